Context: an optimization exercise on an open-source flow, tuned for small area and a short achievable clock period. The choices shown serve that exercise and are no tape-out recipe.
RTL that was checked went through simulation tests only; none was proved equivalent to the original.
Runs are listed by start time; runs that overlapped did not see each other's results, and the first one shown may already differ from the original design.
Not every run is shown, and edits may drop behaviour that the tests do not exercise.
The RTL of runs 2 to 5, 8, 10, 12 to 17, 20, 21, 23 and 24 was laid out without a check of its function.

`flow/config.mk`:
```
export PLATFORM = sky130hd
export DESIGN_NAME = arm7_execute
export DESIGN_NICKNAME = arm7_execute
export VERILOG_FILES = /design/flow/design.v
export SDC_FILE = /design/flow/constraint.sdc
export NUM_CORES = 4
export LEC_CHECK = 0
export CAP_MARGIN = 20
export CORE_MARGIN = 2
export CORE_UTILIZATION = 40
export SLEW_MARGIN = 20
```
`flow/design.v`:
```
module alu(opcode, operand_1, operand_2, result, nzcv_old, nzcv, c_from_shifter, isWriteback);
parameter N = 32; 
input[3:0] opcode;	 
input wire [N-1:0] operand_1;  
input wire [N-1:0] operand_2;
input wire[3:0] nzcv_old;  
input wire c_from_shifter; 
output reg isWriteback;  
output reg[N-1:0] result;  
output reg [3:0] nzcv; 	 
reg cin;
reg cout;
reg[N-1:0] neg;
always @(*) begin
	cin = 0;
	cout = 0;
	neg = 0;
	nzcv= nzcv_old;
	case(opcode)
		4'd0: begin
			result = operand_1 & operand_2;
			nzcv[1] = c_from_shifter;
			isWriteback = 1;
		end
		4'd1: begin
			result = operand_1 ^ operand_2;
			isWriteback = 1;
			nzcv[1] = c_from_shifter;
		end
		4'd2: begin
			neg = -operand_2;
			{cin, result[N-2:0]} = operand_1[N-2:0]+neg[N-2:0]; 
			{cout, result[N-1]} = cin+ operand_1[N-1]+neg[N-1];
			nzcv[1]  = cout;	 
			nzcv[0] = cin^cout;  
			isWriteback = 1;
		end
		4'd3: begin
			neg = -operand_1;
			{cin, result[N-2:0]} = operand_2[N-2:0]+neg[N-2:0]; 
			{cout, result[N-1]} = cin+ operand_2[N-1]+neg[N-1];
			nzcv[1]  = cout;	 
			nzcv[0] = cin^cout;  
			isWriteback = 1;
		end
		4'd4: begin
			{cin, result[N-2:0]} = operand_1[N-2:0]+operand_2[N-2:0]; 
			{cout, result[N-1]} = cin+ operand_1[N-1]+operand_2[N-1];
			nzcv[1]  = cout;	 
			nzcv[0] = cin^cout;  
			isWriteback = 1;
		end
		4'd5: begin
			{cin, result[N-2:0]} = operand_1[N-2:0]+operand_2[N-2:0]+nzcv_old[1]; 
			{cout, result[N-1]} = cin+ operand_1[N-1]+operand_2[N-1];
			nzcv[1]  = cout;	 
			nzcv[0] = cin^cout;  
			isWriteback = 1;
		end
		4'd6: begin
			neg = -operand_2;
			{cin, result[N-2:0]} = operand_1[N-2:0]+neg[N-2:0]+nzcv_old[1]-1; 
			{cout, result[N-1]} = cin+ operand_1[N-1]+neg[N-1];
			nzcv[1]  = cout;	 
			nzcv[0] = cin^cout;  
			isWriteback = 1;
		end
		4'd7: begin
			neg = -operand_1;
			{cin, result[N-2:0]} = operand_2[N-2:0]+neg[N-2:0]+nzcv_old[1]-1; 
			{cout, result[N-1]} = cin+ operand_2[N-1]+neg[N-1];
			nzcv[1]  = cout;	 
			nzcv[0] = cin^cout;  
			isWriteback = 1;
		end
		4'd8: begin
			result = operand_1 & operand_2;
			isWriteback = 0;
			nzcv[1] = c_from_shifter;
		end
		4'd9: begin
			result = operand_1 ^ operand_2;
			isWriteback = 0;
			nzcv[1] = c_from_shifter;
		end
		4'd10: begin
			neg = -operand_2;
			{cin, result[N-2:0]} = operand_1[N-2:0]+neg[N-2:0]; 
			{cout, result[N-1]} = cin+ operand_1[N-1]+neg[N-1];
			nzcv[1]  = cout;	 
			nzcv[0] = cin^cout;  
			isWriteback = 0;
		end
		4'd11: begin
			{cin, result[N-2:0]} = operand_1[N-2:0]+operand_2[N-2:0]; 
			{cout, result[N-1]} = cin+ operand_1[N-1]+operand_2[N-1];
			nzcv[1]  = cout;	 
			nzcv[0] = cin^cout;  
			isWriteback = 0;
		end
		4'd12: begin
			result = operand_1 | operand_2;
			isWriteback = 1;
			nzcv[1] = c_from_shifter;
		end
		4'd13: begin
			result = operand_2;
			isWriteback = 1;
			nzcv[1] =c_from_shifter;
		end
		4'd14: begin
			result = operand_1 & (~operand_2);
			isWriteback = 1;
			nzcv[1] =c_from_shifter;
		end
		4'd15: begin
			result = ~operand_2;
			isWriteback = 1;
			nzcv[1] = c_from_shifter;
		end
	endcase
	nzcv[3] = result[N-1]; 	 
	nzcv[2] = (result == 0);  
end
endmodule
module bshift(instr_bit_25,imm_value, Rm, Rs, operand2, cin, c_to_alu, direct_data, use_shifter);
	parameter n=32;
	input [n-1:0] direct_data;
	input use_shifter;
	input instr_bit_25;  
	input [11:0] imm_value;  
	input [n-1:0] Rm;
	input [n-1:0] Rs;
	output [n-1:0] operand2;  
	input cin;
	output reg c_to_alu;
	wire instr_bit_25;
	wire [11:0] imm_value;
	reg [n-1:0] in;
	reg [n-1:0] out;
	reg [7:0] shiftby;  
	reg [n-1:0] junk;
	assign operand2 =(use_shifter==1)?out:direct_data ;
	always @* begin 
		in = 0;
		shiftby = 0;
		junk = 0;
		out = 0;
		c_to_alu = 0;
		if (instr_bit_25) begin
			in[n-1:8] = 0;
			in[7:0] = imm_value[7:0];
			shiftby[0]=0;
			shiftby[7:4]=4'd0;
			shiftby[4:1] = imm_value[11:8];
			{junk,out} = {in,in} >> shiftby[7:0];
			if(shiftby[7:0]==0) c_to_alu = cin;
			else c_to_alu = out[31];
		end
		else begin  
			if(imm_value[6:4] == 0) begin
				in = Rm;
				{c_to_alu,out} = {cin ,in} << imm_value[11:7];
			end
			if(imm_value[6:4] == 3'd1) begin
				in = Rm;
				shiftby[7:0] = Rs[7:0];
				{c_to_alu,out} = {cin,in} << shiftby[7:0];
			end
			if(imm_value[6:4] == 3'd2) begin
				in = Rm;
				{out, c_to_alu} = {in,cin} >> imm_value[11:7];
			end
			if(imm_value[6:4] == 3'd3) begin
				in = Rm;
				shiftby[7:0] = Rs[7:0];
				{out, c_to_alu} = {in,cin} >> shiftby[7:0];
			end
			if(imm_value[6:4] == 3'd4) begin
				in = Rm;
				if(in[n-1]){junk,out, c_to_alu} = {32'hFFFFFFFF,in,cin} >> imm_value[11:7];
				else {out, c_to_alu} = {in,cin} >> imm_value[11:7];
			end
			if(imm_value[6:4] == 3'd5) begin
				in = Rm;
				shiftby[7:0] = Rs[7:0];
				if(in[n-1]) {junk,out, c_to_alu} = {32'hFFFFFFFF,in,cin} >> shiftby[7:0];
				else {out,c_to_alu} = {in,cin} >> shiftby[7:0];
			end
			if((imm_value[6:4] == 3'd6)&&(imm_value[11:7]!=5'd0)) begin
				in = Rm;
				{junk,out,c_to_alu} = {in,in,cin} >> imm_value[11:7];
			end
			if(imm_value[6:4] == 3'd7) begin
				in=Rm;
				shiftby[7:0] = Rs[7:0];
				{junk,out,c_to_alu} = {in,in,cin} >> shiftby[4:0];  
			end
			if((imm_value[6:4] == 3'd6)&&(imm_value[11:7]==5'd0)) begin
				in= Rm;
				{out, c_to_alu} = {cin, in};
			end
		end
	end
endmodule 
module cond ( nzcv,  condition_code, will_this_be_executed);
input wire[3:0] nzcv;
input wire[3:0] condition_code;
output reg will_this_be_executed;
always @* begin
case(condition_code)
	0: begin	 
	if(nzcv[2] == 1)  will_this_be_executed = 1;
	else will_this_be_executed = 0;	
	end
	1: begin  
	if(nzcv[2] == 0)  will_this_be_executed = 1;
	else will_this_be_executed = 0;	
	end
	2: begin  
	if(nzcv[1] == 1)  will_this_be_executed = 1;
	else will_this_be_executed = 0;	
	end	
	3: begin  
	if(nzcv[1] == 0)  will_this_be_executed = 1;
	else will_this_be_executed = 0;	
	end	
	4: begin  
	if(nzcv[3] == 1)  will_this_be_executed = 1;
	else will_this_be_executed = 0;	
	end	
	5: begin  
	if(nzcv[3] == 0)  will_this_be_executed = 1;
	else will_this_be_executed = 0;	
	end	
	6: begin  
	if(nzcv[0] == 1)  will_this_be_executed = 1;
	else will_this_be_executed = 0;	
	end	
	7: begin  
	if(nzcv[0] == 0)  will_this_be_executed = 1;
	else will_this_be_executed = 0;	
	end	
	8: begin  
	if(nzcv[1] == 1 && nzcv[2] == 0)  will_this_be_executed = 1;
	else will_this_be_executed = 0;	
	end	
	9: begin  
	if(nzcv[1] == 0 && nzcv[2] == 1)  will_this_be_executed = 1;
	else will_this_be_executed = 0;	
	end	
	10: begin  
	if(nzcv[3] == nzcv[0])  will_this_be_executed = 1;
	else will_this_be_executed = 0;	
	end	
	11: begin  
	if(nzcv[3] != nzcv[0])  will_this_be_executed = 1;
	else will_this_be_executed = 0;	
	end	
	12: begin  
	if(nzcv[2] == 0 && nzcv[3] == nzcv[0])  will_this_be_executed = 1;
	else will_this_be_executed = 0;	
	end	
	13: begin  
	if(nzcv[2] == 0 || nzcv[3] != nzcv[0])  will_this_be_executed = 1;
	else will_this_be_executed = 0;	
	end	
	14: begin  
	will_this_be_executed = 1;	
	end	
	15: begin  
	will_this_be_executed = 1;
	end
endcase
end
endmodule
module multiplier(    Rs, Rm, result  );
parameter N = 32; 
output wire[N-1:0] result;
input wire[N-1:0] Rs;
input wire[N-1:0] Rm;
assign result = Rm*Rs;
endmodule
module inst_decode(ir, instr_type);
input wire [31:0] ir;
output reg[3:0] instr_type;
always@* begin
	instr_type = 9;
	if(ir[27] == 1 && ir[26] ==1) instr_type = 12;
	if(ir[27] == 1 && ir[26] == 0) begin
		if(ir[25] == 0) instr_type = 10;
		else if(ir[25] == 1) instr_type = 11;
	end
	if(ir[27] == 0 && ir[26] == 1) begin
		if(ir[25] == 0) instr_type = 8;
		else begin
			if(ir[4] == 1) instr_type = 9;
			if(ir[4] == 0) instr_type = 8;
		end
	end
	if(ir[27] == 0 && ir[26] == 0) begin
		if(ir[25] == 1) instr_type = 7;
		else begin
			if(ir[11:8] == 4'b1111 && ir[7:4] == 4'b0001) instr_type = 2;
			else if( (( ir[7] ==1) && (ir[4] == 1)) == 0) instr_type = 7;
			else if( ir[6] == 1) instr_type = 6;
			else if( ir[6] == 0 && ir[5] == 1 && ir[22] == 1) instr_type = 5;
			else if( ir[6] == 0 && ir[5] == 1 && ir[22] == 1) instr_type = 4;
			else if( ir[6] == 0 && ir[5] == 0 && ir[24] == 1) instr_type = 3;
			else if( ir[6] == 0 && ir[5] == 0 && ir[24] == 0 && ir[23] ==1) instr_type = 1;
			else if( ir[6] == 0 && ir[5] == 0 && ir[24] == 0 && ir[23] ==0) instr_type = 0;
		end
	end
end
endmodule
module arm7_execute (
	input             clk,
	input      [31:0] instr_i,   
	input      [31:0] rn_i,      
	input      [31:0] rd_i,      
	input      [31:0] rs_i,      
	input      [31:0] rm_i,      
	input      [31:0] pc_i,      
	input      [3:0]  nzcv_i,    
	output reg [31:0] result_o,
	output reg [3:0]  nzcv_o,
	output reg        wb_o,
	output reg        exec_o
);
localparam T_MULTIPLY          = 4'd0;
localparam T_DATA_PROCESSING   = 4'd7;
localparam T_LOAD_STORE        = 4'd8;
localparam T_BRANCH            = 4'd11;
localparam OP_SUB              = 4'd2;
localparam OP_ADD              = 4'd4;
reg [31:0] instr_q, rn_q, rd_q, rs_q, rm_q, pc_q;
reg [3:0]  nzcv_q;
always @(posedge clk) begin
	instr_q <= instr_i;
	rn_q    <= rn_i;
	rd_q    <= rd_i;
	rs_q    <= rs_i;
	rm_q    <= rm_i;
	pc_q    <= pc_i;
	nzcv_q  <= nzcv_i;
end
wire [3:0]  instr_type;
wire [31:0] mult_result;
wire [31:0] shifter_result;
wire        c_to_alu;
wire [31:0] alu_result;
wire [3:0]  alu_nzcv;
wire        alu_is_writeback;
wire        will_this_be_executed;
reg        use_shifter;
reg [31:0] alu_operand_1;
reg [31:0] alu_operand_2;
reg [3:0]  alu_opcode;
inst_decode InstructionDecoder(
	.ir(instr_q),
	.instr_type(instr_type)
);
multiplier Multiplier(
	.Rs(rs_q),
	.Rm(rm_q),
	.result(mult_result)
);
always @(*) begin
	alu_operand_2 = 0;
	case (instr_type)
		T_DATA_PROCESSING: begin
			alu_operand_1 = rn_q;
			use_shifter = 1;
			alu_opcode = instr_q[24:21];
		end
		T_MULTIPLY: begin
			alu_operand_1 = (instr_q[21] == 1) ? rd_q : 32'd0;	 
			alu_operand_2 = mult_result;
			use_shifter = 0;
			alu_opcode = OP_ADD;
		end
		T_BRANCH: begin
			alu_operand_1 = pc_q - 4;
			alu_operand_2 = (instr_q[23] == 1) ? {6'b111111, instr_q[23:0], 2'b00} : {6'b000000, instr_q[23:0], 2'b00};
			use_shifter = 0;
			alu_opcode = OP_ADD;
		end
		T_LOAD_STORE: begin
			alu_operand_1 = rn_q;
			use_shifter = 1;
			alu_opcode = (instr_q[23] == 1) ? OP_ADD : OP_SUB;
		end
		default: begin
			alu_operand_1 = rn_q;
			use_shifter = 1;
			alu_opcode = OP_ADD;
		end
	endcase
end
bshift BarrelShifter(
	.instr_bit_25(instr_q[25]),
	.imm_value(instr_q[11:0]),
	.Rs(rs_q),
	.Rm(rm_q),
	.cin(nzcv_q[1]),
	.direct_data(alu_operand_2),
	.use_shifter(use_shifter),
	.operand2(shifter_result),
	.c_to_alu(c_to_alu)
);
alu ALU(
	.opcode(alu_opcode),
	.operand_1(alu_operand_1),
	.operand_2(shifter_result),
	.nzcv_old(nzcv_q),
	.c_from_shifter(c_to_alu),
	.result(alu_result),
	.nzcv(alu_nzcv),
	.isWriteback(alu_is_writeback)
);
cond conditionFieldChecker(
	.nzcv(nzcv_q),
	.condition_code(instr_q[31:28]),
	.will_this_be_executed(will_this_be_executed)
);
always @(posedge clk) begin
	result_o <= alu_result;
	nzcv_o   <= alu_nzcv;
	wb_o     <= alu_is_writeback;
	exec_o   <= will_this_be_executed;
end
endmodule
```
`flow/constraint.sdc`:
```
create_clock -name core_clock -period 13.0 [get_ports {clk}]
set_input_delay 2.6000 -clock core_clock [delete_from_list [all_inputs] [get_ports {clk}]]
set_output_delay 2.6000 -clock core_clock [all_outputs]
set_load 0.01 [all_outputs]
```
`flow/run.sh`:
```
#!/bin/bash
# synth_recipe.tcl (not shown) runs the flow's synth.tcl, then flattens the netlist and writes it again
# the make line also repeats each setting of config.mk as NAME=value (left out here)
make -C /OpenROAD-flow-scripts/flow DESIGN_CONFIG=/design/flow/config.mk WORK_HOME=/design/flow/orfs CLKGATE_MAP_FILE= SYNTH_SCRIPT=/design/flow/synth_recipe.tcl finish
```
==> flow_summary.ini, run 1 <==
[sta]
setup_tns_ns = 0
max_freq_mhz = 80.7
drv_slew = 0
worst-slew-pin-transition_ns = 1.32
slew_headroom_pct = 12.2
setup_viol = 0
final-hold-violation-count = 0
fin_skew_ns = 0.0587
post-route-period-util_pct = 95.3
period_minus_slack_ns = 12.39
rsz0062_at_grt = false

[floorplan]
die_x_um = 360
fp-row-count = 130
fp.dieArea_sq_mm = 0.130
io_pins = 235
die_h_um = 360
initial_core_util_pct = 40.4
coreArea_sq_mm = 0.126

[cells_and_area]
drive_gt1_share_pct = 11.5
fin_nets = 7286
layout-area-overhead-vs-synth_pct = 11.3

[route]
drc_errors = 0
first_pass_iters = 8
viasPerCell = 6.76
routedWlPerCell_um = 35.0
vias = 54579
ant_nets = 0
drtIter0Drc = 7692
routed_wl_um = 283000

[setup_path]
critPathMaxFanout = 14
startpoint_type = flip-flop
critical_path_depth = 39
cp.arrival_ns = 12.95
cp_slowest_stage_delay_ns = 0.66
critPathMostFrequentCell = fa_1
slowest_stage = dfxtp_2
cp.required_ns = 13.56
critPathBufInv = 5
r2r_cells = 39
crit_path_end_kind = flip-flop
criticalPathCategory = reg -> reg
crit_family = adder cells

[synthesis]
ys.flop_type = dfxtp_1
synth-seq-area-share_pct = 9.19
synth_area_sq_mm = 0.0508
synth_top_cell_area_share_pct = 16.4
synthArstFlopShare_pct = 0
synth_warnings = 5
synth_area_leader_cell = fa_1
synth-edff-count = 0
synth_seq_cells = 233
postSynthAreaPerCell_sq_um = 8.00
yosysMostFrequentCell = nand2_1
synthesis.nets = 7248
synthTopCellsByCount = 635 x nand2_1, 517 x inv_1, 434 x nor2_1, 417 x fa_1, 374 x clkbuf_1
synth_cells = 6347
synth.distinct_cells = 114
synthTopCellsByArea = fa_1 16%, dfxtp_1 9.2%, ha_1 7.1%

[global_routing]
antenna_found_initial = 30
overflow = 0
grtUsageTotal_pct = 42.1
grt_pass1_wl_um = 396000
grt_max_degree = 104
first_global_vias = 52008

[status]
run_status = no timing/DRC/antenna violations

[clock_network]
clockBufferDepth = 3
root_buffer = clkbuf_16
hold_buffers = 0
cts_tree = built
clock_latency_ns = 0.70
numCtsBuffers = 31
h-tree-depth = 1
clk_pin_slew_worst_paths_ns = 0.08
clkSinkCount = 233

[placement]
dp_hpwl_um = 223000
numPortBuffers = 234
place.gp.congestion = 1.07

[worst_hold_path]
hold_path_class = reg -> reg
whs_path_depth = 2

[run]
cap_violations = 0
==> cells by family (layout without fill, tap and decap cells) <==
| kind of cell | Yosys count | in the layout | share of synthesized area, % |
|---|---|---|---|
| adders and majority gates | 704 | 704 | 23.5 |
| buffers and inverters | 1034 | 1094 | 8.01 |
| xor gates and xnor gates | 274 | 274 | 4.74 |
| and+or+nand+nor | 2126 | 2126 | 21.0 |
| AOI/OAI and AO/OA | 1567 | 1567 | 21.6 |
| DFF | 233 | 233 | 9.19 |
| muxes | 409 | 409 | 11.9 |
| other | 0 | 11 | 0 |
==> placed cells by master (no fill, tap or decap), drive strengths merged, types with 50 or more instances in the layout <==
cell             n
nor4            60
mux2i          172
dfxtp          233
a21oi          329
nand4           71
mux2            91
xor2            70
o21ai          264
nor2           435
inv            524
nand3          117
mux4           146
fa             417
a31oi           53
clkdlybuf4s50  234
a211oi          98
buf            281
and2           329
o211ai          74
a21o            58
ha             287
nor3           144
xnor2          204
nand2b          50
nand2          636
a221oi          92
o22ai           59
o221ai          50
==> worst register-to-register path, delay by kind of cell, from the launching register on <==
kind	cells	cell delay, ns
buffers and inverters	5	0.37
flip-flops	1	0.66
XOR/XNOR	1	0.30
AND/OR/NAND/NOR	10	2.70
AO/OA/AOI/OAI	12	2.88
adder cells (fa/ha/maj)	11	5.35
==> final timing paths <==
kind | start | end | slack (ns)
setup / recovery | rm_q[11] | nzcv_o[2] | 0.61
hold / removal | instr_q[31] | exec_o | 0.58
setup reg to reg | rm_q[11] | nzcv_o[2] | 0.61
hold reg to reg | instr_q[31] | exec_o | 0.58
==> state kept, by name, indices dropped and copies added, names as in the netlist <==
name      cells
instr_q      32
pc_q         32
rd_q         32
result_o     32
rm_q         32
rn_q         32
rs_q         32
nzcv_q        4
nzcv_o        3
exec_o        1
wb_o          1
==> final cells by class <==
cell class	count	area (sq um)
Clock inverter	17	220
Clock buffer	38	822
Timing Repair Buffer	516	4530
Multi-Input combinational cell	5080	42200
Sequential cell	233	4730
Tap cell	1650	2060
Fill cell	12728	69200
Antenna cell	11	27.5
Inverter	523	1960
==> repair_timing <==
action,4_1_cts,5_1_grt
setup endpoints to repair,0,4
hold endpoints to repair,0,0
gates resized for setup,0,12
buffers inserted,0,1
==> per-layer routing <==
metal  up-vias  routed length, um  share of wire, %  GRT usage, %
li1      22777                  -                 -             -
met1     27149             117000                41          58.1
met2      3809             112000                39          58.6
met3       824              37100                13          14.1
met4        20              17000               6.0          20.3
met5         -                119             0.042             0
==> stage by stage <==
| step | util, % | instance area [sq um] | hold slack (ns) | setup slack, ns | std cells |
|---|---|---|---|---|---|
| after floorplan | - | 50800 | 0.529 | 0.0851 | 6347 |
| after global placement | 44.0 | 55400 | 0.577 | 0.852 | 8000 |
| after detailed placement | 44.0 | 55400 | 0.575 | 0.571 | 8000 |
| after CTS | 44.9 | 56400 | 0.587 | 0.492 | 8055 |
| after global routing | 44.9 | 56500 | 0.627 | 0.00298 | 8057 |
| final | 44.9 | 56500 | 0.581 | 0.607 | 8068 |
Power of run 1 is not shown: the default activity estimate is doubtful for this run.
==> inputs of run 2 (changes only) <==
==> flow/design.v (replaced) <==
module alu(opcode, operand_1, operand_2, c_old, v_old, c_from_shifter,
           is_mul, ms, mc, k31, k32, result, c_flag, v_flag, isWriteback);
	input  [3:0]  opcode;
	input  [31:0] operand_1, operand_2;
	input         c_old, v_old, c_from_shifter;
	input         is_mul;
	input  [31:0] ms, mc;    
	input         k31, k32;
	output reg [31:0] result;
	output reg    c_flag, v_flag;
	output        isWriteback;
	wire arith = (opcode[3:2] == 2'b01) | (opcode[3:1] == 3'b001) | (opcode[3:1] == 3'b101);
	wire sub   = (opcode == 4'd2) | (opcode == 4'd3) | (opcode == 4'd6) | (opcode == 4'd7) | (opcode == 4'd10);
	wire swap  = (opcode == 4'd3) | (opcode == 4'd7);
	wire usec  = (opcode == 4'd5) | (opcode == 4'd6) | (opcode == 4'd7);
	assign isWriteback = (opcode[3:2] != 2'b10);
	wire [31:0] x  = swap ? operand_2 : operand_1;    
	wire [31:0] y  = swap ? operand_1 : operand_2;    
	wire [31:0] yi = y ^ {32{sub}};
	wire        ci = usec ? c_old : sub;
	wire [31:0] aa = is_mul ? ms : x;
	wire [31:0] bb = is_mul ? {mc[30:0], 1'b0} : yi;
	wire        cc = is_mul ? 1'b0 : ci;
	wire [32:0] sum = {1'b0, aa} + {1'b0, bb} + {32'd0, cc};
	wire        cout = sum[32];
	wire        c31  = sum[31] ^ aa[31] ^ bb[31];
	wire        yz   = (y[30:0] == 31'd0);
	wire        zc31 = ~c31;
	wire        zc   = (zc31 & x[31]) | (zc31 & y[31]) | (x[31] & y[31]);
	reg [31:0] logic_r;
	always @* begin
		case (opcode)
			4'd0, 4'd8:  logic_r = operand_1 & operand_2;
			4'd1, 4'd9:  logic_r = operand_1 ^ operand_2;
			4'd12:       logic_r = operand_1 | operand_2;
			4'd13:       logic_r = operand_2;
			4'd14:       logic_r = operand_1 & ~operand_2;
			default:     logic_r = ~operand_2;
		endcase
	end
	always @* begin
		if (is_mul) begin
			result = sum[31:0];
			c_flag = mc[31] ^ cout ^ k32;
			v_flag = (mc[30] ^ c31 ^ k31) ^ c_flag;
		end else if (arith) begin
			result = sum[31:0];
			if (sub & yz) begin
				c_flag = zc;
				v_flag = zc31 ^ zc;
			end else begin
				c_flag = cout;
				v_flag = c31 ^ cout;
			end
		end else begin
			result = logic_r;
			c_flag = c_from_shifter;
			v_flag = v_old;
		end
	end
endmodule
module bshift(instr_bit_25, imm_value, Rm, Rs, cin, operand2, c_to_alu);
	input        instr_bit_25;
	input [11:0] imm_value;
	input [31:0] Rm;
	input [7:0]  Rs;
	input        cin;
	output reg [31:0] operand2;
	output reg        c_to_alu;
	wire [2:0] sh   = imm_value[6:4];
	wire       reg_form = sh[0];
	wire [7:0] amt  = reg_form ? Rs : {3'd0, imm_value[11:7]};
	wire [4:0] a5   = amt[4:0];
	wire       hi   = |amt[7:5];           
	wire       a5z  = (a5 == 5'd0);
	wire       lsl  = (sh[2:1] == 2'd0);
	wire       lsr  = (sh[2:1] == 2'd1);
	wire       asr  = (sh[2:1] == 2'd2);
	wire       ror  = (sh[2:1] == 2'd3);
	wire       rrx  = ror & ~reg_form & a5z;
	wire       sign = Rm[31];
	wire [31:0] src = instr_bit_25 ? {24'd0, imm_value[7:0]} : Rm;
	wire [4:0]  r   = instr_bit_25 ? {imm_value[11:8], 1'b0} :
	                  lsl ? (5'd0 - a5) :
	                  rrx ? 5'd1 : a5;
	wire [31:0] s0 = r[0] ? {src[0],    src[31:1]}  : src;
	wire [31:0] s1 = r[1] ? {s0[1:0],   s0[31:2]}   : s0;
	wire [31:0] s2 = r[2] ? {s1[3:0],   s1[31:4]}   : s1;
	wire [31:0] s3 = r[3] ? {s2[7:0],   s2[31:8]}   : s2;
	wire [31:0] rot = r[4] ? {s3[15:0], s3[31:16]}  : s3;
	wire [31:0] rmask = 32'hffffffff >> a5;
	wire [31:0] lmask = 32'hffffffff << a5;
	always @* begin
		if (instr_bit_25) begin
			operand2 = rot;
			c_to_alu = (imm_value[11:8] == 4'd0) ? cin : rot[31];
		end else if (lsl) begin
			if (amt == 8'd0) begin
				operand2 = Rm;
				c_to_alu = cin;
			end else if (hi) begin
				operand2 = 32'd0;
				c_to_alu = (amt == 8'd32) ? Rm[0] : 1'b0;
			end else begin
				operand2 = rot & lmask;
				c_to_alu = rot[0];
			end
		end else if (lsr) begin
			if (amt == 8'd0) begin
				operand2 = Rm;
				c_to_alu = cin;
			end else if (hi) begin
				operand2 = 32'd0;
				c_to_alu = (amt == 8'd32) ? Rm[31] : 1'b0;
			end else begin
				operand2 = rot & rmask;
				c_to_alu = rot[31];
			end
		end else if (asr) begin
			if (amt == 8'd0) begin
				operand2 = Rm;
				c_to_alu = cin;
			end else if (!hi) begin
				operand2 = (rot & rmask) | ({32{sign}} & ~rmask);
				c_to_alu = rot[31];
			end else if (amt == 8'd32) begin
				operand2 = {32{sign}};
				c_to_alu = sign;
			end else if (amt <= 8'd64) begin
				operand2 = (sign && amt != 8'd64) ? rmask : 32'd0;
				c_to_alu = sign;
			end else begin
				operand2 = 32'd0;
				c_to_alu = 1'b0;
			end
		end else begin  
			if (rrx) begin
				operand2 = {cin, rot[30:0]};
				c_to_alu = rot[31];
			end else if (a5z) begin
				operand2 = Rm;
				c_to_alu = cin;
			end else begin
				operand2 = rot;
				c_to_alu = rot[31];
			end
		end
	end
endmodule
module cond(nzcv, condition_code, will_this_be_executed);
	input  [3:0] nzcv;
	input  [3:0] condition_code;
	output reg   will_this_be_executed;
	wire n = nzcv[3], z = nzcv[2], c = nzcv[1], v = nzcv[0];
	always @* begin
		case (condition_code)
			4'd0:  will_this_be_executed = z;
			4'd1:  will_this_be_executed = ~z;
			4'd2:  will_this_be_executed = c;
			4'd3:  will_this_be_executed = ~c;
			4'd4:  will_this_be_executed = n;
			4'd5:  will_this_be_executed = ~n;
			4'd6:  will_this_be_executed = v;
			4'd7:  will_this_be_executed = ~v;
			4'd8:  will_this_be_executed = c & ~z;
			4'd9:  will_this_be_executed = ~c & z;
			4'd10: will_this_be_executed = (n == v);
			4'd11: will_this_be_executed = (n != v);
			4'd12: will_this_be_executed = ~z & (n == v);
			4'd13: will_this_be_executed = ~z | (n != v);
			default: will_this_be_executed = 1'b1;
		endcase
	end
endmodule
module multiplier(m, m3, rs, S, C);
input wire [31:0] m, m3, rs;
output wire [31:0] S, C;
wire q0_0 = 1'b0 ^ rs[2];
wire q0_1 = rs[0] ^ rs[2];
wire q0_2 = rs[1] ^ rs[2];
wire s1_0 = ~q0_2 & (q0_1 ^ q0_0);
wire s2_0 = (~q0_2 & q0_1 & q0_0) | (q0_2 & ~q0_1 & ~q0_0);
wire s3_0 = q0_2 & (q0_1 ^ q0_0);
wire s4_0 = q0_2 & q0_1 & q0_0;
wire n_0 = rs[2];
wire q1_0 = rs[2] ^ rs[5];
wire q1_1 = rs[3] ^ rs[5];
wire q1_2 = rs[4] ^ rs[5];
wire s1_1 = ~q1_2 & (q1_1 ^ q1_0);
wire s2_1 = (~q1_2 & q1_1 & q1_0) | (q1_2 & ~q1_1 & ~q1_0);
wire s3_1 = q1_2 & (q1_1 ^ q1_0);
wire s4_1 = q1_2 & q1_1 & q1_0;
wire n_1 = rs[5];
wire q2_0 = rs[5] ^ rs[8];
wire q2_1 = rs[6] ^ rs[8];
wire q2_2 = rs[7] ^ rs[8];
wire s1_2 = ~q2_2 & (q2_1 ^ q2_0);
wire s2_2 = (~q2_2 & q2_1 & q2_0) | (q2_2 & ~q2_1 & ~q2_0);
wire s3_2 = q2_2 & (q2_1 ^ q2_0);
wire s4_2 = q2_2 & q2_1 & q2_0;
wire n_2 = rs[8];
wire q3_0 = rs[8] ^ rs[11];
wire q3_1 = rs[9] ^ rs[11];
wire q3_2 = rs[10] ^ rs[11];
wire s1_3 = ~q3_2 & (q3_1 ^ q3_0);
wire s2_3 = (~q3_2 & q3_1 & q3_0) | (q3_2 & ~q3_1 & ~q3_0);
wire s3_3 = q3_2 & (q3_1 ^ q3_0);
wire s4_3 = q3_2 & q3_1 & q3_0;
wire n_3 = rs[11];
wire q4_0 = rs[11] ^ rs[14];
wire q4_1 = rs[12] ^ rs[14];
wire q4_2 = rs[13] ^ rs[14];
wire s1_4 = ~q4_2 & (q4_1 ^ q4_0);
wire s2_4 = (~q4_2 & q4_1 & q4_0) | (q4_2 & ~q4_1 & ~q4_0);
wire s3_4 = q4_2 & (q4_1 ^ q4_0);
wire s4_4 = q4_2 & q4_1 & q4_0;
wire n_4 = rs[14];
wire q5_0 = rs[14] ^ rs[17];
wire q5_1 = rs[15] ^ rs[17];
wire q5_2 = rs[16] ^ rs[17];
wire s1_5 = ~q5_2 & (q5_1 ^ q5_0);
wire s2_5 = (~q5_2 & q5_1 & q5_0) | (q5_2 & ~q5_1 & ~q5_0);
wire s3_5 = q5_2 & (q5_1 ^ q5_0);
wire s4_5 = q5_2 & q5_1 & q5_0;
wire n_5 = rs[17];
wire q6_0 = rs[17] ^ rs[20];
wire q6_1 = rs[18] ^ rs[20];
wire q6_2 = rs[19] ^ rs[20];
wire s1_6 = ~q6_2 & (q6_1 ^ q6_0);
wire s2_6 = (~q6_2 & q6_1 & q6_0) | (q6_2 & ~q6_1 & ~q6_0);
wire s3_6 = q6_2 & (q6_1 ^ q6_0);
wire s4_6 = q6_2 & q6_1 & q6_0;
wire n_6 = rs[20];
wire q7_0 = rs[20] ^ rs[23];
wire q7_1 = rs[21] ^ rs[23];
wire q7_2 = rs[22] ^ rs[23];
wire s1_7 = ~q7_2 & (q7_1 ^ q7_0);
wire s2_7 = (~q7_2 & q7_1 & q7_0) | (q7_2 & ~q7_1 & ~q7_0);
wire s3_7 = q7_2 & (q7_1 ^ q7_0);
wire s4_7 = q7_2 & q7_1 & q7_0;
wire n_7 = rs[23];
wire q8_0 = rs[23] ^ rs[26];
wire q8_1 = rs[24] ^ rs[26];
wire q8_2 = rs[25] ^ rs[26];
wire s1_8 = ~q8_2 & (q8_1 ^ q8_0);
wire s2_8 = (~q8_2 & q8_1 & q8_0) | (q8_2 & ~q8_1 & ~q8_0);
wire s3_8 = q8_2 & (q8_1 ^ q8_0);
wire s4_8 = q8_2 & q8_1 & q8_0;
wire n_8 = rs[26];
wire q9_0 = rs[26] ^ rs[29];
wire q9_1 = rs[27] ^ rs[29];
wire q9_2 = rs[28] ^ rs[29];
wire s1_9 = ~q9_2 & (q9_1 ^ q9_0);
wire s2_9 = (~q9_2 & q9_1 & q9_0) | (q9_2 & ~q9_1 & ~q9_0);
wire s3_9 = q9_2 & (q9_1 ^ q9_0);
wire s4_9 = q9_2 & q9_1 & q9_0;
wire n_9 = rs[29];
wire q10_0 = rs[29] ^ 1'b0;
wire q10_1 = rs[30] ^ 1'b0;
wire q10_2 = rs[31] ^ 1'b0;
wire s1_10 = ~q10_2 & (q10_1 ^ q10_0);
wire s2_10 = (~q10_2 & q10_1 & q10_0) | (q10_2 & ~q10_1 & ~q10_0);
wire s3_10 = q10_2 & (q10_1 ^ q10_0);
wire s4_10 = q10_2 & q10_1 & q10_0;
wire n_10 = 1'b0;
wire pp0_0 = ((s1_0 & m[0]) | (s3_0 & m3[0])) ^ n_0;
wire pp0_1 = ((s1_0 & m[1]) | (s3_0 & m3[1]) | (s2_0 & m[0])) ^ n_0;
wire pp0_2 = ((s1_0 & m[2]) | (s3_0 & m3[2]) | (s2_0 & m[1]) | (s4_0 & m[0])) ^ n_0;
wire pp0_3 = ((s1_0 & m[3]) | (s3_0 & m3[3]) | (s2_0 & m[2]) | (s4_0 & m[1])) ^ n_0;
wire pp0_4 = ((s1_0 & m[4]) | (s3_0 & m3[4]) | (s2_0 & m[3]) | (s4_0 & m[2])) ^ n_0;
wire pp0_5 = ((s1_0 & m[5]) | (s3_0 & m3[5]) | (s2_0 & m[4]) | (s4_0 & m[3])) ^ n_0;
wire pp0_6 = ((s1_0 & m[6]) | (s3_0 & m3[6]) | (s2_0 & m[5]) | (s4_0 & m[4])) ^ n_0;
wire pp0_7 = ((s1_0 & m[7]) | (s3_0 & m3[7]) | (s2_0 & m[6]) | (s4_0 & m[5])) ^ n_0;
wire pp0_8 = ((s1_0 & m[8]) | (s3_0 & m3[8]) | (s2_0 & m[7]) | (s4_0 & m[6])) ^ n_0;
wire pp0_9 = ((s1_0 & m[9]) | (s3_0 & m3[9]) | (s2_0 & m[8]) | (s4_0 & m[7])) ^ n_0;
wire pp0_10 = ((s1_0 & m[10]) | (s3_0 & m3[10]) | (s2_0 & m[9]) | (s4_0 & m[8])) ^ n_0;
wire pp0_11 = ((s1_0 & m[11]) | (s3_0 & m3[11]) | (s2_0 & m[10]) | (s4_0 & m[9])) ^ n_0;
wire pp0_12 = ((s1_0 & m[12]) | (s3_0 & m3[12]) | (s2_0 & m[11]) | (s4_0 & m[10])) ^ n_0;
wire pp0_13 = ((s1_0 & m[13]) | (s3_0 & m3[13]) | (s2_0 & m[12]) | (s4_0 & m[11])) ^ n_0;
wire pp0_14 = ((s1_0 & m[14]) | (s3_0 & m3[14]) | (s2_0 & m[13]) | (s4_0 & m[12])) ^ n_0;
wire pp0_15 = ((s1_0 & m[15]) | (s3_0 & m3[15]) | (s2_0 & m[14]) | (s4_0 & m[13])) ^ n_0;
wire pp0_16 = ((s1_0 & m[16]) | (s3_0 & m3[16]) | (s2_0 & m[15]) | (s4_0 & m[14])) ^ n_0;
wire pp0_17 = ((s1_0 & m[17]) | (s3_0 & m3[17]) | (s2_0 & m[16]) | (s4_0 & m[15])) ^ n_0;
wire pp0_18 = ((s1_0 & m[18]) | (s3_0 & m3[18]) | (s2_0 & m[17]) | (s4_0 & m[16])) ^ n_0;
wire pp0_19 = ((s1_0 & m[19]) | (s3_0 & m3[19]) | (s2_0 & m[18]) | (s4_0 & m[17])) ^ n_0;
wire pp0_20 = ((s1_0 & m[20]) | (s3_0 & m3[20]) | (s2_0 & m[19]) | (s4_0 & m[18])) ^ n_0;
wire pp0_21 = ((s1_0 & m[21]) | (s3_0 & m3[21]) | (s2_0 & m[20]) | (s4_0 & m[19])) ^ n_0;
wire pp0_22 = ((s1_0 & m[22]) | (s3_0 & m3[22]) | (s2_0 & m[21]) | (s4_0 & m[20])) ^ n_0;
wire pp0_23 = ((s1_0 & m[23]) | (s3_0 & m3[23]) | (s2_0 & m[22]) | (s4_0 & m[21])) ^ n_0;
wire pp0_24 = ((s1_0 & m[24]) | (s3_0 & m3[24]) | (s2_0 & m[23]) | (s4_0 & m[22])) ^ n_0;
wire pp0_25 = ((s1_0 & m[25]) | (s3_0 & m3[25]) | (s2_0 & m[24]) | (s4_0 & m[23])) ^ n_0;
wire pp0_26 = ((s1_0 & m[26]) | (s3_0 & m3[26]) | (s2_0 & m[25]) | (s4_0 & m[24])) ^ n_0;
wire pp0_27 = ((s1_0 & m[27]) | (s3_0 & m3[27]) | (s2_0 & m[26]) | (s4_0 & m[25])) ^ n_0;
wire pp0_28 = ((s1_0 & m[28]) | (s3_0 & m3[28]) | (s2_0 & m[27]) | (s4_0 & m[26])) ^ n_0;
wire pp0_29 = ((s1_0 & m[29]) | (s3_0 & m3[29]) | (s2_0 & m[28]) | (s4_0 & m[27])) ^ n_0;
wire pp0_30 = ((s1_0 & m[30]) | (s3_0 & m3[30]) | (s2_0 & m[29]) | (s4_0 & m[28])) ^ n_0;
wire pp0_31 = ((s1_0 & m[31]) | (s3_0 & m3[31]) | (s2_0 & m[30]) | (s4_0 & m[29])) ^ n_0;
wire pp1_0 = ((s1_1 & m[0]) | (s3_1 & m3[0])) ^ n_1;
wire pp1_1 = ((s1_1 & m[1]) | (s3_1 & m3[1]) | (s2_1 & m[0])) ^ n_1;
wire pp1_2 = ((s1_1 & m[2]) | (s3_1 & m3[2]) | (s2_1 & m[1]) | (s4_1 & m[0])) ^ n_1;
wire pp1_3 = ((s1_1 & m[3]) | (s3_1 & m3[3]) | (s2_1 & m[2]) | (s4_1 & m[1])) ^ n_1;
wire pp1_4 = ((s1_1 & m[4]) | (s3_1 & m3[4]) | (s2_1 & m[3]) | (s4_1 & m[2])) ^ n_1;
wire pp1_5 = ((s1_1 & m[5]) | (s3_1 & m3[5]) | (s2_1 & m[4]) | (s4_1 & m[3])) ^ n_1;
wire pp1_6 = ((s1_1 & m[6]) | (s3_1 & m3[6]) | (s2_1 & m[5]) | (s4_1 & m[4])) ^ n_1;
wire pp1_7 = ((s1_1 & m[7]) | (s3_1 & m3[7]) | (s2_1 & m[6]) | (s4_1 & m[5])) ^ n_1;
wire pp1_8 = ((s1_1 & m[8]) | (s3_1 & m3[8]) | (s2_1 & m[7]) | (s4_1 & m[6])) ^ n_1;
wire pp1_9 = ((s1_1 & m[9]) | (s3_1 & m3[9]) | (s2_1 & m[8]) | (s4_1 & m[7])) ^ n_1;
wire pp1_10 = ((s1_1 & m[10]) | (s3_1 & m3[10]) | (s2_1 & m[9]) | (s4_1 & m[8])) ^ n_1;
wire pp1_11 = ((s1_1 & m[11]) | (s3_1 & m3[11]) | (s2_1 & m[10]) | (s4_1 & m[9])) ^ n_1;
wire pp1_12 = ((s1_1 & m[12]) | (s3_1 & m3[12]) | (s2_1 & m[11]) | (s4_1 & m[10])) ^ n_1;
wire pp1_13 = ((s1_1 & m[13]) | (s3_1 & m3[13]) | (s2_1 & m[12]) | (s4_1 & m[11])) ^ n_1;
wire pp1_14 = ((s1_1 & m[14]) | (s3_1 & m3[14]) | (s2_1 & m[13]) | (s4_1 & m[12])) ^ n_1;
wire pp1_15 = ((s1_1 & m[15]) | (s3_1 & m3[15]) | (s2_1 & m[14]) | (s4_1 & m[13])) ^ n_1;
wire pp1_16 = ((s1_1 & m[16]) | (s3_1 & m3[16]) | (s2_1 & m[15]) | (s4_1 & m[14])) ^ n_1;
wire pp1_17 = ((s1_1 & m[17]) | (s3_1 & m3[17]) | (s2_1 & m[16]) | (s4_1 & m[15])) ^ n_1;
wire pp1_18 = ((s1_1 & m[18]) | (s3_1 & m3[18]) | (s2_1 & m[17]) | (s4_1 & m[16])) ^ n_1;
wire pp1_19 = ((s1_1 & m[19]) | (s3_1 & m3[19]) | (s2_1 & m[18]) | (s4_1 & m[17])) ^ n_1;
wire pp1_20 = ((s1_1 & m[20]) | (s3_1 & m3[20]) | (s2_1 & m[19]) | (s4_1 & m[18])) ^ n_1;
wire pp1_21 = ((s1_1 & m[21]) | (s3_1 & m3[21]) | (s2_1 & m[20]) | (s4_1 & m[19])) ^ n_1;
wire pp1_22 = ((s1_1 & m[22]) | (s3_1 & m3[22]) | (s2_1 & m[21]) | (s4_1 & m[20])) ^ n_1;
wire pp1_23 = ((s1_1 & m[23]) | (s3_1 & m3[23]) | (s2_1 & m[22]) | (s4_1 & m[21])) ^ n_1;
wire pp1_24 = ((s1_1 & m[24]) | (s3_1 & m3[24]) | (s2_1 & m[23]) | (s4_1 & m[22])) ^ n_1;
wire pp1_25 = ((s1_1 & m[25]) | (s3_1 & m3[25]) | (s2_1 & m[24]) | (s4_1 & m[23])) ^ n_1;
wire pp1_26 = ((s1_1 & m[26]) | (s3_1 & m3[26]) | (s2_1 & m[25]) | (s4_1 & m[24])) ^ n_1;
wire pp1_27 = ((s1_1 & m[27]) | (s3_1 & m3[27]) | (s2_1 & m[26]) | (s4_1 & m[25])) ^ n_1;
wire pp1_28 = ((s1_1 & m[28]) | (s3_1 & m3[28]) | (s2_1 & m[27]) | (s4_1 & m[26])) ^ n_1;
wire pp2_0 = ((s1_2 & m[0]) | (s3_2 & m3[0])) ^ n_2;
wire pp2_1 = ((s1_2 & m[1]) | (s3_2 & m3[1]) | (s2_2 & m[0])) ^ n_2;
wire pp2_2 = ((s1_2 & m[2]) | (s3_2 & m3[2]) | (s2_2 & m[1]) | (s4_2 & m[0])) ^ n_2;
wire pp2_3 = ((s1_2 & m[3]) | (s3_2 & m3[3]) | (s2_2 & m[2]) | (s4_2 & m[1])) ^ n_2;
wire pp2_4 = ((s1_2 & m[4]) | (s3_2 & m3[4]) | (s2_2 & m[3]) | (s4_2 & m[2])) ^ n_2;
wire pp2_5 = ((s1_2 & m[5]) | (s3_2 & m3[5]) | (s2_2 & m[4]) | (s4_2 & m[3])) ^ n_2;
wire pp2_6 = ((s1_2 & m[6]) | (s3_2 & m3[6]) | (s2_2 & m[5]) | (s4_2 & m[4])) ^ n_2;
wire pp2_7 = ((s1_2 & m[7]) | (s3_2 & m3[7]) | (s2_2 & m[6]) | (s4_2 & m[5])) ^ n_2;
wire pp2_8 = ((s1_2 & m[8]) | (s3_2 & m3[8]) | (s2_2 & m[7]) | (s4_2 & m[6])) ^ n_2;
wire pp2_9 = ((s1_2 & m[9]) | (s3_2 & m3[9]) | (s2_2 & m[8]) | (s4_2 & m[7])) ^ n_2;
wire pp2_10 = ((s1_2 & m[10]) | (s3_2 & m3[10]) | (s2_2 & m[9]) | (s4_2 & m[8])) ^ n_2;
wire pp2_11 = ((s1_2 & m[11]) | (s3_2 & m3[11]) | (s2_2 & m[10]) | (s4_2 & m[9])) ^ n_2;
wire pp2_12 = ((s1_2 & m[12]) | (s3_2 & m3[12]) | (s2_2 & m[11]) | (s4_2 & m[10])) ^ n_2;
wire pp2_13 = ((s1_2 & m[13]) | (s3_2 & m3[13]) | (s2_2 & m[12]) | (s4_2 & m[11])) ^ n_2;
wire pp2_14 = ((s1_2 & m[14]) | (s3_2 & m3[14]) | (s2_2 & m[13]) | (s4_2 & m[12])) ^ n_2;
wire pp2_15 = ((s1_2 & m[15]) | (s3_2 & m3[15]) | (s2_2 & m[14]) | (s4_2 & m[13])) ^ n_2;
wire pp2_16 = ((s1_2 & m[16]) | (s3_2 & m3[16]) | (s2_2 & m[15]) | (s4_2 & m[14])) ^ n_2;
wire pp2_17 = ((s1_2 & m[17]) | (s3_2 & m3[17]) | (s2_2 & m[16]) | (s4_2 & m[15])) ^ n_2;
wire pp2_18 = ((s1_2 & m[18]) | (s3_2 & m3[18]) | (s2_2 & m[17]) | (s4_2 & m[16])) ^ n_2;
wire pp2_19 = ((s1_2 & m[19]) | (s3_2 & m3[19]) | (s2_2 & m[18]) | (s4_2 & m[17])) ^ n_2;
wire pp2_20 = ((s1_2 & m[20]) | (s3_2 & m3[20]) | (s2_2 & m[19]) | (s4_2 & m[18])) ^ n_2;
wire pp2_21 = ((s1_2 & m[21]) | (s3_2 & m3[21]) | (s2_2 & m[20]) | (s4_2 & m[19])) ^ n_2;
wire pp2_22 = ((s1_2 & m[22]) | (s3_2 & m3[22]) | (s2_2 & m[21]) | (s4_2 & m[20])) ^ n_2;
wire pp2_23 = ((s1_2 & m[23]) | (s3_2 & m3[23]) | (s2_2 & m[22]) | (s4_2 & m[21])) ^ n_2;
wire pp2_24 = ((s1_2 & m[24]) | (s3_2 & m3[24]) | (s2_2 & m[23]) | (s4_2 & m[22])) ^ n_2;
wire pp2_25 = ((s1_2 & m[25]) | (s3_2 & m3[25]) | (s2_2 & m[24]) | (s4_2 & m[23])) ^ n_2;
wire pp3_0 = ((s1_3 & m[0]) | (s3_3 & m3[0])) ^ n_3;
wire pp3_1 = ((s1_3 & m[1]) | (s3_3 & m3[1]) | (s2_3 & m[0])) ^ n_3;
wire pp3_2 = ((s1_3 & m[2]) | (s3_3 & m3[2]) | (s2_3 & m[1]) | (s4_3 & m[0])) ^ n_3;
wire pp3_3 = ((s1_3 & m[3]) | (s3_3 & m3[3]) | (s2_3 & m[2]) | (s4_3 & m[1])) ^ n_3;
wire pp3_4 = ((s1_3 & m[4]) | (s3_3 & m3[4]) | (s2_3 & m[3]) | (s4_3 & m[2])) ^ n_3;
wire pp3_5 = ((s1_3 & m[5]) | (s3_3 & m3[5]) | (s2_3 & m[4]) | (s4_3 & m[3])) ^ n_3;
wire pp3_6 = ((s1_3 & m[6]) | (s3_3 & m3[6]) | (s2_3 & m[5]) | (s4_3 & m[4])) ^ n_3;
wire pp3_7 = ((s1_3 & m[7]) | (s3_3 & m3[7]) | (s2_3 & m[6]) | (s4_3 & m[5])) ^ n_3;
wire pp3_8 = ((s1_3 & m[8]) | (s3_3 & m3[8]) | (s2_3 & m[7]) | (s4_3 & m[6])) ^ n_3;
wire pp3_9 = ((s1_3 & m[9]) | (s3_3 & m3[9]) | (s2_3 & m[8]) | (s4_3 & m[7])) ^ n_3;
wire pp3_10 = ((s1_3 & m[10]) | (s3_3 & m3[10]) | (s2_3 & m[9]) | (s4_3 & m[8])) ^ n_3;
wire pp3_11 = ((s1_3 & m[11]) | (s3_3 & m3[11]) | (s2_3 & m[10]) | (s4_3 & m[9])) ^ n_3;
wire pp3_12 = ((s1_3 & m[12]) | (s3_3 & m3[12]) | (s2_3 & m[11]) | (s4_3 & m[10])) ^ n_3;
wire pp3_13 = ((s1_3 & m[13]) | (s3_3 & m3[13]) | (s2_3 & m[12]) | (s4_3 & m[11])) ^ n_3;
wire pp3_14 = ((s1_3 & m[14]) | (s3_3 & m3[14]) | (s2_3 & m[13]) | (s4_3 & m[12])) ^ n_3;
wire pp3_15 = ((s1_3 & m[15]) | (s3_3 & m3[15]) | (s2_3 & m[14]) | (s4_3 & m[13])) ^ n_3;
wire pp3_16 = ((s1_3 & m[16]) | (s3_3 & m3[16]) | (s2_3 & m[15]) | (s4_3 & m[14])) ^ n_3;
wire pp3_17 = ((s1_3 & m[17]) | (s3_3 & m3[17]) | (s2_3 & m[16]) | (s4_3 & m[15])) ^ n_3;
wire pp3_18 = ((s1_3 & m[18]) | (s3_3 & m3[18]) | (s2_3 & m[17]) | (s4_3 & m[16])) ^ n_3;
wire pp3_19 = ((s1_3 & m[19]) | (s3_3 & m3[19]) | (s2_3 & m[18]) | (s4_3 & m[17])) ^ n_3;
wire pp3_20 = ((s1_3 & m[20]) | (s3_3 & m3[20]) | (s2_3 & m[19]) | (s4_3 & m[18])) ^ n_3;
wire pp3_21 = ((s1_3 & m[21]) | (s3_3 & m3[21]) | (s2_3 & m[20]) | (s4_3 & m[19])) ^ n_3;
wire pp3_22 = ((s1_3 & m[22]) | (s3_3 & m3[22]) | (s2_3 & m[21]) | (s4_3 & m[20])) ^ n_3;
wire pp4_0 = ((s1_4 & m[0]) | (s3_4 & m3[0])) ^ n_4;
wire pp4_1 = ((s1_4 & m[1]) | (s3_4 & m3[1]) | (s2_4 & m[0])) ^ n_4;
wire pp4_2 = ((s1_4 & m[2]) | (s3_4 & m3[2]) | (s2_4 & m[1]) | (s4_4 & m[0])) ^ n_4;
wire pp4_3 = ((s1_4 & m[3]) | (s3_4 & m3[3]) | (s2_4 & m[2]) | (s4_4 & m[1])) ^ n_4;
wire pp4_4 = ((s1_4 & m[4]) | (s3_4 & m3[4]) | (s2_4 & m[3]) | (s4_4 & m[2])) ^ n_4;
wire pp4_5 = ((s1_4 & m[5]) | (s3_4 & m3[5]) | (s2_4 & m[4]) | (s4_4 & m[3])) ^ n_4;
wire pp4_6 = ((s1_4 & m[6]) | (s3_4 & m3[6]) | (s2_4 & m[5]) | (s4_4 & m[4])) ^ n_4;
wire pp4_7 = ((s1_4 & m[7]) | (s3_4 & m3[7]) | (s2_4 & m[6]) | (s4_4 & m[5])) ^ n_4;
wire pp4_8 = ((s1_4 & m[8]) | (s3_4 & m3[8]) | (s2_4 & m[7]) | (s4_4 & m[6])) ^ n_4;
wire pp4_9 = ((s1_4 & m[9]) | (s3_4 & m3[9]) | (s2_4 & m[8]) | (s4_4 & m[7])) ^ n_4;
wire pp4_10 = ((s1_4 & m[10]) | (s3_4 & m3[10]) | (s2_4 & m[9]) | (s4_4 & m[8])) ^ n_4;
wire pp4_11 = ((s1_4 & m[11]) | (s3_4 & m3[11]) | (s2_4 & m[10]) | (s4_4 & m[9])) ^ n_4;
wire pp4_12 = ((s1_4 & m[12]) | (s3_4 & m3[12]) | (s2_4 & m[11]) | (s4_4 & m[10])) ^ n_4;
wire pp4_13 = ((s1_4 & m[13]) | (s3_4 & m3[13]) | (s2_4 & m[12]) | (s4_4 & m[11])) ^ n_4;
wire pp4_14 = ((s1_4 & m[14]) | (s3_4 & m3[14]) | (s2_4 & m[13]) | (s4_4 & m[12])) ^ n_4;
wire pp4_15 = ((s1_4 & m[15]) | (s3_4 & m3[15]) | (s2_4 & m[14]) | (s4_4 & m[13])) ^ n_4;
wire pp4_16 = ((s1_4 & m[16]) | (s3_4 & m3[16]) | (s2_4 & m[15]) | (s4_4 & m[14])) ^ n_4;
wire pp4_17 = ((s1_4 & m[17]) | (s3_4 & m3[17]) | (s2_4 & m[16]) | (s4_4 & m[15])) ^ n_4;
wire pp4_18 = ((s1_4 & m[18]) | (s3_4 & m3[18]) | (s2_4 & m[17]) | (s4_4 & m[16])) ^ n_4;
wire pp4_19 = ((s1_4 & m[19]) | (s3_4 & m3[19]) | (s2_4 & m[18]) | (s4_4 & m[17])) ^ n_4;
wire pp5_0 = ((s1_5 & m[0]) | (s3_5 & m3[0])) ^ n_5;
wire pp5_1 = ((s1_5 & m[1]) | (s3_5 & m3[1]) | (s2_5 & m[0])) ^ n_5;
wire pp5_2 = ((s1_5 & m[2]) | (s3_5 & m3[2]) | (s2_5 & m[1]) | (s4_5 & m[0])) ^ n_5;
wire pp5_3 = ((s1_5 & m[3]) | (s3_5 & m3[3]) | (s2_5 & m[2]) | (s4_5 & m[1])) ^ n_5;
wire pp5_4 = ((s1_5 & m[4]) | (s3_5 & m3[4]) | (s2_5 & m[3]) | (s4_5 & m[2])) ^ n_5;
wire pp5_5 = ((s1_5 & m[5]) | (s3_5 & m3[5]) | (s2_5 & m[4]) | (s4_5 & m[3])) ^ n_5;
wire pp5_6 = ((s1_5 & m[6]) | (s3_5 & m3[6]) | (s2_5 & m[5]) | (s4_5 & m[4])) ^ n_5;
wire pp5_7 = ((s1_5 & m[7]) | (s3_5 & m3[7]) | (s2_5 & m[6]) | (s4_5 & m[5])) ^ n_5;
wire pp5_8 = ((s1_5 & m[8]) | (s3_5 & m3[8]) | (s2_5 & m[7]) | (s4_5 & m[6])) ^ n_5;
wire pp5_9 = ((s1_5 & m[9]) | (s3_5 & m3[9]) | (s2_5 & m[8]) | (s4_5 & m[7])) ^ n_5;
wire pp5_10 = ((s1_5 & m[10]) | (s3_5 & m3[10]) | (s2_5 & m[9]) | (s4_5 & m[8])) ^ n_5;
wire pp5_11 = ((s1_5 & m[11]) | (s3_5 & m3[11]) | (s2_5 & m[10]) | (s4_5 & m[9])) ^ n_5;
wire pp5_12 = ((s1_5 & m[12]) | (s3_5 & m3[12]) | (s2_5 & m[11]) | (s4_5 & m[10])) ^ n_5;
wire pp5_13 = ((s1_5 & m[13]) | (s3_5 & m3[13]) | (s2_5 & m[12]) | (s4_5 & m[11])) ^ n_5;
wire pp5_14 = ((s1_5 & m[14]) | (s3_5 & m3[14]) | (s2_5 & m[13]) | (s4_5 & m[12])) ^ n_5;
wire pp5_15 = ((s1_5 & m[15]) | (s3_5 & m3[15]) | (s2_5 & m[14]) | (s4_5 & m[13])) ^ n_5;
wire pp5_16 = ((s1_5 & m[16]) | (s3_5 & m3[16]) | (s2_5 & m[15]) | (s4_5 & m[14])) ^ n_5;
wire pp6_0 = ((s1_6 & m[0]) | (s3_6 & m3[0])) ^ n_6;
wire pp6_1 = ((s1_6 & m[1]) | (s3_6 & m3[1]) | (s2_6 & m[0])) ^ n_6;
wire pp6_2 = ((s1_6 & m[2]) | (s3_6 & m3[2]) | (s2_6 & m[1]) | (s4_6 & m[0])) ^ n_6;
wire pp6_3 = ((s1_6 & m[3]) | (s3_6 & m3[3]) | (s2_6 & m[2]) | (s4_6 & m[1])) ^ n_6;
wire pp6_4 = ((s1_6 & m[4]) | (s3_6 & m3[4]) | (s2_6 & m[3]) | (s4_6 & m[2])) ^ n_6;
wire pp6_5 = ((s1_6 & m[5]) | (s3_6 & m3[5]) | (s2_6 & m[4]) | (s4_6 & m[3])) ^ n_6;
wire pp6_6 = ((s1_6 & m[6]) | (s3_6 & m3[6]) | (s2_6 & m[5]) | (s4_6 & m[4])) ^ n_6;
wire pp6_7 = ((s1_6 & m[7]) | (s3_6 & m3[7]) | (s2_6 & m[6]) | (s4_6 & m[5])) ^ n_6;
wire pp6_8 = ((s1_6 & m[8]) | (s3_6 & m3[8]) | (s2_6 & m[7]) | (s4_6 & m[6])) ^ n_6;
wire pp6_9 = ((s1_6 & m[9]) | (s3_6 & m3[9]) | (s2_6 & m[8]) | (s4_6 & m[7])) ^ n_6;
wire pp6_10 = ((s1_6 & m[10]) | (s3_6 & m3[10]) | (s2_6 & m[9]) | (s4_6 & m[8])) ^ n_6;
wire pp6_11 = ((s1_6 & m[11]) | (s3_6 & m3[11]) | (s2_6 & m[10]) | (s4_6 & m[9])) ^ n_6;
wire pp6_12 = ((s1_6 & m[12]) | (s3_6 & m3[12]) | (s2_6 & m[11]) | (s4_6 & m[10])) ^ n_6;
wire pp6_13 = ((s1_6 & m[13]) | (s3_6 & m3[13]) | (s2_6 & m[12]) | (s4_6 & m[11])) ^ n_6;
wire pp7_0 = ((s1_7 & m[0]) | (s3_7 & m3[0])) ^ n_7;
wire pp7_1 = ((s1_7 & m[1]) | (s3_7 & m3[1]) | (s2_7 & m[0])) ^ n_7;
wire pp7_2 = ((s1_7 & m[2]) | (s3_7 & m3[2]) | (s2_7 & m[1]) | (s4_7 & m[0])) ^ n_7;
wire pp7_3 = ((s1_7 & m[3]) | (s3_7 & m3[3]) | (s2_7 & m[2]) | (s4_7 & m[1])) ^ n_7;
wire pp7_4 = ((s1_7 & m[4]) | (s3_7 & m3[4]) | (s2_7 & m[3]) | (s4_7 & m[2])) ^ n_7;
wire pp7_5 = ((s1_7 & m[5]) | (s3_7 & m3[5]) | (s2_7 & m[4]) | (s4_7 & m[3])) ^ n_7;
wire pp7_6 = ((s1_7 & m[6]) | (s3_7 & m3[6]) | (s2_7 & m[5]) | (s4_7 & m[4])) ^ n_7;
wire pp7_7 = ((s1_7 & m[7]) | (s3_7 & m3[7]) | (s2_7 & m[6]) | (s4_7 & m[5])) ^ n_7;
wire pp7_8 = ((s1_7 & m[8]) | (s3_7 & m3[8]) | (s2_7 & m[7]) | (s4_7 & m[6])) ^ n_7;
wire pp7_9 = ((s1_7 & m[9]) | (s3_7 & m3[9]) | (s2_7 & m[8]) | (s4_7 & m[7])) ^ n_7;
wire pp7_10 = ((s1_7 & m[10]) | (s3_7 & m3[10]) | (s2_7 & m[9]) | (s4_7 & m[8])) ^ n_7;
wire pp8_0 = ((s1_8 & m[0]) | (s3_8 & m3[0])) ^ n_8;
wire pp8_1 = ((s1_8 & m[1]) | (s3_8 & m3[1]) | (s2_8 & m[0])) ^ n_8;
wire pp8_2 = ((s1_8 & m[2]) | (s3_8 & m3[2]) | (s2_8 & m[1]) | (s4_8 & m[0])) ^ n_8;
wire pp8_3 = ((s1_8 & m[3]) | (s3_8 & m3[3]) | (s2_8 & m[2]) | (s4_8 & m[1])) ^ n_8;
wire pp8_4 = ((s1_8 & m[4]) | (s3_8 & m3[4]) | (s2_8 & m[3]) | (s4_8 & m[2])) ^ n_8;
wire pp8_5 = ((s1_8 & m[5]) | (s3_8 & m3[5]) | (s2_8 & m[4]) | (s4_8 & m[3])) ^ n_8;
wire pp8_6 = ((s1_8 & m[6]) | (s3_8 & m3[6]) | (s2_8 & m[5]) | (s4_8 & m[4])) ^ n_8;
wire pp8_7 = ((s1_8 & m[7]) | (s3_8 & m3[7]) | (s2_8 & m[6]) | (s4_8 & m[5])) ^ n_8;
wire pp9_0 = ((s1_9 & m[0]) | (s3_9 & m3[0])) ^ n_9;
wire pp9_1 = ((s1_9 & m[1]) | (s3_9 & m3[1]) | (s2_9 & m[0])) ^ n_9;
wire pp9_2 = ((s1_9 & m[2]) | (s3_9 & m3[2]) | (s2_9 & m[1]) | (s4_9 & m[0])) ^ n_9;
wire pp9_3 = ((s1_9 & m[3]) | (s3_9 & m3[3]) | (s2_9 & m[2]) | (s4_9 & m[1])) ^ n_9;
wire pp9_4 = ((s1_9 & m[4]) | (s3_9 & m3[4]) | (s2_9 & m[3]) | (s4_9 & m[2])) ^ n_9;
wire pp10_0 = (s1_10 & m[0]) | (s3_10 & m3[0]);
wire pp10_1 = (s1_10 & m[1]) | (s3_10 & m3[1]) | (s2_10 & m[0]);
wire hs275 = n_8 ^ pp0_24;
wire hc275 = n_8 & pp0_24;
wire hs277 = pp0_25 ^ pp1_22;
wire hc277 = pp0_25 & pp1_22;
wire hs279 = pp0_26 ^ pp1_23;
wire hc279 = pp0_26 & pp1_23;
wire fs281 = n_9 ^ pp0_27 ^ pp1_24;
wire fc281 = (n_9 & pp0_27) | (n_9 & pp1_24) | (pp0_27 & pp1_24);
wire hs283 = pp2_21 ^ pp3_18;
wire hc283 = pp2_21 & pp3_18;
wire fs285 = pp0_28 ^ pp1_25 ^ pp2_22;
wire fc285 = (pp0_28 & pp1_25) | (pp0_28 & pp2_22) | (pp1_25 & pp2_22);
wire hs287 = pp3_19 ^ pp4_16;
wire hc287 = pp3_19 & pp4_16;
wire fs289 = pp0_29 ^ pp1_26 ^ pp2_23;
wire fc289 = (pp0_29 & pp1_26) | (pp0_29 & pp2_23) | (pp1_26 & pp2_23);
wire hs291 = pp3_20 ^ pp4_17;
wire hc291 = pp3_20 & pp4_17;
wire fs293 = pp0_30 ^ pp10_0 ^ pp1_27;
wire fc293 = (pp0_30 & pp10_0) | (pp0_30 & pp1_27) | (pp10_0 & pp1_27);
wire fs295 = pp2_24 ^ pp3_21 ^ pp4_18;
wire fc295 = (pp2_24 & pp3_21) | (pp2_24 & pp4_18) | (pp3_21 & pp4_18);
wire fs297 = pp0_31 ^ pp10_1 ^ pp1_28;
wire fc297 = (pp0_31 & pp10_1) | (pp0_31 & pp1_28) | (pp10_1 & pp1_28);
wire fs299 = pp2_25 ^ pp3_22 ^ pp4_19;
wire fc299 = (pp2_25 & pp3_22) | (pp2_25 & pp4_19) | (pp3_22 & pp4_19);
wire hs301 = n_5 ^ pp0_15;
wire hc301 = n_5 & pp0_15;
wire hs303 = pp0_16 ^ pp1_13;
wire hc303 = pp0_16 & pp1_13;
wire hs305 = pp0_17 ^ pp1_14;
wire hc305 = pp0_17 & pp1_14;
wire fs307 = n_6 ^ pp0_18 ^ pp1_15;
wire fc307 = (n_6 & pp0_18) | (n_6 & pp1_15) | (pp0_18 & pp1_15);
wire hs309 = pp2_12 ^ pp3_9;
wire hc309 = pp2_12 & pp3_9;
wire fs311 = pp0_19 ^ pp1_16 ^ pp2_13;
wire fc311 = (pp0_19 & pp1_16) | (pp0_19 & pp2_13) | (pp1_16 & pp2_13);
wire hs313 = pp3_10 ^ pp4_7;
wire hc313 = pp3_10 & pp4_7;
wire fs315 = pp0_20 ^ pp1_17 ^ pp2_14;
wire fc315 = (pp0_20 & pp1_17) | (pp0_20 & pp2_14) | (pp1_17 & pp2_14);
wire hs317 = pp3_11 ^ pp4_8;
wire hc317 = pp3_11 & pp4_8;
wire fs319 = n_7 ^ pp0_21 ^ pp1_18;
wire fc319 = (n_7 & pp0_21) | (n_7 & pp1_18) | (pp0_21 & pp1_18);
wire fs321 = pp2_15 ^ pp3_12 ^ pp4_9;
wire fc321 = (pp2_15 & pp3_12) | (pp2_15 & pp4_9) | (pp3_12 & pp4_9);
wire hs323 = pp5_6 ^ pp6_3;
wire hc323 = pp5_6 & pp6_3;
wire fs325 = pp0_22 ^ pp1_19 ^ pp2_16;
wire fc325 = (pp0_22 & pp1_19) | (pp0_22 & pp2_16) | (pp1_19 & pp2_16);
wire fs327 = pp3_13 ^ pp4_10 ^ pp5_7;
wire fc327 = (pp3_13 & pp4_10) | (pp3_13 & pp5_7) | (pp4_10 & pp5_7);
wire hs329 = pp6_4 ^ pp7_1;
wire hc329 = pp6_4 & pp7_1;
wire fs331 = pp0_23 ^ pp1_20 ^ pp2_17;
wire fc331 = (pp0_23 & pp1_20) | (pp0_23 & pp2_17) | (pp1_20 & pp2_17);
wire fs333 = pp3_14 ^ pp4_11 ^ pp5_8;
wire fc333 = (pp3_14 & pp4_11) | (pp3_14 & pp5_8) | (pp4_11 & pp5_8);
wire hs335 = pp6_5 ^ pp7_2;
wire hc335 = pp6_5 & pp7_2;
wire fs337 = pp1_21 ^ pp2_18 ^ pp3_15;
wire fc337 = (pp1_21 & pp2_18) | (pp1_21 & pp3_15) | (pp2_18 & pp3_15);
wire fs339 = pp4_12 ^ pp5_9 ^ pp6_6;
wire fc339 = (pp4_12 & pp5_9) | (pp4_12 & pp6_6) | (pp5_9 & pp6_6);
wire fs341 = pp7_3 ^ pp8_0 ^ hs275;
wire fc341 = (pp7_3 & pp8_0) | (pp7_3 & hs275) | (pp8_0 & hs275);
wire fs343 = pp2_19 ^ pp3_16 ^ pp4_13;
wire fc343 = (pp2_19 & pp3_16) | (pp2_19 & pp4_13) | (pp3_16 & pp4_13);
wire fs345 = pp5_10 ^ pp6_7 ^ pp7_4;
wire fc345 = (pp5_10 & pp6_7) | (pp5_10 & pp7_4) | (pp6_7 & pp7_4);
wire fs347 = pp8_1 ^ hc275 ^ hs277;
wire fc347 = (pp8_1 & hc275) | (pp8_1 & hs277) | (hc275 & hs277);
wire fs349 = pp2_20 ^ pp3_17 ^ pp4_14;
wire fc349 = (pp2_20 & pp3_17) | (pp2_20 & pp4_14) | (pp3_17 & pp4_14);
wire fs351 = pp5_11 ^ pp6_8 ^ pp7_5;
wire fc351 = (pp5_11 & pp6_8) | (pp5_11 & pp7_5) | (pp6_8 & pp7_5);
wire fs353 = pp8_2 ^ hc277 ^ hs279;
wire fc353 = (pp8_2 & hc277) | (pp8_2 & hs279) | (hc277 & hs279);
wire fs355 = pp4_15 ^ pp5_12 ^ pp6_9;
wire fc355 = (pp4_15 & pp5_12) | (pp4_15 & pp6_9) | (pp5_12 & pp6_9);
wire fs357 = pp7_6 ^ pp8_3 ^ pp9_0;
wire fc357 = (pp7_6 & pp8_3) | (pp7_6 & pp9_0) | (pp8_3 & pp9_0);
wire fs359 = hc279 ^ hs283 ^ fs281;
wire fc359 = (hc279 & hs283) | (hc279 & fs281) | (hs283 & fs281);
wire fs361 = pp5_13 ^ pp6_10 ^ pp7_7;
wire fc361 = (pp5_13 & pp6_10) | (pp5_13 & pp7_7) | (pp6_10 & pp7_7);
wire fs363 = pp8_4 ^ pp9_1 ^ hc283;
wire fc363 = (pp8_4 & pp9_1) | (pp8_4 & hc283) | (pp9_1 & hc283);
wire fs365 = hs287 ^ fc281 ^ fs285;
wire fc365 = (hs287 & fc281) | (hs287 & fs285) | (fc281 & fs285);
wire fs367 = pp5_14 ^ pp6_11 ^ pp7_8;
wire fc367 = (pp5_14 & pp6_11) | (pp5_14 & pp7_8) | (pp6_11 & pp7_8);
wire fs369 = pp8_5 ^ pp9_2 ^ hc287;
wire fc369 = (pp8_5 & pp9_2) | (pp8_5 & hc287) | (pp9_2 & hc287);
wire fs371 = hs291 ^ fc285 ^ fs289;
wire fc371 = (hs291 & fc285) | (hs291 & fs289) | (fc285 & fs289);
wire fs373 = pp5_15 ^ pp6_12 ^ pp7_9;
wire fc373 = (pp5_15 & pp6_12) | (pp5_15 & pp7_9) | (pp6_12 & pp7_9);
wire fs375 = pp8_6 ^ pp9_3 ^ hc291;
wire fc375 = (pp8_6 & pp9_3) | (pp8_6 & hc291) | (pp9_3 & hc291);
wire fs377 = fc289 ^ fs293 ^ fs295;
wire fc377 = (fc289 & fs293) | (fc289 & fs295) | (fs293 & fs295);
wire fs379 = pp5_16 ^ pp6_13 ^ pp7_10;
wire fc379 = (pp5_16 & pp6_13) | (pp5_16 & pp7_10) | (pp6_13 & pp7_10);
wire fs381 = pp8_7 ^ pp9_4 ^ fc293;
wire fc381 = (pp8_7 & pp9_4) | (pp8_7 & fc293) | (pp9_4 & fc293);
wire fs383 = fc295 ^ fs297 ^ fs299;
wire fc383 = (fc295 & fs297) | (fc295 & fs299) | (fs297 & fs299);
wire hs385 = n_3 ^ pp0_9;
wire hc385 = n_3 & pp0_9;
wire hs387 = pp0_10 ^ pp1_7;
wire hc387 = pp0_10 & pp1_7;
wire hs389 = pp0_11 ^ pp1_8;
wire hc389 = pp0_11 & pp1_8;
wire fs391 = n_4 ^ pp0_12 ^ pp1_9;
wire fc391 = (n_4 & pp0_12) | (n_4 & pp1_9) | (pp0_12 & pp1_9);
wire hs393 = pp2_6 ^ pp3_3;
wire hc393 = pp2_6 & pp3_3;
wire fs395 = pp0_13 ^ pp1_10 ^ pp2_7;
wire fc395 = (pp0_13 & pp1_10) | (pp0_13 & pp2_7) | (pp1_10 & pp2_7);
wire hs397 = pp3_4 ^ pp4_1;
wire hc397 = pp3_4 & pp4_1;
wire fs399 = pp0_14 ^ pp1_11 ^ pp2_8;
wire fc399 = (pp0_14 & pp1_11) | (pp0_14 & pp2_8) | (pp1_11 & pp2_8);
wire hs401 = pp3_5 ^ pp4_2;
wire hc401 = pp3_5 & pp4_2;
wire fs403 = pp1_12 ^ pp2_9 ^ pp3_6;
wire fc403 = (pp1_12 & pp2_9) | (pp1_12 & pp3_6) | (pp2_9 & pp3_6);
wire fs405 = pp4_3 ^ pp5_0 ^ hs301;
wire fc405 = (pp4_3 & pp5_0) | (pp4_3 & hs301) | (pp5_0 & hs301);
wire fs407 = pp2_10 ^ pp3_7 ^ pp4_4;
wire fc407 = (pp2_10 & pp3_7) | (pp2_10 & pp4_4) | (pp3_7 & pp4_4);
wire fs409 = pp5_1 ^ hc301 ^ hs303;
wire fc409 = (pp5_1 & hc301) | (pp5_1 & hs303) | (hc301 & hs303);
wire fs411 = pp2_11 ^ pp3_8 ^ pp4_5;
wire fc411 = (pp2_11 & pp3_8) | (pp2_11 & pp4_5) | (pp3_8 & pp4_5);
wire fs413 = pp5_2 ^ hc303 ^ hs305;
wire fc413 = (pp5_2 & hc303) | (pp5_2 & hs305) | (hc303 & hs305);
wire fs415 = pp4_6 ^ pp5_3 ^ pp6_0;
wire fc415 = (pp4_6 & pp5_3) | (pp4_6 & pp6_0) | (pp5_3 & pp6_0);
wire fs417 = hc305 ^ hs309 ^ fs307;
wire fc417 = (hc305 & hs309) | (hc305 & fs307) | (hs309 & fs307);
wire fs419 = pp5_4 ^ pp6_1 ^ hc309;
wire fc419 = (pp5_4 & pp6_1) | (pp5_4 & hc309) | (pp6_1 & hc309);
wire fs421 = hs313 ^ fc307 ^ fs311;
wire fc421 = (hs313 & fc307) | (hs313 & fs311) | (fc307 & fs311);
wire fs423 = pp5_5 ^ pp6_2 ^ hc313;
wire fc423 = (pp5_5 & pp6_2) | (pp5_5 & hc313) | (pp6_2 & hc313);
wire fs425 = hs317 ^ fc311 ^ fs315;
wire fc425 = (hs317 & fc311) | (hs317 & fs315) | (fc311 & fs315);
wire fs427 = pp7_0 ^ hc317 ^ hs323;
wire fc427 = (pp7_0 & hc317) | (pp7_0 & hs323) | (hc317 & hs323);
wire fs429 = fc315 ^ fs319 ^ fs321;
wire fc429 = (fc315 & fs319) | (fc315 & fs321) | (fs319 & fs321);
wire fs431 = hc323 ^ hs329 ^ fc319;
wire fc431 = (hc323 & hs329) | (hc323 & fc319) | (hs329 & fc319);
wire fs433 = fc321 ^ fs325 ^ fs327;
wire fc433 = (fc321 & fs325) | (fc321 & fs327) | (fs325 & fs327);
wire fs435 = hc329 ^ hs335 ^ fc325;
wire fc435 = (hc329 & hs335) | (hc329 & fc325) | (hs335 & fc325);
wire fs437 = fc327 ^ fs331 ^ fs333;
wire fc437 = (fc327 & fs331) | (fc327 & fs333) | (fs331 & fs333);
wire fs439 = hc335 ^ fc331 ^ fc333;
wire fc439 = (hc335 & fc331) | (hc335 & fc333) | (fc331 & fc333);
wire fs441 = fs337 ^ fs339 ^ fs341;
wire fc441 = (fs337 & fs339) | (fs337 & fs341) | (fs339 & fs341);
wire fs443 = fc337 ^ fc339 ^ fs343;
wire fc443 = (fc337 & fc339) | (fc337 & fs343) | (fc339 & fs343);
wire fs445 = fs345 ^ fc341 ^ fs347;
wire fc445 = (fs345 & fc341) | (fs345 & fs347) | (fc341 & fs347);
wire fs447 = fc343 ^ fc345 ^ fs349;
wire fc447 = (fc343 & fc345) | (fc343 & fs349) | (fc345 & fs349);
wire fs449 = fs351 ^ fc347 ^ fs353;
wire fc449 = (fs351 & fc347) | (fs351 & fs353) | (fc347 & fs353);
wire fs451 = fc349 ^ fc351 ^ fs355;
wire fc451 = (fc349 & fc351) | (fc349 & fs355) | (fc351 & fs355);
wire fs453 = fs357 ^ fc353 ^ fs359;
wire fc453 = (fs357 & fc353) | (fs357 & fs359) | (fc353 & fs359);
wire fs455 = fc355 ^ fc357 ^ fs361;
wire fc455 = (fc355 & fc357) | (fc355 & fs361) | (fc357 & fs361);
wire fs457 = fs363 ^ fc359 ^ fs365;
wire fc457 = (fs363 & fc359) | (fs363 & fs365) | (fc359 & fs365);
wire fs459 = fc361 ^ fs367 ^ fc363;
wire fc459 = (fc361 & fs367) | (fc361 & fc363) | (fs367 & fc363);
wire fs461 = fs369 ^ fc365 ^ fs371;
wire fc461 = (fs369 & fc365) | (fs369 & fs371) | (fc365 & fs371);
wire fs463 = fc367 ^ fs373 ^ fc369;
wire fc463 = (fc367 & fs373) | (fc367 & fc369) | (fs373 & fc369);
wire fs465 = fs375 ^ fc371 ^ fs377;
wire fc465 = (fs375 & fc371) | (fs375 & fs377) | (fc371 & fs377);
wire fs467 = fc373 ^ fs379 ^ fc375;
wire fc467 = (fc373 & fs379) | (fc373 & fc375) | (fs379 & fc375);
wire fs469 = fc377 ^ fs381 ^ fs383;
wire fc469 = (fc377 & fs381) | (fc377 & fs383) | (fs381 & fs383);
wire hs471 = n_2 ^ pp0_6;
wire hc471 = n_2 & pp0_6;
wire hs473 = pp0_7 ^ pp1_4;
wire hc473 = pp0_7 & pp1_4;
wire hs475 = pp0_8 ^ pp1_5;
wire hc475 = pp0_8 & pp1_5;
wire fs477 = pp1_6 ^ pp2_3 ^ pp3_0;
wire fc477 = (pp1_6 & pp2_3) | (pp1_6 & pp3_0) | (pp2_3 & pp3_0);
wire fs479 = pp2_4 ^ pp3_1 ^ hc385;
wire fc479 = (pp2_4 & pp3_1) | (pp2_4 & hc385) | (pp3_1 & hc385);
wire fs481 = pp2_5 ^ pp3_2 ^ hc387;
wire fc481 = (pp2_5 & pp3_2) | (pp2_5 & hc387) | (pp3_2 & hc387);
wire fs483 = pp4_0 ^ hc389 ^ hs393;
wire fc483 = (pp4_0 & hc389) | (pp4_0 & hs393) | (hc389 & hs393);
wire fs485 = hc393 ^ hs397 ^ fc391;
wire fc485 = (hc393 & hs397) | (hc393 & fc391) | (hs397 & fc391);
wire fs487 = hc397 ^ hs401 ^ fc395;
wire fc487 = (hc397 & hs401) | (hc397 & fc395) | (hs401 & fc395);
wire fs489 = hc401 ^ fc399 ^ fs403;
wire fc489 = (hc401 & fc399) | (hc401 & fs403) | (fc399 & fs403);
wire fs491 = fc403 ^ fs407 ^ fc405;
wire fc491 = (fc403 & fs407) | (fc403 & fc405) | (fs407 & fc405);
wire fs493 = fc407 ^ fs411 ^ fc409;
wire fc493 = (fc407 & fs411) | (fc407 & fc409) | (fs411 & fc409);
wire fs495 = fc411 ^ fs415 ^ fc413;
wire fc495 = (fc411 & fs415) | (fc411 & fc413) | (fs415 & fc413);
wire fs497 = fc415 ^ fs419 ^ fc417;
wire fc497 = (fc415 & fs419) | (fc415 & fc417) | (fs419 & fc417);
wire fs499 = fc419 ^ fs423 ^ fc421;
wire fc499 = (fc419 & fs423) | (fc419 & fc421) | (fs423 & fc421);
wire fs501 = fc423 ^ fs427 ^ fc425;
wire fc501 = (fc423 & fs427) | (fc423 & fc425) | (fs427 & fc425);
wire fs503 = fc427 ^ fc429 ^ fs431;
wire fc503 = (fc427 & fc429) | (fc427 & fs431) | (fc429 & fs431);
wire fs505 = fc431 ^ fc433 ^ fs435;
wire fc505 = (fc431 & fc433) | (fc431 & fs435) | (fc433 & fs435);
wire fs507 = fc435 ^ fc437 ^ fs439;
wire fc507 = (fc435 & fc437) | (fc435 & fs439) | (fc437 & fs439);
wire fs509 = fc439 ^ fs443 ^ fc441;
wire fc509 = (fc439 & fs443) | (fc439 & fc441) | (fs443 & fc441);
wire fs511 = fc443 ^ fs447 ^ fc445;
wire fc511 = (fc443 & fs447) | (fc443 & fc445) | (fs447 & fc445);
wire fs513 = fc447 ^ fs451 ^ fc449;
wire fc513 = (fc447 & fs451) | (fc447 & fc449) | (fs451 & fc449);
wire fs515 = fc451 ^ fs455 ^ fc453;
wire fc515 = (fc451 & fs455) | (fc451 & fc453) | (fs455 & fc453);
wire fs517 = fc455 ^ fs459 ^ fc457;
wire fc517 = (fc455 & fs459) | (fc455 & fc457) | (fs459 & fc457);
wire fs519 = fc459 ^ fs463 ^ fc461;
wire fc519 = (fc459 & fs463) | (fc459 & fc461) | (fs463 & fc461);
wire fs521 = fc463 ^ fs467 ^ fc465;
wire fc521 = (fc463 & fs467) | (fc463 & fc465) | (fs467 & fc465);
wire hs523 = n_1 ^ pp0_3;
wire hc523 = n_1 & pp0_3;
wire hs525 = pp0_4 ^ pp1_1;
wire hc525 = pp0_4 & pp1_1;
wire hs527 = pp0_5 ^ pp1_2;
wire hc527 = pp0_5 & pp1_2;
wire fs529 = pp1_3 ^ pp2_0 ^ hs471;
wire fc529 = (pp1_3 & pp2_0) | (pp1_3 & hs471) | (pp2_0 & hs471);
wire fs531 = pp2_1 ^ hc471 ^ hs473;
wire fc531 = (pp2_1 & hc471) | (pp2_1 & hs473) | (hc471 & hs473);
wire fs533 = pp2_2 ^ hc473 ^ hs475;
wire fc533 = (pp2_2 & hc473) | (pp2_2 & hs475) | (hc473 & hs475);
wire fs535 = hc475 ^ hs385 ^ fs477;
wire fc535 = (hc475 & hs385) | (hc475 & fs477) | (hs385 & fs477);
wire fs537 = hs387 ^ fc477 ^ fs479;
wire fc537 = (hs387 & fc477) | (hs387 & fs479) | (fc477 & fs479);
wire fs539 = hs389 ^ fc479 ^ fs481;
wire fc539 = (hs389 & fc479) | (hs389 & fs481) | (fc479 & fs481);
wire fs541 = fs391 ^ fc481 ^ fs483;
wire fc541 = (fs391 & fc481) | (fs391 & fs483) | (fc481 & fs483);
wire fs543 = fs395 ^ fc483 ^ fs485;
wire fc543 = (fs395 & fc483) | (fs395 & fs485) | (fc483 & fs485);
wire fs545 = fs399 ^ fc485 ^ fs487;
wire fc545 = (fs399 & fc485) | (fs399 & fs487) | (fc485 & fs487);
wire fs547 = fs405 ^ fc487 ^ fs489;
wire fc547 = (fs405 & fc487) | (fs405 & fs489) | (fc487 & fs489);
wire fs549 = fs409 ^ fc489 ^ fs491;
wire fc549 = (fs409 & fc489) | (fs409 & fs491) | (fc489 & fs491);
wire fs551 = fs413 ^ fc491 ^ fs493;
wire fc551 = (fs413 & fc491) | (fs413 & fs493) | (fc491 & fs493);
wire fs553 = fs417 ^ fc493 ^ fs495;
wire fc553 = (fs417 & fc493) | (fs417 & fs495) | (fc493 & fs495);
wire fs555 = fs421 ^ fc495 ^ fs497;
wire fc555 = (fs421 & fc495) | (fs421 & fs497) | (fc495 & fs497);
wire fs557 = fs425 ^ fc497 ^ fs499;
wire fc557 = (fs425 & fc497) | (fs425 & fs499) | (fc497 & fs499);
wire fs559 = fs429 ^ fc499 ^ fs501;
wire fc559 = (fs429 & fc499) | (fs429 & fs501) | (fc499 & fs501);
wire fs561 = fs433 ^ fc501 ^ fs503;
wire fc561 = (fs433 & fc501) | (fs433 & fs503) | (fc501 & fs503);
wire fs563 = fs437 ^ fc503 ^ fs505;
wire fc563 = (fs437 & fc503) | (fs437 & fs505) | (fc503 & fs505);
wire fs565 = fs441 ^ fc505 ^ fs507;
wire fc565 = (fs441 & fc505) | (fs441 & fs507) | (fc505 & fs507);
wire fs567 = fs445 ^ fc507 ^ fs509;
wire fc567 = (fs445 & fc507) | (fs445 & fs509) | (fc507 & fs509);
wire fs569 = fs449 ^ fc509 ^ fs511;
wire fc569 = (fs449 & fc509) | (fs449 & fs511) | (fc509 & fs511);
wire fs571 = fs453 ^ fc511 ^ fs513;
wire fc571 = (fs453 & fc511) | (fs453 & fs513) | (fc511 & fs513);
wire fs573 = fs457 ^ fc513 ^ fs515;
wire fc573 = (fs457 & fc513) | (fs457 & fs515) | (fc513 & fs515);
wire fs575 = fs461 ^ fc515 ^ fs517;
wire fc575 = (fs461 & fc515) | (fs461 & fs517) | (fc515 & fs517);
wire fs577 = fs465 ^ fc517 ^ fs519;
wire fc577 = (fs465 & fc517) | (fs465 & fs519) | (fc517 & fs519);
wire fs579 = fs469 ^ fc519 ^ fs521;
wire fc579 = (fs469 & fc519) | (fs469 & fs521) | (fc519 & fs521);
assign S = {fc577, fc575, fc573, fc571, fc569, fc567, fc565, fc563, fc561, fc559, fc557, fc555, fc553, fc551, fc549, fc547, fc545, fc543, fc541, fc539, fc537, fc535, fc533, fc531, fc529, hc527, hc525, hc523, hs523, pp0_2, pp0_1, n_0};
assign C = {fs579, fs577, fs575, fs573, fs571, fs569, fs567, fs565, fs563, fs561, fs559, fs557, fs555, fs553, fs551, fs549, fs547, fs545, fs543, fs541, fs539, fs537, fs535, fs533, fs531, fs529, hs527, hs525, pp1_0, 1'b0, 1'b0, pp0_0};
endmodule
module inst_decode(ir, is_dp, is_mul, is_ls, is_br);
	input  [31:0] ir;
	output is_dp, is_mul, is_ls, is_br;
	wire c000 = (ir[27:25] == 3'b000);
	wire bx   = (ir[11:4] == 8'hf1);
	assign is_dp  = (ir[27:25] == 3'b001) | (c000 & ~bx & ~(ir[7] & ir[4]));
	assign is_mul = c000 & ir[7] & ir[4] & ~ir[6] & ~ir[5] & ~ir[24] & ~ir[23];
	assign is_ls  = (ir[27:26] == 2'b01) & (~ir[25] | ~ir[4]);
	assign is_br  = (ir[27:25] == 3'b101);
endmodule
module arm7_execute (
	input             clk,
	input      [31:0] instr_i,   
	input      [31:0] rn_i,      
	input      [31:0] rd_i,      
	input      [31:0] rs_i,      
	input      [31:0] rm_i,      
	input      [31:0] pc_i,      
	input      [3:0]  nzcv_i,    
	output     [31:0] result_o,
	output     [3:0]  nzcv_o,
	output reg        wb_o,
	output reg        exec_o
);
localparam OP_SUB = 4'd2;
localparam OP_ADD = 4'd4;
wire is_dp, is_mul, is_ls, is_br;
inst_decode InstructionDecoder(
	.ir(instr_i), .is_dp(is_dp), .is_mul(is_mul), .is_ls(is_ls), .is_br(is_br));
wire [31:0] op1_d = is_mul ? (instr_i[21] ? rd_i : 32'd0) :
                    is_br  ? (pc_i - 32'd4) : rn_i;
wire [3:0]  opc_d = is_dp ? instr_i[24:21] :
                    (is_ls & ~instr_i[23]) ? OP_SUB : OP_ADD;
wire [31:0] m3_d  = is_br ? {{6{instr_i[23]}}, instr_i[23:0], 2'b00} : (rm_i + {rm_i[30:0], 1'b0});
wire exec_d;
cond conditionFieldChecker(
	.nzcv(nzcv_i), .condition_code(instr_i[31:28]),
	.will_this_be_executed(exec_d));
reg [31:0] op1_q, rm_q, m3_q, rs_q;
reg [11:0] imm_q;
reg [3:0]  opc_q;
reg        i25_q, mul_q, br_q, c_q, v_q, exec_q;
always @(posedge clk) begin
	op1_q  <= op1_d;
	rm_q   <= rm_i;
	m3_q   <= m3_d;
	rs_q   <= rs_i;
	imm_q  <= instr_i[11:0];
	opc_q  <= opc_d;
	i25_q  <= instr_i[25];
	mul_q  <= is_mul;
	br_q   <= is_br;
	c_q    <= nzcv_i[1];
	v_q    <= nzcv_i[0];
	exec_q <= exec_d;
end
wire [31:0] ps, pc_;
multiplier Multiplier(.m(rm_q), .m3(m3_q), .rs(rs_q), .S(ps), .C(pc_));
wire [32:0] kk  = {1'b0, ps} + {1'b0, pc_};
wire [31:0] kl  = {1'b0, ps[30:0]} + {1'b0, pc_[30:0]};
wire [31:0] ms  = op1_q ^ ps ^ pc_;
wire [31:0] mc  = (op1_q & ps) | (op1_q & pc_) | (ps & pc_);
wire [31:0] sh_out;
wire        sh_c;
bshift BarrelShifter(
	.instr_bit_25(i25_q), .imm_value(imm_q), .Rm(rm_q), .Rs(rs_q[7:0]),
	.cin(c_q), .operand2(sh_out), .c_to_alu(sh_c));
wire [31:0] op2 = br_q ? m3_q : sh_out;
wire [31:0] alu_result;
wire        alu_c, alu_v, alu_wb;
alu ALU(
	.opcode(opc_q), .operand_1(op1_q), .operand_2(op2),
	.c_old(c_q), .v_old(v_q), .c_from_shifter(sh_c),
	.is_mul(mul_q), .ms(ms), .mc(mc), .k31(kl[31]), .k32(kk[32]),
	.result(alu_result), .c_flag(alu_c), .v_flag(alu_v), .isWriteback(alu_wb));
reg [31:0] res_q;
reg        c_o, v_o;
always @(posedge clk) begin
	res_q  <= alu_result;
	c_o    <= alu_c;
	v_o    <= alu_v;
	wb_o   <= alu_wb;
	exec_o <= exec_q;
end
assign result_o = res_q;
assign nzcv_o   = {res_q[31], ~|res_q, c_o, v_o};
endmodule
==> run 2 against run 1 <==
  * Still clean
  * Critical path depth shrank 5
  * Via count shrank 38%
  * Cell area shrank 39%
  * Flip-flop and latch count shrank 47
  * Register-to-register slack gained 1.4 ns
  * Synthesized area shrank 40%
  * Sequential share of layout area grew 2.6 points
  * Synthesized cell count shrank 36%
  * Global-route usage shrank 2.9 points
  * Utilization grew 0.22 points
  * Hold slack lost 0.24 ns
  * Highest routed layer unchanged
==> flow_summary.ini, run 2 <==
[sta]
timing.hold.ws_ns = 0.338
setup_viol = 0
post-route-period-util_pct = 84.3
rsz0062_at_grt = false
drv_slew = 0
slew_headroom_pct = 16.6
max_freq_mhz = 91.2
setup_tns_ns = 0
period_minus_slack_ns = 10.97
final-hold-violation-count = 0
fin_skew_ns = 0.0357
worst-slew-pin-transition_ns = 1.24

[placement]
dp_hpwl_um = 117000
placedCellCount = 5026
place.gp.congestion = 1.05
numPortBuffers = 234

[route]
routed_wl_um = 158000
drc_errors = 0
routedWlPerCell_um = 31.2
drtIter0Drc = 4751
ant_nets = 0
vias = 34061
first_pass_iters = 6
viasPerCell = 6.73

[synthesis]
synth_area_sq_mm = 0.0305
yosysMostFrequentCell = nand2_1
synthTopCellsByCount = 385 x nand2_1, 328 x a21oi_1, 297 x clkbuf_1, 291 x o21ai_0, 257 x nor2_1
synthesis.nets = 4575
synthArstFlopShare_pct = 0
synth.distinct_cells = 107
synth_top_cell_area_share_pct = 12.2
synth-seq-area-share_pct = 12.2
synth-edff-count = 0
synthTopCellsByArea = dfxtp_1 12%, fa_1 9.8%, ha_1 6.5%
ys.flop_type = dfxtp_1
synth_seq_cells = 186
synth_cells = 4071
postSynthAreaPerCell_sq_um = 7.49
synth_warnings = 4
synth_area_leader_cell = dfxtp_1

[global_routing]
overflow = 0
antenna_found_initial = 8
grt_pass1_wl_um = 225000
grt_max_degree = 81
grtUsageTotal_pct = 39.2
first_global_vias = 31260

[floorplan]
die_h_um = 280
io_pins = 235
die_x_um = 280
coreArea_sq_mm = 0.0757
fp.dieArea_sq_mm = 0.0784
fp-row-count = 101
initial_core_util_pct = 40.3

[clock_network]
root_buffer = clkbuf_16
clkSinkCount = 186
clk_pin_slew_worst_paths_ns = 0.11
hold_buffers = 0
clock_latency_ns = 0.53
cts_tree = built
cts_setup_buffers = 0
h-tree-depth = 4
numCtsBuffers = 17
cts_resized = 0
clockBufferDepth = 2

[worst_hold_path]
hold_path_class = reg -> reg

[setup_path]
cp_slowest_stage_delay_ns = 0.76
critPathMaxFanout = 46
criticalPathCategory = reg -> reg
r2r-start = imm_q[4]
critical_path_depth = 34
startpoint_type = flip-flop
ff2ff_setup_slack_ns = 2.03
slowest_stage = nand4b_2
crit_family = compound AO/OA/AOI/OAI gates
cp.required_ns = 13.38
cp.arrival_ns = 11.34
crit_path_end = c_o
r2r_cells = 34
rr_endpoint = c_o
critPathBufInv = 3
worstSetupStartpoint = imm_q[4]
crit_path_end_kind = flip-flop

[run]
cap_violations = 0

[cells_and_area]
num-fill-cells = 7669
fin_cells = 5061
mostFrequentLayoutCell = nand2_1
final_cell_mix = 385 x nand2_1, 328 x a21oi_1, 287 x o21ai_0, 250 x nor2_1, 234 x clkdlybuf4s50_1
fin_nets = 4571
drive_gt1_share_pct = 7.52
layout-area-overhead-vs-synth_pct = 12.2

[status]
run_status = no timing/DRC/antenna violations
run 2: cell count changes after synthesis, moves of 136 or more:
cell     delta
a22o_1    +136
and2_1    -314
fa_1      -268
inv_1     -313
mux4_2    -144
nand2_1   -250
nor2_1    -177
run 2: layout make-up:
cell class | instances | area, sq um | share of cell area (%)
diodes | 3 | 7.51 | 0.0220
clock buffers | 17 | 425 | 1.24
clock inverters | 15 | 214 | 0.626
inverters | 210 | 792 | 2.32
multi-input cells | 3288 | 24500 | 71.6
flip-flops and latches | 186 | 3740 | 10.9
well taps | 978 | 1220 | 3.58
repair buffers | 364 | 3320 | 9.71
run 2: worst min-delay path by stage:
stage | startpoint | end | slack (ns) | cells past startpoint
2_1_floorplan | exec_q | exec_o | 0.31 | 0
5_1_grt | exec_q | exec_o | 0.35 | 0
3_3_place_gp | exec_q | exec_o | 0.32 | 0
6_report | exec_q | exec_o | 0.34 | 0
4_1_cts | exec_q | exec_o | 0.34 | 0
3_5_place_dp | exec_q | exec_o | 0.32 | 0
run 2: kinds of logic after synthesis:
kind of cell	count (synthesis)	share of synthesized area [%]
AND/OR/NAND/NOR	1052	16.1
AO/OA/AOI/OAI	1471	33.1
multiplexers	157	5.70
adder cells (fa/ha/maj)	308	16.3
flip-flops	186	12.2
buffers and inverters	597	7.83
XOR/XNOR	300	8.67
run 2: layer usage:
metal  part of all wire, %  GRT usage, %
met2                    42          57.8
met5                 0.042             0
met4                   5.7          19.2
met3                    11          11.4
met1                    41          52.1
run 2: per-stage QoR:
step           area, sq um  utilization, %  worst slack [ns]
5_1_grt              34200            45.2              1.37
2_1_floorplan        30500               -              4.70
3_5_place_dp         33500            44.3              2.16
4_1_cts              34200            45.1              2.09
6_report             34200            45.2              2.03
3_3_place_gp         33500            44.3              2.28
Power of run 2 is not shown: the default activity estimate is doubtful for this run.
--- run 3: outline of the changes from run 2 ---
flow/design.v: 848 -> 777 lines; modules unchanged: 3
  alu: edited, 61 -> 24 lines
  multiplier: edited, 587 -> 502 lines, shown in part
  arm7_execute: edited, 77 -> 128 lines, not shown
==> module alu as of run 3 <==
module alu(operand_1, ps, pc, cin, arith, sel_ms, sel_mc, zfix, a31, b31,
           c_from_shifter, v_old, result, c_flag, v_flag);
	input  [31:0] operand_1, ps, pc;
	input         cin, arith, sel_ms, sel_mc, zfix, a31, b31;
	input         c_from_shifter, v_old;
	output [31:0] result;
	output        c_flag, v_flag;
	wire [32:0] kk = {1'b0, ps} + {1'b0, pc};
	wire [31:0] kl = {1'b0, ps[30:0]} + {1'b0, pc[30:0]};
	wire k32 = kk[32], k31 = kl[31];
	wire [31:0] ms = operand_1 ^ ps ^ pc;
	wire [31:0] mc = (operand_1 & ps) | (operand_1 & pc) | (ps & pc);
	wire [32:0] sum  = {1'b0, ms} + {1'b0, mc[30:0], cin};
	wire        cout = sum[32];
	wire        c31  = sum[31] ^ ms[31] ^ mc[30];
	wire cs   = mc[31] ^ cout ^ k32;    
	wire c31s = mc[30] ^ c31 ^ k31;     
	wire zc31 = ~c31s;
	wire zc   = (zc31 & a31) | (zc31 & b31) | (a31 & b31);
	wire [31:0] logic_r = (ms & {32{sel_ms}}) | (mc & {32{sel_mc}});
	assign result = arith ? sum[31:0] : logic_r;
	assign c_flag = ~arith ? c_from_shifter : zfix ? zc : cs;
	assign v_flag = ~arith ? v_old : zfix ? (zc31 ^ zc) : (c31s ^ cs);
endmodule
==> module multiplier, changes in run 3, first 53 of 1088 lines <==
@@ -1,587 +1,502 @@
-module multiplier(m, m3, rs, S, C);
-input wire [31:0] m, m3, rs;
+module multiplier(m, m3, s1, s2, s3, s4, ng, dot0, S, C);
+input wire [31:0] m, m3;
+input wire [10:0] s1, s2, s3, s4;
+input wire [9:0] ng;
+input wire dot0;
 output wire [31:0] S, C;
-wire q0_0 = 1'b0 ^ rs[2];
-wire q0_1 = rs[0] ^ rs[2];
-wire q0_2 = rs[1] ^ rs[2];
-wire s1_0 = ~q0_2 & (q0_1 ^ q0_0);
-wire s2_0 = (~q0_2 & q0_1 & q0_0) | (q0_2 & ~q0_1 & ~q0_0);
-wire s3_0 = q0_2 & (q0_1 ^ q0_0);
-wire s4_0 = q0_2 & q0_1 & q0_0;
-wire n_0 = rs[2];
-wire q1_0 = rs[2] ^ rs[5];
-wire q1_1 = rs[3] ^ rs[5];
-wire q1_2 = rs[4] ^ rs[5];
-wire s1_1 = ~q1_2 & (q1_1 ^ q1_0);
-wire s2_1 = (~q1_2 & q1_1 & q1_0) | (q1_2 & ~q1_1 & ~q1_0);
-wire s3_1 = q1_2 & (q1_1 ^ q1_0);
-wire s4_1 = q1_2 & q1_1 & q1_0;
-wire n_1 = rs[5];
-wire q2_0 = rs[5] ^ rs[8];
-wire q2_1 = rs[6] ^ rs[8];
-wire q2_2 = rs[7] ^ rs[8];
-wire s1_2 = ~q2_2 & (q2_1 ^ q2_0);
-wire s2_2 = (~q2_2 & q2_1 & q2_0) | (q2_2 & ~q2_1 & ~q2_0);
-wire s3_2 = q2_2 & (q2_1 ^ q2_0);
-wire s4_2 = q2_2 & q2_1 & q2_0;
-wire n_2 = rs[8];
-wire q3_0 = rs[8] ^ rs[11];
-wire q3_1 = rs[9] ^ rs[11];
-wire q3_2 = rs[10] ^ rs[11];
-wire s1_3 = ~q3_2 & (q3_1 ^ q3_0);
-wire s2_3 = (~q3_2 & q3_1 & q3_0) | (q3_2 & ~q3_1 & ~q3_0);
-wire s3_3 = q3_2 & (q3_1 ^ q3_0);
-wire s4_3 = q3_2 & q3_1 & q3_0;
-wire n_3 = rs[11];
-wire q4_0 = rs[11] ^ rs[14];
-wire q4_1 = rs[12] ^ rs[14];
-wire q4_2 = rs[13] ^ rs[14];
-wire s1_4 = ~q4_2 & (q4_1 ^ q4_0);
-wire s2_4 = (~q4_2 & q4_1 & q4_0) | (q4_2 & ~q4_1 & ~q4_0);
-wire s3_4 = q4_2 & (q4_1 ^ q4_0);
-wire s4_4 = q4_2 & q4_1 & q4_0;
-wire n_4 = rs[14];
-wire q5_0 = rs[14] ^ rs[17];
-wire q5_1 = rs[15] ^ rs[17];
-wire q5_2 = rs[16] ^ rs[17];
-wire s1_5 = ~q5_2 & (q5_1 ^ q5_0);
--- a/flow/config.mk
+++ b/flow/config.mk
@@ -10,2 +10,3 @@
 export CORE_UTILIZATION = 40
+export SETUP_SLACK_MARGIN = 5
 export SLEW_MARGIN = 20
==> run 3 against run 2 <==
  * Still clean on timing, DRC and antenna
  * Hold slack got worse by 0.017 ns
  * Clock skew fell by 0.0075 ns
  * Cell area fell by 13%
  * Non-clock buffer count fell by 48
  * Highest routed layer unchanged
==> flow_summary.ini, run 3 <==
[setup_path]
criticalPathCategory = in -> reg
critPathMaxFanout = 31
r2r_cells = 21
cp.arrival_ns = 8.51
crit_path_end_kind = flip-flop
startpoint_type = primary input
cp.required_ns = 13.42

[global_routing]
first_global_vias = 27041
antenna_found_initial = 8
grt_max_degree = 74
overflow = 0
grtUsageTotal_pct = 37.2
grt_pass1_wl_um = 185000

[sta]
period_minus_slack_ns = 8.09
setup_viol = 0
rsz0062_at_grt = true
max_freq_mhz = 124
drv_slew = 0
final-hold-violation-count = 0
setup_tns_ns = 0
worst-slew-pin-transition_ns = 1.18
slew_headroom_pct = 21.0
post-route-period-util_pct = 62.2
fin_skew_ns = 0.0282

[route]
vias = 27845
routed_wl_um = 128000
viasPerCell = 6.72
drc_errors = 0
drtIter0Drc = 3385
ant_nets = 0
routedWlPerCell_um = 31.0
first_pass_iters = 8

[synthesis]
synth.distinct_cells = 99
synthTopCellsByCount = 227 x a21oi_1, 215 x clkbuf_1, 214 x a221oi_1, 207 x xnor2_1, 201 x nor2_1
synth_area_leader_cell = dfxtp_1
synth_area_sq_mm = 0.0263
yosysMostFrequentCell = a21oi_1
synth_seq_cells = 197
postSynthAreaPerCell_sq_um = 8.16
synth_top_cell_area_share_pct = 15.0
synth_cells = 3224
ys.flop_type = dfxtp_1
synthArstFlopShare_pct = 0
synth-seq-area-share_pct = 15.0
synthTopCellsByArea = dfxtp_1 15%, fa_1 11%, a221oi_1 7.1%
synth-edff-count = 0
synth_warnings = 3
synthesis.nets = 3696

[cells_and_area]
final_cell_mix = 233 x clkdlybuf4s50_1, 226 x a21oi_1, 214 x a221oi_1, 207 x xnor2_1, 199 x nor2_1
layout-area-overhead-vs-synth_pct = 13.3
fin_cells = 4141
final_util_pct = 45.6
stdcell_area_sq_mm = 0.0298
fin_nets = 3731
mostFrequentLayoutCell = clkdlybuf4s50_1
num-fill-cells = 6544
drive_gt1_share_pct = 6.57

[clock_network]
clkSinkCount = 197
clock_latency_ns = 0.51
numCtsBuffers = 17
clockBufferDepth = 2
hold_buffers = 0
root_buffer = clkbuf_16
clk_pin_slew_worst_paths_ns = 0.08
h-tree-depth = 4
cts_tree = built

[floorplan]
fp-row-count = 94
fp.dieArea_sq_mm = 0.0679
die_x_um = 260
die_h_um = 260
coreArea_sq_mm = 0.0654
initial_core_util_pct = 40.2
io_pins = 235

[placement]
placedCellCount = 4102
place_area_sq_mm = 0.0291
numPortBuffers = 234
dp_hpwl_um = 99200
place.gp.congestion = 1.05

[worst_hold_path]
hold_path_class = reg -> reg
whs_path_depth = 0

[run]
cap_violations = 0

[status]
run_status = no timing/DRC/antenna violations
[run 3: worst paths after layout]
path / from / endpoint / slack, ns
worst max register to register: rm_q[5] / c_o / 5.39
worst min-delay path: wb_q / wb_o / 0.32
worst min register to register: wb_q / wb_o / 0.32
worst max-delay path: instr_i[11] / zfix_q / 4.91
[run 3: cells by family after synthesis]
group                      Yosys count  synth area share (%)
AOI/OAI and AO/OA                 1113                  30.6
xor gates and xnor gates           336                  11.2
adders and majority gates          276                  17.4
buffers and inverters              463                  7.07
DFF                                197                  15.0
muxes                              104                  4.59
and+or+nand+nor                    735                  14.2
[run 3: per-stage QoR]
stage / hold slack, ns / setup WS, ns
after global routing: 0.341 / 4.83
after detailed placement: 0.319 / 3.48
final: 0.321 / 4.91
after floorplan: 0.310 / 5.86
after CTS: 0.319 / 4.83
after global placement: 0.311 / 3.61
[run 3: layout make-up]
cell class	instances	area, sq um	share of cell area [%]
Clock buffer	17	425	1.43
Inverter	162	614	2.06
Antenna cell	5	12.5	0.0419
Timing Repair Buffer	316	2960	9.93
Clock inverter	15	206	0.692
Tap cell	864	1080	3.62
Multi-Input combinational cell	2565	20600	69.0
Sequential cell	197	3950	13.2
[run 3: timing repair]
item                       in CTS  in global routing
setup buffers                   1                  0
gates cloned                    1                  0
gates resized for setup         5                  7
setup endpoints to repair      30                  6
[run 3: worst max-delay path: stages]
cell             delay (ns)
clkdlybuf4s50_1        0.97
mux2_2                 0.64
inv_2                  0.27
ha_4                   0.30
nand4b_4               0.25
nand4_4                0.18
nand2_1                0.11
buf_4                  0.41
mux2_2                 0.41
mux2i_1                0.33
mux4_2                 0.32
o21ai_1                0.07
or4_1                  0.52
or4_1                  0.44
nor4_1                 0.32
nand4b_1               0.14
o21ai_1                0.14
[run 3: metal layers]
layer | vias up | track usage, % | share of wire (%)
met4 | 2 | 23.9 | 7.3
met2 | 1636 | 60.9 | 46
li1 | 12072 | - | -
met1 | 13722 | 45.1 | 39
met5 | - | 0 | 0.010
met3 | 413 | 6.57 | 7.8
Power of run 3 is not shown: the default activity estimate is doubtful for this run.
==> inputs of run 4 (changes only) <==
--- a/flow/config.mk
+++ b/flow/config.mk
@@ -10,3 +10,2 @@
 export CORE_UTILIZATION = 40
-export SETUP_SLACK_MARGIN = 5
 export SLEW_MARGIN = 20
==> run 4 against run 3 <==
  * Still clean
  * Maximum frequency fell by 12%
  * Die area did not move
  * Worst setup slack got worse by 1.1 ns
  * Largest cell class unchanged
==> flow_summary.ini, run 4 <==
[status]
run_status = no timing/DRC/antenna violations

[placement]
dp_hpwl_um = 99200
numPortBuffers = 234
place_worst_setup_slack_ns = 3.48
place.gp.congestion = 1.05

[synthesis]
synthArstFlopShare_pct = 0
synth_area_leader_cell = dfxtp_1
synth_top_cell_area_share_pct = 15.0
ys.flop_type = dfxtp_1
synthesis.nets = 3696
postSynthAreaPerCell_sq_um = 8.16
synth-seq-area-share_pct = 15.0
synth_cells = 3224
synthTopCellsByCount = 227 x a21oi_1, 215 x clkbuf_1, 214 x a221oi_1, 207 x xnor2_1, 201 x nor2_1
synth_seq_cells = 197
synth_warnings = 3
synth.distinct_cells = 99
synth_area_sq_mm = 0.0263
synth-edff-count = 0
yosysMostFrequentCell = a21oi_1
synthTopCellsByArea = dfxtp_1 15%, fa_1 11%, a221oi_1 7.1%

[setup_path]
critPathMaxFanout = 41
cp.required_ns = 13.42
criticalPathCategory = in -> reg
startpoint_type = primary input
ff2ff_setup_slack_ns = 4.52
cp.arrival_ns = 9.63
crit_path_end_kind = flip-flop

[clock_network]
clockBufferDepth = 2
clkSinkCount = 197
h-tree-depth = 4
cts_resized = 0
hold_buffers = 0
cts_setup_buffers = 0
cts_tree = built
numCtsBuffers = 17
clk_pin_slew_worst_paths_ns = 0.09
root_buffer = clkbuf_16
clock_latency_ns = 0.51

[route]
drtIter0Drc = 3404
first_pass_iters = 7
viasPerCell = 6.69
drc_errors = 0
routed_wl_um = 128000
ant_nets = 0
routedWlPerCell_um = 31.0
vias = 27652

[sta]
post-route-period-util_pct = 70.8
setup_viol = 0
worst-slew-pin-transition_ns = 1.22
slew_headroom_pct = 17.9
fin_skew_ns = 0.0305
period_minus_slack_ns = 9.21
max_freq_mhz = 109
drv_slew = 0
final-hold-violation-count = 0
rsz0062_at_grt = false
setup_tns_ns = 0
setup_ws_ns = 3.79

[cells_and_area]
layout-area-overhead-vs-synth_pct = 13.1
drive_gt1_share_pct = 6.30
fin_nets = 3729
final_cell_mix = 233 x clkdlybuf4s50_1, 227 x a21oi_1, 214 x a221oi_1, 207 x xnor2_1, 199 x nor2_1
mostFrequentLayoutCell = clkdlybuf4s50_1

[floorplan]
io_pins = 235
die_h_um = 260
fp.dieArea_sq_mm = 0.0679
coreArea_sq_mm = 0.0654
die_x_um = 260
fp-row-count = 94
initial_core_util_pct = 40.2

[global_routing]
grtUsageTotal_pct = 37.1
use_met1_pct = 45.2
busiest_layer = met2
overflow = 0
first_global_vias = 27020
grt_pass1_wl_um = 185000
grt_max_degree = 74
gr-usage-met3_pct = 6.41
antenna_found_initial = 8
met2_usage_pct = 60.9

[worst_hold_path]
hold_path_class = reg -> reg

[run]
cap_violations = 0
[run 4: cell types whose count changed in the layout (fill, tap and decap cells not counted), moves of 2 or more]
cell,change
buf_6,-2
dfxtp_1,+2
dfxtp_2,-2
diode_2,-3
ha_1,+2
[run 4: kinds of logic after synthesis]
logic type | count (synthesis) | share of synthesized area (%)
buf+inv | 463 | 7.07
flops | 197 | 15.0
compound gates | 1113 | 30.6
fa+ha+maj | 276 | 17.4
mux | 104 | 4.59
simple gates | 735 | 14.2
xor+xnor | 336 | 11.2
[run 4: path summary, 6_finish.rpt]
check        startpoint      to  cells after the start
max          instr_i[4]  zfix_q                     19
min                wb_q    wb_o                      0
max reg2reg     ng_q[4]     c_o                     19
min reg2reg        wb_q    wb_o                      0
[run 4: area by class of cell]
class	instances	area [sq um]
Timing Repair Buffer	315	2950
Clock buffer	17	425
Sequential cell	197	3950
Inverter	162	613
Tap cell	864	1080
Multi-Input combinational cell	2564	20500
Clock inverter	15	206
Fill cell	6539	35600
Antenna cell	2	5.00
[run 4: critical path: stages]
cell and delay [ns]:
clkdlybuf4s50_1 0.46, buf_4 0.44, mux2i_4 0.78, ha_1 0.53, inv_1 0.14, a21oi_1 0.31, ha_1 0.51, nand4b_4 0.44
nand4_4 0.34, nand2_2 0.47, mux2i_1 0.39, mux2i_1 0.20, a211oi_1 0.28, o41ai_1 0.19, or4_1 0.44, or4_1 0.44
nor4_1 0.34, nand4b_1 0.14, o21ai_1 0.14
[run 4: metrics by stage]
stage               hold slack, ns  area (sq um)  utilization [%]  std cells
floorplan                    0.310         26300                -       3224
global placement             0.311         29100             44.5       4102
detailed placement           0.319         29100             44.5       4102
CTS                          0.319         29800             45.5       4134
global route                 0.341         29800             45.5       4134
finish                       0.320         29800             45.5       4136
[run 4: per-layer routing]
layer / wire length, um / part of all wire (%)
met5: 0 / 0
met4: 9090 / 7.1
met3: 10100 / 7.9
met2: 59600 / 47
met1: 49400 / 39
Power of run 4 is not shown: the default activity estimate is doubtful for this run.
==> inputs of run 5 (changes only) <==
--- a/flow/design.v
+++ b/flow/design.v
@@ -30,5 +30,5 @@
 	input        cin;
-	output reg [31:0] operand2;
-	output reg        c_to_alu;
-	wire [2:0] sh   = imm_value[6:4];
+	output [31:0] operand2;
+	output        c_to_alu;
+	wire [2:0] sh       = imm_value[6:4];
 	wire       reg_form = sh[0];
@@ -36,4 +36,6 @@
 	wire [4:0] a5   = amt[4:0];
-	wire       hi   = |amt[7:5];           
-	wire       a5z  = (a5 == 5'd0);
+	wire       hi   = |amt[7:5];                  
+	wire       az   = ~hi & (a5 == 5'd0);         
+	wire       a32  = (amt[7:5] == 3'd1) & (a5 == 5'd0);
+	wire       le64 = (amt[7:6] == 2'd0) | (amt == 8'd64);
 	wire       lsl  = (sh[2:1] == 2'd0);
@@ -42,6 +44,7 @@
 	wire       ror  = (sh[2:1] == 2'd3);
-	wire       rrx  = ror & ~reg_form & a5z;
+	wire       rrx  = ror & ~reg_form & (a5 == 5'd0);
 	wire       sign = Rm[31];
-	wire [31:0] src = instr_bit_25 ? {24'd0, imm_value[7:0]} : Rm;
-	wire [4:0]  r   = instr_bit_25 ? {imm_value[11:8], 1'b0} :
+	wire       imm  = instr_bit_25;
+	wire [31:0] src = imm ? {24'd0, imm_value[7:0]} : Rm;
+	wire [4:0]  r   = imm ? {imm_value[11:8], 1'b0} :
 	                  lsl ? (5'd0 - a5) :
@@ -53,60 +56,19 @@
 	wire [31:0] rot = r[4] ? {s3[15:0], s3[31:16]}  : s3;
-	wire [31:0] rmask = 32'hffffffff >> a5;
-	wire [31:0] lmask = 32'hffffffff << a5;
-	always @* begin
-		if (instr_bit_25) begin
-			operand2 = rot;
-			c_to_alu = (imm_value[11:8] == 4'd0) ? cin : rot[31];
-		end else if (lsl) begin
-			if (amt == 8'd0) begin
-				operand2 = Rm;
-				c_to_alu = cin;
-			end else if (hi) begin
-				operand2 = 32'd0;
-				c_to_alu = (amt == 8'd32) ? Rm[0] : 1'b0;
-			end else begin
-				operand2 = rot & lmask;
-				c_to_alu = rot[0];
-			end
-		end else if (lsr) begin
-			if (amt == 8'd0) begin
-				operand2 = Rm;
-				c_to_alu = cin;
-			end else if (hi) begin
-				operand2 = 32'd0;
-				c_to_alu = (amt == 8'd32) ? Rm[31] : 1'b0;
-			end else begin
-				operand2 = rot & rmask;
-				c_to_alu = rot[31];
-			end
-		end else if (asr) begin
-			if (amt == 8'd0) begin
-				operand2 = Rm;
-				c_to_alu = cin;
-			end else if (!hi) begin
-				operand2 = (rot & rmask) | ({32{sign}} & ~rmask);
-				c_to_alu = rot[31];
-			end else if (amt == 8'd32) begin
-				operand2 = {32{sign}};
-				c_to_alu = sign;
-			end else if (amt <= 8'd64) begin
-				operand2 = (sign && amt != 8'd64) ? rmask : 32'd0;
-				c_to_alu = sign;
-			end else begin
-				operand2 = 32'd0;
-				c_to_alu = 1'b0;
-			end
-		end else begin  
-			if (rrx) begin
-				operand2 = {cin, rot[30:0]};
-				c_to_alu = rot[31];
-			end else if (a5z) begin
-				operand2 = Rm;
-				c_to_alu = cin;
-			end else begin
-				operand2 = rot;
-				c_to_alu = rot[31];
-			end
-		end
-	end
+	wire m_ones = imm | ((ror | az) & ~rrx);
+	wire m_left = ~imm & lsl & ~az & ~hi;
+	wire m_right = ~imm & ((lsr & ~az & ~hi) | (asr & ~az & ~hi) | rrx |
+	                       (asr & hi & ~a32 & sign & le64 & (amt != 8'd64)));
+	wire [4:0] ma = rrx ? 5'd1 : a5;
+	wire [31:0] rmask = 32'hffffffff >> ma;
+	wire [31:0] lmask = 32'hffffffff << ma;
+	wire [31:0] M = {32{m_ones}} | ({32{m_left}} & lmask) | ({32{m_right}} & rmask);
+	wire f1   = ~imm & asr & hi;                  
+	wire fill = ~imm & ((asr & ~az & ~hi) | (asr & a32) ? sign : (rrx ? cin : 1'b0));
+	assign operand2 = ((rot | {32{f1}}) & M) | ({32{fill}} & ~M);
+	wire c_rot31 = imm ? (imm_value[11:8] != 4'd0) :
+	               ((lsr | asr) & ~az & ~hi) | (lsr & a32) | rrx | (ror & ~rrx & (a5 != 5'd0));
+	wire c_rot0  = ~imm & lsl & ~az & (~hi | a32);
+	wire c_const = (imm | az | (ror & ~rrx)) ? cin :
+	               (asr & hi & le64) ? sign : 1'b0;
+	assign c_to_alu = c_rot31 ? rot[31] : c_rot0 ? rot[0] : c_const;
 endmodule
==> flow/flow/run.sh (new file) <==
#!/bin/bash
set -euo pipefail
MARGIN=$(cat flow/margin)
bash standard.sh SETUP_SLACK_MARGIN=$MARGIN finish > flow_standard.log 2>&1
==> flow/flow/margin (new file) <==
7
==> flow/standard.sh (new file) <==
#!/bin/bash
# synth_recipe.tcl (not shown) runs the flow's synth.tcl, then flattens the netlist and writes it again
# the make line also repeats each setting of config.mk as NAME=value (left out here)
make -C /OpenROAD-flow-scripts/flow DESIGN_CONFIG=/design/flow/config.mk WORK_HOME=/design/flow/orfs CLKGATE_MAP_FILE= SYNTH_SCRIPT=/design/flow/synth_recipe.tcl "${@:-finish}"
removed: flow/run.sh
==> run 5 against run 4 <==
  * Still clean
  * Wire length decreased by 19%
  * Clock skew fell by 0.0075 ns
  * Die area shrank 6.4%
  * Critical endpoint unchanged
==> flow_summary.ini, run 5 <==
[cells_and_area]
fin_cells = 3824
num-fill-cells = 5762
multi_input_area_sq_mm = 0.0203
regArea_sq_mm = 0.00399
layout-area-overhead-vs-synth_pct = 22.1
drive_gt1_share_pct = 15.0
fin_nets = 3502
diodes = 0
final_cell_mix = 213 x clkdlybuf4s50_1, 209 x xnor2_1, 176 x nor2_1, 168 x a22o_1, 166 x dfxtp_1
mostFrequentLayoutCell = clkdlybuf4s50_1

[route]
vias = 24577
drtIter0Drc = 2783
viasPerCell = 6.43
ant_nets = 0
first_pass_iters = 8
routedWlPerCell_um = 27.3
drc_errors = 0
routed_wl_um = 104000

[clock_network]
root_buffer = clkbuf_16
numCtsBuffers = 17
clk_pin_slew_worst_paths_ns = 0.07
cts_tree = built
clock_latency_ns = 0.50
h-tree-depth = 4
clockBufferDepth = 2
hold_buffers = 0
clkSinkCount = 197

[setup_path]
crit_family = simple AND/OR/NAND/NOR gates
critical_path_depth = 21
cp_slowest_stage_delay_ns = 0.59
cp.required_ns = 13.40
critPathMaxFanout = 9
crit_path_end_kind = flip-flop
critPathBufInv = 5
r2r-start = s4_q[1]
criticalPathCategory = in -> reg
r2r_cells = 21
worstSetupStartpoint = instr_i[8]
critPathMostFrequentCell = mux2i_4
cp.arrival_ns = 6.91
startpoint_type = primary input
crit_chain = clkdlybuf4s15_2, mux2i_4, ha_4, inv_4, nor2_4, ha_4, a21oi_4, a22o_4, or3_4, o211ai_1, clkbuf_16, buf_6, buf_6, mux2i_4, mux2i_4, o22ai_2, a21oi_2, nor4_1, nand4_1, or4_4, o31ai_4
slowest_stage = or4_4

[synthesis]
synthesis.nets = 3389
synth_area_leader_cell = dfxtp_1
synth_area_sq_mm = 0.0246
synthTopCellsByCount = 211 x xnor2_1, 197 x dfxtp_1, 196 x clkbuf_1, 195 x a221oi_1, 184 x nor2_1
postSynthAreaPerCell_sq_um = 8.44
synth_cells = 2916
ys.flop_type = dfxtp_1
yosysMostFrequentCell = xnor2_1
synthArstFlopShare_pct = 0
synthTopCellsByArea = dfxtp_1 16%, fa_1 12%, xnor2_1 7.5%
synth-edff-count = 0
synth_seq_cells = 197
synth_top_cell_area_share_pct = 16.0
synth-seq-area-share_pct = 16.0
synth_warnings = 2
synth.distinct_cells = 87

[floorplan]
initial_core_util_pct = 40.6
fp-row-count = 90
coreArea_sq_mm = 0.0606
fp.dieArea_sq_mm = 0.0635
io_pins = 235
die_h_um = 252
die_x_um = 252

[run]
cap_violations = 0

[sta]
worst-slew-pin-transition_ns = 1.01
timing.hold.ws_ns = 0.333
max_freq_mhz = 153
rsz0062_at_grt = true
drv_slew = 0
period_minus_slack_ns = 6.52
setup_viol = 0
fin_skew_ns = 0.0230
final-hold-violation-count = 0
post-route-period-util_pct = 50.1
slew_headroom_pct = 32.5
setup_tns_ns = 0

[status]
run_status = no timing/DRC/antenna violations

[placement]
place.gp.congestion = 0.960
numPortBuffers = 234
placedCellCount = 3714
dp_hpwl_um = 77900

[worst_hold_path]
whs_path_depth = 0
hp-start = wb_q
hold_path_class = reg -> reg

[global_routing]
grt_max_degree = 81
overflow = 0
grtUsageTotal_pct = 31.8
first_global_vias = 23952
grt_pass1_wl_um = 153000
antenna_found_initial = 1
run 5: cell types whose count changed after synthesis, sizes merged, moves of 29 or more:
cell	delta
a211oi	-30
o21ai	-29
mux2i	+56
a21oi	-61
nand2	-52
run 5: layer usage:
layer  wire length [um]  GRT usage [%]  share of wire, %
met5                  0              0                 0
met3               8630           5.98               8.3
met1              43200           42.0                41
met2              47000           50.5                45
met4               5390           14.1               5.2
run 5: repair_timing:
item	CTS	global route
buffers inserted	52	15
pin swaps	36	66
gates resized for setup	153	191
setup endpoints to repair	48	39
gates cloned	9	2
run 5: per-stage QoR:
step / util (%) / worst slack (ns) / cell area, sq um
final: 49.6 / 6.48 / 30100
after global routing: 49.6 / 6.41 / 30100
after CTS: 48.0 / 6.59 / 29100
after detailed placement: 45.2 / 4.31 / 27400
after global placement: 45.2 / 4.40 / 27400
after floorplan: - / 6.67 / 24900
run 5: cell type report:
cell class / count / area share [%]
Clock buffer: 20 / 1.59
Tap cell: 782 / 3.25
Sequential cell: 197 / 13.3
Multi-Input combinational cell: 2302 / 67.5
Clock inverter: 12 / 0.354
Inverter: 151 / 1.93
Timing Repair Buffer: 360 / 12.1
run 5: worst paths after layout:
| kind | slack [ns] | end |
|---|---|---|
| setup / recovery | 6.48 | zfix_q |
| hold reg to reg | 0.33 | wb_o |
| hold / removal | 0.33 | wb_o |
| setup reg to reg | 6.61 | v_o |
run 5: cells by family after synthesis:
kind of cell | synth area share (%)
muxes | 6.67
adders and majority gates | 18.6
buffers and inverters | 6.78
AOI/OAI and AO/OA | 26.9
xor gates and xnor gates | 12.1
DFF | 16.0
and+or+nand+nor | 13.0
Power of run 5 is not shown: the default activity estimate is doubtful for this run.
==> inputs of run 6 (changes only) <==
--- a/flow/design.v
+++ b/flow/design.v
@@ -663,3 +663,2 @@
 wire [31:0] m3_d    = is_mul ? (rm_i + {rm_i[30:0], 1'b0}) : op2_raw;
-wire zfix_d = sub & (inv1 ? (op1_raw[30:0] == 31'd0) : (op2_raw[30:0] == 31'd0));
 reg [10:0] s1_d, s2_d, s3_d, s4_d;
@@ -692,3 +691,3 @@
 reg [9:0]  ng_q;
-reg        dot0_q, cin_q, arith_q, sel_ms_q, sel_mc_q, zfix_q, a31_q, b31_q;
+reg        dot0_q, cin_q, arith_q, sel_ms_q, sel_mc_q, sub_q, inv1_q, a31_q;
 reg        csh_q, v_q, wb_q, exec_q;
@@ -708,5 +707,5 @@
 	sel_mc_q <= sel_mc;
-	zfix_q   <= zfix_d;
+	sub_q    <= sub;
+	inv1_q   <= inv1;
 	a31_q    <= op1_raw[31];
-	b31_q    <= op2_raw[31];
 	csh_q    <= sh_c;
@@ -716,2 +715,3 @@
 end
+wire zfix = sub_q & (inv1_q ? (op1_q[30:0] == 31'h7fffffff) : (m3_q[30:0] == 31'd0));
 wire [31:0] ps, pc_;
@@ -724,3 +724,3 @@
 	.operand_1(op1_q), .ps(ps), .pc(pc_), .cin(cin_q), .arith(arith_q),
-	.sel_ms(sel_ms_q), .sel_mc(sel_mc_q), .zfix(zfix_q), .a31(a31_q), .b31(b31_q),
+	.sel_ms(sel_ms_q), .sel_mc(sel_mc_q), .zfix(zfix), .a31(a31_q), .b31(m3_q[31]),
 	.c_from_shifter(csh_q), .v_old(v_q),
==> flow/flow/margin (replaced) <==
10
==> run 6 against run 5 <==
  * Largest cell class unchanged
  * Clock skew fell by 0.0032 ns
  * Synthesized cell count rose by 3.1%
  * Cell area rose by 17%
  * Clock-buffer cell count fell by 3
  * Global-route usage rose by 3.9 points
  * Die area rose by 1.4%
  * Utilization rose by 7.5 points
==> flow_summary.ini, run 6 <==
[synthesis]
synth_warnings = 2
synthesis.nets = 3479
synth-seq-area-share_pct = 15.8
synthTopCellsByCount = 231 x xnor2_1, 214 x clkbuf_1, 213 x a21oi_1, 211 x a221oi_1, 197 x dfxtp_1
synth_area_sq_mm = 0.0250
ys.flop_type = dfxtp_1
synth_seq_cells = 197
synth_top_cell_area_share_pct = 15.8
yosysMostFrequentCell = xnor2_1
synth-edff-count = 0
synth_area_leader_cell = dfxtp_1
synth_cells = 3006
synthArstFlopShare_pct = 0
postSynthAreaPerCell_sq_um = 8.30
synth.distinct_cells = 89
synthTopCellsByArea = dfxtp_1 16%, fa_1 12%, xnor2_1 8.1%

[route]
drtIter0Drc = 2929
drc_errors = 0
vias = 27061
viasPerCell = 6.60
routedWlPerCell_um = 28.8
first_pass_iters = 7
routed_wl_um = 118000
ant_nets = 0

[sta]
fin_skew_ns = 0.0198
period_minus_slack_ns = 6.31
slew_headroom_pct = 29.4
setup_tns_ns = 0
setup_viol = 0
final-hold-violation-count = 0
drv_slew = 0
rsz0062_at_grt = true
max_freq_mhz = 158
post-route-period-util_pct = 48.6
worst-slew-pin-transition_ns = 1.06

[global_routing]
overflow = 0
first_global_vias = 26535
grt_pass1_wl_um = 172000
grt_max_degree = 76
antenna_found_initial = 1
grtUsageTotal_pct = 35.7

[setup_path]
cp.arrival_ns = 6.62
cp.required_ns = 13.31
rr_endpoint = c_o
crit_chain = buf_4, a221oi_2, xor2_1, fa_1, inv_1, fa_1, fa_2, fa_1, fa_1, fa_1, ha_4, and4_4, nand3_1, o211ai_1, buf_4, xnor3_2, maj3_2, nor3b_2, a311oi_2
critPathMostFrequentCell = fa_1
startpoint_type = flip-flop
crit_path_end_kind = flip-flop
criticalPathCategory = reg -> reg
r2r_cells = 19
r2r-start = s1_q[1]
ff2ff_setup_slack_ns = 6.69
slowest_stage = fa_1
critPathMaxFanout = 29
cp_slowest_stage_delay_ns = 0.67

[run]
cap_violations = 0

[cells_and_area]
regArea_sq_mm = 0.00406
fin_nets = 3725
mostFrequentLayoutCell = xnor2_1
drive_gt1_share_pct = 34.6
num-fill-cells = 5454
layout-area-overhead-vs-synth_pct = 41.2
multi_input_area_sq_mm = 0.0233
final_cell_mix = 188 x xnor2_1, 166 x buf_4, 165 x a22o_1, 135 x a21oi_1, 134 x inv_1

[floorplan]
io_pins = 235
fp.dieArea_sq_mm = 0.0644
initial_core_util_pct = 40.5
fp-row-count = 91
die_h_um = 254
die_x_um = 254
coreArea_sq_mm = 0.0617

[clock_network]
clock_latency_ns = 0.50
clockBufferDepth = 2
hold_buffers = 0
root_buffer = clkbuf_16
cts_tree = built
clkSinkCount = 197
numCtsBuffers = 17
clk_pin_slew_worst_paths_ns = 0.09
h-tree-depth = 4

[worst_hold_path]
hp-start = exec_q
hold_path_class = reg -> reg
worst_hold_path.endpoint = exec_o
whs_path_depth = 0

[placement]
numPortBuffers = 234
dp_hpwl_um = 81500
place.gp.congestion = 0.966

[status]
run_status = no timing/DRC/antenna violations
[run 6: changes by cell type in the layout (fill, tap and decap cells not counted), moves of 31 or more]
cell,change
buf_6,+79
clkdlybuf4s50_1,-101
a221oi_1,-32
o21ai_1,+36
mux2i_1,-51
buf_4,+75
dfxtp_2,+31
nor2_1,-43
xnor2_2,+33
o21ai_0,-40
a221oi_2,+45
dfxtp_1,-39
a21oi_2,+54
[run 6: through the flow]
step	area, sq um	hold WS [ns]	setup slack (ns)	util (%)	std cells
2_1_floorplan	26700	0.310	6.90	-	3006
3_3_place_gp	28800	0.314	5.17	46.6	3845
3_5_place_dp	28800	0.312	5.01	46.6	3845
4_1_cts	33900	0.330	6.70	54.9	4052
5_1_grt	35200	0.340	6.49	57.1	4102
6_report	35200	0.330	6.69	57.1	4103
[run 6: cell type report]
class / count / area share, %
Inverter: 156 / 1.82
Tap cell: 837 / 2.97
Clock buffer: 17 / 1.21
Antenna cell: 1 / 0.00710
Sequential cell: 197 / 11.5
Timing Repair inverter: 3 / 0.135
Timing Repair Buffer: 509 / 15.8
Multi-Input combinational cell: 2368 / 66.1
Clock inverter: 15 / 0.518
[run 6: cells by family after synthesis]
logic type / share of synthesized area, %
and+or+nand+nor: 12.9
AOI/OAI and AO/OA: 29.8
buffers and inverters: 7.08
xor gates and xnor gates: 11.9
adders and majority gates: 18.4
DFF: 15.8
muxes: 4.17
[run 6: what timing repair did]
item                                    in CTS  in global routing
pin swaps                                  210                146
endpoints found under the setup margin     209                204
resized for setup                         1105                212
gates cloned                                28                  1
setup buffers                              147                 49
endpoints found under the hold margin        0                  0
[run 6: worst max-delay path: cells and delay by family (launching register included)]
kind	cells	cell delay (ns)
AND/OR/NAND/NOR	3	0.50
buffers and inverters	3	0.60
XOR/XNOR	2	0.52
flip-flops	1	0.32
adder cells (fa/ha/maj)	8	3.77
AO/OA/AOI/OAI	3	0.39
[run 6: worst max-delay path by stage]
stage,to,startpoint,cells past startpoint
2_1_floorplan,m3_q[11],instr_i[4],21
3_3_place_gp,m3_q[30],instr_i[4],14
3_5_place_dp,csh_q,instr_i[4],14
4_1_cts,c_o,s4_q[1],22
5_1_grt,c_o,s4_q[1],21
6_report,c_o,s1_q[1],19
[run 6: layer usage]
metal	GRT usage (%)	part of all wire (%)	vias to the layer above
met5	0	0.0093	-
met3	7.24	8.5	408
li1	-	-	11708
met1	46.2	40	13426
met4	19.5	6.5	2
met2	55.8	44	1517
Power of run 6 is not shown: the default activity estimate is doubtful for this run.
==> inputs of run 7 (changes only) <==
==> flow/flow/margin (replaced) <==
8
==> run 7 against run 6 <==
  * Synthesized cell count did not move
  * Critical path depth fell by 1
  * Wire length fell by 5.4%
  * Still clean on timing, DRC and antenna
  * Highest routed layer unchanged
  * Sequential share of layout area rose by 1.1 points
  * Synthesized area did not move
  * Hold slack improved by 0.014 ns
  * Flip-flop and latch count did not move
  * Via count fell by 3.4%
  * Maximum frequency rose by 2.4%
  * Critical path type unchanged
  * Global-route usage fell by 2.0 points
==> flow_summary.ini, run 7 <==
[route]
viasPerCell = 6.53
routed_wl_um = 112000
vias = 26151
ant_nets = 0
first_pass_iters = 6
routedWlPerCell_um = 27.9
drtIter0Drc = 2681
drc_errors = 0

[global_routing]
gr-usage-met3_pct = 6.18
overflow = 0
met2_usage_pct = 54.6
busiest_layer = met2
grt_pass1_wl_um = 163000
antenna_found_initial = 2
use_met1_pct = 42.4
grt_max_degree = 76
grtUsageTotal_pct = 33.8
first_global_vias = 25524

[synthesis]
synth_area_sq_mm = 0.0250
synth-edff-count = 0
postSynthAreaPerCell_sq_um = 8.30
synth.distinct_cells = 89
synthTopCellsByArea = dfxtp_1 16%, fa_1 12%, xnor2_1 8.1%
synth_cells = 3006
synthTopCellsByCount = 231 x xnor2_1, 214 x clkbuf_1, 213 x a21oi_1, 211 x a221oi_1, 197 x dfxtp_1
synthArstFlopShare_pct = 0
synth_warnings = 2
synth_seq_cells = 197
synth_area_leader_cell = dfxtp_1
yosysMostFrequentCell = xnor2_1
synth_top_cell_area_share_pct = 15.8
synth-seq-area-share_pct = 15.8
ys.flop_type = dfxtp_1
synthesis.nets = 3479

[run]
cap_violations = 0

[setup_path]
cp.required_ns = 13.35
crit_chain = buf_6, a221oi_2, xnor2_1, ha_1, fa_1, fa_2, fa_1, fa_1, fa_1, ha_2, nand3_1, nor2_2, nand3_1, o211ai_1, xnor3_2, maj3_2, nor3b_2, a311oi_1
criticalPathCategory = reg -> reg
critPathBufInv = 1
critPathMostFrequentCell = fa_1
cp.arrival_ns = 6.51
critPathMaxFanout = 32
cp_slowest_stage_delay_ns = 0.58
crit_path_end_kind = flip-flop
startpoint_type = flip-flop
slowest_stage = fa_1
crit_family = adder cells

[sta]
slew_headroom_pct = 29.8
post-route-period-util_pct = 47.4
final-hold-violation-count = 0
drv_slew = 0
timing.hold.ws_ns = 0.344
setup_viol = 0
period_minus_slack_ns = 6.17
fin_skew_ns = 0.0167
worst-slew-pin-transition_ns = 1.05
rsz0062_at_grt = true
setup_tns_ns = 0
max_freq_mhz = 162

[clock_network]
clk_pin_slew_worst_paths_ns = 0.09
h-tree-depth = 4
clockBufferDepth = 2
clkSinkCount = 197
root_buffer = clkbuf_16
numCtsBuffers = 17
clock_latency_ns = 0.51
cts_tree = built

[floorplan]
io_pins = 235
coreArea_sq_mm = 0.0617
initial_core_util_pct = 40.5
die_h_um = 254
fp.dieArea_sq_mm = 0.0644
die_x_um = 254
fp-row-count = 91

[placement]
numPortBuffers = 234
placedCellCount = 3848
dp_hpwl_um = 81100
place.gp.congestion = 0.936

[cells_and_area]
diodes = 0
layout-area-overhead-vs-synth_pct = 28.6
drive_gt1_share_pct = 21.9
final_util_pct = 52.0
final_cell_mix = 224 x xnor2_1, 211 x clkdlybuf4s50_1, 178 x a21oi_1, 165 x a22o_1, 155 x dfxtp_1
mostFrequentLayoutCell = xnor2_1
fin_cells = 4004
fin_nets = 3627

[worst_hold_path]
hold_path_class = reg -> reg

[status]
run_status = no timing/DRC/antenna violations
run 7: repair_timing:
action                                  CTS  global route
hold buffers                              0             0
endpoints found under the setup margin   89            73
gates cloned                             11             2
buffers inserted                         78            33
resized for setup                       440           154
pin swaps                               152            89
run 7: through the flow:
step,instance area (sq um),worst slack (ns)
finish,32100,6.83
global route,32100,6.67
CTS,31100,6.95
detailed placement,28100,5.47
global placement,28100,5.56
floorplan,25700,6.90
run 7: cell type report:
| cell class | count | area, sq um |
|---|---|---|
| repair buffers | 412 | 4180 |
| multi-input cells | 2369 | 21600 |
| clock inverters | 15 | 205 |
| clock buffers | 17 | 425 |
| flip-flops and latches | 197 | 4040 |
| well taps | 837 | 1050 |
| fillers | 5722 | 29600 |
| inverters | 156 | 599 |
| repair inverters | 1 | 5.00 |
run 7: final timing paths:
kind	start	end	slack, ns	cells after the start
setup / recovery	s1_q[0]	c_o	6.83	18
hold / removal	exec_q	exec_o	0.34	0
hold reg to reg	exec_q	exec_o	0.34	0
setup reg to reg	s1_q[0]	c_o	6.83	18
run 7: cells by family (layout without fill, tap and decap cells):
family	count (synthesis)	after routing	share of synthesized area, %
muxes	89	89	4.17
DFF	197	197	15.8
xor gates and xnor gates	338	338	11.9
buffers and inverters	442	601	7.08
adders and majority gates	277	277	18.4
AOI/OAI and AO/OA	1027	1028	29.8
and+or+nand+nor	636	637	12.9
run 7: per-layer routing:
| metal | part of all wire [%] | wire, um |
|---|---|---|
| met2 | 46 | 51100 |
| met5 | 0.0089 | 10 |
| met1 | 40 | 44500 |
| met4 | 6.4 | 7180 |
| met3 | 8.2 | 9120 |
Power of run 7 is not shown: the default activity estimate is doubtful for this run.
## Run 8: large edit since run 7, in outline
flow/design.v: 739 -> 856 lines; modules unchanged: 2
  alu_flags: new, 12 lines
  alu_logic: new, 7 lines
  bshift_ctl: new, 46 lines
  bshift_dp: new, 19 lines
  multiplier: edited, 502 -> 566 lines, shown in part
  arm7_execute: edited, 128 -> 171 lines, not shown
  removed: alu, bshift
==> module alu_flags as of run 8 <==
module alu_flags(res, operand_1, qfull, qfull31, arith, zfix, a31, b31,
                 c_from_shifter, v_old, c_flag, v_flag);
	input  [31:0] res, operand_1;
	input         qfull, qfull31, arith, zfix, a31, b31, c_from_shifter, v_old;
	output        c_flag, v_flag;
	wire cs   = (res < operand_1) | ((res == operand_1) & qfull);
	wire c31s = (res[30:0] < operand_1[30:0]) | ((res[30:0] == operand_1[30:0]) & qfull31);
	wire zc31 = ~c31s;
	wire zc   = (zc31 & a31) | (zc31 & b31) | (a31 & b31);
	assign c_flag = ~arith ? c_from_shifter : zfix ? zc : cs;
	assign v_flag = ~arith ? v_old : zfix ? (zc31 ^ zc) : (c31s ^ cs);
endmodule
==> module alu_logic as of run 8 <==
module alu_logic(a, b, tt, y);
	input  [31:0] a, b;
	input  [3:0]  tt;
	output [31:0] y;
	assign y = (a & b & {32{tt[3]}}) | (a & ~b & {32{tt[2]}}) |
	           (~a & b & {32{tt[1]}}) | (~a & ~b & {32{tt[0]}});
endmodule
==> module bshift_ctl as of run 8 <==
module bshift_ctl(en, instr_bit_25, imm_value, Rs, sign, cin,
                  r, ma, m_ones, m_left, m_right, f1, fill,
                  c_rot31, c_rot0, c_const, imm_out);
	input        en;              
	input        instr_bit_25;
	input [11:0] imm_value;
	input [7:0]  Rs;
	input        sign;            
	input        cin;
	output [4:0] r, ma;
	output       m_ones, m_left, m_right, f1, fill;
	output       c_rot31, c_rot0, c_const;
	output [31:0] imm_out;        
	wire [2:0] sh       = imm_value[6:4];
	wire       reg_form = sh[0];
	wire [7:0] amt  = reg_form ? Rs : {3'd0, imm_value[11:7]};
	wire [4:0] a5   = amt[4:0];
	wire       hi   = |amt[7:5];                  
	wire       az   = ~hi & (a5 == 5'd0);         
	wire       a32  = (amt[7:5] == 3'd1) & (a5 == 5'd0);
	wire       le64 = (amt[7:6] == 2'd0) | (amt == 8'd64);
	wire       lsl  = (sh[2:1] == 2'd0);
	wire       lsr  = (sh[2:1] == 2'd1);
	wire       asr  = (sh[2:1] == 2'd2);
	wire       ror  = (sh[2:1] == 2'd3);
	wire       rrx  = ror & ~reg_form & (a5 == 5'd0);
	assign r  = lsl ? (5'd0 - a5) : rrx ? 5'd1 : a5;
	assign ma = rrx ? 5'd1 : a5;
	assign m_ones  = en & ((ror | az) & ~rrx);
	assign m_left  = en & lsl & ~az & ~hi;
	assign m_right = en & ((lsr & ~az & ~hi) | (asr & ~az & ~hi) | rrx |
	                       (asr & hi & ~a32 & sign & le64 & (amt != 8'd64)));
	assign f1   = en & asr & hi;
	assign fill = en & (((asr & ~az & ~hi) | (asr & a32)) ? sign : (rrx ? cin : 1'b0));
	assign c_rot31 = en & (((lsr | asr) & ~az & ~hi) | (lsr & a32) | rrx | (ror & ~rrx & (a5 != 5'd0)));
	assign c_rot0  = en & lsl & ~az & (~hi | a32);
	wire [4:0]  ri = {imm_value[11:8], 1'b0};
	wire [31:0] i0 = {24'd0, imm_value[7:0]};
	wire [31:0] i1 = ri[1] ? {i0[1:0],   i0[31:2]}   : i0;
	wire [31:0] i2 = ri[2] ? {i1[3:0],   i1[31:4]}   : i1;
	wire [31:0] i3 = ri[3] ? {i2[7:0],   i2[31:8]}   : i2;
	assign imm_out = ri[4] ? {i3[15:0],  i3[31:16]}  : i3;
	assign c_const = instr_bit_25 ? ((imm_value[11:8] == 4'd0) ? cin : imm_out[31]) :
	                 (az | (ror & ~rrx)) ? cin :
	                 (asr & hi & le64) ? sign : 1'b0;
endmodule
==> module bshift_dp as of run 8 <==
module bshift_dp(Rm, r, ma, m_ones, m_left, m_right, f1, fill,
                 c_rot31, c_rot0, c_const, operand2, c_to_alu);
	input [31:0] Rm;
	input [4:0]  r, ma;
	input        m_ones, m_left, m_right, f1, fill;
	input        c_rot31, c_rot0, c_const;
	output [31:0] operand2;
	output        c_to_alu;
	wire [31:0] s0 = r[0] ? {Rm[0],     Rm[31:1]}   : Rm;
	wire [31:0] s1 = r[1] ? {s0[1:0],   s0[31:2]}   : s0;
	wire [31:0] s2 = r[2] ? {s1[3:0],   s1[31:4]}   : s1;
	wire [31:0] s3 = r[3] ? {s2[7:0],   s2[31:8]}   : s2;
	wire [31:0] rot = r[4] ? {s3[15:0], s3[31:16]}  : s3;
	wire [31:0] rmask = 32'hffffffff >> ma;
	wire [31:0] lmask = 32'hffffffff << ma;
	wire [31:0] M = {32{m_ones}} | ({32{m_left}} & lmask) | ({32{m_right}} & rmask);
	assign operand2 = ((rot | {32{f1}}) & M) | ({32{fill}} & ~M);
	assign c_to_alu = c_rot31 ? rot[31] : c_rot0 ? rot[0] : c_const;
endmodule
==> module multiplier as of run 8, first 23 of 566 lines <==
module multiplier(m, m3, s1, s2, s3, s4, ng, dot0, a, S, C);
input wire [31:0] m, m3, a;
input wire [10:0] s1, s2, s3, s4;
input wire [9:0] ng;
input wire dot0;
output wire [31:0] S, C;
wire pp0_0 = ((s1[0] & m[0]) | (s3[0] & m3[0])) ^ ng[0];
wire pp0_1 = ((s1[0] & m[1]) | (s3[0] & m3[1]) | (s2[0] & m[0])) ^ ng[0];
wire pp0_2 = ((s1[0] & m[2]) | (s3[0] & m3[2]) | (s2[0] & m[1]) | (s4[0] & m[0])) ^ ng[0];
wire pp0_3 = ((s1[0] & m[3]) | (s3[0] & m3[3]) | (s2[0] & m[2]) | (s4[0] & m[1])) ^ ng[0];
wire pp0_4 = ((s1[0] & m[4]) | (s3[0] & m3[4]) | (s2[0] & m[3]) | (s4[0] & m[2])) ^ ng[0];
wire pp0_5 = ((s1[0] & m[5]) | (s3[0] & m3[5]) | (s2[0] & m[4]) | (s4[0] & m[3])) ^ ng[0];
wire pp0_6 = ((s1[0] & m[6]) | (s3[0] & m3[6]) | (s2[0] & m[5]) | (s4[0] & m[4])) ^ ng[0];
wire pp0_7 = ((s1[0] & m[7]) | (s3[0] & m3[7]) | (s2[0] & m[6]) | (s4[0] & m[5])) ^ ng[0];
wire pp0_8 = ((s1[0] & m[8]) | (s3[0] & m3[8]) | (s2[0] & m[7]) | (s4[0] & m[6])) ^ ng[0];
wire pp0_9 = ((s1[0] & m[9]) | (s3[0] & m3[9]) | (s2[0] & m[8]) | (s4[0] & m[7])) ^ ng[0];
wire pp0_10 = ((s1[0] & m[10]) | (s3[0] & m3[10]) | (s2[0] & m[9]) | (s4[0] & m[8])) ^ ng[0];
wire pp0_11 = ((s1[0] & m[11]) | (s3[0] & m3[11]) | (s2[0] & m[10]) | (s4[0] & m[9])) ^ ng[0];
wire pp0_12 = ((s1[0] & m[12]) | (s3[0] & m3[12]) | (s2[0] & m[11]) | (s4[0] & m[10])) ^ ng[0];
wire pp0_13 = ((s1[0] & m[13]) | (s3[0] & m3[13]) | (s2[0] & m[12]) | (s4[0] & m[11])) ^ ng[0];
wire pp0_14 = ((s1[0] & m[14]) | (s3[0] & m3[14]) | (s2[0] & m[13]) | (s4[0] & m[12])) ^ ng[0];
wire pp0_15 = ((s1[0] & m[15]) | (s3[0] & m3[15]) | (s2[0] & m[14]) | (s4[0] & m[13])) ^ ng[0];
wire pp0_16 = ((s1[0] & m[16]) | (s3[0] & m3[16]) | (s2[0] & m[15]) | (s4[0] & m[14])) ^ ng[0];
==> run 8 against run 7 <==
  * Still clean
  * Highest routed layer unchanged
  * Maximum frequency grew 7.1%
  * Global-route usage shrank 2.0 points
  * Largest cell class unchanged
  * Die area grew 20%
  * Clock-buffer cell count grew 19
  * Cell count grew 14%
==> flow_summary.ini, run 8 <==
[run]
cap_violations = 0

[route]
first_pass_iters = 9
drc_errors = 0
drtIter0Drc = 4108
routed_wl_um = 131000
ant_nets = 0
vias = 29869
routedWlPerCell_um = 28.6
viasPerCell = 6.55

[clock_network]
hold_buffers = 0
clock_latency_ns = 0.60
clockBufferDepth = 3
h-tree-depth = 1
clk_pin_slew_worst_paths_ns = 0.07
root_buffer = clkbuf_16
numCtsBuffers = 28
cts_tree = built
clkSinkCount = 257

[setup_path]
critPathMaxFanout = 3
criticalPathCategory = reg -> out
cp.required_ns = 10.40
crit_path_end = nzcv_o[0]
cp.arrival_ns = 3.16
crit_path_end_kind = output port
rr_endpoint = res_q[31]
ff2ff_setup_slack_ns = 7.81
worstSetupStartpoint = res_q[3]
r2r_cells = 17
startpoint_type = flip-flop
r2r-start = s2_q[1]

[floorplan]
io_pins = 235
initial_core_util_pct = 40.4
die_x_um = 278
fp-row-count = 100
coreArea_sq_mm = 0.0744
fp.dieArea_sq_mm = 0.0774
die_h_um = 278

[global_routing]
use_met1_pct = 43.7
busiest_layer = met2
grt_pass1_wl_um = 186000
first_global_vias = 27380
grt_max_degree = 64
met2_usage_pct = 46.9
overflow = 0
gr-usage-met3_pct = 6.41
grtUsageTotal_pct = 31.8
antenna_found_initial = 6

[synthesis]
synth_top_cell_area_share_pct = 17.1
synth-seq-area-share_pct = 17.1
synth_area_sq_mm = 0.0301
synthesis.nets = 3941
synthTopCellsByCount = 260 x inv_1, 257 x dfxtp_1, 252 x xnor2_1, 244 x clkbuf_1, 201 x nand2_1
postSynthAreaPerCell_sq_um = 8.67
synthTopCellsByArea = dfxtp_1 17%, fa_1 9.8%, xnor2_1 7.3%
synth_area_leader_cell = dfxtp_1
synth.distinct_cells = 87
synth_warnings = 2
synth_cells = 3467
ys.flop_type = dfxtp_1
synth-edff-count = 0
synth_seq_cells = 257
yosysMostFrequentCell = inv_1
synthArstFlopShare_pct = 0

[sta]
drv_slew = 0
rsz0062_at_grt = true
max_freq_mhz = 174
fin_skew_ns = 0.0492
setup_viol = 0
period_minus_slack_ns = 5.76
worst-slew-pin-transition_ns = 1.14
post-route-period-util_pct = 44.3
final-hold-violation-count = 0
setup_tns_ns = 0
slew_headroom_pct = 23.7

[placement]
dp_hpwl_um = 93100
numPortBuffers = 234
place.gp.congestion = 0.988
placedCellCount = 4406

[cells_and_area]
drive_gt1_share_pct = 20.6
final_cell_mix = 243 x xnor2_1, 239 x inv_1, 208 x clkdlybuf4s50_1, 203 x dfxtp_1, 195 x nand2_1
fin_cells = 4561
multi_input_area_sq_mm = 0.0240
layout-area-overhead-vs-synth_pct = 23.0
regArea_sq_mm = 0.00527
num-fill-cells = 6931
fin_nets = 4044
mostFrequentLayoutCell = xnor2_1

[worst_hold_path]
hold_path_class = reg -> reg

[status]
run_status = no timing/DRC/antenna violations
run 8: repair_timing:
item | CTS | global route
buffers inserted | 47 | 42
pin swaps | 78 | 111
gates cloned | 9 | 5
hold endpoints to repair | 0 | 0
setup endpoints to repair | 118 | 42
gates resized for setup | 282 | 192
run 8: kinds of logic (layout without fill, tap and decap cells):
group                    Yosys count  after routing  synth area share, %
AO/OA/AOI/OAI                    997            997                 24.6
adder cells (fa/ha/maj)          278            278                 15.2
XOR/XNOR                         371            371                 10.8
AND/OR/NAND/NOR                  739            740                 12.7
multiplexers                     215            215                 11.3
buffers and inverters            610            733                 8.17
flip-flops                       257            257                 17.1
other                              0              1                    0
run 8: per-stage QoR:
step | setup WS, ns | util [%] | hold slack [ns] | instance area [sq um]
after floorplan | 7.92 | - | 0.310 | 30400
after global placement | 5.93 | 44.3 | 0.313 | 33000
after global routing | 7.10 | 49.7 | 0.336 | 37000
final | 7.24 | 49.7 | 0.327 | 37000
after detailed placement | 5.93 | 44.3 | 0.312 | 33000
after CTS | 7.24 | 48.0 | 0.327 | 35700
run 8: cell type report:
| cell class | count | share of cell area [%] |
|---|---|---|
| multi-input combinational | 2601 | 65.0 |
| sequential | 257 | 14.2 |
| timing repair buffer | 414 | 11.9 |
| tap | 969 | 3.28 |
| inverter | 268 | 2.74 |
| clock buffer | 36 | 2.20 |
| clock inverter | 15 | 0.650 |
| antenna | 1 | 0.00677 |
run 8: routing by layer:
| layer | vias up | wire length, um |
|---|---|---|
| met5 | - | 28 |
| met1 | 14331 | 51700 |
| met4 | 4 | 8860 |
| met2 | 2099 | 54900 |
| met3 | 429 | 15000 |
| li1 | 13006 | - |
run 8: worst min path at each step:
stage | from | endpoint | depth (start not counted)
2_1_floorplan | a31_q | a31_o | 0
3_3_place_gp | exec_q | exec_o | 0
3_5_place_dp | wb_q | wb_o | 0
4_1_cts | wb_q | wb_o | 0
5_1_grt | exec_q | exec_o | 0
6_report | wb_q | wb_o | 0
run 8: critical path, stage by stage (launching register included):
cell and delay [ns]:
dfxtp_4 0.35, ha_4 0.24, a21o_1 0.16, a21oi_2 0.15
a21oi_1 0.09, o31a_1 0.31, o211ai_1 0.23, a22o_1 0.26
xor2_1 0.16, nor2_1 0.08, nor4_4 0.23, o22ai_2 0.15
buf_2 0.16
Power of run 8 is not shown: the default activity estimate is doubtful for this run.
==> inputs of run 9 (changes only) <==
==> flow/design.v: back to that of run 6 <==
--- a/flow/config.mk
+++ b/flow/config.mk
@@ -11 +11,2 @@
 export SLEW_MARGIN = 20
+export TNS_END_PERCENT = 0
==> run 9 against run 8 <==
  * Via count is 15% lower
  * Die area is 17% lower
  * Wire length is 17% lower
  * Clock-buffer cell count is 18 lower
  * Critical path depth is 9 higher
  * Hold slack better by 0.0027 ns
  * Synthesized cell count is 13% lower
  * Cell area is 20% lower
  * Synthesized area is 17% lower
  * Global-route usage is 1.4 points higher
==> flow_summary.ini, run 9 <==
[status]
run_status = no timing/DRC/antenna violations

[worst_hold_path]
hold_path_class = reg -> reg
whs_path_depth = 0
hp-start = exec_q
worst_hold_path.endpoint = exec_o

[route]
routedWlPerCell_um = 27.6
drc_errors = 0
routed_wl_um = 108000
viasPerCell = 6.48
drtIter0Drc = 2643
first_pass_iters = 8
vias = 25397
ant_nets = 0

[synthesis]
synth_top_cell_area_share_pct = 15.8
synthArstFlopShare_pct = 0
synth_area_leader_cell = dfxtp_1
synth_warnings = 2
ys.flop_type = dfxtp_1
synth_area_sq_mm = 0.0250
synth.distinct_cells = 89
synth-seq-area-share_pct = 15.8
synthesis.nets = 3479
synth_cells = 3006
synthTopCellsByArea = dfxtp_1 16%, fa_1 12%, xnor2_1 8.1%
synthTopCellsByCount = 231 x xnor2_1, 214 x clkbuf_1, 213 x a21oi_1, 211 x a221oi_1, 197 x dfxtp_1
synth_seq_cells = 197
yosysMostFrequentCell = xnor2_1
postSynthAreaPerCell_sq_um = 8.30
synth-edff-count = 0

[sta]
drv_slew = 0
setup_viol = 0
post-route-period-util_pct = 48.0
slew_headroom_pct = 32.0
rsz0062_at_grt = true
max_freq_mhz = 160
setup_tns_ns = 0
final-hold-violation-count = 0
period_minus_slack_ns = 6.24
fin_skew_ns = 0.0131
worst-slew-pin-transition_ns = 1.02

[cells_and_area]
drive_gt1_share_pct = 11.5
fin_nets = 3539
regArea_sq_mm = 0.00401
final_util_pct = 47.8
final_cell_mix = 229 x xnor2_1, 222 x clkdlybuf4s50_1, 207 x a21oi_1, 183 x a221oi_1, 165 x a22o_1
mostFrequentLayoutCell = xnor2_1
layout-area-overhead-vs-synth_pct = 18.2
multi_input_area_sq_mm = 0.0200
num-fill-cells = 6024

[setup_path]
criticalPathCategory = reg -> reg
r2r_cells = 21
r2r-start = s2_q[0]
crit_path_end_kind = flip-flop
rr_endpoint = c_o
ff2ff_setup_slack_ns = 6.76
critPathMaxFanout = 14
startpoint_type = flip-flop
cp.arrival_ns = 6.55
cp.required_ns = 13.31

[clock_network]
h-tree-depth = 4
clkSinkCount = 197
cts_tree = built
clk_pin_slew_worst_paths_ns = 0.08
clock_latency_ns = 0.49
hold_buffers = 0
numCtsBuffers = 17
root_buffer = clkbuf_16
clockBufferDepth = 2

[placement]
numPortBuffers = 234
dp_hpwl_um = 81900
place.gp.congestion = 0.995

[floorplan]
die_h_um = 254
coreArea_sq_mm = 0.0617
die_x_um = 254
initial_core_util_pct = 40.5
io_pins = 235
fp.dieArea_sq_mm = 0.0644
fp-row-count = 91

[global_routing]
antenna_found_initial = 1
grtUsageTotal_pct = 33.2
grt_max_degree = 76
first_global_vias = 24865
grt_pass1_wl_um = 160000
overflow = 0

[run]
cap_violations = 0
==> run 9: changes by cell type in the layout (fill, tap and decap cells not counted), moves of 46 or more <==
cell	delta
mux4_2	-85
nand2_1	-48
inv_1	-92
buf_4	-48
mux2_2	-46
==> run 9: critical path, cell delays in order, from the launching register on <==
cell	delay, ns
dfxtp_4	0.35
buf_12	0.14
a22o_1	0.24
a221oi_2	0.25
xor2_1	0.23
fa_1	0.45
fa_1	0.50
inv_1	0.05
fa_2	0.33
inv_2	0.06
fa_2	0.44
fa_2	0.59
inv_2	0.06
fa_2	0.48
ha_4	0.29
and4_4	0.23
nand3_1	0.08
o211ai_1	0.26
xnor3_1	0.41
maj3_2	0.34
nor3b_2	0.18
a311oi_1	0.07
==> run 9: kinds of logic (layout without fill, tap and decap cells) <==
group / after synthesis / in the layout / share of synthesized area (%)
compound gates: 1027 / 1027 / 29.8
xor+xnor: 338 / 338 / 11.9
fa+ha+maj: 277 / 277 / 18.4
buf+inv: 442 / 515 / 7.08
flops: 197 / 197 / 15.8
mux: 89 / 89 / 4.17
other cells: 0 / 1 / 0
simple gates: 636 / 636 / 12.9
==> run 9: area by class of cell <==
type	instances	share of cell area (%)
Multi-Input combinational cell	2367	67.7
Sequential cell	197	13.6
Timing Repair Buffer	327	11.1
Tap cell	837	3.55
Inverter	156	2.01
Clock buffer	18	1.49
Clock inverter	14	0.517
Antenna cell	1	0.00848
==> run 9: how the worst max path moves through the flow <==
| stage | startpoint | end | slack (ns) | depth (start not counted) |
|---|---|---|---|---|
| after floorplan | instr_i[4] | m3_q[11] | 6.90 | 21 |
| after global placement | instr_i[4] | m3_q[25] | 5.13 | 16 |
| after detailed placement | instr_i[4] | m3_q[25] | 5.24 | 16 |
| after CTS | s2_q[0] | c_o | 6.92 | 21 |
| after global routing | rm_q[7] | c_o | 6.59 | 20 |
| final | s2_q[0] | c_o | 6.76 | 21 |
==> run 9: routing by layer <==
metal,part of all wire [%],vias up,track usage [%],wire (um)
met1,41,12434,42.4,44500
met4,5.8,0,17.5,6280
met3,7.4,285,5.17,7980
met5,0,-,0,0
met2,46,1369,53.8,49400
li1,-,11309,-,-
==> run 9: metrics by stage <==
| step | area [sq um] | setup slack (ns) | std cells | hold WS [ns] |
|---|---|---|---|---|
| after floorplan | 25100 | 6.90 | 3006 | 0.310 |
| after global placement | 27700 | 5.13 | 3850 | 0.310 |
| after detailed placement | 27700 | 5.24 | 3850 | 0.312 |
| after CTS | 29300 | 6.92 | 3911 | 0.330 |
| after global routing | 29500 | 6.59 | 3916 | 0.337 |
| final | 29500 | 6.76 | 3917 | 0.330 |
==> run 9: timing repair <==
item	CTS	global route
buffers inserted	23	5
resized for setup	171	38
endpoints found under the setup margin	88	88
cloned	6	0
pin swaps	58	36
Power of run 9 is not shown: the default activity estimate is doubtful for this run.
==> inputs of run 10 (changes only) <==
--- a/flow/design.v
+++ b/flow/design.v
@@ -1,8 +1,7 @@
-module alu(operand_1, ps, pc, cin, arith, sel_ms, sel_mc, zfix, a31, b31,
-           c_from_shifter, v_old, result, c_flag, v_flag);
+module alu(operand_1, ps, pc, cin, arith, sel_ms, sel_mc,
+           result, cout, c31, e32, e31);
 	input  [31:0] operand_1, ps, pc;
-	input         cin, arith, sel_ms, sel_mc, zfix, a31, b31;
-	input         c_from_shifter, v_old;
+	input         cin, arith, sel_ms, sel_mc;
 	output [31:0] result;
-	output        c_flag, v_flag;
+	output        cout, c31, e32, e31;
 	wire [32:0] kk = {1'b0, ps} + {1'b0, pc};
@@ -13,10 +12,17 @@
 	wire [32:0] sum  = {1'b0, ms} + {1'b0, mc[30:0], cin};
-	wire        cout = sum[32];
-	wire        c31  = sum[31] ^ ms[31] ^ mc[30];
-	wire cs   = mc[31] ^ cout ^ k32;    
-	wire c31s = mc[30] ^ c31 ^ k31;     
-	wire zc31 = ~c31s;
-	wire zc   = (zc31 & a31) | (zc31 & b31) | (a31 & b31);
+	assign cout = sum[32];
+	assign c31  = sum[31] ^ ms[31] ^ mc[30];
+	assign e32 = mc[31] ^ k32;
+	assign e31 = mc[30] ^ k31;
 	wire [31:0] logic_r = (ms & {32{sel_ms}}) | (mc & {32{sel_mc}});
 	assign result = arith ? sum[31:0] : logic_r;
+endmodule
+module alu_flags(cout, c31, e32, e31, arith, zfix, a31, b31, c_from_shifter, v_old,
+                 c_flag, v_flag);
+	input  cout, c31, e32, e31, arith, zfix, a31, b31, c_from_shifter, v_old;
+	output c_flag, v_flag;
+	wire cs   = cout ^ e32;    
+	wire c31s = c31 ^ e31;     
+	wire zc31 = ~c31s;
+	wire zc   = (zc31 & a31) | (zc31 & b31) | (a31 & b31);
 	assign c_flag = ~arith ? c_from_shifter : zfix ? zc : cs;
@@ -48,6 +54,7 @@
 	wire [31:0] src = imm ? {24'd0, imm_value[7:0]} : Rm;
+	wire        pre = ~imm & lsl;
 	wire [4:0]  r   = imm ? {imm_value[11:8], 1'b0} :
-	                  lsl ? (5'd0 - a5) :
-	                  rrx ? 5'd1 : a5;
-	wire [31:0] s0 = r[0] ? {src[0],    src[31:1]}  : src;
+	                  rrx ? 5'd1 : (a5 ^ {5{lsl}});
+	wire [31:0] sp = pre  ? {src[0],    src[31:1]}  : src;
+	wire [31:0] s0 = r[0] ? {sp[0],     sp[31:1]}   : sp;
 	wire [31:0] s1 = r[1] ? {s0[1:0],   s0[31:2]}   : s0;
@@ -721,14 +728,21 @@
 wire [31:0] alu_result;
-wire        alu_c, alu_v;
+wire        alu_cout, alu_c31, alu_e32, alu_e31;
 alu ALU(
 	.operand_1(op1_q), .ps(ps), .pc(pc_), .cin(cin_q), .arith(arith_q),
-	.sel_ms(sel_ms_q), .sel_mc(sel_mc_q), .zfix(zfix), .a31(a31_q), .b31(m3_q[31]),
-	.c_from_shifter(csh_q), .v_old(v_q),
-	.result(alu_result), .c_flag(alu_c), .v_flag(alu_v));
+	.sel_ms(sel_ms_q), .sel_mc(sel_mc_q),
+	.result(alu_result), .cout(alu_cout), .c31(alu_c31), .e32(alu_e32), .e31(alu_e31));
 reg [31:0] res_q;
-reg        c_o, v_o;
+reg        cout_o, c31_o, e32_o, e31_o, arith_o, zfix_o, a31_o, b31_o, csh_o, v_o;
 always @(posedge clk) begin
 	res_q  <= alu_result;
-	c_o    <= alu_c;
-	v_o    <= alu_v;
+	cout_o <= alu_cout;
+	c31_o  <= alu_c31;
+	e32_o  <= alu_e32;
+	e31_o  <= alu_e31;
+	arith_o <= arith_q;
+	zfix_o <= zfix;
+	a31_o  <= a31_q;
+	b31_o  <= m3_q[31];
+	csh_o  <= csh_q;
+	v_o    <= v_q;
 	wb_o   <= wb_q;
@@ -736,4 +750,9 @@
 end
+wire c_flag, v_flag;
+alu_flags Flags(
+	.cout(cout_o), .c31(c31_o), .e32(e32_o), .e31(e31_o), .arith(arith_o), .zfix(zfix_o),
+	.a31(a31_o), .b31(b31_o), .c_from_shifter(csh_o), .v_old(v_o),
+	.c_flag(c_flag), .v_flag(v_flag));
 assign result_o = res_q;
-assign nzcv_o   = {res_q[31], ~|res_q, c_o, v_o};
+assign nzcv_o   = {res_q[31], ~|res_q, c_flag, v_flag};
 endmodule
==> flow/flow/run.sh (replaced) <==
#!/bin/bash
set -euo pipefail
MARGIN=$(cat flow/margin)
bash standard.sh SETUP_SLACK_MARGIN=$MARGIN \
  "BUFFER_PORTS_ARGS=-buffer_cell sky130_fd_sc_hd__buf_2" finish > flow_standard.log 2>&1
==> run 10 against run 9 <==
  * Sequential share of layout area up 0.91 points
  * Via count up 4.2%
  * Still clean on timing, DRC and antenna
  * Hold slack better by 0.0054 ns
  * First-iteration DRC count down 1.2%
  * Critical path depth down 8
  * Worst setup slack better by 0.51 ns
  * Maximum frequency up 8.9%
  * Largest cell class unchanged
==> flow_summary.ini, run 10 <==
[sta]
fin_skew_ns = 0.0204
max_freq_mhz = 175
drv_slew = 0
worst-slew-pin-transition_ns = 0.948
setup_tns_ns = 0
setup_viol = 0
post-route-period-util_pct = 44.1
period_minus_slack_ns = 5.73
rsz0062_at_grt = true
slew_headroom_pct = 36.5
final-hold-violation-count = 0

[route]
first_pass_iters = 9
drtIter0Drc = 2611
viasPerCell = 6.63
vias = 26459
wl_met2_um = 53600
ant_nets = 0
routedWlPerCell_um = 29.1
route.top_layer_used = met5
wl_met1_um = 45900
met3RoutedLength_um = 8980
drc_errors = 0
routed_wl_um = 116000

[floorplan]
fp-row-count = 92
die_x_um = 257
die_h_um = 257
initial_core_util_pct = 40.5
io_pins = 235
coreArea_sq_mm = 0.0631
fp.dieArea_sq_mm = 0.0659

[synthesis]
synthArstFlopShare_pct = 0
synth_top_cell_area_share_pct = 16.1
ys.flop_type = dfxtp_1
synthTopCellsByCount = 221 x xnor2_1, 210 x a21oi_1, 209 x a221oi_1, 205 x dfxtp_1, 198 x clkbuf_1
synthTopCellsByArea = dfxtp_1 16%, fa_1 12%, xnor2_1 7.6%
postSynthAreaPerCell_sq_um = 8.31
synth_area_sq_mm = 0.0256
synth-seq-area-share_pct = 16.1
synth_area_leader_cell = dfxtp_1
synth.distinct_cells = 96
synth_warnings = 2
yosysMostFrequentCell = xnor2_1
synth-edff-count = 0
synth_cells = 3076
synth_seq_cells = 205
synthesis.nets = 3547

[global_routing]
overflow = 0
grt_max_degree = 80
grt_pass1_wl_um = 171000
grtUsageTotal_pct = 33.8
antenna_found_initial = 1
first_global_vias = 25996

[setup_path]
worstSetupStartpoint = instr_i[5]
crit_chain = buf_2, ha_1, nor4b_4, buf_4, and2_1, buf_4, o21ai_0, and3_1, a21o_1, a21oi_1, a2111oi_0, a2111oi_0, a221o_1
cp.required_ns = 13.50
cp_slowest_stage_delay_ns = 0.54
cp.arrival_ns = 6.22
startpoint_type = primary input
criticalPathCategory = in -> reg
r2r-start = m3_q[9]
rr_endpoint = res_q[26]
r2r_cells = 16
slowest_stage = a21oi_1
crit_path_end_kind = flip-flop
ff2ff_setup_slack_ns = 7.28
critPathMaxFanout = 23

[clock_network]
clock_latency_ns = 0.56
clockBufferDepth = 3
root_buffer = clkbuf_16
numCtsBuffers = 25
cts_tree = built
hold_buffers = 0
clkSinkCount = 205
clk_pin_slew_worst_paths_ns = 0.06
h-tree-depth = 1

[cells_and_area]
mostFrequentLayoutCell = buf_2
fin_nets = 3595
layout-area-overhead-vs-synth_pct = 12.7
final_cell_mix = 233 x buf_2, 217 x xnor2_1, 209 x a21oi_1, 181 x a221oi_1, 172 x a22o_1
drive_gt1_share_pct = 17.2
diodes = 0

[status]
run_status = no timing/DRC/antenna violations

[worst_hold_path]
hp-start = exec_q
hold_path_class = reg -> reg
whs_path_depth = 0
worst_hold_path.endpoint = exec_o

[placement]
numPortBuffers = 234
place.gp.congestion = 1.04
dp_hpwl_um = 87300

[run]
cap_violations = 0
-- run 10: metrics by stage --
stage	util, %	hold slack (ns)	instances	cell area, sq um	setup WS (ns)
2_1_floorplan	-	0.310	3076	25900	7.66
3_3_place_gp	43.3	0.311	3924	27300	6.44
3_5_place_dp	43.3	0.319	3924	27300	6.29
4_1_cts	45.4	0.335	3985	28700	7.45
5_1_grt	45.7	0.340	3988	28800	7.15
6_report	45.7	0.335	3988	28800	7.27
-- run 10: worst max-delay path by stage --
stage,endpoint,slack (ns)
global placement,m3_q[29],6.44
floorplan,res_q[28],7.66
detailed placement,m3_q[6],6.29
finish,m3_q[20],7.27
CTS,c31_o,7.45
global route,c31_o,7.15
-- run 10: timing repair --
item	CTS	global route
pin swaps	25	15
gates resized for setup	109	24
gates cloned	3	1
endpoints found under the setup margin	90	88
buffers inserted	13	2
-- run 10: metal layers --
metal | track usage (%) | vias to the layer above
li1 | - | 11609
met5 | 0 | -
met3 | 5.45 | 348
met1 | 42.5 | 13033
met4 | 18.4 | 2
met2 | 55.4 | 1467
-- run 10: cells by family (layout without fill, tap and decap cells) --
| family | Yosys count | count (layout) | synth area share (%) |
|---|---|---|---|
| simple gates | 658 | 658 | 13.2 |
| xor+xnor | 337 | 338 | 11.6 |
| fa+ha+maj | 274 | 274 | 17.8 |
| flops | 205 | 205 | 16.1 |
| mux | 94 | 94 | 3.93 |
| compound gates | 1069 | 1069 | 30.6 |
| buf+inv | 439 | 504 | 6.76 |
-- run 10: worst max-delay path, delay by kind of cell --
family,cells,cell delay (ns)
AOI/OAI and AO/OA,6,1.76
adders and majority gates,1,0.38
buffers and inverters,3,0.70
and+or+nand+nor,3,0.76
-- run 10: final cells by class --
class / count / area, sq um
tap: 846 / 1060
sequential: 205 / 4180
clock buffer: 34 / 699
fill: 6304 / 34300
timing repair buffer: 307 / 1890
inverter: 152 / 579
clock inverter: 11 / 146
multi-input combinational: 2433 / 20300
Power of run 10 is not shown: the default activity estimate is doubtful for this run.
==> inputs of run 11 (changes only) <==
--- a/flow/design.v
+++ b/flow/design.v
@@ -54,7 +54,6 @@
 	wire [31:0] src = imm ? {24'd0, imm_value[7:0]} : Rm;
-	wire        pre = ~imm & lsl;
 	wire [4:0]  r   = imm ? {imm_value[11:8], 1'b0} :
-	                  rrx ? 5'd1 : (a5 ^ {5{lsl}});
-	wire [31:0] sp = pre  ? {src[0],    src[31:1]}  : src;
-	wire [31:0] s0 = r[0] ? {sp[0],     sp[31:1]}   : sp;
+	                  lsl ? (5'd0 - a5) :
+	                  rrx ? 5'd1 : a5;
+	wire [31:0] s0 = r[0] ? {src[0],    src[31:1]}  : src;
 	wire [31:0] s1 = r[1] ? {s0[1:0],   s0[31:2]}   : s0;
==> run 11 against run 10 <==
  * Synthesized area fell by 3.1%
  * Critical path depth up 5
  * Still clean
  * Utilization is 0.82 points higher
  * Clock-buffer cell count unchanged
  * Worst setup slack better by 0.039 ns
  * Highest routed layer unchanged
  * Die area down 3.0%
  * Critical path type is now reg -> reg
  * Register-to-register slack improved by 0.03 ns
  * Cell count shrank 3.3%
==> flow_summary.ini, run 11 <==
[synthesis]
postSynthAreaPerCell_sq_um = 8.36
synthArstFlopShare_pct = 0
synthTopCellsByArea = dfxtp_1 17%, fa_1 12%, xnor2_1 7.9%
synth.distinct_cells = 93
yosysMostFrequentCell = xnor2_1
synthesis.nets = 3437
synthTopCellsByCount = 224 x xnor2_1, 209 x clkbuf_1, 205 x a221oi_1, 205 x dfxtp_1, 204 x a21oi_1
synth_warnings = 2
synth_seq_cells = 205
synth-edff-count = 0
synth_area_sq_mm = 0.0248
synth_area_leader_cell = dfxtp_1
ys.flop_type = dfxtp_1
synth-seq-area-share_pct = 16.6
synth_top_cell_area_share_pct = 16.6
synth_cells = 2964

[route]
drtIter0Drc = 2601
first_pass_iters = 6
viasPerCell = 6.57
ant_nets = 0
vias = 25350
drc_errors = 0
routedWlPerCell_um = 28.3
routed_wl_um = 109000

[floorplan]
coreArea_sq_mm = 0.0615
initial_core_util_pct = 40.3
io_pins = 235
fp.dieArea_sq_mm = 0.0640
die_h_um = 253
die_x_um = 253
fp-row-count = 91

[sta]
drv_slew = 0
rsz0062_at_grt = true
period_minus_slack_ns = 5.69
fin_skew_ns = 0.0340
setup_viol = 0
post-route-period-util_pct = 43.8
slew_headroom_pct = 33.1
max_freq_mhz = 176
timing.hold.ws_ns = 0.319
final-hold-violation-count = 0
setup_tns_ns = 0
worst-slew-pin-transition_ns = 0.996

[clock_network]
clk_pin_slew_worst_paths_ns = 0.06
h-tree-depth = 1
clock_latency_ns = 0.56
clkSinkCount = 205
clockBufferDepth = 3
root_buffer = clkbuf_16
cts_tree = built
numCtsBuffers = 24

[placement]
numPortBuffers = 234
dp_hpwl_um = 82000
place.gp.congestion = 1.02
placedCellCount = 3776

[setup_path]
critPathMaxFanout = 8
cp_slowest_stage_delay_ns = 0.60
cp.required_ns = 13.42
crit_family = adder cells
crit_path_end_kind = flip-flop
critPathMostFrequentCell = fa_1
critPathBufInv = 1
slowest_stage = fa_2
cp.arrival_ns = 6.11
crit_chain = buf_12, a22o_1, a221oi_2, xnor2_2, ha_1, fa_1, fa_1, fa_1, fa_2, fa_1, ha_4, a21oi_1, o21ai_2, a21oi_2, o21ai_2, a221o_1, xnor2_1, a21oi_1
startpoint_type = flip-flop
criticalPathCategory = reg -> reg

[worst_hold_path]
hold_path_class = reg -> reg

[cells_and_area]
fin_nets = 3521
final_cell_mix = 232 x buf_2, 221 x xnor2_1, 193 x a21oi_1, 188 x dfxtp_1, 171 x a22o_1
drive_gt1_share_pct = 20.0
final_util_pct = 46.5
fin_cells = 3858
layout-area-overhead-vs-synth_pct = 15.4
mostFrequentLayoutCell = buf_2

[global_routing]
overflow = 0
grt_max_degree = 76
antenna_found_initial = 7
first_global_vias = 24699
grt_pass1_wl_um = 161000
grtUsageTotal_pct = 33.2

[run]
cap_violations = 0

[status]
run_status = no timing/DRC/antenna violations
[run 11: cell count changes after synthesis, sizes merged, moves of 11 or more]
cell    previous run  this run
clkbuf           198       209
and2              25        14
buf               89        68
or3               16         4
nand2            140       125
o21ai            122       157
a211o             15         4
a211oi            62        46
nor2             165       151
nand4             21        32
[run 11: stage by stage]
stage	cell area, sq um	worst slack (ns)
after global placement	26400	4.89
after detailed placement	26400	4.80
final	28600	7.31
after floorplan	25000	7.51
after CTS	28300	7.42
after global routing	28600	7.18
[run 11: timing repair]
item                                    4_1_cts  5_1_grt
resized for setup                           147       73
endpoints found under the setup margin       79       82
pin swaps                                    43       37
buffers inserted                             26        2
gates cloned                                  7        1
hold buffers                                  0        0
[run 11: metal layers]
| metal | GRT usage, % | routed length, um | vias up |
|---|---|---|---|
| met5 | 0 | 10 | - |
| met1 | 42.5 | 43900 | 12440 |
| met2 | 54.2 | 49900 | 1349 |
| li1 | - | - | 11260 |
| met4 | 16.6 | 6360 | 2 |
| met3 | 5.29 | 9100 | 299 |
[run 11: final timing paths]
check | slack, ns | end | depth (start not counted) | start
min reg2reg | 0.32 | wb_o | 0 | wb_q
min | 0.32 | wb_o | 0 | wb_q
max | 7.31 | res_q[30] | 18 | s2_q[0]
max reg2reg | 7.31 | res_q[30] | 18 | s2_q[0]
[run 11: logic make-up (layout without fill, tap and decap cells)]
kind of cell,count (synthesis),count (layout),share of synthesized area [%]
other cells,0,3,0
mux,89,90,3.73
simple gates,590,593,12.3
flops,205,205,16.6
compound gates,1042,1044,30.3
fa+ha+maj,276,276,18.4
buf+inv,427,522,6.83
xor+xnor,335,335,11.8
[run 11: cell type report]
class	count	area (sq um)
Antenna cell	3	7.51
Multi-Input combinational cell	2338	20000
Timing Repair Buffer	329	2060
Inverter	150	581
Fill cell	5996	32900
Clock inverter	9	155
Clock buffer	34	729
Sequential cell	205	4130
Tap cell	790	988
Power of run 11 is not shown: the default activity estimate is doubtful for this run.
==> inputs of run 12 (changes only) <==
--- a/flow/design.v
+++ b/flow/design.v
@@ -54,6 +54,7 @@
 	wire [31:0] src = imm ? {24'd0, imm_value[7:0]} : Rm;
+	wire        pre = ~imm & lsl;
 	wire [4:0]  r   = imm ? {imm_value[11:8], 1'b0} :
-	                  lsl ? (5'd0 - a5) :
-	                  rrx ? 5'd1 : a5;
-	wire [31:0] s0 = r[0] ? {src[0],    src[31:1]}  : src;
+	                  rrx ? 5'd1 : (a5 ^ {5{lsl}});
+	wire [31:0] sp = pre  ? {src[0],    src[31:1]}  : src;
+	wire [31:0] s0 = r[0] ? {sp[0],     sp[31:1]}   : sp;
 	wire [31:0] s1 = r[1] ? {s0[1:0],   s0[31:2]}   : s0;
@@ -105,6 +106,6 @@
 endmodule
-module multiplier(m, m3, s1, s2, s3, s4, ng, dot0, S, C);
+module multiplier(m, m3, s1, s2, s3, s4, ng, dot0, hi8, S, C);
 input wire [31:0] m, m3;
-input wire [10:0] s1, s2, s3, s4;
-input wire [9:0] ng;
+input wire [7:0] s1, s2, s3, s4;
+input wire [7:0] ng, hi8;
 input wire dot0;
@@ -283,325 +284,284 @@
 wire pp7_10 = ((s1[7] & m[10]) | (s3[7] & m3[10]) | (s2[7] & m[9]) | (s4[7] & m[8])) ^ ng[7];
-wire pp8_0 = ((s1[8] & m[0]) | (s3[8] & m3[0])) ^ ng[8];
-wire pp8_1 = ((s1[8] & m[1]) | (s3[8] & m3[1]) | (s2[8] & m[0])) ^ ng[8];
-wire pp8_2 = ((s1[8] & m[2]) | (s3[8] & m3[2]) | (s2[8] & m[1]) | (s4[8] & m[0])) ^ ng[8];
-wire pp8_3 = ((s1[8] & m[3]) | (s3[8] & m3[3]) | (s2[8] & m[2]) | (s4[8] & m[1])) ^ ng[8];
-wire pp8_4 = ((s1[8] & m[4]) | (s3[8] & m3[4]) | (s2[8] & m[3]) | (s4[8] & m[2])) ^ ng[8];
-wire pp8_5 = ((s1[8] & m[5]) | (s3[8] & m3[5]) | (s2[8] & m[4]) | (s4[8] & m[3])) ^ ng[8];
-wire pp8_6 = ((s1[8] & m[6]) | (s3[8] & m3[6]) | (s2[8] & m[5]) | (s4[8] & m[4])) ^ ng[8];
-wire pp8_7 = ((s1[8] & m[7]) | (s3[8] & m3[7]) | (s2[8] & m[6]) | (s4[8] & m[5])) ^ ng[8];
-wire pp9_0 = ((s1[9] & m[0]) | (s3[9] & m3[0])) ^ ng[9];
-wire pp9_1 = ((s1[9] & m[1]) | (s3[9] & m3[1]) | (s2[9] & m[0])) ^ ng[9];
-wire pp9_2 = ((s1[9] & m[2]) | (s3[9] & m3[2]) | (s2[9] & m[1]) | (s4[9] & m[0])) ^ ng[9];
-wire pp9_3 = ((s1[9] & m[3]) | (s3[9] & m3[3]) | (s2[9] & m[2]) | (s4[9] & m[1])) ^ ng[9];
-wire pp9_4 = ((s1[9] & m[4]) | (s3[9] & m3[4]) | (s2[9] & m[3]) | (s4[9] & m[2])) ^ ng[9];
-wire pp10_0 = (s1[10] & m[0]) | (s3[10] & m3[0]);
-wire pp10_1 = (s1[10] & m[1]) | (s3[10] & m3[1]) | (s2[10] & m[0]);
-wire hs187 = ng[8] ^ pp0_24;
-wire hc187 = ng[8] & pp0_24;
-wire hs189 = pp0_25 ^ pp1_22;
-wire hc189 = pp0_25 & pp1_22;
-wire hs191 = pp0_26 ^ pp1_23;
-wire hc191 = pp0_26 & pp1_23;
-wire fs193 = ng[9] ^ pp0_27 ^ pp1_24;
-wire fc193 = (ng[9] & pp0_27) | (ng[9] & pp1_24) | (pp0_27 & pp1_24);
-wire hs195 = pp2_21 ^ pp3_18;
-wire hc195 = pp2_21 & pp3_18;
-wire fs197 = pp0_28 ^ pp1_25 ^ pp2_22;
-wire fc197 = (pp0_28 & pp1_25) | (pp0_28 & pp2_22) | (pp1_25 & pp2_22);
-wire hs199 = pp3_19 ^ pp4_16;
-wire hc199 = pp3_19 & pp4_16;
-wire fs201 = pp0_29 ^ pp1_26 ^ pp2_23;
-wire fc201 = (pp0_29 & pp1_26) | (pp0_29 & pp2_23) | (pp1_26 & pp2_23);
-wire hs203 = pp3_20 ^ pp4_17;
-wire hc203 = pp3_20 & pp4_17;
-wire fs205 = pp0_30 ^ pp10_0 ^ pp1_27;
-wire fc205 = (pp0_30 & pp10_0) | (pp0_30 & pp1_27) | (pp10_0 & pp1_27);
-wire fs207 = pp2_24 ^ pp3_21 ^ pp4_18;
-wire fc207 = (pp2_24 & pp3_21) | (pp2_24 & pp4_18) | (pp3_21 & pp4_18);
-wire fs209 = pp0_31 ^ pp10_1 ^ pp1_28;
-wire fc209 = (pp0_31 & pp10_1) | (pp0_31 & pp1_28) | (pp10_1 & pp1_28);
-wire fs211 = pp2_25 ^ pp3_22 ^ pp4_19;
-wire fc211 = (pp2_25 & pp3_22) | (pp2_25 & pp4_19) | (pp3_22 & pp4_19);
-wire hs213 = ng[5] ^ pp0_15;
-wire hc213 = ng[5] & pp0_15;
-wire hs215 = pp0_16 ^ pp1_13;
-wire hc215 = pp0_16 & pp1_13;
-wire hs217 = pp0_17 ^ pp1_14;
-wire hc217 = pp0_17 & pp1_14;
-wire fs219 = ng[6] ^ pp0_18 ^ pp1_15;
-wire fc219 = (ng[6] & pp0_18) | (ng[6] & pp1_15) | (pp0_18 & pp1_15);
-wire hs221 = pp2_12 ^ pp3_9;
-wire hc221 = pp2_12 & pp3_9;
-wire fs223 = pp0_19 ^ pp1_16 ^ pp2_13;
-wire fc223 = (pp0_19 & pp1_16) | (pp0_19 & pp2_13) | (pp1_16 & pp2_13);
-wire hs225 = pp3_10 ^ pp4_7;
-wire hc225 = pp3_10 & pp4_7;
-wire fs227 = pp0_20 ^ pp1_17 ^ pp2_14;
-wire fc227 = (pp0_20 & pp1_17) | (pp0_20 & pp2_14) | (pp1_17 & pp2_14);
-wire hs229 = pp3_11 ^ pp4_8;
-wire hc229 = pp3_11 & pp4_8;
-wire fs231 = ng[7] ^ pp0_21 ^ pp1_18;
-wire fc231 = (ng[7] & pp0_21) | (ng[7] & pp1_18) | (pp0_21 & pp1_18);
-wire fs233 = pp2_15 ^ pp3_12 ^ pp4_9;
-wire fc233 = (pp2_15 & pp3_12) | (pp2_15 & pp4_9) | (pp3_12 & pp4_9);
-wire hs235 = pp5_6 ^ pp6_3;
-wire hc235 = pp5_6 & pp6_3;
-wire fs237 = pp0_22 ^ pp1_19 ^ pp2_16;
-wire fc237 = (pp0_22 & pp1_19) | (pp0_22 & pp2_16) | (pp1_19 & pp2_16);
-wire fs239 = pp3_13 ^ pp4_10 ^ pp5_7;
-wire fc239 = (pp3_13 & pp4_10) | (pp3_13 & pp5_7) | (pp4_10 & pp5_7);
-wire hs241 = pp6_4 ^ pp7_1;
-wire hc241 = pp6_4 & pp7_1;
-wire fs243 = pp0_23 ^ pp1_20 ^ pp2_17;
-wire fc243 = (pp0_23 & pp1_20) | (pp0_23 & pp2_17) | (pp1_20 & pp2_17);
-wire fs245 = pp3_14 ^ pp4_11 ^ pp5_8;
-wire fc245 = (pp3_14 & pp4_11) | (pp3_14 & pp5_8) | (pp4_11 & pp5_8);
-wire hs247 = pp6_5 ^ pp7_2;
-wire hc247 = pp6_5 & pp7_2;
-wire fs249 = pp1_21 ^ pp2_18 ^ pp3_15;
-wire fc249 = (pp1_21 & pp2_18) | (pp1_21 & pp3_15) | (pp2_18 & pp3_15);
-wire fs251 = pp4_12 ^ pp5_9 ^ pp6_6;
-wire fc251 = (pp4_12 & pp5_9) | (pp4_12 & pp6_6) | (pp5_9 & pp6_6);
-wire fs253 = pp7_3 ^ pp8_0 ^ hs187;
-wire fc253 = (pp7_3 & pp8_0) | (pp7_3 & hs187) | (pp8_0 & hs187);
-wire fs255 = pp2_19 ^ pp3_16 ^ pp4_13;
-wire fc255 = (pp2_19 & pp3_16) | (pp2_19 & pp4_13) | (pp3_16 & pp4_13);
-wire fs257 = pp5_10 ^ pp6_7 ^ pp7_4;
-wire fc257 = (pp5_10 & pp6_7) | (pp5_10 & pp7_4) | (pp6_7 & pp7_4);
-wire fs259 = pp8_1 ^ hc187 ^ hs189;
-wire fc259 = (pp8_1 & hc187) | (pp8_1 & hs189) | (hc187 & hs189);
-wire fs261 = pp2_20 ^ pp3_17 ^ pp4_14;
-wire fc261 = (pp2_20 & pp3_17) | (pp2_20 & pp4_14) | (pp3_17 & pp4_14);
-wire fs263 = pp5_11 ^ pp6_8 ^ pp7_5;
-wire fc263 = (pp5_11 & pp6_8) | (pp5_11 & pp7_5) | (pp6_8 & pp7_5);
-wire fs265 = pp8_2 ^ hc189 ^ hs191;
-wire fc265 = (pp8_2 & hc189) | (pp8_2 & hs191) | (hc189 & hs191);
-wire fs267 = pp4_15 ^ pp5_12 ^ pp6_9;
-wire fc267 = (pp4_15 & pp5_12) | (pp4_15 & pp6_9) | (pp5_12 & pp6_9);
-wire fs269 = pp7_6 ^ pp8_3 ^ pp9_0;
-wire fc269 = (pp7_6 & pp8_3) | (pp7_6 & pp9_0) | (pp8_3 & pp9_0);
-wire fs271 = hc191 ^ hs195 ^ fs193;
-wire fc271 = (hc191 & hs195) | (hc191 & fs193) | (hs195 & fs193);
-wire fs273 = pp5_13 ^ pp6_10 ^ pp7_7;
-wire fc273 = (pp5_13 & pp6_10) | (pp5_13 & pp7_7) | (pp6_10 & pp7_7);
-wire fs275 = pp8_4 ^ pp9_1 ^ hc195;
-wire fc275 = (pp8_4 & pp9_1) | (pp8_4 & hc195) | (pp9_1 & hc195);
-wire fs277 = hs199 ^ fc193 ^ fs197;
-wire fc277 = (hs199 & fc193) | (hs199 & fs197) | (fc193 & fs197);
-wire fs279 = pp5_14 ^ pp6_11 ^ pp7_8;
-wire fc279 = (pp5_14 & pp6_11) | (pp5_14 & pp7_8) | (pp6_11 & pp7_8);
-wire fs281 = pp8_5 ^ pp9_2 ^ hc199;
-wire fc281 = (pp8_5 & pp9_2) | (pp8_5 & hc199) | (pp9_2 & hc199);
-wire fs283 = hs203 ^ fc197 ^ fs201;
-wire fc283 = (hs203 & fc197) | (hs203 & fs201) | (fc197 & fs201);
-wire fs285 = pp5_15 ^ pp6_12 ^ pp7_9;
-wire fc285 = (pp5_15 & pp6_12) | (pp5_15 & pp7_9) | (pp6_12 & pp7_9);
-wire fs287 = pp8_6 ^ pp9_3 ^ hc203;
-wire fc287 = (pp8_6 & pp9_3) | (pp8_6 & hc203) | (pp9_3 & hc203);
-wire fs289 = fc201 ^ fs205 ^ fs207;
-wire fc289 = (fc201 & fs205) | (fc201 & fs207) | (fs205 & fs207);
-wire fs291 = pp5_16 ^ pp6_13 ^ pp7_10;
-wire fc291 = (pp5_16 & pp6_13) | (pp5_16 & pp7_10) | (pp6_13 & pp7_10);
-wire fs293 = pp8_7 ^ pp9_4 ^ fc205;
-wire fc293 = (pp8_7 & pp9_4) | (pp8_7 & fc205) | (pp9_4 & fc205);
-wire fs295 = fc207 ^ fs209 ^ fs211;
-wire fc295 = (fc207 & fs209) | (fc207 & fs211) | (fs209 & fs211);
-wire hs297 = ng[3] ^ pp0_9;
-wire hc297 = ng[3] & pp0_9;
-wire hs299 = pp0_10 ^ pp1_7;
-wire hc299 = pp0_10 & pp1_7;
-wire hs301 = pp0_11 ^ pp1_8;
-wire hc301 = pp0_11 & pp1_8;
-wire fs303 = ng[4] ^ pp0_12 ^ pp1_9;
-wire fc303 = (ng[4] & pp0_12) | (ng[4] & pp1_9) | (pp0_12 & pp1_9);
-wire hs305 = pp2_6 ^ pp3_3;
-wire hc305 = pp2_6 & pp3_3;
-wire fs307 = pp0_13 ^ pp1_10 ^ pp2_7;
-wire fc307 = (pp0_13 & pp1_10) | (pp0_13 & pp2_7) | (pp1_10 & pp2_7);
-wire hs309 = pp3_4 ^ pp4_1;
-wire hc309 = pp3_4 & pp4_1;
-wire fs311 = pp0_14 ^ pp1_11 ^ pp2_8;
-wire fc311 = (pp0_14 & pp1_11) | (pp0_14 & pp2_8) | (pp1_11 & pp2_8);
-wire hs313 = pp3_5 ^ pp4_2;
-wire hc313 = pp3_5 & pp4_2;
-wire fs315 = pp1_12 ^ pp2_9 ^ pp3_6;
-wire fc315 = (pp1_12 & pp2_9) | (pp1_12 & pp3_6) | (pp2_9 & pp3_6);
-wire fs317 = pp4_3 ^ pp5_0 ^ hs213;
-wire fc317 = (pp4_3 & pp5_0) | (pp4_3 & hs213) | (pp5_0 & hs213);
-wire fs319 = pp2_10 ^ pp3_7 ^ pp4_4;
-wire fc319 = (pp2_10 & pp3_7) | (pp2_10 & pp4_4) | (pp3_7 & pp4_4);
-wire fs321 = pp5_1 ^ hc213 ^ hs215;
-wire fc321 = (pp5_1 & hc213) | (pp5_1 & hs215) | (hc213 & hs215);
-wire fs323 = pp2_11 ^ pp3_8 ^ pp4_5;
-wire fc323 = (pp2_11 & pp3_8) | (pp2_11 & pp4_5) | (pp3_8 & pp4_5);
-wire fs325 = pp5_2 ^ hc215 ^ hs217;
-wire fc325 = (pp5_2 & hc215) | (pp5_2 & hs217) | (hc215 & hs217);
-wire fs327 = pp4_6 ^ pp5_3 ^ pp6_0;
-wire fc327 = (pp4_6 & pp5_3) | (pp4_6 & pp6_0) | (pp5_3 & pp6_0);
-wire fs329 = hc217 ^ hs221 ^ fs219;
-wire fc329 = (hc217 & hs221) | (hc217 & fs219) | (hs221 & fs219);
-wire fs331 = pp5_4 ^ pp6_1 ^ hc221;
-wire fc331 = (pp5_4 & pp6_1) | (pp5_4 & hc221) | (pp6_1 & hc221);
-wire fs333 = hs225 ^ fc219 ^ fs223;
-wire fc333 = (hs225 & fc219) | (hs225 & fs223) | (fc219 & fs223);
-wire fs335 = pp5_5 ^ pp6_2 ^ hc225;
-wire fc335 = (pp5_5 & pp6_2) | (pp5_5 & hc225) | (pp6_2 & hc225);
-wire fs337 = hs229 ^ fc223 ^ fs227;
-wire fc337 = (hs229 & fc223) | (hs229 & fs227) | (fc223 & fs227);
-wire fs339 = pp7_0 ^ hc229 ^ hs235;
-wire fc339 = (pp7_0 & hc229) | (pp7_0 & hs235) | (hc229 & hs235);
-wire fs341 = fc227 ^ fs231 ^ fs233;
-wire fc341 = (fc227 & fs231) | (fc227 & fs233) | (fs231 & fs233);
-wire fs343 = hc235 ^ hs241 ^ fc231;
-wire fc343 = (hc235 & hs241) | (hc235 & fc231) | (hs241 & fc231);
-wire fs345 = fc233 ^ fs237 ^ fs239;
-wire fc345 = (fc233 & fs237) | (fc233 & fs239) | (fs237 & fs239);
-wire fs347 = hc241 ^ hs247 ^ fc237;
-wire fc347 = (hc241 & hs247) | (hc241 & fc237) | (hs247 & fc237);
-wire fs349 = fc239 ^ fs243 ^ fs245;
-wire fc349 = (fc239 & fs243) | (fc239 & fs245) | (fs243 & fs245);
-wire fs351 = hc247 ^ fc243 ^ fc245;
-wire fc351 = (hc247 & fc243) | (hc247 & fc245) | (fc243 & fc245);
-wire fs353 = fs249 ^ fs251 ^ fs253;
-wire fc353 = (fs249 & fs251) | (fs249 & fs253) | (fs251 & fs253);
-wire fs355 = fc249 ^ fc251 ^ fs255;
-wire fc355 = (fc249 & fc251) | (fc249 & fs255) | (fc251 & fs255);
-wire fs357 = fs257 ^ fc253 ^ fs259;
-wire fc357 = (fs257 & fc253) | (fs257 & fs259) | (fc253 & fs259);
-wire fs359 = fc255 ^ fc257 ^ fs261;
-wire fc359 = (fc255 & fc257) | (fc255 & fs261) | (fc257 & fs261);
-wire fs361 = fs263 ^ fc259 ^ fs265;
-wire fc361 = (fs263 & fc259) | (fs263 & fs265) | (fc259 & fs265);
-wire fs363 = fc261 ^ fc263 ^ fs267;
-wire fc363 = (fc261 & fc263) | (fc261 & fs267) | (fc263 & fs267);
-wire fs365 = fs269 ^ fc265 ^ fs271;
-wire fc365 = (fs269 & fc265) | (fs269 & fs271) | (fc265 & fs271);
-wire fs367 = fc267 ^ fc269 ^ fs273;
-wire fc367 = (fc267 & fc269) | (fc267 & fs273) | (fc269 & fs273);
-wire fs369 = fs275 ^ fc271 ^ fs277;
-wire fc369 = (fs275 & fc271) | (fs275 & fs277) | (fc271 & fs277);
-wire fs371 = fc273 ^ fs279 ^ fc275;
-wire fc371 = (fc273 & fs279) | (fc273 & fc275) | (fs279 & fc275);
-wire fs373 = fs281 ^ fc277 ^ fs283;
-wire fc373 = (fs281 & fc277) | (fs281 & fs283) | (fc277 & fs283);
-wire fs375 = fc279 ^ fs285 ^ fc281;
-wire fc375 = (fc279 & fs285) | (fc279 & fc281) | (fs285 & fc281);
-wire fs377 = fs287 ^ fc283 ^ fs289;
-wire fc377 = (fs287 & fc283) | (fs287 & fs289) | (fc283 & fs289);
-wire fs379 = fc285 ^ fs291 ^ fc287;
-wire fc379 = (fc285 & fs291) | (fc285 & fc287) | (fs291 & fc287);
-wire fs381 = fs293 ^ fc289 ^ fs295;
-wire fc381 = (fs293 & fc289) | (fs293 & fs295) | (fc289 & fs295);
-wire hs383 = ng[2] ^ pp0_6;
-wire hc383 = ng[2] & pp0_6;
-wire hs385 = pp0_7 ^ pp1_4;
-wire hc385 = pp0_7 & pp1_4;
-wire hs387 = pp0_8 ^ pp1_5;
-wire hc387 = pp0_8 & pp1_5;
-wire fs389 = pp1_6 ^ pp2_3 ^ pp3_0;
-wire fc389 = (pp1_6 & pp2_3) | (pp1_6 & pp3_0) | (pp2_3 & pp3_0);
-wire fs391 = pp2_4 ^ pp3_1 ^ hc297;
-wire fc391 = (pp2_4 & pp3_1) | (pp2_4 & hc297) | (pp3_1 & hc297);
-wire fs393 = pp2_5 ^ pp3_2 ^ hc299;
-wire fc393 = (pp2_5 & pp3_2) | (pp2_5 & hc299) | (pp3_2 & hc299);
-wire fs395 = pp4_0 ^ hc301 ^ hs305;
-wire fc395 = (pp4_0 & hc301) | (pp4_0 & hs305) | (hc301 & hs305);
-wire fs397 = hc305 ^ hs309 ^ fc303;
-wire fc397 = (hc305 & hs309) | (hc305 & fc303) | (hs309 & fc303);
-wire fs399 = hc309 ^ hs313 ^ fc307;
-wire fc399 = (hc309 & hs313) | (hc309 & fc307) | (hs313 & fc307);
-wire fs401 = hc313 ^ fc311 ^ fs315;
-wire fc401 = (hc313 & fc311) | (hc313 & fs315) | (fc311 & fs315);
-wire fs403 = fc315 ^ fs319 ^ fc317;
-wire fc403 = (fc315 & fs319) | (fc315 & fc317) | (fs319 & fc317);
-wire fs405 = fc319 ^ fs323 ^ fc321;
-wire fc405 = (fc319 & fs323) | (fc319 & fc321) | (fs323 & fc321);
-wire fs407 = fc323 ^ fs327 ^ fc325;
-wire fc407 = (fc323 & fs327) | (fc323 & fc325) | (fs327 & fc325);
-wire fs409 = fc327 ^ fs331 ^ fc329;
-wire fc409 = (fc327 & fs331) | (fc327 & fc329) | (fs331 & fc329);
-wire fs411 = fc331 ^ fs335 ^ fc333;
-wire fc411 = (fc331 & fs335) | (fc331 & fc333) | (fs335 & fc333);
-wire fs413 = fc335 ^ fs339 ^ fc337;
-wire fc413 = (fc335 & fs339) | (fc335 & fc337) | (fs339 & fc337);
-wire fs415 = fc339 ^ fs343 ^ fc341;
-wire fc415 = (fc339 & fs343) | (fc339 & fc341) | (fs343 & fc341);
-wire fs417 = fc343 ^ fs347 ^ fc345;
-wire fc417 = (fc343 & fs347) | (fc343 & fc345) | (fs347 & fc345);
-wire fs419 = fc347 ^ fs351 ^ fc349;
-wire fc419 = (fc347 & fs351) | (fc347 & fc349) | (fs351 & fc349);
-wire fs421 = fc351 ^ fs355 ^ fc353;
-wire fc421 = (fc351 & fs355) | (fc351 & fc353) | (fs355 & fc353);
-wire fs423 = fc355 ^ fs359 ^ fc357;
-wire fc423 = (fc355 & fs359) | (fc355 & fc357) | (fs359 & fc357);
-wire fs425 = fc359 ^ fs363 ^ fc361;
-wire fc425 = (fc359 & fs363) | (fc359 & fc361) | (fs363 & fc361);
-wire fs427 = fc363 ^ fs367 ^ fc365;
-wire fc427 = (fc363 & fs367) | (fc363 & fc365) | (fs367 & fc365);
-wire fs429 = fc367 ^ fs371 ^ fc369;
-wire fc429 = (fc367 & fs371) | (fc367 & fc369) | (fs371 & fc369);
-wire fs431 = fc371 ^ fs375 ^ fc373;
-wire fc431 = (fc371 & fs375) | (fc371 & fc373) | (fs375 & fc373);
-wire fs433 = fc375 ^ fs379 ^ fc377;
-wire fc433 = (fc375 & fs379) | (fc375 & fc377) | (fs379 & fc377);
-wire hs435 = ng[1] ^ pp0_3;
-wire hc435 = ng[1] & pp0_3;
-wire hs437 = pp0_4 ^ pp1_1;
-wire hc437 = pp0_4 & pp1_1;
-wire hs439 = pp0_5 ^ pp1_2;
-wire hc439 = pp0_5 & pp1_2;
-wire fs441 = pp1_3 ^ pp2_0 ^ hs383;
-wire fc441 = (pp1_3 & pp2_0) | (pp1_3 & hs383) | (pp2_0 & hs383);
-wire fs443 = pp2_1 ^ hc383 ^ hs385;
-wire fc443 = (pp2_1 & hc383) | (pp2_1 & hs385) | (hc383 & hs385);
-wire fs445 = pp2_2 ^ hc385 ^ hs387;
-wire fc445 = (pp2_2 & hc385) | (pp2_2 & hs387) | (hc385 & hs387);
-wire fs447 = hc387 ^ hs297 ^ fs389;
-wire fc447 = (hc387 & hs297) | (hc387 & fs389) | (hs297 & fs389);
-wire fs449 = hs299 ^ fc389 ^ fs391;
-wire fc449 = (hs299 & fc389) | (hs299 & fs391) | (fc389 & fs391);
-wire fs451 = hs301 ^ fc391 ^ fs393;
-wire fc451 = (hs301 & fc391) | (hs301 & fs393) | (fc391 & fs393);
-wire fs453 = fs303 ^ fc393 ^ fs395;
-wire fc453 = (fs303 & fc393) | (fs303 & fs395) | (fc393 & fs395);
-wire fs455 = fs307 ^ fc395 ^ fs397;
-wire fc455 = (fs307 & fc395) | (fs307 & fs397) | (fc395 & fs397);
-wire fs457 = fs311 ^ fc397 ^ fs399;
-wire fc457 = (fs311 & fc397) | (fs311 & fs399) | (fc397 & fs399);
-wire fs459 = fs317 ^ fc399 ^ fs401;
-wire fc459 = (fs317 & fc399) | (fs317 & fs401) | (fc399 & fs401);
-wire fs461 = fs321 ^ fc401 ^ fs403;
-wire fc461 = (fs321 & fc401) | (fs321 & fs403) | (fc401 & fs403);
-wire fs463 = fs325 ^ fc403 ^ fs405;
-wire fc463 = (fs325 & fc403) | (fs325 & fs405) | (fc403 & fs405);
-wire fs465 = fs329 ^ fc405 ^ fs407;
-wire fc465 = (fs329 & fc405) | (fs329 & fs407) | (fc405 & fs407);
-wire fs467 = fs333 ^ fc407 ^ fs409;
-wire fc467 = (fs333 & fc407) | (fs333 & fs409) | (fc407 & fs409);
-wire fs469 = fs337 ^ fc409 ^ fs411;
-wire fc469 = (fs337 & fc409) | (fs337 & fs411) | (fc409 & fs411);
-wire fs471 = fs341 ^ fc411 ^ fs413;
-wire fc471 = (fs341 & fc411) | (fs341 & fs413) | (fc411 & fs413);
-wire fs473 = fs345 ^ fc413 ^ fs415;
-wire fc473 = (fs345 & fc413) | (fs345 & fs415) | (fc413 & fs415);
-wire fs475 = fs349 ^ fc415 ^ fs417;
-wire fc475 = (fs349 & fc415) | (fs349 & fs417) | (fc415 & fs417);
-wire fs477 = fs353 ^ fc417 ^ fs419;
-wire fc477 = (fs353 & fc417) | (fs353 & fs419) | (fc417 & fs419);
-wire fs479 = fs357 ^ fc419 ^ fs421;
-wire fc479 = (fs357 & fc419) | (fs357 & fs421) | (fc419 & fs421);
-wire fs481 = fs361 ^ fc421 ^ fs423;
-wire fc481 = (fs361 & fc421) | (fs361 & fs423) | (fc421 & fs423);
-wire fs483 = fs365 ^ fc423 ^ fs425;
-wire fc483 = (fs365 & fc423) | (fs365 & fs425) | (fc423 & fs425);
-wire fs485 = fs369 ^ fc425 ^ fs427;
-wire fc485 = (fs369 & fc425) | (fs369 & fs427) | (fc425 & fs427);
-wire fs487 = fs373 ^ fc427 ^ fs429;
-wire fc487 = (fs373 & fc427) | (fs373 & fs429) | (fc427 & fs429);
-wire fs489 = fs377 ^ fc429 ^ fs431;
-wire fc489 = (fs377 & fc429) | (fs377 & fs431) | (fc429 & fs431);
-wire fs491 = fs381 ^ fc431 ^ fs433;
-wire fc491 = (fs381 & fc431) | (fs381 & fs433) | (fc431 & fs433);
-assign S = {fc489, fc487, fc485, fc483, fc481, fc479, fc477, fc475, fc473, fc471, fc469, fc467, fc465, fc463, fc461, fc459, fc457, fc455, fc453, fc451, fc449, fc447, fc445, fc443, fc441, hc439, hc437, hc435, pp1_0, pp0_2, pp0_1, dot0};
-assign C = {fs491, fs489, fs487, fs485, fs483, fs481, fs479, fs477, fs475, fs473, fs471, fs469, fs467, fs465, fs463, fs461, fs459, fs457, fs455, fs453, fs451, fs449, fs447, fs445, fs443, fs441, hs439, hs437, hs435, 1'b0, 1'b0, pp0_0};
+wire hs172 = ng[5] ^ pp0_15;
+wire hc172 = ng[5] & pp0_15;
+wire hs174 = pp0_16 ^ pp1_13;
+wire hc174 = pp0_16 & pp1_13;
+wire hs176 = pp0_17 ^ pp1_14;
+wire hc176 = pp0_17 & pp1_14;
+wire fs178 = ng[6] ^ pp0_18 ^ pp1_15;
+wire fc178 = (ng[6] & pp0_18) | (ng[6] & pp1_15) | (pp0_18 & pp1_15);
+wire hs180 = pp2_12 ^ pp3_9;
+wire hc180 = pp2_12 & pp3_9;
+wire fs182 = pp0_19 ^ pp1_16 ^ pp2_13;
+wire fc182 = (pp0_19 & pp1_16) | (pp0_19 & pp2_13) | (pp1_16 & pp2_13);
+wire hs184 = pp3_10 ^ pp4_7;
+wire hc184 = pp3_10 & pp4_7;
+wire fs186 = pp0_20 ^ pp1_17 ^ pp2_14;
+wire fc186 = (pp0_20 & pp1_17) | (pp0_20 & pp2_14) | (pp1_17 & pp2_14);
+wire hs188 = pp3_11 ^ pp4_8;
+wire hc188 = pp3_11 & pp4_8;
+wire fs190 = ng[7] ^ pp0_21 ^ pp1_18;
+wire fc190 = (ng[7] & pp0_21) | (ng[7] & pp1_18) | (pp0_21 & pp1_18);
+wire fs192 = pp2_15 ^ pp3_12 ^ pp4_9;
+wire fc192 = (pp2_15 & pp3_12) | (pp2_15 & pp4_9) | (pp3_12 & pp4_9);
+wire hs194 = pp5_6 ^ pp6_3;
+wire hc194 = pp5_6 & pp6_3;
+wire fs196 = pp0_22 ^ pp1_19 ^ pp2_16;
+wire fc196 = (pp0_22 & pp1_19) | (pp0_22 & pp2_16) | (pp1_19 & pp2_16);
+wire fs198 = pp3_13 ^ pp4_10 ^ pp5_7;
+wire fc198 = (pp3_13 & pp4_10) | (pp3_13 & pp5_7) | (pp4_10 & pp5_7);
+wire hs200 = pp6_4 ^ pp7_1;
+wire hc200 = pp6_4 & pp7_1;
+wire fs202 = pp0_23 ^ pp1_20 ^ pp2_17;
+wire fc202 = (pp0_23 & pp1_20) | (pp0_23 & pp2_17) | (pp1_20 & pp2_17);
+wire fs204 = pp3_14 ^ pp4_11 ^ pp5_8;
+wire fc204 = (pp3_14 & pp4_11) | (pp3_14 & pp5_8) | (pp4_11 & pp5_8);
+wire hs206 = pp6_5 ^ pp7_2;
+wire hc206 = pp6_5 & pp7_2;
+wire fs208 = hi8[0] ^ pp0_24 ^ pp1_21;
+wire fc208 = (hi8[0] & pp0_24) | (hi8[0] & pp1_21) | (pp0_24 & pp1_21);
+wire fs210 = pp2_18 ^ pp3_15 ^ pp4_12;
+wire fc210 = (pp2_18 & pp3_15) | (pp2_18 & pp4_12) | (pp3_15 & pp4_12);
+wire fs212 = pp5_9 ^ pp6_6 ^ pp7_3;
+wire fc212 = (pp5_9 & pp6_6) | (pp5_9 & pp7_3) | (pp6_6 & pp7_3);
+wire fs214 = hi8[1] ^ pp0_25 ^ pp1_22;
+wire fc214 = (hi8[1] & pp0_25) | (hi8[1] & pp1_22) | (pp0_25 & pp1_22);
+wire fs216 = pp2_19 ^ pp3_16 ^ pp4_13;
+wire fc216 = (pp2_19 & pp3_16) | (pp2_19 & pp4_13) | (pp3_16 & pp4_13);
+wire fs218 = pp5_10 ^ pp6_7 ^ pp7_4;
+wire fc218 = (pp5_10 & pp6_7) | (pp5_10 & pp7_4) | (pp6_7 & pp7_4);
+wire fs220 = hi8[2] ^ pp0_26 ^ pp1_23;
+wire fc220 = (hi8[2] & pp0_26) | (hi8[2] & pp1_23) | (pp0_26 & pp1_23);
+wire fs222 = pp2_20 ^ pp3_17 ^ pp4_14;
+wire fc222 = (pp2_20 & pp3_17) | (pp2_20 & pp4_14) | (pp3_17 & pp4_14);
+wire fs224 = pp5_11 ^ pp6_8 ^ pp7_5;
+wire fc224 = (pp5_11 & pp6_8) | (pp5_11 & pp7_5) | (pp6_8 & pp7_5);
+wire fs226 = hi8[3] ^ pp0_27 ^ pp1_24;
+wire fc226 = (hi8[3] & pp0_27) | (hi8[3] & pp1_24) | (pp0_27 & pp1_24);
+wire fs228 = pp2_21 ^ pp3_18 ^ pp4_15;
+wire fc228 = (pp2_21 & pp3_18) | (pp2_21 & pp4_15) | (pp3_18 & pp4_15);
+wire fs230 = pp5_12 ^ pp6_9 ^ pp7_6;
+wire fc230 = (pp5_12 & pp6_9) | (pp5_12 & pp7_6) | (pp6_9 & pp7_6);
+wire fs232 = hi8[4] ^ pp0_28 ^ pp1_25;
+wire fc232 = (hi8[4] & pp0_28) | (hi8[4] & pp1_25) | (pp0_28 & pp1_25);
+wire fs234 = pp2_22 ^ pp3_19 ^ pp4_16;
+wire fc234 = (pp2_22 & pp3_19) | (pp2_22 & pp4_16) | (pp3_19 & pp4_16);
+wire fs236 = pp5_13 ^ pp6_10 ^ pp7_7;
+wire fc236 = (pp5_13 & pp6_10) | (pp5_13 & pp7_7) | (pp6_10 & pp7_7);
+wire fs238 = hi8[5] ^ pp0_29 ^ pp1_26;
+wire fc238 = (hi8[5] & pp0_29) | (hi8[5] & pp1_26) | (pp0_29 & pp1_26);
+wire fs240 = pp2_23 ^ pp3_20 ^ pp4_17;
+wire fc240 = (pp2_23 & pp3_20) | (pp2_23 & pp4_17) | (pp3_20 & pp4_17);
+wire fs242 = pp5_14 ^ pp6_11 ^ pp7_8;
+wire fc242 = (pp5_14 & pp6_11) | (pp5_14 & pp7_8) | (pp6_11 & pp7_8);
+wire fs244 = hi8[6] ^ pp0_30 ^ pp1_27;
+wire fc244 = (hi8[6] & pp0_30) | (hi8[6] & pp1_27) | (pp0_30 & pp1_27);
+wire fs246 = pp2_24 ^ pp3_21 ^ pp4_18;
+wire fc246 = (pp2_24 & pp3_21) | (pp2_24 & pp4_18) | (pp3_21 & pp4_18);
+wire fs248 = pp5_15 ^ pp6_12 ^ pp7_9;
+wire fc248 = (pp5_15 & pp6_12) | (pp5_15 & pp7_9) | (pp6_12 & pp7_9);
+wire fs250 = hi8[7] ^ pp0_31 ^ pp1_28;
+wire fc250 = (hi8[7] & pp0_31) | (hi8[7] & pp1_28) | (pp0_31 & pp1_28);
+wire fs252 = pp2_25 ^ pp3_22 ^ pp4_19;
+wire fc252 = (pp2_25 & pp3_22) | (pp2_25 & pp4_19) | (pp3_22 & pp4_19);
+wire fs254 = pp5_16 ^ pp6_13 ^ pp7_10;
+wire fc254 = (pp5_16 & pp6_13) | (pp5_16 & pp7_10) | (pp6_13 & pp7_10);
+wire hs256 = ng[3] ^ pp0_9;
+wire hc256 = ng[3] & pp0_9;
+wire hs258 = pp0_10 ^ pp1_7;
+wire hc258 = pp0_10 & pp1_7;
+wire hs260 = pp0_11 ^ pp1_8;
+wire hc260 = pp0_11 & pp1_8;
+wire fs262 = ng[4] ^ pp0_12 ^ pp1_9;
+wire fc262 = (ng[4] & pp0_12) | (ng[4] & pp1_9) | (pp0_12 & pp1_9);
+wire hs264 = pp2_6 ^ pp3_3;
+wire hc264 = pp2_6 & pp3_3;
+wire fs266 = pp0_13 ^ pp1_10 ^ pp2_7;
+wire fc266 = (pp0_13 & pp1_10) | (pp0_13 & pp2_7) | (pp1_10 & pp2_7);
+wire hs268 = pp3_4 ^ pp4_1;
+wire hc268 = pp3_4 & pp4_1;
+wire fs270 = pp0_14 ^ pp1_11 ^ pp2_8;
+wire fc270 = (pp0_14 & pp1_11) | (pp0_14 & pp2_8) | (pp1_11 & pp2_8);
+wire hs272 = pp3_5 ^ pp4_2;
+wire hc272 = pp3_5 & pp4_2;
+wire fs274 = pp1_12 ^ pp2_9 ^ pp3_6;
+wire fc274 = (pp1_12 & pp2_9) | (pp1_12 & pp3_6) | (pp2_9 & pp3_6);
+wire fs276 = pp4_3 ^ pp5_0 ^ hs172;
+wire fc276 = (pp4_3 & pp5_0) | (pp4_3 & hs172) | (pp5_0 & hs172);
+wire fs278 = pp2_10 ^ pp3_7 ^ pp4_4;
+wire fc278 = (pp2_10 & pp3_7) | (pp2_10 & pp4_4) | (pp3_7 & pp4_4);
+wire fs280 = pp5_1 ^ hc172 ^ hs174;
+wire fc280 = (pp5_1 & hc172) | (pp5_1 & hs174) | (hc172 & hs174);
+wire fs282 = pp2_11 ^ pp3_8 ^ pp4_5;
+wire fc282 = (pp2_11 & pp3_8) | (pp2_11 & pp4_5) | (pp3_8 & pp4_5);
+wire fs284 = pp5_2 ^ hc174 ^ hs176;
+wire fc284 = (pp5_2 & hc174) | (pp5_2 & hs176) | (hc174 & hs176);
+wire fs286 = pp4_6 ^ pp5_3 ^ pp6_0;
+wire fc286 = (pp4_6 & pp5_3) | (pp4_6 & pp6_0) | (pp5_3 & pp6_0);
+wire fs288 = hc176 ^ hs180 ^ fs178;
+wire fc288 = (hc176 & hs180) | (hc176 & fs178) | (hs180 & fs178);
+wire fs290 = pp5_4 ^ pp6_1 ^ hc180;
+wire fc290 = (pp5_4 & pp6_1) | (pp5_4 & hc180) | (pp6_1 & hc180);
+wire fs292 = hs184 ^ fc178 ^ fs182;
+wire fc292 = (hs184 & fc178) | (hs184 & fs182) | (fc178 & fs182);
+wire fs294 = pp5_5 ^ pp6_2 ^ hc184;
+wire fc294 = (pp5_5 & pp6_2) | (pp5_5 & hc184) | (pp6_2 & hc184);
+wire fs296 = hs188 ^ fc182 ^ fs186;
+wire fc296 = (hs188 & fc182) | (hs188 & fs186) | (fc182 & fs186);
+wire fs298 = pp7_0 ^ hc188 ^ hs194;
+wire fc298 = (pp7_0 & hc188) | (pp7_0 & hs194) | (hc188 & hs194);
+wire fs300 = fc186 ^ fs190 ^ fs192;
+wire fc300 = (fc186 & fs190) | (fc186 & fs192) | (fs190 & fs192);
+wire fs302 = hc194 ^ hs200 ^ fc190;
+wire fc302 = (hc194 & hs200) | (hc194 & fc190) | (hs200 & fc190);
+wire fs304 = fc192 ^ fs196 ^ fs198;
+wire fc304 = (fc192 & fs196) | (fc192 & fs198) | (fs196 & fs198);
+wire fs306 = hc200 ^ hs206 ^ fc196;
+wire fc306 = (hc200 & hs206) | (hc200 & fc196) | (hs206 & fc196);
+wire fs308 = fc198 ^ fs202 ^ fs204;
+wire fc308 = (fc198 & fs202) | (fc198 & fs204) | (fs202 & fs204);
+wire fs310 = hc206 ^ fc202 ^ fc204;
+wire fc310 = (hc206 & fc202) | (hc206 & fc204) | (fc202 & fc204);
+wire fs312 = fs208 ^ fs210 ^ fs212;
+wire fc312 = (fs208 & fs210) | (fs208 & fs212) | (fs210 & fs212);
+wire fs314 = fc208 ^ fc210 ^ fc212;
+wire fc314 = (fc208 & fc210) | (fc208 & fc212) | (fc210 & fc212);
+wire fs316 = fs214 ^ fs216 ^ fs218;
+wire fc316 = (fs214 & fs216) | (fs214 & fs218) | (fs216 & fs218);
+wire fs318 = fc214 ^ fc216 ^ fc218;
+wire fc318 = (fc214 & fc216) | (fc214 & fc218) | (fc216 & fc218);
+wire fs320 = fs220 ^ fs222 ^ fs224;
+wire fc320 = (fs220 & fs222) | (fs220 & fs224) | (fs222 & fs224);
+wire fs322 = fc220 ^ fc222 ^ fc224;
+wire fc322 = (fc220 & fc222) | (fc220 & fc224) | (fc222 & fc224);
+wire fs324 = fs226 ^ fs228 ^ fs230;
+wire fc324 = (fs226 & fs228) | (fs226 & fs230) | (fs228 & fs230);
+wire fs326 = fc226 ^ fc228 ^ fc230;
+wire fc326 = (fc226 & fc228) | (fc226 & fc230) | (fc228 & fc230);
+wire fs328 = fs232 ^ fs234 ^ fs236;
+wire fc328 = (fs232 & fs234) | (fs232 & fs236) | (fs234 & fs236);
+wire fs330 = fc232 ^ fc234 ^ fc236;
+wire fc330 = (fc232 & fc234) | (fc232 & fc236) | (fc234 & fc236);
+wire fs332 = fs238 ^ fs240 ^ fs242;
+wire fc332 = (fs238 & fs240) | (fs238 & fs242) | (fs240 & fs242);
+wire fs334 = fc238 ^ fc240 ^ fc242;
+wire fc334 = (fc238 & fc240) | (fc238 & fc242) | (fc240 & fc242);
+wire fs336 = fs244 ^ fs246 ^ fs248;
+wire fc336 = (fs244 & fs246) | (fs244 & fs248) | (fs246 & fs248);
+wire fs338 = fc244 ^ fc246 ^ fc248;
+wire fc338 = (fc244 & fc246) | (fc244 & fc248) | (fc246 & fc248);
+wire fs340 = fs250 ^ fs252 ^ fs254;
+wire fc340 = (fs250 & fs252) | (fs250 & fs254) | (fs252 & fs254);
+wire hs342 = ng[2] ^ pp0_6;
+wire hc342 = ng[2] & pp0_6;
+wire hs344 = pp0_7 ^ pp1_4;
+wire hc344 = pp0_7 & pp1_4;
+wire hs346 = pp0_8 ^ pp1_5;
+wire hc346 = pp0_8 & pp1_5;
+wire fs348 = pp1_6 ^ pp2_3 ^ pp3_0;
+wire fc348 = (pp1_6 & pp2_3) | (pp1_6 & pp3_0) | (pp2_3 & pp3_0);
+wire fs350 = pp2_4 ^ pp3_1 ^ hc256;
+wire fc350 = (pp2_4 & pp3_1) | (pp2_4 & hc256) | (pp3_1 & hc256);
+wire fs352 = pp2_5 ^ pp3_2 ^ hc258;
+wire fc352 = (pp2_5 & pp3_2) | (pp2_5 & hc258) | (pp3_2 & hc258);
+wire fs354 = pp4_0 ^ hc260 ^ hs264;
+wire fc354 = (pp4_0 & hc260) | (pp4_0 & hs264) | (hc260 & hs264);
+wire fs356 = hc264 ^ hs268 ^ fc262;
+wire fc356 = (hc264 & hs268) | (hc264 & fc262) | (hs268 & fc262);
+wire fs358 = hc268 ^ hs272 ^ fc266;
+wire fc358 = (hc268 & hs272) | (hc268 & fc266) | (hs272 & fc266);
+wire fs360 = hc272 ^ fc270 ^ fs274;
+wire fc360 = (hc272 & fc270) | (hc272 & fs274) | (fc270 & fs274);
+wire fs362 = fc274 ^ fs278 ^ fc276;
+wire fc362 = (fc274 & fs278) | (fc274 & fc276) | (fs278 & fc276);
+wire fs364 = fc278 ^ fs282 ^ fc280;
+wire fc364 = (fc278 & fs282) | (fc278 & fc280) | (fs282 & fc280);
+wire fs366 = fc282 ^ fs286 ^ fc284;
+wire fc366 = (fc282 & fs286) | (fc282 & fc284) | (fs286 & fc284);
+wire fs368 = fc286 ^ fs290 ^ fc288;
+wire fc368 = (fc286 & fs290) | (fc286 & fc288) | (fs290 & fc288);
+wire fs370 = fc290 ^ fs294 ^ fc292;
+wire fc370 = (fc290 & fs294) | (fc290 & fc292) | (fs294 & fc292);
+wire fs372 = fc294 ^ fs298 ^ fc296;
+wire fc372 = (fc294 & fs298) | (fc294 & fc296) | (fs298 & fc296);
+wire fs374 = fc298 ^ fs302 ^ fc300;
+wire fc374 = (fc298 & fs302) | (fc298 & fc300) | (fs302 & fc300);
+wire fs376 = fc302 ^ fs306 ^ fc304;
+wire fc376 = (fc302 & fs306) | (fc302 & fc304) | (fs306 & fc304);
+wire fs378 = fc306 ^ fs310 ^ fc308;
+wire fc378 = (fc306 & fs310) | (fc306 & fc308) | (fs310 & fc308);
+wire fs380 = fc310 ^ fs314 ^ fc312;
+wire fc380 = (fc310 & fs314) | (fc310 & fc312) | (fs314 & fc312);
+wire fs382 = fc314 ^ fs318 ^ fc316;
+wire fc382 = (fc314 & fs318) | (fc314 & fc316) | (fs318 & fc316);
+wire fs384 = fc318 ^ fs322 ^ fc320;
+wire fc384 = (fc318 & fs322) | (fc318 & fc320) | (fs322 & fc320);
+wire fs386 = fc322 ^ fs326 ^ fc324;
+wire fc386 = (fc322 & fs326) | (fc322 & fc324) | (fs326 & fc324);
+wire fs388 = fc326 ^ fs330 ^ fc328;
+wire fc388 = (fc326 & fs330) | (fc326 & fc328) | (fs330 & fc328);
+wire fs390 = fc330 ^ fs334 ^ fc332;
+wire fc390 = (fc330 & fs334) | (fc330 & fc332) | (fs334 & fc332);
+wire fs392 = fc334 ^ fs338 ^ fc336;
+wire fc392 = (fc334 & fs338) | (fc334 & fc336) | (fs338 & fc336);
+wire hs394 = ng[1] ^ pp0_3;
+wire hc394 = ng[1] & pp0_3;
+wire hs396 = pp0_4 ^ pp1_1;
+wire hc396 = pp0_4 & pp1_1;
+wire hs398 = pp0_5 ^ pp1_2;
+wire hc398 = pp0_5 & pp1_2;
+wire fs400 = pp1_3 ^ pp2_0 ^ hs342;
+wire fc400 = (pp1_3 & pp2_0) | (pp1_3 & hs342) | (pp2_0 & hs342);
+wire fs402 = pp2_1 ^ hc342 ^ hs344;
+wire fc402 = (pp2_1 & hc342) | (pp2_1 & hs344) | (hc342 & hs344);
+wire fs404 = pp2_2 ^ hc344 ^ hs346;
+wire fc404 = (pp2_2 & hc344) | (pp2_2 & hs346) | (hc344 & hs346);
+wire fs406 = hc346 ^ hs256 ^ fs348;
+wire fc406 = (hc346 & hs256) | (hc346 & fs348) | (hs256 & fs348);
+wire fs408 = hs258 ^ fc348 ^ fs350;
+wire fc408 = (hs258 & fc348) | (hs258 & fs350) | (fc348 & fs350);
+wire fs410 = hs260 ^ fc350 ^ fs352;
+wire fc410 = (hs260 & fc350) | (hs260 & fs352) | (fc350 & fs352);
+wire fs412 = fs262 ^ fc352 ^ fs354;
+wire fc412 = (fs262 & fc352) | (fs262 & fs354) | (fc352 & fs354);
+wire fs414 = fs266 ^ fc354 ^ fs356;
+wire fc414 = (fs266 & fc354) | (fs266 & fs356) | (fc354 & fs356);
+wire fs416 = fs270 ^ fc356 ^ fs358;
+wire fc416 = (fs270 & fc356) | (fs270 & fs358) | (fc356 & fs358);
+wire fs418 = fs276 ^ fc358 ^ fs360;
+wire fc418 = (fs276 & fc358) | (fs276 & fs360) | (fc358 & fs360);
+wire fs420 = fs280 ^ fc360 ^ fs362;
+wire fc420 = (fs280 & fc360) | (fs280 & fs362) | (fc360 & fs362);
+wire fs422 = fs284 ^ fc362 ^ fs364;
+wire fc422 = (fs284 & fc362) | (fs284 & fs364) | (fc362 & fs364);
+wire fs424 = fs288 ^ fc364 ^ fs366;
+wire fc424 = (fs288 & fc364) | (fs288 & fs366) | (fc364 & fs366);
+wire fs426 = fs292 ^ fc366 ^ fs368;
+wire fc426 = (fs292 & fc366) | (fs292 & fs368) | (fc366 & fs368);
+wire fs428 = fs296 ^ fc368 ^ fs370;
+wire fc428 = (fs296 & fc368) | (fs296 & fs370) | (fc368 & fs370);
+wire fs430 = fs300 ^ fc370 ^ fs372;
+wire fc430 = (fs300 & fc370) | (fs300 & fs372) | (fc370 & fs372);
+wire fs432 = fs304 ^ fc372 ^ fs374;
+wire fc432 = (fs304 & fc372) | (fs304 & fs374) | (fc372 & fs374);
+wire fs434 = fs308 ^ fc374 ^ fs376;
+wire fc434 = (fs308 & fc374) | (fs308 & fs376) | (fc374 & fs376);
+wire fs436 = fs312 ^ fc376 ^ fs378;
+wire fc436 = (fs312 & fc376) | (fs312 & fs378) | (fc376 & fs378);
+wire fs438 = fs316 ^ fc378 ^ fs380;
+wire fc438 = (fs316 & fc378) | (fs316 & fs380) | (fc378 & fs380);
+wire fs440 = fs320 ^ fc380 ^ fs382;
+wire fc440 = (fs320 & fc380) | (fs320 & fs382) | (fc380 & fs382);
+wire fs442 = fs324 ^ fc382 ^ fs384;
+wire fc442 = (fs324 & fc382) | (fs324 & fs384) | (fc382 & fs384);
+wire fs444 = fs328 ^ fc384 ^ fs386;
+wire fc444 = (fs328 & fc384) | (fs328 & fs386) | (fc384 & fs386);
+wire fs446 = fs332 ^ fc386 ^ fs388;
+wire fc446 = (fs332 & fc386) | (fs332 & fs388) | (fc386 & fs388);
+wire fs448 = fs336 ^ fc388 ^ fs390;
+wire fc448 = (fs336 & fc388) | (fs336 & fs390) | (fc388 & fs390);
+wire fs450 = fs340 ^ fc390 ^ fs392;
+wire fc450 = (fs340 & fc390) | (fs340 & fs392) | (fc390 & fs392);
+assign S = {fc448, fc446, fc444, fc442, fc440, fc438, fc436, fc434, fc432, fc430, fc428, fc426, fc424, fc422, fc420, fc418, fc416, fc414, fc412, fc410, fc408, fc406, fc404, fc402, fc400, hc398, hc396, hc394, pp1_0, pp0_2, pp0_1, dot0};
+assign C = {fs450, fs448, fs446, fs444, fs442, fs440, fs438, fs436, fs434, fs432, fs430, fs428, fs426, fs424, fs422, fs420, fs418, fs416, fs414, fs412, fs410, fs408, fs406, fs404, fs402, fs400, hs398, hs396, hs394, 1'b0, 1'b0, pp0_0};
 endmodule
@@ -669,5 +629,4 @@
 wire [31:0] m3_d    = is_mul ? (rm_i + {rm_i[30:0], 1'b0}) : op2_raw;
-reg [10:0] s1_d, s2_d, s3_d, s4_d;
-reg [9:0]  ng_d;
-reg        dot0_d;
+reg [7:0] s1_d, s2_d, s3_d, s4_d, ng_d;
+reg       dot0_d;
 integer j;
@@ -676,3 +635,3 @@
 always @* begin
-	for (j = 0; j < 11; j = j + 1) begin
+	for (j = 0; j < 8; j = j + 1) begin
 		bb[0] = (j == 0) ? 1'b0 : rs_i[3*j-1];
@@ -680,3 +639,3 @@
 		bb[2] = rs_i[3*j+1];
-		bb[3] = (j == 10) ? 1'b0 : rs_i[3*j+2];
+		bb[3] = rs_i[3*j+2];
 		q = bb[2:0] ^ {3{bb[3]}};
@@ -686,3 +645,3 @@
 		s4_d[j] = is_mul & q[2] & q[1] & q[0];
-		if (j < 10) ng_d[j] = is_mul ? bb[3] : ((j == 0) & inv2);
+		ng_d[j] = is_mul ? bb[3] : ((j == 0) & inv2);
 	end
@@ -690,2 +649,3 @@
 end
+wire [7:0] hi8_d = is_mul ? (rm_i[7:0] * rs_i[31:24] + (rm_i[7:0] & {8{rs_i[23]}})) : 8'd0;
 wire exec_d;
@@ -695,4 +655,3 @@
 reg [31:0] op1_q, rm_q, m3_q;
-reg [10:0] s1_q, s2_q, s3_q, s4_q;
-reg [9:0]  ng_q;
+reg [7:0]  s1_q, s2_q, s3_q, s4_q, ng_q, hi8_q;
 reg        dot0_q, cin_q, arith_q, sel_ms_q, sel_mc_q, sub_q, inv1_q, a31_q;
@@ -708,2 +667,3 @@
 	ng_q     <= ng_d;
+	hi8_q    <= hi8_d;
 	dot0_q   <= dot0_d;
@@ -725,3 +685,3 @@
 	.m(rm_q), .m3(m3_q), .s1(s1_q), .s2(s2_q), .s3(s3_q), .s4(s4_q),
-	.ng(ng_q), .dot0(dot0_q), .S(ps), .C(pc_));
+	.ng(ng_q), .dot0(dot0_q), .hi8(hi8_q), .S(ps), .C(pc_));
 wire [31:0] alu_result;
==> run 12 against run 11 <==
  * Die area is 3.8% higher
  * Flip-flop and latch count is 5 lower
  * Cell area is 1.5% higher
  * Non-clock buffer count is 1 lower
  * Via count is 3.4% higher
  * Sequential share of layout area is 0.41 points lower
  * Critical path type is now in -> reg
  * Critical endpoint is now m3_q[29]
  * Highest routed layer unchanged
==> flow_summary.ini, run 12 <==
[synthesis]
synth-edff-count = 0
synthTopCellsByArea = dfxtp_1 16%, fa_1 13%, xnor2_1 7.8%
synth.distinct_cells = 92
postSynthAreaPerCell_sq_um = 8.17
synthTopCellsByCount = 230 x xnor2_1, 217 x clkbuf_1, 209 x a21oi_1, 200 x dfxtp_1, 195 x a221oi_1
synth_top_cell_area_share_pct = 15.6
synth_area_leader_cell = dfxtp_1
synthArstFlopShare_pct = 0
synth_seq_cells = 200
synth_cells = 3149
synth_warnings = 2
yosysMostFrequentCell = xnor2_1
ys.flop_type = dfxtp_1
synth-seq-area-share_pct = 15.6
synthesis.nets = 3644
synth_area_sq_mm = 0.0257

[cells_and_area]
fin_nets = 3711
drive_gt1_share_pct = 17.5
layout-area-overhead-vs-synth_pct = 12.8
final_cell_mix = 234 x buf_2, 229 x xnor2_1, 205 x a21oi_1, 175 x nor2_1, 174 x inv_1
mostFrequentLayoutCell = buf_2

[sta]
max_freq_mhz = 171
final-hold-violation-count = 0
fin_skew_ns = 0.0145
period_minus_slack_ns = 5.84
setup_tns_ns = 0
post-route-period-util_pct = 44.9
setup_viol = 0
drv_slew = 0
rsz0062_at_grt = true
slew_headroom_pct = 35.5
worst-slew-pin-transition_ns = 0.967

[clock_network]
cts_tree = built
clkSinkCount = 200
clockBufferDepth = 2
h-tree-depth = 4
root_buffer = clkbuf_16
clk_pin_slew_worst_paths_ns = 0.08
numCtsBuffers = 17
clock_latency_ns = 0.50

[floorplan]
fp.dieArea_sq_mm = 0.0664
io_pins = 235
die_h_um = 258
coreArea_sq_mm = 0.0633
fp-row-count = 92
initial_core_util_pct = 40.6
die_x_um = 258

[setup_path]
critPathMostFrequentCell = nand2_1
critPathBufInv = 2
cp.arrival_ns = 6.17
crit_path_end_kind = flip-flop
cp.required_ns = 13.34
crit_family = compound AO/OA/AOI/OAI gates
r2r_cells = 18
cp_slowest_stage_delay_ns = 0.54
crit_chain = buf_2, ha_1, nor2b_1, buf_4, nand2_1, a221oi_1, or2_0, a21oi_1, o22ai_1, nand2_1, a2111oi_0, a211o_1, o211ai_1
critical_path_depth = 13
criticalPathCategory = in -> reg
critPathMaxFanout = 16
slowest_stage = a221oi_1
startpoint_type = primary input

[worst_hold_path]
hold_path_class = reg -> reg
whs_path_depth = 0

[placement]
place.gp.congestion = 0.989
numPortBuffers = 234
dp_hpwl_um = 79300

[global_routing]
grt_max_degree = 67
grt_pass1_wl_um = 161000
antenna_found_initial = 6
overflow = 0
first_global_vias = 24734
grtUsageTotal_pct = 31.5

[route]
routedWlPerCell_um = 26.3
routed_wl_um = 107000
vias = 26207
drtIter0Drc = 3140
ant_nets = 0
drc_errors = 0
viasPerCell = 6.43
first_pass_iters = 9

[run]
cap_violations = 0

[status]
run_status = no timing/DRC/antenna violations
-- run 12: changes by cell type after synthesis, moves of 19 or more --
cell / previous run / this run
inv_1: 146 / 187
nor2_1: 150 / 178
and2_1: 13 / 32
nor3_1: 55 / 75
mux2i_1: 66 / 44
nand2_1: 125 / 167
-- run 12: path summary, 6_finish.rpt --
check	from	endpoint	slack [ns]
setup / recovery	instr_i[6]	m3_q[29]	7.16
hold / removal	exec_q	exec_o	0.33
setup reg to reg	rm_q[14]	res_q[29]	7.23
hold reg to reg	exec_q	exec_o	0.33
-- run 12: cell type report --
type | count | area [sq um]
clock buffers | 18 | 439
repair inverters | 1 | 5.00
multi-input cells | 2479 | 20400
well taps | 846 | 1060
clock inverters | 13 | 113
repair buffers | 328 | 2180
flip-flops and latches | 200 | 4080
fillers | 6330 | 34300
diodes | 1 | 2.50
inverters | 189 | 726
-- run 12: per-stage QoR --
stage / cells / area, sq um / hold WS, ns / util [%] / setup slack (ns)
after floorplan: 3149 / 25900 / 0.310 / - / 7.37
after global placement: 4002 / 27400 / 0.311 / 43.2 / 6.35
after detailed placement: 4002 / 27400 / 0.312 / 43.2 / 6.23
after CTS: 4074 / 29000 / 0.334 / 45.7 / 7.33
after global routing: 4074 / 29000 / 0.344 / 45.8 / 7.07
final: 4075 / 29000 / 0.333 / 45.9 / 7.16
-- run 12: cells by family (layout without fill, tap and decap cells) --
group / count (synthesis) / count (layout) / synth area share (%)
AO/OA/AOI/OAI: 1073 / 1074 / 30.2
XOR/XNOR: 342 / 342 / 11.6
adder cells (fa/ha/maj): 298 / 298 / 19.2
buffers and inverters: 471 / 549 / 7.18
flip-flops: 200 / 200 / 15.6
multiplexers: 66 / 66 / 2.72
other: 0 / 1 / 0
AND/OR/NAND/NOR: 699 / 699 / 13.5
-- run 12: timing repair --
item                                    in CTS  in global routing
buffers inserted                            32                  0
cloned                                       9                  0
endpoints found under the setup margin      96                 97
pin swaps                                   63                 10
gates resized for setup                    145                 18
hold buffers                                 0                  0
-- run 12: layer usage --
layer / global-route usage (%) / routed length (um) / vias to the layer above
li1: - / - / 11770
met1: 41.7 / 43900 / 12601
met2: 49.1 / 47500 / 1531
met3: 6.48 / 10100 / 299
met4: 15.0 / 5480 / 6
met5: 0 / 40 / -
Power of run 12 is not shown: the default activity estimate is doubtful for this run.
==> inputs of run 13 (changes only) <==
--- a/flow/design.v
+++ b/flow/design.v
@@ -68,4 +68,10 @@
 	wire [4:0] ma = rrx ? 5'd1 : a5;
-	wire [31:0] rmask = 32'hffffffff >> ma;
-	wire [31:0] lmask = 32'hffffffff << ma;
+	reg  [31:0] lmask, rmask;
+	integer i;
+	always @* begin
+		for (i = 0; i < 32; i = i + 1) begin
+			lmask[i]      = (ma <= i);
+			rmask[31 - i] = (ma <= i);
+		end
+	end
 	wire [31:0] M = {32{m_ones}} | ({32{m_left}} & lmask) | ({32{m_right}} & rmask);
==> run 13 against run 12 <==
  * Worst setup slack got worse by 0.048 ns
  * Sequential share of layout area up 0.25 points
  * Global-route usage down 1.1 points
  * Clock-buffer cell count unchanged
  * Hold slack is essentially flat
  * Synthesized cell count decreased by 1.2%
  * First-iteration DRC count is 9.4% lower
  * Non-clock buffer count decreased by 14
  * Register-to-register slack got worse by 0.07 ns
  * Utilization decreased by 0.99 points
  * Critical endpoint is now m3_q[31]
==> flow_summary.ini, run 13 <==
[floorplan]
fp.dieArea_sq_mm = 0.0658
io_pins = 235
die_h_um = 256
die_x_um = 256
fp-row-count = 92
initial_core_util_pct = 40.4
coreArea_sq_mm = 0.0631

[synthesis]
synthTopCellsByCount = 223 x xnor2_1, 215 x a21oi_1, 210 x clkbuf_1, 200 x dfxtp_1, 199 x nor2_1
synth_warnings = 3
synth_area_leader_cell = dfxtp_1
synth_seq_cells = 200
synth_area_sq_mm = 0.0255
synth_cells = 3111
yosysMostFrequentCell = xnor2_1
synth-seq-area-share_pct = 15.7
synth_top_cell_area_share_pct = 15.7
ys.flop_type = dfxtp_1
synth-edff-count = 0
synth.distinct_cells = 83
synthTopCellsByArea = dfxtp_1 16%, fa_1 13%, xnor2_1 7.7%
synthesis.nets = 3606
postSynthAreaPerCell_sq_um = 8.20
synthArstFlopShare_pct = 0

[route]
ant_nets = 0
vias = 25257
viasPerCell = 6.28
routedWlPerCell_um = 25.4
first_pass_iters = 7
drtIter0Drc = 2844
drc_errors = 0
routed_wl_um = 102000

[setup_path]
startpoint_type = primary input
critPathMaxFanout = 16
crit_path_end_kind = flip-flop
criticalPathCategory = in -> reg
cp.arrival_ns = 6.24
cp.required_ns = 13.35
r2r_cells = 22
r2r-start = s2_q[0]
rr_endpoint = res_q[31]
ff2ff_setup_slack_ns = 7.16

[clock_network]
numCtsBuffers = 17
cts_tree = built
clkSinkCount = 200
clockBufferDepth = 2
clk_pin_slew_worst_paths_ns = 0.08
hold_buffers = 0
h-tree-depth = 4
root_buffer = clkbuf_16
clock_latency_ns = 0.50

[cells_and_area]
mostFrequentLayoutCell = buf_2
layout-area-overhead-vs-synth_pct = 11.0
diodes = 0
final_cell_mix = 233 x buf_2, 222 x xnor2_1, 210 x a21oi_1, 197 x nor2_1, 185 x a221oi_1
drive_gt1_share_pct = 15.4
fin_nets = 3661
final_util_pct = 44.9
stdcell_area_sq_mm = 0.0283

[sta]
fin_skew_ns = 0.0134
worst-slew-pin-transition_ns = 0.983
setup_viol = 0
timing.hold.ws_ns = 0.333
slew_headroom_pct = 32.6
period_minus_slack_ns = 5.88
rsz0062_at_grt = true
final-hold-violation-count = 0
post-route-period-util_pct = 45.3
max_freq_mhz = 170
setup_tns_ns = 0
drv_slew = 0

[worst_hold_path]
worst_hold_path.endpoint = wb_o
hold_path_class = reg -> reg
hp-start = wb_q
whs_path_depth = 0

[placement]
place.gp.congestion = 0.996
dp_hpwl_um = 77800
numPortBuffers = 234
place_area_sq_mm = 0.0271

[global_routing]
first_global_vias = 24402
overflow = 0
grtUsageTotal_pct = 30.4
antenna_found_initial = 2
grt_max_degree = 75
grt_pass1_wl_um = 155000

[run]
cap_violations = 0

[status]
run_status = no timing/DRC/antenna violations
[run 13: cell types whose count changed after synthesis, moves of 8 or more]
cell,before,now
a211oi_1,50,34
and2_1,32,42
inv_1,187,177
mux2i_1,44,60
nand2_1,167,178
nand2b_1,22,14
nand3_1,66,35
nor2_1,178,199
o21ai_1,15,4
o221ai_1,5,16
o22a_1,9,0
[run 13: worst max path at each step]
stage | cells after the start | slack [ns] | to | from
floorplan | 13 | 7.31 | hi8_q[7] | rs_i[24]
global placement | 13 | 6.50 | m3_q[16] | instr_i[4]
detailed placement | 14 | 6.45 | m3_q[31] | instr_i[6]
CTS | 21 | 7.20 | res_q[30] | s2_q[0]
global route | 20 | 6.92 | res_q[31] | rm_q[19]
finish | 15 | 7.12 | m3_q[31] | rm_i[1]
[run 13: layout make-up]
type	count	area, sq um
Inverter	181	681
Clock inverter	14	149
Clock buffer	18	439
Tap cell	846	1060
Multi-Input combinational cell	2452	20000
Timing Repair Buffer	314	1920
Fill cell	6407	34800
Sequential cell	200	4040
[run 13: logic make-up after synthesis]
logic type	synth area share, %
AOI/OAI and AO/OA	29.0
adders and majority gates	19.4
and+or+nand+nor	13.5
DFF	15.7
muxes	3.73
xor gates and xnor gates	11.7
buffers and inverters	6.99
[run 13: critical path, cell delays in order]
cell and delay [ns]:
buf_2 0.36, ha_1 0.31, inv_1 0.07, fa_1 0.42, nor2b_1 0.18, o31a_1 0.22
o31ai_1 0.13, a21oi_1 0.39, a21oi_1 0.24, o21bai_1 0.25, nand3_1 0.10, a21boi_0 0.27
o21ai_0 0.19, mux2i_1 0.37, o21ai_0 0.14
[run 13: per-stage QoR]
stage                     setup slack (ns)  cells
after CTS                             7.20   4021
after global placement                6.50   3972
after floorplan                       7.31   3111
after detailed placement              6.45   3972
after global routing                  6.92   4025
final                                 7.12   4025
[run 13: timing repair]
item                                    CTS  global route
cloned                                    3             0
endpoints found under the setup margin   83            88
pin swaps                                25            20
buffers inserted                         14             4
gates resized for setup                  56            35
[run 13: routing by layer]
metal	track usage, %	vias up	routed length (um)	part of all wire, %
met5	0	-	13	0.013
met4	16.3	2	6040	5.9
met3	5.24	312	8040	7.9
met2	47.5	1259	45700	45
met1	39.9	12158	42500	42
li1	-	11526	-	-
Power of run 13 is not shown: the default activity estimate is doubtful for this run.
==> inputs of run 14 (changes only) <==
--- a/flow/design.v
+++ b/flow/design.v
@@ -30,10 +30,15 @@
 endmodule
-module bshift(instr_bit_25, imm_value, Rm, Rs, cin, operand2, c_to_alu);
+module bshift_ctl(en, instr_bit_25, imm_value, Rs, sign, cin,
+                  r, ma, m_ones, m_left, m_right, f1, fill,
+                  c_rot31, c_rot0, c_const, imm_out);
+	input        en;              
 	input        instr_bit_25;
 	input [11:0] imm_value;
-	input [31:0] Rm;
 	input [7:0]  Rs;
+	input        sign;            
 	input        cin;
-	output [31:0] operand2;
-	output        c_to_alu;
+	output [4:0] r, ma;
+	output       m_ones, m_left, m_right, f1, fill;
+	output       c_rot31, c_rot0, c_const;
+	output [31:0] imm_out;        
 	wire [2:0] sh       = imm_value[6:4];
@@ -51,10 +56,31 @@
 	wire       rrx  = ror & ~reg_form & (a5 == 5'd0);
-	wire       sign = Rm[31];
-	wire       imm  = instr_bit_25;
-	wire [31:0] src = imm ? {24'd0, imm_value[7:0]} : Rm;
-	wire        pre = ~imm & lsl;
-	wire [4:0]  r   = imm ? {imm_value[11:8], 1'b0} :
-	                  rrx ? 5'd1 : (a5 ^ {5{lsl}});
-	wire [31:0] sp = pre  ? {src[0],    src[31:1]}  : src;
-	wire [31:0] s0 = r[0] ? {sp[0],     sp[31:1]}   : sp;
+	assign r  = lsl ? (5'd0 - a5) : rrx ? 5'd1 : a5;
+	assign ma = rrx ? 5'd1 : a5;
+	assign m_ones  = en & ((ror | az) & ~rrx);
+	assign m_left  = en & lsl & ~az & ~hi;
+	assign m_right = en & ((lsr & ~az & ~hi) | (asr & ~az & ~hi) | rrx |
+	                       (asr & hi & ~a32 & sign & le64 & (amt != 8'd64)));
+	assign f1   = en & asr & hi;
+	assign fill = en & (((asr & ~az & ~hi) | (asr & a32)) ? sign : (rrx ? cin : 1'b0));
+	assign c_rot31 = en & (((lsr | asr) & ~az & ~hi) | (lsr & a32) | rrx | (ror & ~rrx & (a5 != 5'd0)));
+	assign c_rot0  = en & lsl & ~az & (~hi | a32);
+	wire [4:0]  ri = {imm_value[11:8], 1'b0};
+	wire [31:0] i0 = {24'd0, imm_value[7:0]};
+	wire [31:0] i1 = ri[1] ? {i0[1:0],   i0[31:2]}   : i0;
+	wire [31:0] i2 = ri[2] ? {i1[3:0],   i1[31:4]}   : i1;
+	wire [31:0] i3 = ri[3] ? {i2[7:0],   i2[31:8]}   : i2;
+	assign imm_out = ri[4] ? {i3[15:0],  i3[31:16]}  : i3;
+	assign c_const = instr_bit_25 ? ((imm_value[11:8] == 4'd0) ? cin : imm_out[31]) :
+	                 (az | (ror & ~rrx)) ? cin :
+	                 (asr & hi & le64) ? sign : 1'b0;
+endmodule
+module bshift_dp(Rm, r, ma, m_ones, m_left, m_right, f1, fill,
+                 c_rot31, c_rot0, c_const, operand2, c_to_alu);
+	input [31:0] Rm;
+	input [4:0]  r, ma;
+	input        m_ones, m_left, m_right, f1, fill;
+	input        c_rot31, c_rot0, c_const;
+	output [31:0] operand2;
+	output        c_to_alu;
+	wire [31:0] s0 = r[0] ? {Rm[0],     Rm[31:1]}   : Rm;
 	wire [31:0] s1 = r[1] ? {s0[1:0],   s0[31:2]}   : s0;
@@ -63,7 +89,2 @@
 	wire [31:0] rot = r[4] ? {s3[15:0], s3[31:16]}  : s3;
-	wire m_ones = imm | ((ror | az) & ~rrx);
-	wire m_left = ~imm & lsl & ~az & ~hi;
-	wire m_right = ~imm & ((lsr & ~az & ~hi) | (asr & ~az & ~hi) | rrx |
-	                       (asr & hi & ~a32 & sign & le64 & (amt != 8'd64)));
-	wire [4:0] ma = rrx ? 5'd1 : a5;
 	reg  [31:0] lmask, rmask;
@@ -77,10 +98,3 @@
 	wire [31:0] M = {32{m_ones}} | ({32{m_left}} & lmask) | ({32{m_right}} & rmask);
-	wire f1   = ~imm & asr & hi;                  
-	wire fill = ~imm & ((asr & ~az & ~hi) | (asr & a32) ? sign : (rrx ? cin : 1'b0));
 	assign operand2 = ((rot | {32{f1}}) & M) | ({32{fill}} & ~M);
-	wire c_rot31 = imm ? (imm_value[11:8] != 4'd0) :
-	               ((lsr | asr) & ~az & ~hi) | (lsr & a32) | rrx | (ror & ~rrx & (a5 != 5'd0));
-	wire c_rot0  = ~imm & lsl & ~az & (~hi | a32);
-	wire c_const = (imm | az | (ror & ~rrx)) ? cin :
-	               (asr & hi & le64) ? sign : 1'b0;
 	assign c_to_alu = c_rot31 ? rot[31] : c_rot0 ? rot[0] : c_const;
@@ -628,9 +642,15 @@
 wire [31:0] op1_d   = zero1 ? 32'd0 : (op1_raw ^ {32{inv1}});
-wire [31:0] sh_out;
-wire        sh_c;
-bshift BarrelShifter(
-	.instr_bit_25(instr_i[25]), .imm_value(instr_i[11:0]), .Rm(rm_i), .Rs(rs_i[7:0]),
-	.cin(nzcv_i[1]), .operand2(sh_out), .c_to_alu(sh_c));
-wire [31:0] op2_raw = is_br ? {{6{instr_i[23]}}, instr_i[23:0], 2'b00} : sh_out;
-wire [31:0] m3_d    = is_mul ? (rm_i + {rm_i[30:0], 1'b0}) : op2_raw;
+wire shift_en = ~is_mul & ~is_br & ~instr_i[25];
+wire pass     = ~is_mul & (is_br | instr_i[25]);
+wire [4:0]  sh_r, sh_ma;
+wire        sh_ones, sh_left, sh_right, sh_f1, sh_fill, sh_c31, sh_c0, sh_cc;
+wire [31:0] rot_imm;
+bshift_ctl ShiftControl(
+	.en(shift_en), .instr_bit_25(instr_i[25]), .imm_value(instr_i[11:0]),
+	.Rs(rs_i[7:0]), .sign(rm_i[31]), .cin(nzcv_i[1]),
+	.r(sh_r), .ma(sh_ma), .m_ones(sh_ones), .m_left(sh_left), .m_right(sh_right),
+	.f1(sh_f1), .fill(sh_fill), .c_rot31(sh_c31), .c_rot0(sh_c0), .c_const(sh_cc),
+	.imm_out(rot_imm));
+wire [31:0] m3_d = is_mul ? (rm_i + {rm_i[30:0], 1'b0}) :
+                   is_br  ? {{6{instr_i[23]}}, instr_i[23:0], 2'b00} : rot_imm;
 reg [7:0] s1_d, s2_d, s3_d, s4_d, ng_d;
@@ -649,5 +669,5 @@
 		s2_d[j] = is_mul & ((~q[2] & q[1] & q[0]) | (q[2] & ~q[1] & ~q[0]));
-		s3_d[j] = is_mul ? (q[2] & (q[1] ^ q[0])) : (j == 0);
+		s3_d[j] = is_mul ? (q[2] & (q[1] ^ q[0])) : ((j == 0) & pass);
 		s4_d[j] = is_mul & q[2] & q[1] & q[0];
-		ng_d[j] = is_mul ? bb[3] : ((j == 0) & inv2);
+		ng_d[j] = is_mul ? bb[3] : ((j == 0) & pass & inv2);
 	end
@@ -663,3 +683,5 @@
 reg        dot0_q, cin_q, arith_q, sel_ms_q, sel_mc_q, sub_q, inv1_q, a31_q;
-reg        csh_q, v_q, wb_q, exec_q;
+reg        v_q, wb_q, exec_q;
+reg [4:0]  r_q, ma_q;
+reg        ones_q, left_q, right_q, f1_q, fill_q, c31sel_q, c0sel_q, cc_q, pass_q, invb_q;
 always @(posedge clk) begin
@@ -682,3 +704,14 @@
 	a31_q    <= op1_raw[31];
-	csh_q    <= sh_c;
+	r_q      <= sh_r;
+	ma_q     <= sh_ma;
+	ones_q   <= sh_ones;
+	left_q   <= sh_left;
+	right_q  <= sh_right;
+	f1_q     <= sh_f1;
+	fill_q   <= sh_fill;
+	c31sel_q <= sh_c31;
+	c0sel_q  <= sh_c0;
+	cc_q     <= sh_cc;
+	pass_q   <= pass;
+	invb_q   <= inv2 & shift_en;
 	v_q      <= nzcv_i[0];
@@ -687,3 +720,2 @@
 end
-wire zfix = sub_q & (inv1_q ? (op1_q[30:0] == 31'h7fffffff) : (m3_q[30:0] == 31'd0));
 wire [31:0] ps, pc_;
@@ -692,2 +724,11 @@
 	.ng(ng_q), .dot0(dot0_q), .hi8(hi8_q), .S(ps), .C(pc_));
+wire [31:0] sh_out;
+wire        csh_q;
+bshift_dp Shifter(
+	.Rm(rm_q), .r(r_q), .ma(ma_q), .m_ones(ones_q), .m_left(left_q), .m_right(right_q),
+	.f1(f1_q), .fill(fill_q), .c_rot31(c31sel_q), .c_rot0(c0sel_q), .c_const(cc_q),
+	.operand2(sh_out), .c_to_alu(csh_q));
+wire [31:0] op2 = sh_out | (m3_q & {32{pass_q}});
+wire [31:0] qs = ps | (sh_out ^ {32{invb_q}});
+wire zfix = sub_q & (inv1_q ? (op1_q[30:0] == 31'h7fffffff) : (op2[30:0] == 31'd0));
 wire [31:0] alu_result;
@@ -695,3 +736,3 @@
 alu ALU(
-	.operand_1(op1_q), .ps(ps), .pc(pc_), .cin(cin_q), .arith(arith_q),
+	.operand_1(op1_q), .ps(qs), .pc(pc_), .cin(cin_q), .arith(arith_q),
 	.sel_ms(sel_ms_q), .sel_mc(sel_mc_q),
@@ -709,3 +750,3 @@
 	a31_o  <= a31_q;
-	b31_o  <= m3_q[31];
+	b31_o  <= op2[31];
 	csh_o  <= csh_q;
==> flow/flow/margin (replaced) <==
9
==> run 14 against run 13 <==
  * Still clean
  * Die area increased by 6.3%
  * Highest routed layer is now met4
  * Cell count increased by 0.77%
  * Via count increased by 2.2%
  * Sequential share of layout area increased by 0.33 points
  * First-iteration DRC count increased by 7.3%
  * Clock skew increased by 0.025 ns
  * Utilization increased by 1.1 points
==> flow_summary.ini, run 14 <==
[setup_path]
critPathBufInv = 2
critPathMaxFanout = 14
startpoint_type = flip-flop
cp.required_ns = 13.40
cp_slowest_stage_delay_ns = 0.58
crit_chain = buf_16, mux4_1, mux2_2, mux4_2, o31ai_4, xor2_1, nand2b_1, fa_1, ha_2, inv_1, fa_2, nor2b_1, o31a_1, o31ai_4, nand3_1, o2111ai_4, o211ai_1, nand3_1, and3b_1, xor2_1, a21oi_1
crit_family = multiplexers
cp.arrival_ns = 5.92
slowest_stage = mux4_1
crit_path_end_kind = flip-flop
criticalPathCategory = reg -> reg

[cells_and_area]
final_cell_mix = 234 x buf_2, 225 x xnor2_1, 191 x a21oi_1, 190 x nor2_1, 169 x inv_1
mostFrequentLayoutCell = buf_2
num-fill-cells = 6500
fin_nets = 3656
drive_gt1_share_pct = 21.5
layout-area-overhead-vs-synth_pct = 13.8
final_util_pct = 46.0
fin_cells = 4056

[floorplan]
io_pins = 235
die_h_um = 264
fp-row-count = 95
initial_core_util_pct = 40.4
coreArea_sq_mm = 0.0672
fp.dieArea_sq_mm = 0.0699
die_x_um = 264

[synthesis]
synth-seq-area-share_pct = 16.2
muxShareOfSynthArea_pct = 9.50
synth_seq_cells = 219
synth_xor_area_share_pct = 11.6
synth.distinct_cells = 88
synth_top_family_by_area = compound AO/OA/AOI/OAI gates
postSynthAreaPerCell_sq_um = 8.69
synth_compound_area_share_pct = 24.1
synthesis.nets = 3621
synthSimpleGateAreaFrac_pct = 13.2
synth_area_leader_cell = dfxtp_1
synth_adder_area_share_pct = 18.3
yosysMostFrequentCell = xnor2_1
synthArstFlopShare_pct = 0
synthTopCellsByCount = 227 x xnor2_1, 219 x clkbuf_1, 219 x dfxtp_1, 202 x a221oi_1, 200 x a21oi_1
synthTopCellsByArea = dfxtp_1 16%, fa_1 12%, xnor2_1 7.3%
synth_top_cell_area_share_pct = 16.2
synth_cells = 3124
synth_area_sq_mm = 0.0271
synth-edff-count = 0
ys.flop_type = dfxtp_1
synth_warnings = 3

[placement]
place.gp.congestion = 0.938
placedCellCount = 3968
numPortBuffers = 234
dp_hpwl_um = 74400

[sta]
worst-slew-pin-transition_ns = 1.06
drv_slew = 0
period_minus_slack_ns = 5.51
rsz0062_at_grt = true
fin_skew_ns = 0.0383
max_freq_mhz = 181
timing.hold.ws_ns = 0.323
setup_viol = 0
post-route-period-util_pct = 42.4
slew_headroom_pct = 29.1
final-hold-violation-count = 0
setup_tns_ns = 0

[route]
viasPerCell = 6.37
ant_nets = 0
routedWlPerCell_um = 25.6
routed_wl_um = 104000
vias = 25821
drc_errors = 0
first_pass_iters = 6
drtIter0Drc = 3053

[clock_network]
h-tree-depth = 1
clock_latency_ns = 0.58
cts_tree = built
clk_pin_slew_worst_paths_ns = 0.06
numCtsBuffers = 27
clockBufferDepth = 3
root_buffer = clkbuf_16
clkSinkCount = 219

[worst_hold_path]
hold_path_class = reg -> reg

[global_routing]
antenna_found_initial = 2
grtUsageTotal_pct = 28.2
overflow = 0
grt_max_degree = 66
first_global_vias = 24420
grt_pass1_wl_um = 154000

[status]
run_status = no timing/DRC/antenna violations

[run]
cap_violations = 0
run 14: cell types whose count changed after synthesis, moves of 15 or more:
cell and delta:
mux2_2 +16, buf_2 -17, xor2_1 +15, nand2_1 -18, o22ai_1 -23, o21ai_0 -23
dfxtp_1 +19, mux4_2 +40, mux4_1 +21, a21oi_1 -15, buf_1 +22, nor3_1 -30
a22oi_1 -16, nand2b_1 +32
run 14: final timing paths:
| kind | slack, ns | cells after the start | from | end |
|---|---|---|---|---|
| worst max-delay path | 7.49 | 21 | r_q[1] | res_q[30] |
| worst min-delay path | 0.32 | 0 | v_q | v_o |
| worst max register to register | 7.49 | 21 | r_q[1] | res_q[30] |
| worst min register to register | 0.32 | 0 | v_q | v_o |
run 14: cell families after synthesis:
family,Yosys count
AO/OA/AOI/OAI,904
AND/OR/NAND/NOR,700
buffers and inverters,480
XOR/XNOR,360
adder cells (fa/ha/maj),300
flip-flops,219
multiplexers,161
run 14: area by class of cell:
class | instances | area [sq um] | area share (%)
clock inverter | 16 | 210 | 0.680
antenna | 3 | 7.51 | 0.0243
timing repair inverter | 1 | 7.51 | 0.0243
timing repair buffer | 305 | 1970 | 6.38
sequential | 219 | 4520 | 14.6
clock buffer | 34 | 742 | 2.40
inverter | 180 | 683 | 2.21
tap | 873 | 1090 | 3.54
multi-input combinational | 2425 | 21700 | 70.1
run 14: timing repair:
| action | 4_1_cts | 5_1_grt |
|---|---|---|
| cloned | 5 | 2 |
| pin swaps | 20 | 47 |
| endpoints found under the setup margin | 156 | 175 |
| hold endpoints to repair | 0 | 0 |
| hold buffers | 0 | 0 |
| gates resized for setup | 136 | 129 |
| buffers inserted | 12 | 16 |
run 14: layer usage:
metal	vias up	part of all wire, %	GRT usage (%)
li1	11546	-	-
met1	12449	41	38.0
met2	1509	45	44.7
met3	317	9.5	5.03
met4	0	5.2	11.7
met5	-	0	0
run 14: stage by stage:
step	cell area (sq um)	worst slack, ns
global placement	28500	6.79
global route	30900	7.29
CTS	30100	7.52
floorplan	27200	7.39
detailed placement	28500	6.78
finish	30900	7.49
Power of run 14 is not shown: the default activity estimate is doubtful for this run.
==> inputs of run 15 (changes only) <==
==> flow/flow/margin (replaced) <==
8
==> run 15 against run 14 <==
  * Flip-flop and latch count stayed put
  * Hold slack stayed put
  * Still clean on timing, DRC and antenna
  * Cell area stayed put
  * Maximum frequency stayed put
  * Clock skew stayed put
  * Largest cell class unchanged
==> flow_summary.ini, run 15 <==
[setup_path]
cp.required_ns = 13.40
cp_slowest_stage_delay_ns = 0.58
crit_chain = buf_16, mux4_1, mux2_2, mux4_2, o31ai_4, xor2_1, nand2b_1, fa_1, ha_2, inv_1, fa_2, nor2b_1, o31a_1, o31ai_4, nand3_1, o2111ai_4, o211ai_1, nand3_1, and3b_1, xor2_1, a21oi_1
crit_path_end_kind = flip-flop
critPathMaxFanout = 14
criticalPathCategory = reg -> reg
crit_family = multiplexers
startpoint_type = flip-flop
cp.arrival_ns = 5.92
critPathBufInv = 2
slowest_stage = mux4_1

[global_routing]
overflow = 0
antenna_found_initial = 2
grtUsageTotal_pct = 28.2
first_global_vias = 24420
grt_pass1_wl_um = 154000
grt_max_degree = 66

[synthesis]
synthArstFlopShare_pct = 0
postSynthAreaPerCell_sq_um = 8.69
synth_area_sq_mm = 0.0271
yosysMostFrequentCell = xnor2_1
synth_area_leader_cell = dfxtp_1
synth_seq_cells = 219
synth_top_cell_area_share_pct = 16.2
synth_cells = 3124
synth-seq-area-share_pct = 16.2
synthTopCellsByArea = dfxtp_1 16%, fa_1 12%, xnor2_1 7.3%
synthesis.nets = 3621
synthTopCellsByCount = 227 x xnor2_1, 219 x clkbuf_1, 219 x dfxtp_1, 202 x a221oi_1, 200 x a21oi_1
ys.flop_type = dfxtp_1
synth_warnings = 3
synth.distinct_cells = 88
synth-edff-count = 0

[sta]
setup_viol = 0
rsz0062_at_grt = true
final-hold-violation-count = 0
fin_skew_ns = 0.0383
drv_slew = 0
setup_tns_ns = 0
max_freq_mhz = 181
post-route-period-util_pct = 42.4
worst-slew-pin-transition_ns = 1.06
slew_headroom_pct = 29.1
period_minus_slack_ns = 5.51

[route]
routedWlPerCell_um = 25.6
routed_wl_um = 104000
viasPerCell = 6.37
drtIter0Drc = 3053
vias = 25821
ant_nets = 0
drc_errors = 0
first_pass_iters = 6

[placement]
numPortBuffers = 234
place_area_sq_mm = 0.0285
dp_hpwl_um = 74400
place.gp.congestion = 0.938

[cells_and_area]
final_util_pct = 46.0
num-fill-cells = 6500
fin_nets = 3656
multi_input_area_sq_mm = 0.0217
regArea_sq_mm = 0.00452
stdcell_area_sq_mm = 0.0309
mostFrequentLayoutCell = buf_2
final_cell_mix = 234 x buf_2, 225 x xnor2_1, 191 x a21oi_1, 190 x nor2_1, 169 x inv_1
drive_gt1_share_pct = 21.5
layout-area-overhead-vs-synth_pct = 13.8

[floorplan]
initial_core_util_pct = 40.4
die_x_um = 264
die_h_um = 264
fp-row-count = 95
io_pins = 235
fp.dieArea_sq_mm = 0.0699
coreArea_sq_mm = 0.0672

[clock_network]
hold_buffers = 0
clk_pin_slew_worst_paths_ns = 0.06
clock_latency_ns = 0.58
clockBufferDepth = 3
numCtsBuffers = 27
cts_tree = built
h-tree-depth = 1
root_buffer = clkbuf_16
clkSinkCount = 219

[status]
run_status = no timing/DRC/antenna violations

[worst_hold_path]
hold_path_class = reg -> reg

[run]
cap_violations = 0
run 15: cell counts in the layout (fill, tap and decap cells not counted):
Identical to the previous run, type by type.
run 15: stage by stage:
stage | setup WS [ns] | hold slack [ns] | cells
after floorplan | 7.39 | 0.310 | 3124
after global placement | 6.79 | 0.310 | 3968
after detailed placement | 6.78 | 0.312 | 3968
after CTS | 7.52 | 0.322 | 4035
after global routing | 7.29 | 0.327 | 4055
final | 7.49 | 0.323 | 4056
run 15: final timing paths:
kind / from / to / slack [ns] / depth (start not counted)
worst max-delay path: r_q[1] / res_q[30] / 7.49 / 21
worst min-delay path: v_q / v_o / 0.32 / 0
worst max register to register: r_q[1] / res_q[30] / 7.49 / 21
worst min register to register: v_q / v_o / 0.32 / 0
run 15: layout make-up:
type	count	area share (%)
clock inverters	16	0.680
clock buffers	34	2.40
flip-flops and latches	219	14.6
multi-input cells	2425	70.1
inverters	180	2.21
well taps	873	3.54
diodes	3	0.0243
repair inverters	1	0.0243
repair buffers	305	6.38
run 15: kinds of logic after synthesis:
kind of cell	after synthesis	synth area share [%]
AOI/OAI and AO/OA	904	24.1
xor gates and xnor gates	360	11.6
adders and majority gates	300	18.3
buffers and inverters	480	7.10
DFF	219	16.2
muxes	161	9.50
and+or+nand+nor	700	13.2
run 15: what timing repair did:
| item | in CTS | in global routing |
|---|---|---|
| endpoints found under the setup margin | 60 | 73 |
| resized for setup | 136 | 129 |
| gates cloned | 5 | 2 |
| pin swaps | 20 | 47 |
| hold endpoints to repair | 0 | 0 |
| setup buffers | 12 | 16 |
run 15: metal layers:
layer  global-route usage, %  vias to the layer above  wire length [um]
met5                       0                        -                 0
met4                    11.7                        0              5350
met3                    5.03                      317              9880
met2                    44.7                     1509             46300
met1                    38.0                    12449             42100
li1                        -                    11546                 -
Power of run 15 is not shown: the default activity estimate is doubtful for this run.
==> inputs of run 16 (changes only) <==
--- a/flow/design.v
+++ b/flow/design.v
@@ -6,14 +6,15 @@
 	output        cout, c31, e32, e31;
-	wire [32:0] kk = {1'b0, ps} + {1'b0, pc};
-	wire [31:0] kl = {1'b0, ps[30:0]} + {1'b0, pc[30:0]};
-	wire k32 = kk[32], k31 = kl[31];
+	wire k31, k32;
+	carry31_32 K(.a(ps), .b(pc), .k31(k31), .k32(k32));
 	wire [31:0] ms = operand_1 ^ ps ^ pc;
 	wire [31:0] mc = (operand_1 & ps) | (operand_1 & pc) | (ps & pc);
-	wire [32:0] sum  = {1'b0, ms} + {1'b0, mc[30:0], cin};
-	assign cout = sum[32];
-	assign c31  = sum[31] ^ ms[31] ^ mc[30];
+	wire [31:0] hs = ms ^ {mc[30:0], 1'b0};
+	wire [31:0] logic_r = (ms & {32{sel_ms}}) | (mc & {32{sel_mc}});
+	wire [32:0] c;
+	add32_sk A(.a(ms), .b({mc[30:0], 1'b0}), .cin(cin), .c(c));
+	assign result = (arith ? hs : logic_r) ^ (c[31:0] & {32{arith}});
+	assign cout = c[32];
+	assign c31  = c[31];
 	assign e32 = mc[31] ^ k32;
 	assign e31 = mc[30] ^ k31;
-	wire [31:0] logic_r = (ms & {32{sel_ms}}) | (mc & {32{sel_mc}});
-	assign result = arith ? sum[31:0] : logic_r;
 endmodule
@@ -30,2 +31,205 @@
 endmodule
+module add32_sk(a, b, cin, c);
+input [31:0] a, b; input cin; output [32:0] c;
+wire [31:0] p0 = a ^ b;
+wire [31:0] g0 = a & b;
+wire gg0_0 = g0[0] | (p0[0] & cin);
+wire g1_1 = g0[1] | (p0[1] & gg0_0);
+wire g1_3 = g0[3] | (p0[3] & g0[2]);
+wire p1_3 = p0[3] & p0[2];
+wire g1_5 = g0[5] | (p0[5] & g0[4]);
+wire p1_5 = p0[5] & p0[4];
+wire g1_7 = g0[7] | (p0[7] & g0[6]);
+wire p1_7 = p0[7] & p0[6];
+wire g1_9 = g0[9] | (p0[9] & g0[8]);
+wire p1_9 = p0[9] & p0[8];
+wire g1_11 = g0[11] | (p0[11] & g0[10]);
+wire p1_11 = p0[11] & p0[10];
+wire g1_13 = g0[13] | (p0[13] & g0[12]);
+wire p1_13 = p0[13] & p0[12];
+wire g1_15 = g0[15] | (p0[15] & g0[14]);
+wire p1_15 = p0[15] & p0[14];
+wire g1_17 = g0[17] | (p0[17] & g0[16]);
+wire p1_17 = p0[17] & p0[16];
+wire g1_19 = g0[19] | (p0[19] & g0[18]);
+wire p1_19 = p0[19] & p0[18];
+wire g1_21 = g0[21] | (p0[21] & g0[20]);
+wire p1_21 = p0[21] & p0[20];
+wire g1_23 = g0[23] | (p0[23] & g0[22]);
+wire p1_23 = p0[23] & p0[22];
+wire g1_25 = g0[25] | (p0[25] & g0[24]);
+wire p1_25 = p0[25] & p0[24];
+wire g1_27 = g0[27] | (p0[27] & g0[26]);
+wire p1_27 = p0[27] & p0[26];
+wire g1_29 = g0[29] | (p0[29] & g0[28]);
+wire p1_29 = p0[29] & p0[28];
+wire g1_31 = g0[31] | (p0[31] & g0[30]);
+wire p1_31 = p0[31] & p0[30];
+wire g2_2 = g0[2] | (p0[2] & g1_1);
+wire g2_3 = g1_3 | (p1_3 & g1_1);
+wire g2_6 = g0[6] | (p0[6] & g1_5);
+wire p2_6 = p0[6] & p1_5;
+wire g2_7 = g1_7 | (p1_7 & g1_5);
+wire p2_7 = p1_7 & p1_5;
+wire g2_10 = g0[10] | (p0[10] & g1_9);
+wire p2_10 = p0[10] & p1_9;
+wire g2_11 = g1_11 | (p1_11 & g1_9);
+wire p2_11 = p1_11 & p1_9;
+wire g2_14 = g0[14] | (p0[14] & g1_13);
+wire p2_14 = p0[14] & p1_13;
+wire g2_15 = g1_15 | (p1_15 & g1_13);
+wire p2_15 = p1_15 & p1_13;
+wire g2_18 = g0[18] | (p0[18] & g1_17);
+wire p2_18 = p0[18] & p1_17;
+wire g2_19 = g1_19 | (p1_19 & g1_17);
+wire p2_19 = p1_19 & p1_17;
+wire g2_22 = g0[22] | (p0[22] & g1_21);
+wire p2_22 = p0[22] & p1_21;
+wire g2_23 = g1_23 | (p1_23 & g1_21);
+wire p2_23 = p1_23 & p1_21;
+wire g2_26 = g0[26] | (p0[26] & g1_25);
+wire p2_26 = p0[26] & p1_25;
+wire g2_27 = g1_27 | (p1_27 & g1_25);
+wire p2_27 = p1_27 & p1_25;
+wire g2_30 = g0[30] | (p0[30] & g1_29);
+wire p2_30 = p0[30] & p1_29;
+wire g2_31 = g1_31 | (p1_31 & g1_29);
+wire p2_31 = p1_31 & p1_29;
+wire g3_4 = g0[4] | (p0[4] & g2_3);
+wire g3_5 = g1_5 | (p1_5 & g2_3);
+wire g3_6 = g2_6 | (p2_6 & g2_3);
+wire g3_7 = g2_7 | (p2_7 & g2_3);
+wire g3_12 = g0[12] | (p0[12] & g2_11);
+wire p3_12 = p0[12] & p2_11;
+wire g3_13 = g1_13 | (p1_13 & g2_11);
+wire p3_13 = p1_13 & p2_11;
+wire g3_14 = g2_14 | (p2_14 & g2_11);
+wire p3_14 = p2_14 & p2_11;
+wire g3_15 = g2_15 | (p2_15 & g2_11);
+wire p3_15 = p2_15 & p2_11;
+wire g3_20 = g0[20] | (p0[20] & g2_19);
+wire p3_20 = p0[20] & p2_19;
+wire g3_21 = g1_21 | (p1_21 & g2_19);
+wire p3_21 = p1_21 & p2_19;
+wire g3_22 = g2_22 | (p2_22 & g2_19);
+wire p3_22 = p2_22 & p2_19;
+wire g3_23 = g2_23 | (p2_23 & g2_19);
+wire p3_23 = p2_23 & p2_19;
+wire g3_28 = g0[28] | (p0[28] & g2_27);
+wire p3_28 = p0[28] & p2_27;
+wire g3_29 = g1_29 | (p1_29 & g2_27);
+wire p3_29 = p1_29 & p2_27;
+wire g3_30 = g2_30 | (p2_30 & g2_27);
+wire p3_30 = p2_30 & p2_27;
+wire g3_31 = g2_31 | (p2_31 & g2_27);
+wire p3_31 = p2_31 & p2_27;
+wire g4_8 = g0[8] | (p0[8] & g3_7);
+wire g4_9 = g1_9 | (p1_9 & g3_7);
+wire g4_10 = g2_10 | (p2_10 & g3_7);
+wire g4_11 = g2_11 | (p2_11 & g3_7);
+wire g4_12 = g3_12 | (p3_12 & g3_7);
+wire g4_13 = g3_13 | (p3_13 & g3_7);
+wire g4_14 = g3_14 | (p3_14 & g3_7);
+wire g4_15 = g3_15 | (p3_15 & g3_7);
+wire g4_24 = g0[24] | (p0[24] & g3_23);
+wire p4_24 = p0[24] & p3_23;
+wire g4_25 = g1_25 | (p1_25 & g3_23);
+wire p4_25 = p1_25 & p3_23;
+wire g4_26 = g2_26 | (p2_26 & g3_23);
+wire p4_26 = p2_26 & p3_23;
+wire g4_27 = g2_27 | (p2_27 & g3_23);
+wire p4_27 = p2_27 & p3_23;
+wire g4_28 = g3_28 | (p3_28 & g3_23);
+wire p4_28 = p3_28 & p3_23;
+wire g4_29 = g3_29 | (p3_29 & g3_23);
+wire p4_29 = p3_29 & p3_23;
+wire g4_30 = g3_30 | (p3_30 & g3_23);
+wire p4_30 = p3_30 & p3_23;
+wire g4_31 = g3_31 | (p3_31 & g3_23);
+wire p4_31 = p3_31 & p3_23;
+wire g5_16 = g0[16] | (p0[16] & g4_15);
+wire g5_17 = g1_17 | (p1_17 & g4_15);
+wire g5_18 = g2_18 | (p2_18 & g4_15);
+wire g5_19 = g2_19 | (p2_19 & g4_15);
+wire g5_20 = g3_20 | (p3_20 & g4_15);
+wire g5_21 = g3_21 | (p3_21 & g4_15);
+wire g5_22 = g3_22 | (p3_22 & g4_15);
+wire g5_23 = g3_23 | (p3_23 & g4_15);
+wire g5_24 = g4_24 | (p4_24 & g4_15);
+wire g5_25 = g4_25 | (p4_25 & g4_15);
+wire g5_26 = g4_26 | (p4_26 & g4_15);
+wire g5_27 = g4_27 | (p4_27 & g4_15);
+wire g5_28 = g4_28 | (p4_28 & g4_15);
+wire g5_29 = g4_29 | (p4_29 & g4_15);
+wire g5_30 = g4_30 | (p4_30 & g4_15);
+wire g5_31 = g4_31 | (p4_31 & g4_15);
+assign c = {g5_31, g5_30, g5_29, g5_28, g5_27, g5_26, g5_25, g5_24, g5_23, g5_22, g5_21, g5_20, g5_19, g5_18, g5_17, g5_16, g4_15, g4_14, g4_13, g4_12, g4_11, g4_10, g4_9, g4_8, g3_7, g3_6, g3_5, g3_4, g2_3, g2_2, g1_1, gg0_0, cin};
+endmodule
+module carry31_32(a, b, k31, k32);
+input [31:0] a, b; output k31, k32;
+wire [31:0] p0 = a ^ b;
+wire [31:0] g0 = a & b;
+wire tg1 = g0[30] | (p0[30] & g0[29]);
+wire tp1 = p0[30] & p0[29];
+wire tg2 = g0[28] | (p0[28] & g0[27]);
+wire tp2 = p0[28] & p0[27];
+wire tg3 = tg1 | (tp1 & tg2);
+wire tp3 = tp1 & tp2;
+wire tg4 = g0[26] | (p0[26] & g0[25]);
+wire tp4 = p0[26] & p0[25];
+wire tg5 = g0[24] | (p0[24] & g0[23]);
+wire tp5 = p0[24] & p0[23];
+wire tg6 = tg4 | (tp4 & tg5);
+wire tp6 = tp4 & tp5;
+wire tg7 = tg3 | (tp3 & tg6);
+wire tp7 = tp3 & tp6;
+wire tg8 = g0[22] | (p0[22] & g0[21]);
+wire tp8 = p0[22] & p0[21];
+wire tg9 = g0[20] | (p0[20] & g0[19]);
+wire tp9 = p0[20] & p0[19];
+wire tg10 = tg8 | (tp8 & tg9);
+wire tp10 = tp8 & tp9;
+wire tg11 = g0[18] | (p0[18] & g0[17]);
+wire tp11 = p0[18] & p0[17];
+wire tg12 = g0[16] | (p0[16] & g0[15]);
+wire tp12 = p0[16] & p0[15];
+wire tg13 = tg11 | (tp11 & tg12);
+wire tp13 = tp11 & tp12;
+wire tg14 = tg10 | (tp10 & tg13);
+wire tp14 = tp10 & tp13;
+wire tg15 = tg7 | (tp7 & tg14);
+wire tp15 = tp7 & tp14;
+wire tg16 = g0[14] | (p0[14] & g0[13]);
+wire tp16 = p0[14] & p0[13];
+wire tg17 = g0[12] | (p0[12] & g0[11]);
+wire tp17 = p0[12] & p0[11];
+wire tg18 = tg16 | (tp16 & tg17);
+wire tp18 = tp16 & tp17;
+wire tg19 = g0[10] | (p0[10] & g0[9]);
+wire tp19 = p0[10] & p0[9];
+wire tg20 = g0[8] | (p0[8] & g0[7]);
+wire tp20 = p0[8] & p0[7];
+wire tg21 = tg19 | (tp19 & tg20);
+wire tp21 = tp19 & tp20;
+wire tg22 = tg18 | (tp18 & tg21);
+wire tp22 = tp18 & tp21;
+wire tg23 = g0[6] | (p0[6] & g0[5]);
+wire tp23 = p0[6] & p0[5];
+wire tg24 = g0[4] | (p0[4] & g0[3]);
+wire tp24 = p0[4] & p0[3];
+wire tg25 = tg23 | (tp23 & tg24);
+wire tp25 = tp23 & tp24;
+wire tg26 = g0[2] | (p0[2] & g0[1]);
+wire tp26 = p0[2] & p0[1];
+wire tg27 = tg26 | (tp26 & g0[0]);
+wire tp27 = tp26 & p0[0];
+wire tg28 = tg25 | (tp25 & tg27);
+wire tp28 = tp25 & tp27;
+wire tg29 = tg22 | (tp22 & tg28);
+wire tp29 = tp22 & tp28;
+wire tg30 = tg15 | (tp15 & tg29);
+wire tp30 = tp15 & tp29;
+assign k31 = tg30;
+assign k32 = g0[31] | (p0[31] & tg30);
+endmodule
 module bshift_ctl(en, instr_bit_25, imm_value, Rs, sign, cin,
==> run 16 against run 15 <==
  * Die area is 3.1% lower
  * Wire length down 0.55%
  * Maximum frequency is 3.4% lower
  * Sequential share of layout area up 0.38 points
  * Non-clock buffer count up 28
  * Worst setup slack lost 0.19 ns
  * Synthesized cell count fell by 2.7%
  * Register-to-register slack lost 0.19 ns
  * Synthesized area decreased by 3.2%
  * Flip-flop and latch count is the same
  * Cell count shrank 1.7%
  * Critical path depth shrank 4
  * Critical endpoint is now res_q[19]
  * Largest cell class unchanged
  * Highest routed layer is now met5
==> flow_summary.ini, run 16 <==
[floorplan]
die_x_um = 260
coreArea_sq_mm = 0.0647
io_pins = 235
fp-row-count = 93
initial_core_util_pct = 40.6
die_h_um = 260
fp.dieArea_sq_mm = 0.0678

[global_routing]
grtUsageTotal_pct = 29.6
grt_pass1_wl_um = 154000
antenna_found_initial = 2
grt_max_degree = 66
first_global_vias = 24655
overflow = 0

[sta]
rsz0062_at_grt = true
setup_tns_ns = 0
period_minus_slack_ns = 5.71
slew_headroom_pct = 26.5
setup_ws_ns = 7.29
final-hold-violation-count = 0
drv_slew = 0
max_freq_mhz = 175
fin_skew_ns = 0.0283
worst-slew-pin-transition_ns = 1.10
post-route-period-util_pct = 43.9
setup_viol = 0

[setup_path]
critPathMostFrequentCell = fa_1
critPathMaxFanout = 20
criticalPathCategory = reg -> reg
crit_family = adder cells
startpoint_type = flip-flop
critPathBufInv = 0
slowest_stage = dfxtp_2
cp_slowest_stage_delay_ns = 0.67
cp.required_ns = 13.41
crit_chain = a222oi_1, xnor2_1, ha_1, fa_1, fa_1, fa_1, ha_1, a21o_1, a21o_1, a221oi_2, o22ai_2, o21a_1, or2_2, a211oi_1, nor2_1, nand2_1, o21ai_0
crit_path_end_kind = flip-flop
cp.arrival_ns = 6.11

[synthesis]
synth-edff-count = 0
synthTopCellsByArea = dfxtp_1 17%, fa_1 12%, xnor2_1 7.9%
ys.flop_type = dfxtp_1
synth_seq_cells = 219
synthSimpleGateAreaFrac_pct = 12.7
synth_cells = 3039
postSynthAreaPerCell_sq_um = 8.65
synth_compound_area_share_pct = 24.5
synth_area_sq_mm = 0.0263
muxShareOfSynthArea_pct = 8.19
synth-seq-area-share_pct = 16.7
synth_top_family_by_area = compound AO/OA/AOI/OAI gates
yosysMostFrequentCell = xnor2_1
synth_top_cell_area_share_pct = 16.7
synth_xor_area_share_pct = 12.0
synthArstFlopShare_pct = 0
synthesis.nets = 3534
synth_adder_area_share_pct = 18.8
synth_area_leader_cell = dfxtp_1
synth_warnings = 3
synthTopCellsByCount = 238 x xnor2_1, 224 x clkbuf_1, 219 x dfxtp_1, 209 x a221oi_1, 200 x inv_1
synth.distinct_cells = 78

[cells_and_area]
final_util_pct = 46.5
final_cell_mix = 235 x xnor2_1, 234 x buf_2, 192 x inv_1, 164 x a21oi_1, 164 x dfxtp_1
drive_gt1_share_pct = 22.0
stdcell_area_sq_mm = 0.0301
num-fill-cells = 6312
layout-area-overhead-vs-synth_pct = 14.5
fin_nets = 3605
mostFrequentLayoutCell = xnor2_1

[clock_network]
h-tree-depth = 1
clk_pin_slew_worst_paths_ns = 0.06
clock_latency_ns = 0.58
clockBufferDepth = 3
cts_tree = built
hold_buffers = 0
root_buffer = clkbuf_16
numCtsBuffers = 28
clkSinkCount = 219

[placement]
place_worst_setup_slack_ns = 6.56
dp_hpwl_um = 77500
place.gp.congestion = 0.941
numPortBuffers = 234
place_area_sq_mm = 0.0277

[route]
drtIter0Drc = 2958
routed_wl_um = 103000
viasPerCell = 6.34
first_pass_iters = 6
drc_errors = 0
vias = 25284
routedWlPerCell_um = 25.9
ant_nets = 0

[run]
cap_violations = 0

[worst_hold_path]
hold_path_class = reg -> reg

[status]
run_status = no timing/DRC/antenna violations
run 16: cell families after synthesis:
group                      after synthesis
adders and majority gates              298
xor gates and xnor gates               360
muxes                                  137
and+or+nand+nor                        651
DFF                                    219
buffers and inverters                  496
AOI/OAI and AO/OA                      878
run 16: through the flow:
stage	std cells	hold slack (ns)
6_report	3986	0.325
4_1_cts	3984	0.326
2_1_floorplan	3039	0.310
3_3_place_gp	3872	0.313
5_1_grt	3985	0.335
3_5_place_dp	3872	0.313
run 16: layer usage:
metal	GRT usage [%]	routed length, um	share of wire, %
met1	39.3	42300	41
met2	46.8	45900	45
met3	5.00	8970	8.7
met4	14.6	5970	5.8
met5	0	13	0.013
run 16: layout make-up:
type | count | area, sq um | area share, %
Antenna cell | 1 | 2.50 | 0.00832
Clock buffer | 35 | 777 | 2.58
Clock inverter | 15 | 186 | 0.620
Inverter | 204 | 769 | 2.56
Multi-Input combinational cell | 2324 | 20700 | 68.7
Sequential cell | 219 | 4510 | 15.0
Tap cell | 855 | 1070 | 3.56
Timing Repair Buffer | 333 | 2090 | 6.95
run 16: worst paths after layout:
check                           startpoint        end  slack, ns  depth (start not counted)
worst max-delay path               s1_q[4]  res_q[19]       7.29                         17
worst min-delay path                  wb_q       wb_o       0.32                          0
worst max register to register     s1_q[4]  res_q[19]       7.29                         17
worst min register to register        wb_q       wb_o       0.32                          0
run 16: what timing repair did:
action,in CTS,in global routing
cloned,2,0
buffers inserted,60,1
resized for setup,208,16
setup endpoints to repair,43,76
pin swaps,42,11
Power of run 16 is not shown: the default activity estimate is doubtful for this run.
## Run 17: large edit since run 16, in outline
flow/design.v: 968 -> 961 lines; modules unchanged: 6
  bshift: new, 50 lines
  multiplier: edited, 461 -> 502 lines, shown in part
  arm7_execute: edited, 167 -> 140 lines, not shown
  removed: bshift_ctl, bshift_dp
==> module bshift as of run 17 <==
module bshift(instr_bit_25, imm_value, Rm, Rs, cin, operand2, c_to_alu);
	input        instr_bit_25;
	input [11:0] imm_value;
	input [31:0] Rm;
	input [7:0]  Rs;
	input        cin;
	output [31:0] operand2;
	output        c_to_alu;
	wire [2:0] sh       = imm_value[6:4];
	wire       reg_form = sh[0];
	wire [7:0] amt  = reg_form ? Rs : {3'd0, imm_value[11:7]};
	wire [4:0] a5   = amt[4:0];
	wire       hi   = |amt[7:5];                  
	wire       az   = ~hi & (a5 == 5'd0);         
	wire       a32  = (amt[7:5] == 3'd1) & (a5 == 5'd0);
	wire       le64 = (amt[7:6] == 2'd0) | (amt == 8'd64);
	wire       lsl  = (sh[2:1] == 2'd0);
	wire       lsr  = (sh[2:1] == 2'd1);
	wire       asr  = (sh[2:1] == 2'd2);
	wire       ror  = (sh[2:1] == 2'd3);
	wire       rrx  = ror & ~reg_form & (a5 == 5'd0);
	wire       sign = Rm[31];
	wire       imm  = instr_bit_25;
	wire [31:0] src = imm ? {24'd0, imm_value[7:0]} : Rm;
	wire [4:0]  r   = imm ? {imm_value[11:8], 1'b0} :
	                  lsl ? (5'd0 - a5) :
	                  rrx ? 5'd1 : a5;
	wire [31:0] s0 = r[0] ? {src[0],    src[31:1]}  : src;
	wire [31:0] s1 = r[1] ? {s0[1:0],   s0[31:2]}   : s0;
	wire [31:0] s2 = r[2] ? {s1[3:0],   s1[31:4]}   : s1;
	wire [31:0] s3 = r[3] ? {s2[7:0],   s2[31:8]}   : s2;
	wire [31:0] rot = r[4] ? {s3[15:0], s3[31:16]}  : s3;
	wire m_ones = imm | ((ror | az) & ~rrx);
	wire m_left = ~imm & lsl & ~az & ~hi;
	wire m_right = ~imm & ((lsr & ~az & ~hi) | (asr & ~az & ~hi) | rrx |
	                       (asr & hi & ~a32 & sign & le64 & (amt != 8'd64)));
	wire [4:0] ma = rrx ? 5'd1 : a5;
	wire [31:0] rmask = 32'hffffffff >> ma;
	wire [31:0] lmask = 32'hffffffff << ma;
	wire [31:0] M = {32{m_ones}} | ({32{m_left}} & lmask) | ({32{m_right}} & rmask);
	wire f1   = ~imm & asr & hi;                  
	wire fill = ~imm & ((asr & ~az & ~hi) | (asr & a32) ? sign : (rrx ? cin : 1'b0));
	assign operand2 = ((rot | {32{f1}}) & M) | ({32{fill}} & ~M);
	wire c_rot31 = imm ? (imm_value[11:8] != 4'd0) :
	               ((lsr | asr) & ~az & ~hi) | (lsr & a32) | rrx | (ror & ~rrx & (a5 != 5'd0));
	wire c_rot0  = ~imm & lsl & ~az & (~hi | a32);
	wire c_const = (imm | az | (ror & ~rrx)) ? cin :
	               (asr & hi & le64) ? sign : 1'b0;
	assign c_to_alu = c_rot31 ? rot[31] : c_rot0 ? rot[0] : c_const;
endmodule
==> module multiplier as of run 17, first 23 of 502 lines <==
module multiplier(m, m3, s1, s2, s3, s4, ng, dot0, S, C);
input wire [31:0] m, m3;
input wire [10:0] s1, s2, s3, s4;
input wire [9:0] ng;
input wire dot0;
output wire [31:0] S, C;
wire pp0_0 = ((s1[0] & m[0]) | (s3[0] & m3[0])) ^ ng[0];
wire pp0_1 = ((s1[0] & m[1]) | (s3[0] & m3[1]) | (s2[0] & m[0])) ^ ng[0];
wire pp0_2 = ((s1[0] & m[2]) | (s3[0] & m3[2]) | (s2[0] & m[1]) | (s4[0] & m[0])) ^ ng[0];
wire pp0_3 = ((s1[0] & m[3]) | (s3[0] & m3[3]) | (s2[0] & m[2]) | (s4[0] & m[1])) ^ ng[0];
wire pp0_4 = ((s1[0] & m[4]) | (s3[0] & m3[4]) | (s2[0] & m[3]) | (s4[0] & m[2])) ^ ng[0];
wire pp0_5 = ((s1[0] & m[5]) | (s3[0] & m3[5]) | (s2[0] & m[4]) | (s4[0] & m[3])) ^ ng[0];
wire pp0_6 = ((s1[0] & m[6]) | (s3[0] & m3[6]) | (s2[0] & m[5]) | (s4[0] & m[4])) ^ ng[0];
wire pp0_7 = ((s1[0] & m[7]) | (s3[0] & m3[7]) | (s2[0] & m[6]) | (s4[0] & m[5])) ^ ng[0];
wire pp0_8 = ((s1[0] & m[8]) | (s3[0] & m3[8]) | (s2[0] & m[7]) | (s4[0] & m[6])) ^ ng[0];
wire pp0_9 = ((s1[0] & m[9]) | (s3[0] & m3[9]) | (s2[0] & m[8]) | (s4[0] & m[7])) ^ ng[0];
wire pp0_10 = ((s1[0] & m[10]) | (s3[0] & m3[10]) | (s2[0] & m[9]) | (s4[0] & m[8])) ^ ng[0];
wire pp0_11 = ((s1[0] & m[11]) | (s3[0] & m3[11]) | (s2[0] & m[10]) | (s4[0] & m[9])) ^ ng[0];
wire pp0_12 = ((s1[0] & m[12]) | (s3[0] & m3[12]) | (s2[0] & m[11]) | (s4[0] & m[10])) ^ ng[0];
wire pp0_13 = ((s1[0] & m[13]) | (s3[0] & m3[13]) | (s2[0] & m[12]) | (s4[0] & m[11])) ^ ng[0];
wire pp0_14 = ((s1[0] & m[14]) | (s3[0] & m3[14]) | (s2[0] & m[13]) | (s4[0] & m[12])) ^ ng[0];
wire pp0_15 = ((s1[0] & m[15]) | (s3[0] & m3[15]) | (s2[0] & m[14]) | (s4[0] & m[13])) ^ ng[0];
wire pp0_16 = ((s1[0] & m[16]) | (s3[0] & m3[16]) | (s2[0] & m[15]) | (s4[0] & m[14])) ^ ng[0];
==> run 17 against run 16 <==
  * Cell count shrank 3.3%
  * Maximum frequency is 1.5% lower
  * Synthesized cell count decreased by 2.0%
  * Register-to-register slack worse by 0.09 ns
  * Die area fell by 5.5%
  * Wire length up 3.0%
  * Synthesized area down 5.6%
  * Global-route usage grew 2.6 points
  * Largest cell class unchanged
  * Non-clock buffer count shrank 15
==> flow_summary.ini, run 17 <==
[synthesis]
ys.flop_type = dfxtp_1
synth_top_family_by_area = compound AO/OA/AOI/OAI gates
synth.distinct_cells = 87
synth_adder_area_share_pct = 18.3
synth_warnings = 2
synth_top_cell_area_share_pct = 16.5
synth_area_leader_cell = dfxtp_1
synth_xor_area_share_pct = 12.0
synthArstFlopShare_pct = 0
synth_cells = 2978
yosysMostFrequentCell = xnor2_1
synthSimpleGateAreaFrac_pct = 11.8
postSynthAreaPerCell_sq_um = 8.33
muxShareOfSynthArea_pct = 5.38
synth-edff-count = 0
synth_compound_area_share_pct = 28.1
synthTopCellsByCount = 228 x xnor2_1, 217 x a21oi_1, 216 x inv_1, 210 x clkbuf_1, 209 x a221oi_1
synth_seq_cells = 205
synth_area_sq_mm = 0.0248
synthTopCellsByArea = dfxtp_1 17%, fa_1 12%, xnor2_1 8.0%
synthesis.nets = 3449
synth-seq-area-share_pct = 16.5

[global_routing]
grt_pass1_wl_um = 156000
use_met1_pct = 40.3
busiest_layer = met2
first_global_vias = 24325
gr-usage-met3_pct = 4.20
antenna_found_initial = 1
grt_max_degree = 66
grtUsageTotal_pct = 32.3
overflow = 0
met2_usage_pct = 55.0

[route]
drc_errors = 0
viasPerCell = 6.46
routed_wl_um = 106000
routedWlPerCell_um = 27.5
first_pass_iters = 9
ant_nets = 0
vias = 24908
drtIter0Drc = 2684

[placement]
numPortBuffers = 234
dp_hpwl_um = 78800
place_area_sq_mm = 0.0263
place.gp.congestion = 0.978

[setup_path]
critPathMostFrequentCell = a21o_1
cp.arrival_ns = 6.22
cp.required_ns = 13.43
crit_chain = a221oi_1, xor2_1, fa_1, inv_2, fa_2, fa_1, fa_1, inv_1, fa_1, inv_2, ha_4, a21o_1, a21o_1, a21o_1, a21o_1, a21o_1, o31a_1, xnor2_1, a21oi_1
critPathMaxFanout = 11
cp_slowest_stage_delay_ns = 0.99
startpoint_type = flip-flop
critPathBufInv = 3
slowest_stage = dfxtp_1
criticalPathCategory = reg -> reg
crit_family = adder cells
crit_path_end_kind = flip-flop

[sta]
drv_slew = 0
fin_skew_ns = 0.0399
slew_headroom_pct = 26.6
setup_viol = 0
max_freq_mhz = 173
post-route-period-util_pct = 44.6
period_minus_slack_ns = 5.79
rsz0062_at_grt = true
worst-slew-pin-transition_ns = 1.10
final-hold-violation-count = 0
setup_tns_ns = 0

[floorplan]
io_pins = 235
fp-row-count = 91
die_x_um = 253
die_h_um = 253
fp.dieArea_sq_mm = 0.0640
initial_core_util_pct = 40.4
coreArea_sq_mm = 0.0615

[clock_network]
clock_latency_ns = 0.57
root_buffer = clkbuf_16
clockBufferDepth = 3
numCtsBuffers = 25
clk_pin_slew_worst_paths_ns = 0.06
clkSinkCount = 205
cts_tree = built
h-tree-depth = 1

[cells_and_area]
final_cell_mix = 230 x buf_2, 223 x xnor2_1, 210 x a21oi_1, 207 x inv_1, 190 x a221oi_1
mostFrequentLayoutCell = buf_2
multi_input_area_sq_mm = 0.0194
regArea_sq_mm = 0.00414
num-fill-cells = 6046
drive_gt1_share_pct = 17.4
layout-area-overhead-vs-synth_pct = 13.9
stdcell_area_sq_mm = 0.0283
fin_nets = 3516

[status]
run_status = no timing/DRC/antenna violations

[run]
cap_violations = 0

[worst_hold_path]
hold_path_class = reg -> reg
-- run 17: timing repair --
action / in CTS / in global routing
hold buffers: 0 / 0
endpoints found under the hold margin: 0 / 0
setup buffers: 23 / 8
pin swaps: 26 / 26
cloned: 6 / 2
resized for setup: 81 / 69
setup endpoints to repair: 79 / 91
-- run 17: cell type report --
type | instances | area share [%]
Clock buffer | 29 | 2.30
Antenna cell | 3 | 0.0266
Tap cell | 790 | 3.50
Clock inverter | 16 | 0.788
Multi-Input combinational cell | 2274 | 68.7
Sequential cell | 205 | 14.7
Timing Repair Buffer | 318 | 7.01
Inverter | 221 | 3.04
-- run 17: worst register-to-register path: cells and delay by family, from the launching register on --
family	cells	cell delay, ns
buf+inv	3	0.17
fa+ha+maj	6	2.71
xor+xnor	2	0.37
compound gates	8	1.43
flops	1	0.99
-- run 17: metrics by stage --
stage / cells / utilization, % / hold slack, ns / worst slack (ns)
5_1_grt: 3853 / 45.9 / 0.331 / 7.06
2_1_floorplan: 2978 / - / 0.310 / 7.23
3_5_place_dp: 3769 / 42.8 / 0.315 / 5.45
6_report: 3856 / 45.9 / 0.327 / 7.21
3_3_place_gp: 3769 / 42.8 / 0.310 / 5.55
4_1_cts: 3843 / 45.3 / 0.328 / 7.20
-- run 17: kinds of logic (layout without fill, tap and decap cells) --
group / count (synthesis) / in the layout
other: 0 / 3
XOR/XNOR: 339 / 339
adder cells (fa/ha/maj): 274 / 274
flip-flops: 205 / 205
AND/OR/NAND/NOR: 562 / 566
buffers and inverters: 504 / 584
AO/OA/AOI/OAI: 969 / 969
multiplexers: 125 / 126
-- run 17: final timing paths --
kind | slack [ns] | from | endpoint | cells past startpoint
worst max-delay path | 7.21 | m3_q[3] | res_q[31] | 19
worst min-delay path | 0.33 | v_q | v_o | 0
worst max register to register | 7.21 | m3_q[3] | res_q[31] | 19
worst min register to register | 0.33 | v_q | v_o | 0
-- run 17: per-layer routing --
layer / wire [um] / up-vias
li1: - / 11057
met1: 42400 / 12266
met2: 50300 / 1286
met3: 7560 / 299
met4: 5930 / 0
met5: 0 / -
Power of run 17 is not shown: the default activity estimate is doubtful for this run.
==> inputs of run 18 (changes only) <==
==> flow/design.v: back to that of run 11 <==
==> flow/flow/margin (replaced) <==
9
==> run 18 against run 17 <==
  * Hold slack lost 0.0074 ns
  * Wire length grew 3.0%
  * First-iteration DRC count shrank 3.1%
  * Via count grew 1.8%
  * Cell count is essentially flat
  * Sequential share of layout area shrank 0.21 points
  * Worst setup slack gained 0.11 ns
  * Global-route usage grew 0.94 points
  * Largest cell class unchanged
==> flow_summary.ini, run 18 <==
[status]
run_status = no timing/DRC/antenna violations

[setup_path]
cp_slowest_stage_delay_ns = 0.60
critPathMaxFanout = 8
crit_chain = buf_12, a22o_1, a221oi_2, xnor2_2, ha_1, fa_1, fa_1, fa_1, fa_2, fa_1, ha_4, a21oi_1, o21ai_2, a21oi_2, o21ai_2, a221o_1, xnor2_1, a21oi_1
critPathMostFrequentCell = fa_1
crit_path_end_kind = flip-flop
cp.arrival_ns = 6.11
critPathBufInv = 1
slowest_stage = fa_2
cp.required_ns = 13.42
criticalPathCategory = reg -> reg
startpoint_type = flip-flop
crit_family = adder cells

[synthesis]
synthesis.nets = 3437
postSynthAreaPerCell_sq_um = 8.36
synth_area_leader_cell = dfxtp_1
synthTopCellsByCount = 224 x xnor2_1, 209 x clkbuf_1, 205 x a221oi_1, 205 x dfxtp_1, 204 x a21oi_1
synth_warnings = 2
ys.flop_type = dfxtp_1
synth-edff-count = 0
synthTopCellsByArea = dfxtp_1 17%, fa_1 12%, xnor2_1 7.9%
synth_top_family_by_area = compound AO/OA/AOI/OAI gates
synth_cells = 2964
synth_compound_area_share_pct = 30.3
synth_xor_area_share_pct = 11.8
muxShareOfSynthArea_pct = 3.73
synth_top_cell_area_share_pct = 16.6
synth-seq-area-share_pct = 16.6
synth_area_sq_mm = 0.0248
synth_seq_cells = 205
synthArstFlopShare_pct = 0
yosysMostFrequentCell = xnor2_1
synthSimpleGateAreaFrac_pct = 12.3
synth.distinct_cells = 93
synth_adder_area_share_pct = 18.4

[cells_and_area]
final_cell_mix = 232 x buf_2, 221 x xnor2_1, 193 x a21oi_1, 188 x dfxtp_1, 171 x a22o_1
stdcell_area_sq_mm = 0.0286
num-fill-cells = 5996
mostFrequentLayoutCell = buf_2
drive_gt1_share_pct = 20.0
fin_nets = 3521
layout-area-overhead-vs-synth_pct = 15.4

[clock_network]
hold_buffers = 0
cts_tree = built
root_buffer = clkbuf_16
numCtsBuffers = 24
h-tree-depth = 1
clk_pin_slew_worst_paths_ns = 0.06
clock_latency_ns = 0.56
clockBufferDepth = 3
clkSinkCount = 205

[floorplan]
die_h_um = 253
fp-row-count = 91
initial_core_util_pct = 40.3
coreArea_sq_mm = 0.0615
fp.dieArea_sq_mm = 0.0640
die_x_um = 253
io_pins = 235

[route]
routedWlPerCell_um = 28.3
ant_nets = 0
drtIter0Drc = 2601
vias = 25350
viasPerCell = 6.57
routed_wl_um = 109000
first_pass_iters = 6
drc_errors = 0

[placement]
numPortBuffers = 234
place_area_sq_mm = 0.0264
dp_hpwl_um = 82000
place.gp.congestion = 1.02

[sta]
worst-slew-pin-transition_ns = 0.996
slew_headroom_pct = 33.1
fin_skew_ns = 0.0340
final-hold-violation-count = 0
setup_viol = 0
drv_slew = 0
period_minus_slack_ns = 5.69
rsz0062_at_grt = true
max_freq_mhz = 176
setup_tns_ns = 0
post-route-period-util_pct = 43.8

[worst_hold_path]
hold_path_class = reg -> reg

[run]
cap_violations = 0

[global_routing]
first_global_vias = 24699
antenna_found_initial = 7
grtUsageTotal_pct = 33.2
grt_pass1_wl_um = 161000
overflow = 0
grt_max_degree = 76
run 18: kinds of logic after synthesis:
kind of cell | count (synthesis)
and+or+nand+nor | 590
AOI/OAI and AO/OA | 1042
buffers and inverters | 427
muxes | 89
xor gates and xnor gates | 335
DFF | 205
adders and majority gates | 276
run 18: timing repair:
item                       in CTS  in global routing
gates resized for setup       147                 73
buffers inserted               26                  2
setup endpoints to repair     151                159
gates cloned                    7                  1
pin swaps                      43                 37
run 18: final cells by class:
class	count	area, sq um	area share (%)
multi-input combinational	2338	20000	69.8
sequential	205	4130	14.5
timing repair buffer	329	2060	7.19
tap	790	988	3.46
clock buffer	34	729	2.55
inverter	150	581	2.03
clock inverter	9	155	0.542
antenna	3	7.51	0.0262
run 18: final timing paths:
kind	start	to	slack, ns	depth (start not counted)
setup / recovery	s2_q[0]	res_q[30]	7.31	18
hold / removal	wb_q	wb_o	0.32	0
hold reg to reg	wb_q	wb_o	0.32	0
setup reg to reg	s2_q[0]	res_q[30]	7.31	18
run 18: per-stage QoR:
stage	setup slack (ns)	hold WS, ns	util (%)	cells
2_1_floorplan	7.51	0.310	-	2964
3_3_place_gp	4.89	0.311	43.0	3776
3_5_place_dp	4.80	0.315	43.0	3776
4_1_cts	7.42	0.316	46.0	3852
5_1_grt	7.18	0.330	46.5	3855
6_report	7.31	0.319	46.5	3858
run 18: layer usage:
metal,track usage [%],up-vias,routed length (um)
li1,-,11260,-
met1,42.5,12440,43900
met2,54.2,1349,49900
met3,5.29,299,9100
met4,16.6,2,6360
met5,0,-,10
Power of run 18 is not shown: the default activity estimate is doubtful for this run.
==> inputs of run 19 (changes only) <==
==> flow/flow/margin (replaced) <==
8
--- a/flow/config.mk
+++ b/flow/config.mk
@@ -9,3 +9,3 @@
 export CORE_MARGIN = 2
-export CORE_UTILIZATION = 40
+export CORE_UTILIZATION = 55
 export SLEW_MARGIN = 20
==> run 19 against run 18 <==
  * Still clean on timing, DRC and antenna
  * Worst setup slack lost 0.058 ns
  * Clock-buffer cell count is 4 lower
  * Maximum frequency down 1.0%
  * Die area shrank 27%
  * Synthesized cell count stayed put
==> flow_summary.ini, run 19 <==
[sta]
post-route-period-util_pct = 44.2
setup_viol = 0
final-hold-violation-count = 0
drv_slew = 0
setup_tns_ns = 0
slew_headroom_pct = 27.7
period_minus_slack_ns = 5.75
max_freq_mhz = 174
worst-slew-pin-transition_ns = 1.08
fin_skew_ns = 0.0134
rsz0062_at_grt = true

[cells_and_area]
drive_gt1_share_pct = 18.2
fin_nets = 3501
mostFrequentLayoutCell = buf_2
layout-area-overhead-vs-synth_pct = 12.7
num-fill-cells = 3871
final_cell_mix = 233 x buf_2, 219 x xnor2_1, 198 x a21oi_1, 173 x a221oi_1, 173 x dfxtp_1

[synthesis]
synth_area_leader_cell = dfxtp_1
synthTopCellsByArea = dfxtp_1 17%, fa_1 12%, xnor2_1 7.9%
synth_area_sq_mm = 0.0248
ys.flop_type = dfxtp_1
postSynthAreaPerCell_sq_um = 8.36
synth_cells = 2964
yosysMostFrequentCell = xnor2_1
synth.distinct_cells = 93
synth_seq_cells = 205
synthTopCellsByCount = 224 x xnor2_1, 209 x clkbuf_1, 205 x a221oi_1, 205 x dfxtp_1, 204 x a21oi_1
synthArstFlopShare_pct = 0
synth_top_cell_area_share_pct = 16.6
synth-seq-area-share_pct = 16.6
synth_warnings = 2
synth-edff-count = 0
synthesis.nets = 3437

[floorplan]
die_x_um = 216
fp.dieArea_sq_mm = 0.0468
io_pins = 235
coreArea_sq_mm = 0.0443
die_h_um = 216
fp-row-count = 77
initial_core_util_pct = 55.9

[clock_network]
root_buffer = clkbuf_16
numCtsBuffers = 25
clkSinkCount = 205
h-tree-depth = 1
clockBufferDepth = 3
clk_pin_slew_worst_paths_ns = 0.06
clock_latency_ns = 0.57
hold_buffers = 0
cts_tree = built

[setup_path]
cp.required_ns = 13.50
critPathBufInv = 4
startpoint_type = flip-flop
critPathMostFrequentCell = fa_1
crit_family = adder cells
crit_chain = buf_12, a22o_1, a221oi_2, xnor2_1, fa_1, inv_1, fa_1, fa_1, inv_1, fa_1, fa_2, fa_2, ha_4, a21o_1, nor3_1, nand2_1, o22ai_2, xor2_1, buf_4, xnor2_1
slowest_stage = fa_2
ff2ff_setup_slack_ns = 7.25
crit_path_end_kind = flip-flop
r2r-start = s2_q[0]
criticalPathCategory = reg -> reg
cp.arrival_ns = 6.25
critPathMaxFanout = 16
worstSetupStartpoint = s2_q[0]
rr_endpoint = c31_o
r2r_cells = 20
cp_slowest_stage_delay_ns = 0.68

[status]
run_status = no timing/DRC/antenna violations

[global_routing]
first_global_vias = 24838
antenna_found_initial = 7
grt_pass1_wl_um = 152000
grtUsageTotal_pct = 42.1
overflow = 0
grt_max_degree = 60

[worst_hold_path]
hp-start = v_q
whs_path_depth = 0
hold_path_class = reg -> reg
worst_hold_path.endpoint = v_o

[placement]
numPortBuffers = 234
dp_hpwl_um = 75600
place.gp.congestion = 1.05

[route]
drc_errors = 0
routed_wl_um = 103000
wl_met2_um = 43800
ant_nets = 0
wl_met1_um = 40000
routedWlPerCell_um = 28.2
viasPerCell = 7.17
route.top_layer_used = met5
met3RoutedLength_um = 11200
first_pass_iters = 8
drtIter0Drc = 3418
vias = 26136

[run]
cap_violations = 0
[run 19: cell counts after synthesis]
No cell type changed its count.
[run 19: cell type report]
| cell class | instances | area (sq um) | area share (%) |
|---|---|---|---|
| timing repair buffer | 309 | 1920 | 6.87 |
| clock inverter | 15 | 196 | 0.703 |
| inverter | 150 | 581 | 2.08 |
| sequential | 205 | 4180 | 14.9 |
| tap | 592 | 741 | 2.65 |
| clock buffer | 30 | 674 | 2.41 |
| multi-input combinational | 2337 | 19600 | 70.3 |
| antenna | 7 | 17.5 | 0.0627 |
[run 19: cells by family (layout without fill, tap and decap cells)]
family | Yosys count | in the layout | synth area share, %
adders and majority gates | 276 | 276 | 18.4
muxes | 89 | 90 | 3.73
AOI/OAI and AO/OA | 1042 | 1044 | 30.3
DFF | 205 | 205 | 16.6
xor gates and xnor gates | 335 | 335 | 11.8
other | 0 | 7 | 0
buffers and inverters | 427 | 504 | 6.83
and+or+nand+nor | 590 | 592 | 12.3
[run 19: metal layers]
layer | vias up | GRT usage, %
li1 | 11211 | -
met1 | 12639 | 55.8
met2 | 1874 | 63.1
met3 | 410 | 8.58
met4 | 2 | 25.7
met5 | - | 0
[run 19: worst register-to-register path, stage by stage, from the launching register on]
cell and delay, ns:
dfxtp_4 0.35, buf_12 0.15, a22o_1 0.24, a221oi_2 0.26
xnor2_1 0.16, fa_1 0.52, inv_1 0.05, fa_1 0.48
fa_1 0.43, inv_1 0.09, fa_1 0.43, fa_2 0.68
fa_2 0.50, ha_4 0.28, a21o_1 0.17, nor3_1 0.15
nand2_1 0.09, o22ai_2 0.17, xor2_1 0.23, buf_4 0.15
xnor2_1 0.10
[run 19: how the worst max path moves through the flow]
| stage | endpoint | slack [ns] | depth (start not counted) |
|---|---|---|---|
| 5_1_grt | res_q[25] | 7.09 | 20 |
| 2_1_floorplan | m3_q[30] | 7.51 | 18 |
| 3_3_place_gp | m3_q[30] | 5.29 | 15 |
| 4_1_cts | res_q[30] | 7.33 | 21 |
| 6_report | c31_o | 7.25 | 20 |
| 3_5_place_dp | m3_q[30] | 5.09 | 15 |
[run 19: through the flow]
stage               util, %  cell area (sq um)  setup slack [ns]  hold WS (ns)  cells
floorplan                 -              25000              7.51         0.310   2964
global placement       58.9              26100              5.29         0.310   3565
detailed placement     58.9              26100              5.09         0.315   3566
CTS                    62.1              27500              7.33         0.330   3631
global route           63.0              27900              7.09         0.339   3638
finish                 63.0              27900              7.25         0.328   3645
[run 19: what timing repair did]
item | CTS | global route
setup buffers | 15 | 4
resized for setup | 116 | 63
cloned | 5 | 3
setup endpoints to repair | 63 | 85
pin swaps | 31 | 31
Power of run 19 is not shown: the default activity estimate is doubtful for this run.
==> inputs of run 20 (changes only) <==
--- a/flow/design.v
+++ b/flow/design.v
@@ -38,2 +38,4 @@
 	output        c_to_alu;
+	wire   [31:0] reg_out;
+	wire          reg_c;
 	wire [2:0] sh       = imm_value[6:4];
@@ -52,8 +54,9 @@
 	wire       sign = Rm[31];
-	wire       imm  = instr_bit_25;
+	wire       imm  = 1'b0;   
 	wire [31:0] src = imm ? {24'd0, imm_value[7:0]} : Rm;
+	wire        pre = ~imm & lsl;
 	wire [4:0]  r   = imm ? {imm_value[11:8], 1'b0} :
-	                  lsl ? (5'd0 - a5) :
-	                  rrx ? 5'd1 : a5;
-	wire [31:0] s0 = r[0] ? {src[0],    src[31:1]}  : src;
+	                  rrx ? 5'd1 : (a5 ^ {5{lsl}});
+	wire [31:0] sp = pre  ? {src[0],    src[31:1]}  : src;
+	wire [31:0] s0 = r[0] ? {sp[0],     sp[31:1]}   : sp;
 	wire [31:0] s1 = r[1] ? {s0[1:0],   s0[31:2]}   : s0;
@@ -67,4 +70,10 @@
 	wire [4:0] ma = rrx ? 5'd1 : a5;
-	wire [31:0] rmask = 32'hffffffff >> ma;
-	wire [31:0] lmask = 32'hffffffff << ma;
+	reg  [31:0] lmask, rmask;
+	integer i;
+	always @* begin
+		for (i = 0; i < 32; i = i + 1) begin
+			lmask[i]      = (ma <= i);
+			rmask[31 - i] = (ma <= i);
+		end
+	end
 	wire [31:0] M = {32{m_ones}} | ({32{m_left}} & lmask) | ({32{m_right}} & rmask);
@@ -72,3 +81,3 @@
 	wire fill = ~imm & ((asr & ~az & ~hi) | (asr & a32) ? sign : (rrx ? cin : 1'b0));
-	assign operand2 = ((rot | {32{f1}}) & M) | ({32{fill}} & ~M);
+	assign reg_out = ((rot | {32{f1}}) & M) | ({32{fill}} & ~M);
 	wire c_rot31 = imm ? (imm_value[11:8] != 4'd0) :
@@ -78,3 +87,12 @@
 	               (asr & hi & le64) ? sign : 1'b0;
-	assign c_to_alu = c_rot31 ? rot[31] : c_rot0 ? rot[0] : c_const;
+	assign reg_c = c_rot31 ? rot[31] : c_rot0 ? rot[0] : c_const;
+	wire [4:0]  ri = {imm_value[11:8], 1'b0};
+	wire [31:0] i0 = {24'd0, imm_value[7:0]};
+	wire [31:0] i1 = ri[1] ? {i0[1:0],   i0[31:2]}   : i0;
+	wire [31:0] i2 = ri[2] ? {i1[3:0],   i1[31:4]}   : i1;
+	wire [31:0] i3 = ri[3] ? {i2[7:0],   i2[31:8]}   : i2;
+	wire [31:0] iv = ri[4] ? {i3[15:0],  i3[31:16]}  : i3;
+	wire        ic = (imm_value[11:8] == 4'd0) ? cin : iv[31];
+	assign operand2 = instr_bit_25 ? iv : reg_out;
+	assign c_to_alu = instr_bit_25 ? ic : reg_c;
 endmodule
@@ -105,6 +123,6 @@
 endmodule
-module multiplier(m, m3, s1, s2, s3, s4, ng, dot0, S, C);
+module multiplier(m, m3, s1, s2, s3, s4, ng, dot0, hi8, S, C);
 input wire [31:0] m, m3;
-input wire [10:0] s1, s2, s3, s4;
-input wire [9:0] ng;
+input wire [7:0] s1, s2, s3, s4;
+input wire [7:0] ng, hi8;
 input wire dot0;
@@ -283,325 +301,284 @@
 wire pp7_10 = ((s1[7] & m[10]) | (s3[7] & m3[10]) | (s2[7] & m[9]) | (s4[7] & m[8])) ^ ng[7];
-wire pp8_0 = ((s1[8] & m[0]) | (s3[8] & m3[0])) ^ ng[8];
-wire pp8_1 = ((s1[8] & m[1]) | (s3[8] & m3[1]) | (s2[8] & m[0])) ^ ng[8];
-wire pp8_2 = ((s1[8] & m[2]) | (s3[8] & m3[2]) | (s2[8] & m[1]) | (s4[8] & m[0])) ^ ng[8];
-wire pp8_3 = ((s1[8] & m[3]) | (s3[8] & m3[3]) | (s2[8] & m[2]) | (s4[8] & m[1])) ^ ng[8];
-wire pp8_4 = ((s1[8] & m[4]) | (s3[8] & m3[4]) | (s2[8] & m[3]) | (s4[8] & m[2])) ^ ng[8];
-wire pp8_5 = ((s1[8] & m[5]) | (s3[8] & m3[5]) | (s2[8] & m[4]) | (s4[8] & m[3])) ^ ng[8];
-wire pp8_6 = ((s1[8] & m[6]) | (s3[8] & m3[6]) | (s2[8] & m[5]) | (s4[8] & m[4])) ^ ng[8];
-wire pp8_7 = ((s1[8] & m[7]) | (s3[8] & m3[7]) | (s2[8] & m[6]) | (s4[8] & m[5])) ^ ng[8];
-wire pp9_0 = ((s1[9] & m[0]) | (s3[9] & m3[0])) ^ ng[9];
-wire pp9_1 = ((s1[9] & m[1]) | (s3[9] & m3[1]) | (s2[9] & m[0])) ^ ng[9];
-wire pp9_2 = ((s1[9] & m[2]) | (s3[9] & m3[2]) | (s2[9] & m[1]) | (s4[9] & m[0])) ^ ng[9];
-wire pp9_3 = ((s1[9] & m[3]) | (s3[9] & m3[3]) | (s2[9] & m[2]) | (s4[9] & m[1])) ^ ng[9];
-wire pp9_4 = ((s1[9] & m[4]) | (s3[9] & m3[4]) | (s2[9] & m[3]) | (s4[9] & m[2])) ^ ng[9];
-wire pp10_0 = (s1[10] & m[0]) | (s3[10] & m3[0]);
-wire pp10_1 = (s1[10] & m[1]) | (s3[10] & m3[1]) | (s2[10] & m[0]);
-wire hs187 = ng[8] ^ pp0_24;
-wire hc187 = ng[8] & pp0_24;
-wire hs189 = pp0_25 ^ pp1_22;
-wire hc189 = pp0_25 & pp1_22;
-wire hs191 = pp0_26 ^ pp1_23;
-wire hc191 = pp0_26 & pp1_23;
-wire fs193 = ng[9] ^ pp0_27 ^ pp1_24;
-wire fc193 = (ng[9] & pp0_27) | (ng[9] & pp1_24) | (pp0_27 & pp1_24);
-wire hs195 = pp2_21 ^ pp3_18;
-wire hc195 = pp2_21 & pp3_18;
-wire fs197 = pp0_28 ^ pp1_25 ^ pp2_22;
-wire fc197 = (pp0_28 & pp1_25) | (pp0_28 & pp2_22) | (pp1_25 & pp2_22);
-wire hs199 = pp3_19 ^ pp4_16;
-wire hc199 = pp3_19 & pp4_16;
-wire fs201 = pp0_29 ^ pp1_26 ^ pp2_23;
-wire fc201 = (pp0_29 & pp1_26) | (pp0_29 & pp2_23) | (pp1_26 & pp2_23);
-wire hs203 = pp3_20 ^ pp4_17;
-wire hc203 = pp3_20 & pp4_17;
-wire fs205 = pp0_30 ^ pp10_0 ^ pp1_27;
-wire fc205 = (pp0_30 & pp10_0) | (pp0_30 & pp1_27) | (pp10_0 & pp1_27);
-wire fs207 = pp2_24 ^ pp3_21 ^ pp4_18;
-wire fc207 = (pp2_24 & pp3_21) | (pp2_24 & pp4_18) | (pp3_21 & pp4_18);
-wire fs209 = pp0_31 ^ pp10_1 ^ pp1_28;
-wire fc209 = (pp0_31 & pp10_1) | (pp0_31 & pp1_28) | (pp10_1 & pp1_28);
-wire fs211 = pp2_25 ^ pp3_22 ^ pp4_19;
-wire fc211 = (pp2_25 & pp3_22) | (pp2_25 & pp4_19) | (pp3_22 & pp4_19);
-wire hs213 = ng[5] ^ pp0_15;
-wire hc213 = ng[5] & pp0_15;
-wire hs215 = pp0_16 ^ pp1_13;
-wire hc215 = pp0_16 & pp1_13;
-wire hs217 = pp0_17 ^ pp1_14;
-wire hc217 = pp0_17 & pp1_14;
-wire fs219 = ng[6] ^ pp0_18 ^ pp1_15;
-wire fc219 = (ng[6] & pp0_18) | (ng[6] & pp1_15) | (pp0_18 & pp1_15);
-wire hs221 = pp2_12 ^ pp3_9;
-wire hc221 = pp2_12 & pp3_9;
-wire fs223 = pp0_19 ^ pp1_16 ^ pp2_13;
-wire fc223 = (pp0_19 & pp1_16) | (pp0_19 & pp2_13) | (pp1_16 & pp2_13);
-wire hs225 = pp3_10 ^ pp4_7;
-wire hc225 = pp3_10 & pp4_7;
-wire fs227 = pp0_20 ^ pp1_17 ^ pp2_14;
-wire fc227 = (pp0_20 & pp1_17) | (pp0_20 & pp2_14) | (pp1_17 & pp2_14);
-wire hs229 = pp3_11 ^ pp4_8;
-wire hc229 = pp3_11 & pp4_8;
-wire fs231 = ng[7] ^ pp0_21 ^ pp1_18;
-wire fc231 = (ng[7] & pp0_21) | (ng[7] & pp1_18) | (pp0_21 & pp1_18);
-wire fs233 = pp2_15 ^ pp3_12 ^ pp4_9;
-wire fc233 = (pp2_15 & pp3_12) | (pp2_15 & pp4_9) | (pp3_12 & pp4_9);
-wire hs235 = pp5_6 ^ pp6_3;
-wire hc235 = pp5_6 & pp6_3;
-wire fs237 = pp0_22 ^ pp1_19 ^ pp2_16;
-wire fc237 = (pp0_22 & pp1_19) | (pp0_22 & pp2_16) | (pp1_19 & pp2_16);
-wire fs239 = pp3_13 ^ pp4_10 ^ pp5_7;
-wire fc239 = (pp3_13 & pp4_10) | (pp3_13 & pp5_7) | (pp4_10 & pp5_7);
-wire hs241 = pp6_4 ^ pp7_1;
-wire hc241 = pp6_4 & pp7_1;
-wire fs243 = pp0_23 ^ pp1_20 ^ pp2_17;
-wire fc243 = (pp0_23 & pp1_20) | (pp0_23 & pp2_17) | (pp1_20 & pp2_17);
-wire fs245 = pp3_14 ^ pp4_11 ^ pp5_8;
-wire fc245 = (pp3_14 & pp4_11) | (pp3_14 & pp5_8) | (pp4_11 & pp5_8);
-wire hs247 = pp6_5 ^ pp7_2;
-wire hc247 = pp6_5 & pp7_2;
-wire fs249 = pp1_21 ^ pp2_18 ^ pp3_15;
-wire fc249 = (pp1_21 & pp2_18) | (pp1_21 & pp3_15) | (pp2_18 & pp3_15);
-wire fs251 = pp4_12 ^ pp5_9 ^ pp6_6;
-wire fc251 = (pp4_12 & pp5_9) | (pp4_12 & pp6_6) | (pp5_9 & pp6_6);
-wire fs253 = pp7_3 ^ pp8_0 ^ hs187;
-wire fc253 = (pp7_3 & pp8_0) | (pp7_3 & hs187) | (pp8_0 & hs187);
-wire fs255 = pp2_19 ^ pp3_16 ^ pp4_13;
-wire fc255 = (pp2_19 & pp3_16) | (pp2_19 & pp4_13) | (pp3_16 & pp4_13);
-wire fs257 = pp5_10 ^ pp6_7 ^ pp7_4;
-wire fc257 = (pp5_10 & pp6_7) | (pp5_10 & pp7_4) | (pp6_7 & pp7_4);
-wire fs259 = pp8_1 ^ hc187 ^ hs189;
-wire fc259 = (pp8_1 & hc187) | (pp8_1 & hs189) | (hc187 & hs189);
-wire fs261 = pp2_20 ^ pp3_17 ^ pp4_14;
-wire fc261 = (pp2_20 & pp3_17) | (pp2_20 & pp4_14) | (pp3_17 & pp4_14);
-wire fs263 = pp5_11 ^ pp6_8 ^ pp7_5;
-wire fc263 = (pp5_11 & pp6_8) | (pp5_11 & pp7_5) | (pp6_8 & pp7_5);
-wire fs265 = pp8_2 ^ hc189 ^ hs191;
-wire fc265 = (pp8_2 & hc189) | (pp8_2 & hs191) | (hc189 & hs191);
-wire fs267 = pp4_15 ^ pp5_12 ^ pp6_9;
-wire fc267 = (pp4_15 & pp5_12) | (pp4_15 & pp6_9) | (pp5_12 & pp6_9);
-wire fs269 = pp7_6 ^ pp8_3 ^ pp9_0;
-wire fc269 = (pp7_6 & pp8_3) | (pp7_6 & pp9_0) | (pp8_3 & pp9_0);
-wire fs271 = hc191 ^ hs195 ^ fs193;
-wire fc271 = (hc191 & hs195) | (hc191 & fs193) | (hs195 & fs193);
-wire fs273 = pp5_13 ^ pp6_10 ^ pp7_7;
-wire fc273 = (pp5_13 & pp6_10) | (pp5_13 & pp7_7) | (pp6_10 & pp7_7);
-wire fs275 = pp8_4 ^ pp9_1 ^ hc195;
-wire fc275 = (pp8_4 & pp9_1) | (pp8_4 & hc195) | (pp9_1 & hc195);
-wire fs277 = hs199 ^ fc193 ^ fs197;
-wire fc277 = (hs199 & fc193) | (hs199 & fs197) | (fc193 & fs197);
-wire fs279 = pp5_14 ^ pp6_11 ^ pp7_8;
-wire fc279 = (pp5_14 & pp6_11) | (pp5_14 & pp7_8) | (pp6_11 & pp7_8);
-wire fs281 = pp8_5 ^ pp9_2 ^ hc199;
-wire fc281 = (pp8_5 & pp9_2) | (pp8_5 & hc199) | (pp9_2 & hc199);
-wire fs283 = hs203 ^ fc197 ^ fs201;
-wire fc283 = (hs203 & fc197) | (hs203 & fs201) | (fc197 & fs201);
-wire fs285 = pp5_15 ^ pp6_12 ^ pp7_9;
-wire fc285 = (pp5_15 & pp6_12) | (pp5_15 & pp7_9) | (pp6_12 & pp7_9);
-wire fs287 = pp8_6 ^ pp9_3 ^ hc203;
-wire fc287 = (pp8_6 & pp9_3) | (pp8_6 & hc203) | (pp9_3 & hc203);
-wire fs289 = fc201 ^ fs205 ^ fs207;
-wire fc289 = (fc201 & fs205) | (fc201 & fs207) | (fs205 & fs207);
-wire fs291 = pp5_16 ^ pp6_13 ^ pp7_10;
-wire fc291 = (pp5_16 & pp6_13) | (pp5_16 & pp7_10) | (pp6_13 & pp7_10);
-wire fs293 = pp8_7 ^ pp9_4 ^ fc205;
-wire fc293 = (pp8_7 & pp9_4) | (pp8_7 & fc205) | (pp9_4 & fc205);
-wire fs295 = fc207 ^ fs209 ^ fs211;
-wire fc295 = (fc207 & fs209) | (fc207 & fs211) | (fs209 & fs211);
-wire hs297 = ng[3] ^ pp0_9;
-wire hc297 = ng[3] & pp0_9;
-wire hs299 = pp0_10 ^ pp1_7;
-wire hc299 = pp0_10 & pp1_7;
-wire hs301 = pp0_11 ^ pp1_8;
-wire hc301 = pp0_11 & pp1_8;
-wire fs303 = ng[4] ^ pp0_12 ^ pp1_9;
-wire fc303 = (ng[4] & pp0_12) | (ng[4] & pp1_9) | (pp0_12 & pp1_9);
-wire hs305 = pp2_6 ^ pp3_3;
-wire hc305 = pp2_6 & pp3_3;
-wire fs307 = pp0_13 ^ pp1_10 ^ pp2_7;
-wire fc307 = (pp0_13 & pp1_10) | (pp0_13 & pp2_7) | (pp1_10 & pp2_7);
-wire hs309 = pp3_4 ^ pp4_1;
-wire hc309 = pp3_4 & pp4_1;
-wire fs311 = pp0_14 ^ pp1_11 ^ pp2_8;
-wire fc311 = (pp0_14 & pp1_11) | (pp0_14 & pp2_8) | (pp1_11 & pp2_8);
-wire hs313 = pp3_5 ^ pp4_2;
-wire hc313 = pp3_5 & pp4_2;
-wire fs315 = pp1_12 ^ pp2_9 ^ pp3_6;
-wire fc315 = (pp1_12 & pp2_9) | (pp1_12 & pp3_6) | (pp2_9 & pp3_6);
-wire fs317 = pp4_3 ^ pp5_0 ^ hs213;
-wire fc317 = (pp4_3 & pp5_0) | (pp4_3 & hs213) | (pp5_0 & hs213);
-wire fs319 = pp2_10 ^ pp3_7 ^ pp4_4;
-wire fc319 = (pp2_10 & pp3_7) | (pp2_10 & pp4_4) | (pp3_7 & pp4_4);
-wire fs321 = pp5_1 ^ hc213 ^ hs215;
-wire fc321 = (pp5_1 & hc213) | (pp5_1 & hs215) | (hc213 & hs215);
-wire fs323 = pp2_11 ^ pp3_8 ^ pp4_5;
-wire fc323 = (pp2_11 & pp3_8) | (pp2_11 & pp4_5) | (pp3_8 & pp4_5);
-wire fs325 = pp5_2 ^ hc215 ^ hs217;
-wire fc325 = (pp5_2 & hc215) | (pp5_2 & hs217) | (hc215 & hs217);
-wire fs327 = pp4_6 ^ pp5_3 ^ pp6_0;
-wire fc327 = (pp4_6 & pp5_3) | (pp4_6 & pp6_0) | (pp5_3 & pp6_0);
-wire fs329 = hc217 ^ hs221 ^ fs219;
-wire fc329 = (hc217 & hs221) | (hc217 & fs219) | (hs221 & fs219);
-wire fs331 = pp5_4 ^ pp6_1 ^ hc221;
-wire fc331 = (pp5_4 & pp6_1) | (pp5_4 & hc221) | (pp6_1 & hc221);
-wire fs333 = hs225 ^ fc219 ^ fs223;
-wire fc333 = (hs225 & fc219) | (hs225 & fs223) | (fc219 & fs223);
-wire fs335 = pp5_5 ^ pp6_2 ^ hc225;
-wire fc335 = (pp5_5 & pp6_2) | (pp5_5 & hc225) | (pp6_2 & hc225);
-wire fs337 = hs229 ^ fc223 ^ fs227;
-wire fc337 = (hs229 & fc223) | (hs229 & fs227) | (fc223 & fs227);
-wire fs339 = pp7_0 ^ hc229 ^ hs235;
-wire fc339 = (pp7_0 & hc229) | (pp7_0 & hs235) | (hc229 & hs235);
-wire fs341 = fc227 ^ fs231 ^ fs233;
-wire fc341 = (fc227 & fs231) | (fc227 & fs233) | (fs231 & fs233);
-wire fs343 = hc235 ^ hs241 ^ fc231;
-wire fc343 = (hc235 & hs241) | (hc235 & fc231) | (hs241 & fc231);
-wire fs345 = fc233 ^ fs237 ^ fs239;
-wire fc345 = (fc233 & fs237) | (fc233 & fs239) | (fs237 & fs239);
-wire fs347 = hc241 ^ hs247 ^ fc237;
-wire fc347 = (hc241 & hs247) | (hc241 & fc237) | (hs247 & fc237);
-wire fs349 = fc239 ^ fs243 ^ fs245;
-wire fc349 = (fc239 & fs243) | (fc239 & fs245) | (fs243 & fs245);
-wire fs351 = hc247 ^ fc243 ^ fc245;
-wire fc351 = (hc247 & fc243) | (hc247 & fc245) | (fc243 & fc245);
-wire fs353 = fs249 ^ fs251 ^ fs253;
-wire fc353 = (fs249 & fs251) | (fs249 & fs253) | (fs251 & fs253);
-wire fs355 = fc249 ^ fc251 ^ fs255;
-wire fc355 = (fc249 & fc251) | (fc249 & fs255) | (fc251 & fs255);
-wire fs357 = fs257 ^ fc253 ^ fs259;
-wire fc357 = (fs257 & fc253) | (fs257 & fs259) | (fc253 & fs259);
-wire fs359 = fc255 ^ fc257 ^ fs261;
-wire fc359 = (fc255 & fc257) | (fc255 & fs261) | (fc257 & fs261);
-wire fs361 = fs263 ^ fc259 ^ fs265;
-wire fc361 = (fs263 & fc259) | (fs263 & fs265) | (fc259 & fs265);
-wire fs363 = fc261 ^ fc263 ^ fs267;
-wire fc363 = (fc261 & fc263) | (fc261 & fs267) | (fc263 & fs267);
-wire fs365 = fs269 ^ fc265 ^ fs271;
-wire fc365 = (fs269 & fc265) | (fs269 & fs271) | (fc265 & fs271);
-wire fs367 = fc267 ^ fc269 ^ fs273;
-wire fc367 = (fc267 & fc269) | (fc267 & fs273) | (fc269 & fs273);
-wire fs369 = fs275 ^ fc271 ^ fs277;
-wire fc369 = (fs275 & fc271) | (fs275 & fs277) | (fc271 & fs277);
-wire fs371 = fc273 ^ fs279 ^ fc275;
-wire fc371 = (fc273 & fs279) | (fc273 & fc275) | (fs279 & fc275);
-wire fs373 = fs281 ^ fc277 ^ fs283;
-wire fc373 = (fs281 & fc277) | (fs281 & fs283) | (fc277 & fs283);
-wire fs375 = fc279 ^ fs285 ^ fc281;
-wire fc375 = (fc279 & fs285) | (fc279 & fc281) | (fs285 & fc281);
-wire fs377 = fs287 ^ fc283 ^ fs289;
-wire fc377 = (fs287 & fc283) | (fs287 & fs289) | (fc283 & fs289);
-wire fs379 = fc285 ^ fs291 ^ fc287;
-wire fc379 = (fc285 & fs291) | (fc285 & fc287) | (fs291 & fc287);
-wire fs381 = fs293 ^ fc289 ^ fs295;
-wire fc381 = (fs293 & fc289) | (fs293 & fs295) | (fc289 & fs295);
-wire hs383 = ng[2] ^ pp0_6;
-wire hc383 = ng[2] & pp0_6;
-wire hs385 = pp0_7 ^ pp1_4;
-wire hc385 = pp0_7 & pp1_4;
-wire hs387 = pp0_8 ^ pp1_5;
-wire hc387 = pp0_8 & pp1_5;
-wire fs389 = pp1_6 ^ pp2_3 ^ pp3_0;
-wire fc389 = (pp1_6 & pp2_3) | (pp1_6 & pp3_0) | (pp2_3 & pp3_0);
-wire fs391 = pp2_4 ^ pp3_1 ^ hc297;
-wire fc391 = (pp2_4 & pp3_1) | (pp2_4 & hc297) | (pp3_1 & hc297);
-wire fs393 = pp2_5 ^ pp3_2 ^ hc299;
-wire fc393 = (pp2_5 & pp3_2) | (pp2_5 & hc299) | (pp3_2 & hc299);
-wire fs395 = pp4_0 ^ hc301 ^ hs305;
-wire fc395 = (pp4_0 & hc301) | (pp4_0 & hs305) | (hc301 & hs305);
-wire fs397 = hc305 ^ hs309 ^ fc303;
-wire fc397 = (hc305 & hs309) | (hc305 & fc303) | (hs309 & fc303);
-wire fs399 = hc309 ^ hs313 ^ fc307;
-wire fc399 = (hc309 & hs313) | (hc309 & fc307) | (hs313 & fc307);
-wire fs401 = hc313 ^ fc311 ^ fs315;
-wire fc401 = (hc313 & fc311) | (hc313 & fs315) | (fc311 & fs315);
-wire fs403 = fc315 ^ fs319 ^ fc317;
-wire fc403 = (fc315 & fs319) | (fc315 & fc317) | (fs319 & fc317);
-wire fs405 = fc319 ^ fs323 ^ fc321;
-wire fc405 = (fc319 & fs323) | (fc319 & fc321) | (fs323 & fc321);
-wire fs407 = fc323 ^ fs327 ^ fc325;
-wire fc407 = (fc323 & fs327) | (fc323 & fc325) | (fs327 & fc325);
-wire fs409 = fc327 ^ fs331 ^ fc329;
-wire fc409 = (fc327 & fs331) | (fc327 & fc329) | (fs331 & fc329);
-wire fs411 = fc331 ^ fs335 ^ fc333;
-wire fc411 = (fc331 & fs335) | (fc331 & fc333) | (fs335 & fc333);
-wire fs413 = fc335 ^ fs339 ^ fc337;
-wire fc413 = (fc335 & fs339) | (fc335 & fc337) | (fs339 & fc337);
-wire fs415 = fc339 ^ fs343 ^ fc341;
-wire fc415 = (fc339 & fs343) | (fc339 & fc341) | (fs343 & fc341);
-wire fs417 = fc343 ^ fs347 ^ fc345;
-wire fc417 = (fc343 & fs347) | (fc343 & fc345) | (fs347 & fc345);
-wire fs419 = fc347 ^ fs351 ^ fc349;
-wire fc419 = (fc347 & fs351) | (fc347 & fc349) | (fs351 & fc349);
-wire fs421 = fc351 ^ fs355 ^ fc353;
-wire fc421 = (fc351 & fs355) | (fc351 & fc353) | (fs355 & fc353);
-wire fs423 = fc355 ^ fs359 ^ fc357;
-wire fc423 = (fc355 & fs359) | (fc355 & fc357) | (fs359 & fc357);
-wire fs425 = fc359 ^ fs363 ^ fc361;
-wire fc425 = (fc359 & fs363) | (fc359 & fc361) | (fs363 & fc361);
-wire fs427 = fc363 ^ fs367 ^ fc365;
-wire fc427 = (fc363 & fs367) | (fc363 & fc365) | (fs367 & fc365);
-wire fs429 = fc367 ^ fs371 ^ fc369;
-wire fc429 = (fc367 & fs371) | (fc367 & fc369) | (fs371 & fc369);
-wire fs431 = fc371 ^ fs375 ^ fc373;
-wire fc431 = (fc371 & fs375) | (fc371 & fc373) | (fs375 & fc373);
-wire fs433 = fc375 ^ fs379 ^ fc377;
-wire fc433 = (fc375 & fs379) | (fc375 & fc377) | (fs379 & fc377);
-wire hs435 = ng[1] ^ pp0_3;
-wire hc435 = ng[1] & pp0_3;
-wire hs437 = pp0_4 ^ pp1_1;
-wire hc437 = pp0_4 & pp1_1;
-wire hs439 = pp0_5 ^ pp1_2;
-wire hc439 = pp0_5 & pp1_2;
-wire fs441 = pp1_3 ^ pp2_0 ^ hs383;
-wire fc441 = (pp1_3 & pp2_0) | (pp1_3 & hs383) | (pp2_0 & hs383);
-wire fs443 = pp2_1 ^ hc383 ^ hs385;
-wire fc443 = (pp2_1 & hc383) | (pp2_1 & hs385) | (hc383 & hs385);
-wire fs445 = pp2_2 ^ hc385 ^ hs387;
-wire fc445 = (pp2_2 & hc385) | (pp2_2 & hs387) | (hc385 & hs387);
-wire fs447 = hc387 ^ hs297 ^ fs389;
-wire fc447 = (hc387 & hs297) | (hc387 & fs389) | (hs297 & fs389);
-wire fs449 = hs299 ^ fc389 ^ fs391;
-wire fc449 = (hs299 & fc389) | (hs299 & fs391) | (fc389 & fs391);
-wire fs451 = hs301 ^ fc391 ^ fs393;
-wire fc451 = (hs301 & fc391) | (hs301 & fs393) | (fc391 & fs393);
-wire fs453 = fs303 ^ fc393 ^ fs395;
-wire fc453 = (fs303 & fc393) | (fs303 & fs395) | (fc393 & fs395);
-wire fs455 = fs307 ^ fc395 ^ fs397;
-wire fc455 = (fs307 & fc395) | (fs307 & fs397) | (fc395 & fs397);
-wire fs457 = fs311 ^ fc397 ^ fs399;
-wire fc457 = (fs311 & fc397) | (fs311 & fs399) | (fc397 & fs399);
-wire fs459 = fs317 ^ fc399 ^ fs401;
-wire fc459 = (fs317 & fc399) | (fs317 & fs401) | (fc399 & fs401);
-wire fs461 = fs321 ^ fc401 ^ fs403;
-wire fc461 = (fs321 & fc401) | (fs321 & fs403) | (fc401 & fs403);
-wire fs463 = fs325 ^ fc403 ^ fs405;
-wire fc463 = (fs325 & fc403) | (fs325 & fs405) | (fc403 & fs405);
-wire fs465 = fs329 ^ fc405 ^ fs407;
-wire fc465 = (fs329 & fc405) | (fs329 & fs407) | (fc405 & fs407);
-wire fs467 = fs333 ^ fc407 ^ fs409;
-wire fc467 = (fs333 & fc407) | (fs333 & fs409) | (fc407 & fs409);
-wire fs469 = fs337 ^ fc409 ^ fs411;
-wire fc469 = (fs337 & fc409) | (fs337 & fs411) | (fc409 & fs411);
-wire fs471 = fs341 ^ fc411 ^ fs413;
-wire fc471 = (fs341 & fc411) | (fs341 & fs413) | (fc411 & fs413);
-wire fs473 = fs345 ^ fc413 ^ fs415;
-wire fc473 = (fs345 & fc413) | (fs345 & fs415) | (fc413 & fs415);
-wire fs475 = fs349 ^ fc415 ^ fs417;
-wire fc475 = (fs349 & fc415) | (fs349 & fs417) | (fc415 & fs417);
-wire fs477 = fs353 ^ fc417 ^ fs419;
-wire fc477 = (fs353 & fc417) | (fs353 & fs419) | (fc417 & fs419);
-wire fs479 = fs357 ^ fc419 ^ fs421;
-wire fc479 = (fs357 & fc419) | (fs357 & fs421) | (fc419 & fs421);
-wire fs481 = fs361 ^ fc421 ^ fs423;
-wire fc481 = (fs361 & fc421) | (fs361 & fs423) | (fc421 & fs423);
-wire fs483 = fs365 ^ fc423 ^ fs425;
-wire fc483 = (fs365 & fc423) | (fs365 & fs425) | (fc423 & fs425);
-wire fs485 = fs369 ^ fc425 ^ fs427;
-wire fc485 = (fs369 & fc425) | (fs369 & fs427) | (fc425 & fs427);
-wire fs487 = fs373 ^ fc427 ^ fs429;
-wire fc487 = (fs373 & fc427) | (fs373 & fs429) | (fc427 & fs429);
-wire fs489 = fs377 ^ fc429 ^ fs431;
-wire fc489 = (fs377 & fc429) | (fs377 & fs431) | (fc429 & fs431);
-wire fs491 = fs381 ^ fc431 ^ fs433;
-wire fc491 = (fs381 & fc431) | (fs381 & fs433) | (fc431 & fs433);
-assign S = {fc489, fc487, fc485, fc483, fc481, fc479, fc477, fc475, fc473, fc471, fc469, fc467, fc465, fc463, fc461, fc459, fc457, fc455, fc453, fc451, fc449, fc447, fc445, fc443, fc441, hc439, hc437, hc435, pp1_0, pp0_2, pp0_1, dot0};
-assign C = {fs491, fs489, fs487, fs485, fs483, fs481, fs479, fs477, fs475, fs473, fs471, fs469, fs467, fs465, fs463, fs461, fs459, fs457, fs455, fs453, fs451, fs449, fs447, fs445, fs443, fs441, hs439, hs437, hs435, 1'b0, 1'b0, pp0_0};
+wire hs172 = ng[5] ^ pp0_15;
+wire hc172 = ng[5] & pp0_15;
+wire hs174 = pp0_16 ^ pp1_13;
+wire hc174 = pp0_16 & pp1_13;
+wire hs176 = pp0_17 ^ pp1_14;
+wire hc176 = pp0_17 & pp1_14;
+wire fs178 = ng[6] ^ pp0_18 ^ pp1_15;
+wire fc178 = (ng[6] & pp0_18) | (ng[6] & pp1_15) | (pp0_18 & pp1_15);
+wire hs180 = pp2_12 ^ pp3_9;
+wire hc180 = pp2_12 & pp3_9;
+wire fs182 = pp0_19 ^ pp1_16 ^ pp2_13;
+wire fc182 = (pp0_19 & pp1_16) | (pp0_19 & pp2_13) | (pp1_16 & pp2_13);
+wire hs184 = pp3_10 ^ pp4_7;
+wire hc184 = pp3_10 & pp4_7;
+wire fs186 = pp0_20 ^ pp1_17 ^ pp2_14;
+wire fc186 = (pp0_20 & pp1_17) | (pp0_20 & pp2_14) | (pp1_17 & pp2_14);
+wire hs188 = pp3_11 ^ pp4_8;
+wire hc188 = pp3_11 & pp4_8;
+wire fs190 = ng[7] ^ pp0_21 ^ pp1_18;
+wire fc190 = (ng[7] & pp0_21) | (ng[7] & pp1_18) | (pp0_21 & pp1_18);
+wire fs192 = pp2_15 ^ pp3_12 ^ pp4_9;
+wire fc192 = (pp2_15 & pp3_12) | (pp2_15 & pp4_9) | (pp3_12 & pp4_9);
+wire hs194 = pp5_6 ^ pp6_3;
+wire hc194 = pp5_6 & pp6_3;
+wire fs196 = pp0_22 ^ pp1_19 ^ pp2_16;
+wire fc196 = (pp0_22 & pp1_19) | (pp0_22 & pp2_16) | (pp1_19 & pp2_16);
+wire fs198 = pp3_13 ^ pp4_10 ^ pp5_7;
+wire fc198 = (pp3_13 & pp4_10) | (pp3_13 & pp5_7) | (pp4_10 & pp5_7);
+wire hs200 = pp6_4 ^ pp7_1;
+wire hc200 = pp6_4 & pp7_1;
+wire fs202 = pp0_23 ^ pp1_20 ^ pp2_17;
+wire fc202 = (pp0_23 & pp1_20) | (pp0_23 & pp2_17) | (pp1_20 & pp2_17);
+wire fs204 = pp3_14 ^ pp4_11 ^ pp5_8;
+wire fc204 = (pp3_14 & pp4_11) | (pp3_14 & pp5_8) | (pp4_11 & pp5_8);
+wire hs206 = pp6_5 ^ pp7_2;
+wire hc206 = pp6_5 & pp7_2;
+wire fs208 = hi8[0] ^ pp0_24 ^ pp1_21;
+wire fc208 = (hi8[0] & pp0_24) | (hi8[0] & pp1_21) | (pp0_24 & pp1_21);
+wire fs210 = pp2_18 ^ pp3_15 ^ pp4_12;
+wire fc210 = (pp2_18 & pp3_15) | (pp2_18 & pp4_12) | (pp3_15 & pp4_12);
+wire fs212 = pp5_9 ^ pp6_6 ^ pp7_3;
+wire fc212 = (pp5_9 & pp6_6) | (pp5_9 & pp7_3) | (pp6_6 & pp7_3);
+wire fs214 = hi8[1] ^ pp0_25 ^ pp1_22;
+wire fc214 = (hi8[1] & pp0_25) | (hi8[1] & pp1_22) | (pp0_25 & pp1_22);
+wire fs216 = pp2_19 ^ pp3_16 ^ pp4_13;
+wire fc216 = (pp2_19 & pp3_16) | (pp2_19 & pp4_13) | (pp3_16 & pp4_13);
+wire fs218 = pp5_10 ^ pp6_7 ^ pp7_4;
+wire fc218 = (pp5_10 & pp6_7) | (pp5_10 & pp7_4) | (pp6_7 & pp7_4);
+wire fs220 = hi8[2] ^ pp0_26 ^ pp1_23;
+wire fc220 = (hi8[2] & pp0_26) | (hi8[2] & pp1_23) | (pp0_26 & pp1_23);
+wire fs222 = pp2_20 ^ pp3_17 ^ pp4_14;
+wire fc222 = (pp2_20 & pp3_17) | (pp2_20 & pp4_14) | (pp3_17 & pp4_14);
+wire fs224 = pp5_11 ^ pp6_8 ^ pp7_5;
+wire fc224 = (pp5_11 & pp6_8) | (pp5_11 & pp7_5) | (pp6_8 & pp7_5);
+wire fs226 = hi8[3] ^ pp0_27 ^ pp1_24;
+wire fc226 = (hi8[3] & pp0_27) | (hi8[3] & pp1_24) | (pp0_27 & pp1_24);
+wire fs228 = pp2_21 ^ pp3_18 ^ pp4_15;
+wire fc228 = (pp2_21 & pp3_18) | (pp2_21 & pp4_15) | (pp3_18 & pp4_15);
+wire fs230 = pp5_12 ^ pp6_9 ^ pp7_6;
+wire fc230 = (pp5_12 & pp6_9) | (pp5_12 & pp7_6) | (pp6_9 & pp7_6);
+wire fs232 = hi8[4] ^ pp0_28 ^ pp1_25;
+wire fc232 = (hi8[4] & pp0_28) | (hi8[4] & pp1_25) | (pp0_28 & pp1_25);
+wire fs234 = pp2_22 ^ pp3_19 ^ pp4_16;
+wire fc234 = (pp2_22 & pp3_19) | (pp2_22 & pp4_16) | (pp3_19 & pp4_16);
+wire fs236 = pp5_13 ^ pp6_10 ^ pp7_7;
+wire fc236 = (pp5_13 & pp6_10) | (pp5_13 & pp7_7) | (pp6_10 & pp7_7);
+wire fs238 = hi8[5] ^ pp0_29 ^ pp1_26;
+wire fc238 = (hi8[5] & pp0_29) | (hi8[5] & pp1_26) | (pp0_29 & pp1_26);
+wire fs240 = pp2_23 ^ pp3_20 ^ pp4_17;
+wire fc240 = (pp2_23 & pp3_20) | (pp2_23 & pp4_17) | (pp3_20 & pp4_17);
+wire fs242 = pp5_14 ^ pp6_11 ^ pp7_8;
+wire fc242 = (pp5_14 & pp6_11) | (pp5_14 & pp7_8) | (pp6_11 & pp7_8);
+wire fs244 = hi8[6] ^ pp0_30 ^ pp1_27;
+wire fc244 = (hi8[6] & pp0_30) | (hi8[6] & pp1_27) | (pp0_30 & pp1_27);
+wire fs246 = pp2_24 ^ pp3_21 ^ pp4_18;
+wire fc246 = (pp2_24 & pp3_21) | (pp2_24 & pp4_18) | (pp3_21 & pp4_18);
+wire fs248 = pp5_15 ^ pp6_12 ^ pp7_9;
+wire fc248 = (pp5_15 & pp6_12) | (pp5_15 & pp7_9) | (pp6_12 & pp7_9);
+wire fs250 = hi8[7] ^ pp0_31 ^ pp1_28;
+wire fc250 = (hi8[7] & pp0_31) | (hi8[7] & pp1_28) | (pp0_31 & pp1_28);
+wire fs252 = pp2_25 ^ pp3_22 ^ pp4_19;
+wire fc252 = (pp2_25 & pp3_22) | (pp2_25 & pp4_19) | (pp3_22 & pp4_19);
+wire fs254 = pp5_16 ^ pp6_13 ^ pp7_10;
+wire fc254 = (pp5_16 & pp6_13) | (pp5_16 & pp7_10) | (pp6_13 & pp7_10);
+wire hs256 = ng[3] ^ pp0_9;
+wire hc256 = ng[3] & pp0_9;
+wire hs258 = pp0_10 ^ pp1_7;
+wire hc258 = pp0_10 & pp1_7;
+wire hs260 = pp0_11 ^ pp1_8;
+wire hc260 = pp0_11 & pp1_8;
+wire fs262 = ng[4] ^ pp0_12 ^ pp1_9;
+wire fc262 = (ng[4] & pp0_12) | (ng[4] & pp1_9) | (pp0_12 & pp1_9);
+wire hs264 = pp2_6 ^ pp3_3;
+wire hc264 = pp2_6 & pp3_3;
+wire fs266 = pp0_13 ^ pp1_10 ^ pp2_7;
+wire fc266 = (pp0_13 & pp1_10) | (pp0_13 & pp2_7) | (pp1_10 & pp2_7);
+wire hs268 = pp3_4 ^ pp4_1;
+wire hc268 = pp3_4 & pp4_1;
+wire fs270 = pp0_14 ^ pp1_11 ^ pp2_8;
+wire fc270 = (pp0_14 & pp1_11) | (pp0_14 & pp2_8) | (pp1_11 & pp2_8);
+wire hs272 = pp3_5 ^ pp4_2;
+wire hc272 = pp3_5 & pp4_2;
+wire fs274 = pp1_12 ^ pp2_9 ^ pp3_6;
+wire fc274 = (pp1_12 & pp2_9) | (pp1_12 & pp3_6) | (pp2_9 & pp3_6);
+wire fs276 = pp4_3 ^ pp5_0 ^ hs172;
+wire fc276 = (pp4_3 & pp5_0) | (pp4_3 & hs172) | (pp5_0 & hs172);
+wire fs278 = pp2_10 ^ pp3_7 ^ pp4_4;
+wire fc278 = (pp2_10 & pp3_7) | (pp2_10 & pp4_4) | (pp3_7 & pp4_4);
+wire fs280 = pp5_1 ^ hc172 ^ hs174;
+wire fc280 = (pp5_1 & hc172) | (pp5_1 & hs174) | (hc172 & hs174);
+wire fs282 = pp2_11 ^ pp3_8 ^ pp4_5;
+wire fc282 = (pp2_11 & pp3_8) | (pp2_11 & pp4_5) | (pp3_8 & pp4_5);
+wire fs284 = pp5_2 ^ hc174 ^ hs176;
+wire fc284 = (pp5_2 & hc174) | (pp5_2 & hs176) | (hc174 & hs176);
+wire fs286 = pp4_6 ^ pp5_3 ^ pp6_0;
+wire fc286 = (pp4_6 & pp5_3) | (pp4_6 & pp6_0) | (pp5_3 & pp6_0);
+wire fs288 = hc176 ^ hs180 ^ fs178;
+wire fc288 = (hc176 & hs180) | (hc176 & fs178) | (hs180 & fs178);
+wire fs290 = pp5_4 ^ pp6_1 ^ hc180;
+wire fc290 = (pp5_4 & pp6_1) | (pp5_4 & hc180) | (pp6_1 & hc180);
+wire fs292 = hs184 ^ fc178 ^ fs182;
+wire fc292 = (hs184 & fc178) | (hs184 & fs182) | (fc178 & fs182);
+wire fs294 = pp5_5 ^ pp6_2 ^ hc184;
+wire fc294 = (pp5_5 & pp6_2) | (pp5_5 & hc184) | (pp6_2 & hc184);
+wire fs296 = hs188 ^ fc182 ^ fs186;
+wire fc296 = (hs188 & fc182) | (hs188 & fs186) | (fc182 & fs186);
+wire fs298 = pp7_0 ^ hc188 ^ hs194;
+wire fc298 = (pp7_0 & hc188) | (pp7_0 & hs194) | (hc188 & hs194);
+wire fs300 = fc186 ^ fs190 ^ fs192;
+wire fc300 = (fc186 & fs190) | (fc186 & fs192) | (fs190 & fs192);
+wire fs302 = hc194 ^ hs200 ^ fc190;
+wire fc302 = (hc194 & hs200) | (hc194 & fc190) | (hs200 & fc190);
+wire fs304 = fc192 ^ fs196 ^ fs198;
+wire fc304 = (fc192 & fs196) | (fc192 & fs198) | (fs196 & fs198);
+wire fs306 = hc200 ^ hs206 ^ fc196;
+wire fc306 = (hc200 & hs206) | (hc200 & fc196) | (hs206 & fc196);
+wire fs308 = fc198 ^ fs202 ^ fs204;
+wire fc308 = (fc198 & fs202) | (fc198 & fs204) | (fs202 & fs204);
+wire fs310 = hc206 ^ fc202 ^ fc204;
+wire fc310 = (hc206 & fc202) | (hc206 & fc204) | (fc202 & fc204);
+wire fs312 = fs208 ^ fs210 ^ fs212;
+wire fc312 = (fs208 & fs210) | (fs208 & fs212) | (fs210 & fs212);
+wire fs314 = fc208 ^ fc210 ^ fc212;
+wire fc314 = (fc208 & fc210) | (fc208 & fc212) | (fc210 & fc212);
+wire fs316 = fs214 ^ fs216 ^ fs218;
+wire fc316 = (fs214 & fs216) | (fs214 & fs218) | (fs216 & fs218);
+wire fs318 = fc214 ^ fc216 ^ fc218;
+wire fc318 = (fc214 & fc216) | (fc214 & fc218) | (fc216 & fc218);
+wire fs320 = fs220 ^ fs222 ^ fs224;
+wire fc320 = (fs220 & fs222) | (fs220 & fs224) | (fs222 & fs224);
+wire fs322 = fc220 ^ fc222 ^ fc224;
+wire fc322 = (fc220 & fc222) | (fc220 & fc224) | (fc222 & fc224);
+wire fs324 = fs226 ^ fs228 ^ fs230;
+wire fc324 = (fs226 & fs228) | (fs226 & fs230) | (fs228 & fs230);
+wire fs326 = fc226 ^ fc228 ^ fc230;
+wire fc326 = (fc226 & fc228) | (fc226 & fc230) | (fc228 & fc230);
+wire fs328 = fs232 ^ fs234 ^ fs236;
+wire fc328 = (fs232 & fs234) | (fs232 & fs236) | (fs234 & fs236);
+wire fs330 = fc232 ^ fc234 ^ fc236;
+wire fc330 = (fc232 & fc234) | (fc232 & fc236) | (fc234 & fc236);
+wire fs332 = fs238 ^ fs240 ^ fs242;
+wire fc332 = (fs238 & fs240) | (fs238 & fs242) | (fs240 & fs242);
+wire fs334 = fc238 ^ fc240 ^ fc242;
+wire fc334 = (fc238 & fc240) | (fc238 & fc242) | (fc240 & fc242);
+wire fs336 = fs244 ^ fs246 ^ fs248;
+wire fc336 = (fs244 & fs246) | (fs244 & fs248) | (fs246 & fs248);
+wire fs338 = fc244 ^ fc246 ^ fc248;
+wire fc338 = (fc244 & fc246) | (fc244 & fc248) | (fc246 & fc248);
+wire fs340 = fs250 ^ fs252 ^ fs254;
+wire fc340 = (fs250 & fs252) | (fs250 & fs254) | (fs252 & fs254);
+wire hs342 = ng[2] ^ pp0_6;
+wire hc342 = ng[2] & pp0_6;
+wire hs344 = pp0_7 ^ pp1_4;
+wire hc344 = pp0_7 & pp1_4;
+wire hs346 = pp0_8 ^ pp1_5;
+wire hc346 = pp0_8 & pp1_5;
+wire fs348 = pp1_6 ^ pp2_3 ^ pp3_0;
+wire fc348 = (pp1_6 & pp2_3) | (pp1_6 & pp3_0) | (pp2_3 & pp3_0);
+wire fs350 = pp2_4 ^ pp3_1 ^ hc256;
+wire fc350 = (pp2_4 & pp3_1) | (pp2_4 & hc256) | (pp3_1 & hc256);
+wire fs352 = pp2_5 ^ pp3_2 ^ hc258;
+wire fc352 = (pp2_5 & pp3_2) | (pp2_5 & hc258) | (pp3_2 & hc258);
+wire fs354 = pp4_0 ^ hc260 ^ hs264;
+wire fc354 = (pp4_0 & hc260) | (pp4_0 & hs264) | (hc260 & hs264);
+wire fs356 = hc264 ^ hs268 ^ fc262;
+wire fc356 = (hc264 & hs268) | (hc264 & fc262) | (hs268 & fc262);
+wire fs358 = hc268 ^ hs272 ^ fc266;
+wire fc358 = (hc268 & hs272) | (hc268 & fc266) | (hs272 & fc266);
+wire fs360 = hc272 ^ fc270 ^ fs274;
+wire fc360 = (hc272 & fc270) | (hc272 & fs274) | (fc270 & fs274);
+wire fs362 = fc274 ^ fs278 ^ fc276;
+wire fc362 = (fc274 & fs278) | (fc274 & fc276) | (fs278 & fc276);
+wire fs364 = fc278 ^ fs282 ^ fc280;
+wire fc364 = (fc278 & fs282) | (fc278 & fc280) | (fs282 & fc280);
+wire fs366 = fc282 ^ fs286 ^ fc284;
+wire fc366 = (fc282 & fs286) | (fc282 & fc284) | (fs286 & fc284);
+wire fs368 = fc286 ^ fs290 ^ fc288;
+wire fc368 = (fc286 & fs290) | (fc286 & fc288) | (fs290 & fc288);
+wire fs370 = fc290 ^ fs294 ^ fc292;
+wire fc370 = (fc290 & fs294) | (fc290 & fc292) | (fs294 & fc292);
+wire fs372 = fc294 ^ fs298 ^ fc296;
+wire fc372 = (fc294 & fs298) | (fc294 & fc296) | (fs298 & fc296);
+wire fs374 = fc298 ^ fs302 ^ fc300;
+wire fc374 = (fc298 & fs302) | (fc298 & fc300) | (fs302 & fc300);
+wire fs376 = fc302 ^ fs306 ^ fc304;
+wire fc376 = (fc302 & fs306) | (fc302 & fc304) | (fs306 & fc304);
+wire fs378 = fc306 ^ fs310 ^ fc308;
+wire fc378 = (fc306 & fs310) | (fc306 & fc308) | (fs310 & fc308);
+wire fs380 = fc310 ^ fs314 ^ fc312;
+wire fc380 = (fc310 & fs314) | (fc310 & fc312) | (fs314 & fc312);
+wire fs382 = fc314 ^ fs318 ^ fc316;
+wire fc382 = (fc314 & fs318) | (fc314 & fc316) | (fs318 & fc316);
+wire fs384 = fc318 ^ fs322 ^ fc320;
+wire fc384 = (fc318 & fs322) | (fc318 & fc320) | (fs322 & fc320);
+wire fs386 = fc322 ^ fs326 ^ fc324;
+wire fc386 = (fc322 & fs326) | (fc322 & fc324) | (fs326 & fc324);
+wire fs388 = fc326 ^ fs330 ^ fc328;
+wire fc388 = (fc326 & fs330) | (fc326 & fc328) | (fs330 & fc328);
+wire fs390 = fc330 ^ fs334 ^ fc332;
+wire fc390 = (fc330 & fs334) | (fc330 & fc332) | (fs334 & fc332);
+wire fs392 = fc334 ^ fs338 ^ fc336;
+wire fc392 = (fc334 & fs338) | (fc334 & fc336) | (fs338 & fc336);
+wire hs394 = ng[1] ^ pp0_3;
+wire hc394 = ng[1] & pp0_3;
+wire hs396 = pp0_4 ^ pp1_1;
+wire hc396 = pp0_4 & pp1_1;
+wire hs398 = pp0_5 ^ pp1_2;
+wire hc398 = pp0_5 & pp1_2;
+wire fs400 = pp1_3 ^ pp2_0 ^ hs342;
+wire fc400 = (pp1_3 & pp2_0) | (pp1_3 & hs342) | (pp2_0 & hs342);
+wire fs402 = pp2_1 ^ hc342 ^ hs344;
+wire fc402 = (pp2_1 & hc342) | (pp2_1 & hs344) | (hc342 & hs344);
+wire fs404 = pp2_2 ^ hc344 ^ hs346;
+wire fc404 = (pp2_2 & hc344) | (pp2_2 & hs346) | (hc344 & hs346);
+wire fs406 = hc346 ^ hs256 ^ fs348;
+wire fc406 = (hc346 & hs256) | (hc346 & fs348) | (hs256 & fs348);
+wire fs408 = hs258 ^ fc348 ^ fs350;
+wire fc408 = (hs258 & fc348) | (hs258 & fs350) | (fc348 & fs350);
+wire fs410 = hs260 ^ fc350 ^ fs352;
+wire fc410 = (hs260 & fc350) | (hs260 & fs352) | (fc350 & fs352);
+wire fs412 = fs262 ^ fc352 ^ fs354;
+wire fc412 = (fs262 & fc352) | (fs262 & fs354) | (fc352 & fs354);
+wire fs414 = fs266 ^ fc354 ^ fs356;
+wire fc414 = (fs266 & fc354) | (fs266 & fs356) | (fc354 & fs356);
+wire fs416 = fs270 ^ fc356 ^ fs358;
+wire fc416 = (fs270 & fc356) | (fs270 & fs358) | (fc356 & fs358);
+wire fs418 = fs276 ^ fc358 ^ fs360;
+wire fc418 = (fs276 & fc358) | (fs276 & fs360) | (fc358 & fs360);
+wire fs420 = fs280 ^ fc360 ^ fs362;
+wire fc420 = (fs280 & fc360) | (fs280 & fs362) | (fc360 & fs362);
+wire fs422 = fs284 ^ fc362 ^ fs364;
+wire fc422 = (fs284 & fc362) | (fs284 & fs364) | (fc362 & fs364);
+wire fs424 = fs288 ^ fc364 ^ fs366;
+wire fc424 = (fs288 & fc364) | (fs288 & fs366) | (fc364 & fs366);
+wire fs426 = fs292 ^ fc366 ^ fs368;
+wire fc426 = (fs292 & fc366) | (fs292 & fs368) | (fc366 & fs368);
+wire fs428 = fs296 ^ fc368 ^ fs370;
+wire fc428 = (fs296 & fc368) | (fs296 & fs370) | (fc368 & fs370);
+wire fs430 = fs300 ^ fc370 ^ fs372;
+wire fc430 = (fs300 & fc370) | (fs300 & fs372) | (fc370 & fs372);
+wire fs432 = fs304 ^ fc372 ^ fs374;
+wire fc432 = (fs304 & fc372) | (fs304 & fs374) | (fc372 & fs374);
+wire fs434 = fs308 ^ fc374 ^ fs376;
+wire fc434 = (fs308 & fc374) | (fs308 & fs376) | (fc374 & fs376);
+wire fs436 = fs312 ^ fc376 ^ fs378;
+wire fc436 = (fs312 & fc376) | (fs312 & fs378) | (fc376 & fs378);
+wire fs438 = fs316 ^ fc378 ^ fs380;
+wire fc438 = (fs316 & fc378) | (fs316 & fs380) | (fc378 & fs380);
+wire fs440 = fs320 ^ fc380 ^ fs382;
+wire fc440 = (fs320 & fc380) | (fs320 & fs382) | (fc380 & fs382);
+wire fs442 = fs324 ^ fc382 ^ fs384;
+wire fc442 = (fs324 & fc382) | (fs324 & fs384) | (fc382 & fs384);
+wire fs444 = fs328 ^ fc384 ^ fs386;
+wire fc444 = (fs328 & fc384) | (fs328 & fs386) | (fc384 & fs386);
+wire fs446 = fs332 ^ fc386 ^ fs388;
+wire fc446 = (fs332 & fc386) | (fs332 & fs388) | (fc386 & fs388);
+wire fs448 = fs336 ^ fc388 ^ fs390;
+wire fc448 = (fs336 & fc388) | (fs336 & fs390) | (fc388 & fs390);
+wire fs450 = fs340 ^ fc390 ^ fs392;
+wire fc450 = (fs340 & fc390) | (fs340 & fs392) | (fc390 & fs392);
+assign S = {fc448, fc446, fc444, fc442, fc440, fc438, fc436, fc434, fc432, fc430, fc428, fc426, fc424, fc422, fc420, fc418, fc416, fc414, fc412, fc410, fc408, fc406, fc404, fc402, fc400, hc398, hc396, hc394, pp1_0, pp0_2, pp0_1, dot0};
+assign C = {fs450, fs448, fs446, fs444, fs442, fs440, fs438, fs436, fs434, fs432, fs430, fs428, fs426, fs424, fs422, fs420, fs418, fs416, fs414, fs412, fs410, fs408, fs406, fs404, fs402, fs400, hs398, hs396, hs394, 1'b0, 1'b0, pp0_0};
 endmodule
@@ -669,5 +646,4 @@
 wire [31:0] m3_d    = is_mul ? (rm_i + {rm_i[30:0], 1'b0}) : op2_raw;
-reg [10:0] s1_d, s2_d, s3_d, s4_d;
-reg [9:0]  ng_d;
-reg        dot0_d;
+reg [7:0] s1_d, s2_d, s3_d, s4_d, ng_d;
+reg       dot0_d;
 integer j;
@@ -676,3 +652,3 @@
 always @* begin
-	for (j = 0; j < 11; j = j + 1) begin
+	for (j = 0; j < 8; j = j + 1) begin
 		bb[0] = (j == 0) ? 1'b0 : rs_i[3*j-1];
@@ -680,3 +656,3 @@
 		bb[2] = rs_i[3*j+1];
-		bb[3] = (j == 10) ? 1'b0 : rs_i[3*j+2];
+		bb[3] = rs_i[3*j+2];
 		q = bb[2:0] ^ {3{bb[3]}};
@@ -686,3 +662,3 @@
 		s4_d[j] = is_mul & q[2] & q[1] & q[0];
-		if (j < 10) ng_d[j] = is_mul ? bb[3] : ((j == 0) & inv2);
+		ng_d[j] = is_mul ? bb[3] : ((j == 0) & inv2);
 	end
@@ -690,2 +666,3 @@
 end
+wire [7:0] hi8_d = is_mul ? (rm_i[7:0] * rs_i[31:24] + (rm_i[7:0] & {8{rs_i[23]}})) : 8'd0;
 wire exec_d;
@@ -695,4 +672,3 @@
 reg [31:0] op1_q, rm_q, m3_q;
-reg [10:0] s1_q, s2_q, s3_q, s4_q;
-reg [9:0]  ng_q;
+reg [7:0]  s1_q, s2_q, s3_q, s4_q, ng_q, hi8_q;
 reg        dot0_q, cin_q, arith_q, sel_ms_q, sel_mc_q, sub_q, inv1_q, a31_q;
@@ -708,2 +684,3 @@
 	ng_q     <= ng_d;
+	hi8_q    <= hi8_d;
 	dot0_q   <= dot0_d;
@@ -725,3 +702,3 @@
 	.m(rm_q), .m3(m3_q), .s1(s1_q), .s2(s2_q), .s3(s3_q), .s4(s4_q),
-	.ng(ng_q), .dot0(dot0_q), .S(ps), .C(pc_));
+	.ng(ng_q), .dot0(dot0_q), .hi8(hi8_q), .S(ps), .C(pc_));
 wire [31:0] alu_result;
--- a/flow/config.mk
+++ b/flow/config.mk
@@ -9,3 +9,3 @@
 export CORE_MARGIN = 2
-export CORE_UTILIZATION = 55
+export CORE_UTILIZATION = 40
 export SLEW_MARGIN = 20
==> run 20 against run 19 <==
  * Sequential share of layout area is 1.2 points lower
  * Critical path depth is 1 lower
  * First-iteration DRC count up 5.1%
  * Maximum frequency fell by 1.3%
  * Flip-flop and latch count is 5 lower
  * Worst setup slack got worse by 0.077 ns
  * Clock-buffer cell count down 11
  * Die area increased by 46%
  * Global-route usage down 11 points
  * Hold slack better by 0.0011 ns
  * Largest cell class unchanged
  * Highest routed layer is now met4
==> flow_summary.ini, run 20 <==
[synthesis]
synth-seq-area-share_pct = 15.1
ys.flop_type = dfxtp_1
synthSimpleGateAreaFrac_pct = 14.2
synth_warnings = 3
muxShareOfSynthArea_pct = 3.86
synth_compound_area_share_pct = 29.5
synth_cells = 3282
synthTopCellsByArea = dfxtp_1 15%, fa_1 12%, xnor2_1 7.5%
synth_xor_area_share_pct = 11.3
synthArstFlopShare_pct = 0
synth-edff-count = 0
synth_adder_area_share_pct = 18.7
synth_seq_cells = 200
yosysMostFrequentCell = nand2_1
synthTopCellsByCount = 266 x nand2_1, 226 x xnor2_1, 218 x clkbuf_1, 214 x nor2_1, 212 x a21oi_1
synth_area_leader_cell = dfxtp_1
synthesis.nets = 3777
synth_top_family_by_area = compound AO/OA/AOI/OAI gates
synth.distinct_cells = 93
synth_top_cell_area_share_pct = 15.1
synth_area_sq_mm = 0.0264
postSynthAreaPerCell_sq_um = 8.06

[setup_path]
cp.required_ns = 13.34
ff2ff_setup_slack_ns = 7.18
crit_path_end_kind = flip-flop
startpoint_type = flip-flop
cp.arrival_ns = 6.17
worstSetupStartpoint = s2_q[0]
r2r_cells = 19
critPathMaxFanout = 11
criticalPathCategory = reg -> reg
r2r-start = s2_q[0]
rr_endpoint = res_q[31]

[sta]
drv_slew = 0
max_freq_mhz = 172
post-route-period-util_pct = 44.8
setup_tns_ns = 0
setup_viol = 0
final-hold-violation-count = 0
slew_headroom_pct = 24.5
period_minus_slack_ns = 5.82
fin_skew_ns = 0.0208
worst-slew-pin-transition_ns = 1.13
rsz0062_at_grt = true

[route]
vias = 26947
drc_errors = 0
viasPerCell = 6.43
first_pass_iters = 6
routed_wl_um = 109000
ant_nets = 0
drtIter0Drc = 3594
routedWlPerCell_um = 26.0

[run]
cap_violations = 0

[clock_network]
clock_latency_ns = 0.49
cts_tree = built
clk_pin_slew_worst_paths_ns = 0.09
clockBufferDepth = 2
clkSinkCount = 200
hold_buffers = 0
h-tree-depth = 4
numCtsBuffers = 17
root_buffer = clkbuf_16

[worst_hold_path]
whs_path_depth = 0
hold_path_class = reg -> reg
hp-start = a31_q
worst_hold_path.endpoint = a31_o

[floorplan]
coreArea_sq_mm = 0.0656
initial_core_util_pct = 40.3
die_h_um = 261
fp.dieArea_sq_mm = 0.0682
io_pins = 235
die_x_um = 261
fp-row-count = 94

[cells_and_area]
layout-area-overhead-vs-synth_pct = 10.8
fin_nets = 3810
stdcell_area_sq_mm = 0.0293
final_cell_mix = 264 x nand2_1, 226 x buf_2, 224 x xnor2_1, 213 x nor2_1, 203 x a21oi_1
mostFrequentLayoutCell = nand2_1
drive_gt1_share_pct = 15.3
fin_cells = 4194

[global_routing]
antenna_found_initial = 6
first_global_vias = 25277
overflow = 0
grtUsageTotal_pct = 31.2
grt_max_degree = 66
grt_pass1_wl_um = 161000

[placement]
place_area_sq_mm = 0.0280
numPortBuffers = 234
dp_hpwl_um = 81900
place.gp.congestion = 1.00
placedCellCount = 4144

[status]
run_status = no timing/DRC/antenna violations
==> run 20: worst max path at each step <==
stage | end | slack [ns] | depth (start not counted)
after floorplan | hi8_q[7] | 7.31 | 13
after global placement | m3_q[19] | 6.08 | 16
after detailed placement | m3_q[8] | 6.04 | 15
after CTS | res_q[30] | 7.21 | 19
after global routing | res_q[31] | 7.04 | 19
final | res_q[31] | 7.18 | 19
==> run 20: final cells by class <==
cell class | instances | area, sq um
Multi-Input combinational cell | 2596 | 21000
Tap cell | 864 | 1080
Timing Repair Buffer | 310 | 1880
Inverter | 190 | 724
Clock buffer | 19 | 443
Antenna cell | 2 | 5.00
Fill cell | 6675 | 36300
Clock inverter | 13 | 188
Sequential cell | 200 | 4040
==> run 20: timing repair <==
item                                    in CTS  in global routing
pin swaps                                   21                 15
resized for setup                           81                 32
gates cloned                                 3                  0
buffers inserted                            11                  2
endpoints found under the setup margin      85                 96
==> run 20: cells by family (layout without fill, tap and decap cells) <==
kind of cell | after synthesis | count (layout)
other | 0 | 2
buffers and inverters | 487 | 532
muxes | 95 | 95
xor gates and xnor gates | 340 | 340
and+or+nand+nor | 792 | 792
DFF | 200 | 200
AOI/OAI and AO/OA | 1070 | 1071
adders and majority gates | 298 | 298
==> run 20: routing by layer <==
layer | GRT usage (%) | vias up | wire length [um]
met5 | 0 | - | 0
met4 | 16.2 | 0 | 6260
met3 | 5.64 | 338 | 10400
met2 | 50.1 | 1588 | 49900
met1 | 40.0 | 12955 | 42700
li1 | - | 12066 | -
==> run 20: worst max-delay path, cell delays in order (launching register included) <==
cell and delay, ns:
dfxtp_4 0.36, buf_12 0.14, a22o_1 0.20, a221oi_1 0.27, xor2_1 0.32, fa_1 0.51
fa_1 0.41, inv_1 0.07, fa_1 0.44, fa_2 0.64, fa_1 0.47, ha_1 0.35
or2_2 0.33, a21o_1 0.20, a21oi_1 0.24, a21oi_4 0.07, a41oi_2 0.26, a21oi_2 0.11
xnor2_2 0.19, a21oi_1 0.09
==> run 20: metrics by stage <==
stage | util [%] | hold WS [ns] | setup WS (ns)
after floorplan | - | 0.310 | 7.31
after global placement | 42.7 | 0.312 | 6.08
after detailed placement | 42.7 | 0.314 | 6.04
after CTS | 44.4 | 0.331 | 7.21
after global routing | 44.7 | 0.336 | 7.04
final | 44.7 | 0.329 | 7.18
Power of run 20 is not shown: the default activity estimate is doubtful for this run.
==> inputs of run 21 (changes only) <==
--- a/flow/config.mk
+++ b/flow/config.mk
@@ -11,2 +11,2 @@
 export SLEW_MARGIN = 20
-export TNS_END_PERCENT = 0
+export TNS_END_PERCENT = 10
==> run 21 against run 20 <==
  * Synthesized area did not move
  * Sequential share of layout area fell by 0.37 points
  * Utilization rose by 1.7 points
  * Still clean
  * Die area did not move
  * Maximum frequency rose by 1.5%
==> flow_summary.ini, run 21 <==
[status]
run_status = no timing/DRC/antenna violations

[clock_network]
numCtsBuffers = 17
clockBufferDepth = 2
clkSinkCount = 200
clock_latency_ns = 0.49
h-tree-depth = 4
cts_tree = built
root_buffer = clkbuf_16
clk_pin_slew_worst_paths_ns = 0.08

[synthesis]
synth_cells = 3282
synth_seq_cells = 200
synthTopCellsByCount = 266 x nand2_1, 226 x xnor2_1, 218 x clkbuf_1, 214 x nor2_1, 212 x a21oi_1
ys.flop_type = dfxtp_1
synthArstFlopShare_pct = 0
synth_adder_area_share_pct = 18.7
synth_top_cell_area_share_pct = 15.1
synthTopCellsByArea = dfxtp_1 15%, fa_1 12%, xnor2_1 7.5%
muxShareOfSynthArea_pct = 3.86
synthesis.nets = 3777
synth_xor_area_share_pct = 11.3
postSynthAreaPerCell_sq_um = 8.06
synth_warnings = 3
synth_area_leader_cell = dfxtp_1
synthSimpleGateAreaFrac_pct = 14.2
synth.distinct_cells = 93
yosysMostFrequentCell = nand2_1
synth_area_sq_mm = 0.0264
synth_top_family_by_area = compound AO/OA/AOI/OAI gates
synth-seq-area-share_pct = 15.1
synth-edff-count = 0
synth_compound_area_share_pct = 29.5

[setup_path]
cp.arrival_ns = 6.12
cp_slowest_stage_delay_ns = 0.60
startpoint_type = flip-flop
criticalPathCategory = reg -> reg
crit_chain = buf_6, a221oi_4, xor2_1, fa_1, inv_2, fa_2, fa_1, fa_2, fa_1, ha_4, and2_4, nand3_4, or2_4, o22ai_4, a31oi_4, a21oi_4, a41oi_2, buf_4, xor2_1, a21oi_2
crit_path_end_kind = flip-flop
critPathMostFrequentCell = fa_1
cp.required_ns = 13.38
slowest_stage = fa_1
critPathMaxFanout = 19

[sta]
final-hold-violation-count = 0
drv_slew = 0
setup_viol = 0
fin_skew_ns = 0.0213
worst-slew-pin-transition_ns = 0.954
setup_tns_ns = 0
max_freq_mhz = 174
post-route-period-util_pct = 44.1
slew_headroom_pct = 36.4
period_minus_slack_ns = 5.74
rsz0062_at_grt = true

[worst_hold_path]
hold_path_class = reg -> reg

[route]
first_pass_iters = 26
drtIter0Drc = 3949
routedWlPerCell_um = 26.5
ant_nets = 0
routed_wl_um = 112000
drc_errors = 0
viasPerCell = 6.44
vias = 27304

[run]
cap_violations = 0

[cells_and_area]
mostFrequentLayoutCell = nand2_1
final_cell_mix = 258 x nand2_1, 223 x xnor2_1, 219 x buf_2, 210 x nor2_1, 196 x a21oi_1
layout-area-overhead-vs-synth_pct = 15.2
num-fill-cells = 6519
fin_nets = 3854
drive_gt1_share_pct = 18.9

[floorplan]
fp-row-count = 94
fp.dieArea_sq_mm = 0.0682
coreArea_sq_mm = 0.0656
die_h_um = 261
die_x_um = 261
initial_core_util_pct = 40.3
io_pins = 235

[global_routing]
antenna_found_initial = 4
overflow = 0
first_global_vias = 25547
grt_max_degree = 66
grt_pass1_wl_um = 163000
grtUsageTotal_pct = 31.7

[placement]
dp_hpwl_um = 81500
numPortBuffers = 234
place.gp.congestion = 0.987
-- run 21: cell count changes in the layout (fill, tap and decap cells not counted), moves of 9 or more --
| cell | previous run | this run |
|---|---|---|
| a221oi_2 | 15 | 27 |
| a221oi_1 | 176 | 161 |
| buf_6 | 3 | 13 |
| dfxtp_4 | 3 | 13 |
| buf_4 | 69 | 93 |
| dfxtp_1 | 180 | 164 |
| buf_12 | 4 | 13 |
-- run 21: what timing repair did --
| action | 4_1_cts | 5_1_grt |
|---|---|---|
| gates resized for setup | 179 | 96 |
| cloned | 8 | 2 |
| hold buffers | 0 | 0 |
| pin swaps | 46 | 34 |
| hold endpoints to repair | 0 | 0 |
| setup endpoints to repair | 81 | 85 |
| setup buffers | 38 | 15 |
-- run 21: area by class of cell --
cell class	count	area [sq um]	share of cell area, %
multi-input cells	2599	21400	70.4
flip-flops and latches	200	4080	13.4
repair buffers	351	2520	8.29
well taps	864	1080	3.55
inverters	190	719	2.36
clock buffers	21	470	1.54
clock inverters	11	134	0.440
diodes	1	2.50	0.00822
-- run 21: routing by layer --
layer	track usage (%)	vias to the layer above	routed length [um]
met3	6.91	420	11100
met4	17.4	0	7140
met5	0	-	0
met2	50.9	1719	50800
li1	-	12162	-
met1	39.6	13003	43100
-- run 21: worst paths after layout --
check,startpoint,endpoint,slack [ns],depth (start not counted)
worst max-delay path,s1_q[0],res_q[29],7.26,20
worst min-delay path,wb_q,wb_o,0.33,0
worst max register to register,s1_q[0],res_q[29],7.26,20
worst min register to register,wb_q,wb_o,0.33,0
-- run 21: stage by stage --
stage          cell area, sq um  setup slack, ns  hold WS (ns)  util [%]  std cells
2_1_floorplan             26700             7.31         0.310         -       3282
3_5_place_dp              28100             6.35         0.314      42.8       4141
6_report                  30500             7.26         0.332      46.4       4237
3_3_place_gp              28100             6.40         0.312      42.8       4140
4_1_cts                   29900             7.28         0.330      45.5       4219
5_1_grt                   30500             7.11         0.338      46.4       4237
-- run 21: cell families (layout without fill, tap and decap cells) --
logic type	after synthesis	count (layout)
other	0	1
and+or+nand+nor	792	794
AOI/OAI and AO/OA	1070	1071
DFF	200	200
adders and majority gates	298	298
xor gates and xnor gates	340	340
muxes	95	96
buffers and inverters	487	573
-- run 21: critical path: cells and delay by family (launching register included) --
family | cells | cell delay [ns]
adders and majority gates | 6 | 2.76
AOI/OAI and AO/OA | 6 | 0.99
and+or+nand+nor | 3 | 0.53
buffers and inverters | 3 | 0.50
DFF | 1 | 0.48
xor gates and xnor gates | 2 | 0.35
Power of run 21 is not shown: the default activity estimate is doubtful for this run.
==> inputs of run 22 (changes only) <==
==> flow/design.v: back to that of run 11 <==
--- a/flow/config.mk
+++ b/flow/config.mk
@@ -7,6 +7,6 @@
 export LEC_CHECK = 0
-export CAP_MARGIN = 20
+export CAP_MARGIN = 5
 export CORE_MARGIN = 2
 export CORE_UTILIZATION = 40
-export SLEW_MARGIN = 20
-export TNS_END_PERCENT = 10
+export SLEW_MARGIN = 5
+export TNS_END_PERCENT = 0
==> run 22 against run 21 <==
  * Flip-flop and latch count grew 5
  * Synthesized cell count shrank 9.7%
  * Worst setup slack gained 0.041 ns
  * Sequential share of layout area grew 1.0 points
  * Critical path type unchanged
  * Critical endpoint is now res_q[30]
  * Largest cell class unchanged
  * Highest routed layer is now met5
==> flow_summary.ini, run 22 <==
[cells_and_area]
fin_nets = 3521
layout-area-overhead-vs-synth_pct = 15.4
mostFrequentLayoutCell = buf_2
fin_cells = 3857
final_cell_mix = 232 x buf_2, 221 x xnor2_1, 193 x a21oi_1, 190 x dfxtp_1, 171 x a22o_1
drive_gt1_share_pct = 19.9

[clock_network]
root_buffer = clkbuf_16
cts_tree = built
clkSinkCount = 205
clockBufferDepth = 3
clk_pin_slew_worst_paths_ns = 0.06
numCtsBuffers = 24
clock_latency_ns = 0.56
h-tree-depth = 1

[sta]
period_minus_slack_ns = 5.69
drv_slew = 0
post-route-period-util_pct = 43.8
worst-slew-pin-transition_ns = 1.31
max_freq_mhz = 176
rsz0062_at_grt = true
setup_viol = 0
slew_headroom_pct = 11.8
setup_tns_ns = 0
fin_skew_ns = 0.0330
final-hold-violation-count = 0

[setup_path]
critPathMostFrequentCell = fa_1
crit_path_end_kind = flip-flop
crit_family = adder cells
critPathMaxFanout = 8
startpoint_type = flip-flop
criticalPathCategory = reg -> reg
crit_chain = buf_12, a22o_1, a221oi_2, xnor2_2, ha_1, fa_1, fa_1, fa_1, fa_2, fa_1, ha_4, a21oi_1, o21ai_2, a21oi_2, o21ai_2, a221o_1, xnor2_1, a21oi_1
cp_slowest_stage_delay_ns = 0.60
slowest_stage = fa_1
cp.required_ns = 13.47
critPathBufInv = 1
cp.arrival_ns = 6.17

[run]
cap_violations = 0

[global_routing]
antenna_found_initial = 7
busiest_layer = met2
grtUsageTotal_pct = 33.2
overflow = 0
grt_max_degree = 76
met2_usage_pct = 54.2
first_global_vias = 24699
use_met1_pct = 42.5
gr-usage-met3_pct = 5.29
grt_pass1_wl_um = 161000

[floorplan]
die_h_um = 253
die_x_um = 253
io_pins = 235
coreArea_sq_mm = 0.0615
fp-row-count = 91
fp.dieArea_sq_mm = 0.0640
initial_core_util_pct = 40.3

[placement]
numPortBuffers = 234
placedCellCount = 3776
place.gp.congestion = 1.02
dp_hpwl_um = 82000

[synthesis]
synthTopCellsByArea = dfxtp_1 17%, fa_1 12%, xnor2_1 7.9%
ys.flop_type = dfxtp_1
synth.distinct_cells = 93
synth-seq-area-share_pct = 16.6
synthArstFlopShare_pct = 0
synth_seq_cells = 205
postSynthAreaPerCell_sq_um = 8.36
synth-edff-count = 0
synthTopCellsByCount = 224 x xnor2_1, 209 x clkbuf_1, 205 x a221oi_1, 205 x dfxtp_1, 204 x a21oi_1
synth_warnings = 2
synth_area_sq_mm = 0.0248
yosysMostFrequentCell = xnor2_1
synth_area_leader_cell = dfxtp_1
synthesis.nets = 3437
synth_top_cell_area_share_pct = 16.6
synth_cells = 2964

[route]
drtIter0Drc = 2538
first_pass_iters = 7
viasPerCell = 6.58
ant_nets = 0
routedWlPerCell_um = 28.3
routed_wl_um = 109000
vias = 25378
drc_errors = 0

[worst_hold_path]
hold_path_class = reg -> reg

[status]
run_status = no timing/DRC/antenna violations
[run 22: cell count changes after synthesis, sizes merged, moves of 20 or more]
cell	previous run	this run
and2	45	14
inv	188	148
nand2	267	125
a22oi	25	48
o21ai	137	157
nor2	215	151
[run 22: timing repair]
| item | in CTS | in global routing |
|---|---|---|
| gates resized for setup | 147 | 73 |
| setup endpoints to repair | 79 | 82 |
| hold buffers | 0 | 0 |
| pin swaps | 43 | 38 |
| cloned | 7 | 1 |
| buffers inserted | 26 | 2 |
[run 22: through the flow]
stage          utilization (%)  hold slack, ns  cell area [sq um]  setup slack, ns
5_1_grt                   46.5           0.330              28600             7.19
4_1_cts                   46.0           0.316              28300             7.42
3_5_place_dp              43.0           0.315              26400             4.80
2_1_floorplan                -           0.310              25000             7.51
6_report                  46.5           0.319              28600             7.31
3_3_place_gp              43.0           0.311              26400             4.89
[run 22: cells by family after synthesis]
family,count (synthesis),share of synthesized area [%]
compound gates,1042,30.3
xor+xnor,335,11.8
fa+ha+maj,276,18.4
buf+inv,427,6.83
flops,205,16.6
mux,89,3.73
simple gates,590,12.3
[run 22: final cells by class]
cell class                 count  area [sq um]
multi-input combinational   2338         20000
tap                          790           988
sequential                   205          4130
inverter                     150           581
clock inverter                 9           155
antenna                        2          5.00
fill                        5996         32900
clock buffer                  34           729
timing repair buffer         329          2060
[run 22: final timing paths]
kind,from,to,slack [ns],cells after the start
max,s2_q[0],res_q[30],7.31,18
min reg2reg,wb_q,wb_o,0.32,0
min,wb_q,wb_o,0.32,0
max reg2reg,s2_q[0],res_q[30],7.31,18
[run 22: layer usage]
metal | part of all wire [%] | routed length [um] | up-vias
li1 | - | - | 11257
met1 | 40 | 43900 | 12448
met2 | 46 | 49700 | 1366
met3 | 8.3 | 9120 | 305
met4 | 5.9 | 6440 | 2
met5 | 0.0092 | 10 | -
Power of run 22 is not shown: the default activity estimate is doubtful for this run.
==> inputs of run 23 (changes only) <==
--- a/flow/design.v
+++ b/flow/design.v
@@ -105,6 +105,6 @@
 endmodule
-module multiplier(m, m3, s1, s2, s3, s4, ng, dot0, S, C);
+module multiplier(m, m3, s1, s2, s3, s4, ng, dot0, hi8, S, C);
 input wire [31:0] m, m3;
-input wire [10:0] s1, s2, s3, s4;
-input wire [9:0] ng;
+input wire [7:0] s1, s2, s3, s4;
+input wire [7:0] ng, hi8;
 input wire dot0;
@@ -283,325 +283,284 @@
 wire pp7_10 = ((s1[7] & m[10]) | (s3[7] & m3[10]) | (s2[7] & m[9]) | (s4[7] & m[8])) ^ ng[7];
-wire pp8_0 = ((s1[8] & m[0]) | (s3[8] & m3[0])) ^ ng[8];
-wire pp8_1 = ((s1[8] & m[1]) | (s3[8] & m3[1]) | (s2[8] & m[0])) ^ ng[8];
-wire pp8_2 = ((s1[8] & m[2]) | (s3[8] & m3[2]) | (s2[8] & m[1]) | (s4[8] & m[0])) ^ ng[8];
-wire pp8_3 = ((s1[8] & m[3]) | (s3[8] & m3[3]) | (s2[8] & m[2]) | (s4[8] & m[1])) ^ ng[8];
-wire pp8_4 = ((s1[8] & m[4]) | (s3[8] & m3[4]) | (s2[8] & m[3]) | (s4[8] & m[2])) ^ ng[8];
-wire pp8_5 = ((s1[8] & m[5]) | (s3[8] & m3[5]) | (s2[8] & m[4]) | (s4[8] & m[3])) ^ ng[8];
-wire pp8_6 = ((s1[8] & m[6]) | (s3[8] & m3[6]) | (s2[8] & m[5]) | (s4[8] & m[4])) ^ ng[8];
-wire pp8_7 = ((s1[8] & m[7]) | (s3[8] & m3[7]) | (s2[8] & m[6]) | (s4[8] & m[5])) ^ ng[8];
-wire pp9_0 = ((s1[9] & m[0]) | (s3[9] & m3[0])) ^ ng[9];
-wire pp9_1 = ((s1[9] & m[1]) | (s3[9] & m3[1]) | (s2[9] & m[0])) ^ ng[9];
-wire pp9_2 = ((s1[9] & m[2]) | (s3[9] & m3[2]) | (s2[9] & m[1]) | (s4[9] & m[0])) ^ ng[9];
-wire pp9_3 = ((s1[9] & m[3]) | (s3[9] & m3[3]) | (s2[9] & m[2]) | (s4[9] & m[1])) ^ ng[9];
-wire pp9_4 = ((s1[9] & m[4]) | (s3[9] & m3[4]) | (s2[9] & m[3]) | (s4[9] & m[2])) ^ ng[9];
-wire pp10_0 = (s1[10] & m[0]) | (s3[10] & m3[0]);
-wire pp10_1 = (s1[10] & m[1]) | (s3[10] & m3[1]) | (s2[10] & m[0]);
-wire hs187 = ng[8] ^ pp0_24;
-wire hc187 = ng[8] & pp0_24;
-wire hs189 = pp0_25 ^ pp1_22;
-wire hc189 = pp0_25 & pp1_22;
-wire hs191 = pp0_26 ^ pp1_23;
-wire hc191 = pp0_26 & pp1_23;
-wire fs193 = ng[9] ^ pp0_27 ^ pp1_24;
-wire fc193 = (ng[9] & pp0_27) | (ng[9] & pp1_24) | (pp0_27 & pp1_24);
-wire hs195 = pp2_21 ^ pp3_18;
-wire hc195 = pp2_21 & pp3_18;
-wire fs197 = pp0_28 ^ pp1_25 ^ pp2_22;
-wire fc197 = (pp0_28 & pp1_25) | (pp0_28 & pp2_22) | (pp1_25 & pp2_22);
-wire hs199 = pp3_19 ^ pp4_16;
-wire hc199 = pp3_19 & pp4_16;
-wire fs201 = pp0_29 ^ pp1_26 ^ pp2_23;
-wire fc201 = (pp0_29 & pp1_26) | (pp0_29 & pp2_23) | (pp1_26 & pp2_23);
-wire hs203 = pp3_20 ^ pp4_17;
-wire hc203 = pp3_20 & pp4_17;
-wire fs205 = pp0_30 ^ pp10_0 ^ pp1_27;
-wire fc205 = (pp0_30 & pp10_0) | (pp0_30 & pp1_27) | (pp10_0 & pp1_27);
-wire fs207 = pp2_24 ^ pp3_21 ^ pp4_18;
-wire fc207 = (pp2_24 & pp3_21) | (pp2_24 & pp4_18) | (pp3_21 & pp4_18);
-wire fs209 = pp0_31 ^ pp10_1 ^ pp1_28;
-wire fc209 = (pp0_31 & pp10_1) | (pp0_31 & pp1_28) | (pp10_1 & pp1_28);
-wire fs211 = pp2_25 ^ pp3_22 ^ pp4_19;
-wire fc211 = (pp2_25 & pp3_22) | (pp2_25 & pp4_19) | (pp3_22 & pp4_19);
-wire hs213 = ng[5] ^ pp0_15;
-wire hc213 = ng[5] & pp0_15;
-wire hs215 = pp0_16 ^ pp1_13;
-wire hc215 = pp0_16 & pp1_13;
-wire hs217 = pp0_17 ^ pp1_14;
-wire hc217 = pp0_17 & pp1_14;
-wire fs219 = ng[6] ^ pp0_18 ^ pp1_15;
-wire fc219 = (ng[6] & pp0_18) | (ng[6] & pp1_15) | (pp0_18 & pp1_15);
-wire hs221 = pp2_12 ^ pp3_9;
-wire hc221 = pp2_12 & pp3_9;
-wire fs223 = pp0_19 ^ pp1_16 ^ pp2_13;
-wire fc223 = (pp0_19 & pp1_16) | (pp0_19 & pp2_13) | (pp1_16 & pp2_13);
-wire hs225 = pp3_10 ^ pp4_7;
-wire hc225 = pp3_10 & pp4_7;
-wire fs227 = pp0_20 ^ pp1_17 ^ pp2_14;
-wire fc227 = (pp0_20 & pp1_17) | (pp0_20 & pp2_14) | (pp1_17 & pp2_14);
-wire hs229 = pp3_11 ^ pp4_8;
-wire hc229 = pp3_11 & pp4_8;
-wire fs231 = ng[7] ^ pp0_21 ^ pp1_18;
-wire fc231 = (ng[7] & pp0_21) | (ng[7] & pp1_18) | (pp0_21 & pp1_18);
-wire fs233 = pp2_15 ^ pp3_12 ^ pp4_9;
-wire fc233 = (pp2_15 & pp3_12) | (pp2_15 & pp4_9) | (pp3_12 & pp4_9);
-wire hs235 = pp5_6 ^ pp6_3;
-wire hc235 = pp5_6 & pp6_3;
-wire fs237 = pp0_22 ^ pp1_19 ^ pp2_16;
-wire fc237 = (pp0_22 & pp1_19) | (pp0_22 & pp2_16) | (pp1_19 & pp2_16);
-wire fs239 = pp3_13 ^ pp4_10 ^ pp5_7;
-wire fc239 = (pp3_13 & pp4_10) | (pp3_13 & pp5_7) | (pp4_10 & pp5_7);
-wire hs241 = pp6_4 ^ pp7_1;
-wire hc241 = pp6_4 & pp7_1;
-wire fs243 = pp0_23 ^ pp1_20 ^ pp2_17;
-wire fc243 = (pp0_23 & pp1_20) | (pp0_23 & pp2_17) | (pp1_20 & pp2_17);
-wire fs245 = pp3_14 ^ pp4_11 ^ pp5_8;
-wire fc245 = (pp3_14 & pp4_11) | (pp3_14 & pp5_8) | (pp4_11 & pp5_8);
-wire hs247 = pp6_5 ^ pp7_2;
-wire hc247 = pp6_5 & pp7_2;
-wire fs249 = pp1_21 ^ pp2_18 ^ pp3_15;
-wire fc249 = (pp1_21 & pp2_18) | (pp1_21 & pp3_15) | (pp2_18 & pp3_15);
-wire fs251 = pp4_12 ^ pp5_9 ^ pp6_6;
-wire fc251 = (pp4_12 & pp5_9) | (pp4_12 & pp6_6) | (pp5_9 & pp6_6);
-wire fs253 = pp7_3 ^ pp8_0 ^ hs187;
-wire fc253 = (pp7_3 & pp8_0) | (pp7_3 & hs187) | (pp8_0 & hs187);
-wire fs255 = pp2_19 ^ pp3_16 ^ pp4_13;
-wire fc255 = (pp2_19 & pp3_16) | (pp2_19 & pp4_13) | (pp3_16 & pp4_13);
-wire fs257 = pp5_10 ^ pp6_7 ^ pp7_4;
-wire fc257 = (pp5_10 & pp6_7) | (pp5_10 & pp7_4) | (pp6_7 & pp7_4);
-wire fs259 = pp8_1 ^ hc187 ^ hs189;
-wire fc259 = (pp8_1 & hc187) | (pp8_1 & hs189) | (hc187 & hs189);
-wire fs261 = pp2_20 ^ pp3_17 ^ pp4_14;
-wire fc261 = (pp2_20 & pp3_17) | (pp2_20 & pp4_14) | (pp3_17 & pp4_14);
-wire fs263 = pp5_11 ^ pp6_8 ^ pp7_5;
-wire fc263 = (pp5_11 & pp6_8) | (pp5_11 & pp7_5) | (pp6_8 & pp7_5);
-wire fs265 = pp8_2 ^ hc189 ^ hs191;
-wire fc265 = (pp8_2 & hc189) | (pp8_2 & hs191) | (hc189 & hs191);
-wire fs267 = pp4_15 ^ pp5_12 ^ pp6_9;
-wire fc267 = (pp4_15 & pp5_12) | (pp4_15 & pp6_9) | (pp5_12 & pp6_9);
-wire fs269 = pp7_6 ^ pp8_3 ^ pp9_0;
-wire fc269 = (pp7_6 & pp8_3) | (pp7_6 & pp9_0) | (pp8_3 & pp9_0);
-wire fs271 = hc191 ^ hs195 ^ fs193;
-wire fc271 = (hc191 & hs195) | (hc191 & fs193) | (hs195 & fs193);
-wire fs273 = pp5_13 ^ pp6_10 ^ pp7_7;
-wire fc273 = (pp5_13 & pp6_10) | (pp5_13 & pp7_7) | (pp6_10 & pp7_7);
-wire fs275 = pp8_4 ^ pp9_1 ^ hc195;
-wire fc275 = (pp8_4 & pp9_1) | (pp8_4 & hc195) | (pp9_1 & hc195);
-wire fs277 = hs199 ^ fc193 ^ fs197;
-wire fc277 = (hs199 & fc193) | (hs199 & fs197) | (fc193 & fs197);
-wire fs279 = pp5_14 ^ pp6_11 ^ pp7_8;
-wire fc279 = (pp5_14 & pp6_11) | (pp5_14 & pp7_8) | (pp6_11 & pp7_8);
-wire fs281 = pp8_5 ^ pp9_2 ^ hc199;
-wire fc281 = (pp8_5 & pp9_2) | (pp8_5 & hc199) | (pp9_2 & hc199);
-wire fs283 = hs203 ^ fc197 ^ fs201;
-wire fc283 = (hs203 & fc197) | (hs203 & fs201) | (fc197 & fs201);
-wire fs285 = pp5_15 ^ pp6_12 ^ pp7_9;
-wire fc285 = (pp5_15 & pp6_12) | (pp5_15 & pp7_9) | (pp6_12 & pp7_9);
-wire fs287 = pp8_6 ^ pp9_3 ^ hc203;
-wire fc287 = (pp8_6 & pp9_3) | (pp8_6 & hc203) | (pp9_3 & hc203);
-wire fs289 = fc201 ^ fs205 ^ fs207;
-wire fc289 = (fc201 & fs205) | (fc201 & fs207) | (fs205 & fs207);
-wire fs291 = pp5_16 ^ pp6_13 ^ pp7_10;
-wire fc291 = (pp5_16 & pp6_13) | (pp5_16 & pp7_10) | (pp6_13 & pp7_10);
-wire fs293 = pp8_7 ^ pp9_4 ^ fc205;
-wire fc293 = (pp8_7 & pp9_4) | (pp8_7 & fc205) | (pp9_4 & fc205);
-wire fs295 = fc207 ^ fs209 ^ fs211;
-wire fc295 = (fc207 & fs209) | (fc207 & fs211) | (fs209 & fs211);
-wire hs297 = ng[3] ^ pp0_9;
-wire hc297 = ng[3] & pp0_9;
-wire hs299 = pp0_10 ^ pp1_7;
-wire hc299 = pp0_10 & pp1_7;
-wire hs301 = pp0_11 ^ pp1_8;
-wire hc301 = pp0_11 & pp1_8;
-wire fs303 = ng[4] ^ pp0_12 ^ pp1_9;
-wire fc303 = (ng[4] & pp0_12) | (ng[4] & pp1_9) | (pp0_12 & pp1_9);
-wire hs305 = pp2_6 ^ pp3_3;
-wire hc305 = pp2_6 & pp3_3;
-wire fs307 = pp0_13 ^ pp1_10 ^ pp2_7;
-wire fc307 = (pp0_13 & pp1_10) | (pp0_13 & pp2_7) | (pp1_10 & pp2_7);
-wire hs309 = pp3_4 ^ pp4_1;
-wire hc309 = pp3_4 & pp4_1;
-wire fs311 = pp0_14 ^ pp1_11 ^ pp2_8;
-wire fc311 = (pp0_14 & pp1_11) | (pp0_14 & pp2_8) | (pp1_11 & pp2_8);
-wire hs313 = pp3_5 ^ pp4_2;
-wire hc313 = pp3_5 & pp4_2;
-wire fs315 = pp1_12 ^ pp2_9 ^ pp3_6;
-wire fc315 = (pp1_12 & pp2_9) | (pp1_12 & pp3_6) | (pp2_9 & pp3_6);
-wire fs317 = pp4_3 ^ pp5_0 ^ hs213;
-wire fc317 = (pp4_3 & pp5_0) | (pp4_3 & hs213) | (pp5_0 & hs213);
-wire fs319 = pp2_10 ^ pp3_7 ^ pp4_4;
-wire fc319 = (pp2_10 & pp3_7) | (pp2_10 & pp4_4) | (pp3_7 & pp4_4);
-wire fs321 = pp5_1 ^ hc213 ^ hs215;
-wire fc321 = (pp5_1 & hc213) | (pp5_1 & hs215) | (hc213 & hs215);
-wire fs323 = pp2_11 ^ pp3_8 ^ pp4_5;
-wire fc323 = (pp2_11 & pp3_8) | (pp2_11 & pp4_5) | (pp3_8 & pp4_5);
-wire fs325 = pp5_2 ^ hc215 ^ hs217;
-wire fc325 = (pp5_2 & hc215) | (pp5_2 & hs217) | (hc215 & hs217);
-wire fs327 = pp4_6 ^ pp5_3 ^ pp6_0;
-wire fc327 = (pp4_6 & pp5_3) | (pp4_6 & pp6_0) | (pp5_3 & pp6_0);
-wire fs329 = hc217 ^ hs221 ^ fs219;
-wire fc329 = (hc217 & hs221) | (hc217 & fs219) | (hs221 & fs219);
-wire fs331 = pp5_4 ^ pp6_1 ^ hc221;
-wire fc331 = (pp5_4 & pp6_1) | (pp5_4 & hc221) | (pp6_1 & hc221);
-wire fs333 = hs225 ^ fc219 ^ fs223;
-wire fc333 = (hs225 & fc219) | (hs225 & fs223) | (fc219 & fs223);
-wire fs335 = pp5_5 ^ pp6_2 ^ hc225;
-wire fc335 = (pp5_5 & pp6_2) | (pp5_5 & hc225) | (pp6_2 & hc225);
-wire fs337 = hs229 ^ fc223 ^ fs227;
-wire fc337 = (hs229 & fc223) | (hs229 & fs227) | (fc223 & fs227);
-wire fs339 = pp7_0 ^ hc229 ^ hs235;
-wire fc339 = (pp7_0 & hc229) | (pp7_0 & hs235) | (hc229 & hs235);
-wire fs341 = fc227 ^ fs231 ^ fs233;
-wire fc341 = (fc227 & fs231) | (fc227 & fs233) | (fs231 & fs233);
-wire fs343 = hc235 ^ hs241 ^ fc231;
-wire fc343 = (hc235 & hs241) | (hc235 & fc231) | (hs241 & fc231);
-wire fs345 = fc233 ^ fs237 ^ fs239;
-wire fc345 = (fc233 & fs237) | (fc233 & fs239) | (fs237 & fs239);
-wire fs347 = hc241 ^ hs247 ^ fc237;
-wire fc347 = (hc241 & hs247) | (hc241 & fc237) | (hs247 & fc237);
-wire fs349 = fc239 ^ fs243 ^ fs245;
-wire fc349 = (fc239 & fs243) | (fc239 & fs245) | (fs243 & fs245);
-wire fs351 = hc247 ^ fc243 ^ fc245;
-wire fc351 = (hc247 & fc243) | (hc247 & fc245) | (fc243 & fc245);
-wire fs353 = fs249 ^ fs251 ^ fs253;
-wire fc353 = (fs249 & fs251) | (fs249 & fs253) | (fs251 & fs253);
-wire fs355 = fc249 ^ fc251 ^ fs255;
-wire fc355 = (fc249 & fc251) | (fc249 & fs255) | (fc251 & fs255);
-wire fs357 = fs257 ^ fc253 ^ fs259;
-wire fc357 = (fs257 & fc253) | (fs257 & fs259) | (fc253 & fs259);
-wire fs359 = fc255 ^ fc257 ^ fs261;
-wire fc359 = (fc255 & fc257) | (fc255 & fs261) | (fc257 & fs261);
-wire fs361 = fs263 ^ fc259 ^ fs265;
-wire fc361 = (fs263 & fc259) | (fs263 & fs265) | (fc259 & fs265);
-wire fs363 = fc261 ^ fc263 ^ fs267;
-wire fc363 = (fc261 & fc263) | (fc261 & fs267) | (fc263 & fs267);
-wire fs365 = fs269 ^ fc265 ^ fs271;
-wire fc365 = (fs269 & fc265) | (fs269 & fs271) | (fc265 & fs271);
-wire fs367 = fc267 ^ fc269 ^ fs273;
-wire fc367 = (fc267 & fc269) | (fc267 & fs273) | (fc269 & fs273);
-wire fs369 = fs275 ^ fc271 ^ fs277;
-wire fc369 = (fs275 & fc271) | (fs275 & fs277) | (fc271 & fs277);
-wire fs371 = fc273 ^ fs279 ^ fc275;
-wire fc371 = (fc273 & fs279) | (fc273 & fc275) | (fs279 & fc275);
-wire fs373 = fs281 ^ fc277 ^ fs283;
-wire fc373 = (fs281 & fc277) | (fs281 & fs283) | (fc277 & fs283);
-wire fs375 = fc279 ^ fs285 ^ fc281;
-wire fc375 = (fc279 & fs285) | (fc279 & fc281) | (fs285 & fc281);
-wire fs377 = fs287 ^ fc283 ^ fs289;
-wire fc377 = (fs287 & fc283) | (fs287 & fs289) | (fc283 & fs289);
-wire fs379 = fc285 ^ fs291 ^ fc287;
-wire fc379 = (fc285 & fs291) | (fc285 & fc287) | (fs291 & fc287);
-wire fs381 = fs293 ^ fc289 ^ fs295;
-wire fc381 = (fs293 & fc289) | (fs293 & fs295) | (fc289 & fs295);
-wire hs383 = ng[2] ^ pp0_6;
-wire hc383 = ng[2] & pp0_6;
-wire hs385 = pp0_7 ^ pp1_4;
-wire hc385 = pp0_7 & pp1_4;
-wire hs387 = pp0_8 ^ pp1_5;
-wire hc387 = pp0_8 & pp1_5;
-wire fs389 = pp1_6 ^ pp2_3 ^ pp3_0;
-wire fc389 = (pp1_6 & pp2_3) | (pp1_6 & pp3_0) | (pp2_3 & pp3_0);
-wire fs391 = pp2_4 ^ pp3_1 ^ hc297;
-wire fc391 = (pp2_4 & pp3_1) | (pp2_4 & hc297) | (pp3_1 & hc297);
-wire fs393 = pp2_5 ^ pp3_2 ^ hc299;
-wire fc393 = (pp2_5 & pp3_2) | (pp2_5 & hc299) | (pp3_2 & hc299);
-wire fs395 = pp4_0 ^ hc301 ^ hs305;
-wire fc395 = (pp4_0 & hc301) | (pp4_0 & hs305) | (hc301 & hs305);
-wire fs397 = hc305 ^ hs309 ^ fc303;
-wire fc397 = (hc305 & hs309) | (hc305 & fc303) | (hs309 & fc303);
-wire fs399 = hc309 ^ hs313 ^ fc307;
-wire fc399 = (hc309 & hs313) | (hc309 & fc307) | (hs313 & fc307);
-wire fs401 = hc313 ^ fc311 ^ fs315;
-wire fc401 = (hc313 & fc311) | (hc313 & fs315) | (fc311 & fs315);
-wire fs403 = fc315 ^ fs319 ^ fc317;
-wire fc403 = (fc315 & fs319) | (fc315 & fc317) | (fs319 & fc317);
-wire fs405 = fc319 ^ fs323 ^ fc321;
-wire fc405 = (fc319 & fs323) | (fc319 & fc321) | (fs323 & fc321);
-wire fs407 = fc323 ^ fs327 ^ fc325;
-wire fc407 = (fc323 & fs327) | (fc323 & fc325) | (fs327 & fc325);
-wire fs409 = fc327 ^ fs331 ^ fc329;
-wire fc409 = (fc327 & fs331) | (fc327 & fc329) | (fs331 & fc329);
-wire fs411 = fc331 ^ fs335 ^ fc333;
-wire fc411 = (fc331 & fs335) | (fc331 & fc333) | (fs335 & fc333);
-wire fs413 = fc335 ^ fs339 ^ fc337;
-wire fc413 = (fc335 & fs339) | (fc335 & fc337) | (fs339 & fc337);
-wire fs415 = fc339 ^ fs343 ^ fc341;
-wire fc415 = (fc339 & fs343) | (fc339 & fc341) | (fs343 & fc341);
-wire fs417 = fc343 ^ fs347 ^ fc345;
-wire fc417 = (fc343 & fs347) | (fc343 & fc345) | (fs347 & fc345);
-wire fs419 = fc347 ^ fs351 ^ fc349;
-wire fc419 = (fc347 & fs351) | (fc347 & fc349) | (fs351 & fc349);
-wire fs421 = fc351 ^ fs355 ^ fc353;
-wire fc421 = (fc351 & fs355) | (fc351 & fc353) | (fs355 & fc353);
-wire fs423 = fc355 ^ fs359 ^ fc357;
-wire fc423 = (fc355 & fs359) | (fc355 & fc357) | (fs359 & fc357);
-wire fs425 = fc359 ^ fs363 ^ fc361;
-wire fc425 = (fc359 & fs363) | (fc359 & fc361) | (fs363 & fc361);
-wire fs427 = fc363 ^ fs367 ^ fc365;
-wire fc427 = (fc363 & fs367) | (fc363 & fc365) | (fs367 & fc365);
-wire fs429 = fc367 ^ fs371 ^ fc369;
-wire fc429 = (fc367 & fs371) | (fc367 & fc369) | (fs371 & fc369);
-wire fs431 = fc371 ^ fs375 ^ fc373;
-wire fc431 = (fc371 & fs375) | (fc371 & fc373) | (fs375 & fc373);
-wire fs433 = fc375 ^ fs379 ^ fc377;
-wire fc433 = (fc375 & fs379) | (fc375 & fc377) | (fs379 & fc377);
-wire hs435 = ng[1] ^ pp0_3;
-wire hc435 = ng[1] & pp0_3;
-wire hs437 = pp0_4 ^ pp1_1;
-wire hc437 = pp0_4 & pp1_1;
-wire hs439 = pp0_5 ^ pp1_2;
-wire hc439 = pp0_5 & pp1_2;
-wire fs441 = pp1_3 ^ pp2_0 ^ hs383;
-wire fc441 = (pp1_3 & pp2_0) | (pp1_3 & hs383) | (pp2_0 & hs383);
-wire fs443 = pp2_1 ^ hc383 ^ hs385;
-wire fc443 = (pp2_1 & hc383) | (pp2_1 & hs385) | (hc383 & hs385);
-wire fs445 = pp2_2 ^ hc385 ^ hs387;
-wire fc445 = (pp2_2 & hc385) | (pp2_2 & hs387) | (hc385 & hs387);
-wire fs447 = hc387 ^ hs297 ^ fs389;
-wire fc447 = (hc387 & hs297) | (hc387 & fs389) | (hs297 & fs389);
-wire fs449 = hs299 ^ fc389 ^ fs391;
-wire fc449 = (hs299 & fc389) | (hs299 & fs391) | (fc389 & fs391);
-wire fs451 = hs301 ^ fc391 ^ fs393;
-wire fc451 = (hs301 & fc391) | (hs301 & fs393) | (fc391 & fs393);
-wire fs453 = fs303 ^ fc393 ^ fs395;
-wire fc453 = (fs303 & fc393) | (fs303 & fs395) | (fc393 & fs395);
-wire fs455 = fs307 ^ fc395 ^ fs397;
-wire fc455 = (fs307 & fc395) | (fs307 & fs397) | (fc395 & fs397);
-wire fs457 = fs311 ^ fc397 ^ fs399;
-wire fc457 = (fs311 & fc397) | (fs311 & fs399) | (fc397 & fs399);
-wire fs459 = fs317 ^ fc399 ^ fs401;
-wire fc459 = (fs317 & fc399) | (fs317 & fs401) | (fc399 & fs401);
-wire fs461 = fs321 ^ fc401 ^ fs403;
-wire fc461 = (fs321 & fc401) | (fs321 & fs403) | (fc401 & fs403);
-wire fs463 = fs325 ^ fc403 ^ fs405;
-wire fc463 = (fs325 & fc403) | (fs325 & fs405) | (fc403 & fs405);
-wire fs465 = fs329 ^ fc405 ^ fs407;
-wire fc465 = (fs329 & fc405) | (fs329 & fs407) | (fc405 & fs407);
-wire fs467 = fs333 ^ fc407 ^ fs409;
-wire fc467 = (fs333 & fc407) | (fs333 & fs409) | (fc407 & fs409);
-wire fs469 = fs337 ^ fc409 ^ fs411;
-wire fc469 = (fs337 & fc409) | (fs337 & fs411) | (fc409 & fs411);
-wire fs471 = fs341 ^ fc411 ^ fs413;
-wire fc471 = (fs341 & fc411) | (fs341 & fs413) | (fc411 & fs413);
-wire fs473 = fs345 ^ fc413 ^ fs415;
-wire fc473 = (fs345 & fc413) | (fs345 & fs415) | (fc413 & fs415);
-wire fs475 = fs349 ^ fc415 ^ fs417;
-wire fc475 = (fs349 & fc415) | (fs349 & fs417) | (fc415 & fs417);
-wire fs477 = fs353 ^ fc417 ^ fs419;
-wire fc477 = (fs353 & fc417) | (fs353 & fs419) | (fc417 & fs419);
-wire fs479 = fs357 ^ fc419 ^ fs421;
-wire fc479 = (fs357 & fc419) | (fs357 & fs421) | (fc419 & fs421);
-wire fs481 = fs361 ^ fc421 ^ fs423;
-wire fc481 = (fs361 & fc421) | (fs361 & fs423) | (fc421 & fs423);
-wire fs483 = fs365 ^ fc423 ^ fs425;
-wire fc483 = (fs365 & fc423) | (fs365 & fs425) | (fc423 & fs425);
-wire fs485 = fs369 ^ fc425 ^ fs427;
-wire fc485 = (fs369 & fc425) | (fs369 & fs427) | (fc425 & fs427);
-wire fs487 = fs373 ^ fc427 ^ fs429;
-wire fc487 = (fs373 & fc427) | (fs373 & fs429) | (fc427 & fs429);
-wire fs489 = fs377 ^ fc429 ^ fs431;
-wire fc489 = (fs377 & fc429) | (fs377 & fs431) | (fc429 & fs431);
-wire fs491 = fs381 ^ fc431 ^ fs433;
-wire fc491 = (fs381 & fc431) | (fs381 & fs433) | (fc431 & fs433);
-assign S = {fc489, fc487, fc485, fc483, fc481, fc479, fc477, fc475, fc473, fc471, fc469, fc467, fc465, fc463, fc461, fc459, fc457, fc455, fc453, fc451, fc449, fc447, fc445, fc443, fc441, hc439, hc437, hc435, pp1_0, pp0_2, pp0_1, dot0};
-assign C = {fs491, fs489, fs487, fs485, fs483, fs481, fs479, fs477, fs475, fs473, fs471, fs469, fs467, fs465, fs463, fs461, fs459, fs457, fs455, fs453, fs451, fs449, fs447, fs445, fs443, fs441, hs439, hs437, hs435, 1'b0, 1'b0, pp0_0};
+wire hs172 = ng[5] ^ pp0_15;
+wire hc172 = ng[5] & pp0_15;
+wire hs174 = pp0_16 ^ pp1_13;
+wire hc174 = pp0_16 & pp1_13;
+wire hs176 = pp0_17 ^ pp1_14;
+wire hc176 = pp0_17 & pp1_14;
+wire fs178 = ng[6] ^ pp0_18 ^ pp1_15;
+wire fc178 = (ng[6] & pp0_18) | (ng[6] & pp1_15) | (pp0_18 & pp1_15);
+wire hs180 = pp2_12 ^ pp3_9;
+wire hc180 = pp2_12 & pp3_9;
+wire fs182 = pp0_19 ^ pp1_16 ^ pp2_13;
+wire fc182 = (pp0_19 & pp1_16) | (pp0_19 & pp2_13) | (pp1_16 & pp2_13);
+wire hs184 = pp3_10 ^ pp4_7;
+wire hc184 = pp3_10 & pp4_7;
+wire fs186 = pp0_20 ^ pp1_17 ^ pp2_14;
+wire fc186 = (pp0_20 & pp1_17) | (pp0_20 & pp2_14) | (pp1_17 & pp2_14);
+wire hs188 = pp3_11 ^ pp4_8;
+wire hc188 = pp3_11 & pp4_8;
+wire fs190 = ng[7] ^ pp0_21 ^ pp1_18;
+wire fc190 = (ng[7] & pp0_21) | (ng[7] & pp1_18) | (pp0_21 & pp1_18);
+wire fs192 = pp2_15 ^ pp3_12 ^ pp4_9;
+wire fc192 = (pp2_15 & pp3_12) | (pp2_15 & pp4_9) | (pp3_12 & pp4_9);
+wire hs194 = pp5_6 ^ pp6_3;
+wire hc194 = pp5_6 & pp6_3;
+wire fs196 = pp0_22 ^ pp1_19 ^ pp2_16;
+wire fc196 = (pp0_22 & pp1_19) | (pp0_22 & pp2_16) | (pp1_19 & pp2_16);
+wire fs198 = pp3_13 ^ pp4_10 ^ pp5_7;
+wire fc198 = (pp3_13 & pp4_10) | (pp3_13 & pp5_7) | (pp4_10 & pp5_7);
+wire hs200 = pp6_4 ^ pp7_1;
+wire hc200 = pp6_4 & pp7_1;
+wire fs202 = pp0_23 ^ pp1_20 ^ pp2_17;
+wire fc202 = (pp0_23 & pp1_20) | (pp0_23 & pp2_17) | (pp1_20 & pp2_17);
+wire fs204 = pp3_14 ^ pp4_11 ^ pp5_8;
+wire fc204 = (pp3_14 & pp4_11) | (pp3_14 & pp5_8) | (pp4_11 & pp5_8);
+wire hs206 = pp6_5 ^ pp7_2;
+wire hc206 = pp6_5 & pp7_2;
+wire fs208 = hi8[0] ^ pp0_24 ^ pp1_21;
+wire fc208 = (hi8[0] & pp0_24) | (hi8[0] & pp1_21) | (pp0_24 & pp1_21);
+wire fs210 = pp2_18 ^ pp3_15 ^ pp4_12;
+wire fc210 = (pp2_18 & pp3_15) | (pp2_18 & pp4_12) | (pp3_15 & pp4_12);
+wire fs212 = pp5_9 ^ pp6_6 ^ pp7_3;
+wire fc212 = (pp5_9 & pp6_6) | (pp5_9 & pp7_3) | (pp6_6 & pp7_3);
+wire fs214 = hi8[1] ^ pp0_25 ^ pp1_22;
+wire fc214 = (hi8[1] & pp0_25) | (hi8[1] & pp1_22) | (pp0_25 & pp1_22);
+wire fs216 = pp2_19 ^ pp3_16 ^ pp4_13;
+wire fc216 = (pp2_19 & pp3_16) | (pp2_19 & pp4_13) | (pp3_16 & pp4_13);
+wire fs218 = pp5_10 ^ pp6_7 ^ pp7_4;
+wire fc218 = (pp5_10 & pp6_7) | (pp5_10 & pp7_4) | (pp6_7 & pp7_4);
+wire fs220 = hi8[2] ^ pp0_26 ^ pp1_23;
+wire fc220 = (hi8[2] & pp0_26) | (hi8[2] & pp1_23) | (pp0_26 & pp1_23);
+wire fs222 = pp2_20 ^ pp3_17 ^ pp4_14;
+wire fc222 = (pp2_20 & pp3_17) | (pp2_20 & pp4_14) | (pp3_17 & pp4_14);
+wire fs224 = pp5_11 ^ pp6_8 ^ pp7_5;
+wire fc224 = (pp5_11 & pp6_8) | (pp5_11 & pp7_5) | (pp6_8 & pp7_5);
+wire fs226 = hi8[3] ^ pp0_27 ^ pp1_24;
+wire fc226 = (hi8[3] & pp0_27) | (hi8[3] & pp1_24) | (pp0_27 & pp1_24);
+wire fs228 = pp2_21 ^ pp3_18 ^ pp4_15;
+wire fc228 = (pp2_21 & pp3_18) | (pp2_21 & pp4_15) | (pp3_18 & pp4_15);
+wire fs230 = pp5_12 ^ pp6_9 ^ pp7_6;
+wire fc230 = (pp5_12 & pp6_9) | (pp5_12 & pp7_6) | (pp6_9 & pp7_6);
+wire fs232 = hi8[4] ^ pp0_28 ^ pp1_25;
+wire fc232 = (hi8[4] & pp0_28) | (hi8[4] & pp1_25) | (pp0_28 & pp1_25);
+wire fs234 = pp2_22 ^ pp3_19 ^ pp4_16;
+wire fc234 = (pp2_22 & pp3_19) | (pp2_22 & pp4_16) | (pp3_19 & pp4_16);
+wire fs236 = pp5_13 ^ pp6_10 ^ pp7_7;
+wire fc236 = (pp5_13 & pp6_10) | (pp5_13 & pp7_7) | (pp6_10 & pp7_7);
+wire fs238 = hi8[5] ^ pp0_29 ^ pp1_26;
+wire fc238 = (hi8[5] & pp0_29) | (hi8[5] & pp1_26) | (pp0_29 & pp1_26);
+wire fs240 = pp2_23 ^ pp3_20 ^ pp4_17;
+wire fc240 = (pp2_23 & pp3_20) | (pp2_23 & pp4_17) | (pp3_20 & pp4_17);
+wire fs242 = pp5_14 ^ pp6_11 ^ pp7_8;
+wire fc242 = (pp5_14 & pp6_11) | (pp5_14 & pp7_8) | (pp6_11 & pp7_8);
+wire fs244 = hi8[6] ^ pp0_30 ^ pp1_27;
+wire fc244 = (hi8[6] & pp0_30) | (hi8[6] & pp1_27) | (pp0_30 & pp1_27);
+wire fs246 = pp2_24 ^ pp3_21 ^ pp4_18;
+wire fc246 = (pp2_24 & pp3_21) | (pp2_24 & pp4_18) | (pp3_21 & pp4_18);
+wire fs248 = pp5_15 ^ pp6_12 ^ pp7_9;
+wire fc248 = (pp5_15 & pp6_12) | (pp5_15 & pp7_9) | (pp6_12 & pp7_9);
+wire fs250 = hi8[7] ^ pp0_31 ^ pp1_28;
+wire fc250 = (hi8[7] & pp0_31) | (hi8[7] & pp1_28) | (pp0_31 & pp1_28);
+wire fs252 = pp2_25 ^ pp3_22 ^ pp4_19;
+wire fc252 = (pp2_25 & pp3_22) | (pp2_25 & pp4_19) | (pp3_22 & pp4_19);
+wire fs254 = pp5_16 ^ pp6_13 ^ pp7_10;
+wire fc254 = (pp5_16 & pp6_13) | (pp5_16 & pp7_10) | (pp6_13 & pp7_10);
+wire hs256 = ng[3] ^ pp0_9;
+wire hc256 = ng[3] & pp0_9;
+wire hs258 = pp0_10 ^ pp1_7;
+wire hc258 = pp0_10 & pp1_7;
+wire hs260 = pp0_11 ^ pp1_8;
+wire hc260 = pp0_11 & pp1_8;
+wire fs262 = ng[4] ^ pp0_12 ^ pp1_9;
+wire fc262 = (ng[4] & pp0_12) | (ng[4] & pp1_9) | (pp0_12 & pp1_9);
+wire hs264 = pp2_6 ^ pp3_3;
+wire hc264 = pp2_6 & pp3_3;
+wire fs266 = pp0_13 ^ pp1_10 ^ pp2_7;
+wire fc266 = (pp0_13 & pp1_10) | (pp0_13 & pp2_7) | (pp1_10 & pp2_7);
+wire hs268 = pp3_4 ^ pp4_1;
+wire hc268 = pp3_4 & pp4_1;
+wire fs270 = pp0_14 ^ pp1_11 ^ pp2_8;
+wire fc270 = (pp0_14 & pp1_11) | (pp0_14 & pp2_8) | (pp1_11 & pp2_8);
+wire hs272 = pp3_5 ^ pp4_2;
+wire hc272 = pp3_5 & pp4_2;
+wire fs274 = pp1_12 ^ pp2_9 ^ pp3_6;
+wire fc274 = (pp1_12 & pp2_9) | (pp1_12 & pp3_6) | (pp2_9 & pp3_6);
+wire fs276 = pp4_3 ^ pp5_0 ^ hs172;
+wire fc276 = (pp4_3 & pp5_0) | (pp4_3 & hs172) | (pp5_0 & hs172);
+wire fs278 = pp2_10 ^ pp3_7 ^ pp4_4;
+wire fc278 = (pp2_10 & pp3_7) | (pp2_10 & pp4_4) | (pp3_7 & pp4_4);
+wire fs280 = pp5_1 ^ hc172 ^ hs174;
+wire fc280 = (pp5_1 & hc172) | (pp5_1 & hs174) | (hc172 & hs174);
+wire fs282 = pp2_11 ^ pp3_8 ^ pp4_5;
+wire fc282 = (pp2_11 & pp3_8) | (pp2_11 & pp4_5) | (pp3_8 & pp4_5);
+wire fs284 = pp5_2 ^ hc174 ^ hs176;
+wire fc284 = (pp5_2 & hc174) | (pp5_2 & hs176) | (hc174 & hs176);
+wire fs286 = pp4_6 ^ pp5_3 ^ pp6_0;
+wire fc286 = (pp4_6 & pp5_3) | (pp4_6 & pp6_0) | (pp5_3 & pp6_0);
+wire fs288 = hc176 ^ hs180 ^ fs178;
+wire fc288 = (hc176 & hs180) | (hc176 & fs178) | (hs180 & fs178);
+wire fs290 = pp5_4 ^ pp6_1 ^ hc180;
+wire fc290 = (pp5_4 & pp6_1) | (pp5_4 & hc180) | (pp6_1 & hc180);
+wire fs292 = hs184 ^ fc178 ^ fs182;
+wire fc292 = (hs184 & fc178) | (hs184 & fs182) | (fc178 & fs182);
+wire fs294 = pp5_5 ^ pp6_2 ^ hc184;
+wire fc294 = (pp5_5 & pp6_2) | (pp5_5 & hc184) | (pp6_2 & hc184);
+wire fs296 = hs188 ^ fc182 ^ fs186;
+wire fc296 = (hs188 & fc182) | (hs188 & fs186) | (fc182 & fs186);
+wire fs298 = pp7_0 ^ hc188 ^ hs194;
+wire fc298 = (pp7_0 & hc188) | (pp7_0 & hs194) | (hc188 & hs194);
+wire fs300 = fc186 ^ fs190 ^ fs192;
+wire fc300 = (fc186 & fs190) | (fc186 & fs192) | (fs190 & fs192);
+wire fs302 = hc194 ^ hs200 ^ fc190;
+wire fc302 = (hc194 & hs200) | (hc194 & fc190) | (hs200 & fc190);
+wire fs304 = fc192 ^ fs196 ^ fs198;
+wire fc304 = (fc192 & fs196) | (fc192 & fs198) | (fs196 & fs198);
+wire fs306 = hc200 ^ hs206 ^ fc196;
+wire fc306 = (hc200 & hs206) | (hc200 & fc196) | (hs206 & fc196);
+wire fs308 = fc198 ^ fs202 ^ fs204;
+wire fc308 = (fc198 & fs202) | (fc198 & fs204) | (fs202 & fs204);
+wire fs310 = hc206 ^ fc202 ^ fc204;
+wire fc310 = (hc206 & fc202) | (hc206 & fc204) | (fc202 & fc204);
+wire fs312 = fs208 ^ fs210 ^ fs212;
+wire fc312 = (fs208 & fs210) | (fs208 & fs212) | (fs210 & fs212);
+wire fs314 = fc208 ^ fc210 ^ fc212;
+wire fc314 = (fc208 & fc210) | (fc208 & fc212) | (fc210 & fc212);
+wire fs316 = fs214 ^ fs216 ^ fs218;
+wire fc316 = (fs214 & fs216) | (fs214 & fs218) | (fs216 & fs218);
+wire fs318 = fc214 ^ fc216 ^ fc218;
+wire fc318 = (fc214 & fc216) | (fc214 & fc218) | (fc216 & fc218);
+wire fs320 = fs220 ^ fs222 ^ fs224;
+wire fc320 = (fs220 & fs222) | (fs220 & fs224) | (fs222 & fs224);
+wire fs322 = fc220 ^ fc222 ^ fc224;
+wire fc322 = (fc220 & fc222) | (fc220 & fc224) | (fc222 & fc224);
+wire fs324 = fs226 ^ fs228 ^ fs230;
+wire fc324 = (fs226 & fs228) | (fs226 & fs230) | (fs228 & fs230);
+wire fs326 = fc226 ^ fc228 ^ fc230;
+wire fc326 = (fc226 & fc228) | (fc226 & fc230) | (fc228 & fc230);
+wire fs328 = fs232 ^ fs234 ^ fs236;
+wire fc328 = (fs232 & fs234) | (fs232 & fs236) | (fs234 & fs236);
+wire fs330 = fc232 ^ fc234 ^ fc236;
+wire fc330 = (fc232 & fc234) | (fc232 & fc236) | (fc234 & fc236);
+wire fs332 = fs238 ^ fs240 ^ fs242;
+wire fc332 = (fs238 & fs240) | (fs238 & fs242) | (fs240 & fs242);
+wire fs334 = fc238 ^ fc240 ^ fc242;
+wire fc334 = (fc238 & fc240) | (fc238 & fc242) | (fc240 & fc242);
+wire fs336 = fs244 ^ fs246 ^ fs248;
+wire fc336 = (fs244 & fs246) | (fs244 & fs248) | (fs246 & fs248);
+wire fs338 = fc244 ^ fc246 ^ fc248;
+wire fc338 = (fc244 & fc246) | (fc244 & fc248) | (fc246 & fc248);
+wire fs340 = fs250 ^ fs252 ^ fs254;
+wire fc340 = (fs250 & fs252) | (fs250 & fs254) | (fs252 & fs254);
+wire hs342 = ng[2] ^ pp0_6;
+wire hc342 = ng[2] & pp0_6;
+wire hs344 = pp0_7 ^ pp1_4;
+wire hc344 = pp0_7 & pp1_4;
+wire hs346 = pp0_8 ^ pp1_5;
+wire hc346 = pp0_8 & pp1_5;
+wire fs348 = pp1_6 ^ pp2_3 ^ pp3_0;
+wire fc348 = (pp1_6 & pp2_3) | (pp1_6 & pp3_0) | (pp2_3 & pp3_0);
+wire fs350 = pp2_4 ^ pp3_1 ^ hc256;
+wire fc350 = (pp2_4 & pp3_1) | (pp2_4 & hc256) | (pp3_1 & hc256);
+wire fs352 = pp2_5 ^ pp3_2 ^ hc258;
+wire fc352 = (pp2_5 & pp3_2) | (pp2_5 & hc258) | (pp3_2 & hc258);
+wire fs354 = pp4_0 ^ hc260 ^ hs264;
+wire fc354 = (pp4_0 & hc260) | (pp4_0 & hs264) | (hc260 & hs264);
+wire fs356 = hc264 ^ hs268 ^ fc262;
+wire fc356 = (hc264 & hs268) | (hc264 & fc262) | (hs268 & fc262);
+wire fs358 = hc268 ^ hs272 ^ fc266;
+wire fc358 = (hc268 & hs272) | (hc268 & fc266) | (hs272 & fc266);
+wire fs360 = hc272 ^ fc270 ^ fs274;
+wire fc360 = (hc272 & fc270) | (hc272 & fs274) | (fc270 & fs274);
+wire fs362 = fc274 ^ fs278 ^ fc276;
+wire fc362 = (fc274 & fs278) | (fc274 & fc276) | (fs278 & fc276);
+wire fs364 = fc278 ^ fs282 ^ fc280;
+wire fc364 = (fc278 & fs282) | (fc278 & fc280) | (fs282 & fc280);
+wire fs366 = fc282 ^ fs286 ^ fc284;
+wire fc366 = (fc282 & fs286) | (fc282 & fc284) | (fs286 & fc284);
+wire fs368 = fc286 ^ fs290 ^ fc288;
+wire fc368 = (fc286 & fs290) | (fc286 & fc288) | (fs290 & fc288);
+wire fs370 = fc290 ^ fs294 ^ fc292;
+wire fc370 = (fc290 & fs294) | (fc290 & fc292) | (fs294 & fc292);
+wire fs372 = fc294 ^ fs298 ^ fc296;
+wire fc372 = (fc294 & fs298) | (fc294 & fc296) | (fs298 & fc296);
+wire fs374 = fc298 ^ fs302 ^ fc300;
+wire fc374 = (fc298 & fs302) | (fc298 & fc300) | (fs302 & fc300);
+wire fs376 = fc302 ^ fs306 ^ fc304;
+wire fc376 = (fc302 & fs306) | (fc302 & fc304) | (fs306 & fc304);
+wire fs378 = fc306 ^ fs310 ^ fc308;
+wire fc378 = (fc306 & fs310) | (fc306 & fc308) | (fs310 & fc308);
+wire fs380 = fc310 ^ fs314 ^ fc312;
+wire fc380 = (fc310 & fs314) | (fc310 & fc312) | (fs314 & fc312);
+wire fs382 = fc314 ^ fs318 ^ fc316;
+wire fc382 = (fc314 & fs318) | (fc314 & fc316) | (fs318 & fc316);
+wire fs384 = fc318 ^ fs322 ^ fc320;
+wire fc384 = (fc318 & fs322) | (fc318 & fc320) | (fs322 & fc320);
+wire fs386 = fc322 ^ fs326 ^ fc324;
+wire fc386 = (fc322 & fs326) | (fc322 & fc324) | (fs326 & fc324);
+wire fs388 = fc326 ^ fs330 ^ fc328;
+wire fc388 = (fc326 & fs330) | (fc326 & fc328) | (fs330 & fc328);
+wire fs390 = fc330 ^ fs334 ^ fc332;
+wire fc390 = (fc330 & fs334) | (fc330 & fc332) | (fs334 & fc332);
+wire fs392 = fc334 ^ fs338 ^ fc336;
+wire fc392 = (fc334 & fs338) | (fc334 & fc336) | (fs338 & fc336);
+wire hs394 = ng[1] ^ pp0_3;
+wire hc394 = ng[1] & pp0_3;
+wire hs396 = pp0_4 ^ pp1_1;
+wire hc396 = pp0_4 & pp1_1;
+wire hs398 = pp0_5 ^ pp1_2;
+wire hc398 = pp0_5 & pp1_2;
+wire fs400 = pp1_3 ^ pp2_0 ^ hs342;
+wire fc400 = (pp1_3 & pp2_0) | (pp1_3 & hs342) | (pp2_0 & hs342);
+wire fs402 = pp2_1 ^ hc342 ^ hs344;
+wire fc402 = (pp2_1 & hc342) | (pp2_1 & hs344) | (hc342 & hs344);
+wire fs404 = pp2_2 ^ hc344 ^ hs346;
+wire fc404 = (pp2_2 & hc344) | (pp2_2 & hs346) | (hc344 & hs346);
+wire fs406 = hc346 ^ hs256 ^ fs348;
+wire fc406 = (hc346 & hs256) | (hc346 & fs348) | (hs256 & fs348);
+wire fs408 = hs258 ^ fc348 ^ fs350;
+wire fc408 = (hs258 & fc348) | (hs258 & fs350) | (fc348 & fs350);
+wire fs410 = hs260 ^ fc350 ^ fs352;
+wire fc410 = (hs260 & fc350) | (hs260 & fs352) | (fc350 & fs352);
+wire fs412 = fs262 ^ fc352 ^ fs354;
+wire fc412 = (fs262 & fc352) | (fs262 & fs354) | (fc352 & fs354);
+wire fs414 = fs266 ^ fc354 ^ fs356;
+wire fc414 = (fs266 & fc354) | (fs266 & fs356) | (fc354 & fs356);
+wire fs416 = fs270 ^ fc356 ^ fs358;
+wire fc416 = (fs270 & fc356) | (fs270 & fs358) | (fc356 & fs358);
+wire fs418 = fs276 ^ fc358 ^ fs360;
+wire fc418 = (fs276 & fc358) | (fs276 & fs360) | (fc358 & fs360);
+wire fs420 = fs280 ^ fc360 ^ fs362;
+wire fc420 = (fs280 & fc360) | (fs280 & fs362) | (fc360 & fs362);
+wire fs422 = fs284 ^ fc362 ^ fs364;
+wire fc422 = (fs284 & fc362) | (fs284 & fs364) | (fc362 & fs364);
+wire fs424 = fs288 ^ fc364 ^ fs366;
+wire fc424 = (fs288 & fc364) | (fs288 & fs366) | (fc364 & fs366);
+wire fs426 = fs292 ^ fc366 ^ fs368;
+wire fc426 = (fs292 & fc366) | (fs292 & fs368) | (fc366 & fs368);
+wire fs428 = fs296 ^ fc368 ^ fs370;
+wire fc428 = (fs296 & fc368) | (fs296 & fs370) | (fc368 & fs370);
+wire fs430 = fs300 ^ fc370 ^ fs372;
+wire fc430 = (fs300 & fc370) | (fs300 & fs372) | (fc370 & fs372);
+wire fs432 = fs304 ^ fc372 ^ fs374;
+wire fc432 = (fs304 & fc372) | (fs304 & fs374) | (fc372 & fs374);
+wire fs434 = fs308 ^ fc374 ^ fs376;
+wire fc434 = (fs308 & fc374) | (fs308 & fs376) | (fc374 & fs376);
+wire fs436 = fs312 ^ fc376 ^ fs378;
+wire fc436 = (fs312 & fc376) | (fs312 & fs378) | (fc376 & fs378);
+wire fs438 = fs316 ^ fc378 ^ fs380;
+wire fc438 = (fs316 & fc378) | (fs316 & fs380) | (fc378 & fs380);
+wire fs440 = fs320 ^ fc380 ^ fs382;
+wire fc440 = (fs320 & fc380) | (fs320 & fs382) | (fc380 & fs382);
+wire fs442 = fs324 ^ fc382 ^ fs384;
+wire fc442 = (fs324 & fc382) | (fs324 & fs384) | (fc382 & fs384);
+wire fs444 = fs328 ^ fc384 ^ fs386;
+wire fc444 = (fs328 & fc384) | (fs328 & fs386) | (fc384 & fs386);
+wire fs446 = fs332 ^ fc386 ^ fs388;
+wire fc446 = (fs332 & fc386) | (fs332 & fs388) | (fc386 & fs388);
+wire fs448 = fs336 ^ fc388 ^ fs390;
+wire fc448 = (fs336 & fc388) | (fs336 & fs390) | (fc388 & fs390);
+wire fs450 = fs340 ^ fc390 ^ fs392;
+wire fc450 = (fs340 & fc390) | (fs340 & fs392) | (fc390 & fs392);
+assign S = {fc448, fc446, fc444, fc442, fc440, fc438, fc436, fc434, fc432, fc430, fc428, fc426, fc424, fc422, fc420, fc418, fc416, fc414, fc412, fc410, fc408, fc406, fc404, fc402, fc400, hc398, hc396, hc394, pp1_0, pp0_2, pp0_1, dot0};
+assign C = {fs450, fs448, fs446, fs444, fs442, fs440, fs438, fs436, fs434, fs432, fs430, fs428, fs426, fs424, fs422, fs420, fs418, fs416, fs414, fs412, fs410, fs408, fs406, fs404, fs402, fs400, hs398, hs396, hs394, 1'b0, 1'b0, pp0_0};
 endmodule
@@ -669,5 +628,4 @@
 wire [31:0] m3_d    = is_mul ? (rm_i + {rm_i[30:0], 1'b0}) : op2_raw;
-reg [10:0] s1_d, s2_d, s3_d, s4_d;
-reg [9:0]  ng_d;
-reg        dot0_d;
+reg [7:0] s1_d, s2_d, s3_d, s4_d, ng_d;
+reg       dot0_d;
 integer j;
@@ -676,3 +634,3 @@
 always @* begin
-	for (j = 0; j < 11; j = j + 1) begin
+	for (j = 0; j < 8; j = j + 1) begin
 		bb[0] = (j == 0) ? 1'b0 : rs_i[3*j-1];
@@ -680,3 +638,3 @@
 		bb[2] = rs_i[3*j+1];
-		bb[3] = (j == 10) ? 1'b0 : rs_i[3*j+2];
+		bb[3] = rs_i[3*j+2];
 		q = bb[2:0] ^ {3{bb[3]}};
@@ -686,3 +644,3 @@
 		s4_d[j] = is_mul & q[2] & q[1] & q[0];
-		if (j < 10) ng_d[j] = is_mul ? bb[3] : ((j == 0) & inv2);
+		ng_d[j] = is_mul ? bb[3] : ((j == 0) & inv2);
 	end
@@ -690,2 +648,3 @@
 end
+wire [7:0] hi8_d = is_mul ? (rm_i[7:0] * rs_i[31:24] + (rm_i[7:0] & {8{rs_i[23]}})) : 8'd0;
 wire exec_d;
@@ -695,4 +654,3 @@
 reg [31:0] op1_q, rm_q, m3_q;
-reg [10:0] s1_q, s2_q, s3_q, s4_q;
-reg [9:0]  ng_q;
+reg [7:0]  s1_q, s2_q, s3_q, s4_q, ng_q, hi8_q;
 reg        dot0_q, cin_q, arith_q, sel_ms_q, sel_mc_q, sub_q, inv1_q, a31_q;
@@ -708,2 +666,3 @@
 	ng_q     <= ng_d;
+	hi8_q    <= hi8_d;
 	dot0_q   <= dot0_d;
@@ -725,3 +684,3 @@
 	.m(rm_q), .m3(m3_q), .s1(s1_q), .s2(s2_q), .s3(s3_q), .s4(s4_q),
-	.ng(ng_q), .dot0(dot0_q), .S(ps), .C(pc_));
+	.ng(ng_q), .dot0(dot0_q), .hi8(hi8_q), .S(ps), .C(pc_));
 wire [31:0] alu_result;
--- a/flow/config.mk
+++ b/flow/config.mk
@@ -7,6 +7,6 @@
 export LEC_CHECK = 0
-export CAP_MARGIN = 5
+export CAP_MARGIN = 20
 export CORE_MARGIN = 2
 export CORE_UTILIZATION = 40
-export SLEW_MARGIN = 5
+export SLEW_MARGIN = 20
 export TNS_END_PERCENT = 0
==> run 23 against run 22 <==
  * Die area is 1.6% higher
  * Flip-flop and latch count fell by 5
  * Hold slack better by 0.017 ns
  * Wire length is 0.97% higher
  * Clock-buffer cell count down 16
  * Synthesized area up 1.6%
  * Maximum frequency is 5.7% lower
  * Still clean
  * Global-route usage increased by 0.15 points
  * First-iteration DRC count grew 18%
  * Largest cell class unchanged
  * Sequential share of layout area about the same
  * Cell area is 2.7% lower
==> flow_summary.ini, run 23 <==
[status]
run_status = no timing/DRC/antenna violations

[route]
drtIter0Drc = 2995
vias = 25328
drc_errors = 0
routed_wl_um = 110000
routedWlPerCell_um = 28.1
viasPerCell = 6.47
first_pass_iters = 9
ant_nets = 0

[sta]
period_minus_slack_ns = 6.04
final-hold-violation-count = 0
setup_viol = 0
slew_headroom_pct = 28.3
worst-slew-pin-transition_ns = 1.07
max_freq_mhz = 166
rsz0062_at_grt = true
setup_tns_ns = 0
post-route-period-util_pct = 46.4
fin_skew_ns = 0.0182
drv_slew = 0

[synthesis]
synth_cells = 3012
postSynthAreaPerCell_sq_um = 8.36
synth_top_cell_area_share_pct = 15.9
ys.flop_type = dfxtp_1
synth_warnings = 2
synth-seq-area-share_pct = 15.9
synth_area_leader_cell = dfxtp_1
synthArstFlopShare_pct = 0
synthTopCellsByArea = dfxtp_1 16%, fa_1 13%, xnor2_1 7.5%
synth_seq_cells = 200
synthesis.nets = 3509
yosysMostFrequentCell = xnor2_1
synth_area_sq_mm = 0.0252
synth.distinct_cells = 93
synthTopCellsByCount = 217 x xnor2_1, 213 x a21oi_1, 206 x clkbuf_1, 200 x dfxtp_1, 193 x a221oi_1
synth-edff-count = 0

[global_routing]
overflow = 0
first_global_vias = 24109
grtUsageTotal_pct = 33.4
grt_max_degree = 66
grt_pass1_wl_um = 161000
antenna_found_initial = 7

[clock_network]
clockBufferDepth = 2
clk_pin_slew_worst_paths_ns = 0.08
root_buffer = clkbuf_16
hold_buffers = 0
numCtsBuffers = 17
cts_tree = built
clkSinkCount = 200
h-tree-depth = 4
clock_latency_ns = 0.51

[floorplan]
initial_core_util_pct = 40.6
io_pins = 235
die_x_um = 255
coreArea_sq_mm = 0.0619
fp.dieArea_sq_mm = 0.0650
die_h_um = 255
fp-row-count = 91

[run]
cap_violations = 0

[setup_path]
critPathMaxFanout = 8
cp.arrival_ns = 6.37
critPathBufInv = 2
crit_family = adder cells
criticalPathCategory = reg -> reg
crit_path_end_kind = flip-flop
crit_chain = a221oi_1, xor2_1, fa_1, inv_1, fa_1, fa_2, fa_1, ha_1, a21oi_1, o21ai_0, a311o_1, a221o_1, a31oi_4, a21oi_2, a211oi_2, buf_4, xor2_1, a21oi_1
startpoint_type = flip-flop
cp.required_ns = 13.34
slowest_stage = dfxtp_1
cp_slowest_stage_delay_ns = 0.81
critPathMostFrequentCell = fa_1

[placement]
numPortBuffers = 234
place.gp.congestion = 0.966
dp_hpwl_um = 83000

[worst_hold_path]
hold_path_class = reg -> reg

[cells_and_area]
fin_nets = 3561
mostFrequentLayoutCell = buf_2
final_cell_mix = 232 x buf_2, 217 x xnor2_1, 208 x a21oi_1, 184 x dfxtp_1, 181 x a221oi_1
drive_gt1_share_pct = 15.2
layout-area-overhead-vs-synth_pct = 10.5
num-fill-cells = 6310
run 23: worst paths after layout:
kind / startpoint / end / slack, ns / cells past startpoint
hold / removal: exec_q / exec_o / 0.34 / 0
setup / recovery: m3_q[12] / res_q[28] / 6.96 / 18
hold reg to reg: exec_q / exec_o / 0.34 / 0
setup reg to reg: m3_q[12] / res_q[28] / 6.96 / 18
run 23: logic make-up after synthesis:
group | count (synthesis) | synth area share (%)
AO/OA/AOI/OAI | 982 | 28.4
AND/OR/NAND/NOR | 637 | 12.5
buffers and inverters | 453 | 7.31
XOR/XNOR | 337 | 11.7
adder cells (fa/ha/maj) | 300 | 19.7
flip-flops | 200 | 15.9
multiplexers | 103 | 4.41
run 23: final cells by class:
class	instances	area, sq um	share of cell area (%)
Multi-Input combinational cell	2361	19700	70.7
Sequential cell	200	4030	14.5
Clock buffer	18	439	1.58
Inverter	180	683	2.46
Timing Repair Buffer	304	1800	6.48
Tap cell	837	1050	3.76
Antenna cell	3	7.51	0.0270
Clock inverter	14	159	0.571
run 23: what timing repair did:
action / in CTS / in global routing
cloned: 3 / 1
pin swaps: 11 / 6
buffers inserted: 8 / 3
endpoints found under the setup margin: 78 / 91
gates resized for setup: 63 / 27
run 23: routing by layer:
metal | global-route usage (%) | vias up | routed length (um)
li1 | - | 11173 | -
met2 | 52.6 | 1397 | 50000
met3 | 5.52 | 261 | 8980
met5 | 0 | - | 0
met4 | 14.9 | 0 | 5100
met1 | 44.8 | 12497 | 46100
run 23: worst register-to-register path, delay by kind of cell (launching register included):
family | cells | cell delay [ns]
XOR/XNOR | 2 | 0.38
flip-flops | 1 | 0.81
AO/OA/AOI/OAI | 9 | 1.99
adder cells (fa/ha/maj) | 5 | 2.48
buffers and inverters | 2 | 0.23
run 23: per-stage QoR:
| step | utilization [%] | instances | hold slack (ns) | worst slack [ns] | cell area, sq um |
|---|---|---|---|---|---|
| floorplan | - | 3012 | 0.310 | 6.80 | 25200 |
| finish | 44.9 | 3917 | 0.336 | 6.96 | 27800 |
| CTS | 44.6 | 3910 | 0.340 | 7.06 | 27600 |
| detailed placement | 43.1 | 3867 | 0.319 | 5.04 | 26700 |
| global route | 44.9 | 3916 | 0.342 | 6.92 | 27800 |
| global placement | 43.1 | 3867 | 0.312 | 5.23 | 26700 |
Power of run 23 is not shown: the default activity estimate is doubtful for this run.
==> inputs of run 24 (changes only) <==
--- a/flow/config.mk
+++ b/flow/config.mk
@@ -11,2 +11,2 @@
 export SLEW_MARGIN = 20
-export TNS_END_PERCENT = 0
+export TNS_END_PERCENT = 5
==> run 24 against run 23 <==
  * Wire length up 2.3%
  * Worst setup slack better by 0.16 ns
  * Synthesized area unchanged
  * Global-route usage up 0.90 points
  * Non-clock buffer count up 61
  * Register-to-register slack better by 0.16 ns
  * Still clean
  * Synthesized cell count unchanged
  * Via count up 2.5%
  * Utilization up 1.8 points
==> flow_summary.ini, run 24 <==
[status]
run_status = no timing/DRC/antenna violations

[synthesis]
muxShareOfSynthArea_pct = 4.41
synth_top_cell_area_share_pct = 15.9
synth_xor_area_share_pct = 11.7
synth_cells = 3012
synthTopCellsByArea = dfxtp_1 16%, fa_1 13%, xnor2_1 7.5%
yosysMostFrequentCell = xnor2_1
synth_adder_area_share_pct = 19.7
synth-edff-count = 0
synth_area_leader_cell = dfxtp_1
synth_top_family_by_area = compound AO/OA/AOI/OAI gates
ys.flop_type = dfxtp_1
synthArstFlopShare_pct = 0
synthSimpleGateAreaFrac_pct = 12.5
synth-seq-area-share_pct = 15.9
synth_compound_area_share_pct = 28.4
postSynthAreaPerCell_sq_um = 8.36
synth_warnings = 2
synth_area_sq_mm = 0.0252
synth_seq_cells = 200
synth.distinct_cells = 93
synthTopCellsByCount = 217 x xnor2_1, 213 x a21oi_1, 206 x clkbuf_1, 200 x dfxtp_1, 193 x a221oi_1
synthesis.nets = 3509

[clock_network]
h-tree-depth = 4
root_buffer = clkbuf_16
clk_pin_slew_worst_paths_ns = 0.08
cts_tree = built
clkSinkCount = 200
clockBufferDepth = 2
hold_buffers = 0
clock_latency_ns = 0.51
numCtsBuffers = 17

[setup_path]
crit_path_end_kind = flip-flop
crit_chain = a22o_1, a221oi_2, xor2_2, fa_1, inv_2, fa_2, fa_1, fa_2, fa_2, ha_4, a21boi_1, a311o_1, a221o_1, a31oi_4, a21oi_2, a211oi_2, a21oi_1, xnor2_1, a21oi_2
critPathMaxFanout = 15
slowest_stage = fa_2
cp.required_ns = 13.36
r2r_cells = 19
ff2ff_setup_slack_ns = 7.13
rr_endpoint = res_q[30]
cp_slowest_stage_delay_ns = 0.61
criticalPathCategory = reg -> reg
startpoint_type = flip-flop
cp.arrival_ns = 6.24
crit_family = adder cells
r2r-start = rm_q[17]
worstSetupStartpoint = rm_q[17]
critPathBufInv = 1
critPathMostFrequentCell = fa_2

[cells_and_area]
layout-area-overhead-vs-synth_pct = 15.0
drive_gt1_share_pct = 18.6
num-fill-cells = 6212
stdcell_area_sq_mm = 0.0290
fin_cells = 3977
regArea_sq_mm = 0.00405
fin_nets = 3621
final_cell_mix = 228 x buf_2, 216 x xnor2_1, 205 x a21oi_1, 179 x dfxtp_1, 174 x inv_1
mostFrequentLayoutCell = buf_2
multi_input_area_sq_mm = 0.0200

[sta]
post-route-period-util_pct = 45.2
timing.hold.ws_ns = 0.332
rsz0062_at_grt = true
worst-slew-pin-transition_ns = 1.15
setup_viol = 0
slew_headroom_pct = 23.1
setup_tns_ns = 0
drv_slew = 0
final-hold-violation-count = 0
fin_skew_ns = 0.0254
period_minus_slack_ns = 5.87
max_freq_mhz = 170

[route]
ant_nets = 0
routed_wl_um = 113000
drtIter0Drc = 3258
routedWlPerCell_um = 28.4
drc_errors = 0
first_pass_iters = 9
vias = 25972
viasPerCell = 6.53

[floorplan]
fp-row-count = 91
io_pins = 235
die_h_um = 255
initial_core_util_pct = 40.6
coreArea_sq_mm = 0.0619
fp.dieArea_sq_mm = 0.0650
die_x_um = 255

[placement]
place.gp.congestion = 1.00
numPortBuffers = 234
placedCellCount = 3871
place_area_sq_mm = 0.0268
dp_hpwl_um = 83200

[global_routing]
grtUsageTotal_pct = 34.3
grt_pass1_wl_um = 165000
antenna_found_initial = 9
overflow = 0
first_global_vias = 25220
grt_max_degree = 66

[worst_hold_path]
hold_path_class = reg -> reg
whs_path_depth = 0
worst_hold_path.endpoint = wb_o
hp-start = wb_q

[run]
cap_violations = 0
[run 24: cell types whose count changed in the layout (fill, tap and decap cells not counted), moves of 6 or more]
cell      delta
dfxtp_4      +6
a221oi_1    -10
fa_1         -7
mux2i_1      -6
mux2i_4      +7
buf_12       +6
a221oi_2    +10
ha_1         -7
buf_4       +45
fa_2         +7
[run 24: how the worst max path moves through the flow]
stage | cells after the start | endpoint | slack [ns]
final | 19 | res_q[30] | 7.13
after global routing | 20 | res_q[28] | 7.01
after CTS | 20 | res_q[30] | 7.08
after detailed placement | 13 | m3_q[0] | 4.93
after global placement | 13 | m3_q[0] | 5.12
after floorplan | 22 | m3_q[30] | 6.81
[run 24: cell families after synthesis]
group | count (synthesis)
muxes | 103
DFF | 200
AOI/OAI and AO/OA | 982
buffers and inverters | 453
xor gates and xnor gates | 337
and+or+nand+nor | 637
adders and majority gates | 300
[run 24: metrics by stage]
stage               util, %  setup slack, ns
finish                 46.7             7.13
global route           46.7             7.01
floorplan                 -             6.81
global placement       43.2             5.12
CTS                    46.4             7.08
detailed placement     43.2             4.93
[run 24: per-layer routing]
metal  global-route usage [%]  wire length (um)  vias to the layer above
li1                         -                 -                    11295
met1                     44.2             44300                    12733
met2                     53.7             50400                     1581
met3                     6.95             10900                      355
met4                     18.8              7140                        8
met5                        0                43                        -
[run 24: repair_timing]
action / 4_1_cts / 5_1_grt
pin swaps: 31 / 27
gates resized for setup: 138 / 49
setup endpoints to repair: 85 / 92
setup buffers: 58 / 3
hold endpoints to repair: 0 / 0
cloned: 10 / 0
[run 24: layout make-up]
| type | count | share of cell area [%] |
|---|---|---|
| inverters | 180 | 2.36 |
| flip-flops and latches | 200 | 14.0 |
| clock buffers | 20 | 1.54 |
| multi-input cells | 2360 | 69.1 |
| diodes | 3 | 0.0259 |
| clock inverters | 12 | 0.532 |
| repair buffers | 365 | 8.82 |
| well taps | 837 | 3.62 |
Power of run 24 is not shown: the default activity estimate is doubtful for this run.
==> inputs of run 25 (changes only) <==
==> flow/design.v: back to that of run 11 <==
==> run 25 against run 24 <==
  * First-iteration DRC count down 22%
  * Via count fell by 1.5%
  * Synthesized cell count decreased by 1.6%
  * Sequential share of layout area grew 0.33 points
  * Global-route usage down 1.0 points
  * Flip-flop and latch count grew 5
  * Clock-buffer cell count grew 13
  * Synthesized area fell by 1.6%
  * Critical endpoint is now res_q[29]
  * Highest routed layer unchanged
==> flow_summary.ini, run 25 <==
[status]
run_status = no timing/DRC/antenna violations

[setup_path]
cp.required_ns = 13.47
crit_chain = a221oi_2, xor2_1, fa_1, fa_1, inv_1, fa_1, fa_2, fa_1, ha_4, a21o_1, a21oi_1, o21bai_2, a21oi_1, a211oi_1, o21a_1, o21a_1, o31ai_1
criticalPathCategory = reg -> reg
worstSetupStartpoint = m3_q[8]
crit_path_end_kind = flip-flop
slowest_stage = dfxtp_1
startpoint_type = flip-flop
r2r-start = m3_q[8]
critPathMaxFanout = 9
cp.arrival_ns = 6.07
cp_slowest_stage_delay_ns = 0.83
critPathMostFrequentCell = fa_1

[synthesis]
synthesis.nets = 3437
yosysMostFrequentCell = xnor2_1
postSynthAreaPerCell_sq_um = 8.36
synth_cells = 2964
synth_top_cell_area_share_pct = 16.6
synth_area_sq_mm = 0.0248
synth_seq_cells = 205
synth_warnings = 2
synth_area_leader_cell = dfxtp_1
ys.flop_type = dfxtp_1
synth-seq-area-share_pct = 16.6
synthTopCellsByCount = 224 x xnor2_1, 209 x clkbuf_1, 205 x a221oi_1, 205 x dfxtp_1, 204 x a21oi_1
synth.distinct_cells = 93
synthTopCellsByArea = dfxtp_1 17%, fa_1 12%, xnor2_1 7.9%
synth-edff-count = 0
synthArstFlopShare_pct = 0

[clock_network]
h-tree-depth = 1
clock_latency_ns = 0.56
root_buffer = clkbuf_16
cts_tree = built
clockBufferDepth = 3
clkSinkCount = 205
clk_pin_slew_worst_paths_ns = 0.06
numCtsBuffers = 24

[cells_and_area]
fin_nets = 3550
layout-area-overhead-vs-synth_pct = 17.1
drive_gt1_share_pct = 21.3
fin_cells = 3885
mostFrequentLayoutCell = buf_2
final_cell_mix = 230 x buf_2, 221 x xnor2_1, 196 x a21oi_1, 177 x dfxtp_1, 171 x a22o_1

[sta]
fin_skew_ns = 0.0276
max_freq_mhz = 178
slew_headroom_pct = 36.6
worst-slew-pin-transition_ns = 0.948
post-route-period-util_pct = 43.1
period_minus_slack_ns = 5.60
final-hold-violation-count = 0
drv_slew = 0
setup_viol = 0
setup_tns_ns = 0
rsz0062_at_grt = true

[global_routing]
antenna_found_initial = 3
grt_max_degree = 60
first_global_vias = 25151
grt_pass1_wl_um = 161000
overflow = 0
grtUsageTotal_pct = 33.3

[floorplan]
fp.dieArea_sq_mm = 0.0640
fp-row-count = 91
io_pins = 235
initial_core_util_pct = 40.3
die_h_um = 253
die_x_um = 253
coreArea_sq_mm = 0.0615

[route]
ant_nets = 0
drc_errors = 0
routedWlPerCell_um = 28.2
viasPerCell = 6.58
first_pass_iters = 9
vias = 25570
routed_wl_um = 110000
drtIter0Drc = 2549

[run]
cap_violations = 0

[placement]
dp_hpwl_um = 80400
numPortBuffers = 234
placedCellCount = 3772
place.gp.congestion = 1.01

[worst_hold_path]
hp-start = wb_q
hold_path_class = reg -> reg
[run 25: changes by cell type in the layout (fill, tap and decap cells not counted), moves of 16 or more]
| cell | before | now |
|---|---|---|
| inv_1 | 174 | 138 |
| a22oi_1 | 23 | 44 |
| ha_1 | 126 | 110 |
| and2_1 | 36 | 11 |
| nand2_1 | 165 | 121 |
| o21ai_0 | 102 | 126 |
| a221oi_2 | 22 | 42 |
| fa_1 | 147 | 125 |
[run 25: metal layers]
metal  share of wire [%]  track usage (%)
met5               0.012                0
met4                 7.4             20.8
met3                 8.1             5.99
met2                  45             53.5
met1                  39             41.2
[run 25: cells by family (layout without fill, tap and decap cells)]
group                    after synthesis  count (layout)  share of synthesized area [%]
buffers and inverters                427             549                           6.83
AND/OR/NAND/NOR                      590             595                           12.3
AO/OA/AOI/OAI                       1042            1044                           30.3
multiplexers                          89              90                           3.73
other                                  0               1                              0
flip-flops                           205             205                           16.6
XOR/XNOR                             335             335                           11.8
adder cells (fa/ha/maj)              276             276                           18.4
[run 25: worst paths after layout]
path | end | slack, ns | depth (start not counted)
max | res_q[29] | 7.40 | 17
min | wb_o | 0.32 | 0
max reg2reg | res_q[29] | 7.40 | 17
min reg2reg | wb_o | 0.32 | 0
[run 25: area by class of cell]
| class | instances | area (sq um) |
|---|---|---|
| inverters | 150 | 583 |
| flip-flops and latches | 205 | 4150 |
| fillers | 5951 | 32500 |
| repair buffers | 355 | 2390 |
| well taps | 790 | 988 |
| diodes | 1 | 2.50 |
| clock buffers | 33 | 686 |
| repair inverters | 1 | 8.76 |
| multi-input cells | 2340 | 20100 |
| clock inverters | 10 | 105 |
[run 25: worst max-delay path, delay by kind of cell, from the launching register on]
kind            cells  cell delay, ns
compound gates      9            1.51
xor+xnor            1            0.21
fa+ha+maj           6            2.93
buf+inv             1            0.06
flops               1            0.83
[run 25: through the flow]
stage                     area, sq um  setup WS (ns)  utilization, %  hold slack (ns)
final                           29000           7.40            47.2            0.323
after global routing            29000           7.23            47.2            0.334
after CTS                       28600           7.39            46.5            0.325
after detailed placement        26400           4.88            42.9            0.313
after global placement          26400           4.94            42.9            0.314
after floorplan                 25000           7.51               -            0.310
[run 25: what timing repair did]
item | in CTS | in global routing
endpoints found under the hold margin | 0 | 0
gates cloned | 13 | 0
setup buffers | 48 | 8
pin swaps | 46 | 40
gates resized for setup | 196 | 84
setup endpoints to repair | 80 | 67
hold buffers | 0 | 0
Power of run 25 is not shown: the default activity estimate is doubtful for this run.
==> inputs of run 26 (changes only) <==
==> flow/flow/margin (replaced) <==
7.3
--- a/flow/config.mk
+++ b/flow/config.mk
@@ -11,2 +11,2 @@
 export SLEW_MARGIN = 20
-export TNS_END_PERCENT = 5
+export TNS_END_PERCENT = 0
==> run 26 against run 25 <==
  * Still clean
  * Die area is the same
  * Synthesized area unchanged
  * Hold slack better by 0.0028 ns
  * Utilization down 0.70 points
  * Clock-buffer cell count is 2 lower
  * Synthesized cell count unchanged
  * Maximum frequency is 2.1% lower
  * Sequential share of layout area up 0.19 points
  * Via count decreased by 0.56%
  * Cell area is 1.5% lower
  * Register-to-register slack lost 0.12 ns
  * Critical endpoint is now res_q[30]
  * Highest routed layer is now met4
==> flow_summary.ini, run 26 <==
[synthesis]
synth_top_cell_area_share_pct = 16.6
postSynthAreaPerCell_sq_um = 8.36
synthArstFlopShare_pct = 0
synth_area_sq_mm = 0.0248
synthTopCellsByArea = dfxtp_1 17%, fa_1 12%, xnor2_1 7.9%
synthesis.nets = 3437
ys.flop_type = dfxtp_1
synth-seq-area-share_pct = 16.6
synth-edff-count = 0
synthTopCellsByCount = 224 x xnor2_1, 209 x clkbuf_1, 205 x a221oi_1, 205 x dfxtp_1, 204 x a21oi_1
synth_seq_cells = 205
synth_cells = 2964
yosysMostFrequentCell = xnor2_1
synth_warnings = 2
synth_area_leader_cell = dfxtp_1
synth.distinct_cells = 93

[clock_network]
clkSinkCount = 205
root_buffer = clkbuf_16
clk_pin_slew_worst_paths_ns = 0.06
hold_buffers = 0
cts_tree = built
clockBufferDepth = 3
numCtsBuffers = 25
clock_latency_ns = 0.57
h-tree-depth = 1

[setup_path]
r2r_cells = 21
cp_slowest_stage_delay_ns = 0.64
cp.required_ns = 13.40
critPathMaxFanout = 15
slowest_stage = fa_2
crit_path_end_kind = flip-flop
startpoint_type = flip-flop
crit_chain = buf_12, a22o_1, a221oi_2, xnor2_1, fa_2, inv_2, fa_2, inv_2, fa_1, fa_2, fa_2, ha_4, and2_4, a311o_1, a21oi_2, o21ai_2, a21oi_2, o21ai_2, a221o_1, xnor2_1, a21oi_1
criticalPathCategory = reg -> reg
critPathMostFrequentCell = fa_2
cp.arrival_ns = 6.12

[route]
first_pass_iters = 6
drtIter0Drc = 2716
ant_nets = 0
viasPerCell = 6.57
routed_wl_um = 107000
routedWlPerCell_um = 27.7
drc_errors = 0
vias = 25426

[worst_hold_path]
hold_path_class = reg -> reg
whs_path_depth = 0

[sta]
fin_skew_ns = 0.0308
setup_viol = 0
drv_slew = 0
period_minus_slack_ns = 5.72
post-route-period-util_pct = 44.0
rsz0062_at_grt = true
worst-slew-pin-transition_ns = 0.985
final-hold-violation-count = 0
setup_ws_ns = 7.28
slew_headroom_pct = 33.6
setup_tns_ns = 0
max_freq_mhz = 175

[cells_and_area]
stdcell_area_sq_mm = 0.0286
diodes = 0
final_cell_mix = 231 x buf_2, 223 x xnor2_1, 196 x a21oi_1, 184 x dfxtp_1, 176 x a221oi_1
fin_nets = 3535
drive_gt1_share_pct = 19.4
layout-area-overhead-vs-synth_pct = 15.4
mostFrequentLayoutCell = buf_2
fin_cells = 3871

[floorplan]
initial_core_util_pct = 40.3
fp-row-count = 91
coreArea_sq_mm = 0.0615
fp.dieArea_sq_mm = 0.0640
io_pins = 235
die_x_um = 253
die_h_um = 253

[global_routing]
first_global_vias = 24798
overflow = 0
grt_max_degree = 60
grtUsageTotal_pct = 32.1
antenna_found_initial = 1
grt_pass1_wl_um = 157000

[run]
cap_violations = 0

[placement]
numPortBuffers = 234
place.gp.congestion = 0.965
place_worst_setup_slack_ns = 4.06
place_area_sq_mm = 0.0264
dp_hpwl_um = 79200
placedCellCount = 3780

[status]
run_status = no timing/DRC/antenna violations
run 26: cell counts after synthesis:
Identical to the previous run, type by type.
run 26: layer usage:
metal | track usage [%] | vias up | share of wire, %
li1 | - | 11277 | -
met1 | 41.2 | 12388 | 40
met2 | 52.1 | 1456 | 45
met3 | 4.79 | 305 | 8.4
met4 | 17.2 | 0 | 6.4
met5 | 0 | - | 0
run 26: cells by family after synthesis:
logic type / after synthesis / share of synthesized area (%)
compound gates: 1042 / 30.3
buf+inv: 427 / 6.83
simple gates: 590 / 12.3
flops: 205 / 16.6
xor+xnor: 335 / 11.8
mux: 89 / 3.73
fa+ha+maj: 276 / 18.4
run 26: stage by stage:
stage | hold slack, ns | utilization, %
3_3_place_gp | 0.310 | 42.9
4_1_cts | 0.327 | 45.1
2_1_floorplan | 0.310 | -
3_5_place_dp | 0.314 | 42.9
6_report | 0.326 | 46.5
5_1_grt | 0.336 | 46.5
run 26: what timing repair did:
| item | in CTS | in global routing |
|---|---|---|
| gates cloned | 6 | 5 |
| resized for setup | 82 | 143 |
| endpoints found under the hold margin | 0 | 0 |
| pin swaps | 13 | 49 |
| setup endpoints to repair | 51 | 46 |
| setup buffers | 7 | 26 |
run 26: worst paths after layout:
check / from / to / slack, ns
worst max-delay path: s4_q[0] / res_q[30] / 7.28
worst min-delay path: v_q / v_o / 0.33
worst max register to register: s4_q[0] / res_q[30] / 7.28
worst min register to register: v_q / v_o / 0.33
run 26: layout make-up:
cell class	instances	area [sq um]
Sequential cell	205	4150
Clock inverter	15	223
Multi-Input combinational cell	2339	19800
Timing Repair Buffer	341	2220
Clock buffer	31	658
Tap cell	790	988
Inverter	150	584
Fill cell	6065	32900
run 26: critical path: cells and delay by family, from the launching register on:
family                   cells  cell delay, ns
AO/OA/AOI/OAI                9            1.63
XOR/XNOR                     2            0.33
adder cells (fa/ha/maj)      6            2.81
buffers and inverters        3            0.26
flip-flops                   1            0.35
AND/OR/NAND/NOR              1            0.16
Power of run 26 is not shown: the default activity estimate is doubtful for this run.

re-timing with driven ports:
The flow's constraints put no driver on any port. The routed layouts listed below were extracted and timed again, unchanged, in two steps.
Step 1: set_driving_cell puts a clkbuf_16 on clk and a buf_2 on each other input, an assumption about the parent block.
Step 2 also shifts input and output timing later by t, the mid clock arrival at the registers, as if the neighbouring blocks saw the same clock.
Three values: no drivers, after step 1, after step 2; two values: the first two.
run	t (ns)	slack for setup (ns)	hold WS [ns]	worst setup path at the end
run 1	0.747	0.607 / 0.607 / 0.607	0.581 / 0.581 / 0.581	register to register
run 2	0.589	2.035 / 2.035 / 2.035	0.338 / 0.338 / 0.338	register to register
run 3	0.550	4.911 / 4.930 / 4.379	0.321 / 0.321 / 0.321	input to register
run 4	0.556	3.791 / 3.832 / 3.276	0.320 / 0.320 / 0.320	input to register
run 5	0.540	6.481 / 6.514 / 5.974	0.333 / 0.333 / 0.333	input to register
run 6	0.557	6.686 / 6.686 / 6.686	0.330 / 0.330 / 0.330	register to register
run 7	0.558	6.835 / 6.835 / 6.785	0.344 / 0.344 / 0.344	input to register
run 8	0.633	7.244 / 7.184 / 7.431	0.327 / 0.327 / 0.327	input to register
run 9	0.548	6.760 / 6.760 / 6.312	0.330 / 0.330 / 0.330	input to register
run 10	0.609	7.273 / 7.277 / 6.698	0.335 / 0.335 / 0.335	input to register
run 11	0.603	7.312 / 7.312 / 6.777	0.319 / 0.319 / 0.319	input to register
run 12	0.546	7.164 / 7.199 / 6.652	0.333 / 0.333 / 0.333	input to register
run 13	0.555	7.117 / 7.154 / 6.599	0.333 / 0.333 / 0.333	input to register
run 14	0.618	7.487 / 7.487 / 7.111	0.323 / 0.323 / 0.323	input to register
run 15	0.618	7.487 / 7.487 / 7.111	0.323 / 0.323 / 0.323	input to register
run 16	0.623	7.294 / 7.294 / 6.966	0.325 / 0.325 / 0.325	input to register
run 17	0.609	7.206 / 7.188 / 6.579	0.327 / 0.327 / 0.327	input to register
run 18	0.603	7.312 / 7.312 / 6.777	0.319 / 0.319 / 0.319	input to register
run 19	0.608	7.254 / 7.254 / 6.676	0.328 / 0.328 / 0.328	input to register
run 20	0.545	7.177 / 7.177 / 6.725	0.329 / 0.329 / 0.329	input to register
run 21	0.536	7.264 / 7.264 / 6.996	0.332 / 0.332 / 0.332	input to register
run 22	0.601	7.305 / 7.305 / 6.762	0.319 / 0.319 / 0.319	input to register
run 23	0.563	6.963 / 6.963 / 6.449	0.336 / 0.336 / 0.336	input to register
run 24	0.555	7.127 / 7.127 / 6.655	0.332 / 0.332 / 0.332	input to register
run 25	0.604	7.397 / 7.397 / 6.919	0.323 / 0.323 / 0.323	input to register
run 26	0.613	7.276 / 7.276 / 6.732	0.326 / 0.326 / 0.326	input to register
After both steps setup and hold are still met in every run listed. For run 17, which loses most, drivers alone change the setup slack by -0.018 ns; drivers and shift together by -0.627 ns.
